This design comes from an exercise in tuning for small area, a short achievable clock period and few clock cycles per item on the open sky130 flow, not from production work.
In this exercise RTL edits were held to simulation tests only and were not proved equivalent to the original.
The runs stand in the order in which they began. Some may have run side by side, so a run need not build on the results above it, and the first need not be the original design.
Some runs may be left out. An edit can pass the tests and still lose a function that they never use.
Power is estimated from default activity; no workload was simulated.

==> flow/design.v <==
package ebpc_pkg;
  localparam logic [5-1:0] ALL_ONES = 5'b00000;
  localparam logic [5-1:0] DBXZ_DBPNZ = 5'b00001;
  localparam logic [5-1:0] TWO_ONES_PREFIX = 5'b00010;
  localparam logic [5-1:0] SINGLE_ONE_PREFIX = 5'b00011;
  parameter int unsigned   LOG_MAX_WORDS = 24;
  parameter int unsigned   LOG_MAX_ZRLE_LEN = 4;
  parameter int unsigned   MAX_ZRLE_LEN = 2**LOG_MAX_ZRLE_LEN;
  parameter int unsigned   LOG_DATA_W = 3;  
  parameter int unsigned   DATA_W = 2**LOG_DATA_W;
  parameter int unsigned   BLOCK_SIZE = 8;
  parameter int unsigned   MAX_SYMB_LEN = BLOCK_SIZE > 3+$clog2(DATA_W) ? (BLOCK_SIZE > 5+$clog2(BLOCK_SIZE) ? BLOCK_SIZE : 5+$clog2(BLOCK_SIZE)): (3+$clog2(DATA_W)> 5+$clog2(BLOCK_SIZE)? 3+$clog2(DATA_W) : 5+$clog2(BLOCK_SIZE));
  typedef enum             {
                            TWO,
                            THREE_PLUS_LOGM,
                            FIVE,
                            FIVE_PLUS_LOGN,
                            N
                            } symb_len_t;
  typedef struct packed {
    logic [0:DATA_W] [BLOCK_SIZE-2:0] dbp;
    logic [DATA_W-1:0]                base;
  } dbp_block_t;
  typedef struct packed {
    logic [MAX_SYMB_LEN-1:0] symb;
    symb_len_t            len;
    logic                 zero;
  } encoding_t;
endpackage  
module fifo_slice
  #(
    parameter int unsigned W = 1
    )
  (
   input  logic  clk_i,
   input  logic  rst_ni,
   input  logic [W-1:0] din_i,
   input  logic  vld_i,
   output logic  rdy_o,
   output logic [W-1:0] dout_o,
   output logic  vld_o,
   input  logic  rdy_i
   );
  logic [W-1:0] data_d, data_q;
  typedef enum  {empty, full} state_t;
  state_t       state_d, state_q;
  assign dout_o = data_q;
  always_comb begin : fsm
    vld_o   = 1'b0;
    rdy_o = 1'b0;
    data_d  = data_q;
    state_d = state_q;
    case (state_q)
      empty: begin
        rdy_o = 1'b1;
        if (vld_i) begin
          state_d = full;
          data_d  = din_i;
        end
      end
      full: begin
        vld_o = 1'b1;
        if (rdy_i) begin
          rdy_o = 1'b1;
          if (vld_i)
            data_d = din_i;
          else
            state_d = empty;
        end
      end
      endcase  
  end  
  always @(posedge clk_i or negedge rst_ni) begin : sequential
    if (~rst_ni) begin
      state_q <= empty;
      data_q  <= '0;
    end else begin
      state_q <= state_d;
      data_q  <= data_d;
    end
  end
endmodule  
import ebpc_pkg::*;
module zrle_decoder
  (
   input logic              clk_i,
   input logic              rst_ni,
   input logic [DATA_W-1:0] znz_i,
   input logic              vld_i,
   output logic             rdy_o,
   output logic             znz_o,
   output logic             vld_o,
   input logic              flush_i,
   input logic              rdy_i
   );
  logic [2*DATA_W-1:0] stream_reg_d, stream_reg_q;
  logic [LOG_DATA_W:0] fill_state_d, fill_state_q;
  logic [LOG_MAX_ZRLE_LEN-1:0] zero_cnt_d, zero_cnt_q;
  typedef enum                 {empty, filling, full, zeros} state_t;
  state_t                      state_d, state_q;
  always_comb begin : fsm
    stream_reg_d = stream_reg_q;
    fill_state_d = fill_state_q;
    zero_cnt_d   = zero_cnt_q;
    state_d      = state_q;
    vld_o        = 1'b0;
    rdy_o        = 1'b0;
    znz_o        = stream_reg_q[2*DATA_W-1];
    case (state_q)
      empty : begin
        rdy_o = 1'b1;
        if (vld_i) begin
          state_d      = full;
          fill_state_d = DATA_W;
          stream_reg_d = {znz_i, {DATA_W{1'b0}}};
        end
      end
      full : begin
        vld_o = 1'b1;
        if (rdy_i) begin
          if (~stream_reg_q[2*DATA_W-1]) begin
            stream_reg_d = (stream_reg_q << 1+LOG_MAX_ZRLE_LEN);
            fill_state_d = fill_state_q - 1-LOG_MAX_ZRLE_LEN;
            if (stream_reg_q[2*DATA_W-2:2*DATA_W-LOG_MAX_ZRLE_LEN-1] > 'd0) begin
              state_d    = zeros;
              zero_cnt_d = stream_reg_q[2*DATA_W-2:2*DATA_W-LOG_MAX_ZRLE_LEN-1] - 1;
            end
          end else begin
            stream_reg_d = stream_reg_q << 1;
            fill_state_d = fill_state_q - 1;
          end  
          if (fill_state_d < DATA_W) begin
            rdy_o = 1'b1;
            if (vld_i) begin
              stream_reg_d         = stream_reg_d | ({znz_i, {DATA_W{1'b0}}} >> fill_state_d);
              fill_state_d         = fill_state_d + DATA_W;
            end else if (state_d != zeros)
              state_d            = filling;
          end
          if (flush_i) begin
            stream_reg_d = 'd0;
            state_d      = empty;
            fill_state_d = 'd0;
            zero_cnt_d     = 'd0;
            rdy_o = 1'b0;
          end
        end  
      end  
      filling : begin
        rdy_o = 1'b1;
        if (vld_i) begin
          stream_reg_d = stream_reg_q | ({znz_i, {DATA_W{1'b0}}} >> fill_state_q);
          fill_state_d = fill_state_q + DATA_W;
          state_d = full;
        end
        if (stream_reg_q[2*DATA_W-1] || fill_state_q > LOG_MAX_ZRLE_LEN) begin
          vld_o = 1'b1;
          if (rdy_i) begin
            if (flush_i) begin
              rdy_o = 1'b0;
              stream_reg_d = 'd0;
              state_d      = empty;
              fill_state_d = 'd0;
            end else if (stream_reg_q[2*DATA_W-1]) begin
              stream_reg_d     = stream_reg_d << 1;
              fill_state_d     = fill_state_d-1;
              if (fill_state_d == 'd0)
                state_d = empty;
            end else begin
              stream_reg_d = stream_reg_d << (LOG_MAX_ZRLE_LEN + 1);
              fill_state_d = fill_state_d - LOG_MAX_ZRLE_LEN - 1;
              if (stream_reg_q[2*DATA_W-2:2*DATA_W-LOG_MAX_ZRLE_LEN-1] > 'd0) begin
                state_d    = zeros;
                zero_cnt_d = stream_reg_q[2*DATA_W-2:2*DATA_W-LOG_MAX_ZRLE_LEN-1] - 1;
              end else if (fill_state_d == 'd0)
                state_d = empty;
            end
          end
        end
      end  
      zeros : begin
        znz_o = 1'b0;
        vld_o = 1'b1;
        if (rdy_i) begin
          if (flush_i) begin
            zero_cnt_d   = 'd0;
            state_d      = empty;
            stream_reg_d = 'd0;
          end else if (zero_cnt_q == 'd0) begin
            if (fill_state_q < DATA_W)
              state_d = filling;
            else if (fill_state_q == 'd0)
              state_d = empty;
            else
              state_d   = full;
          end else
            zero_cnt_d = zero_cnt_q - 1;
        end  
      end  
    endcase  
  end
  always_ff @(posedge clk_i or negedge rst_ni) begin : sequential
    if (~rst_ni) begin
      state_q      <= empty;
      zero_cnt_q   <= 'd0;
      stream_reg_q <= 'd0;
      fill_state_q <= 'd0;
    end else begin
      state_q      <= state_d;
      zero_cnt_q   <= zero_cnt_d;
      stream_reg_q <= stream_reg_d;
      fill_state_q <= fill_state_d;
    end  
  end
endmodule  
import ebpc_pkg::*;
module unpacker
  (
   input logic                 clk_i,
   input logic                 rst_ni,
   input logic [DATA_W-1:0]    data_i,
   input logic                 vld_i,
   output logic                rdy_o,
   output logic [DATA_W-1:0]   data_o,
   output logic [LOG_DATA_W:0] fill_state_o,
   input logic [LOG_DATA_W:0]  len_i,
   output logic                vld_o,
   input logic                 rdy_i,
   input logic                 clr_i
   );
  logic [2*DATA_W-1:0]       stream_reg_d, stream_reg_q;
  logic [LOG_DATA_W:0]     fill_state_d, fill_state_q;
  typedef enum             {idle, full, filling}                 state_t;
  state_t                      state_d, state_q;
  assign data_o = stream_reg_q[2*DATA_W-1:DATA_W];
  assign fill_state_o = fill_state_q;
  always_comb begin : fsm
    automatic logic [LOG_DATA_W:0] shift;
    shift        = 0;
    stream_reg_d = stream_reg_q;
    fill_state_d = fill_state_q;
    rdy_o        = 1'b0;
    vld_o        = 1'b0;
    state_d = state_q;
    case (state_q)
      idle: begin
        rdy_o     = 1'b1;
        if (vld_i) begin
          fill_state_d = DATA_W;
          stream_reg_d = {data_i, {DATA_W{1'b0}}};
          state_d = full;
        end
      end
      full : begin
        vld_o = 1'b1;
        if (rdy_i) begin
          shift        = len_i;
          stream_reg_d = stream_reg_q << shift;
          fill_state_d = fill_state_q - shift;
          if (fill_state_d < DATA_W) begin
            rdy_o = 1'b1;
            if (vld_i) begin
              stream_reg_d = stream_reg_d | ({data_i, {DATA_W{1'b0}}}>>fill_state_d);
              fill_state_d = fill_state_d+DATA_W;
            end else
              state_d = filling;
          end
        end  
      end  
      filling : begin
        rdy_o          = 1'b1;
        if (vld_i) begin
          state_d      = full;
          stream_reg_d = stream_reg_q | ({data_i, {DATA_W{1'b0}}}>>fill_state_d);
          fill_state_d = fill_state_q + DATA_W;
        end
        if (fill_state_q != 'd0) begin
          vld_o = 1'b1;
          if (rdy_i) begin
            shift        = len_i;
            stream_reg_d = stream_reg_d << shift;
            fill_state_d = fill_state_d - shift;
          end
        end
      end
    endcase  
    if (clr_i) begin
      rdy_o = 1'b0;
      stream_reg_d = 'd0;
      fill_state_d = 'd0;
      state_d      = idle;
    end
  end
  always_ff @(posedge(clk_i) or negedge(rst_ni)) begin : sequential
    if (~rst_ni) begin
      state_q      <= idle;
      stream_reg_q <= 'd0;
      fill_state_q <= 'd0;
    end else begin
      state_q      <= state_d;
      stream_reg_q <= stream_reg_d;
      fill_state_q <= fill_state_d;
    end
  end  
endmodule
import ebpc_pkg::*;
module expander
  (
   input logic [DATA_W-1:0]      data_i,
   output logic [LOG_DATA_W:0] zeros_o,
   output ebpc_pkg::symb_len_t             len_o,
   output logic [BLOCK_SIZE-2:0] dbx_dbp_o,
   output logic                  is_dbp_o
   );
  always_comb begin
    zeros_o   = 'd0;
    is_dbp_o  = 1'b0;
    len_o     = N;
    dbx_dbp_o = 'd0;
    if (data_i[DATA_W-1] == 1'b1) begin
      dbx_dbp_o                                                            = data_i[DATA_W-2 -: BLOCK_SIZE-1];
    end else if (data_i[DATA_W-1:DATA_W-2] == 2'b01) begin
      dbx_dbp_o                                                          = 'd0;
      len_o                                                              = TWO;
    end else if (data_i[DATA_W-1:DATA_W-3] == 3'b001) begin
      dbx_dbp_o                                                        = 'd0;
      len_o                                                            = THREE_PLUS_LOGM;
      zeros_o                                                          = data_i[DATA_W-4 -: LOG_DATA_W] + 1;
    end else if (data_i[DATA_W-1:DATA_W-5] == 5'b00000) begin
      dbx_dbp_o                                                      = {BLOCK_SIZE-1{1'b1}};
             len_o                                                   = FIVE;
           end else if (data_i[DATA_W-1:DATA_W-5] == 5'b00001) begin
             dbx_dbp_o                                             = {BLOCK_SIZE-1{1'b0}};
                    len_o                                          = FIVE;
                    is_dbp_o                                       = 1'b1;
                  end else if (data_i[DATA_W-1:DATA_W-5] == 5'b00010) begin
                    dbx_dbp_o                                    = ({2'b11, {BLOCK_SIZE-3{1'b0}}} >> data_i[DATA_W - 6 -: $clog2(BLOCK_SIZE-1)]);
                    len_o                                        = FIVE_PLUS_LOGN;
                  end else if (data_i[DATA_W-1:DATA_W-5] == 5'b00011) begin
                    dbx_dbp_o                                  = {BLOCK_SIZE-1{1'b0}} | ({1'b1, {BLOCK_SIZE-2{1'b0}}} >> data_i[DATA_W - 6 -: $clog2(BLOCK_SIZE-1)]);
                           len_o                               = FIVE_PLUS_LOGN;
                         end
  end  
endmodule  
import ebpc_pkg::*;
module symbol_decoder
  (
   input logic                          clk_i,
   input logic                          rst_ni,
   input logic [DATA_W-1:0]             data_i,
   input logic [LOG_DATA_W:0]           unpacker_fill_state_i,
   output logic [LOG_DATA_W:0]          len_o,
   input logic                          data_vld_i,
   output logic                         data_rdy_o,
   output logic [DATA_W-1:0]            data_o,
   output logic                         push_o,
   output logic                         vld_o,
   input logic                          rdy_i,
   input logic                          clr_i
   );
  logic [LOG_DATA_W:0]                dbx_cnt_d, dbx_cnt_q;
  logic [LOG_DATA_W-1:0]                  zero_cnt_d, zero_cnt_q;
  logic [BLOCK_SIZE-2:0]                expander_out;
  logic                                 expander_is_dbp;
  logic [LOG_DATA_W:0]                expander_zeros;
  ebpc_pkg::symb_len_t                            expander_len;
  logic [BLOCK_SIZE-2:0]                dbp_reg_d, dbp_reg_q;
  typedef enum                          {idle, dbx_decode, zeros} state_t;
  state_t                               state_d, state_q;
  function logic [$clog2(DATA_W+1)-1:0] get_shift(ebpc_pkg::symb_len_t s);
    if (s == TWO)
      get_shift = 2;
    else if (s == THREE_PLUS_LOGM)
      get_shift = 3 + $clog2(DATA_W);
    else if (s == FIVE)
      get_shift = 5;
    else if (s == FIVE_PLUS_LOGN)
      get_shift = 5 + $clog2(BLOCK_SIZE-1);
    else
      get_shift = BLOCK_SIZE;
  endfunction 
  always_comb begin : fsm
    data_rdy_o = 1'b0;
    vld_o      = 1'b0;
    state_d    = state_q;
    dbx_cnt_d  = dbx_cnt_q;
    zero_cnt_d = zero_cnt_q;
    dbp_reg_d  = dbp_reg_q;
    len_o      = get_shift(expander_len);
    push_o     = 1'b0;
    data_o = {dbp_reg_q ^ expander_out, {DATA_W-BLOCK_SIZE+1{1'b0}}};
    case (state_q)
      idle : begin
        data_o = data_i;
        len_o = DATA_W;
        if (unpacker_fill_state_i >= DATA_W && rdy_i) begin
          data_rdy_o = 1'b1;
          if (data_vld_i) begin
            push_o = 1'b1;
            state_d = dbx_decode;
          end
        end
      end
      dbx_decode : begin
        if (unpacker_fill_state_i >= get_shift(expander_len)) begin
          data_rdy_o = 1'b1;
          if (data_vld_i) begin
            dbx_cnt_d = dbx_cnt_q + 1;
            push_o    = 1'b1;
            if (expander_is_dbp) begin
              dbp_reg_d = expander_out;
              data_o = expander_out;
            end else
              dbp_reg_d   = expander_out ^ dbp_reg_q;
            if (|expander_zeros) begin
              zero_cnt_d  = expander_zeros - 1;
              state_d     = zeros;
              data_rdy_o  = 1'b0;
            end  
            if (dbx_cnt_q == DATA_W) begin
              dbp_reg_d = 'd0;
              state_d   = idle;
              dbx_cnt_d = 'd0;
              vld_o     = 1'b1;
            end
          end  
        end  
      end  
      zeros : begin
        push_o    = 1'b1;
        dbx_cnt_d = dbx_cnt_q + 1;
        if (zero_cnt_q == 'd0) begin
          data_rdy_o    = 1'b1;
          if (dbx_cnt_q == DATA_W) begin
            dbp_reg_d = 'd0;
            state_d   = idle;
            dbx_cnt_d = 'd0;
            vld_o = 1'b1;
          end else
            state_d = dbx_decode;
        end else begin  
          zero_cnt_d = zero_cnt_q-1;
        end  
      end  
    endcase  
    if (clr_i) begin
      dbx_cnt_d   = 'd0;
      zero_cnt_d  = 'd0;
      dbp_reg_d   = 'd0;
      state_d     = idle;
    end
  end  
  expander
    expander_i(
               .data_i(data_i),
               .zeros_o(expander_zeros),
               .len_o(expander_len),
               .dbx_dbp_o(expander_out),
               .is_dbp_o(expander_is_dbp)
               );
  always_ff @(posedge clk_i or negedge rst_ni) begin
    if (~rst_ni) begin
      dbx_cnt_q   <= 'd0;
      zero_cnt_q  <= 'd0;
      dbp_reg_q   <= 'd0;
      state_q     <= idle;
    end else begin
      dbx_cnt_q  <= dbx_cnt_d;
      zero_cnt_q <= zero_cnt_d;
      dbp_reg_q  <= dbp_reg_d;
      state_q    <= state_d;
    end
  end
endmodule  
import ebpc_pkg::*;
module buffer
  (
   input logic clk_i,
   input logic rst_ni,
   input logic [DATA_W-1:0] data_i,
   input logic push_i,
   input logic vld_i,
   output logic rdy_o,
   output ebpc_pkg::dbp_block_t data_o,
   output logic vld_o,
   input logic rdy_i,
   input logic clr_i
   );
  typedef enum {wait_base, filling, full} state_t;
  state_t      state_d, state_q;
  logic [DATA_W-1:0] base_d, base_q;
  logic [DATA_W:0][BLOCK_SIZE-2:0] shift_reg_d, shift_reg_q;
  logic                        vld_to_slice, rdy_from_slice;
  logic                        rdy_to_slice;
  ebpc_pkg::dbp_block_t                  dbp_block_to_fifo;
  always_comb begin : dbp_block_assign
    dbp_block_to_fifo.base = base_q;
    for (int i=0; i<DATA_W+1; i++)
      dbp_block_to_fifo.dbp[i] = shift_reg_q[i];
  end
  always_comb begin : fsm
    rdy_o        = 1'b0;
    shift_reg_d  = shift_reg_q;
    vld_to_slice = 1'b0;
    rdy_to_slice = rdy_i;
    state_d      = state_q;
    base_d       = base_q;
    case (state_q)
      wait_base : begin
        rdy_o = 1'b1;
        if (push_i) begin
          base_d  = data_i;
          state_d = filling;
        end
      end
      filling : begin
        rdy_o = 1'b1;
        if (push_i) begin
          shift_reg_d[DATA_W] = data_i[DATA_W-1:DATA_W-BLOCK_SIZE+1];
          for (int i=DATA_W-1; i>=0; i--)
            shift_reg_d[i] = shift_reg_q[i+1];
        end
        if (vld_i) begin
          state_d = full;
        end
      end  
      full : begin
        vld_to_slice = 1'b1;
        if (rdy_from_slice) begin
          rdy_o = 1'b1;
          if (push_i) begin
            base_d  = data_i;
            state_d = filling;
          end else
            state_d = wait_base;
        end
      end
    endcase  
    if (clr_i) begin
      for (int i=0; i<DATA_W+1; i++)
        shift_reg_d[i] = 'd0;
      base_d           = 'd0;
      state_d          = wait_base;
      rdy_to_slice     = 1'b1;
    end
  end
  always_ff @(posedge clk_i or negedge rst_ni) begin
    if (~rst_ni) begin
      for (int i=0; i<DATA_W+1; i++)
        shift_reg_q[i] <= 'd0;
      base_q           <= 'd0;
      state_q          <= wait_base;
    end else begin
      shift_reg_q <= shift_reg_d;
      base_q      <= base_d;
      state_q <= state_d;
    end
  end  
  fifo_slice #(.W((DATA_W+1)*(BLOCK_SIZE-1)+DATA_W))
    slice_i (
             .clk_i(clk_i),
             .rst_ni(rst_ni),
             .din_i(dbp_block_to_fifo),
             .vld_i(vld_to_slice),
             .rdy_o(rdy_from_slice),
             .dout_o(data_o),
             .vld_o(vld_o),
             .rdy_i(rdy_to_slice)
             );
endmodule  
import ebpc_pkg::*;
module delta_reverse
  (
   input logic                      clk_i,
   input logic                      rst_ni,
   input ebpc_pkg::dbp_block_t                data_i,
   input logic                      vld_i,
   output logic                     rdy_o,
   output logic signed [DATA_W-1:0] data_o,
   output logic                     vld_o,
   input logic                      rdy_i,
   input logic                      clr_i
   );
  logic signed [DATA_W:0]    diffs [0:BLOCK_SIZE-2];
  typedef enum               {base, stream} state_t;
  state_t                    state_d, state_q;
  logic signed [DATA_W-1:0]  acc_reg_d, acc_reg_q;
  logic [$clog2(BLOCK_SIZE-1)-1:0] diff_idx_d, diff_idx_q;
  always_comb begin
    for (int i=0; i<BLOCK_SIZE-1; i++)
      for (int j=0; j<DATA_W+1; j++)
        diffs[i][j] = data_i.dbp[j][BLOCK_SIZE-2-i];
  end
  always_comb begin : fsm
    state_d    = state_q;
    acc_reg_d  = acc_reg_q;
    rdy_o      = 1'b0;
    vld_o      = 1'b0;
    diff_idx_d = diff_idx_q;
    data_o     = acc_reg_q;
    case (state_q)
      base : begin
        diff_idx_d = 'd0;
        data_o    = data_i.base;
        if (vld_i) begin
          acc_reg_d = data_i.base + diffs[diff_idx_q];
          vld_o     = 1'b1;
          if (rdy_i) begin
            state_d    = stream;
            diff_idx_d = diff_idx_q + 'd1;
          end
        end
      end
      stream : begin
        vld_o = 1'b1;
        if (rdy_i) begin
          acc_reg_d      = acc_reg_q + diffs[diff_idx_q];
          if (diff_idx_q == 'd0) begin
            rdy_o = 1'b1;
            state_d      = base;
          end else if (diff_idx_q < BLOCK_SIZE-2)
            diff_idx_d = diff_idx_q + 'd1;
          else
            diff_idx_d = 'd0;
        end
      end  
    endcase  
    if (clr_i) begin
      state_d    = base;
      acc_reg_d  = 'd0;
      diff_idx_d = 'd0;
    end
  end
  always_ff @(posedge clk_i or negedge rst_ni) begin
    if (~rst_ni) begin
      state_q    <= base;
      acc_reg_q  <= 'd0;
      diff_idx_q <= 'd0;
    end else begin
      state_q    <= state_d;
      acc_reg_q  <= acc_reg_d;
      diff_idx_q <= diff_idx_d;
    end
  end  
endmodule  
import ebpc_pkg::*;
module bpc_decoder
  (
   input logic                          clk_i,
   input logic                          rst_ni,
   input logic [DATA_W-1:0]             bpc_i,
   input logic                          bpc_vld_i,
   output logic                         bpc_rdy_o,
   output logic [DATA_W-1:0]            data_o,
   output logic                         vld_o,
   input logic                          rdy_i,
   input logic                          clr_i
   );
  logic [DATA_W-1:0]                    data_unpacker_to_decoder;
  logic [LOG_DATA_W:0]                  fill_state_unpacker_to_decoder;
  logic [LOG_DATA_W:0]                  len_decoder_to_unpacker;
  logic                                 vld_unpacker_to_decoder, rdy_decoder_to_unpacker;
  logic [DATA_W-1:0]                    data_decoder_to_buffer;
  logic                                 push_decoder_to_buffer;
  logic                                 vld_decoder_to_buffer, rdy_buffer_to_decoder;
  ebpc_pkg::dbp_block_t                           data_buffer_to_dr;
  logic                                 vld_buffer_to_dr, rdy_dr_to_buffer;
  unpacker
    unpacker_i (
                .clk_i(clk_i),
                .rst_ni(rst_ni),
                .data_i(bpc_i),
                .vld_i(bpc_vld_i),
                .rdy_o(bpc_rdy_o),
                .data_o(data_unpacker_to_decoder),
                .fill_state_o(fill_state_unpacker_to_decoder),
                .len_i(len_decoder_to_unpacker),
                .vld_o(vld_unpacker_to_decoder),
                .rdy_i(rdy_decoder_to_unpacker),
                .clr_i(clr_i)
                );
  symbol_decoder
    decoder_i(
              .clk_i(clk_i),
              .rst_ni(rst_ni),
              .data_i(data_unpacker_to_decoder),
              .unpacker_fill_state_i(fill_state_unpacker_to_decoder),
              .len_o(len_decoder_to_unpacker),
              .data_vld_i(vld_unpacker_to_decoder),
              .data_rdy_o(rdy_decoder_to_unpacker),
              .data_o(data_decoder_to_buffer),
              .push_o(push_decoder_to_buffer),
              .vld_o(vld_decoder_to_buffer),
              .rdy_i(rdy_buffer_to_decoder),
              .clr_i(clr_i)
              );
  buffer
    buffer_i(
             .clk_i(clk_i),
             .rst_ni(rst_ni),
             .data_i(data_decoder_to_buffer),
             .push_i(push_decoder_to_buffer),
             .vld_i(vld_decoder_to_buffer),
             .rdy_o(rdy_buffer_to_decoder),
             .data_o(data_buffer_to_dr),
             .vld_o(vld_buffer_to_dr),
             .rdy_i(rdy_dr_to_buffer),
             .clr_i(clr_i)
             );
  delta_reverse
    dr_i(
         .clk_i(clk_i),
         .rst_ni(rst_ni),
         .data_i(data_buffer_to_dr),
         .vld_i(vld_buffer_to_dr),
         .rdy_o(rdy_dr_to_buffer),
         .data_o(data_o),
         .vld_o(vld_o),
         .rdy_i(rdy_i),
         .clr_i(clr_i)
         );
endmodule  
import ebpc_pkg::*;
module ebpc_decoder
  (
   input logic                     clk_i,
   input logic                     rst_ni,
   input logic [DATA_W-1:0]        bpc_i,
   input logic                     bpc_last_i,
   input logic                     bpc_vld_i,
   output logic                    bpc_rdy_o,
   input logic [DATA_W-1:0]        znz_i,
   input logic                     znz_last_i,
   input logic                     znz_vld_i,
   output logic                    znz_rdy_o,
   input logic [LOG_MAX_WORDS-1:0] num_words_i,
   input logic                     num_words_vld_i,
   output logic                    num_words_rdy_o,
   output logic [DATA_W-1:0]       data_o,
   output logic                    last_o,
   output logic                    vld_o,
   input logic                     rdy_i
   );
  logic [LOG_MAX_WORDS-1:0]             word_cnt_d, word_cnt_q;
  logic                                 vld_to_bpc, rdy_from_bpc;
  logic                                 block_bpc_inp_d, block_bpc_inp_q;
  assign bpc_rdy_o = (block_bpc_inp_q) ? 1'b0 : rdy_from_bpc;
  assign vld_to_bpc = (block_bpc_inp_q) ? 1'b0 : bpc_vld_i;
  logic                                 vld_to_zrld, rdy_from_zrld;
  logic                                 znz;
  logic                                 flush_to_zrld;
  logic                                 vld_from_zrld, rdy_to_zrld;
  logic                                 block_znz_inp_d, block_znz_inp_q;
  assign znz_rdy_o = (block_znz_inp_q) ? 1'b0 : rdy_from_zrld;
  assign vld_to_zrld = (block_znz_inp_q) ? 1'b0 : znz_vld_i;
  logic [DATA_W-1:0]                    data_from_bpc;
  logic                                 clr_to_bpc;
  logic                                 vld_from_bpc, rdy_to_bpc;
  typedef enum                          {idle, running, flush} state_t;
  state_t                               state_d, state_q;
  always_comb begin : fsm
    num_words_rdy_o = 1'b0;
    vld_o           = 1'b0;
    last_o          = 1'b0;
    word_cnt_d      = word_cnt_q;
    state_d         = state_q;
    flush_to_zrld   = 1'b0;
    clr_to_bpc      = 1'b0;
    data_o          = 'd0;
    rdy_to_bpc      = 1'b0;
    rdy_to_zrld     = 1'b0;
    block_bpc_inp_d = block_bpc_inp_q;
    block_znz_inp_d = block_znz_inp_q;
    case (state_q)
      idle : begin
        num_words_rdy_o = 1'b1;
        if (num_words_vld_i) begin
          word_cnt_d      = num_words_i;
          state_d         = running;
        end
      end
      running : begin
        if (vld_from_zrld) begin
          if (word_cnt_q == 'd0)
            last_o = 1'b1;
          if (znz) begin
            vld_o       = vld_from_bpc;
            data_o      = data_from_bpc;
            rdy_to_zrld = vld_from_bpc && rdy_i;
            rdy_to_bpc  = vld_from_bpc && rdy_i;
            if (vld_from_bpc && rdy_i) begin
              if (word_cnt_q == 'd0) begin
                flush_to_zrld   = 1'b1;
                clr_to_bpc      = 1'b1;
                state_d         = idle;
                block_znz_inp_d = 1'b0;
                block_bpc_inp_d = 1'b0;
              end else
                word_cnt_d = word_cnt_q-1;
            end
          end else begin
            vld_o       = 1'b1;
            rdy_to_zrld = rdy_i;
            data_o = 'd0;
            if (rdy_i) begin
              if (word_cnt_q == 'd0) begin
                flush_to_zrld = 1'b1;
                clr_to_bpc    = 1'b1;
                state_d       = idle;
                block_znz_inp_d = 1'b0;
                block_bpc_inp_d = 1'b0;
              end else
                word_cnt_d = word_cnt_q - 1;
            end
          end  
        end  
      end  
    endcase
    if (bpc_vld_i & bpc_last_i & bpc_rdy_o)
      block_bpc_inp_d = 1'b1;
    if (znz_vld_i & znz_last_i & znz_rdy_o)
      block_znz_inp_d = 1'b1;
  end  
  always_ff @(posedge clk_i or negedge rst_ni) begin : sequential
    if (~rst_ni) begin
      state_q         <= idle;
      word_cnt_q      <= 'd0;
      block_znz_inp_q <= 1'b0;
      block_bpc_inp_q <= 1'b0;
    end else begin
      state_q         <= state_d;
      word_cnt_q      <= word_cnt_d;
      block_znz_inp_q <= block_znz_inp_d;
      block_bpc_inp_q <= block_bpc_inp_d;
    end
  end
  zrle_decoder
    zrld_i (
            .clk_i(clk_i),
            .rst_ni(rst_ni),
            .znz_i(znz_i),
            .vld_i(vld_to_zrld),
            .rdy_o(rdy_from_zrld),
            .znz_o(znz),
            .vld_o(vld_from_zrld),
            .rdy_i(rdy_to_zrld),
            .flush_i(flush_to_zrld)
            );
  bpc_decoder
    bpcd_i (
            .clk_i(clk_i),
            .rst_ni(rst_ni),
            .bpc_i(bpc_i),
            .bpc_vld_i(vld_to_bpc),
            .bpc_rdy_o(rdy_from_bpc),
            .data_o(data_from_bpc),
            .vld_o(vld_from_bpc),
            .rdy_i(rdy_to_bpc),
            .clr_i(clr_to_bpc)
            );
endmodule  
==> flow/run.sh <==
#!/bin/bash
# synth_recipe.tcl (not shown) runs the flow's synth.tcl, then flattens the netlist and writes it again
# the make line also repeats each setting of config.mk as NAME=value (left out here)
make -C /OpenROAD-flow-scripts/flow DESIGN_CONFIG=/design/flow/config.mk WORK_HOME=/design/flow/orfs CLKGATE_MAP_FILE= SYNTH_SCRIPT=/design/flow/synth_recipe.tcl finish
==> flow/config.mk <==
export PLATFORM = sky130hd
export DESIGN_NAME = ebpc_decoder
export DESIGN_NICKNAME = ebpc_decoder
export VERILOG_FILES = /design/flow/design.v
export SDC_FILE = /design/flow/constraint.sdc
export NUM_CORES = 4
export LEC_CHECK = 0
export CAP_MARGIN = 20
export CORE_MARGIN = 2
export CORE_UTILIZATION = 40
export PLACE_DENSITY = 0.6
export SLEW_MARGIN = 20
==> flow/constraint.sdc <==
create_clock -name core_clock -period 12.0 [get_ports {clk_i}]
set_input_delay 2.4000 -clock core_clock [delete_from_list [all_inputs] [get_ports {clk_i}]]
set_output_delay 2.4000 -clock core_clock [all_outputs]
set_load 0.01 [all_outputs]
==> out/qor.txt, run 1 <==
Resized cells post-CTS: 0
Die Area: 46400 um2
Post-CTS Hold Buffers: 0
post-route setup TNS: 0 ns
Post-CTS Setup Bufs: 0
DRT Pass-1 Iters: 7
row count: 77
Final Hold Fails: 0
WP data arrival: 6.17 ns
routed length per placed instance: 20.4 um
Mapped Nets: 2159
Hold Path Depth: 0
Worst setup EP type: primary output
clk sinks: 271
synthesized area per cell: 8.68 um2
initial detailed-routing violation count: 1660
vias in the first global route: 14900
via count: 15700
mux share of post-synthesis cell area: 9.90%
antenna viol nets, final: 0
Post-synth EDFFs: 0
# IOs: 61
Yosys reg bits: 271
worst min path class: reg -> reg
post-route cell area: 19900 um2
post-synthesis sequential area ratio: 37.9%
most common cell in the netlist: dfrtp_1
chip width: 215 um
reg2reg path depth: 13
RSZ-0062 raised after global routing: false
cts bufs inserted: 34
top post-synthesis cells by count: dfrtp_1, nand2_1, nor2_1, clkbuf_1, a21oi_1
placed inst area: 18700 um2
grt total ovfl: 0
Area growth, synth to finish: 11.1%
Compound-Gate Fraction of Synth Area: 22.6%
Critical Path RT: 9.60 ns
CTS tree: done
Post-Synth Simple-Gate Area: 18.5%
clock-pin slew on the worst setup and hold paths: 0.06 ns
max cap viols: 0
post-synthesis xor/xnor area fraction: 1.92%
clk buf depth: 3
Mapped Area: 17900 um2
Startpoint Class: primary input
share of layout cells above drive strength 1: 10.5%
Die Ht: 215 um
IO buf count: 60
# DRC: 0
Tmin final: 8.57 ns
top cell type's share of synthesized area: 37.9%
Synth area leaders: dfrtp_1, mux2_2, nand2_1
routability cong.: 0.963
WL final: 53.4 mm
Synth warnings: 9
ys async rst share: 100%
main combinational cell family by area after synthesis: compound AO/OA/AOI/OAI gates
initial core utilization: 40.5%
Power Dens Cells: 257 nW/um2
clock root cell: clkbuf_16
H-tree Lvls: 2
Peak Freq: 117 MHz
CORE AREA: 44100 um2
Via density: 6.00
Least-Margin Pin Slew: 1.10 ns
leading area contributor after synthesis: dfrtp_1
Final setup viols: 0
post-synthesis adder-cell area fraction: 3.75%
crit path kind: in -> out
worst skew pair latency: 0.56 ns
global-route wire length before repair: 84.7 mm
DP Wirelength: 36.7 mm
CP max FO: 20
Final period util: 71.5%
Max VDD drop: 0.000175 V
initial antenna violation count: 1
Syn Inst Count: 2060
total global routing track utilization: 22.7%
number of library cell types mapped by synthesis: 93
outcome: finished clean
Main synth FF type: dfrtp_1
worst relative slew slack: 26.0%
NumNets Final: 2097
largest net degree at the start of global routing: 179
Lkg Pwr: 8.39 nW
Fin Clk Skew: 0.0186 ns
Pins Over Slew Limit: 0
==> worst max-delay path, stage by stage <==
cell and delay, ns:
clkdlybuf4s50_1 0.56, nand2_1 0.07, a21oi_1 0.18, o2111ai_1 0.48, nor2_4 0.74, o21a_4 0.26
o211a_1 0.20, nor3_1 0.07, nor4_1 0.54, clkdlybuf4s50_1 0.67
==> kinds of logic after synthesis <==
logic type / after synthesis
buf+inv: 242
xor+xnor: 36
mux: 150
flops: 271
simple gates: 699
fa+ha+maj: 52
compound gates: 610
==> area by class of cell <==
cell class              instances  area, um2
clock buffers                  44        958
well taps                     592        741
repair buffers                 76        742
multi-input cells            1547      10200
flip-flops and latches        271       6780
clock inverters                16        215
fillers                      4334      24300
diodes                          1       2.50
inverters                      68        255
==> placed cells by master, fill, tap and decap left out, drive strengths merged, types with 9 or more instances in the layout <==
cell / instances
or3: 17
nand4: 13
dfrtp: 271
xor2: 9
o22ai: 21
ha: 48
o31ai: 16
or4: 11
nor4: 15
o21bai: 9
a21oi: 138
inv: 68
a21o: 23
nor3: 52
o211ai: 14
clkinv: 10
o21a: 11
mux2: 84
clkbuf: 44
nor2b: 19
a221oi: 19
nor2: 166
mux2i: 53
or2: 13
o21ai: 168
nand2: 225
a31oi: 25
buf: 17
a22oi: 22
and2: 19
nand3: 101
clkdlybuf4s50: 59
a211oi: 35
nand2b: 20
a222oi: 9
a221o: 13
mux4: 13
xnor2: 25
==> final timing paths <==
| check | start | to | slack, ns |
|---|---|---|---|
| max in group asynchronous | rst_ni | zrld_i.fill_state_q[3] | 8.67 |
| min reg2reg | zrld_i.state_q[26] | zrld_i.state_q[26] | 0.38 |
| min in group asynchronous | rst_ni | bpcd_i.unpacker_i.stream_reg_q[4] | 1.85 |
| max reg2reg | bpcd_i.unpacker_i.stream_reg_q[14] | bpcd_i.unpacker_i.stream_reg_q[9] | 6.71 |
| max | rdy_i | bpc_rdy_o | 3.43 |
| min | zrld_i.state_q[26] | zrld_i.state_q[26] | 0.38 |
==> flip-flops by register name, indices dropped and copies added, names as in the netlist, 4 cells and up <==
name and cells:
bpcd_i.buffer_i.slice_i.data_q 64, bpcd_i.buffer_i.shift_reg_q 63, zrld_i.state_q 32, word_cnt_q 24, bpcd_i.unpacker_i.stream_reg_q 16, zrld_i.stream_reg_q 16, bpcd_i.buffer_i.base_q 8, bpcd_i.dr_i.acc_reg_q 8
bpcd_i.decoder_i.dbp_reg_q 7, bpcd_i.decoder_i.dbx_cnt_q 4, bpcd_i.unpacker_i.fill_state_q 4, zrld_i.fill_state_q 4, zrld_i.zero_cnt_q 4
==> power breakdown <==
| group | leakage [nW] | internal (W) | switching, W |
|---|---|---|---|
| clock network | 0.571 | 0.000639 | 0.000428 |
| registers | 3.57 | 0.00112 | 0.000295 |
| logic | 4.25 | 0.000932 | 0.00170 |
==> per-layer routing <==
metal / vias to the layer above / wire (um) / GRT usage, %
li1: 7388 / - / -
met1: 7638 / 23800 / 31.3
met2: 545 / 24700 / 36.2
met3: 119 / 3120 / 3.47
met4: 0 / 1830 / 8.14
met5: - / 0 / 0
==> stage by stage <==
stage,total power (W),hold WS (ns),setup WS [ns],utilization (%),cells
after floorplan,0.00327,0.429,5.63,-,2060
after global placement,0.00398,0.365,3.69,42.3,2554
after detailed placement,0.00400,0.367,3.61,42.3,2554
after CTS,0.00509,0.380,3.58,45.0,2614
after global routing,0.00547,0.386,3.32,45.0,2614
final,0.00511,0.375,3.43,45.0,2615
Testbench counts, summed over its fixed seeds: cycles 32,367, words 28,155.
==> inputs of run 2 (changes only) <==
==> flow/design.v (replaced) <==
package ebpc_pkg;
  localparam logic [5-1:0] ALL_ONES = 5'b00000;
  localparam logic [5-1:0] DBXZ_DBPNZ = 5'b00001;
  localparam logic [5-1:0] TWO_ONES_PREFIX = 5'b00010;
  localparam logic [5-1:0] SINGLE_ONE_PREFIX = 5'b00011;
  parameter int unsigned   LOG_MAX_WORDS = 24;
  parameter int unsigned   LOG_MAX_ZRLE_LEN = 4;
  parameter int unsigned   MAX_ZRLE_LEN = 2**LOG_MAX_ZRLE_LEN;
  parameter int unsigned   LOG_DATA_W = 3;  
  parameter int unsigned   DATA_W = 2**LOG_DATA_W;
  parameter int unsigned   BLOCK_SIZE = 8;
  parameter int unsigned   MAX_SYMB_LEN = BLOCK_SIZE > 3+$clog2(DATA_W) ? (BLOCK_SIZE > 5+$clog2(BLOCK_SIZE) ? BLOCK_SIZE : 5+$clog2(BLOCK_SIZE)): (3+$clog2(DATA_W)> 5+$clog2(BLOCK_SIZE)? 3+$clog2(DATA_W) : 5+$clog2(BLOCK_SIZE));
  typedef enum             {
                            TWO,
                            THREE_PLUS_LOGM,
                            FIVE,
                            FIVE_PLUS_LOGN,
                            N
                            } symb_len_t;
  typedef struct packed {
    logic [0:DATA_W] [BLOCK_SIZE-2:0] dbp;
    logic [DATA_W-1:0]                base;
  } dbp_block_t;
  typedef struct packed {
    logic [MAX_SYMB_LEN-1:0] symb;
    symb_len_t            len;
    logic                 zero;
  } encoding_t;
endpackage  
import ebpc_pkg::*;
module ebpc_decoder
  (
   input logic                     clk_i,
   input logic                     rst_ni,
   input logic [DATA_W-1:0]        bpc_i,
   input logic                     bpc_last_i,
   input logic                     bpc_vld_i,
   output logic                    bpc_rdy_o,
   input logic [DATA_W-1:0]        znz_i,
   input logic                     znz_last_i,
   input logic                     znz_vld_i,
   output logic                    znz_rdy_o,
   input logic [LOG_MAX_WORDS-1:0] num_words_i,
   input logic                     num_words_vld_i,
   output logic                    num_words_rdy_o,
   output logic [DATA_W-1:0]       data_o,
   output logic                    last_o,
   output logic                    vld_o,
   input logic                     rdy_i
   );
  logic [23:0] cnt_q;
  logic        act_q, fin_q, nxt_q;
  logic [7:0]  dout_q;
  logic        last_q, vld_q;
  logic [7:0]  z0_q, z1_q;
  logic        zv0_q, zv1_q;
  logic        zl0_q, zl1_q;
  logic [2:0]  zp_q;
  logic [3:0]  zc_q;
  logic [7:0]  b0_q, b1_q, b2_q;
  logic        bv0_q, bv1_q, bv2_q;
  logic        bl0_q, bl1_q, bl2_q;
  logic [2:0]  bp_q;
  logic        inbase_q;       
  logic [3:0]  k_q;            
  logic [6:0]  pv_q;           
  logic [6:0]  pl_q [8];       
  logic [7:0]  base_q;
  logic        dfull_q;        
  logic [7:0]  acc_q;
  logic [7:0]  row_q [7];
  logic [2:0]  om_q;
  logic        ov_q;
  assign data_o = dout_q;
  assign last_o = last_q;
  assign vld_o  = vld_q;
  logic [15:0] zsh;
  logic        zbit, zrun, zsym_ok;
  logic [3:0]  zcnt;
  assign zsh     = {z0_q, z1_q} << zp_q;
  assign zbit    = zsh[15];
  assign zcnt    = zsh[14:11];
  assign zrun    = (zc_q != 4'd0);
  assign zsym_ok = zv0_q && (zbit || !zp_q[2] || zv1_q);
  logic out_free, can_emit, emit, emit_nz, blk_end;
  logic adv, odone, ld_out;
  assign out_free = !vld_q || rdy_i;
  assign can_emit = act_q && (zrun || (zsym_ok && (!zbit || ov_q)));
  assign emit     = can_emit && out_free;
  assign emit_nz  = emit && !zrun && zbit;
  assign blk_end  = emit && fin_q;
  assign num_words_rdy_o = !act_q || (fin_q && !nxt_q);
  logic nw_take;
  assign nw_take = num_words_vld_i && num_words_rdy_o;
  always_ff @(posedge clk_i or negedge rst_ni) begin
    if (!rst_ni) begin
      cnt_q  <= '0;
      act_q  <= 1'b0;
      fin_q  <= 1'b0;
      nxt_q  <= 1'b0;
      last_q <= 1'b0;
      vld_q  <= 1'b0;
    end else begin
      if (emit) begin
        vld_q  <= 1'b1;
        last_q <= fin_q;
      end else if (rdy_i)
        vld_q <= 1'b0;
      if (!act_q) begin
        if (nw_take) begin
          cnt_q <= num_words_i;
          fin_q <= (num_words_i == '0);
          act_q <= 1'b1;
        end
      end else if (!fin_q) begin
        if (emit) begin
          cnt_q <= cnt_q - 24'd1;
          fin_q <= (cnt_q == 24'd1);
        end
      end else begin
        if (emit) begin
          if (nxt_q) begin
            fin_q <= (cnt_q == '0);
            nxt_q <= 1'b0;
          end else if (nw_take) begin
            cnt_q <= num_words_i;
            fin_q <= (num_words_i == '0);
          end else begin
            act_q <= 1'b0;
            fin_q <= 1'b0;
          end
        end else if (nw_take) begin
          cnt_q <= num_words_i;
          nxt_q <= 1'b1;
        end
      end
    end
  end
  always_ff @(posedge clk_i) begin
    if (emit)
      dout_q <= emit_nz ? acc_q : 8'd0;
  end
  assign znz_rdy_o = !zv1_q;
  always_ff @(posedge clk_i or negedge rst_ni) begin
    if (!rst_ni) begin
      zv0_q <= 1'b0;
      zv1_q <= 1'b0;
      zl0_q <= 1'b0;
      zl1_q <= 1'b0;
      zp_q  <= '0;
      zc_q  <= '0;
    end else begin
      logic [3:0] pn;
      logic [1:0] npop;
      logic       v0, v1, l0, l1;
      pn   = {1'b0, zp_q};
      if (emit) begin
        if (zrun)
          zc_q <= zc_q - 4'd1;
        else begin
          pn = {1'b0, zp_q} + (zbit ? 4'd1 : 4'd5);
          if (!zbit)
            zc_q <= zcnt;
        end
      end
      npop = {1'b0, pn[3]};
      if (blk_end) begin
        zc_q <= '0;
        if (pn[2:0] != 3'd0)
          npop = npop + 2'd1;
        pn = 4'd0;
      end
      zp_q <= pn[2:0];
      {v0, v1} = {zv0_q, zv1_q};
      {l0, l1} = {zl0_q, zl1_q};
      if (npop == 2'd1) begin
        {v0, v1} = {zv1_q, 1'b0};
        {l0, l1} = {zl1_q, 1'b0};
      end else if (npop == 2'd2) begin
        {v0, v1} = 2'b00;
        {l0, l1} = 2'b00;
      end
      if (znz_vld_i && !zv1_q) begin
        if (!v0) begin
          v0 = 1'b1; l0 = znz_last_i;
        end else begin
          v1 = 1'b1; l1 = znz_last_i;
        end
      end
      {zv0_q, zv1_q} <= {v0, v1};
      {zl0_q, zl1_q} <= {l0, l1};
    end
  end
  always_ff @(posedge clk_i) begin
    logic [1:0] npop;
    logic [3:0] pn;
    logic       v0;
    pn = {1'b0, zp_q};
    if (emit && !zrun)
      pn = {1'b0, zp_q} + (zbit ? 4'd1 : 4'd5);
    npop = {1'b0, pn[3]};
    if (blk_end && pn[2:0] != 3'd0)
      npop = npop + 2'd1;
    v0 = zv0_q;
    if (npop == 2'd1) begin
      z0_q <= z1_q;
      v0 = zv1_q;
    end else if (npop == 2'd2)
      v0 = 1'b0;
    if (znz_vld_i && !zv1_q) begin
      if (!v0) z0_q <= znz_i;
      else     z1_q <= znz_i;
    end
  end
  logic [15:0] bsh;
  logic [7:0]  win;
  assign bsh = {b0_q, b1_q} << bp_q;
  assign win = bsh[15:8];
  logic [3:0] slen;        
  logic [6:0] sdbx;        
  logic       sdbp, srun;
  always_comb begin
    slen = 4'd8;
    sdbx = win[6:0];
    sdbp = 1'b0;
    srun = 1'b0;
    if (win[7]) begin
      slen = 4'd8;
      sdbx = win[6:0];
    end else if (win[6]) begin
      slen = 4'd2;
      sdbx = 7'd0;
    end else if (win[5]) begin
      slen = 4'd6;
      sdbx = 7'd0;
      srun = 1'b1;
    end else if (win[4:3] == 2'b00) begin
      slen = 4'd5;
      sdbx = 7'h7f;
    end else if (win[4:3] == 2'b01) begin
      slen = 4'd5;
      sdbx = 7'd0;
      sdbp = 1'b1;
    end else if (win[4:3] == 2'b10) begin
      slen = 4'd8;
      sdbx = 7'b1100000 >> win[2:0];
    end else begin
      slen = 4'd8;
      sdbx = 7'b1000000 >> win[2:0];
    end
  end
  logic [3:0] bpn;         
  logic       bfit;        
  assign bpn  = {1'b0, bp_q} + slen;
  assign bfit = bv0_q && (bv1_q || bl0_q);
  logic       base_ok;
  assign base_ok = bfit;
  logic       go, d_base, d_sym, d_end;
  logic [6:0] newpl;
  logic [3:0] kn;          
  logic [7:0] wen;         
  assign go = !dfull_q || !ov_q;
  always_comb begin
    d_base = 1'b0;
    d_sym  = 1'b0;
    if (go) begin
      if (inbase_q)
        d_base = base_ok;
      else
        d_sym  = bfit;
    end
    newpl = sdbp ? 7'd0 : (sdbx ^ pv_q);
    kn    = k_q + (srun ? {1'b0, win[4:2]} + 4'd2 : 4'd1);
    for (int i = 0; i < 8; i++)
      wen[i] = d_sym && (k_q <= 4'(i)) && (4'(i) < kn);
  end
  assign d_end = d_sym && (k_q == 4'd8 || kn == 4'd9);
  logic [3:0] bpa;         
  logic [1:0] bnpop;
  logic       bl0_after;
  always_comb begin
    bpa   = {1'b0, bp_q};
    if (d_sym)
      bpa = bpn;
    bnpop = {1'b0, bpa[3] || d_base};
    bl0_after = bpa[3] ? bl1_q : bl0_q;
    if (d_end && bpa[2:0] != 3'd0 && bl0_after) begin
      bnpop = bnpop + 2'd1;
      bpa   = 4'd0;
    end
  end
  assign bpc_rdy_o = !bv2_q;
  logic btake;
  assign btake = bpc_vld_i && !bv2_q;
  always_ff @(posedge clk_i or negedge rst_ni) begin
    if (!rst_ni) begin
      bv0_q    <= 1'b0;
      bv1_q    <= 1'b0;
      bv2_q    <= 1'b0;
      bl0_q    <= 1'b0;
      bl1_q    <= 1'b0;
      bl2_q    <= 1'b0;
      bp_q     <= '0;
      inbase_q <= 1'b1;
      k_q      <= '0;
      pv_q     <= '0;
      dfull_q  <= 1'b0;
    end else begin
      logic v0, v1, v2, l0, l1, l2;
      {v0, v1, v2} = {bv0_q, bv1_q, bv2_q};
      {l0, l1, l2} = {bl0_q, bl1_q, bl2_q};
      if (bnpop == 2'd1) begin
        {v0, v1, v2} = {bv1_q, bv2_q, 1'b0};
        {l0, l1, l2} = {bl1_q, bl2_q, 1'b0};
      end else if (bnpop == 2'd2) begin
        {v0, v1, v2} = {bv2_q, 1'b0, 1'b0};
        {l0, l1, l2} = {bl2_q, 1'b0, 1'b0};
      end
      if (btake) begin
        if (!v0) begin
          v0 = 1'b1; l0 = bpc_last_i;
        end else if (!v1) begin
          v1 = 1'b1; l1 = bpc_last_i;
        end else begin
          v2 = 1'b1; l2 = bpc_last_i;
        end
      end
      {bv0_q, bv1_q, bv2_q} <= {v0, v1, v2};
      {bl0_q, bl1_q, bl2_q} <= {l0, l1, l2};
      bp_q <= bpa[2:0];
      if (d_base) begin
        inbase_q <= 1'b0;
        k_q      <= 4'd0;
        pv_q     <= '0;
      end
      if (d_sym) begin
        k_q  <= kn;
        pv_q <= newpl;
      end
      if (d_end) begin
        inbase_q <= 1'b1;
        dfull_q  <= 1'b1;
      end else if (ld_out)
        dfull_q  <= 1'b0;
    end
  end
  always_ff @(posedge clk_i) begin
    logic [7:0] s0, s1, s2;
    logic       v0, v1;
    {s0, s1, s2} = {b0_q, b1_q, b2_q};
    v0 = bv0_q;
    v1 = bv1_q;
    if (bnpop == 2'd1) begin
      {s0, s1} = {b1_q, b2_q};
      {v0, v1} = {bv1_q, bv2_q};
    end else if (bnpop == 2'd2) begin
      s0 = b2_q;
      {v0, v1} = {bv2_q, 1'b0};
    end
    if (btake) begin
      if (!v0)      s0 = bpc_i;
      else if (!v1) s1 = bpc_i;
      else          s2 = bpc_i;
    end
    {b0_q, b1_q, b2_q} <= {s0, s1, s2};
    if (d_base)
      base_q <= win;
    for (int i = 0; i < 8; i++)
      if (wen[i])
        pl_q[i] <= newpl;
  end
  assign adv    = emit_nz;
  assign odone  = (adv && (om_q == 3'd7 || fin_q)) || (blk_end && om_q != 3'd0);
  assign ld_out = dfull_q && (!ov_q || odone);
  always_ff @(posedge clk_i or negedge rst_ni) begin
    if (!rst_ni) begin
      om_q <= '0;
      ov_q <= 1'b0;
    end else begin
      if (ld_out) begin
        om_q <= '0;
        ov_q <= 1'b1;
      end else if (odone) begin
        om_q <= '0;
        ov_q <= 1'b0;
      end else if (adv)
        om_q <= om_q + 3'd1;
    end
  end
  always_ff @(posedge clk_i) begin
    if (ld_out) begin
      acc_q <= base_q;
      for (int j = 0; j < 7; j++)
        for (int b = 0; b < 8; b++)
          row_q[j][b] <= pl_q[b][6-j];
    end else if (adv) begin
      acc_q <= acc_q + row_q[0];
      for (int j = 0; j < 6; j++)
        row_q[j] <= row_q[j+1];
    end
  end
endmodule  
==> out/qor.txt, run 2 <==
outcome: finished clean
Die Ht: 180 um
Power Dens Cells: 236 nW/um2
routability cong.: 0.843
area of the multi-input gates: 5400 um2
most frequent cells in the layout: edfxtp_1, nand2_1, nor2_1
post-synthesis sequential area ratio: 53.6%
initial antenna violation count: 0
Max VDD drop: 0.000116 V
Layout fillers: 2815
number of library cell types mapped by synthesis: 82
clock power share: 24.2%
DRT Pass-1 Iters: 4
Critical Path RT: 12.20 ns
global-route wire length before repair: 42.6 mm
WL final: 25.8 mm
Crit Reg-Reg Startpoint: bp_q[0]
Fin Clk Skew: 0.00927 ns
# DRC: 0
top post-synthesis cells by count: edfxtp_1, nand2_1, nor2_1, a21oi_1, dfrtp_1
Synth warnings: 3
max cap viols: 0
reg2reg end: b2_q[6]
Pwr Total: 0.00335 W
Mapped Area: 12400 um2
top flop regs: pl_q x56, row_q x56, cnt_q x24
CP endpoint: b2_q[6]
Post-CTS Setup Bufs: 0
Worst R2R Setup Slack: 5.42 ns
worst relative slew slack: 33.1%
grt total ovfl: 0
Final setup viols: 0
Pint: 0.00212 W
IO buf count: 59
DP Wirelength: 17.3 mm
Final period util: 54.8%
post-route setup TNS: 0 ns
Yosys reg bits: 240
synthesized area per cell: 11.7 um2
share of layout cells above drive strength 1: 13.0%
Die Area: 32400 um2
worst min path class: reg -> reg
row count: 64
Worst setup EP type: flip-flop
leading area contributor after synthesis: edfxtp_1
reg2reg path depth: 18
clk sinks: 240
antenna viol nets, final: 0
Final Hold Fails: 0
vias in the first global route: 8160
Main synth FF type: edfxtp_1
Ant. Diodes: 0
Peak Freq: 152 MHz
Resized cells post-CTS: 0
chip width: 180 um
top cell type's share of synthesized area: 36.8%
Placed Cells: 1471
total global routing track utilization: 15.7%
RSZ-0062 raised after global routing: false
H-tree Lvls: 1
crit path kind: reg -> reg
CP max FO: 34
Pins Over Slew Limit: 0
largest net degree at the start of global routing: 67
Synth area leaders: edfxtp_1, dfrtp_1, dfxtp_1
via count: 8424
Syn Inst Count: 1056
Area growth, synth to finish: 14.6%
Post-synth EDFFs: 152
switching pwr: 0.00123 W
Fin Hold WS: 0.420 ns
most common cell in the netlist: edfxtp_1
sequential cell area: 6650 um2
clock-pin slew on the worst setup and hold paths: 0.06 ns
CTS tree: done
sequential power share: 39.7%
NumNets Final: 1183
Tmin final: 6.58 ns
Mapped Nets: 1134
Via density: 5.53
ys async rst share: 26.7%
commonest non-fill, non-tap cell in the layout: edfxtp_1
initial core utilization: 40.5%
cts bufs inserted: 28
CP Launch Point: bp_q[0]
Lkg Pwr: 5.21 nW
initial detailed-routing violation count: 630
Post-CTS Hold Buffers: 0
worst skew pair latency: 0.54 ns
CORE AREA: 30600 um2
Switching Fraction: 36.6%
Least-Margin Pin Slew: 1.00 ns
# IOs: 61
clk buf depth: 3
routed length per placed instance: 17.0 um
clock root cell: clkbuf_16
final std cells w/o fill: 1523
Comb power frac: 36.1%
WP data arrival: 6.77 ns
Startpoint Class: flip-flop
[run 2: cell types whose count changed after synthesis, sizes merged, moves of 67 or more]
cell,delta
nand2,-132
nor2,-84
clkbuf,-110
nand3,-84
a21oi,-67
edfxtp,+152
dfrtp,-208
o21ai,-116
[run 2: cell families after synthesis]
group,Yosys count,synth area share [%]
AO/OA/AOI/OAI,239,12.6
buffers and inverters,82,3.05
adder cells (fa/ha/maj),30,3.21
multiplexers,116,12.7
AND/OR/NAND/NOR,322,12.7
XOR/XNOR,27,2.06
flip-flops,240,53.6
[run 2: critical path, cell delays in order (launching register included)]
cell and delay [ns]:
dfrtp_1 0.94, mux4_1 0.79, or4b_1 0.62, nand2_1 0.11, nand2_1 0.09, inv_1 0.08
ha_1 0.22, a21o_1 0.18, a21oi_1 0.18, xor2_1 0.39, xnor2_4 0.15, o32a_2 0.24
a211oi_2 0.31, and2_1 0.21, ha_2 0.62, nand2_1 0.14, a21boi_0 0.19, or3_1 0.44
inv_1 0.32
[run 2: layer usage]
metal	share of wire [%]	routed length [um]	global-route usage [%]
met1	48	12300	22.3
met2	46	11800	25.1
met3	4.8	1250	2.63
met4	1.7	449	4.16
met5	0	0	0
[run 2: how the worst min path moves through the flow]
stage               slack [ns]  depth (start not counted)          end        from
global placement          0.40                          0  row_q[6][2]  pl_q[2][0]
finish                    0.42                          0  row_q[6][3]  pl_q[3][0]
CTS                       0.42                          0  row_q[6][3]  pl_q[3][0]
floorplan                 0.40                          0  row_q[6][0]  pl_q[0][0]
global route              0.42                          0  row_q[6][4]  pl_q[4][0]
detailed placement        0.40                          0  row_q[6][3]  pl_q[3][0]
[run 2: area by class of cell]
type	count	share of cell area [%]
clock buffers	37	5.32
clock inverters	15	0.881
repair buffers	69	4.65
well taps	396	3.49
multi-input cells	734	38.0
inverters	32	0.845
flip-flops and latches	240	46.8
[run 2: metrics by stage]
stage | cell area (um2) | utilization [%] | setup WS, ns
floorplan | 12400 | - | 6.68
global placement | 13300 | 43.5 | 5.13
detailed placement | 13300 | 43.5 | 5.04
CTS | 14200 | 46.4 | 5.02
global route | 14200 | 46.4 | 4.90
finish | 14200 | 46.4 | 5.42
[run 2: power by group through the flow]
stage	logic, W	clock network (W)	registers (W)
floorplan	0.000959	0	0.00126
detailed placement	0.00121	0	0.00134
CTS	0.00121	0.000831	0.00133
finish	0.00121	0.000809	0.00133
global placement	0.00119	0	0.00134
global route	0.00135	0.000866	0.00136
Testbench counts for the RTL of run 2, summed over its fixed seeds: cycles 29,085, words 28,155.
==> inputs of run 3 (changes only) <==
--- a/flow/design.v
+++ b/flow/design.v
@@ -51,11 +51,12 @@
   logic [23:0] cnt_q;
   logic        act_q, fin_q, nxt_q;
-  logic [7:0]  dout_q;
-  logic        last_q, vld_q;
-  logic [7:0]  z0_q, z1_q;
-  logic        zv0_q, zv1_q;
-  logic        zl0_q, zl1_q;
+  logic [7:0]  z0_q, z1_q, z2_q;
+  logic        zv0_q, zv1_q, zv2_q;
+  logic        zl0_q, zl1_q, zl2_q;
   logic [2:0]  zp_q;
   logic [3:0]  zc_q;
+  logic        fv0_q, fv1_q, fn0_q, fn1_q, fe0_q, fe1_q;
+  logic [7:0]  od0_q, od1_q;
+  logic        ov0_q, ov1_q, ol0_q, ol1_q;
   logic [7:0]  b0_q, b1_q, b2_q;
   logic        bv0_q, bv1_q, bv2_q;
@@ -72,9 +73,7 @@
   logic [2:0]  om_q;
   logic        ov_q;
-  assign data_o = dout_q;
-  assign last_o = last_q;
-  assign vld_o  = vld_q;
+  logic        adv, odone, ld_out;
   logic [15:0] zsh;
-  logic        zbit, zrun, zsym_ok;
+  logic        zbit, zrun, zsym_ok, zadv;
   logic [3:0]  zcnt;
   assign zsh     = {z0_q, z1_q} << zp_q;
@@ -82,12 +81,6 @@
   assign zcnt    = zsh[14:11];
   assign zrun    = (zc_q != 4'd0);
-  assign zsym_ok = zv0_q && (zbit || !zp_q[2] || zv1_q);
-  logic out_free, can_emit, emit, emit_nz, blk_end;
-  logic adv, odone, ld_out;
-  assign out_free = !vld_q || rdy_i;
-  assign can_emit = act_q && (zrun || (zsym_ok && (!zbit || ov_q)));
-  assign emit     = can_emit && out_free;
-  assign emit_nz  = emit && !zrun && zbit;
-  assign blk_end  = emit && fin_q;
+  assign zsym_ok = zv0_q && (zv1_q || zl0_q);
+  assign zadv    = act_q && !fv1_q && (zrun || zsym_ok);
   assign num_words_rdy_o = !act_q || (fin_q && !nxt_q);
   logic nw_take;
@@ -99,12 +92,5 @@
       fin_q  <= 1'b0;
       nxt_q  <= 1'b0;
-      last_q <= 1'b0;
-      vld_q  <= 1'b0;
     end else begin
-      if (emit) begin
-        vld_q  <= 1'b1;
-        last_q <= fin_q;
-      end else if (rdy_i)
-        vld_q <= 1'b0;
       if (!act_q) begin
         if (nw_take) begin
@@ -114,10 +100,10 @@
         end
       end else if (!fin_q) begin
-        if (emit) begin
+        if (zadv) begin
           cnt_q <= cnt_q - 24'd1;
           fin_q <= (cnt_q == 24'd1);
         end
       end else begin
-        if (emit) begin
+        if (zadv) begin
           if (nxt_q) begin
             fin_q <= (cnt_q == '0);
@@ -137,78 +123,134 @@
     end
   end
+  logic [3:0] zpn;
+  logic [1:0] znpop;
+  always_comb begin
+    zpn = {1'b0, zp_q};
+    if (zadv && !zrun)
+      zpn = {1'b0, zp_q} + (zbit ? 4'd1 : 4'd5);
+    znpop = {1'b0, zpn[3]};
+    if (zadv && fin_q) begin
+      if (zpn[2:0] != 3'd0)
+        znpop = znpop + 2'd1;
+      zpn = 4'd0;
+    end
+  end
+  assign znz_rdy_o = !zv2_q;
+  logic ztake;
+  assign ztake = znz_vld_i && !zv2_q;
+  always_ff @(posedge clk_i or negedge rst_ni) begin
+    if (!rst_ni) begin
+      {zv0_q, zv1_q, zv2_q} <= '0;
+      {zl0_q, zl1_q, zl2_q} <= '0;
+      zp_q <= '0;
+      zc_q <= '0;
+    end else begin
+      logic v0, v1, v2, l0, l1, l2;
+      {v0, v1, v2} = {zv0_q, zv1_q, zv2_q};
+      {l0, l1, l2} = {zl0_q, zl1_q, zl2_q};
+      if (znpop == 2'd1) begin
+        {v0, v1, v2} = {zv1_q, zv2_q, 1'b0};
+        {l0, l1, l2} = {zl1_q, zl2_q, 1'b0};
+      end else if (znpop == 2'd2) begin
+        {v0, v1, v2} = {zv2_q, 1'b0, 1'b0};
+        {l0, l1, l2} = {zl2_q, 1'b0, 1'b0};
+      end
+      if (ztake) begin
+        if (!v0) begin
+          v0 = 1'b1; l0 = znz_last_i;
+        end else if (!v1) begin
+          v1 = 1'b1; l1 = znz_last_i;
+        end else begin
+          v2 = 1'b1; l2 = znz_last_i;
+        end
+      end
+      {zv0_q, zv1_q, zv2_q} <= {v0, v1, v2};
+      {zl0_q, zl1_q, zl2_q} <= {l0, l1, l2};
+      zp_q <= zpn[2:0];
+      if (zadv) begin
+        if (fin_q)
+          zc_q <= '0;
+        else if (zrun)
+          zc_q <= zc_q - 4'd1;
+        else if (!zbit)
+          zc_q <= zcnt;
+      end
+    end
+  end
   always_ff @(posedge clk_i) begin
-    if (emit)
-      dout_q <= emit_nz ? acc_q : 8'd0;
+    logic [7:0] s0, s1, s2;
+    logic       v0, v1;
+    {s0, s1, s2} = {z0_q, z1_q, z2_q};
+    {v0, v1} = {zv0_q, zv1_q};
+    if (znpop == 2'd1) begin
+      {s0, s1} = {z1_q, z2_q};
+      {v0, v1} = {zv1_q, zv2_q};
+    end else if (znpop == 2'd2) begin
+      s0 = z2_q;
+      {v0, v1} = {zv2_q, 1'b0};
+    end
+    if (ztake) begin
+      if (!v0)      s0 = znz_i;
+      else if (!v1) s1 = znz_i;
+      else          s2 = znz_i;
+    end
+    {z0_q, z1_q, z2_q} <= {s0, s1, s2};
   end
-  assign znz_rdy_o = !zv1_q;
+  logic emit, emit_nz, blk_end, opop;
+  assign emit    = fv0_q && (!fn0_q || ov_q) && !ov1_q;
+  assign emit_nz = emit && fn0_q;
+  assign blk_end = emit && fe0_q;
+  assign opop    = ov0_q && rdy_i;
+  assign data_o = od0_q;
+  assign last_o = ol0_q;
+  assign vld_o  = ov0_q;
   always_ff @(posedge clk_i or negedge rst_ni) begin
     if (!rst_ni) begin
-      zv0_q <= 1'b0;
-      zv1_q <= 1'b0;
-      zl0_q <= 1'b0;
-      zl1_q <= 1'b0;
-      zp_q  <= '0;
-      zc_q  <= '0;
+      {fv0_q, fv1_q, fn0_q, fn1_q, fe0_q, fe1_q} <= '0;
+      {ov0_q, ov1_q, ol0_q, ol1_q} <= '0;
     end else begin
-      logic [3:0] pn;
-      logic [1:0] npop;
-      logic       v0, v1, l0, l1;
-      pn   = {1'b0, zp_q};
+      logic v0, v1;
+      {v0, v1} = {fv0_q, fv1_q};
       if (emit) begin
-        if (zrun)
-          zc_q <= zc_q - 4'd1;
-        else begin
-          pn = {1'b0, zp_q} + (zbit ? 4'd1 : 4'd5);
-          if (!zbit)
-            zc_q <= zcnt;
+        {fn0_q, fe0_q} <= {fn1_q, fe1_q};
+        {v0, v1} = {fv1_q, 1'b0};
+      end
+      if (zadv) begin
+        if (!v0) begin
+          {fn0_q, fe0_q} <= {!zrun && zbit, fin_q};
+          v0 = 1'b1;
+        end else begin
+          {fn1_q, fe1_q} <= {!zrun && zbit, fin_q};
+          v1 = 1'b1;
         end
       end
-      npop = {1'b0, pn[3]};
-      if (blk_end) begin
-        zc_q <= '0;
-        if (pn[2:0] != 3'd0)
-          npop = npop + 2'd1;
-        pn = 4'd0;
-      end
-      zp_q <= pn[2:0];
-      {v0, v1} = {zv0_q, zv1_q};
-      {l0, l1} = {zl0_q, zl1_q};
-      if (npop == 2'd1) begin
-        {v0, v1} = {zv1_q, 1'b0};
-        {l0, l1} = {zl1_q, 1'b0};
-      end else if (npop == 2'd2) begin
-        {v0, v1} = 2'b00;
-        {l0, l1} = 2'b00;
+      {fv0_q, fv1_q} <= {v0, v1};
+      {v0, v1} = {ov0_q, ov1_q};
+      if (opop) begin
+        ol0_q <= ol1_q;
+        {v0, v1} = {ov1_q, 1'b0};
       end
-      if (znz_vld_i && !zv1_q) begin
+      if (emit) begin
         if (!v0) begin
-          v0 = 1'b1; l0 = znz_last_i;
+          ol0_q <= fe0_q;
+          v0 = 1'b1;
         end else begin
-          v1 = 1'b1; l1 = znz_last_i;
+          ol1_q <= fe0_q;
+          v1 = 1'b1;
         end
       end
-      {zv0_q, zv1_q} <= {v0, v1};
-      {zl0_q, zl1_q} <= {l0, l1};
+      {ov0_q, ov1_q} <= {v0, v1};
     end
   end
   always_ff @(posedge clk_i) begin
-    logic [1:0] npop;
-    logic [3:0] pn;
-    logic       v0;
-    pn = {1'b0, zp_q};
-    if (emit && !zrun)
-      pn = {1'b0, zp_q} + (zbit ? 4'd1 : 4'd5);
-    npop = {1'b0, pn[3]};
-    if (blk_end && pn[2:0] != 3'd0)
-      npop = npop + 2'd1;
-    v0 = zv0_q;
-    if (npop == 2'd1) begin
-      z0_q <= z1_q;
-      v0 = zv1_q;
-    end else if (npop == 2'd2)
-      v0 = 1'b0;
-    if (znz_vld_i && !zv1_q) begin
-      if (!v0) z0_q <= znz_i;
-      else     z1_q <= znz_i;
+    logic v0;
+    v0 = ov0_q;
+    if (opop) begin
+      od0_q <= od1_q;
+      v0 = ov1_q;
+    end
+    if (emit) begin
+      if (!v0) od0_q <= fn0_q ? acc_q : 8'd0;
+      else     od1_q <= fn0_q ? acc_q : 8'd0;
     end
   end
@@ -254,6 +296,9 @@
   assign bpn  = {1'b0, bp_q} + slen;
   assign bfit = bv0_q && (bv1_q || bl0_q);
-  logic       base_ok;
-  assign base_ok = bfit;
+  logic       base_ok, bdrop;
+  logic [7:0] bbase;
+  assign bdrop   = (bp_q != 3'd0) && bl0_q;
+  assign base_ok = bv1_q || (bv0_q && bp_q == 3'd0);
+  assign bbase   = bdrop ? b1_q : win;
   logic       go, d_base, d_sym, d_end;
   logic [6:0] newpl;
@@ -278,14 +323,14 @@
   logic [3:0] bpa;         
   logic [1:0] bnpop;
-  logic       bl0_after;
   always_comb begin
     bpa   = {1'b0, bp_q};
-    if (d_sym)
-      bpa = bpn;
-    bnpop = {1'b0, bpa[3] || d_base};
-    bl0_after = bpa[3] ? bl1_q : bl0_q;
-    if (d_end && bpa[2:0] != 3'd0 && bl0_after) begin
-      bnpop = bnpop + 2'd1;
-      bpa   = 4'd0;
+    bnpop = 2'd0;
+    if (d_sym) begin
+      bpa   = bpn;
+      bnpop = {1'b0, bpn[3]};
+    end else if (d_base) begin
+      bnpop = bdrop ? 2'd2 : 2'd1;
+      if (bdrop)
+        bpa = 4'd0;
     end
   end
@@ -365,5 +410,5 @@
     {b0_q, b1_q, b2_q} <= {s0, s1, s2};
     if (d_base)
-      base_q <= win;
+      base_q <= bbase;
     for (int i = 0; i < 8; i++)
       if (wen[i])
@@ -371,5 +416,5 @@
   end
   assign adv    = emit_nz;
-  assign odone  = (adv && (om_q == 3'd7 || fin_q)) || (blk_end && om_q != 3'd0);
+  assign odone  = (adv && (om_q == 3'd7 || fe0_q)) || (blk_end && om_q != 3'd0);
   assign ld_out = dfull_q && (!ov_q || odone);
   always_ff @(posedge clk_i or negedge rst_ni) begin
==> out/qor.txt, run 3 <==
Die Ht: 187 um
via count: 9487
commonest non-fill, non-tap cell in the layout: nand2_1
Main synth FF type: edfxtp_1
IO buf count: 60
ys async rst share: 28.4%
worst relative slew slack: 28.6%
CORE AREA: 32700 um2
Max VDD drop: 0.000160 V
Synth area leaders: edfxtp_1, dfrtp_1, nand2_1
Critical Path RT: 12.43 ns
clock power share: 25.6%
max cap viols: 0
reg2reg path depth: 13
WL final: 29.3 mm
Fin Clk Skew: 0.0150 ns
switching pwr: 0.00135 W
Comb power frac: 36.4%
Post-CTS Hold Buffers: 0
Least-Margin Pin Slew: 1.07 ns
Pins Over Slew Limit: 0
clk buf depth: 3
outcome: finished clean
largest net degree at the start of global routing: 70
H-tree Lvls: 1
Startpoint Class: flip-flop
Placed Cells: 1696
top cell type's share of synthesized area: 34.2%
crit path kind: reg -> reg
row count: 66
post-route cell area: 15400 um2
Switching Fraction: 35.5%
top flop regs: pl_q x56, row_q x56, cnt_q x24
Mapped Nets: 1321
global-route wire length before repair: 48.7 mm
Crit Reg-Reg Startpoint: bp_q[0]
reg2reg end: b1_q[4]
Synth warnings: 3
Via density: 5.41
post-synthesis sequential area ratio: 54.4%
initial core utilization: 40.9%
RSZ-0062 raised after global routing: false
worst skew pair latency: 0.55 ns
synthesized area per cell: 10.8 um2
clock root cell: clkbuf_16
DP Wirelength: 19.2 mm
worst min path class: reg -> reg
Worst setup EP type: flip-flop
leading area contributor after synthesis: edfxtp_1
routed length per placed instance: 16.7 um
clock-pin slew on the worst setup and hold paths: 0.06 ns
total global routing track utilization: 16.7%
Ant. Diodes: 0
most common cell in the netlist: nand2_1
Mapped Area: 13400 um2
Power Dens Cells: 247 nW/um2
Worst R2R Setup Slack: 6.57 ns
final std cells w/o fill: 1755
cts bufs inserted: 30
Yosys reg bits: 268
post-route setup TNS: 0 ns
Peak Freq: 184 MHz
sequential power share: 38.0%
number of library cell types mapped by synthesis: 77
clk sinks: 268
placed inst area: 14300 um2
grt total ovfl: 0
Die Area: 34900 um2
routability cong.: 0.855
CP max FO: 20
Area growth, synth to finish: 15.3%
Tmin final: 5.43 ns
Syn Inst Count: 1243
antenna viol nets, final: 0
# IOs: 61
NumNets Final: 1367
Final Hold Fails: 0
Final period util: 45.3%
Final setup viols: 0
Pint: 0.00246 W
top post-synthesis cells by count: nand2_1, edfxtp_1, nor2_1, a21oi_1, dfrtp_1
CTS tree: done
chip width: 187 um
Resized cells post-CTS: 0
DRT Pass-1 Iters: 5
share of layout cells above drive strength 1: 11.8%
most frequent cells in the layout: nand2_1, edfxtp_1, nor2_1
Lkg Pwr: 6.02 nW
# DRC: 0
initial detailed-routing violation count: 731
CP endpoint: b1_q[4]
CP Launch Point: bp_q[0]
Post-synth EDFFs: 152
WP data arrival: 5.87 ns
Post-CTS Setup Bufs: 0
vias in the first global route: 9392
initial antenna violation count: 0
==> run 3: cell types whose count changed after synthesis, moves of 11 or more <==
cell and change:
a31oi_1 +13, and3_1 -11, clkbuf_1 +17, dfrtp_1 +12, dfxtp_1 +16, mux2i_1 -12
nand2_1 +156, nand2b_1 -15, nor2_1 +23, o21ai_0 +15
==> run 3: routing by layer <==
metal,wire length (um),vias up,GRT usage [%],part of all wire [%]
met5,0,-,0,0
met2,13000,266,26.2,45
met1,14100,4571,24.2,48
met3,1550,48,2.86,5.3
li1,-,4602,-,-
met4,580,0,4.12,2.0
==> run 3: cell families after synthesis <==
group,Yosys count,share of synthesized area (%)
buffers and inverters,98,3.20
adders and majority gates,30,2.98
AOI/OAI and AO/OA,254,11.7
xor gates and xnor gates,20,1.37
muxes,106,11.0
and+or+nand+nor,467,15.3
DFF,268,54.4
==> run 3: how the worst min path moves through the flow <==
stage / startpoint / endpoint / cells past startpoint
2_1_floorplan: pl_q[0][0] / row_q[6][0] / 0
3_3_place_gp: pl_q[0][0] / row_q[6][0] / 0
3_5_place_dp: pl_q[4][0] / row_q[6][4] / 0
4_1_cts: pl_q[5][0] / row_q[6][5] / 0
5_1_grt: pl_q[5][0] / row_q[6][5] / 0
6_report: pl_q[5][0] / row_q[6][5] / 0
==> run 3: per-stage QoR <==
step / worst slack (ns) / utilization [%] / power (W) / hold WS, ns
global placement: 6.74 / 43.8 / 0.00281 / 0.401
detailed placement: 6.61 / 43.8 / 0.00284 / 0.405
finish: 6.57 / 47.1 / 0.00381 / 0.423
global route: 6.11 / 47.1 / 0.00404 / 0.437
CTS: 6.58 / 47.0 / 0.00383 / 0.423
floorplan: 7.75 / - / 0.00247 / 0.400
==> run 3: power by group through the flow <==
stage | registers, W | logic, W | clock network (W)
global placement | 0.00146 | 0.00135 | 0
global route | 0.00147 | 0.00153 | 0.00104
detailed placement | 0.00146 | 0.00138 | 0
finish | 0.00145 | 0.00139 | 0.000974
CTS | 0.00145 | 0.00138 | 0.000998
floorplan | 0.00139 | 0.00107 | 0
==> run 3: area by class of cell <==
class	count	area, um2
timing repair buffer	73	691
clock inverter	19	263
inverter	39	146
sequential	268	7270
clock buffer	37	798
tap	442	553
multi-input combinational	877	5680
fill	3040	17300
==> run 3: worst max-delay path, stage by stage (launching register included) <==
cell and delay, ns:
dfrtp_1 0.88, mux4_1 0.66, mux2i_1 0.43, inv_1 0.23
ha_1 0.25, nor2_1 0.25, a21oi_1 0.12, ha_1 0.33
a21oi_1 0.33, nor4_1 0.09, a31oi_1 0.24, nand3_2 0.53
a32o_1 0.62, mux2_2 0.33
Testbench counts for the RTL of run 3, summed over its fixed seeds: cycles 29,214, words 28,155.
==> inputs of run 4 (changes only) <==
--- a/flow/design.v
+++ b/flow/design.v
@@ -54,5 +54,5 @@
   logic        zv0_q, zv1_q, zv2_q;
   logic        zl0_q, zl1_q, zl2_q;
-  logic [2:0]  zp_q;
+  logic [7:0]  zp_q;
   logic [3:0]  zc_q;
   logic        fv0_q, fv1_q, fn0_q, fn1_q, fe0_q, fe1_q;
@@ -62,5 +62,5 @@
   logic        bv0_q, bv1_q, bv2_q;
   logic        bl0_q, bl1_q, bl2_q;
-  logic [2:0]  bp_q;
+  logic [7:0]  bp_q;
   logic        inbase_q;       
   logic [3:0]  k_q;            
@@ -74,10 +74,19 @@
   logic        ov_q;
   logic        adv, odone, ld_out;
-  logic [15:0] zsh;
+  function automatic logic [7:0] window8(input logic [7:0] s0, input logic [7:0] s1,
+                                         input logic [7:0] p);
+    logic [15:0] c;
+    c = {s0, s1};
+    window8 = '0;
+    for (int j = 0; j < 8; j++)
+      for (int i = 0; i < 8; i++)
+        window8[7-j] = window8[7-j] | (p[i] & c[15-i-j]);
+  endfunction
+  logic [7:0]  zwin;
   logic        zbit, zrun, zsym_ok, zadv;
   logic [3:0]  zcnt;
-  assign zsh     = {z0_q, z1_q} << zp_q;
-  assign zbit    = zsh[15];
-  assign zcnt    = zsh[14:11];
+  assign zwin    = window8(z0_q, z1_q, zp_q);
+  assign zbit    = zwin[7];
+  assign zcnt    = zwin[6:3];
   assign zrun    = (zc_q != 4'd0);
   assign zsym_ok = zv0_q && (zv1_q || zl0_q);
@@ -88,5 +97,4 @@
   always_ff @(posedge clk_i or negedge rst_ni) begin
     if (!rst_ni) begin
-      cnt_q  <= '0;
       act_q  <= 1'b0;
       fin_q  <= 1'b0;
@@ -95,13 +103,10 @@
       if (!act_q) begin
         if (nw_take) begin
-          cnt_q <= num_words_i;
           fin_q <= (num_words_i == '0);
           act_q <= 1'b1;
         end
       end else if (!fin_q) begin
-        if (zadv) begin
-          cnt_q <= cnt_q - 24'd1;
+        if (zadv)
           fin_q <= (cnt_q == 24'd1);
-        end
       end else begin
         if (zadv) begin
@@ -109,29 +114,44 @@
             fin_q <= (cnt_q == '0);
             nxt_q <= 1'b0;
-          end else if (nw_take) begin
-            cnt_q <= num_words_i;
+          end else if (nw_take)
             fin_q <= (num_words_i == '0);
-          end else begin
+          else begin
             act_q <= 1'b0;
             fin_q <= 1'b0;
           end
-        end else if (nw_take) begin
-          cnt_q <= num_words_i;
+        end else if (nw_take)
           nxt_q <= 1'b1;
-        end
       end
     end
   end
-  logic [3:0] zpn;
+  always_ff @(posedge clk_i) begin
+    if (nw_take)
+      cnt_q <= num_words_i;
+    else if (zadv && !fin_q)
+      cnt_q <= cnt_q - 24'd1;
+  end
+  logic [7:0] zpn;
   logic [1:0] znpop;
   always_comb begin
-    zpn = {1'b0, zp_q};
-    if (zadv && !zrun)
-      zpn = {1'b0, zp_q} + (zbit ? 4'd1 : 4'd5);
-    znpop = {1'b0, zpn[3]};
+    logic wrap, rest;
+    zpn  = zp_q;
+    wrap = 1'b0;
+    rest = !zp_q[0];
+    if (zadv && !zrun) begin
+      if (zbit) begin
+        zpn  = {zp_q[6:0], zp_q[7]};
+        wrap = zp_q[7];
+        rest = !zp_q[7];
+      end else begin
+        zpn  = {zp_q[2:0], zp_q[7:3]};
+        wrap = |zp_q[7:3];
+        rest = !zp_q[3];
+      end
+    end
+    znpop = {1'b0, wrap};
     if (zadv && fin_q) begin
-      if (zpn[2:0] != 3'd0)
+      if (rest)
         znpop = znpop + 2'd1;
-      zpn = 4'd0;
+      zpn = 8'd1;
     end
   end
@@ -143,5 +163,5 @@
       {zv0_q, zv1_q, zv2_q} <= '0;
       {zl0_q, zl1_q, zl2_q} <= '0;
-      zp_q <= '0;
+      zp_q <= 8'd1;
       zc_q <= '0;
     end else begin
@@ -167,5 +187,5 @@
       {zv0_q, zv1_q, zv2_q} <= {v0, v1, v2};
       {zl0_q, zl1_q, zl2_q} <= {l0, l1, l2};
-      zp_q <= zpn[2:0];
+      zp_q <= zpn;
       if (zadv) begin
         if (fin_q)
@@ -207,36 +227,22 @@
   always_ff @(posedge clk_i or negedge rst_ni) begin
     if (!rst_ni) begin
-      {fv0_q, fv1_q, fn0_q, fn1_q, fe0_q, fe1_q} <= '0;
-      {ov0_q, ov1_q, ol0_q, ol1_q} <= '0;
+      {fv0_q, fv1_q} <= '0;
+      {ov0_q, ov1_q} <= '0;
     end else begin
       logic v0, v1;
       {v0, v1} = {fv0_q, fv1_q};
-      if (emit) begin
-        {fn0_q, fe0_q} <= {fn1_q, fe1_q};
+      if (emit)
         {v0, v1} = {fv1_q, 1'b0};
-      end
       if (zadv) begin
-        if (!v0) begin
-          {fn0_q, fe0_q} <= {!zrun && zbit, fin_q};
-          v0 = 1'b1;
-        end else begin
-          {fn1_q, fe1_q} <= {!zrun && zbit, fin_q};
-          v1 = 1'b1;
-        end
+        if (!v0) v0 = 1'b1;
+        else     v1 = 1'b1;
       end
       {fv0_q, fv1_q} <= {v0, v1};
       {v0, v1} = {ov0_q, ov1_q};
-      if (opop) begin
-        ol0_q <= ol1_q;
+      if (opop)
         {v0, v1} = {ov1_q, 1'b0};
-      end
       if (emit) begin
-        if (!v0) begin
-          ol0_q <= fe0_q;
-          v0 = 1'b1;
-        end else begin
-          ol1_q <= fe0_q;
-          v1 = 1'b1;
-        end
+        if (!v0) v0 = 1'b1;
+        else     v1 = 1'b1;
       end
       {ov0_q, ov1_q} <= {v0, v1};
@@ -245,92 +251,92 @@
   always_ff @(posedge clk_i) begin
     logic v0;
+    v0 = fv0_q;
+    if (emit) begin
+      {fn0_q, fe0_q} <= {fn1_q, fe1_q};
+      v0 = fv1_q;
+    end
+    if (zadv) begin
+      if (!v0) {fn0_q, fe0_q} <= {!zrun && zbit, fin_q};
+      else     {fn1_q, fe1_q} <= {!zrun && zbit, fin_q};
+    end
     v0 = ov0_q;
     if (opop) begin
-      od0_q <= od1_q;
+      {ol0_q, od0_q} <= {ol1_q, od1_q};
       v0 = ov1_q;
     end
     if (emit) begin
-      if (!v0) od0_q <= fn0_q ? acc_q : 8'd0;
-      else     od1_q <= fn0_q ? acc_q : 8'd0;
+      if (!v0) {ol0_q, od0_q} <= {fe0_q, fn0_q ? acc_q : 8'd0};
+      else     {ol1_q, od1_q} <= {fe0_q, fn0_q ? acc_q : 8'd0};
     end
   end
-  logic [15:0] bsh;
   logic [7:0]  win;
-  assign bsh = {b0_q, b1_q} << bp_q;
-  assign win = bsh[15:8];
-  logic [3:0] slen;        
+  assign win = window8(b0_q, b1_q, bp_q);
+  logic c_raw, c_zero, c_run, c_ones, c_dbp, c_two, c_one;
+  assign c_raw  = win[7];
+  assign c_zero = win[7:6] == 2'b01;
+  assign c_run  = win[7:5] == 3'b001;
+  assign c_ones = win[7:3] == 5'b00000;
+  assign c_dbp  = win[7:3] == 5'b00001;
+  assign c_two  = win[7:3] == 5'b00010;
+  assign c_one  = win[7:3] == 5'b00011;
+  logic l2, l5, l6, l8;    
+  assign l2 = c_zero;
+  assign l5 = c_ones || c_dbp;
+  assign l6 = c_run;
+  assign l8 = c_raw || c_two || c_one;
   logic [6:0] sdbx;        
-  logic       sdbp, srun;
   always_comb begin
-    slen = 4'd8;
-    sdbx = win[6:0];
-    sdbp = 1'b0;
-    srun = 1'b0;
-    if (win[7]) begin
-      slen = 4'd8;
-      sdbx = win[6:0];
-    end else if (win[6]) begin
-      slen = 4'd2;
-      sdbx = 7'd0;
-    end else if (win[5]) begin
-      slen = 4'd6;
-      sdbx = 7'd0;
-      srun = 1'b1;
-    end else if (win[4:3] == 2'b00) begin
-      slen = 4'd5;
-      sdbx = 7'h7f;
-    end else if (win[4:3] == 2'b01) begin
-      slen = 4'd5;
-      sdbx = 7'd0;
-      sdbp = 1'b1;
-    end else if (win[4:3] == 2'b10) begin
-      slen = 4'd8;
-      sdbx = 7'b1100000 >> win[2:0];
-    end else begin
-      slen = 4'd8;
-      sdbx = 7'b1000000 >> win[2:0];
-    end
+    sdbx = '0;
+    if (c_raw)  sdbx = win[6:0];
+    if (c_ones) sdbx = 7'h7f;
+    if (c_two)  sdbx = 7'b1100000 >> win[2:0];
+    if (c_one)  sdbx = 7'b1000000 >> win[2:0];
   end
-  logic [3:0] bpn;         
-  logic       bfit;        
-  assign bpn  = {1'b0, bp_q} + slen;
+  logic bfit;
   assign bfit = bv0_q && (bv1_q || bl0_q);
   logic       base_ok, bdrop;
   logic [7:0] bbase;
-  assign bdrop   = (bp_q != 3'd0) && bl0_q;
-  assign base_ok = bv1_q || (bv0_q && bp_q == 3'd0);
+  assign bdrop   = !bp_q[0] && bl0_q;
+  assign base_ok = bv1_q || (bv0_q && bp_q[0]);
   assign bbase   = bdrop ? b1_q : win;
   logic       go, d_base, d_sym, d_end;
   logic [6:0] newpl;
   logic [3:0] kn;          
-  logic [7:0] wen;         
-  assign go = !dfull_q || !ov_q;
-  always_comb begin
-    d_base = 1'b0;
-    d_sym  = 1'b0;
-    if (go) begin
-      if (inbase_q)
-        d_base = base_ok;
-      else
-        d_sym  = bfit;
-    end
-    newpl = sdbp ? 7'd0 : (sdbx ^ pv_q);
-    kn    = k_q + (srun ? {1'b0, win[4:2]} + 4'd2 : 4'd1);
-    for (int i = 0; i < 8; i++)
-      wen[i] = d_sym && (k_q <= 4'(i)) && (4'(i) < kn);
-  end
-  assign d_end = d_sym && (k_q == 4'd8 || kn == 4'd9);
-  logic [3:0] bpa;         
+  assign go     = !dfull_q || !ov_q;
+  assign d_base = go && inbase_q && base_ok;
+  assign d_sym  = go && !inbase_q && bfit;
+  assign newpl  = c_dbp ? 7'd0 : (sdbx ^ pv_q);
+  assign kn     = k_q + (c_run ? {1'b0, win[4:2]} + 4'd2 : 4'd1);
+  assign d_end  = d_sym && (k_q == 4'd8 || kn == 4'd9);
+  logic [7:0] bpn;
   logic [1:0] bnpop;
   always_comb begin
-    bpa   = {1'b0, bp_q};
+    logic wrap;
+    bpn  = bp_q;
+    wrap = 1'b0;
+    if (l2) begin
+      bpn  = {bp_q[5:0], bp_q[7:6]};
+      wrap = |bp_q[7:6];
+    end
+    if (l5) begin
+      bpn  = {bp_q[2:0], bp_q[7:3]};
+      wrap = |bp_q[7:3];
+    end
+    if (l6) begin
+      bpn  = {bp_q[1:0], bp_q[7:2]};
+      wrap = |bp_q[7:2];
+    end
+    if (l8)
+      wrap = 1'b1;
     bnpop = 2'd0;
-    if (d_sym) begin
-      bpa   = bpn;
-      bnpop = {1'b0, bpn[3]};
-    end else if (d_base) begin
-      bnpop = bdrop ? 2'd2 : 2'd1;
-      if (bdrop)
-        bpa = 4'd0;
+    if (d_sym)
+      bnpop = {1'b0, wrap};
+    else begin
+      bpn = bp_q;
+      if (d_base) begin
+        bnpop = bdrop ? 2'd2 : 2'd1;
+        if (bdrop)
+          bpn = 8'd1;
+      end
     end
   end
@@ -340,14 +346,8 @@
   always_ff @(posedge clk_i or negedge rst_ni) begin
     if (!rst_ni) begin
-      bv0_q    <= 1'b0;
-      bv1_q    <= 1'b0;
-      bv2_q    <= 1'b0;
-      bl0_q    <= 1'b0;
-      bl1_q    <= 1'b0;
-      bl2_q    <= 1'b0;
-      bp_q     <= '0;
+      {bv0_q, bv1_q, bv2_q} <= '0;
+      {bl0_q, bl1_q, bl2_q} <= '0;
+      bp_q     <= 8'd1;
       inbase_q <= 1'b1;
-      k_q      <= '0;
-      pv_q     <= '0;
       dfull_q  <= 1'b0;
     end else begin
@@ -373,14 +373,7 @@
       {bv0_q, bv1_q, bv2_q} <= {v0, v1, v2};
       {bl0_q, bl1_q, bl2_q} <= {l0, l1, l2};
-      bp_q <= bpa[2:0];
-      if (d_base) begin
+      bp_q <= bpn;
+      if (d_base)
         inbase_q <= 1'b0;
-        k_q      <= 4'd0;
-        pv_q     <= '0;
-      end
-      if (d_sym) begin
-        k_q  <= kn;
-        pv_q <= newpl;
-      end
       if (d_end) begin
         inbase_q <= 1'b1;
@@ -394,6 +387,5 @@
     logic       v0, v1;
     {s0, s1, s2} = {b0_q, b1_q, b2_q};
-    v0 = bv0_q;
-    v1 = bv1_q;
+    {v0, v1} = {bv0_q, bv1_q};
     if (bnpop == 2'd1) begin
       {s0, s1} = {b1_q, b2_q};
@@ -409,29 +401,33 @@
     end
     {b0_q, b1_q, b2_q} <= {s0, s1, s2};
-    if (d_base)
+    if (d_base) begin
       base_q <= bbase;
+      k_q    <= 4'd0;
+      pv_q   <= '0;
+    end
+    if (d_sym) begin
+      k_q  <= kn;
+      pv_q <= newpl;
+    end
     for (int i = 0; i < 8; i++)
-      if (wen[i])
+      if (d_sym && k_q <= 4'(i))
         pl_q[i] <= newpl;
   end
   assign adv    = emit_nz;
-  assign odone  = (adv && (om_q == 3'd7 || fe0_q)) || (blk_end && om_q != 3'd0);
+  assign odone  = (adv && (om_q == 3'd7 || fe0_q)) || (blk_end && ov_q && om_q != 3'd0);
   assign ld_out = dfull_q && (!ov_q || odone);
   always_ff @(posedge clk_i or negedge rst_ni) begin
-    if (!rst_ni) begin
-      om_q <= '0;
+    if (!rst_ni)
+      ov_q <= 1'b0;
+    else if (ld_out)
+      ov_q <= 1'b1;
+    else if (odone)
       ov_q <= 1'b0;
-    end else begin
-      if (ld_out) begin
-        om_q <= '0;
-        ov_q <= 1'b1;
-      end else if (odone) begin
-        om_q <= '0;
-        ov_q <= 1'b0;
-      end else if (adv)
-        om_q <= om_q + 3'd1;
-    end
   end
   always_ff @(posedge clk_i) begin
+    if (ld_out || odone)
+      om_q <= '0;
+    else if (adv)
+      om_q <= om_q + 3'd1;
     if (ld_out) begin
       acc_q <= base_q;
==> out/qor.txt, run 4 <==
Final period util: 37.6%
Fin Clk Skew: 0.0157 ns
post-route setup TNS: 0 ns
initial core utilization: 40.7%
post-synthesis sequential area ratio: 56.3%
RSZ-0062 raised after global routing: false
outcome: finished clean
Die Area: 35600 um2
crit path kind: reg -> out
routability cong.: 0.825
Post-CTS Hold Buffers: 0
clk buf depth: 3
Worst R2R Setup Slack: 7.92 ns
Syn Inst Count: 1240
CORE AREA: 33500 um2
hold path endpoint: row_q[6][3]
Via density: 5.27
Mapped Area: 13700 um2
Worst setup EP type: primary output
worst min path class: reg -> reg
global route hottest layer: met2
top flop regs: pl_q x56, row_q x56, cnt_q x24
final std cells w/o fill: 1744
DP Wirelength: 18.7 mm
Synth area leaders: edfxtp_1, dfrtp_1, dfxtp_1
clock root cell: clkbuf_16
Post-CTS Setup Bufs: 0
grt total ovfl: 0
# DRC: 0
reg2reg path depth: 12
DRT Pass-1 Iters: 6
via count: 9189
WL final: 27.8 mm
Critical Path RT: 9.60 ns
most frequent cells in the layout: nand2_1, edfxtp_1, nor2_1
NumNets Final: 1348
clk sinks: 278
Area growth, synth to finish: 13.4%
Global Route met2 Usage: 25.2%
Final setup viols: 0
Final Hold Fails: 0
ys async rst share: 15.1%
Hold Path Depth: 0
Startpoint Class: flip-flop
antenna viol nets, final: 0
Mapped Nets: 1316
top cell type's share of synthesized area: 41.8%
row count: 67
top post-synthesis cells by count: nand2_1, edfxtp_1, nor2_1, a21oi_1, mux2i_1
clock-pin slew on the worst setup and hold paths: 0.06 ns
CP max FO: 21
IO buf count: 60
Yosys reg bits: 278
Post-synth EDFFs: 190
most common cell in the netlist: nand2_1
chip width: 189 um
CTS tree: done
synthesized area per cell: 11.0 um2
Main synth FF type: edfxtp_1
number of library cell types mapped by synthesis: 78
Placed Cells: 1687
total global routing track utilization: 15.6%
reg2reg end: z0_q[7]
Peak Freq: 221 MHz
H-tree Lvls: 1
cts bufs inserted: 31
routed length per placed instance: 15.9 um
worst skew pair latency: 0.55 ns
Synth warnings: 3
max cap viols: 0
Crit Reg-Reg Startpoint: zc_q[0]
Least-Margin Pin Slew: 1.01 ns
share of layout cells above drive strength 1: 10.3%
GRT met3 Usage: 2.25%
Resized cells post-CTS: 0
vias in the first global route: 9052
largest net degree at the start of global routing: 70
WP data arrival: 2.12 ns
Pins Over Slew Limit: 0
leading area contributor after synthesis: edfxtp_1
Ant. Diodes: 0
Tmin final: 4.52 ns
worst min-delay path startpoint: pl_q[3][0]
global-route wire length before repair: 46.2 mm
initial antenna violation count: 0
worst relative slew slack: 32.4%
# IOs: 61
initial detailed-routing violation count: 919
commonest non-fill, non-tap cell in the layout: nand2_1
GRT met1 Usage: 22.0%
Die Ht: 189 um
run 4: cell count changes after synthesis, sizes merged, moves of 11 or more:
cell / previous run / this run
buf: 13 / 27
nand4: 3 / 14
edfxtp: 152 / 190
mux2i: 31 / 49
a31oi: 32 / 10
a22oi: 8 / 45
o21ai: 69 / 49
mux4: 19 / 0
nand2: 250 / 228
dfrtp: 75 / 39
run 4: cells by family after synthesis:
| logic type | synth area share [%] |
|---|---|
| AND/OR/NAND/NOR | 14.5 |
| flip-flops | 56.3 |
| AO/OA/AOI/OAI | 11.8 |
| buffers and inverters | 3.69 |
| multiplexers | 8.67 |
| XOR/XNOR | 2.37 |
| adder cells (fa/ha/maj) | 2.68 |
run 4: stage by stage:
stage          worst slack (ns)  area [um2]  utilization, %  hold WS, ns
2_1_floorplan              7.57       13700               -        0.400
3_3_place_gp               7.64       14500            43.3        0.400
3_5_place_dp               7.58       14500            43.3        0.405
4_1_cts                    7.43       15500            46.2        0.419
5_1_grt                    7.31       15500            46.2        0.422
6_report                   7.48       15500            46.2        0.417
run 4: per-layer routing:
layer | share of wire (%) | wire length [um] | vias up
met4 | 1.8 | 507 | 0
li1 | - | - | 4556
met3 | 4.7 | 1290 | 48
met2 | 46 | 12700 | 223
met5 | 0 | 0 | -
met1 | 48 | 13300 | 4362
run 4: how the worst max path moves through the flow:
stage / end / from / depth (start not counted)
2_1_floorplan: cnt_q[0] / num_words_vld_i / 4
3_3_place_gp: z2_q[4] / znz_vld_i / 4
3_5_place_dp: z2_q[2] / znz_vld_i / 4
4_1_cts: num_words_rdy_o / fin_q / 3
5_1_grt: num_words_rdy_o / fin_q / 3
6_report: num_words_rdy_o / fin_q / 3
run 4: critical path: stages, from the launching register on:
cell and delay [ns]:
dfrtp_1 0.76, nand2b_1 0.14, nand2_1 0.13, clkdlybuf4s50_1 0.54
run 4: area by class of cell:
type / count / area, um2
well taps: 448 / 561
flip-flops and latches: 278 / 7680
multi-input cells: 857 / 5490
clock inverters: 22 / 145
clock buffers: 35 / 822
repair buffers: 67 / 648
inverters: 37 / 139
fillers: 3102 / 18000
Testbench counts for the RTL of run 4, summed over its fixed seeds: cycles 29,214, words 28,155.
Power of run 4 is not shown: the default activity estimate is doubtful for this run.
==> inputs of run 5 (changes only) <==
--- a/flow/design.v
+++ b/flow/design.v
@@ -56,4 +56,5 @@
   logic [7:0]  zp_q;
   logic [3:0]  zc_q;
+  logic        zrun_q;         
   logic        fv0_q, fv1_q, fn0_q, fn1_q, fe0_q, fe1_q;
   logic [7:0]  od0_q, od1_q;
@@ -65,5 +66,4 @@
   logic        inbase_q;       
   logic [3:0]  k_q;            
-  logic [6:0]  pv_q;           
   logic [6:0]  pl_q [8];       
   logic [7:0]  base_q;
@@ -89,10 +89,11 @@
   assign zbit    = zwin[7];
   assign zcnt    = zwin[6:3];
-  assign zrun    = (zc_q != 4'd0);
+  assign zrun    = zrun_q;
   assign zsym_ok = zv0_q && (zv1_q || zl0_q);
   assign zadv    = act_q && !fv1_q && (zrun || zsym_ok);
-  assign num_words_rdy_o = !act_q || (fin_q && !nxt_q);
+  logic nwr_q;
+  assign num_words_rdy_o = nwr_q;
   logic nw_take;
-  assign nw_take = num_words_vld_i && num_words_rdy_o;
+  assign nw_take = num_words_vld_i && nwr_q;
   always_ff @(posedge clk_i or negedge rst_ni) begin
     if (!rst_ni) begin
@@ -100,27 +101,32 @@
       fin_q  <= 1'b0;
       nxt_q  <= 1'b0;
+      nwr_q  <= 1'b1;
     end else begin
+      logic a, f, n;
+      {a, f, n} = {act_q, fin_q, nxt_q};
       if (!act_q) begin
         if (nw_take) begin
-          fin_q <= (num_words_i == '0);
-          act_q <= 1'b1;
+          f = (num_words_i == '0);
+          a = 1'b1;
         end
       end else if (!fin_q) begin
         if (zadv)
-          fin_q <= (cnt_q == 24'd1);
+          f = (cnt_q == 24'd1);
       end else begin
         if (zadv) begin
           if (nxt_q) begin
-            fin_q <= (cnt_q == '0);
-            nxt_q <= 1'b0;
+            f = (cnt_q == '0);
+            n = 1'b0;
           end else if (nw_take)
-            fin_q <= (num_words_i == '0);
+            f = (num_words_i == '0);
           else begin
-            act_q <= 1'b0;
-            fin_q <= 1'b0;
+            a = 1'b0;
+            f = 1'b0;
           end
         end else if (nw_take)
-          nxt_q <= 1'b1;
+          n = 1'b1;
       end
+      {act_q, fin_q, nxt_q} <= {a, f, n};
+      nwr_q <= !a || (f && !n);
     end
   end
@@ -134,5 +140,5 @@
   logic [1:0] znpop;
   always_comb begin
-    logic wrap, rest;
+    logic wrap, rest, drop;
     zpn  = zp_q;
     wrap = 1'b0;
@@ -149,14 +155,13 @@
       end
     end
-    znpop = {1'b0, wrap};
-    if (zadv && fin_q) begin
-      if (rest)
-        znpop = znpop + 2'd1;
+    drop = zadv && fin_q && rest;
+    znpop = {wrap && drop, wrap ^ drop};
+    if (zadv && fin_q)
       zpn = 8'd1;
-    end
   end
-  assign znz_rdy_o = !zv2_q;
+  logic zrdy_q;
+  assign znz_rdy_o = zrdy_q;
   logic ztake;
-  assign ztake = znz_vld_i && !zv2_q;
+  assign ztake = znz_vld_i && zrdy_q;
   always_ff @(posedge clk_i or negedge rst_ni) begin
     if (!rst_ni) begin
@@ -165,4 +170,6 @@
       zp_q <= 8'd1;
       zc_q <= '0;
+      zrun_q <= 1'b0;
+      zrdy_q <= 1'b1;
     end else begin
       logic v0, v1, v2, l0, l1, l2;
@@ -186,13 +193,18 @@
       end
       {zv0_q, zv1_q, zv2_q} <= {v0, v1, v2};
+      zrdy_q <= !v2;
       {zl0_q, zl1_q, zl2_q} <= {l0, l1, l2};
       zp_q <= zpn;
       if (zadv) begin
-        if (fin_q)
-          zc_q <= '0;
-        else if (zrun)
-          zc_q <= zc_q - 4'd1;
-        else if (!zbit)
-          zc_q <= zcnt;
+        if (fin_q) begin
+          zc_q   <= '0;
+          zrun_q <= 1'b0;
+        end else if (zrun) begin
+          zc_q   <= zc_q - 4'd1;
+          zrun_q <= (zc_q != 4'd1);
+        end else if (!zbit) begin
+          zc_q   <= zcnt;
+          zrun_q <= (zcnt != 4'd0);
+        end
       end
     end
@@ -306,5 +318,7 @@
   assign d_base = go && inbase_q && base_ok;
   assign d_sym  = go && !inbase_q && bfit;
-  assign newpl  = c_dbp ? 7'd0 : (sdbx ^ pv_q);
+  logic [6:0] prev;
+  assign prev   = (k_q == 4'd0) ? 7'd0 : pl_q[7];
+  assign newpl  = c_dbp ? 7'd0 : (sdbx ^ prev);
   assign kn     = k_q + (c_run ? {1'b0, win[4:2]} + 4'd2 : 4'd1);
   assign d_end  = d_sym && (k_q == 4'd8 || kn == 4'd9);
@@ -341,7 +355,8 @@
     end
   end
-  assign bpc_rdy_o = !bv2_q;
+  logic brdy_q;
+  assign bpc_rdy_o = brdy_q;
   logic btake;
-  assign btake = bpc_vld_i && !bv2_q;
+  assign btake = bpc_vld_i && brdy_q;
   always_ff @(posedge clk_i or negedge rst_ni) begin
     if (!rst_ni) begin
@@ -349,4 +364,5 @@
       {bl0_q, bl1_q, bl2_q} <= '0;
       bp_q     <= 8'd1;
+      brdy_q   <= 1'b1;
       inbase_q <= 1'b1;
       dfull_q  <= 1'b0;
@@ -372,4 +388,5 @@
       end
       {bv0_q, bv1_q, bv2_q} <= {v0, v1, v2};
+      brdy_q <= !v2;
       {bl0_q, bl1_q, bl2_q} <= {l0, l1, l2};
       bp_q <= bpn;
@@ -404,9 +421,7 @@
       base_q <= bbase;
       k_q    <= 4'd0;
-      pv_q   <= '0;
     end
     if (d_sym) begin
       k_q  <= kn;
-      pv_q <= newpl;
     end
     for (int i = 0; i < 8; i++)
==> out/qor.txt, run 5 <==
most frequent cells in the layout: nand2_1, edfxtp_1, nor2_1
Synth area leaders: edfxtp_1, nand2_1, dfrtp_1
Worst R2R Setup Slack: 7.80 ns
CP max FO: 27
commonest non-fill, non-tap cell in the layout: nand2_1
Yosys reg bits: 275
Fin Hold WS: 0.417 ns
worst relative slew slack: 36.6%
Tmin final: 4.20 ns
Via density: 5.27
top post-synthesis cells by count: nand2_1, edfxtp_1, nor2_1, o21ai_0, clkbuf_1
Least-Margin Pin Slew: 0.947 ns
global-route wire length before repair: 46.8 mm
crit path kind: reg -> reg
post-route cell area: 15200 um2
# DRC: 0
initial core utilization: 40.8%
Post-CTS Setup Bufs: 0
post-synthesis sequential area ratio: 56.8%
Main synth FF type: edfxtp_1
total global routing track utilization: 16.0%
Startpoint Class: flip-flop
Critical Path RT: 12.19 ns
DP Wirelength: 18.5 mm
DRT Pass-1 Iters: 5
Worst setup EP type: flip-flop
number of library cell types mapped by synthesis: 67
Peak Freq: 238 MHz
top cell type's share of synthesized area: 41.2%
clock root cell: clkbuf_16
Post-CTS Hold Buffers: 0
Final period util: 35.0%
routability cong.: 0.830
Synth warnings: 3
row count: 66
max cap viols: 0
IO buf count: 60
Ant. Diodes: 0
synthesized area per cell: 10.5 um2
clk buf depth: 3
final core utilization: 46.5%
Syn Inst Count: 1268
Final setup viols: 0
chip width: 187 um
Die Area: 34800 um2
Post-synth EDFFs: 183
placed inst area: 14300 um2
WL final: 28.0 mm
WP data arrival: 4.38 ns
post-route setup TNS: 0 ns
initial antenna violation count: 0
top flop regs: pl_q x56, row_q x56, cnt_q x24
Mapped Nets: 1344
Die Ht: 187 um
leading area contributor after synthesis: edfxtp_1
ys async rst share: 16.7%
Layout fillers: 3039
clock-pin slew on the worst setup and hold paths: 0.06 ns
most common cell in the netlist: nand2_1
vias in the first global route: 9134
Fin Clk Skew: 0.0237 ns
worst min path class: reg -> reg
H-tree Lvls: 1
NumNets Final: 1375
grt total ovfl: 0
CTS tree: done
clk sinks: 275
Pins Over Slew Limit: 0
routed length per placed instance: 15.9 um
share of layout cells above drive strength 1: 8.47%
antenna viol nets, final: 0
via count: 9304
cts bufs inserted: 30
Resized cells post-CTS: 0
largest net degree at the start of global routing: 70
worst skew pair latency: 0.56 ns
Area growth, synth to finish: 14.0%
RSZ-0062 raised after global routing: false
Mapped Area: 13300 um2
Final Hold Fails: 0
# IOs: 61
outcome: finished clean
CORE AREA: 32700 um2
initial detailed-routing violation count: 855
## run 5: changes by cell type after synthesis, moves of 7 or more
cell | before | now
nand2_1 | 228 | 279
o21ai_0 | 44 | 83
a21oi_1 | 85 | 53
mux2_4 | 25 | 0
nor2_1 | 108 | 83
mux2_2 | 18 | 41
clkbuf_1 | 41 | 56
nor3_1 | 12 | 23
buf_6 | 9 | 0
a22oi_1 | 44 | 52
buf_1 | 0 | 8
o211ai_1 | 1 | 9
edfxtp_1 | 190 | 183
mux2i_1 | 47 | 40
## run 5: final cells by class
cell class | instances | area (um2) | share of cell area, %
clock buffers | 34 | 787 | 5.18
repair buffers | 70 | 668 | 4.40
well taps | 442 | 553 | 3.64
inverters | 33 | 124 | 0.815
flip-flops and latches | 275 | 7570 | 49.8
clock inverters | 21 | 124 | 0.815
multi-input cells | 889 | 5370 | 35.3
## run 5: cell families after synthesis
group	count (synthesis)	share of synthesized area [%]
simple gates	480	15.8
buf+inv	104	3.03
flops	275	56.8
xor+xnor	34	2.23
compound gates	262	12.6
fa+ha+maj	28	2.74
mux	85	6.82
## run 5: final timing paths
path                            startpoint     endpoint  cells past startpoint
min in group asynchronous           rst_ni        bv2_q                      2
worst max register to register     bp_q[6]      b2_q[0]                     10
worst min register to register  pl_q[3][0]  row_q[6][3]                      0
worst max-delay path               bp_q[6]      b2_q[0]                     10
worst min-delay path            pl_q[3][0]  row_q[6][3]                      0
max in group asynchronous           rst_ni        ov1_q                      2
## run 5: critical path, stage by stage, from the launching register on
cell      delay, ns
dfrtp_1        0.56
a22oi_1        0.25
and4_1         0.35
inv_1          0.10
ha_1           0.32
nor2_1         0.22
and3_1         0.21
o311ai_2       0.12
a22oi_4        0.79
mux2i_1        0.27
nor2_1         0.62
## run 5: through the flow
step / worst slack (ns) / cells
floorplan: 7.88 / 1268
global placement: 7.63 / 1708
detailed placement: 7.61 / 1709
CTS: 7.80 / 1764
global route: 7.45 / 1764
finish: 7.80 / 1764
## run 5: routing by layer
metal	wire, um	GRT usage [%]	up-vias
li1	-	-	4640
met4	625	4.58	0
met5	0	0	-
met3	1430	2.60	48
met2	12200	25.5	240
met1	13700	22.6	4376
Testbench counts for the RTL of run 5, summed over its fixed seeds: cycles 29,214, words 28,155.
Power of run 5 is not shown: the default activity estimate is doubtful for this run.
==> inputs of run 6 (changes only) <==
==> flow/flow/run.sh (new file) <==
#!/bin/bash
# Standard ORFS layout, with timing repair aiming for extra setup slack
# (the clock period and constraints are unchanged).
set -euo pipefail
bash standard.sh SETUP_SLACK_MARGIN=8 finish > standard_flow.log 2>&1
==> flow/standard.sh (new file) <==
#!/bin/bash
# synth_recipe.tcl (not shown) runs the flow's synth.tcl, then flattens the netlist and writes it again
# the make line also repeats each setting of config.mk as NAME=value (left out here)
make -C /OpenROAD-flow-scripts/flow DESIGN_CONFIG=/design/flow/config.mk WORK_HOME=/design/flow/orfs CLKGATE_MAP_FILE= SYNTH_SCRIPT=/design/flow/synth_recipe.tcl "${@:-finish}"
removed: flow/run.sh
==> out/qor.txt, run 6 <==
Pins Over Slew Limit: 0
global-route wire length before repair: 47.0 mm
Post-CTS Hold Buffers: 0
Fin Clk Skew: 0.0116 ns
row count: 66
routability cong.: 0.832
Crit Reg-Reg Startpoint: bp_q[5]
Crit path largest cell delay: 0.55 ns
leading area contributor after synthesis: edfxtp_1
Die Ht: 187 um
Synth area leaders: edfxtp_1, nand2_1, dfrtp_1
IO buf count: 60
reg2reg path depth: 11
via count: 9489
Worst R2R Setup Slack: 8.27 ns
post-synthesis sequential area ratio: 56.8%
synthesized area per cell: 10.5 um2
commonest non-fill, non-tap cell in the layout: nand2_1
Ant. Diodes: 0
sequential cell area: 7570 um2
Mapped Nets: 1344
initial antenna violation count: 0
CORE AREA: 32700 um2
chip width: 187 um
Synth warnings: 3
crit path kind: reg -> out
Tmin final: 3.87 ns
clk buf depth: 3
initial core utilization: 40.8%
cts bufs inserted: 30
pre-CTS WS: 7.59 ns
antenna viol nets, final: 0
Final Hold Fails: 0
DP Wirelength: 18.4 mm
worst skew pair latency: 0.55 ns
NumNets Final: 1379
worst min-delay path startpoint: pl_q[3][0]
clock-pin slew on the worst setup and hold paths: 0.06 ns
most frequent cells in the layout: nand2_1, edfxtp_1, o21ai_0
DRT Pass-1 Iters: 6
# DRC: 0
post-route setup TNS: 0 ns
ys async rst share: 16.7%
top post-synthesis cells by count: nand2_1, edfxtp_1, nor2_1, o21ai_0, clkbuf_1
number of library cell types mapped by synthesis: 67
total global routing track utilization: 16.0%
Critical Path RT: 9.60 ns
max cap viols: 0
outcome: finished clean
Least-Margin Pin Slew: 0.885 ns
worst-path cell chain: clkdlybuf4s50_1
Layout fillers: 2977
area of the multi-input gates: 5430 um2
Post-synth EDFFs: 183
Mapped Area: 13300 um2
# IOs: 61
Via density: 5.36
H-tree Lvls: 1
initial detailed-routing violation count: 840
Area growth, synth to finish: 15.5%
RSZ-0062 raised after global routing: false
clock root cell: clkbuf_16
CP max FO: 3
worst relative slew slack: 40.6%
grt total ovfl: 0
Main synth FF type: edfxtp_1
routed length per placed instance: 16.0 um
CTS tree: done
largest net degree at the start of global routing: 70
Final period util: 32.3%
vias in the first global route: 9053
share of layout cells above drive strength 1: 9.34%
Bufs and invs on worst path: 1
final setup margin: 8.13 ns
slowest CP cell: clkdlybuf4s50_1
WL final: 28.3 mm
family with the most delay on the worst path: buffers and inverters
clk sinks: 275
worst min path class: reg -> reg
reg2reg end: b1_q[1]
hold path endpoint: row_q[6][3]
most common cell in the netlist: nand2_1
Peak Freq: 258 MHz
Yosys reg bits: 275
Syn Inst Count: 1268
Final setup viols: 0
WP data arrival: 1.47 ns
top flop regs: pl_q x56, row_q x56, cnt_q x24
Hold Path Depth: 0
Startpoint Class: flip-flop
Die Area: 34800 um2
Worst setup EP type: primary output
top cell type's share of synthesized area: 41.2%
-- run 6: cell counts after synthesis --
No cell type changed its count.
-- run 6: worst max path at each step --
stage,from,depth (start not counted),end
final,ov0_q,1,vld_o
after global routing,zp_q[1],11,zl2_q
after detailed placement,num_words_vld_i,9,nwr_q
after floorplan,num_words_vld_i,3,cnt_q[0]
after global placement,num_words_vld_i,9,nwr_q
after CTS,bp_q[5],10,b2_q[2]
-- run 6: per-stage QoR --
step                hold WS [ns]  area [um2]  instances  utilization [%]
finish                     0.419       15400       1769             47.1
global route               0.426       15400       1769             47.1
detailed placement         0.405       14300       1707             43.7
global placement           0.401       14300       1707             43.7
CTS                        0.420       15300       1764             46.8
floorplan                  0.400       13300       1268                -
-- run 6: repair_timing --
item	in CTS	in global routing
pin swaps	1	1
buffers inserted	0	5
endpoints found under the setup margin	19	76
gates cloned	1	0
gates resized for setup	3	10
-- run 6: layout make-up --
class | instances | area share (%)
inverters | 33 | 0.804
flip-flops and latches | 275 | 49.2
multi-input cells | 890 | 35.3
clock buffers | 47 | 5.43
repair buffers | 73 | 4.61
well taps | 442 | 3.59
clock inverters | 9 | 1.12
-- run 6: routing by layer --
layer	vias up	wire, um	global-route usage, %
met2	268	12800	25.3
met3	47	1460	2.09
li1	4651	-	-
met5	-	0	0
met4	0	650	4.43
met1	4523	13300	23.0
-- run 6: cell families after synthesis --
kind of cell    after synthesis  synth area share [%]
compound gates              262                  12.6
xor+xnor                     34                  2.23
fa+ha+maj                    28                  2.74
buf+inv                     104                  3.03
flops                       275                  56.8
mux                          85                  6.82
simple gates                480                  15.8
Power of run 6 is not shown: the default activity estimate is doubtful for this run.
==> inputs of run 7 (changes only) <==
==> flow/run.sh (new file) <==
#!/bin/bash
# synth_recipe.tcl (not shown) runs the flow's synth.tcl, then flattens the netlist and writes it again
# the make line also repeats each setting of config.mk as NAME=value (left out here)
make -C /OpenROAD-flow-scripts/flow DESIGN_CONFIG=/design/flow/config.mk WORK_HOME=/design/flow/orfs CLKGATE_MAP_FILE= SYNTH_SCRIPT=/design/flow/synth_recipe.tcl finish
--- a/flow/config.mk
+++ b/flow/config.mk
@@ -9,4 +9,5 @@
 export CORE_MARGIN = 2
 export CORE_UTILIZATION = 40
+export CTS_BUF_LIST = sky130_fd_sc_hd__clkbuf_4 sky130_fd_sc_hd__clkbuf_8
 export PLACE_DENSITY = 0.6
 export SLEW_MARGIN = 20
removed: flow/flow/run.sh
removed: flow/standard.sh
==> out/qor.txt, run 7 <==
outcome: finished clean
Main synth FF type: edfxtp_1
most common cell in the netlist: nand2_1
# IOs: 61
DP Wirelength: 18.5 mm
post-route cell area: 15300 um2
number of library cell types mapped by synthesis: 67
synthesized area per cell: 10.5 um2
placed inst area: 14300 um2
row count: 66
vias in the first global route: 9337
CP max FO: 27
NumNets Final: 1393
initial core utilization: 40.8%
worst skew pair latency: 0.57 ns
Resized cells post-CTS: 0
top flop regs: pl_q x56, row_q x56, cnt_q x24
RSZ-0062 raised after global routing: false
ys async rst share: 16.7%
post-synthesis sequential area ratio: 56.8%
Critical Path RT: 12.18 ns
chip width: 187 um
routed length per placed instance: 15.7 um
Post-CTS Setup Bufs: 0
Mapped Nets: 1344
via count: 9488
Die Ht: 187 um
Area growth, synth to finish: 14.6%
Final Hold Fails: 0
H-tree Lvls: 2
clock-pin slew on the worst setup and hold paths: 0.06 ns
initial antenna violation count: 0
final std cells w/o fill: 1795
Worst setup EP type: flip-flop
Pins Over Slew Limit: 0
Peak Freq: 236 MHz
Ant. Diodes: 0
total global routing track utilization: 16.3%
clk buf depth: 3
leading area contributor after synthesis: edfxtp_1
top cell type's share of synthesized area: 41.2%
DRT Pass-1 Iters: 5
Fin Clk Skew: 0.0326 ns
cts bufs inserted: 48
Die Area: 34800 um2
most frequent cells in the layout: nand2_1, edfxtp_1, nor2_1
crit path kind: reg -> reg
top post-synthesis cells by count: nand2_1, edfxtp_1, nor2_1, o21ai_0, clkbuf_1
IO buf count: 60
post-route setup TNS: 0 ns
Final period util: 35.4%
Synth warnings: 3
Post-synth EDFFs: 183
Via density: 5.29
clk sinks: 275
CORE AREA: 32700 um2
clock root cell: clkbuf_8
global-route wire length before repair: 47.5 mm
Syn Inst Count: 1268
Synth area leaders: edfxtp_1, nand2_1, dfrtp_1
Startpoint Class: flip-flop
Yosys reg bits: 275
grt total ovfl: 0
Tmin final: 4.24 ns
Final setup viols: 0
largest net degree at the start of global routing: 70
max cap viols: 0
initial detailed-routing violation count: 827
routability cong.: 0.830
Post-CTS Hold Buffers: 0
WL final: 28.2 mm
Least-Margin Pin Slew: 0.965 ns
WP data arrival: 4.43 ns
CTS tree: done
worst min path class: reg -> reg
Mapped Area: 13300 um2
share of layout cells above drive strength 1: 11.3%
Placed Cells: 1709
antenna viol nets, final: 0
worst relative slew slack: 35.4%
commonest non-fill, non-tap cell in the layout: nand2_1
# DRC: 0
run 7: cell count changes in the layout (fill, tap and decap cells not counted), moves of 4 or more:
cell / before / now
clkbuf_16: 31 / 0
bufinv_16: 5 / 1
clkbuf_4: 0 / 19
clkbuf_8: 0 / 56
clkbuf_1: 16 / 0
run 7: layout make-up:
class                   instances  area [um2]
fillers                      3054       17400
flip-flops and latches        275        7570
multi-input cells             889        5370
clock buffers                  75         913
repair buffers                 70         668
well taps                     442         553
inverters                      33         124
clock inverters                11        81.3
run 7: logic make-up after synthesis:
family / synth area share [%]
AND/OR/NAND/NOR: 15.8
flip-flops: 56.8
AO/OA/AOI/OAI: 12.6
buffers and inverters: 3.03
multiplexers: 6.82
XOR/XNOR: 2.23
adder cells (fa/ha/maj): 2.74
run 7: critical path, cell delays in order, from the launching register on:
cell and delay (ns):
dfrtp_1 0.55, a22oi_1 0.25, and4_1 0.35, inv_1 0.10, ha_1 0.32, nor2_1 0.22
and3_1 0.21, o311ai_2 0.11, a22oi_4 0.80, mux2i_1 0.27, nor2_1 0.66
run 7: per-layer routing:
metal	GRT usage [%]	vias to the layer above	routed length [um]
li1	-	4687	-
met1	22.6	4493	13600
met2	25.5	243	12400
met3	3.16	65	1440
met4	5.59	0	719
met5	0	-	0
run 7: worst paths after layout:
kind,start,endpoint,slack [ns],depth (start not counted)
max reg2reg,bp_q[6],b2_q[0],7.76,10
max in group asynchronous,rst_ni,ov1_q,9.57,2
max,bp_q[6],b2_q[0],7.76,10
min,pl_q[3][0],row_q[6][3],0.42,0
min in group asynchronous,rst_ni,bl1_q,1.94,2
min reg2reg,pl_q[3][0],row_q[6][3],0.42,0
run 7: through the flow:
stage                     hold WS [ns]  util, %  setup WS [ns]
after global routing             0.428     46.7           7.42
final                            0.417     46.7           7.76
after CTS                        0.419     46.7           7.77
after detailed placement         0.406     43.7           7.61
after floorplan                  0.400        -           7.88
after global placement           0.401     43.7           7.63
Power of run 7 is not shown: the default activity estimate is doubtful for this run.
==> inputs of run 8 (changes only) <==
--- a/flow/design.v
+++ b/flow/design.v
@@ -71,5 +71,5 @@
   logic [7:0]  acc_q;
   logic [7:0]  row_q [7];
-  logic [2:0]  om_q;
+  logic [7:0]  om_q;           
   logic        ov_q;
   logic        adv, odone, ld_out;
@@ -430,5 +430,5 @@
   end
   assign adv    = emit_nz;
-  assign odone  = (adv && (om_q == 3'd7 || fe0_q)) || (blk_end && ov_q && om_q != 3'd0);
+  assign odone  = (adv && (om_q[7] || fe0_q)) || (blk_end && ov_q && !om_q[0]);
   assign ld_out = dfull_q && (!ov_q || odone);
   always_ff @(posedge clk_i or negedge rst_ni) begin
@@ -440,9 +440,15 @@
       ov_q <= 1'b0;
   end
+  logic [7:0] dsel;
+  always_comb begin
+    dsel = '0;
+    for (int j = 0; j < 7; j++)
+      dsel = dsel | ({8{om_q[j]}} & row_q[j]);
+  end
   always_ff @(posedge clk_i) begin
     if (ld_out || odone)
-      om_q <= '0;
+      om_q <= 8'd1;
     else if (adv)
-      om_q <= om_q + 3'd1;
+      om_q <= {om_q[6:0], 1'b0};
     if (ld_out) begin
       acc_q <= base_q;
@@ -450,9 +456,6 @@
         for (int b = 0; b < 8; b++)
           row_q[j][b] <= pl_q[b][6-j];
-    end else if (adv) begin
-      acc_q <= acc_q + row_q[0];
-      for (int j = 0; j < 6; j++)
-        row_q[j] <= row_q[j+1];
-    end
+    end else if (adv)
+      acc_q <= acc_q + dsel;
   end
 endmodule  
==> flow/flow/run.sh (new file) <==
#!/bin/bash
# Standard ORFS layout with timing repair aiming for extra setup slack and
# plain buffers on the ports (the clock period and constraints are unchanged).
set -euo pipefail
bash standard.sh SETUP_SLACK_MARGIN=9 'BUFFER_PORTS_ARGS=-buffer_cell sky130_fd_sc_hd__buf_2' finish > standard_flow.log 2>&1
==> flow/standard.sh (new file) <==
#!/bin/bash
# synth_recipe.tcl (not shown) runs the flow's synth.tcl, then flattens the netlist and writes it again
# the make line also repeats each setting of config.mk as NAME=value (left out here)
make -C /OpenROAD-flow-scripts/flow DESIGN_CONFIG=/design/flow/config.mk WORK_HOME=/design/flow/orfs CLKGATE_MAP_FILE= SYNTH_SCRIPT=/design/flow/synth_recipe.tcl "${@:-finish}"
--- a/flow/config.mk
+++ b/flow/config.mk
@@ -9,5 +9,4 @@
 export CORE_MARGIN = 2
 export CORE_UTILIZATION = 40
-export CTS_BUF_LIST = sky130_fd_sc_hd__clkbuf_4 sky130_fd_sc_hd__clkbuf_8
 export PLACE_DENSITY = 0.6
 export SLEW_MARGIN = 20
removed: flow/run.sh
==> out/qor.txt, run 8 <==
routed length per placed instance: 18.4 um
antenna viol nets, final: 0
Die Area: 34600 um2
worst-path cell chain: buf_6
initial core utilization: 40.6%
grt total ovfl: 0
Mapped Nets: 1217
row count: 66
family with the most delay on the worst path: flip-flops
DRT Pass-1 Iters: 5
Bufs and invs on worst path: 1
Crit path largest cell delay: 0.61 ns
post-route setup TNS: 0 ns
Critical Path RT: 9.60 ns
# IOs: 61
Via density: 5.52
Worst setup EP type: primary output
CTS tree: done
Syn Inst Count: 1144
Peak Freq: 271 MHz
Tmin final: 3.69 ns
routability cong.: 0.854
worst relative slew slack: 30.1%
worst min path class: reg -> reg
CP max FO: 3
Final Hold Fails: 0
worst skew pair latency: 0.56 ns
initial antenna violation count: 0
Die Ht: 186 um
# DRC: 0
top post-synthesis cells by count: edfxtp_1, nand2_1, nor2_1, o21ai_0, a22oi_1
slowest CP cell: dfstp_2
clock root cell: clkbuf_16
WL final: 31.9 mm
synthesized area per cell: 11.6 um2
share of layout cells above drive strength 1: 28.7%
Synth warnings: 3
Ant. Diodes: 0
WP data arrival: 1.29 ns
global-route wire length before repair: 49.2 mm
chip width: 186 um
crit path kind: reg -> out
Yosys reg bits: 280
via count: 9541
clk sinks: 280
clock-pin slew on the worst setup and hold paths: 0.06 ns
H-tree Lvls: 1
commonest non-fill, non-tap cell in the layout: edfxtp_1
outcome: finished clean
Area growth, synth to finish: 24.1%
NumNets Final: 1338
Post-synth EDFFs: 183
clk buf depth: 3
Synth area leaders: edfxtp_1, dfxtp_1, dfrtp_1
Main synth FF type: edfxtp_1
Final setup viols: 0
top flop regs: pl_q x56, row_q x56, cnt_q x24
top cell type's share of synthesized area: 41.5%
Final period util: 30.8%
IO buf count: 60
RSZ-0062 raised after global routing: true
most common cell in the netlist: edfxtp_1
DP Wirelength: 19.8 mm
Mapped Area: 13300 um2
vias in the first global route: 9220
post-synthesis sequential area ratio: 57.9%
Fin Clk Skew: 0.0110 ns
Least-Margin Pin Slew: 1.04 ns
largest net degree at the start of global routing: 59
CORE AREA: 32600 um2
Pins Over Slew Limit: 0
ys async rst share: 16.4%
Startpoint Class: flip-flop
cts bufs inserted: 29
total global routing track utilization: 17.9%
max cap viols: 0
number of library cell types mapped by synthesis: 74
most frequent cells in the layout: edfxtp_1, nand2_1, nor2_1
initial detailed-routing violation count: 988
leading area contributor after synthesis: edfxtp_1
run 8: area by class of cell:
type	count	area, um2
clock buffer	32	737
clock inverter	21	253
fill	2833	16200
inverter	27	119
multi-input combinational	774	5860
sequential	280	7710
tap	442	553
timing repair buffer	153	1220
run 8: cell families after synthesis:
logic type / synth area share, %
xor+xnor: 2.12
compound gates: 15.0
flops: 57.9
buf+inv: 3.05
mux: 7.60
fa+ha+maj: 2.47
simple gates: 11.8
run 8: per-layer routing:
metal,up-vias,GRT usage [%],share of wire [%]
met2,274,29.3,47
met5,-,0,0
met4,0,5.07,2.5
met3,64,2.19,4.4
met1,4640,24.9,46
li1,4563,-,-
run 8: timing repair:
action	4_1_cts	5_1_grt
pin swaps	27	30
cloned	1	2
gates resized for setup	83	55
setup endpoints to repair	143	127
buffers inserted	53	33
hold buffers	0	0
run 8: path summary, 6_finish.rpt:
check	to	start	slack, ns	cells after the start
max	num_words_rdy_o	nwr_q	8.31	1
min	row_q[0][5]	pl_q[5][6]	0.41	0
max reg2reg	b2_q[1]	bp_q[3]	8.98	11
min reg2reg	row_q[0][5]	pl_q[5][6]	0.41	0
max in group asynchronous	ov0_q	rst_ni	9.58	2
min in group asynchronous	bp_q[6]	rst_ni	1.93	2
run 8: stage by stage:
step | utilization [%] | area, um2 | hold slack [ns] | instances | setup WS, ns
finish | 50.4 | 16400 | 0.413 | 1729 | 8.31
global route | 50.4 | 16400 | 0.423 | 1729 | 8.28
CTS | 48.9 | 15900 | 0.415 | 1694 | 8.28
detailed placement | 43.4 | 14200 | 0.405 | 1587 | 7.92
global placement | 43.4 | 14200 | 0.401 | 1587 | 8.08
floorplan | - | 13700 | 0.400 | 1144 | 8.51
Testbench counts for the RTL of run 8, summed over its fixed seeds: cycles 29,214, words 28,155.
Power of run 8 is not shown: the default activity estimate is doubtful for this run.
==> inputs of run 9 (changes only) <==
==> flow/flow/run.sh (replaced) <==
#!/bin/bash
# Standard ORFS layout with timing repair aiming for extra setup slack and
# plain buffers on the ports (the clock period and constraints are unchanged).
set -euo pipefail
bash standard.sh SETUP_SLACK_MARGIN=8 'BUFFER_PORTS_ARGS=-buffer_cell sky130_fd_sc_hd__buf_2' finish > standard_flow.log 2>&1
==> out/qor.txt, run 9 <==
Least-Margin Pin Slew: 1.03 ns
Mapped Nets: 1217
max cap viols: 0
clk buf depth: 3
clk sinks: 280
Bufs and invs on worst path: 1
Synth warnings: 3
number of library cell types mapped by synthesis: 74
WP data arrival: 4.23 ns
top cell type's share of synthesized area: 41.5%
Main synth FF type: edfxtp_1
most frequent cells in the layout: edfxtp_1, nand2_1, nor2_1
WL final: 29.3 mm
share of layout cells above drive strength 1: 15.2%
antenna viol nets, final: 0
Die Area: 34600 um2
grt total ovfl: 0
initial core utilization: 40.6%
largest net degree at the start of global routing: 47
Area growth, synth to finish: 11.9%
CTS tree: done
worst relative slew slack: 30.9%
chip width: 186 um
outcome: finished clean
Post-synth EDFFs: 183
H-tree Lvls: 1
CORE AREA: 32600 um2
via count: 8983
RSZ-0062 raised after global routing: false
worst min path class: reg -> reg
NumNets Final: 1251
total global routing track utilization: 17.1%
cts bufs inserted: 30
slowest CP cell: dfrtp_1
worst skew pair latency: 0.55 ns
commonest non-fill, non-tap cell in the layout: edfxtp_1
ys async rst share: 16.4%
row count: 66
post-route setup TNS: 0 ns
Via density: 5.46
Pins Over Slew Limit: 0
global-route wire length before repair: 47.1 mm
most common cell in the netlist: edfxtp_1
Peak Freq: 264 MHz
Startpoint Class: flip-flop
clock-pin slew on the worst setup and hold paths: 0.07 ns
Synth area leaders: edfxtp_1, dfxtp_1, dfrtp_1
routed length per placed instance: 17.8 um
Critical Path RT: 12.44 ns
# IOs: 61
synthesized area per cell: 11.6 um2
family with the most delay on the worst path: simple AND/OR/NAND/NOR gates
Post-CTS Setup Bufs: 0
Final Hold Fails: 0
Layout fillers: 2993
initial antenna violation count: 0
Crit path largest cell delay: 0.57 ns
Mapped Area: 13300 um2
Worst setup EP type: flip-flop
Syn Inst Count: 1144
clock root cell: clkbuf_16
Final setup viols: 0
Tmin final: 3.79 ns
crit path kind: reg -> reg
initial detailed-routing violation count: 648
Ant. Diodes: 0
post-synthesis sequential area ratio: 57.9%
# DRC: 0
top post-synthesis cells by count: edfxtp_1, nand2_1, nor2_1, o21ai_0, a22oi_1
DP Wirelength: 19.7 mm
top flop regs: pl_q x56, row_q x56, cnt_q x24
vias in the first global route: 8742
Final period util: 31.6%
Fin Clk Skew: 0.0266 ns
Die Ht: 186 um
IO buf count: 60
routability cong.: 0.834
leading area contributor after synthesis: edfxtp_1
DRT Pass-1 Iters: 5
CP max FO: 25
Yosys reg bits: 280
worst-path cell chain: a22oi_1, nand4_1, ha_1, or2_2, nor2_1, o41ai_4, or2_1, buf_4, o31ai_4, mux2_2
## run 9: worst reg2reg max path, stage by stage (launching register included)
cell and delay (ns):
dfrtp_1 0.57, a22oi_1 0.26, nand4_1 0.27, ha_1 0.40, or2_2 0.36, nor2_1 0.19
o41ai_4 0.18, or2_1 0.31, buf_4 0.25, o31ai_4 0.51, mux2_2 0.39
## run 9: worst paths after layout
kind | start | endpoint | slack (ns) | depth (start not counted)
setup / recovery | bp_q[7] | bl0_q | 8.21 | 10
hold / removal | pl_q[4][6] | row_q[0][4] | 0.42 | 0
setup reg to reg | bp_q[7] | bl0_q | 8.21 | 10
hold reg to reg | pl_q[4][6] | row_q[0][4] | 0.42 | 0
max in group asynchronous | rst_ni | ov0_q | 9.60 | 2
min in group asynchronous | rst_ni | bp_q[1] | 1.95 | 2
## run 9: cells by family (layout without fill, tap and decap cells)
family / after synthesis / count (layout) / synth area share [%]
AO/OA/AOI/OAI: 295 / 295 / 15.0
XOR/XNOR: 32 / 32 / 2.12
adder cells (fa/ha/maj): 25 / 25 / 2.47
buffers and inverters: 91 / 149 / 3.05
flip-flops: 280 / 280 / 57.9
multiplexers: 96 / 96 / 7.60
AND/OR/NAND/NOR: 325 / 325 / 11.8
## run 9: cell type report
| type | instances | area (um2) | share of cell area, % |
|---|---|---|---|
| sequential | 280 | 7670 | 51.7 |
| multi-input combinational | 773 | 5210 | 35.1 |
| clock buffer | 49 | 913 | 6.16 |
| tap | 442 | 553 | 3.73 |
| timing repair buffer | 66 | 345 | 2.33 |
| inverter | 27 | 101 | 0.683 |
| clock inverter | 7 | 33.8 | 0.228 |
## run 9: stage by stage
stage	utilization [%]	instance area, um2	instances	hold slack (ns)	setup WS (ns)
2_1_floorplan	-	13300	1144	0.400	8.28
3_3_place_gp	42.5	13900	1588	0.400	7.52
3_5_place_dp	42.5	13900	1588	0.405	7.53
4_1_cts	45.4	14800	1644	0.414	8.09
5_1_grt	45.5	14800	1644	0.423	8.04
6_report	45.5	14800	1644	0.416	8.21
## run 9: metal layers
metal  GRT usage [%]  vias up  wire (um)
met5               0        -          0
met4            4.25        0        544
met3            1.94       45       1360
met2            28.5      240      13800
met1            23.7     4322      13700
li1                -     4376          -
## run 9: timing repair
action                                  4_1_cts  5_1_grt
pin swaps                                     0        1
gates resized for setup                       1        1
hold buffers                                  0        0
endpoints found under the setup margin        3       26
Power of run 9 is not shown: the default activity estimate is doubtful for this run.
==> inputs of run 10 (changes only) <==
--- a/flow/design.v
+++ b/flow/design.v
@@ -83,4 +83,27 @@
         window8[7-j] = window8[7-j] | (p[i] & c[15-i-j]);
   endfunction
+  function automatic logic [29:0] slots_next(input logic [7:0] s0, input logic [7:0] s1,
+                                             input logic [7:0] s2, input logic [2:0] v,
+                                             input logic [2:0] l, input logic [1:0] n,
+                                             input logic take, input logic [7:0] d,
+                                             input logic dl);
+    logic [7:0] t0, t1, t2;
+    logic [2:0] tv, tl;    
+    {t0, t1, t2, tv, tl} = {s0, s1, s2, v, l};
+    if (n == 2'd1)
+      {t0, t1, tv, tl} = {s1, s2, v[1:0], 1'b0, l[1:0], 1'b0};
+    else if (n == 2'd2)
+      {t0, tv, tl} = {s2, v[0], 2'b00, l[0], 2'b00};
+    if (take) begin
+      if (!tv[2]) begin
+        t0 = d; tv[2] = 1'b1; tl[2] = dl;
+      end else if (!tv[1]) begin
+        t1 = d; tv[1] = 1'b1; tl[1] = dl;
+      end else begin
+        t2 = d; tv[0] = 1'b1; tl[0] = dl;
+      end
+    end
+    slots_next = {t0, t1, t2, tv, tl};
+  endfunction
   logic [7:0]  zwin;
   logic        zbit, zrun, zsym_ok, zadv;
@@ -137,26 +160,29 @@
       cnt_q <= cnt_q - 24'd1;
   end
-  logic [7:0] zpn;
-  logic [1:0] znpop;
+  logic [7:0]  zpn1, zpn0;
+  logic [1:0]  zn1, zn0;
   always_comb begin
-    logic wrap, rest, drop;
-    zpn  = zp_q;
-    wrap = 1'b0;
-    rest = !zp_q[0];
-    if (zadv && !zrun) begin
-      if (zbit) begin
-        zpn  = {zp_q[6:0], zp_q[7]};
-        wrap = zp_q[7];
-        rest = !zp_q[7];
+    zpn1 = zp_q;
+    zpn0 = zp_q;
+    zn1  = 2'd0;
+    zn0  = 2'd0;
+    if (zadv) begin
+      if (zrun) begin
+        zn1 = {1'b0, fin_q && !zp_q[0]};
       end else begin
-        zpn  = {zp_q[2:0], zp_q[7:3]};
-        wrap = |zp_q[7:3];
-        rest = !zp_q[3];
+        zpn1 = {zp_q[6:0], zp_q[7]};
+        zpn0 = {zp_q[2:0], zp_q[7:3]};
+        zn1  = {1'b0, zp_q[7] || (fin_q && !zp_q[7])};
+        zn0  = {(|zp_q[7:3]) && fin_q && !zp_q[3],
+                (|zp_q[7:3]) ^ (fin_q && !zp_q[3])};
+      end
+      if (fin_q) begin
+        zpn1 = 8'd1;
+        zpn0 = 8'd1;
+      end
+      if (zrun) begin
+        zn0  = zn1;
       end
     end
-    drop = zadv && fin_q && rest;
-    znpop = {wrap && drop, wrap ^ drop};
-    if (zadv && fin_q)
-      zpn = 8'd1;
   end
   logic zrdy_q;
@@ -164,4 +190,10 @@
   logic ztake;
   assign ztake = znz_vld_i && zrdy_q;
+  logic [29:0] zs1, zs0, zs;
+  assign zs1 = slots_next(z0_q, z1_q, z2_q, {zv0_q, zv1_q, zv2_q}, {zl0_q, zl1_q, zl2_q},
+                          zn1, ztake, znz_i, znz_last_i);
+  assign zs0 = slots_next(z0_q, z1_q, z2_q, {zv0_q, zv1_q, zv2_q}, {zl0_q, zl1_q, zl2_q},
+                          zn0, ztake, znz_i, znz_last_i);
+  assign zs  = zbit ? zs1 : zs0;
   always_ff @(posedge clk_i or negedge rst_ni) begin
     if (!rst_ni) begin
@@ -173,27 +205,8 @@
       zrdy_q <= 1'b1;
     end else begin
-      logic v0, v1, v2, l0, l1, l2;
-      {v0, v1, v2} = {zv0_q, zv1_q, zv2_q};
-      {l0, l1, l2} = {zl0_q, zl1_q, zl2_q};
-      if (znpop == 2'd1) begin
-        {v0, v1, v2} = {zv1_q, zv2_q, 1'b0};
-        {l0, l1, l2} = {zl1_q, zl2_q, 1'b0};
-      end else if (znpop == 2'd2) begin
-        {v0, v1, v2} = {zv2_q, 1'b0, 1'b0};
-        {l0, l1, l2} = {zl2_q, 1'b0, 1'b0};
-      end
-      if (ztake) begin
-        if (!v0) begin
-          v0 = 1'b1; l0 = znz_last_i;
-        end else if (!v1) begin
-          v1 = 1'b1; l1 = znz_last_i;
-        end else begin
-          v2 = 1'b1; l2 = znz_last_i;
-        end
-      end
-      {zv0_q, zv1_q, zv2_q} <= {v0, v1, v2};
-      zrdy_q <= !v2;
-      {zl0_q, zl1_q, zl2_q} <= {l0, l1, l2};
-      zp_q <= zpn;
+      {zv0_q, zv1_q, zv2_q} <= zs[5:3];
+      zrdy_q <= !zs[3];
+      {zl0_q, zl1_q, zl2_q} <= zs[2:0];
+      zp_q <= zbit ? zpn1 : zpn0;
       if (zadv) begin
         if (fin_q) begin
@@ -210,23 +223,6 @@
     end
   end
-  always_ff @(posedge clk_i) begin
-    logic [7:0] s0, s1, s2;
-    logic       v0, v1;
-    {s0, s1, s2} = {z0_q, z1_q, z2_q};
-    {v0, v1} = {zv0_q, zv1_q};
-    if (znpop == 2'd1) begin
-      {s0, s1} = {z1_q, z2_q};
-      {v0, v1} = {zv1_q, zv2_q};
-    end else if (znpop == 2'd2) begin
-      s0 = z2_q;
-      {v0, v1} = {zv2_q, 1'b0};
-    end
-    if (ztake) begin
-      if (!v0)      s0 = znz_i;
-      else if (!v1) s1 = znz_i;
-      else          s2 = znz_i;
-    end
-    {z0_q, z1_q, z2_q} <= {s0, s1, s2};
-  end
+  always_ff @(posedge clk_i)
+    {z0_q, z1_q, z2_q} <= zs[29:6];
   logic emit, emit_nz, blk_end, opop;
   assign emit    = fv0_q && (!fn0_q || ov_q) && !ov1_q;
@@ -323,35 +319,20 @@
   assign kn     = k_q + (c_run ? {1'b0, win[4:2]} + 4'd2 : 4'd1);
   assign d_end  = d_sym && (k_q == 4'd8 || kn == 4'd9);
+  logic       bwrap, blate;
   logic [7:0] bpn;
-  logic [1:0] bnpop;
+  logic [1:0] bnearly;
+  assign bwrap = win[7] || (win[6] ? (|bp_q[7:6]) :
+                            win[5] ? (|bp_q[7:2]) :
+                            win[4] ? 1'b1 : (|bp_q[7:3]));
+  assign blate = d_sym && bwrap;
   always_comb begin
-    logic wrap;
-    bpn  = bp_q;
-    wrap = 1'b0;
-    if (l2) begin
-      bpn  = {bp_q[5:0], bp_q[7:6]};
-      wrap = |bp_q[7:6];
-    end
-    if (l5) begin
-      bpn  = {bp_q[2:0], bp_q[7:3]};
-      wrap = |bp_q[7:3];
-    end
-    if (l6) begin
-      bpn  = {bp_q[1:0], bp_q[7:2]};
-      wrap = |bp_q[7:2];
-    end
-    if (l8)
-      wrap = 1'b1;
-    bnpop = 2'd0;
-    if (d_sym)
-      bnpop = {1'b0, wrap};
-    else begin
-      bpn = bp_q;
-      if (d_base) begin
-        bnpop = bdrop ? 2'd2 : 2'd1;
-        if (bdrop)
-          bpn = 8'd1;
-      end
-    end
+    bpn = bp_q;
+    if (d_sym) begin
+      if (l2) bpn = {bp_q[5:0], bp_q[7:6]};
+      if (l5) bpn = {bp_q[2:0], bp_q[7:3]};
+      if (l6) bpn = {bp_q[1:0], bp_q[7:2]};
+    end else if (d_base && bdrop)
+      bpn = 8'd1;
+    bnearly = d_base ? (bdrop ? 2'd2 : 2'd1) : 2'd0;
   end
   logic brdy_q;
@@ -359,4 +340,10 @@
   logic btake;
   assign btake = bpc_vld_i && brdy_q;
+  logic [29:0] bs1, bse, bs;
+  assign bs1 = slots_next(b0_q, b1_q, b2_q, {bv0_q, bv1_q, bv2_q}, {bl0_q, bl1_q, bl2_q},
+                          2'd1, btake, bpc_i, bpc_last_i);
+  assign bse = slots_next(b0_q, b1_q, b2_q, {bv0_q, bv1_q, bv2_q}, {bl0_q, bl1_q, bl2_q},
+                          bnearly, btake, bpc_i, bpc_last_i);
+  assign bs  = blate ? bs1 : bse;
   always_ff @(posedge clk_i or negedge rst_ni) begin
     if (!rst_ni) begin
@@ -368,26 +355,7 @@
       dfull_q  <= 1'b0;
     end else begin
-      logic v0, v1, v2, l0, l1, l2;
-      {v0, v1, v2} = {bv0_q, bv1_q, bv2_q};
-      {l0, l1, l2} = {bl0_q, bl1_q, bl2_q};
-      if (bnpop == 2'd1) begin
-        {v0, v1, v2} = {bv1_q, bv2_q, 1'b0};
-        {l0, l1, l2} = {bl1_q, bl2_q, 1'b0};
-      end else if (bnpop == 2'd2) begin
-        {v0, v1, v2} = {bv2_q, 1'b0, 1'b0};
-        {l0, l1, l2} = {bl2_q, 1'b0, 1'b0};
-      end
-      if (btake) begin
-        if (!v0) begin
-          v0 = 1'b1; l0 = bpc_last_i;
-        end else if (!v1) begin
-          v1 = 1'b1; l1 = bpc_last_i;
-        end else begin
-          v2 = 1'b1; l2 = bpc_last_i;
-        end
-      end
-      {bv0_q, bv1_q, bv2_q} <= {v0, v1, v2};
-      brdy_q <= !v2;
-      {bl0_q, bl1_q, bl2_q} <= {l0, l1, l2};
+      {bv0_q, bv1_q, bv2_q} <= bs[5:3];
+      brdy_q <= !bs[3];
+      {bl0_q, bl1_q, bl2_q} <= bs[2:0];
       bp_q <= bpn;
       if (d_base)
@@ -401,21 +369,5 @@
   end
   always_ff @(posedge clk_i) begin
-    logic [7:0] s0, s1, s2;
-    logic       v0, v1;
-    {s0, s1, s2} = {b0_q, b1_q, b2_q};
-    {v0, v1} = {bv0_q, bv1_q};
-    if (bnpop == 2'd1) begin
-      {s0, s1} = {b1_q, b2_q};
-      {v0, v1} = {bv1_q, bv2_q};
-    end else if (bnpop == 2'd2) begin
-      s0 = b2_q;
-      {v0, v1} = {bv2_q, 1'b0};
-    end
-    if (btake) begin
-      if (!v0)      s0 = bpc_i;
-      else if (!v1) s1 = bpc_i;
-      else          s2 = bpc_i;
-    end
-    {b0_q, b1_q, b2_q} <= {s0, s1, s2};
+    {b0_q, b1_q, b2_q} <= bs[29:6];
     if (d_base) begin
       base_q <= bbase;
--- a/flow/config.mk
+++ b/flow/config.mk
@@ -9,4 +9,5 @@
 export CORE_MARGIN = 2
 export CORE_UTILIZATION = 40
+export CTS_CLUSTER_SIZE = 30
 export PLACE_DENSITY = 0.6
 export SLEW_MARGIN = 20
==> out/qor.txt, run 10 <==
outcome: finished clean
Area growth, synth to finish: 11.5%
chip width: 188 um
via count: 10000
DP Wirelength: 21.5 mm
Die Area: 35400 um2
routability cong.: 0.816
IO buf count: 60
cts bufs inserted: 29
NumNets Final: 1364
Synth warnings: 3
Syn Inst Count: 1262
H-tree Lvls: 1
hold path endpoint: row_q[2][0]
Mapped Area: 13600 um2
grt total ovfl: 0
global-route wire length before repair: 51.3 mm
Worst R2R Setup Slack: 8.27 ns
Final setup viols: 0
worst relative slew slack: 28.7%
Final Hold Fails: 0
Mapped Nets: 1334
Max VDD drop: 0.000151 V
Post-CTS Setup Bufs: 0
worst min-delay path startpoint: pl_q[0][4]
initial detailed-routing violation count: 1006
total global routing track utilization: 17.8%
clock root cell: clkbuf_16
Tmin final: 3.73 ns
Worst setup EP type: flip-flop
Lkg Pwr: 5.84 nW
most frequent cells in the layout: edfxtp_1, nand2_1, nor2_1
Startpoint Class: flip-flop
initial core utilization: 40.6%
Least-Margin Pin Slew: 1.06 ns
pre-CTS WS: 7.96 ns
row count: 67
share of layout cells above drive strength 1: 11.2%
CP max FO: 14
DRT Pass-1 Iters: 5
Die Ht: 188 um
top cell type's share of synthesized area: 40.5%
top flop regs: pl_q x56, row_q x56, cnt_q x24
clk buf depth: 3
vias in the first global route: 9575
Yosys reg bits: 280
Pins Over Slew Limit: 0
worst skew pair latency: 0.54 ns
leading area contributor after synthesis: edfxtp_1
most common cell in the netlist: edfxtp_1
RSZ-0062 raised after global routing: false
WP data arrival: 4.17 ns
top post-synthesis cells by count: edfxtp_1, nand2_1, nor2_1, a21oi_1, a22oi_1
post-route setup TNS: 0 ns
Post-CTS Hold Buffers: 0
post-synthesis sequential area ratio: 56.5%
ys async rst share: 16.4%
final core utilization: 45.3%
routed length per placed instance: 18.2 um
worst min path class: reg -> reg
Synth area leaders: edfxtp_1, dfxtp_1, dfrtp_1
Post-synth EDFFs: 183
largest net degree at the start of global routing: 60
Peak Freq: 268 MHz
Hold Path Depth: 0
Final period util: 31.1%
# IOs: 61
Pwr Total: 0.00329 W
clock-pin slew on the worst setup and hold paths: 0.06 ns
reg2reg path depth: 7
CORE AREA: 33400 um2
Critical Path RT: 12.44 ns
commonest non-fill, non-tap cell in the layout: edfxtp_1
Via density: 5.70
reg2reg end: b1_q[5]
# DRC: 0
Power Dens Cells: 217 nW/um2
Main synth FF type: edfxtp_1
synthesized area per cell: 10.8 um2
Ant. Diodes: 0
Fin Hold WS: 0.411 ns
initial antenna violation count: 0
crit path kind: reg -> reg
number of library cell types mapped by synthesis: 80
CTS tree: done
antenna viol nets, final: 0
Resized cells post-CTS: 0
max cap viols: 0
clk sinks: 280
Fin Clk Skew: 0.0121 ns
Crit Reg-Reg Startpoint: bp_q[2]
WL final: 32.1 mm
final setup margin: 8.27 ns
run 10: cell count changes after synthesis, moves of 8 or more:
cell	delta
a221oi_1	+14
a21oi_1	+17
nor2b_1	+8
inv_1	+26
clkbuf_1	+18
o22ai_1	+10
mux2i_1	-15
a211oi_1	+15
a211o_1	+11
nor2_1	+20
nand3_1	+17
nand4_1	+10
mux2_2	-32
a22oi_1	+9
run 10: layout make-up:
type | count | area (um2)
inverter | 54 | 203
timing repair buffer | 74 | 405
fill | 3096 | 18300
tap | 448 | 561
clock inverter | 14 | 97.6
sequential | 280 | 7670
clock buffer | 38 | 800
multi-input combinational | 853 | 5400
run 10: stage by stage:
step | instance area [um2] | cells
final | 15100 | 1761
after global routing | 15100 | 1761
after CTS | 15100 | 1757
after detailed placement | 14200 | 1705
after global placement | 14200 | 1705
after floorplan | 13600 | 1262
run 10: cell families (layout without fill, tap and decap cells):
kind of cell	after synthesis	count (layout)	share of synthesized area, %
and+or+nand+nor	375	375	13.0
muxes	48	48	3.58
AOI/OAI and AO/OA	369	369	18.4
DFF	280	280	56.5
buffers and inverters	129	180	3.74
xor gates and xnor gates	37	37	2.39
adders and majority gates	24	24	2.32
run 10: critical path: stages (launching register included):
cell	delay [ns]
dfrtp_1	0.56
a22oi_1	0.32
and4_1	0.44
mux2_2	0.38
o21ai_1	0.83
mux2i_1	0.78
nor2_1	0.09
a221oi_1	0.23
run 10: how the worst max path moves through the flow:
stage | depth (start not counted) | from | endpoint
finish | 7 | bp_q[2] | b1_q[5]
global route | 7 | bp_q[7] | b1_q[4]
CTS | 12 | bp_q[2] | dfull_q
detailed placement | 9 | num_words_vld_i | nwr_q
global placement | 7 | znz_vld_i | z1_q[5]
floorplan | 7 | znz_vld_i | z1_q[0]
run 10: metal layers:
metal	routed length (um)	GRT usage, %
met1	14900	25.2
met2	14600	28.4
met3	1700	2.44
met4	854	5.51
met5	0	0
run 10: report_power, final:
part           internal, W  switching (W)
Clock             0.000487       0.000366
Combinational     0.000330       0.000644
Sequential         0.00131       0.000150
Total              0.00213        0.00116
Testbench counts for the RTL of run 10, summed over its fixed seeds: cycles 29,214, words 28,155.
==> inputs of run 11 (changes only) <==
--- a/flow/config.mk
+++ b/flow/config.mk
@@ -9,5 +9,4 @@
 export CORE_MARGIN = 2
 export CORE_UTILIZATION = 40
-export CTS_CLUSTER_SIZE = 30
 export PLACE_DENSITY = 0.6
 export SLEW_MARGIN = 20
==> out/qor.txt, run 11 <==
outcome: finished clean
Lkg Pwr: 5.84 nW
Layout fillers: 3096
Die Area: 35400 um2
top flop regs: pl_q x56, row_q x56, cnt_q x24
routed length per placed instance: 18.2 um
Fin Clk Skew: 0.0121 ns
DRT Pass-1 Iters: 5
Yosys reg bits: 280
CTS tree: done
Pint: 0.00213 W
antenna viol nets, final: 0
Startpoint Class: flip-flop
Post-CTS Setup Bufs: 0
Post-CTS Hold Buffers: 0
initial core utilization: 40.6%
Final period util: 31.1%
synthesized area per cell: 10.8 um2
Final setup viols: 0
chip width: 188 um
Syn Inst Count: 1262
NumNets Final: 1364
routability cong.: 0.816
RSZ-0062 raised after global routing: false
ys async rst share: 16.4%
Synth area leaders: edfxtp_1, dfxtp_1, dfrtp_1
# DRC: 0
IO buf count: 60
Pwr Total: 0.00329 W
Worst setup EP type: flip-flop
Mapped Nets: 1334
switching pwr: 0.00116 W
total global routing track utilization: 17.8%
worst skew pair latency: 0.54 ns
cts bufs inserted: 29
# IOs: 61
initial detailed-routing violation count: 1006
Resized cells post-CTS: 0
max cap viols: 0
Die Ht: 188 um
Main synth FF type: edfxtp_1
final std cells w/o fill: 1761
post-synthesis sequential area ratio: 56.5%
largest net degree at the start of global routing: 60
worst min path class: reg -> reg
CP max FO: 14
grt total ovfl: 0
Power Dens Cells: 217 nW/um2
sequential power share: 44.4%
post-route setup TNS: 0 ns
Ant. Diodes: 0
Tmin final: 3.73 ns
Max VDD drop: 0.000151 V
worst relative slew slack: 28.7%
number of library cell types mapped by synthesis: 80
clk buf depth: 3
Peak Freq: 268 MHz
Via density: 5.70
commonest non-fill, non-tap cell in the layout: edfxtp_1
Switching Fraction: 35.3%
clock-pin slew on the worst setup and hold paths: 0.06 ns
WP data arrival: 4.17 ns
top post-synthesis cells by count: edfxtp_1, nand2_1, nor2_1, a21oi_1, a22oi_1
clock power share: 26.0%
most common cell in the netlist: edfxtp_1
Pins Over Slew Limit: 0
Critical Path RT: 12.44 ns
Area growth, synth to finish: 11.5%
top cell type's share of synthesized area: 40.5%
share of layout cells above drive strength 1: 11.2%
via count: 10000
crit path kind: reg -> reg
row count: 67
Final Hold Fails: 0
H-tree Lvls: 1
initial antenna violation count: 0
DP Wirelength: 21.5 mm
Synth warnings: 3
Least-Margin Pin Slew: 1.06 ns
vias in the first global route: 9575
WL final: 32.1 mm
clock root cell: clkbuf_16
clk sinks: 280
Mapped Area: 13600 um2
Placed Cells: 1705
Post-synth EDFFs: 183
Comb power frac: 29.6%
global-route wire length before repair: 51.3 mm
most frequent cells in the layout: edfxtp_1, nand2_1, nor2_1
leading area contributor after synthesis: edfxtp_1
CORE AREA: 33400 um2
## run 11: cell counts in the layout (fill, tap and decap cells not counted)
Identical to the previous run, type by type.
## run 11: per-layer routing
| metal | wire [um] | GRT usage (%) | part of all wire, % |
|---|---|---|---|
| met1 | 14900 | 25.2 | 47 |
| met2 | 14600 | 28.4 | 45 |
| met3 | 1700 | 2.44 | 5.3 |
| met4 | 854 | 5.51 | 2.7 |
| met5 | 0 | 0 | 0 |
## run 11: critical path, cell delays in order (launching register included)
cell      delay [ns]
dfrtp_1         0.56
a22oi_1         0.32
and4_1          0.44
mux2_2          0.38
o21ai_1         0.83
mux2i_1         0.78
nor2_1          0.09
a221oi_1        0.23
## run 11: worst paths after layout
kind | cells after the start | slack (ns) | endpoint | startpoint
setup / recovery | 7 | 8.27 | b1_q[5] | bp_q[2]
hold / removal | 0 | 0.41 | row_q[2][0] | pl_q[0][4]
setup reg to reg | 7 | 8.27 | b1_q[5] | bp_q[2]
hold reg to reg | 0 | 0.41 | row_q[2][0] | pl_q[0][4]
max in group asynchronous | 2 | 9.59 | ov_q | rst_ni
min in group asynchronous | 2 | 1.96 | bv2_q | rst_ni
## run 11: layout make-up
type | count | area [um2] | area share [%]
multi-input cells | 853 | 5400 | 35.7
clock inverters | 14 | 97.6 | 0.645
clock buffers | 38 | 800 | 5.28
repair buffers | 74 | 405 | 2.68
flip-flops and latches | 280 | 7670 | 50.7
well taps | 448 | 561 | 3.70
inverters | 54 | 203 | 1.34
## run 11: power groups by stage
stage,logic (W),registers [W],clock network [W]
2_1_floorplan,0.000710,0.00138,0
3_3_place_gp,0.000938,0.00147,0
3_5_place_dp,0.000958,0.00147,0
4_1_cts,0.000961,0.00145,0.000871
5_1_grt,0.00109,0.00148,0.000909
6_report,0.000974,0.00146,0.000853
## run 11: logic make-up (layout without fill, tap and decap cells)
family,Yosys count,in the layout,share of synthesized area (%)
AOI/OAI and AO/OA,369,369,18.4
adders and majority gates,24,24,2.32
and+or+nand+nor,375,375,13.0
xor gates and xnor gates,37,37,2.39
DFF,280,280,56.5
buffers and inverters,129,180,3.74
muxes,48,48,3.58
## run 11: through the flow
stage | worst slack (ns) | hold WS, ns | util (%) | area (um2)
3_5_place_dp | 7.96 | 0.405 | 42.5 | 14200
3_3_place_gp | 7.99 | 0.400 | 42.5 | 14200
6_report | 8.27 | 0.411 | 45.3 | 15100
5_1_grt | 8.08 | 0.421 | 45.3 | 15100
4_1_cts | 8.23 | 0.409 | 45.2 | 15100
2_1_floorplan | 8.14 | 0.400 | - | 13600
==> inputs of run 12 (changes only) <==
==> flow/flow/run.sh (replaced) <==
#!/bin/bash
# Standard ORFS layout with timing repair aiming for extra setup slack and
# plain buffers on the ports (the clock period and constraints are unchanged).
set -euo pipefail
bash standard.sh SETUP_SLACK_MARGIN=8.4 'BUFFER_PORTS_ARGS=-buffer_cell sky130_fd_sc_hd__buf_2' finish > standard_flow.log 2>&1
==> out/qor.txt, run 12 <==
Fin Clk Skew: 0.0123 ns
Lkg Pwr: 5.87 nW
clock root cell: clkbuf_16
max cap viols: 0
clock-pin slew on the worst setup and hold paths: 0.06 ns
Syn Inst Count: 1262
post-synthesis sequential area ratio: 56.5%
Max VDD drop: 0.000125 V
Synth area leaders: edfxtp_1, dfxtp_1, dfrtp_1
post-synthesis xor/xnor area fraction: 2.39%
Critical Path RT: 9.60 ns
Tmin final: 3.60 ns
vias in the first global route: 9768
via count: 10000
Worst R2R Setup Slack: 8.64 ns
synthesized area per cell: 10.8 um2
Via density: 5.66
largest net degree at the start of global routing: 47
Synth warnings: 3
GRT met1 Usage: 25.9%
Area growth, synth to finish: 12.4%
slowest CP cell: dfstp_2
routability cong.: 0.865
Power Dens Cells: 218 nW/um2
initial detailed-routing violation count: 927
Main synth FF type: edfxtp_1
global-route wire length before repair: 52.6 mm
Least-Margin Pin Slew: 0.979 ns
main combinational cell family by area after synthesis: compound AO/OA/AOI/OAI gates
DP Wirelength: 21.4 mm
final std cells w/o fill: 1768
CORE AREA: 33400 um2
top cell type's share of synthesized area: 40.5%
outcome: finished clean
Ant. Diodes: 0
global route hottest layer: met2
Startpoint Class: flip-flop
CP max FO: 2
Die Ht: 188 um
number of library cell types mapped by synthesis: 80
total global routing track utilization: 18.1%
top post-synthesis cells by count: edfxtp_1, nand2_1, nor2_1, a21oi_1, a22oi_1
ys async rst share: 16.4%
post-route setup TNS: 0 ns
WL final: 31.8 mm
Final setup viols: 0
Die Area: 35400 um2
initial antenna violation count: 0
RSZ-0062 raised after global routing: true
worst relative slew slack: 34.3%
top flop regs: pl_q x56, row_q x56, cnt_q x24
CP endpoint: znz_rdy_o
row count: 67
Final period util: 30.0%
Pins Over Slew Limit: 0
Mapped Nets: 1334
worst min path class: reg -> reg
grt total ovfl: 0
NumNets Final: 1368
most common cell in the netlist: edfxtp_1
Crit path depth: 1
Mapped Area: 13600 um2
Yosys reg bits: 280
post-route cell area: 15300 um2
CP Launch Point: zrdy_q
chip width: 188 um
Placed Cells: 1705
Compound-Gate Fraction of Synth Area: 18.4%
family with the most delay on the worst path: flip-flops
Peak Freq: 278 MHz
worst skew pair latency: 0.55 ns
DRT Pass-1 Iters: 6
worst-path cell chain: buf_6
Global Route met2 Usage: 28.6%
mux share of post-synthesis cell area: 3.58%
# IOs: 61
share of layout cells above drive strength 1: 11.7%
leading area contributor after synthesis: edfxtp_1
post-synthesis adder-cell area fraction: 2.32%
Bufs and invs on worst path: 1
IO buf count: 60
H-tree Lvls: 1
Final Hold Fails: 0
reg2reg end: pl_q[5][4]
WP data arrival: 1.20 ns
clk sinks: 280
reg2reg path depth: 10
crit path kind: reg -> out
# DRC: 0
clk buf depth: 3
commonest non-fill, non-tap cell in the layout: edfxtp_1
routed length per placed instance: 18.0 um
Post-Synth Simple-Gate Area: 13.0%
cts bufs inserted: 31
initial core utilization: 40.6%
Post-CTS Hold Buffers: 0
Crit path largest cell delay: 0.54 ns
Crit Reg-Reg Startpoint: bp_q[6]
GRT met3 Usage: 2.74%
placed inst area: 14200 um2
Worst setup EP type: primary output
most frequent cells in the layout: edfxtp_1, nand2_1, nor2_1
antenna viol nets, final: 0
Post-synth EDFFs: 183
CTS tree: done
## run 12: cell counts after synthesis
Identical to the previous run, type by type.
## run 12: per-stage QoR
stage | power [W] | util, % | hold WS [ns] | worst slack (ns)
after CTS | 0.00334 | 45.5 | 0.415 | 8.37
after detailed placement | 0.00242 | 42.5 | 0.405 | 7.92
final | 0.00332 | 45.6 | 0.417 | 8.40
after floorplan | 0.00209 | - | 0.400 | 8.24
after global routing | 0.00352 | 45.6 | 0.424 | 8.38
after global placement | 0.00241 | 42.5 | 0.401 | 7.98
## run 12: how the worst min path moves through the flow
stage	slack, ns	cells past startpoint	endpoint	startpoint
6_report	0.42	0	row_q[0][1]	pl_q[1][6]
3_5_place_dp	0.40	0	row_q[0][1]	pl_q[1][6]
2_1_floorplan	0.40	0	row_q[0][0]	pl_q[0][6]
3_3_place_gp	0.40	0	row_q[1][5]	pl_q[5][5]
4_1_cts	0.41	0	row_q[3][1]	pl_q[1][3]
5_1_grt	0.42	0	row_q[1][3]	pl_q[3][5]
## run 12: cell families after synthesis
family,after synthesis
DFF,280
muxes,48
and+or+nand+nor,375
xor gates and xnor gates,37
AOI/OAI and AO/OA,369
buffers and inverters,129
adders and majority gates,24
## run 12: timing repair
| item | 4_1_cts | 5_1_grt |
|---|---|---|
| setup endpoints to repair | 14 | 39 |
| resized for setup | 5 | 7 |
| pin swaps | 1 | 1 |
| setup buffers | 4 | 2 |
## run 12: cell type report
type                    instances  area (um2)
fillers                      3079       18200
flip-flops and latches        280        7670
multi-input cells             853        5430
clock buffers                  42         827
well taps                     448         561
repair buffers                 76         443
inverters                      54         203
clock inverters                15         128
## run 12: power by group
part	switching (W)	internal, W
clock	0.000368	0.000523
sequential	0.000148	0.00131
combinational	0.000642	0.000334
total	0.00116	0.00217
## run 12: metal layers
metal  part of all wire (%)  wire, um
met1                     47     14900
met2                     45     14400
met3                    5.7      1820
met4                    2.3       737
met5                      0         0
==> inputs of run 13 (changes only) <==
==> flow/design.v: back to that of run 8 <==
==> out/qor.txt, run 13 <==
outcome: finished clean
Post-CTS Hold Buffers: 0
Bufs and invs on worst path: 1
Area growth, synth to finish: 14.5%
Mapped Area: 13300 um2
Die Ht: 186 um
CP max FO: 2
Fin Clk Skew: 0.0183 ns
top cell type's share of synthesized area: 41.5%
Worst setup EP type: primary output
post-synthesis sequential area ratio: 57.9%
Mapped Nets: 1217
final std cells w/o fill: 1655
reg2reg path depth: 10
clock-pin slew on the worst setup and hold paths: 0.06 ns
row count: 66
Crit path largest cell delay: 0.55 ns
synthesized area per cell: 11.6 um2
leading area contributor after synthesis: edfxtp_1
Final setup viols: 0
GRT met1 Usage: 23.8%
worst skew pair latency: 0.52 ns
Worst R2R Setup Slack: 8.58 ns
most common cell in the netlist: edfxtp_1
crit path kind: reg -> out
Synth warnings: 3
Pins Over Slew Limit: 0
worst relative slew slack: 35.8%
Critical Path RT: 9.60 ns
Global Route met2 Usage: 28.8%
CP Launch Point: zrdy_q
clk sinks: 280
global route hottest layer: met2
DP Wirelength: 19.7 mm
slowest CP cell: dfstp_2
Final period util: 29.8%
# IOs: 61
routability cong.: 0.838
CTS tree: done
Placed Cells: 1586
most frequent cells in the layout: edfxtp_1, nand2_1, nor2_1
clk buf depth: 3
top post-synthesis cells by count: edfxtp_1, nand2_1, nor2_1, o21ai_0, a22oi_1
max cap viols: 0
routed length per placed instance: 18.0 um
initial antenna violation count: 0
clock root cell: clkbuf_16
DRT Pass-1 Iters: 5
Main synth FF type: edfxtp_1
Crit path depth: 1
initial core utilization: 40.6%
worst min-delay path startpoint: pl_q[1][3]
total global routing track utilization: 17.5%
family with the most delay on the worst path: flip-flops
Startpoint Class: flip-flop
largest net degree at the start of global routing: 63
IO buf count: 60
RSZ-0062 raised after global routing: true
top flop regs: pl_q x56, row_q x56, cnt_q x24
Syn Inst Count: 1144
Tmin final: 3.57 ns
GRT met3 Usage: 2.95%
global-route wire length before repair: 48.0 mm
WP data arrival: 1.17 ns
worst-path cell chain: buf_6
commonest non-fill, non-tap cell in the layout: edfxtp_1
WL final: 29.8 mm
Crit Reg-Reg Startpoint: bp_q[5]
initial detailed-routing violation count: 612
NumNets Final: 1261
Synth area leaders: edfxtp_1, dfxtp_1, dfrtp_1
Least-Margin Pin Slew: 0.955 ns
share of layout cells above drive strength 1: 17.0%
vias in the first global route: 8829
Via density: 5.46
Post-synth EDFFs: 183
grt total ovfl: 0
# DRC: 0
Hold Path Depth: 0
number of library cell types mapped by synthesis: 74
Yosys reg bits: 280
chip width: 186 um
Die Area: 34600 um2
worst min path class: reg -> reg
via count: 9041
antenna viol nets, final: 0
ys async rst share: 16.4%
pre-CTS WS: 7.53 ns
CORE AREA: 32600 um2
Final Hold Fails: 0
post-route setup TNS: 0 ns
final setup margin: 8.43 ns
Peak Freq: 280 MHz
cts bufs inserted: 34
H-tree Lvls: 2
Ant. Diodes: 0
-- run 13: cell type report --
cell class              count  area, um2
clock buffers              42        912
flip-flops and latches    280       7680
repair buffers             72        422
clock inverters            19        204
well taps                 442        553
multi-input cells         773       5300
inverters                  27        101
fillers                  2943      17500
-- run 13: metal layers --
layer / vias to the layer above / wire [um]
met5: - / 0
met4: 0 / 649
met3: 49 / 1430
met2: 247 / 13900
met1: 4349 / 13800
li1: 4396 / -
-- run 13: kinds of logic after synthesis --
| kind of cell | share of synthesized area, % |
|---|---|
| AO/OA/AOI/OAI | 15.0 |
| flip-flops | 57.9 |
| adder cells (fa/ha/maj) | 2.47 |
| XOR/XNOR | 2.12 |
| multiplexers | 7.60 |
| buffers and inverters | 3.05 |
| AND/OR/NAND/NOR | 11.8 |
-- run 13: worst register-to-register path: cells and delay by family, from the launching register on --
kind / cells / cell delay (ns)
flops: 1 / 0.56
compound gates: 3 / 0.73
buf+inv: 1 / 0.24
simple gates: 4 / 1.04
mux: 1 / 0.39
fa+ha+maj: 1 / 0.34
-- run 13: metrics by stage --
stage,util (%),hold WS (ns),cell area (um2)
after floorplan,-,0.400,13300
after global placement,42.4,0.400,13800
after detailed placement,42.5,0.405,13900
after CTS,46.2,0.416,15100
after global routing,46.5,0.420,15200
final,46.5,0.415,15200
-- run 13: final timing paths --
| kind | endpoint |
|---|---|
| max | znz_rdy_o |
| min | row_q[3][1] |
| max reg2reg | b1_q[6] |
| min reg2reg | row_q[3][1] |
| max in group asynchronous | zc_q[3] |
| min in group asynchronous | bp_q[7] |
-- run 13: timing repair --
| item | in CTS | in global routing |
|---|---|---|
| resized for setup | 10 | 16 |
| setup buffers | 6 | 2 |
| hold endpoints to repair | 0 | 0 |
| pin swaps | 4 | 1 |
| setup endpoints to repair | 64 | 109 |
Testbench counts for the RTL of run 13, summed over its fixed seeds: cycles 29,214, words 28,155.
Power of run 13 is not shown: the default activity estimate is doubtful for this run.
==> inputs of run 14 (changes only) <==
--- a/flow/design.v
+++ b/flow/design.v
@@ -51,7 +51,7 @@
   logic [23:0] cnt_q;
   logic        act_q, fin_q, nxt_q;
-  logic [7:0]  z0_q, z1_q, z2_q;
-  logic        zv0_q, zv1_q, zv2_q;
-  logic        zl0_q, zl1_q, zl2_q;
+  logic [7:0]  z0_q, z1_q;
+  logic        zv0_q, zv1_q;
+  logic        zl0_q, zl1_q;
   logic [7:0]  zp_q;
   logic [3:0]  zc_q;
@@ -90,5 +90,5 @@
   assign zcnt    = zwin[6:3];
   assign zrun    = zrun_q;
-  assign zsym_ok = zv0_q && (zv1_q || zl0_q);
+  assign zsym_ok = zv0_q && (zv1_q || zl0_q || (|zp_q[3:0]));
   assign zadv    = act_q && !fv1_q && (zrun || zsym_ok);
   logic nwr_q;
@@ -166,6 +166,6 @@
   always_ff @(posedge clk_i or negedge rst_ni) begin
     if (!rst_ni) begin
-      {zv0_q, zv1_q, zv2_q} <= '0;
-      {zl0_q, zl1_q, zl2_q} <= '0;
+      {zv0_q, zv1_q} <= '0;
+      {zl0_q, zl1_q} <= '0;
       zp_q <= 8'd1;
       zc_q <= '0;
@@ -173,26 +173,24 @@
       zrdy_q <= 1'b1;
     end else begin
-      logic v0, v1, v2, l0, l1, l2;
-      {v0, v1, v2} = {zv0_q, zv1_q, zv2_q};
-      {l0, l1, l2} = {zl0_q, zl1_q, zl2_q};
+      logic v0, v1, l0, l1;
+      {v0, v1} = {zv0_q, zv1_q};
+      {l0, l1} = {zl0_q, zl1_q};
       if (znpop == 2'd1) begin
-        {v0, v1, v2} = {zv1_q, zv2_q, 1'b0};
-        {l0, l1, l2} = {zl1_q, zl2_q, 1'b0};
+        {v0, v1} = {zv1_q, 1'b0};
+        {l0, l1} = {zl1_q, 1'b0};
       end else if (znpop == 2'd2) begin
-        {v0, v1, v2} = {zv2_q, 1'b0, 1'b0};
-        {l0, l1, l2} = {zl2_q, 1'b0, 1'b0};
+        {v0, v1} = 2'b00;
+        {l0, l1} = 2'b00;
       end
       if (ztake) begin
         if (!v0) begin
           v0 = 1'b1; l0 = znz_last_i;
-        end else if (!v1) begin
-          v1 = 1'b1; l1 = znz_last_i;
         end else begin
-          v2 = 1'b1; l2 = znz_last_i;
+          v1 = 1'b1; l1 = znz_last_i;
         end
       end
-      {zv0_q, zv1_q, zv2_q} <= {v0, v1, v2};
-      zrdy_q <= !v2;
-      {zl0_q, zl1_q, zl2_q} <= {l0, l1, l2};
+      {zv0_q, zv1_q} <= {v0, v1};
+      zrdy_q <= !v1;
+      {zl0_q, zl1_q} <= {l0, l1};
       zp_q <= zpn;
       if (zadv) begin
@@ -211,21 +209,15 @@
   end
   always_ff @(posedge clk_i) begin
-    logic [7:0] s0, s1, s2;
-    logic       v0, v1;
-    {s0, s1, s2} = {z0_q, z1_q, z2_q};
-    {v0, v1} = {zv0_q, zv1_q};
+    logic v0;
+    v0 = zv0_q;
     if (znpop == 2'd1) begin
-      {s0, s1} = {z1_q, z2_q};
-      {v0, v1} = {zv1_q, zv2_q};
-    end else if (znpop == 2'd2) begin
-      s0 = z2_q;
-      {v0, v1} = {zv2_q, 1'b0};
-    end
+      z0_q <= z1_q;
+      v0 = zv1_q;
+    end else if (znpop == 2'd2)
+      v0 = 1'b0;
     if (ztake) begin
-      if (!v0)      s0 = znz_i;
-      else if (!v1) s1 = znz_i;
-      else          s2 = znz_i;
+      if (!v0) z0_q <= znz_i;
+      else     z1_q <= znz_i;
     end
-    {z0_q, z1_q, z2_q} <= {s0, s1, s2};
   end
   logic emit, emit_nz, blk_end, opop;
==> flow/flow/run.sh (replaced) <==
#!/bin/bash
# Standard ORFS layout with timing repair aiming for extra setup slack and
# plain buffers on the ports (the clock period and constraints are unchanged).
set -euo pipefail
bash standard.sh SETUP_SLACK_MARGIN=8.7 'BUFFER_PORTS_ARGS=-buffer_cell sky130_fd_sc_hd__buf_2' finish > standard_flow.log 2>&1
==> out/qor.txt, run 14 <==
Area growth, synth to finish: 17.7%
H-tree Lvls: 1
Ant. Diodes: 0
top flop regs: pl_q x56, row_q x56, cnt_q x24
slowest CP cell: dfstp_2
chip width: 182 um
worst-path cell chain: buf_6
leading area contributor after synthesis: edfxtp_1
worst skew pair latency: 0.54 ns
Post-Synth Simple-Gate Area: 12.5%
Least-Margin Pin Slew: 0.914 ns
Worst setup EP type: primary output
top post-synthesis cells by count: edfxtp_1, nand2_1, nor2_1, a22oi_1, a21oi_1
routability cong.: 0.868
Die Area: 33200 um2
family with the most delay on the worst path: flip-flops
IO buf count: 60
synthesized area per cell: 11.7 um2
Via density: 5.57
cts bufs inserted: 30
Critical Path RT: 9.60 ns
Synth warnings: 3
initial antenna violation count: 0
commonest non-fill, non-tap cell in the layout: edfxtp_1
clock root cell: clkbuf_16
CORE AREA: 31400 um2
Synth area leaders: edfxtp_1, dfrtp_1, dfxtp_1
initial core utilization: 40.5%
Startpoint Class: flip-flop
share of layout cells above drive strength 1: 20.9%
routed length per placed instance: 18.2 um
Syn Inst Count: 1088
initial detailed-routing violation count: 882
max cap viols: 0
DRT Pass-1 Iters: 8
grt total ovfl: 0
Fin Clk Skew: 0.00648 ns
Final setup viols: 0
CTS tree: done
most frequent cells in the layout: edfxtp_1, nand2_1, nor2_1
Peak Freq: 278 MHz
final core utilization: 47.6%
post-synthesis xor/xnor area fraction: 2.34%
Bufs and invs on worst path: 1
Post-synth EDFFs: 183
Crit path largest cell delay: 0.55 ns
Mapped Nets: 1161
ys async rst share: 16.3%
clock-pin slew on the worst setup and hold paths: 0.06 ns
worst min path class: reg -> reg
mux share of post-synthesis cell area: 6.45%
Mapped Area: 12700 um2
Die Ht: 182 um
main combinational cell family by area after synthesis: compound AO/OA/AOI/OAI gates
most common cell in the netlist: edfxtp_1
Pins Over Slew Limit: 0
global-route wire length before repair: 45.8 mm
worst relative slew slack: 38.7%
post-route setup TNS: 0 ns
post-synthesis adder-cell area fraction: 2.58%
WL final: 29.0 mm
Tmin final: 3.59 ns
outcome: finished clean
crit path kind: reg -> out
Yosys reg bits: 270
via count: 8868
Final Hold Fails: 0
antenna viol nets, final: 0
post-synthesis sequential area ratio: 58.8%
# IOs: 61
CP max FO: 2
Compound-Gate Fraction of Synth Area: 14.5%
NumNets Final: 1240
RSZ-0062 raised after global routing: true
clk sinks: 270
Final period util: 29.9%
clk buf depth: 3
top cell type's share of synthesized area: 43.3%
row count: 65
Fin Hold WS: 0.416 ns
total global routing track utilization: 17.1%
DP Wirelength: 18.9 mm
vias in the first global route: 8514
Post-CTS Hold Buffers: 0
WP data arrival: 1.19 ns
number of library cell types mapped by synthesis: 78
largest net degree at the start of global routing: 45
# DRC: 0
Main synth FF type: edfxtp_1
## run 14: cell types whose count changed in the layout (fill, tap and decap cells not counted), sizes merged, moves of 5 or more
| cell | change |
|---|---|
| o21ai | -11 |
| nand2 | -8 |
| a21oi | -7 |
| mux2i | -14 |
| buf | +31 |
| dfxtp | -8 |
| a22o | -5 |
| o211ai | +9 |
| nor3 | +7 |
| mux2 | -8 |
## run 14: path summary, 6_finish.rpt
check,startpoint,end,slack (ns),cells after the start
max in group asynchronous,rst_ni,bp_q[6],9.61,2
min reg2reg,pl_q[2][5],row_q[1][2],0.42,0
max reg2reg,zp_q[1],z0_q[5],8.85,13
min in group asynchronous,rst_ni,bp_q[5],1.95,2
min,pl_q[2][5],row_q[1][2],0.42,0
max,zrdy_q,znz_rdy_o,8.41,1
## run 14: stage by stage
stage / area, um2 / instances / setup slack, ns
finish: 15000 / 1592 / 8.41
global route: 15000 / 1592 / 8.37
CTS: 14700 / 1573 / 8.38
detailed placement: 13300 / 1495 / 7.91
global placement: 13300 / 1495 / 7.90
floorplan: 12700 / 1088 / 8.50
## run 14: final cells by class
| type | instances | area (um2) |
|---|---|---|
| clock buffer | 39 | 806 |
| clock inverter | 16 | 165 |
| fill | 2860 | 16400 |
| inverter | 26 | 97.6 |
| multi-input combinational | 735 | 5140 |
| sequential | 270 | 7490 |
| tap | 402 | 503 |
| timing repair buffer | 104 | 758 |
## run 14: logic make-up (layout without fill, tap and decap cells)
family,Yosys count,count (layout)
buffers and inverters,87,185
AOI/OAI and AO/OA,275,277
muxes,74,74
DFF,270,270
adders and majority gates,25,25
and+or+nand+nor,323,325
xor gates and xnor gates,34,34
## run 14: per-layer routing
layer	vias to the layer above	share of wire [%]	track usage (%)
met3	47	5.0	2.45
met5	-	0	0
li1	4275	-	-
met4	0	2.3	5.26
met1	4267	45	23.2
met2	279	47	28.4
## run 14: repair_timing
| action | 4_1_cts | 5_1_grt |
|---|---|---|
| hold endpoints to repair | 0 | 0 |
| gates cloned | 2 | 3 |
| buffers inserted | 21 | 16 |
| pin swaps | 6 | 7 |
| endpoints found under the setup margin | 127 | 112 |
| gates resized for setup | 49 | 20 |
Testbench counts for the RTL of run 14, summed over its fixed seeds: cycles 29,513, words 28,155.
Power of run 14 is not shown: the default activity estimate is doubtful for this run.
==> inputs of run 15 (changes only) <==
==> flow/flow/run.sh (replaced) <==
#!/bin/bash
# Standard ORFS layout with timing repair aiming for extra setup slack and
# plain buffers on the ports (the clock period and constraints are unchanged).
set -euo pipefail
bash standard.sh SETUP_SLACK_MARGIN=8.4 'BUFFER_PORTS_ARGS=-buffer_cell sky130_fd_sc_hd__buf_2' finish > standard_flow.log 2>&1
==> out/qor.txt, run 15 <==
Final period util: 29.9%
initial antenna violation count: 0
Critical Path RT: 9.60 ns
grt total ovfl: 0
outcome: finished clean
Synth warnings: 3
post-synthesis sequential area ratio: 58.8%
clk buf depth: 3
Area growth, synth to finish: 14.2%
Main synth FF type: edfxtp_1
worst-path cell chain: buf_6
number of library cell types mapped by synthesis: 78
Startpoint Class: flip-flop
Synth area leaders: edfxtp_1, dfrtp_1, dfxtp_1
commonest non-fill, non-tap cell in the layout: edfxtp_1
Placed Cells: 1495
top flop regs: pl_q x56, row_q x56, cnt_q x24
antenna viol nets, final: 0
CORE AREA: 31400 um2
clock root cell: clkbuf_16
CTS tree: done
clock-pin slew on the worst setup and hold paths: 0.06 ns
RSZ-0062 raised after global routing: true
Peak Freq: 279 MHz
leading area contributor after synthesis: edfxtp_1
CP endpoint: znz_rdy_o
most frequent cells in the layout: edfxtp_1, nand2_1, nor2_1
worst min path class: reg -> reg
most common cell in the netlist: edfxtp_1
initial core utilization: 40.5%
Syn Inst Count: 1088
WL final: 28.4 mm
DRT Pass-1 Iters: 5
reg2reg end: dfull_q
Mapped Nets: 1161
crit path kind: reg -> out
Least-Margin Pin Slew: 0.886 ns
Bufs and invs on worst path: 1
Pins Over Slew Limit: 0
Tmin final: 3.59 ns
slowest CP cell: dfstp_2
CP Launch Point: zrdy_q
# IOs: 61
family with the most delay on the worst path: flip-flops
IO buf count: 60
Mapped Area: 12700 um2
vias in the first global route: 8457
share of layout cells above drive strength 1: 16.8%
Post-synth EDFFs: 183
Ant. Diodes: 0
CP max FO: 2
Yosys reg bits: 270
# DRC: 0
Post-Synth Simple-Gate Area: 12.5%
final std cells w/o fill: 1560
Die Ht: 182 um
area of the multi-input gates: 5000 um2
synthesized area per cell: 11.7 um2
H-tree Lvls: 1
largest net degree at the start of global routing: 45
ys async rst share: 16.3%
total global routing track utilization: 16.7%
routed length per placed instance: 18.2 um
Layout fillers: 2881
top cell type's share of synthesized area: 43.3%
sequential cell area: 7470 um2
mux share of post-synthesis cell area: 6.45%
Fin Clk Skew: 0.0152 ns
via count: 8788
routability cong.: 0.937
Fin Hold WS: 0.415 ns
worst skew pair latency: 0.54 ns
clk sinks: 270
row count: 65
max cap viols: 0
global-route wire length before repair: 45.1 mm
post-synthesis adder-cell area fraction: 2.58%
NumNets Final: 1210
Compound-Gate Fraction of Synth Area: 14.5%
post-route setup TNS: 0 ns
Crit Reg-Reg Startpoint: bp_q[4]
Crit path depth: 1
reg2reg path depth: 11
Final Hold Fails: 0
Via density: 5.63
Final setup viols: 0
WP data arrival: 1.19 ns
worst min-delay path startpoint: pl_q[4][6]
DP Wirelength: 19.0 mm
main combinational cell family by area after synthesis: compound AO/OA/AOI/OAI gates
worst relative slew slack: 40.7%
cts bufs inserted: 29
chip width: 182 um
Die Area: 33200 um2
initial detailed-routing violation count: 813
post-synthesis xor/xnor area fraction: 2.34%
Worst setup EP type: primary output
Worst R2R Setup Slack: 8.60 ns
Crit path largest cell delay: 0.55 ns
top post-synthesis cells by count: edfxtp_1, nand2_1, nor2_1, a22oi_1, a21oi_1
## run 15: kinds of logic after synthesis
group / Yosys count
adders and majority gates: 25
AOI/OAI and AO/OA: 275
muxes: 74
and+or+nand+nor: 323
buffers and inverters: 87
DFF: 270
xor gates and xnor gates: 34
## run 15: routing by layer
layer	global-route usage (%)	vias up	share of wire, %
li1	-	4201	-
met5	0	-	0
met2	28.1	303	46
met1	22.9	4224	45
met4	4.48	0	2.3
met3	2.29	60	6.4
## run 15: stage by stage
step                      util (%)  cell area [um2]  worst slack (ns)
after floorplan                  -            12700              8.47
after global placement        42.4            13300              7.86
after detailed placement      42.4            13300              7.83
after CTS                     45.9            14400              8.38
after global routing          46.2            14500              8.37
final                         46.2            14500              8.41
## run 15: how the worst min path moves through the flow
stage                     slack [ns]     endpoint  cells past startpoint
final                           0.41  row_q[0][4]                      0
after global routing            0.42  row_q[0][4]                      0
after global placement          0.40  row_q[2][2]                      0
after CTS                       0.41  row_q[0][4]                      0
after detailed placement        0.40  row_q[0][0]                      0
after floorplan                 0.40  row_q[0][0]                      0
## run 15: what timing repair did
item                                   CTS  global route
cloned                                   1             0
pin swaps                                3             2
setup endpoints to repair               77            93
hold buffers                             0             0
setup buffers                            9             3
gates resized for setup                 17            12
endpoints found under the hold margin    0             0
## run 15: final cells by class
type / count / area share (%)
clock inverter: 16 / 1.10
tap: 402 / 3.47
sequential: 270 / 51.5
inverter: 26 / 0.673
clock buffer: 36 / 5.61
timing repair buffer: 78 / 3.18
multi-input combinational: 732 / 34.5
Power of run 15 is not shown: the default activity estimate is doubtful for this run.
==> inputs of run 16 (changes only) <==
--- a/flow/design.v
+++ b/flow/design.v
@@ -101,5 +101,4 @@
       fin_q  <= 1'b0;
       nxt_q  <= 1'b0;
-      nwr_q  <= 1'b1;
     end else begin
       logic a, f, n;
@@ -128,8 +127,34 @@
       end
       {act_q, fin_q, nxt_q} <= {a, f, n};
-      nwr_q <= !a || (f && !n);
     end
   end
   always_ff @(posedge clk_i) begin
+    logic a, f, n;
+    {a, f, n} = {act_q, fin_q, nxt_q};
+    if (!act_q) begin
+      if (nw_take) begin
+        f = (num_words_i == '0);
+        a = 1'b1;
+      end
+    end else if (!fin_q) begin
+      if (zadv)
+        f = (cnt_q == 24'd1);
+    end else begin
+      if (zadv) begin
+        if (nxt_q) begin
+          f = (cnt_q == '0);
+          n = 1'b0;
+        end else if (nw_take)
+          f = (num_words_i == '0);
+        else begin
+          a = 1'b0;
+          f = 1'b0;
+        end
+      end else if (nw_take)
+        n = 1'b1;
+    end
+    nwr_q <= !a || (f && !n);
+  end
+  always_ff @(posedge clk_i) begin
     if (nw_take)
       cnt_q <= num_words_i;
@@ -162,4 +187,10 @@
   logic zrdy_q;
   assign znz_rdy_o = zrdy_q;
+  always_ff @(posedge clk_i) begin
+    logic v0a, v1a;
+    v0a = (znpop == 2'd0) ? zv0_q : (znpop == 2'd1) ? zv1_q : 1'b0;
+    v1a = (znpop == 2'd0) ? zv1_q : 1'b0;
+    zrdy_q <= !(v1a || (ztake && v0a));
+  end
   logic ztake;
   assign ztake = znz_vld_i && zrdy_q;
@@ -171,5 +202,4 @@
       zc_q <= '0;
       zrun_q <= 1'b0;
-      zrdy_q <= 1'b1;
     end else begin
       logic v0, v1, l0, l1;
@@ -191,5 +221,4 @@
       end
       {zv0_q, zv1_q} <= {v0, v1};
-      zrdy_q <= !v1;
       {zl0_q, zl1_q} <= {l0, l1};
       zp_q <= zpn;
@@ -349,4 +378,11 @@
   logic brdy_q;
   assign bpc_rdy_o = brdy_q;
+  always_ff @(posedge clk_i) begin
+    logic v0a, v1a, v2a;
+    v0a = (bnpop == 2'd0) ? bv0_q : (bnpop == 2'd1) ? bv1_q : bv2_q;
+    v1a = (bnpop == 2'd0) ? bv1_q : (bnpop == 2'd1) ? bv2_q : 1'b0;
+    v2a = (bnpop == 2'd0) ? bv2_q : 1'b0;
+    brdy_q <= !(v2a || (btake && v0a && v1a));
+  end
   logic btake;
   assign btake = bpc_vld_i && brdy_q;
@@ -356,5 +392,4 @@
       {bl0_q, bl1_q, bl2_q} <= '0;
       bp_q     <= 8'd1;
-      brdy_q   <= 1'b1;
       inbase_q <= 1'b1;
       dfull_q  <= 1'b0;
@@ -380,5 +415,4 @@
       end
       {bv0_q, bv1_q, bv2_q} <= {v0, v1, v2};
-      brdy_q <= !v2;
       {bl0_q, bl1_q, bl2_q} <= {l0, l1, l2};
       bp_q <= bpn;
==> flow/flow/run.sh (replaced) <==
#!/bin/bash
# Standard ORFS layout with timing repair aiming for extra setup slack and
# plain buffers on the ports (the clock period and constraints are unchanged).
set -euo pipefail
bash standard.sh SETUP_SLACK_MARGIN=8.7 'BUFFER_PORTS_ARGS=-buffer_cell sky130_fd_sc_hd__buf_2' finish > standard_flow.log 2>&1
==> out/qor.txt, run 16 <==
outcome: finished clean
reg2reg path depth: 13
final std cells w/o fill: 1624
Ant. Diodes: 0
pre-CTS WS: 7.76 ns
NumNets Final: 1274
top flop regs: pl_q x56, row_q x56, cnt_q x24
post-route setup TNS: 0 ns
grt total ovfl: 0
initial core utilization: 40.5%
Synth warnings: 3
Mapped Nets: 1170
cts bufs inserted: 29
Worst setup EP type: primary output
top post-synthesis cells by count: edfxtp_1, nor2_1, nand2_1, o21ai_0, a22oi_1
worst min-delay path startpoint: pl_q[3][3]
CP Launch Point: ov0_q
Die Area: 33300 um2
most frequent cells in the layout: edfxtp_1, nand2_1, nor2_1
Worst R2R Setup Slack: 8.72 ns
Die Ht: 183 um
Post-synth EDFFs: 183
number of library cell types mapped by synthesis: 72
via count: 9203
share of layout cells above drive strength 1: 24.4%
worst min path class: reg -> reg
Crit path depth: 1
Syn Inst Count: 1096
reg2reg end: b0_q[2]
commonest non-fill, non-tap cell in the layout: edfxtp_1
antenna viol nets, final: 0
Critical Path RT: 9.60 ns
most common cell in the netlist: edfxtp_1
Placed Cells: 1502
vias in the first global route: 8751
leading area contributor after synthesis: edfxtp_1
ys async rst share: 15.2%
largest net degree at the start of global routing: 61
Crit path largest cell delay: 0.40 ns
post-synthesis sequential area ratio: 58.4%
Fin Hold WS: 0.417 ns
worst-path cell chain: buf_2
synthesized area per cell: 11.6 um2
Main synth FF type: edfxtp_1
CP endpoint: vld_o
row count: 65
IO buf count: 60
final setup margin: 8.51 ns
clock root cell: clkbuf_16
slowest CP cell: dfrtp_1
WP data arrival: 1.09 ns
Pins Over Slew Limit: 0
H-tree Lvls: 1
Yosys reg bits: 270
clock-pin slew on the worst setup and hold paths: 0.06 ns
Tmin final: 3.49 ns
global-route wire length before repair: 47.5 mm
Final setup viols: 0
chip width: 183 um
DP Wirelength: 18.8 mm
Via density: 5.67
DRT Pass-1 Iters: 8
# IOs: 61
top cell type's share of synthesized area: 43.1%
worst skew pair latency: 0.55 ns
initial detailed-routing violation count: 909
CORE AREA: 31500 um2
worst relative slew slack: 30.7%
initial antenna violation count: 0
WL final: 30.1 mm
routability cong.: 0.882
Peak Freq: 286 MHz
Mapped Area: 12800 um2
routed length per placed instance: 18.5 um
RSZ-0062 raised after global routing: true
Area growth, synth to finish: 20.0%
Final period util: 29.1%
Fin Clk Skew: 0.0181 ns
Startpoint Class: flip-flop
Final Hold Fails: 0
# DRC: 0
CP max FO: 3
clk sinks: 270
Layout fillers: 2803
Crit Reg-Reg Startpoint: bp_q[4]
total global routing track utilization: 17.6%
Least-Margin Pin Slew: 1.03 ns
max cap viols: 0
clk buf depth: 3
Bufs and invs on worst path: 1
crit path kind: reg -> out
family with the most delay on the worst path: flip-flops
Synth area leaders: edfxtp_1, dfrtp_1, dfxtp_1
CTS tree: done
==> run 16: cell count changes in the layout (fill, tap and decap cells not counted), moves of 10 or more <==
cell     delta
buf_4      +43
buf_6      +10
dfxtp_1    -10
dfxtp_2    +10
mux2_2     +13
mux2_4     +11
nand2_1    -17
o21ai_0    +12
o21ai_1    -20
==> run 16: area by class of cell <==
class | instances | area, um2 | share of cell area, %
Inverter | 34 | 128 | 0.834
Clock inverter | 11 | 136 | 0.891
Timing Repair Buffer | 128 | 967 | 6.32
Sequential cell | 270 | 7480 | 48.9
Tap cell | 402 | 503 | 3.29
Multi-Input combinational cell | 737 | 5280 | 34.5
Clock buffer | 42 | 806 | 5.26
==> run 16: cells by family (layout without fill, tap and decap cells) <==
logic type	Yosys count	after routing	synth area share, %
muxes	82	82	7.16
AOI/OAI and AO/OA	278	278	14.6
and+or+nand+nor	315	319	11.8
DFF	270	270	58.4
xor gates and xnor gates	32	32	2.20
adders and majority gates	26	26	2.67
buffers and inverters	93	215	3.24
==> run 16: worst min path at each step <==
stage,to,depth (start not counted)
detailed placement,row_q[0][3],0
CTS,row_q[3][3],0
finish,row_q[3][3],0
global route,row_q[2][1],0
global placement,row_q[3][4],0
floorplan,row_q[0][0],0
==> run 16: layer usage <==
layer	share of wire (%)	track usage (%)	routed length, um	vias to the layer above
li1	-	-	-	4350
met1	45	24.5	13600	4471
met2	46	28.7	13900	307
met3	5.3	2.27	1580	75
met4	3.1	5.74	943	0
met5	0	0	0	-
==> run 16: what timing repair did <==
| action | 4_1_cts | 5_1_grt |
|---|---|---|
| pin swaps | 9 | 12 |
| setup endpoints to repair | 118 | 96 |
| hold buffers | 0 | 0 |
| cloned | 3 | 2 |
| setup buffers | 27 | 37 |
| resized for setup | 53 | 33 |
==> run 16: stage by stage <==
| step | utilization (%) | area [um2] |
|---|---|---|
| final | 48.6 | 15300 |
| after global routing | 48.6 | 15300 |
| after CTS | 47.1 | 14800 |
| after detailed placement | 42.6 | 13400 |
| after global placement | 42.6 | 13400 |
| after floorplan | - | 12900 |
Testbench counts for the RTL of run 16, summed over its fixed seeds: cycles 29,513, words 28,155.
Power of run 16 is not shown: the default activity estimate is doubtful for this run.
==> inputs of run 17 (changes only) <==
==> flow/flow/run.sh (replaced) <==
#!/bin/bash
# Standard ORFS layout with timing repair aiming for extra setup slack and
# plain buffers on the ports (the clock period and constraints are unchanged).
set -euo pipefail
bash standard.sh SETUP_SLACK_MARGIN=8.4 'BUFFER_PORTS_ARGS=-buffer_cell sky130_fd_sc_hd__buf_2' finish > standard_flow.log 2>&1
==> out/qor.txt, run 17 <==
post-synthesis sequential area ratio: 58.4%
worst skew pair latency: 0.54 ns
Critical Path RT: 9.60 ns
worst relative slew slack: 36.1%
main combinational cell family by area after synthesis: compound AO/OA/AOI/OAI gates
NumNets Final: 1224
largest net degree at the start of global routing: 61
total global routing track utilization: 17.1%
Post-synth EDFFs: 183
Post-Synth Simple-Gate Area: 11.8%
most frequent cells in the layout: edfxtp_1, nor2_1, nand2_1
Fin Clk Skew: 0.0222 ns
outcome: finished clean
share of layout cells above drive strength 1: 18.5%
top post-synthesis cells by count: edfxtp_1, nor2_1, nand2_1, o21ai_0, a22oi_1
Final setup viols: 0
# IOs: 61
commonest non-fill, non-tap cell in the layout: edfxtp_1
CP max FO: 4
most common cell in the netlist: edfxtp_1
Die Area: 33300 um2
clk sinks: 270
worst min path class: reg -> reg
Peak Freq: 282 MHz
routed length per placed instance: 18.2 um
family with the most delay on the worst path: flip-flops
Main synth FF type: edfxtp_1
synthesized area per cell: 11.6 um2
Via density: 5.63
Final period util: 29.5%
Final Hold Fails: 0
Ant. Diodes: 0
clock-pin slew on the worst setup and hold paths: 0.06 ns
clock root cell: clkbuf_16
# DRC: 0
post-route setup TNS: 0 ns
sequential cell area: 7460 um2
H-tree Lvls: 1
initial detailed-routing violation count: 801
initial antenna violation count: 0
number of library cell types mapped by synthesis: 72
Pins Over Slew Limit: 0
area of the multi-input gates: 5000 um2
Synth area leaders: edfxtp_1, dfrtp_1, dfxtp_1
Synth warnings: 3
post-synthesis xor/xnor area fraction: 2.20%
Area growth, synth to finish: 13.8%
CORE AREA: 31500 um2
crit path kind: reg -> out
Syn Inst Count: 1096
Mapped Area: 12800 um2
Yosys reg bits: 270
WP data arrival: 1.14 ns
chip width: 183 um
cts bufs inserted: 29
Worst setup EP type: primary output
RSZ-0062 raised after global routing: true
mux share of post-synthesis cell area: 7.16%
top cell type's share of synthesized area: 43.1%
worst-path cell chain: buf_2
Startpoint Class: flip-flop
IO buf count: 60
top flop regs: pl_q x56, row_q x56, cnt_q x24
clk buf depth: 3
ys async rst share: 15.2%
antenna viol nets, final: 0
Layout fillers: 2849
slowest CP cell: dfxtp_1
Die Ht: 183 um
routability cong.: 0.877
WL final: 28.6 mm
vias in the first global route: 8564
grt total ovfl: 0
Crit path depth: 1
Crit path largest cell delay: 0.42 ns
global-route wire length before repair: 46.3 mm
Bufs and invs on worst path: 1
initial core utilization: 40.5%
CTS tree: done
DRT Pass-1 Iters: 7
Mapped Nets: 1170
post-synthesis adder-cell area fraction: 2.67%
Compound-Gate Fraction of Synth Area: 14.6%
Worst R2R Setup Slack: 8.49 ns
reg2reg path depth: 10
row count: 65
Post-CTS Hold Buffers: 0
Tmin final: 3.54 ns
leading area contributor after synthesis: edfxtp_1
via count: 8865
DP Wirelength: 19.0 mm
max cap viols: 0
Least-Margin Pin Slew: 0.953 ns
Hold Path Depth: 0
==> run 17: cell counts after synthesis <==
Identical to the previous run, type by type.
==> run 17: final timing paths <==
path / start / to
setup / recovery: zrdy_q / znz_rdy_o
hold / removal: pl_q[2][0] / row_q[6][2]
setup reg to reg: zp_q[1] / z1_q[2]
hold reg to reg: pl_q[2][0] / row_q[6][2]
max in group asynchronous: rst_ni / bp_q[2]
min in group asynchronous: rst_ni / bp_q[7]
==> run 17: stage by stage <==
stage	cell area, um2	worst slack [ns]	cells	hold WS [ns]	util (%)
after CTS	14400	8.40	1566	0.416	45.8
after global placement	13300	7.89	1505	0.401	42.4
after global routing	14500	8.29	1574	0.421	46.1
final	14500	8.46	1574	0.416	46.1
after detailed placement	13300	7.75	1505	0.405	42.4
after floorplan	12800	8.49	1096	0.400	-
==> run 17: cells by family after synthesis <==
kind of cell               after synthesis
DFF                                    270
muxes                                   82
xor gates and xnor gates                32
and+or+nand+nor                        315
buffers and inverters                   93
AOI/OAI and AO/OA                      278
adders and majority gates               26
==> run 17: timing repair <==
action                                  4_1_cts  5_1_grt
pin swaps                                     3        5
resized for setup                            15       12
gates cloned                                  1        0
endpoints found under the setup margin       83       79
buffers inserted                              7        8
==> run 17: layout make-up <==
cell class | count | area share [%]
Inverter | 34 | 0.879
Tap cell | 402 | 3.46
Timing Repair Buffer | 81 | 3.26
Clock inverter | 20 | 1.47
Multi-Input combinational cell | 734 | 34.4
Sequential cell | 270 | 51.3
Clock buffer | 33 | 5.17
==> run 17: per-layer routing <==
metal	track usage (%)	part of all wire (%)	vias to the layer above
met1	24.3	47	4279
met5	0	0	-
met4	4.29	2.0	0
li1	-	-	4243
met3	2.33	5.7	56
met2	27.7	45	287
Power of run 17 is not shown: the default activity estimate is doubtful for this run.
==> inputs of run 18 (changes only) <==
--- a/flow/config.mk
+++ b/flow/config.mk
@@ -8,5 +8,5 @@
 export CAP_MARGIN = 20
 export CORE_MARGIN = 2
-export CORE_UTILIZATION = 40
-export PLACE_DENSITY = 0.6
+export CORE_UTILIZATION = 60
+export PLACE_DENSITY = 0.75
 export SLEW_MARGIN = 20
==> out/qor.txt, run 18 <==
Post-synth EDFFs: 183
clk sinks: 270
chip width: 150 um
initial core utilization: 60.9%
post-synthesis xor/xnor area fraction: 2.20%
clk buf depth: 3
CTS tree: done
top post-synthesis cells by count: edfxtp_1, nor2_1, nand2_1, o21ai_0, a22oi_1
Yosys reg bits: 270
reg2reg path depth: 11
leading area contributor after synthesis: edfxtp_1
post-synthesis sequential area ratio: 58.4%
post-route setup TNS: 0 ns
max cap viols: 0
post-synthesis adder-cell area fraction: 2.67%
antenna viol nets, final: 0
via count: 9008
routability cong.: 0.935
Synth area leaders: edfxtp_1, dfrtp_1, dfxtp_1
Crit path depth: 1
Area growth, synth to finish: 13.3%
Final setup viols: 0
Post-CTS Hold Buffers: 0
worst relative slew slack: 33.9%
Syn Inst Count: 1096
Compound-Gate Fraction of Synth Area: 14.6%
Die Area: 22400 um2
IO buf count: 60
Via density: 6.21
Startpoint Class: flip-flop
Fin Clk Skew: 0.0142 ns
WL final: 27.3 mm
global-route wire length before repair: 43.9 mm
DP Wirelength: 17.8 mm
DRT Pass-1 Iters: 7
Main synth FF type: edfxtp_1
clock root cell: clkbuf_16
Die Ht: 150 um
top flop regs: pl_q x56, row_q x56, cnt_q x24
Final period util: 29.6%
Mapped Nets: 1170
largest net degree at the start of global routing: 61
Worst setup EP type: primary output
share of layout cells above drive strength 1: 18.9%
initial detailed-routing violation count: 803
cts bufs inserted: 28
top cell type's share of synthesized area: 43.1%
Ant. Diodes: 0
Least-Margin Pin Slew: 0.985 ns
crit path kind: reg -> out
number of library cell types mapped by synthesis: 72
NumNets Final: 1227
worst skew pair latency: 0.54 ns
Peak Freq: 282 MHz
worst min path class: reg -> reg
slowest CP cell: dfxtp_1
vias in the first global route: 8462
WP data arrival: 1.15 ns
Mapped Area: 12800 um2
Bufs and invs on worst path: 1
CORE AREA: 21000 um2
Pins Over Slew Limit: 0
worst-path cell chain: buf_2
total global routing track utilization: 24.4%
Synth warnings: 3
clock-pin slew on the worst setup and hold paths: 0.06 ns
commonest non-fill, non-tap cell in the layout: edfxtp_1
# DRC: 0
Critical Path RT: 9.60 ns
CP max FO: 4
family with the most delay on the worst path: flip-flops
Final Hold Fails: 0
grt total ovfl: 0
initial antenna violation count: 0
row count: 53
Crit path largest cell delay: 0.43 ns
synthesized area per cell: 11.6 um2
routed length per placed instance: 18.8 um
RSZ-0062 raised after global routing: true
most frequent cells in the layout: edfxtp_1, nor2_1, nand2_1
Layout fillers: 1508
most common cell in the netlist: edfxtp_1
outcome: finished clean
# IOs: 61
main combinational cell family by area after synthesis: compound AO/OA/AOI/OAI gates
Post-Synth Simple-Gate Area: 11.8%
Hold Path Depth: 0
ys async rst share: 15.2%
H-tree Lvls: 1
Tmin final: 3.55 ns
mux share of post-synthesis cell area: 7.16%
run 18: cell types whose count changed in the layout (fill, tap and decap cells not counted), sizes merged:
| cell | previous run | this run |
|---|---|---|
| inv | 35 | 36 |
| clkinvlp | 1 | 2 |
| bufinv | 4 | 5 |
| buf | 81 | 85 |
| clkinv | 14 | 11 |
| clkbuf | 33 | 32 |
run 18: area by class of cell:
class | count | area (um2) | share of cell area, %
Timing Repair Buffer | 85 | 503 | 3.48
Multi-Input combinational cell | 734 | 5030 | 34.8
Sequential cell | 270 | 7460 | 51.6
Tap cell | 275 | 344 | 2.38
Clock inverter | 20 | 253 | 1.75
Inverter | 34 | 130 | 0.900
Clock buffer | 32 | 736 | 5.09
run 18: worst paths after layout:
| kind | start | endpoint | slack (ns) |
|---|---|---|---|
| hold / removal | pl_q[6][0] | row_q[6][6] | 0.41 |
| setup / recovery | zrdy_q | znz_rdy_o | 8.45 |
| min in group asynchronous | rst_ni | zl1_q | 1.85 |
| hold reg to reg | pl_q[6][0] | row_q[6][6] | 0.41 |
| max in group asynchronous | rst_ni | bp_q[1] | 9.73 |
| setup reg to reg | bp_q[3] | b2_q[2] | 8.56 |
run 18: routing by layer:
layer,part of all wire [%],vias to the layer above,GRT usage (%)
met3,7.4,70,3.75
met5,0,-,0
met4,2.7,0,6.46
met2,46,408,38.2
li1,-,4260,-
met1,44,4270,35.9
run 18: kinds of logic after synthesis:
kind of cell	count (synthesis)
muxes	82
adders and majority gates	26
and+or+nand+nor	315
DFF	270
xor gates and xnor gates	32
AOI/OAI and AO/OA	278
buffers and inverters	93
run 18: timing repair:
action,in CTS,in global routing
gates cloned,1,0
hold endpoints to repair,0,0
buffers inserted,10,11
pin swaps,3,6
setup endpoints to repair,74,80
gates resized for setup,15,15
run 18: worst register-to-register path: stages, from the launching register on:
cell	delay, ns
dfrtp_2	0.51
a22oi_1	0.26
nand4_1	0.27
inv_1	0.20
ha_1	0.32
nor2_2	0.11
a22oi_1	0.27
mux2_4	0.22
o221a_4	0.26
nor2_8	0.06
nor2b_1	0.20
o21a_1	0.41
run 18: per-stage QoR:
stage	util, %	setup WS (ns)	cell area (um2)	hold slack, ns	cells
2_1_floorplan	-	8.49	12800	0.400	1096
3_3_place_gp	62.8	7.96	13200	0.400	1376
3_5_place_dp	62.8	7.80	13200	0.405	1376
4_1_cts	68.2	8.41	14300	0.413	1439
5_1_grt	69.0	8.35	14500	0.423	1450
6_report	69.0	8.45	14500	0.411	1450
Power of run 18 is not shown: the default activity estimate is doubtful for this run.
==> inputs of run 19 (changes only) <==
--- a/flow/config.mk
+++ b/flow/config.mk
@@ -6,7 +6,8 @@
 export NUM_CORES = 4
 export LEC_CHECK = 0
+export ABC_AREA = 1
 export CAP_MARGIN = 20
 export CORE_MARGIN = 2
-export CORE_UTILIZATION = 60
-export PLACE_DENSITY = 0.75
+export CORE_UTILIZATION = 40
+export PLACE_DENSITY = 0.6
 export SLEW_MARGIN = 20
==> out/qor.txt, run 19 <==
RSZ-0062 raised after global routing: false
Tmin final: 3.51 ns
Hold Path Depth: 0
worst skew pair latency: 0.55 ns
Yosys reg bits: 270
Bufs and invs on worst path: 1
crit path kind: reg -> out
clock root cell: clkbuf_16
Worst setup EP type: primary output
routability cong.: 0.894
worst min-delay path startpoint: pl_q[4][2]
DRT Pass-1 Iters: 5
initial antenna violation count: 0
CP Launch Point: ov0_q
Mapped Area: 12900 um2
main combinational cell family by area after synthesis: simple AND/OR/NAND/NOR gates
number of library cell types mapped by synthesis: 56
Compound-Gate Fraction of Synth Area: 11.6%
chip width: 184 um
Post-CTS Hold Buffers: 0
antenna viol nets, final: 0
top cell type's share of synthesized area: 42.5%
NumNets Final: 1513
Final period util: 29.3%
Die Ht: 184 um
IO buf count: 60
Ant. Diodes: 0
CORE AREA: 31700 um2
# IOs: 61
DP Wirelength: 20.2 mm
mux share of post-synthesis cell area: 0%
global-route wire length before repair: 48.4 mm
total global routing track utilization: 17.7%
Post-Synth Simple-Gate Area: 21.0%
CP max FO: 3
Least-Margin Pin Slew: 0.858 ns
Synth area leaders: edfxtp_1, nand2_1, dfrtp_1
Syn Inst Count: 1380
share of layout cells above drive strength 1: 11.5%
post-synthesis xor/xnor area fraction: 1.29%
leading area contributor after synthesis: edfxtp_1
hold path endpoint: row_q[4][4]
Worst R2R Setup Slack: 8.63 ns
family with the most delay on the worst path: flip-flops
Via density: 5.30
Fin Clk Skew: 0.0292 ns
clock-pin slew on the worst setup and hold paths: 0.06 ns
top post-synthesis cells by count: nand2_1, edfxtp_1, inv_1, nor2_1, o21ai_0
WL final: 29.6 mm
worst-path cell chain: buf_2
clk sinks: 270
Mapped Nets: 1454
Critical Path RT: 9.60 ns
worst relative slew slack: 42.6%
most common cell in the netlist: nand2_1
Crit Reg-Reg Startpoint: bp_q[0]
Synth warnings: 3
grt total ovfl: 0
reg2reg end: b2_q[6]
initial detailed-routing violation count: 928
Main synth FF type: edfxtp_1
WP data arrival: 1.11 ns
Startpoint Class: flip-flop
post-synthesis adder-cell area fraction: 2.63%
clk buf depth: 3
Post-synth EDFFs: 183
row count: 65
synthesized area per cell: 9.37 um2
# DRC: 0
post-route setup TNS: 0 ns
routed length per placed instance: 15.9 um
CTS tree: done
Peak Freq: 285 MHz
initial core utilization: 40.8%
ys async rst share: 15.2%
Pins Over Slew Limit: 0
Area growth, synth to finish: 13.3%
commonest non-fill, non-tap cell in the layout: nand2_1
outcome: finished clean
H-tree Lvls: 1
cts bufs inserted: 30
area of the multi-input gates: 4830 um2
vias in the first global route: 9298
reg2reg path depth: 10
Layout fillers: 2990
most frequent cells in the layout: nand2_1, edfxtp_1, inv_1
Die Area: 33800 um2
largest net degree at the start of global routing: 73
slowest CP cell: dfrtp_1
post-synthesis sequential area ratio: 57.6%
Crit path largest cell delay: 0.41 ns
via count: 9883
top flop regs: pl_q x56, row_q x56, cnt_q x24
Final Hold Fails: 0
worst min path class: reg -> reg
max cap viols: 0
Final setup viols: 0
sequential cell area: 7450 um2
-- run 19: cell types whose count changed after synthesis, moves of 13 or more --
| cell | delta |
|---|---|
| mux2i_1 | -35 |
| a21o_1 | -13 |
| mux2_2 | -37 |
| a31oi_1 | +14 |
| nand3_1 | +19 |
| nand4_1 | +17 |
| nor2_1 | +21 |
| inv_1 | +94 |
| a22oi_1 | -59 |
| o21ai_0 | +37 |
| nor3_1 | -15 |
| nand2_1 | +307 |
| clkbuf_1 | -19 |
-- run 19: routing by layer --
metal | part of all wire, % | track usage [%] | vias up
met5 | 0 | 0 | -
met4 | 2.2 | 5.12 | 0
met3 | 5.1 | 2.34 | 48
met2 | 45 | 28.5 | 268
met1 | 47 | 25.2 | 4712
li1 | - | - | 4855
-- run 19: logic make-up (layout without fill, tap and decap cells) --
group           count (synthesis)  after routing
simple gates                  637            637
flops                         270            270
compound gates                252            252
buf+inv                       176            259
fa+ha+maj                      26             26
xor+xnor                       19             19
-- run 19: how the worst max path moves through the flow --
| stage | to | slack (ns) | cells after the start |
|---|---|---|---|
| after floorplan | cnt_q[0] | 8.45 | 3 |
| after global placement | cnt_q[14] | 7.22 | 6 |
| after detailed placement | cnt_q[14] | 7.17 | 6 |
| after CTS | cnt_q[14] | 8.41 | 6 |
| after global routing | z0_q[6] | 8.38 | 19 |
| final | vld_o | 8.49 | 1 |
-- run 19: per-stage QoR --
step	hold WS, ns	std cells	area [um2]	utilization [%]	setup slack, ns
after floorplan	0.400	1380	12900	-	8.45
after global placement	0.400	1805	13500	42.6	7.22
after detailed placement	0.405	1805	13500	42.6	7.17
after CTS	0.416	1861	14600	45.9	8.41
after global routing	0.421	1865	14700	46.2	8.38
final	0.413	1865	14700	46.2	8.49
-- run 19: final cells by class --
class / instances / share of cell area (%)
repair inverters: 1 / 0.0512
repair buffers: 65 / 2.30
flip-flops and latches: 270 / 50.8
multi-input cells: 934 / 32.9
inverters: 137 / 3.54
clock buffers: 41 / 5.69
clock inverters: 15 / 1.24
well taps: 402 / 3.43
-- run 19: what timing repair did --
item,4_1_cts,5_1_grt
cloned,0,1
gates resized for setup,11,13
setup buffers,0,2
pin swaps,0,2
endpoints found under the setup margin,106,63
Power of run 19 is not shown: the default activity estimate is doubtful for this run.
==> inputs of run 20 (changes only) <==
--- a/flow/design.v
+++ b/flow/design.v
@@ -90,5 +90,5 @@
   assign zcnt    = zwin[6:3];
   assign zrun    = zrun_q;
-  assign zsym_ok = zv0_q && (zv1_q || zl0_q || (|zp_q[3:0]));
+  assign zsym_ok = zv0_q && (zv1_q || zl0_q || (|zp_q[3:0]) || zbit);
   assign zadv    = act_q && !fv1_q && (zrun || zsym_ok);
   logic nwr_q;
--- a/flow/config.mk
+++ b/flow/config.mk
@@ -6,5 +6,4 @@
 export NUM_CORES = 4
 export LEC_CHECK = 0
-export ABC_AREA = 1
 export CAP_MARGIN = 20
 export CORE_MARGIN = 2
==> out/qor.txt, run 20 <==
outcome: finished clean
IO buf count: 60
top post-synthesis cells by count: edfxtp_1, nand2_1, nor2_1, a21oi_1, a22oi_1
Via density: 5.57
Critical Path RT: 9.60 ns
Final Hold Fails: 0
clk sinks: 270
slowest CP cell: dfxtp_1
RSZ-0062 raised after global routing: true
post-synthesis sequential area ratio: 59.6%
ys async rst share: 15.2%
synthesized area per cell: 11.6 um2
row count: 64
NumNets Final: 1201
CTS tree: done
antenna viol nets, final: 0
initial detailed-routing violation count: 884
reg2reg path depth: 13
Crit Reg-Reg Startpoint: bp_q[0]
Bufs and invs on worst path: 1
Synth warnings: 3
reg2reg end: b1_q[4]
top cell type's share of synthesized area: 44.0%
global-route wire length before repair: 44.6 mm
family with the most delay on the worst path: flip-flops
Hold Path Depth: 0
# DRC: 0
# IOs: 61
Crit path largest cell delay: 0.43 ns
Yosys reg bits: 270
routability cong.: 0.885
Final period util: 29.6%
grt total ovfl: 0
chip width: 181 um
CP max FO: 4
DP Wirelength: 18.2 mm
leading area contributor after synthesis: edfxtp_1
Worst R2R Setup Slack: 8.62 ns
Peak Freq: 281 MHz
clock root cell: clkbuf_16
most common cell in the netlist: edfxtp_1
vias in the first global route: 8419
Area growth, synth to finish: 13.7%
Synth area leaders: edfxtp_1, dfrtp_1, dfxtp_1
post-route setup TNS: 0 ns
final core utilization: 46.3%
worst min path class: reg -> reg
Layout fillers: 2785
worst-path cell chain: buf_2
WL final: 27.6 mm
clock-pin slew on the worst setup and hold paths: 0.06 ns
worst skew pair latency: 0.56 ns
total global routing track utilization: 16.5%
Die Area: 32700 um2
initial core utilization: 40.7%
share of layout cells above drive strength 1: 16.0%
Pins Over Slew Limit: 0
Mapped Area: 12500 um2
largest net degree at the start of global routing: 63
number of library cell types mapped by synthesis: 69
most frequent cells in the layout: edfxtp_1, nand2_1, nor2_1
clk buf depth: 3
Worst setup EP type: primary output
via count: 8600
Mapped Nets: 1153
Tmin final: 3.56 ns
Post-synth EDFFs: 183
H-tree Lvls: 1
Least-Margin Pin Slew: 0.934 ns
crit path kind: reg -> out
WP data arrival: 1.16 ns
commonest non-fill, non-tap cell in the layout: edfxtp_1
Die Ht: 181 um
Main synth FF type: edfxtp_1
routed length per placed instance: 17.9 um
worst relative slew slack: 37.3%
Startpoint Class: flip-flop
DRT Pass-1 Iters: 8
CORE AREA: 30700 um2
Syn Inst Count: 1079
worst min-delay path startpoint: pl_q[3][6]
hold path endpoint: row_q[0][3]
top flop regs: pl_q x56, row_q x56, cnt_q x24
initial antenna violation count: 0
max cap viols: 0
Fin Clk Skew: 0.0151 ns
cts bufs inserted: 29
Ant. Diodes: 0
Final setup viols: 0
## run 20: changes by cell type in the layout (fill, tap and decap cells not counted), moves of 15 or more
cell | before | now
and2_1 | 0 | 15
inv_1 | 127 | 26
nand3_1 | 41 | 21
a22oi_1 | 4 | 64
o21ai_0 | 100 | 62
mux2i_1 | 0 | 49
mux2_2 | 0 | 28
nor2_1 | 110 | 80
a31oi_1 | 24 | 9
a21oi_1 | 52 | 70
nand4_1 | 30 | 13
nand2_1 | 395 | 111
## run 20: logic make-up (layout without fill, tap and decap cells)
group | after synthesis | count (layout) | share of synthesized area [%]
compound gates | 265 | 265 | 13.7
xor+xnor | 35 | 35 | 2.45
fa+ha+maj | 26 | 26 | 2.72
buf+inv | 82 | 150 | 2.61
flops | 270 | 270 | 59.6
mux | 79 | 79 | 6.62
simple gates | 322 | 322 | 12.2
## run 20: per-stage QoR
| stage | std cells | setup slack, ns | hold WS (ns) | area, um2 |
|---|---|---|---|---|
| 2_1_floorplan | 1079 | 8.37 | 0.400 | 12500 |
| 3_3_place_gp | 1486 | 7.57 | 0.400 | 13100 |
| 3_5_place_dp | 1486 | 7.50 | 0.405 | 13100 |
| 4_1_cts | 1540 | 8.41 | 0.413 | 14100 |
| 5_1_grt | 1543 | 8.37 | 0.416 | 14200 |
| 6_report | 1543 | 8.44 | 0.408 | 14200 |
## run 20: timing repair
action                                  4_1_cts  5_1_grt
gates resized for setup                       9       20
endpoints found under the setup margin       57       85
setup buffers                                 3        3
hold buffers                                  0        0
pin swaps                                     3        1
## run 20: routing by layer
| layer | share of wire [%] | vias up | GRT usage (%) |
|---|---|---|---|
| met5 | 0 | - | 0 |
| li1 | - | 4138 | - |
| met1 | 46 | 4166 | 23.0 |
| met4 | 2.3 | 0 | 4.61 |
| met3 | 5.3 | 49 | 2.28 |
| met2 | 47 | 247 | 27.1 |
## run 20: worst max-delay path by stage
stage,start,end,slack [ns],cells after the start
after global placement,num_words_vld_i,nwr_q,7.57,7
final,brdy_q,bpc_rdy_o,8.44,1
after CTS,bp_q[5],pl_q[7][1],8.41,8
after floorplan,zp_q[0],z1_q[0],8.37,10
after detailed placement,num_words_vld_i,nwr_q,7.50,7
after global routing,zp_q[2],z0_q[0],8.37,12
## run 20: cell type report
type                       count  area, um2  area share, %
clock buffer                  37        766           5.39
clock inverter                14        168           1.18
inverter                      27        101          0.713
multi-input combinational    727       4810           33.9
sequential                   270       7450           52.5
tap                          396        495           3.49
timing repair buffer          72        409           2.88
Testbench counts for the RTL of run 20, summed over its fixed seeds: cycles 29,214, words 28,155.
Power of run 20 is not shown: the default activity estimate is doubtful for this run.
==> inputs of run 21 (changes only) <==
==> flow/flow/run.sh (replaced) <==
#!/bin/bash
# Standard ORFS layout with timing repair aiming for extra setup slack and
# plain buffers on the ports (the clock period and constraints are unchanged).
set -euo pipefail
bash standard.sh SETUP_SLACK_MARGIN=8.55 'BUFFER_PORTS_ARGS=-buffer_cell sky130_fd_sc_hd__buf_2' finish > standard_flow.log 2>&1
==> out/qor.txt, run 21 <==
Layout fillers: 2755
reg2reg path depth: 13
CP Launch Point: ov0_q
reg2reg end: b1_q[6]
clk sinks: 270
Bufs and invs on worst path: 1
Final Hold Fails: 0
top cell type's share of synthesized area: 44.0%
CORE AREA: 30700 um2
RSZ-0062 raised after global routing: true
largest net degree at the start of global routing: 42
Mapped Area: 12500 um2
clock-pin slew on the worst setup and hold paths: 0.06 ns
top flop regs: pl_q x56, row_q x56, cnt_q x24
crit path kind: reg -> out
most common cell in the netlist: edfxtp_1
Crit Reg-Reg Startpoint: bp_q[5]
Area growth, synth to finish: 16.4%
Peak Freq: 285 MHz
Post-synth EDFFs: 183
NumNets Final: 1225
slowest CP cell: dfrtp_1
Syn Inst Count: 1079
total global routing track utilization: 16.7%
ys async rst share: 15.2%
Worst setup EP type: primary output
leading area contributor after synthesis: edfxtp_1
hold path endpoint: row_q[2][1]
IO buf count: 60
initial detailed-routing violation count: 828
chip width: 181 um
Ant. Diodes: 0
antenna viol nets, final: 0
Startpoint Class: flip-flop
# IOs: 61
Post-CTS Hold Buffers: 0
Synth warnings: 3
clock root cell: clkbuf_16
# DRC: 0
most frequent cells in the layout: edfxtp_1, nand2_1, nor2_1
cts bufs inserted: 30
Via density: 5.55
post-synthesis sequential area ratio: 59.6%
synthesized area per cell: 11.6 um2
Die Ht: 181 um
vias in the first global route: 8507
worst min-delay path startpoint: pl_q[1][4]
WP data arrival: 1.10 ns
clk buf depth: 3
Fin Clk Skew: 0.0141 ns
worst relative slew slack: 35.6%
Die Area: 32700 um2
Mapped Nets: 1153
Tmin final: 3.50 ns
worst-path cell chain: buf_2
Final period util: 29.2%
max cap viols: 0
initial antenna violation count: 0
routability cong.: 0.875
Pins Over Slew Limit: 0
post-route setup TNS: 0 ns
post-route cell area: 14500 um2
routed length per placed instance: 17.8 um
grt total ovfl: 0
via count: 8716
H-tree Lvls: 1
Synth area leaders: edfxtp_1, dfrtp_1, dfxtp_1
CP max FO: 3
DP Wirelength: 18.3 mm
global-route wire length before repair: 44.8 mm
number of library cell types mapped by synthesis: 69
Main synth FF type: edfxtp_1
share of layout cells above drive strength 1: 19.1%
commonest non-fill, non-tap cell in the layout: edfxtp_1
worst min path class: reg -> reg
Yosys reg bits: 270
Worst R2R Setup Slack: 8.66 ns
outcome: finished clean
Critical Path RT: 9.60 ns
Hold Path Depth: 0
top post-synthesis cells by count: edfxtp_1, nand2_1, nor2_1, a21oi_1, a22oi_1
CTS tree: done
row count: 64
family with the most delay on the worst path: flip-flops
Least-Margin Pin Slew: 0.960 ns
placed inst area: 13100 um2
worst skew pair latency: 0.55 ns
Final setup viols: 0
DRT Pass-1 Iters: 5
WL final: 27.9 mm
initial core utilization: 40.7%
Crit path largest cell delay: 0.41 ns
run 21: cell count changes in the layout (fill, tap and decap cells not counted), sizes merged:
cell,change
bufinv,-2
inv,-1
clkinvlp,-2
clkinv,-5
buf,+23
clkbuf,+15
run 21: cell families after synthesis:
| logic type | after synthesis | synth area share, % |
|---|---|---|
| DFF | 270 | 59.6 |
| and+or+nand+nor | 322 | 12.2 |
| adders and majority gates | 26 | 2.72 |
| buffers and inverters | 82 | 2.61 |
| xor gates and xnor gates | 35 | 2.45 |
| muxes | 79 | 6.62 |
| AOI/OAI and AO/OA | 265 | 13.7 |
run 21: metal layers:
metal	part of all wire, %	wire length, um	up-vias	track usage [%]
li1	-	-	4189	-
met1	45	12700	4220	22.7
met5	0	0	-	0
met4	2.7	763	0	6.10
met3	5.4	1510	56	3.06
met2	46	13000	251	26.9
run 21: repair_timing:
action                                  4_1_cts  5_1_grt
gates cloned                                  0        0
endpoints found under the setup margin      101       84
resized for setup                            32       21
buffers inserted                             10       20
pin swaps                                     3        3
run 21: worst max-delay path by stage:
stage | end | cells past startpoint
CTS | vld_o | 1
global route | vld_o | 1
finish | vld_o | 1
global placement | nwr_q | 7
detailed placement | nwr_q | 7
floorplan | nwr_q | 6
run 21: final cells by class:
type | count | area (um2) | area share (%)
sequential | 270 | 7470 | 51.4
multi-input combinational | 727 | 4880 | 33.6
clock buffer | 52 | 948 | 6.52
timing repair buffer | 95 | 588 | 4.05
tap | 396 | 495 | 3.41
inverter | 27 | 101 | 0.697
clock inverter | 4 | 47.5 | 0.327
run 21: stage by stage:
step	instances	worst slack [ns]	hold WS, ns	utilization [%]
after CTS	1551	8.47	0.410	46.7
after global placement	1485	7.60	0.401	42.9
after global routing	1571	8.46	0.423	47.4
final	1571	8.50	0.413	47.4
after detailed placement	1485	7.54	0.405	42.9
after floorplan	1079	8.49	0.400	-
Power of run 21 is not shown: the default activity estimate is doubtful for this run.
==> inputs of run 22 (changes only) <==
==> flow/flow/run.sh (replaced) <==
#!/bin/bash
# Standard ORFS layout with timing repair aiming for extra setup slack and
# plain buffers on the ports (the clock period and constraints are unchanged).
set -euo pipefail
bash standard.sh SETUP_SLACK_MARGIN=8.4 'BUFFER_PORTS_ARGS=-buffer_cell sky130_fd_sc_hd__buf_2' finish > standard_flow.log 2>&1
--- a/flow/config.mk
+++ b/flow/config.mk
@@ -9,4 +9,6 @@
 export CORE_MARGIN = 2
 export CORE_UTILIZATION = 40
+export CTS_CLUSTER_DIAMETER = 100
+export CTS_CLUSTER_SIZE = 20
 export PLACE_DENSITY = 0.6
 export SLEW_MARGIN = 20
==> out/qor.txt, run 22 <==
outcome: finished clean
share of layout cells above drive strength 1: 14.1%
Bufs and invs on worst path: 1
worst min-delay path startpoint: pl_q[1][5]
chip width: 181 um
reg2reg path depth: 14
IO buf count: 60
clk buf depth: 3
slowest CP cell: dfxtp_1
crit path kind: reg -> out
post-route setup TNS: 0 ns
Pins Over Slew Limit: 0
WL final: 27.3 mm
Final setup viols: 0
worst min path class: reg -> reg
Die Area: 32700 um2
Hold Path Depth: 0
number of library cell types mapped by synthesis: 69
Yosys reg bits: 270
most frequent cells in the layout: edfxtp_1, nand2_1, nor2_1
hold path endpoint: row_q[1][1]
Syn Inst Count: 1079
# IOs: 61
row count: 64
initial core utilization: 40.7%
reg2reg end: b1_q[4]
most common cell in the netlist: edfxtp_1
cts bufs inserted: 17
Least-Margin Pin Slew: 0.968 ns
DRT Pass-1 Iters: 8
clk sinks: 270
commonest non-fill, non-tap cell in the layout: edfxtp_1
Peak Freq: 286 MHz
Worst R2R Setup Slack: 8.59 ns
RSZ-0062 raised after global routing: true
CP max FO: 4
Mapped Area: 12500 um2
Post-CTS Hold Buffers: 0
Crit path largest cell delay: 0.43 ns
# DRC: 0
leading area contributor after synthesis: edfxtp_1
synthesized area per cell: 11.6 um2
Post-synth EDFFs: 183
routed length per placed instance: 18.0 um
largest net degree at the start of global routing: 63
top flop regs: pl_q x56, row_q x56, cnt_q x24
via count: 8549
family with the most delay on the worst path: flip-flops
post-synthesis sequential area ratio: 59.6%
max cap viols: 0
WP data arrival: 1.10 ns
ys async rst share: 15.2%
routability cong.: 0.885
global-route wire length before repair: 44.1 mm
top post-synthesis cells by count: edfxtp_1, nand2_1, nor2_1, a21oi_1, a22oi_1
Final Hold Fails: 0
Synth warnings: 3
Via density: 5.62
Main synth FF type: edfxtp_1
worst-path cell chain: buf_2
CTS tree: done
NumNets Final: 1189
clock-pin slew on the worst setup and hold paths: 0.08 ns
Area growth, synth to finish: 10.2%
total global routing track utilization: 16.3%
Synth area leaders: edfxtp_1, dfrtp_1, dfxtp_1
antenna viol nets, final: 0
Mapped Nets: 1153
worst relative slew slack: 35.4%
DP Wirelength: 18.2 mm
worst skew pair latency: 0.50 ns
CORE AREA: 30700 um2
initial antenna violation count: 0
Ant. Diodes: 0
initial detailed-routing violation count: 825
Die Ht: 181 um
Startpoint Class: flip-flop
Fin Clk Skew: 0.0151 ns
Layout fillers: 2826
Tmin final: 3.50 ns
grt total ovfl: 0
Worst setup EP type: primary output
Final period util: 29.2%
H-tree Lvls: 1
vias in the first global route: 8222
Crit Reg-Reg Startpoint: bp_q[4]
Critical Path RT: 9.60 ns
top cell type's share of synthesized area: 44.0%
clock root cell: clkbuf_16
-- run 22: through the flow --
| step | cells | hold WS [ns] | setup slack, ns | util (%) | instance area (um2) |
|---|---|---|---|---|---|
| after floorplan | 1079 | 0.400 | 8.37 | - | 12500 |
| after global placement | 1486 | 0.400 | 7.57 | 42.7 | 13100 |
| after detailed placement | 1486 | 0.405 | 7.50 | 42.7 | 13100 |
| after CTS | 1518 | 0.418 | 8.39 | 44.6 | 13700 |
| after global routing | 1521 | 0.417 | 8.40 | 44.9 | 13800 |
| final | 1521 | 0.418 | 8.50 | 44.9 | 13800 |
-- run 22: worst max path at each step --
stage | start | end | cells after the start
after detailed placement | num_words_vld_i | nwr_q | 7
after global routing | zp_q[2] | z0_q[0] | 12
after CTS | bp_q[5] | pl_q[3][1] | 8
final | brdy_q | bpc_rdy_o | 1
after global placement | num_words_vld_i | nwr_q | 7
after floorplan | zp_q[0] | z1_q[0] | 10
-- run 22: metal layers --
layer,vias up,global-route usage (%),wire [um]
li1,4098,-,-
met1,4186,22.9,12700
met2,228,27.2,12900
met3,37,2.10,1280
met4,0,3.55,507
met5,-,0,0
-- run 22: repair_timing --
action,4_1_cts,5_1_grt
setup buffers,3,3
pin swaps,3,1
gates resized for setup,9,18
setup endpoints to repair,56,86
hold endpoints to repair,0,0
-- run 22: final cells by class --
class | count | area, um2 | share of cell area [%]
multi-input combinational | 727 | 4810 | 34.9
clock buffer | 27 | 463 | 3.36
clock inverter | 2 | 38.8 | 0.282
timing repair buffer | 72 | 407 | 2.95
inverter | 27 | 101 | 0.736
tap | 396 | 495 | 3.60
sequential | 270 | 7450 | 54.1
-- run 22: cell families (layout without fill, tap and decap cells) --
kind of cell             Yosys count  after routing  share of synthesized area, %
AO/OA/AOI/OAI                    265            265                          13.7
XOR/XNOR                          35             35                          2.45
adder cells (fa/ha/maj)           26             26                          2.72
buffers and inverters             82            128                          2.61
flip-flops                       270            270                          59.6
multiplexers                      79             79                          6.62
AND/OR/NAND/NOR                  322            322                          12.2
Power of run 22 is not shown: the default activity estimate is doubtful for this run.
==> inputs of run 23 (changes only) <==
--- a/flow/config.mk
+++ b/flow/config.mk
@@ -9,6 +9,6 @@
 export CORE_MARGIN = 2
 export CORE_UTILIZATION = 40
-export CTS_CLUSTER_DIAMETER = 100
-export CTS_CLUSTER_SIZE = 20
+export CTS_CLUSTER_DIAMETER = 120
+export CTS_CLUSTER_SIZE = 25
 export PLACE_DENSITY = 0.6
 export SLEW_MARGIN = 20
==> out/qor.txt, run 23 <==
CTS tree: done
Via density: 5.61
share of layout cells above drive strength 1: 14.0%
Post-synth EDFFs: 183
top cell type's share of synthesized area: 44.0%
most frequent cells in the layout: edfxtp_1, nand2_1, nor2_1
ys async rst share: 15.2%
CP max FO: 4
initial antenna violation count: 0
H-tree Lvls: 1
clk sinks: 270
worst relative slew slack: 35.4%
Area growth, synth to finish: 9.54%
number of library cell types mapped by synthesis: 69
Layout fillers: 2829
DP Wirelength: 18.2 mm
max cap viols: 0
DRT Pass-1 Iters: 5
crit path kind: reg -> out
Compound-Gate Fraction of Synth Area: 13.7%
Final period util: 29.1%
antenna viol nets, final: 0
Die Ht: 181 um
Critical Path RT: 9.60 ns
Crit path depth: 1
routed length per placed instance: 17.9 um
CORE AREA: 30700 um2
synthesized area per cell: 11.6 um2
row count: 64
Final setup viols: 0
clock-pin slew on the worst setup and hold paths: 0.10 ns
mux share of post-synthesis cell area: 6.62%
post-route setup TNS: 0 ns
total global routing track utilization: 16.2%
post-synthesis adder-cell area fraction: 2.72%
Synth warnings: 3
slowest CP cell: dfxtp_1
final setup margin: 8.50 ns
top flop regs: pl_q x56, row_q x56, cnt_q x24
leading area contributor after synthesis: edfxtp_1
worst min path class: reg -> reg
top post-synthesis cells by count: edfxtp_1, nand2_1, nor2_1, a21oi_1, a22oi_1
post-synthesis xor/xnor area fraction: 2.45%
Least-Margin Pin Slew: 0.962 ns
Pins Over Slew Limit: 0
initial detailed-routing violation count: 866
routability cong.: 0.885
Crit path largest cell delay: 0.43 ns
cts bufs inserted: 14
IO buf count: 60
placed inst area: 13100 um2
post-synthesis sequential area ratio: 59.6%
family with the most delay on the worst path: flip-flops
outcome: finished clean
post-route cell area: 13700 um2
Startpoint Class: flip-flop
Main synth FF type: edfxtp_1
Tmin final: 3.50 ns
Bufs and invs on worst path: 1
worst-path cell chain: buf_2
main combinational cell family by area after synthesis: compound AO/OA/AOI/OAI gates
Hold Path Depth: 0
Final Hold Fails: 0
WP data arrival: 1.10 ns
WL final: 27.1 mm
pre-CTS WS: 7.50 ns
Synth area leaders: edfxtp_1, dfrtp_1, dfxtp_1
commonest non-fill, non-tap cell in the layout: edfxtp_1
clock root cell: clkbuf_16
initial core utilization: 40.7%
grt total ovfl: 0
Worst setup EP type: primary output
Syn Inst Count: 1079
NumNets Final: 1186
most common cell in the netlist: edfxtp_1
Yosys reg bits: 270
# IOs: 61
vias in the first global route: 8187
via count: 8509
Peak Freq: 286 MHz
largest net degree at the start of global routing: 63
chip width: 181 um
worst skew pair latency: 0.50 ns
reg2reg path depth: 13
Mapped Nets: 1153
Fin Clk Skew: 0.0208 ns
RSZ-0062 raised after global routing: true
global-route wire length before repair: 43.8 mm
Post-Synth Simple-Gate Area: 12.2%
# DRC: 0
Mapped Area: 12500 um2
Die Area: 32700 um2
clk buf depth: 3
Ant. Diodes: 0
-- run 23: area by class of cell --
type | instances | area, um2 | area share [%]
clock inverter | 1 | 7.51 | 0.0549
multi-input combinational | 727 | 4810 | 35.2
timing repair buffer | 72 | 407 | 2.97
tap | 396 | 495 | 3.62
inverter | 27 | 101 | 0.741
sequential | 270 | 7450 | 54.5
clock buffer | 23 | 405 | 2.96
-- run 23: final timing paths --
| path | start | endpoint | slack (ns) |
|---|---|---|---|
| min in group asynchronous | rst_ni | bp_q[1] | 2.05 |
| max in group asynchronous | rst_ni | bp_q[7] | 9.30 |
| setup reg to reg | bp_q[0] | b1_q[1] | 8.59 |
| setup / recovery | zrdy_q | znz_rdy_o | 8.50 |
| hold reg to reg | pl_q[1][5] | row_q[1][1] | 0.42 |
| hold / removal | pl_q[1][5] | row_q[1][1] | 0.42 |
-- run 23: timing repair --
action                     CTS  global route
setup endpoints to repair   56            86
hold buffers                 0             0
pin swaps                    3             1
gates resized for setup      9            19
setup buffers                3             3
-- run 23: through the flow --
stage / std cells / util (%) / hold slack [ns]
6_report: 1516 / 44.6 / 0.419
5_1_grt: 1516 / 44.6 / 0.424
4_1_cts: 1513 / 44.3 / 0.421
3_5_place_dp: 1486 / 42.7 / 0.405
3_3_place_gp: 1486 / 42.7 / 0.400
2_1_floorplan: 1079 / - / 0.400
-- run 23: logic make-up after synthesis --
logic type	count (synthesis)
AOI/OAI and AO/OA	265
and+or+nand+nor	322
xor gates and xnor gates	35
muxes	79
adders and majority gates	26
buffers and inverters	82
DFF	270
-- run 23: per-layer routing --
layer | track usage (%) | vias up | routed length, um
met5 | 0 | - | 0
met4 | 3.26 | 0 | 435
met3 | 1.94 | 33 | 1280
met2 | 27.0 | 240 | 12800
met1 | 22.9 | 4145 | 12600
li1 | - | 4091 | -
Power of run 23 is not shown: the default activity estimate is doubtful for this run.
==> inputs of run 24 (changes only) <==
--- a/flow/config.mk
+++ b/flow/config.mk
@@ -9,6 +9,6 @@
 export CORE_MARGIN = 2
 export CORE_UTILIZATION = 40
-export CTS_CLUSTER_DIAMETER = 120
-export CTS_CLUSTER_SIZE = 25
+export CTS_CLUSTER_DIAMETER = 130
+export CTS_CLUSTER_SIZE = 30
 export PLACE_DENSITY = 0.6
 export SLEW_MARGIN = 20
==> out/qor.txt, run 24 <==
Fin Clk Skew: 0.0264 ns
leading area contributor after synthesis: edfxtp_1
post-synthesis sequential area ratio: 59.6%
max cap viols: 0
WP data arrival: 1.09 ns
Mapped Nets: 1153
area of the multi-input gates: 4810 um2
Final Hold Fails: 0
Peak Freq: 286 MHz
CORE AREA: 30700 um2
vias in the first global route: 8198
Crit path depth: 1
Main synth FF type: edfxtp_1
Least-Margin Pin Slew: 0.958 ns
routability cong.: 0.885
worst relative slew slack: 35.6%
Die Ht: 181 um
# DRC: 0
Synth warnings: 3
most common cell in the netlist: edfxtp_1
Worst setup EP type: primary output
clock-pin slew on the worst setup and hold paths: 0.12 ns
WL final: 27.0 mm
post-route setup TNS: 0 ns
uppermost layer routed: met4
Die Area: 32700 um2
CTS tree: done
reg2reg end: b1_q[4]
Crit Reg-Reg Startpoint: bp_q[0]
Ant. Diodes: 0
# IOs: 61
Placed Cells: 1486
Final period util: 29.1%
Yosys reg bits: 270
commonest non-fill, non-tap cell in the layout: edfxtp_1
reg2reg path depth: 13
top cell type's share of synthesized area: 44.0%
initial core utilization: 40.7%
family with the most delay on the worst path: flip-flops
Mapped Area: 12500 um2
Via density: 5.61
Synth area leaders: edfxtp_1, dfrtp_1, dfxtp_1
slowest CP cell: dfxtp_1
number of library cell types mapped by synthesis: 69
ys async rst share: 15.2%
global-route wire length before repair: 43.6 mm
final std cells w/o fill: 1512
row count: 64
Final setup viols: 0
final core utilization: 44.4%
largest net degree at the start of global routing: 63
most frequent cells in the layout: edfxtp_1, nand2_1, nor2_1
synthesized area per cell: 11.6 um2
crit path kind: reg -> out
Bufs and invs on worst path: 1
top flop regs: pl_q x56, row_q x56, cnt_q x24
IO buf count: 60
WL met2: 12.7 mm
via count: 8483
post-route cell area: 13600 um2
share of layout cells above drive strength 1: 14.0%
initial detailed-routing violation count: 845
hold path endpoint: row_q[3][1]
clk sinks: 270
met3 wire len: 1.22 mm
worst min path class: reg -> reg
Tmin final: 3.49 ns
worst min-delay path startpoint: pl_q[1][3]
Crit path largest cell delay: 0.44 ns
Metal-1 WL: 12.6 mm
top post-synthesis cells by count: edfxtp_1, nand2_1, nor2_1, a21oi_1, a22oi_1
routed length per placed instance: 17.9 um
grt total ovfl: 0
Worst R2R Setup Slack: 8.62 ns
Hold Path Depth: 0
clk buf depth: 3
Critical Path RT: 9.60 ns
NumNets Final: 1184
placed inst area: 13100 um2
RSZ-0062 raised after global routing: true
Syn Inst Count: 1079
total global routing track utilization: 16.1%
outcome: finished clean
clock root cell: clkbuf_16
CP max FO: 4
H-tree Lvls: 1
Post-CTS Hold Buffers: 0
sequential cell area: 7450 um2
Area growth, synth to finish: 9.07%
Post-synth EDFFs: 183
DRT Pass-1 Iters: 5
worst skew pair latency: 0.49 ns
Startpoint Class: flip-flop
antenna viol nets, final: 0
chip width: 181 um
Layout fillers: 2845
DP Wirelength: 18.2 mm
cts bufs inserted: 12
initial antenna violation count: 0
Pins Over Slew Limit: 0
worst-path cell chain: buf_2
==> run 24: cell counts after synthesis <==
No cell type changed its count.
==> run 24: through the flow <==
stage / setup WS (ns) / hold slack, ns
floorplan: 8.37 / 0.400
global placement: 7.57 / 0.400
detailed placement: 7.50 / 0.405
CTS: 8.36 / 0.430
global route: 8.39 / 0.432
finish: 8.51 / 0.423
==> run 24: layout make-up <==
class                      instances  share of cell area [%]
clock buffer                      20                    2.58
inverter                          27                   0.744
multi-input combinational        727                    35.3
sequential                       270                    54.7
tap                              396                    3.64
timing repair buffer              72                    2.99
==> run 24: cell families after synthesis <==
group,share of synthesized area (%)
and+or+nand+nor,12.2
DFF,59.6
AOI/OAI and AO/OA,13.7
buffers and inverters,2.61
muxes,6.62
xor gates and xnor gates,2.45
adders and majority gates,2.72
==> run 24: per-layer routing <==
layer / up-vias / global-route usage (%)
li1: 4076 / -
met1: 4124 / 22.9
met2: 243 / 26.8
met3: 40 / 1.65
met4: 0 / 3.74
met5: - / 0
==> run 24: worst max-delay path by stage <==
stage | to | from | slack [ns]
global placement | nwr_q | num_words_vld_i | 7.57
CTS | pl_q[2][1] | bp_q[5] | 8.36
global route | z0_q[0] | zp_q[2] | 8.39
floorplan | z1_q[0] | zp_q[0] | 8.37
detailed placement | nwr_q | num_words_vld_i | 7.50
finish | bpc_rdy_o | brdy_q | 8.51
==> run 24: timing repair <==
action,in CTS,in global routing
gates resized for setup,9,21
setup endpoints to repair,57,86
pin swaps,3,1
buffers inserted,3,3
Power of run 24 is not shown: the default activity estimate is doubtful for this run.
==> inputs of run 25 (changes only) <==
--- a/flow/design.v
+++ b/flow/design.v
@@ -58,6 +58,6 @@
   logic        zrun_q;         
   logic        fv0_q, fv1_q, fn0_q, fn1_q, fe0_q, fe1_q;
-  logic [7:0]  od0_q, od1_q;
-  logic        ov0_q, ov1_q, ol0_q, ol1_q;
+  logic [7:0]  od0_q;
+  logic        ov0_q, ol0_q;
   logic [7:0]  b0_q, b1_q, b2_q;
   logic        bv0_q, bv1_q, bv2_q;
@@ -250,9 +250,8 @@
     end
   end
-  logic emit, emit_nz, blk_end, opop;
-  assign emit    = fv0_q && (!fn0_q || ov_q) && !ov1_q;
+  logic emit, emit_nz, blk_end;
+  assign emit    = fv0_q && (!fn0_q || ov_q) && (!ov0_q || rdy_i);
   assign emit_nz = emit && fn0_q;
   assign blk_end = emit && fe0_q;
-  assign opop    = ov0_q && rdy_i;
   assign data_o = od0_q;
   assign last_o = ol0_q;
@@ -261,5 +260,5 @@
     if (!rst_ni) begin
       {fv0_q, fv1_q} <= '0;
-      {ov0_q, ov1_q} <= '0;
+      ov0_q <= 1'b0;
     end else begin
       logic v0, v1;
@@ -272,12 +271,8 @@
       end
       {fv0_q, fv1_q} <= {v0, v1};
-      {v0, v1} = {ov0_q, ov1_q};
-      if (opop)
-        {v0, v1} = {ov1_q, 1'b0};
-      if (emit) begin
-        if (!v0) v0 = 1'b1;
-        else     v1 = 1'b1;
-      end
-      {ov0_q, ov1_q} <= {v0, v1};
+      if (emit)
+        ov0_q <= 1'b1;
+      else if (rdy_i)
+        ov0_q <= 1'b0;
     end
   end
@@ -293,13 +288,6 @@
       else     {fn1_q, fe1_q} <= {!zrun && zbit, fin_q};
     end
-    v0 = ov0_q;
-    if (opop) begin
-      {ol0_q, od0_q} <= {ol1_q, od1_q};
-      v0 = ov1_q;
-    end
-    if (emit) begin
-      if (!v0) {ol0_q, od0_q} <= {fe0_q, fn0_q ? acc_q : 8'd0};
-      else     {ol1_q, od1_q} <= {fe0_q, fn0_q ? acc_q : 8'd0};
-    end
+    if (emit)
+      {ol0_q, od0_q} <= {fe0_q, fn0_q ? acc_q : 8'd0};
   end
   logic [7:0]  win;
--- a/flow/config.mk
+++ b/flow/config.mk
@@ -9,6 +9,6 @@
 export CORE_MARGIN = 2
 export CORE_UTILIZATION = 40
-export CTS_CLUSTER_DIAMETER = 130
-export CTS_CLUSTER_SIZE = 30
+export CTS_CLUSTER_DIAMETER = 100
+export CTS_CLUSTER_SIZE = 20
 export PLACE_DENSITY = 0.6
 export SLEW_MARGIN = 20
==> out/qor.txt, run 25 <==
post-synthesis adder-cell area fraction: 2.79%
Mapped Area: 12200 um2
post-route cell area: 13500 um2
clock root cell: clkbuf_16
most frequent cells in the layout: edfxtp_1, nand2_1, a22oi_1
IO buf count: 60
total global routing track utilization: 16.7%
Pins Over Slew Limit: 0
Critical Path RT: 9.60 ns
chip width: 179 um
RSZ-0062 raised after global routing: false
Hold Path Depth: 0
Synth area leaders: edfxtp_1, dfrtp_1, dfxtp_1
Worst setup EP type: primary output
row count: 63
Crit path largest cell delay: 0.45 ns
crit path kind: reg -> out
initial antenna violation count: 0
initial detailed-routing violation count: 851
slowest CP cell: dfxtp_1
Startpoint Class: flip-flop
initial core utilization: 40.9%
worst min path class: reg -> reg
Fin Clk Skew: 0.0205 ns
Bufs and invs on worst path: 1
sequential cell area: 7250 um2
Via density: 5.57
via count: 8198
worst skew pair latency: 0.49 ns
DRT Pass-1 Iters: 6
Final Hold Fails: 0
leading area contributor after synthesis: edfxtp_1
WP data arrival: 1.13 ns
placed inst area: 12800 um2
antenna viol nets, final: 0
Crit path depth: 1
Main synth FF type: edfxtp_1
reg2reg path depth: 13
Yosys reg bits: 260
cts bufs inserted: 17
top post-synthesis cells by count: edfxtp_1, nand2_1, nor2_1, a22oi_1, a21oi_1
top flop regs: pl_q x56, row_q x56, cnt_q x24
top cell type's share of synthesized area: 45.1%
outcome: finished clean
Ant. Diodes: 0
family with the most delay on the worst path: flip-flops
clk sinks: 260
Mapped Nets: 1115
main combinational cell family by area after synthesis: compound AO/OA/AOI/OAI gates
Die Area: 31900 um2
Final period util: 29.4%
CORE AREA: 29800 um2
grt total ovfl: 0
Post-Synth Simple-Gate Area: 12.7%
H-tree Lvls: 1
post-route setup TNS: 0 ns
WL final: 26.7 mm
Syn Inst Count: 1041
Layout fillers: 2752
Crit Reg-Reg Startpoint: bp_q[3]
Die Ht: 179 um
ys async rst share: 15.4%
commonest non-fill, non-tap cell in the layout: edfxtp_1
Synth warnings: 3
CTS tree: done
share of layout cells above drive strength 1: 16.2%
CP max FO: 4
NumNets Final: 1144
number of library cell types mapped by synthesis: 76
DP Wirelength: 18.0 mm
area of the multi-input gates: 4720 um2
synthesized area per cell: 11.7 um2
post-synthesis sequential area ratio: 59.4%
Area growth, synth to finish: 10.6%
Worst R2R Setup Slack: 8.56 ns
worst min-delay path startpoint: pl_q[1][0]
clk buf depth: 3
largest net degree at the start of global routing: 63
Compound-Gate Fraction of Synth Area: 13.8%
Final setup viols: 0
global-route wire length before repair: 42.3 mm
routed length per placed instance: 18.2 um
max cap viols: 0
routability cong.: 0.876
post-synthesis xor/xnor area fraction: 2.73%
Least-Margin Pin Slew: 0.946 ns
# IOs: 61
Post-CTS Hold Buffers: 0
vias in the first global route: 7864
Peak Freq: 283 MHz
mux share of post-synthesis cell area: 5.61%
Tmin final: 3.53 ns
# DRC: 0
CP Launch Point: zrdy_q
most common cell in the netlist: edfxtp_1
Post-synth EDFFs: 183
clock-pin slew on the worst setup and hold paths: 0.09 ns
worst-path cell chain: buf_2
worst relative slew slack: 36.5%
[run 25: cell count changes in the layout (fill, tap and decap cells not counted), sizes merged, moves of 7 or more]
cell    previous run  this run
dfxtp             46        37
mux2i             50        36
clkbuf            20        27
nor2              89        68
a21oi             71        60
nand2            111       123
[run 25: layout make-up]
type,count,area share (%)
Clock buffer,27,3.43
Multi-Input combinational cell,695,35.0
Sequential cell,260,53.8
Clock inverter,3,0.408
Tap cell,390,3.62
Timing Repair Buffer,71,3.00
Inverter,25,0.752
[run 25: metrics by stage]
stage	hold WS (ns)	util, %	setup slack [ns]	instances
floorplan	0.400	-	7.74	1041
global placement	0.400	42.9	7.75	1435
detailed placement	0.405	42.9	7.66	1436
CTS	0.416	45.0	8.42	1468
global route	0.426	45.2	8.38	1471
finish	0.416	45.2	8.47	1471
[run 25: cells by family after synthesis]
| family | after synthesis |
|---|---|
| AND/OR/NAND/NOR | 314 |
| flip-flops | 260 |
| AO/OA/AOI/OAI | 255 |
| buffers and inverters | 86 |
| multiplexers | 62 |
| XOR/XNOR | 38 |
| adder cells (fa/ha/maj) | 26 |
[run 25: repair_timing]
| action | 4_1_cts | 5_1_grt |
|---|---|---|
| hold endpoints to repair | 0 | 0 |
| setup endpoints to repair | 147 | 107 |
| buffers inserted | 2 | 3 |
| pin swaps | 2 | 1 |
| resized for setup | 15 | 15 |
[run 25: per-layer routing]
layer / up-vias / GRT usage, % / wire length [um]
met2: 236 / 27.5 / 12600
li1: 3940 / - / -
met1: 3989 / 23.5 / 12300
met5: - / 0 / 0
met3: 33 / 1.96 / 1340
met4: 0 / 4.34 / 432
[run 25: final timing paths]
path	endpoint
max	znz_rdy_o
min	row_q[6][1]
max reg2reg	b1_q[2]
min reg2reg	row_q[6][1]
max in group asynchronous	bp_q[6]
min in group asynchronous	bp_q[2]
Testbench counts for the RTL of run 25, summed over its fixed seeds: cycles 29,214, words 28,155.
Power of run 25 is not shown: the default activity estimate is doubtful for this run.
==> inputs of run 26 (changes only) <==
--- a/flow/config.mk
+++ b/flow/config.mk
@@ -9,6 +9,6 @@
 export CORE_MARGIN = 2
 export CORE_UTILIZATION = 40
-export CTS_CLUSTER_DIAMETER = 100
-export CTS_CLUSTER_SIZE = 20
+export CTS_CLUSTER_DIAMETER = 120
+export CTS_CLUSTER_SIZE = 25
 export PLACE_DENSITY = 0.6
 export SLEW_MARGIN = 20
==> out/qor.txt, run 26 <==
outcome: finished clean
Critical Path RT: 9.60 ns
worst skew pair latency: 0.50 ns
initial detailed-routing violation count: 783
Ant. Diodes: 0
worst-path cell chain: buf_2
Tmin final: 3.51 ns
reg2reg path depth: 13
slowest CP cell: dfxtp_1
Via density: 5.54
# IOs: 61
Crit Reg-Reg Startpoint: bp_q[0]
Synth warnings: 3
top post-synthesis cells by count: edfxtp_1, nand2_1, nor2_1, a22oi_1, a21oi_1
worst relative slew slack: 37.4%
clk sinks: 260
clk buf depth: 3
top cell type's share of synthesized area: 45.1%
grt total ovfl: 0
Startpoint Class: flip-flop
clock root cell: clkbuf_16
share of layout cells above drive strength 1: 16.1%
DP Wirelength: 18.0 mm
initial antenna violation count: 0
top flop regs: pl_q x56, row_q x56, cnt_q x24
Main synth FF type: edfxtp_1
crit path kind: reg -> out
row count: 63
routability cong.: 0.876
Area growth, synth to finish: 10.0%
Final Hold Fails: 0
leading area contributor after synthesis: edfxtp_1
Peak Freq: 285 MHz
reg2reg end: b1_q[2]
CTS tree: done
Layout fillers: 2762
global route hottest layer: met2
Least-Margin Pin Slew: 0.932 ns
worst min path class: reg -> reg
vias in the first global route: 7772
Yosys reg bits: 260
post-route setup TNS: 0 ns
most frequent cells in the layout: edfxtp_1, nand2_1, a22oi_1
clock-pin slew on the worst setup and hold paths: 0.09 ns
largest net degree at the start of global routing: 63
IO buf count: 60
number of library cell types mapped by synthesis: 76
WP data arrival: 1.11 ns
GRT met3 Usage: 1.96%
routed length per placed instance: 18.1 um
ys async rst share: 15.4%
Syn Inst Count: 1041
H-tree Lvls: 1
# DRC: 0
chip width: 179 um
Die Ht: 179 um
Mapped Area: 12200 um2
Crit path largest cell delay: 0.44 ns
CP Launch Point: brdy_q
Final period util: 29.2%
global-route wire length before repair: 41.9 mm
family with the most delay on the worst path: flip-flops
most common cell in the netlist: edfxtp_1
NumNets Final: 1141
Bufs and invs on worst path: 1
antenna viol nets, final: 0
WL final: 26.5 mm
CP endpoint: bpc_rdy_o
Die Area: 31900 um2
Fin Clk Skew: 0.0281 ns
Synth area leaders: edfxtp_1, dfrtp_1, dfxtp_1
synthesized area per cell: 11.7 um2
max cap viols: 0
Final setup viols: 0
Post-synth EDFFs: 183
Post-CTS Hold Buffers: 0
CP max FO: 4
CORE AREA: 29800 um2
RSZ-0062 raised after global routing: false
total global routing track utilization: 16.6%
post-synthesis sequential area ratio: 59.4%
Global Route met2 Usage: 27.2%
commonest non-fill, non-tap cell in the layout: edfxtp_1
DRT Pass-1 Iters: 5
initial core utilization: 40.9%
Mapped Nets: 1115
via count: 8123
Worst R2R Setup Slack: 8.59 ns
GRT met1 Usage: 23.5%
Pins Over Slew Limit: 0
Crit path depth: 1
Worst setup EP type: primary output
cts bufs inserted: 14
## run 26: how the worst min path moves through the flow
stage | cells past startpoint | start | endpoint
floorplan | 0 | pl_q[0][6] | row_q[0][0]
global placement | 0 | pl_q[1][2] | row_q[4][1]
detailed placement | 0 | pl_q[5][5] | row_q[1][5]
CTS | 0 | pl_q[1][0] | row_q[6][1]
global route | 0 | pl_q[6][6] | row_q[0][6]
finish | 0 | pl_q[1][0] | row_q[6][1]
## run 26: routing by layer
layer | wire length (um) | part of all wire [%]
met1 | 12400 | 47
met2 | 12500 | 47
met3 | 1130 | 4.3
met4 | 427 | 1.6
met5 | 0 | 0
## run 26: timing repair
action,in CTS,in global routing
buffers inserted,2,3
gates resized for setup,15,18
endpoints found under the setup margin,147,148
pin swaps,2,1
endpoints found under the hold margin,0,0
## run 26: kinds of logic (layout without fill, tap and decap cells)
| logic type | after synthesis | after routing | share of synthesized area (%) |
|---|---|---|---|
| AND/OR/NAND/NOR | 314 | 314 | 12.7 |
| flip-flops | 260 | 260 | 59.4 |
| adder cells (fa/ha/maj) | 26 | 26 | 2.79 |
| buffers and inverters | 86 | 120 | 2.95 |
| AO/OA/AOI/OAI | 255 | 255 | 13.8 |
| XOR/XNOR | 38 | 38 | 2.73 |
| multiplexers | 62 | 62 | 5.61 |
## run 26: final cells by class
cell class / count / area [um2] / area share, %
Clock buffer: 22 / 402 / 3.00
Clock inverter: 2 / 33.8 / 0.252
Inverter: 25 / 101 / 0.756
Multi-Input combinational cell: 695 / 4720 / 35.2
Sequential cell: 260 / 7250 / 54.1
Tap cell: 390 / 488 / 3.64
Timing Repair Buffer: 71 / 409 / 3.05
## run 26: through the flow
| step | instances | setup WS [ns] | hold slack [ns] | cell area (um2) | utilization [%] |
|---|---|---|---|---|---|
| finish | 1465 | 8.49 | 0.416 | 13400 | 45.0 |
| detailed placement | 1436 | 7.66 | 0.405 | 12800 | 42.9 |
| CTS | 1462 | 8.41 | 0.416 | 13300 | 44.7 |
| floorplan | 1041 | 7.74 | 0.400 | 12200 | - |
| global placement | 1435 | 7.75 | 0.400 | 12800 | 42.9 |
| global route | 1465 | 8.39 | 0.433 | 13400 | 45.0 |
Power of run 26 is not shown: the default activity estimate is doubtful for this run.
==> inputs of run 27 (changes only) <==
==> flow/flow/run.sh (replaced) <==
#!/bin/bash
# Standard ORFS layout with timing repair aiming for extra setup slack and
# plain buffers on the ports (the clock period and constraints are unchanged).
set -euo pipefail
bash standard.sh SETUP_SLACK_MARGIN=8.3 'BUFFER_PORTS_ARGS=-buffer_cell sky130_fd_sc_hd__buf_2' finish > standard_flow.log 2>&1
==> out/qor.txt, run 27 <==
outcome: finished clean
Ant. Diodes: 0
worst skew pair latency: 0.50 ns
post-synthesis sequential area ratio: 59.4%
worst-path cell chain: buf_2, nand2b_4, nand3_4, a21oi_2, nor2b_1, nand2b_4, clkinvlp_4, buf_8, nand2_1, o21ai_1
NumNets Final: 1139
worst relative slew slack: 37.1%
most common cell in the netlist: edfxtp_1
Via density: 5.54
# IOs: 61
crit path kind: in -> reg
Pins Over Slew Limit: 0
top cell type's share of synthesized area: 45.1%
vias in the first global route: 7766
Synth area leaders: edfxtp_1, dfrtp_1, dfxtp_1
Crit Reg-Reg Startpoint: bp_q[6]
Critical Path RT: 12.23 ns
most frequent CP cell: nand2b_4
grt total ovfl: 0
commonest non-fill, non-tap cell in the layout: edfxtp_1
row count: 63
Syn Inst Count: 1041
Final period util: 29.7%
Peak Freq: 281 MHz
clock-pin slew on the worst setup and hold paths: 0.10 ns
clock root cell: clkbuf_16
DP Wirelength: 18.0 mm
WP data arrival: 3.79 ns
CP max FO: 62
synthesized area per cell: 11.7 um2
number of library cell types mapped by synthesis: 76
Final Hold Fails: 0
top flop regs: pl_q x56, row_q x56, cnt_q x24
cts bufs inserted: 14
ys async rst share: 15.4%
reg2reg path depth: 9
share of layout cells above drive strength 1: 15.3%
chip width: 179 um
final core utilization: 44.8%
clk sinks: 260
Area growth, synth to finish: 9.61%
Tmin final: 3.56 ns
max cap viols: 0
antenna viol nets, final: 0
initial core utilization: 40.9%
initial detailed-routing violation count: 799
RSZ-0062 raised after global routing: true
# DRC: 0
routed length per placed instance: 18.1 um
Mapped Area: 12200 um2
leading area contributor after synthesis: edfxtp_1
Startpoint Class: primary input
post-route setup TNS: 0 ns
largest net degree at the start of global routing: 63
Main synth FF type: edfxtp_1
routability cong.: 0.876
Crit path largest cell delay: 0.25 ns
IO buf count: 60
WL final: 26.5 mm
Mapped Nets: 1115
Yosys reg bits: 260
worst min path class: reg -> reg
Synth warnings: 3
Fin Clk Skew: 0.0276 ns
DRT Pass-1 Iters: 5
CP endpoint: acc_q[6]
total global routing track utilization: 16.6%
clk buf depth: 3
Layout fillers: 2767
Final setup viols: 0
reg2reg end: pl_q[1][4]
CTS tree: done
initial antenna violation count: 0
H-tree Lvls: 1
CORE AREA: 29800 um2
slowest CP cell: nand2b_4
Hold Path Depth: 0
CP Launch Point: rdy_i
most frequent cells in the layout: edfxtp_1, nand2_1, a22oi_1
via count: 8110
Least-Margin Pin Slew: 0.943 ns
Die Ht: 179 um
Worst setup EP type: flip-flop
global-route wire length before repair: 41.9 mm
Die Area: 31900 um2
top post-synthesis cells by count: edfxtp_1, nand2_1, nor2_1, a22oi_1, a21oi_1
Post-synth EDFFs: 183
Worst R2R Setup Slack: 8.51 ns
## run 27: cell types whose count changed in the layout (fill, tap and decap cells not counted), sizes merged
| cell | previous run | this run |
|---|---|---|
| buf | 71 | 69 |
## run 27: kinds of logic (layout without fill, tap and decap cells)
group,Yosys count,count (layout),share of synthesized area (%)
AOI/OAI and AO/OA,255,255,13.8
adders and majority gates,26,26,2.79
DFF,260,260,59.4
and+or+nand+nor,314,314,12.7
buffers and inverters,86,118,2.95
xor gates and xnor gates,38,38,2.73
muxes,62,62,5.61
## run 27: metal layers
layer	vias to the layer above	part of all wire, %	routed length (um)	track usage [%]
met5	-	0	0	0
li1	3917	-	-	-
met1	3948	47	12400	23.5
met2	219	47	12500	27.2
met3	26	4.4	1180	1.96
met4	0	1.5	403	3.90
## run 27: how the worst min path moves through the flow
stage | start | end
2_1_floorplan | pl_q[0][6] | row_q[0][0]
3_3_place_gp | pl_q[1][2] | row_q[4][1]
3_5_place_dp | pl_q[5][5] | row_q[1][5]
4_1_cts | pl_q[1][0] | row_q[6][1]
5_1_grt | pl_q[6][6] | row_q[0][6]
6_report | pl_q[1][0] | row_q[6][1]
## run 27: metrics by stage
step / cells / instance area (um2) / hold slack, ns / setup slack, ns
floorplan: 1041 / 12200 / 0.400 / 7.74
global placement: 1435 / 12800 / 0.400 / 7.75
detailed placement: 1436 / 12800 / 0.405 / 7.66
CTS: 1462 / 13300 / 0.416 / 8.31
global route: 1463 / 13400 / 0.433 / 8.26
finish: 1463 / 13400 / 0.416 / 8.44
## run 27: final cells by class
type / count / area, um2 / share of cell area, %
timing repair buffer: 69 / 389 / 2.91
clock inverter: 2 / 33.8 / 0.253
multi-input combinational: 695 / 4700 / 35.2
tap: 390 / 488 / 3.65
clock buffer: 22 / 402 / 3.01
sequential: 260 / 7240 / 54.2
inverter: 25 / 101 / 0.759
## run 27: what timing repair did
action                                  in CTS  in global routing
hold buffers                                 0                  0
buffers inserted                             2                  1
pin swaps                                    2                  1
endpoints found under the setup margin     119                103
gates resized for setup                      8                 16
## run 27: worst max-delay path: cells and delay by family
family,cells,cell delay (ns)
AND/OR/NAND/NOR,5,0.77
AO/OA/AOI/OAI,2,0.11
buffers and inverters,3,0.46
Power of run 27 is not shown: the default activity estimate is doubtful for this run.
==> inputs of run 28 (changes only) <==
==> flow/flow/run.sh (replaced) <==
#!/bin/bash
# Standard ORFS layout with timing repair aiming for extra setup slack and
# plain buffers on the ports (the clock period and constraints are unchanged).
set -euo pipefail
bash standard.sh SETUP_SLACK_MARGIN=8.55 'BUFFER_PORTS_ARGS=-buffer_cell sky130_fd_sc_hd__buf_2' finish > standard_flow.log 2>&1
==> out/qor.txt, run 28 <==
most frequent cells in the layout: edfxtp_1, nand2_1, a22oi_1
Layout fillers: 2761
largest net degree at the start of global routing: 63
family with the most delay on the worst path: flip-flops
Pins Over Slew Limit: 0
leading area contributor after synthesis: edfxtp_1
Final Hold Fails: 0
Tmin final: 3.49 ns
crit path kind: reg -> out
final core utilization: 45.8%
grt total ovfl: 0
most common cell in the netlist: edfxtp_1
via count: 8215
routability cong.: 0.867
commonest non-fill, non-tap cell in the layout: edfxtp_1
Post-synth EDFFs: 183
CTS tree: done
worst relative slew slack: 34.2%
IO buf count: 60
DRT Pass-1 Iters: 7
# DRC: 0
Area growth, synth to finish: 12.0%
Post-CTS Hold Buffers: 0
Crit path largest cell delay: 0.45 ns
Peak Freq: 286 MHz
final setup margin: 8.51 ns
antenna viol nets, final: 0
cts bufs inserted: 14
Syn Inst Count: 1041
Fin Clk Skew: 0.0213 ns
chip width: 179 um
Final setup viols: 0
Critical Path RT: 9.60 ns
top cell type's share of synthesized area: 45.1%
post-route setup TNS: 0 ns
pre-CTS WS: 7.66 ns
vias in the first global route: 7768
slowest CP cell: edfxtp_1
worst min path class: reg -> reg
RSZ-0062 raised after global routing: true
initial detailed-routing violation count: 835
# IOs: 61
share of layout cells above drive strength 1: 18.9%
Mapped Area: 12200 um2
Startpoint Class: flip-flop
H-tree Lvls: 1
initial antenna violation count: 0
Mapped Nets: 1115
routed length per placed instance: 17.8 um
CP max FO: 1
Worst setup EP type: primary output
clock-pin slew on the worst setup and hold paths: 0.10 ns
worst skew pair latency: 0.50 ns
NumNets Final: 1161
WL final: 26.5 mm
Synth warnings: 3
Ant. Diodes: 0
Synth area leaders: edfxtp_1, dfrtp_1, dfxtp_1
worst-path cell chain: buf_6
Final period util: 29.1%
Via density: 5.53
clk buf depth: 3
Least-Margin Pin Slew: 0.982 ns
Yosys reg bits: 260
WP data arrival: 1.09 ns
clock root cell: clkbuf_16
clk sinks: 260
Die Area: 31900 um2
Main synth FF type: edfxtp_1
row count: 63
Die Ht: 179 um
ys async rst share: 15.4%
max cap viols: 0
global-route wire length before repair: 41.8 mm
top post-synthesis cells by count: edfxtp_1, nand2_1, nor2_1, a22oi_1, a21oi_1
top flop regs: pl_q x56, row_q x56, cnt_q x24
outcome: finished clean
total global routing track utilization: 16.5%
post-synthesis sequential area ratio: 59.4%
number of library cell types mapped by synthesis: 76
Bufs and invs on worst path: 1
CORE AREA: 29800 um2
DP Wirelength: 17.7 mm
synthesized area per cell: 11.7 um2
initial core utilization: 40.9%
run 28: cell counts after synthesis:
No cell type changed its count.
run 28: final timing paths:
path | start | to | slack [ns] | cells past startpoint
setup / recovery | od0_q[5] | data_o[5] | 8.51 | 1
hold reg to reg | pl_q[3][1] | row_q[5][3] | 0.42 | 0
hold / removal | pl_q[3][1] | row_q[5][3] | 0.42 | 0
min in group asynchronous | rst_ni | bl1_q | 2.04 | 1
max in group asynchronous | rst_ni | bp_q[4] | 9.32 | 1
setup reg to reg | bp_q[6] | b1_q[1] | 8.69 | 14
run 28: metrics by stage:
step	std cells	instance area, um2	hold WS [ns]
4_1_cts	1465	13400	0.421
2_1_floorplan	1041	12200	0.400
3_3_place_gp	1436	12800	0.400
5_1_grt	1485	13600	0.432
3_5_place_dp	1436	12800	0.405
6_report	1485	13600	0.422
run 28: what timing repair did:
| action | in CTS | in global routing |
|---|---|---|
| setup buffers | 5 | 18 |
| pin swaps | 2 | 2 |
| resized for setup | 28 | 29 |
| cloned | 0 | 1 |
| setup endpoints to repair | 172 | 172 |
run 28: final cells by class:
type,instances,area (um2),share of cell area (%)
Sequential cell,260,7260,53.2
Multi-Input combinational cell,695,4790,35.1
Timing Repair Buffer,91,587,4.30
Tap cell,390,488,3.58
Clock buffer,23,405,2.97
Inverter,25,101,0.743
Clock inverter,1,16.3,0.119
run 28: logic make-up after synthesis:
group	after synthesis	synth area share, %
AOI/OAI and AO/OA	255	13.8
xor gates and xnor gates	38	2.73
adders and majority gates	26	2.79
buffers and inverters	86	2.95
DFF	260	59.4
muxes	62	5.61
and+or+nand+nor	314	12.7
run 28: routing by layer:
metal  share of wire (%)  vias up  routed length (um)  GRT usage [%]
met5                   0        -                   0              0
met4                 1.7        0                 441           4.13
met3                 5.5       34                1450           2.13
met2                  47      242               12400           26.6
met1                  46     3973               12200           23.6
li1                    -     3966                   -              -
Power of run 28 is not shown: the default activity estimate is doubtful for this run.
==> inputs of run 29 (changes only) <==
==> flow/flow/run.sh (replaced) <==
#!/bin/bash
# Standard ORFS layout with timing repair aiming for extra setup slack and
# plain buffers on the ports (the clock period and constraints are unchanged).
set -euo pipefail
bash standard.sh SETUP_SLACK_MARGIN=8.4 'BUFFER_PORTS_ARGS=-buffer_cell sky130_fd_sc_hd__buf_2' finish > standard_flow.log 2>&1
--- a/flow/config.mk
+++ b/flow/config.mk
@@ -13,2 +13,3 @@
 export PLACE_DENSITY = 0.6
 export SLEW_MARGIN = 20
+export TNS_END_PERCENT = 10
==> out/qor.txt, run 29 <==
Yosys reg bits: 260
Mapped Nets: 1115
CTS tree: done
Synth area leaders: edfxtp_1, dfrtp_1, dfxtp_1
RSZ-0062 raised after global routing: true
Ant. Diodes: 0
Final Hold Fails: 0
initial core utilization: 40.9%
antenna viol nets, final: 0
Pins Over Slew Limit: 0
post-route cell area: 13400 um2
share of layout cells above drive strength 1: 15.5%
main combinational cell family by area after synthesis: compound AO/OA/AOI/OAI gates
NumNets Final: 1140
worst relative slew slack: 30.0%
Critical Path RT: 12.23 ns
total global routing track utilization: 16.7%
Post-Synth Simple-Gate Area: 12.7%
Die Ht: 179 um
Syn Inst Count: 1041
max cap viols: 0
number of library cell types mapped by synthesis: 76
most frequent cells in the layout: edfxtp_1, nand2_1, a22oi_1
initial antenna violation count: 0
chip width: 179 um
IO buf count: 60
# IOs: 61
Synth warnings: 3
Layout fillers: 2761
top post-synthesis cells by count: edfxtp_1, nand2_1, nor2_1, a22oi_1, a21oi_1
Post-synth EDFFs: 183
clock-pin slew on the worst setup and hold paths: 0.10 ns
Peak Freq: 278 MHz
initial detailed-routing violation count: 923
CP max FO: 62
Via density: 5.56
row count: 63
most common cell in the netlist: edfxtp_1
WP data arrival: 3.82 ns
Final period util: 30.0%
Fin Clk Skew: 0.0245 ns
synthesized area per cell: 11.7 um2
Crit Reg-Reg Startpoint: bp_q[5]
WL final: 26.4 mm
worst skew pair latency: 0.49 ns
Area growth, synth to finish: 9.73%
Main synth FF type: edfxtp_1
top cell type's share of synthesized area: 45.1%
clk sinks: 260
mux share of post-synthesis cell area: 5.61%
DP Wirelength: 17.9 mm
Least-Margin Pin Slew: 1.04 ns
largest net degree at the start of global routing: 63
via count: 8141
post-route setup TNS: 0 ns
post-synthesis sequential area ratio: 59.4%
CP Launch Point: rdy_i
DRT Pass-1 Iters: 6
ys async rst share: 15.4%
top flop regs: pl_q x56, row_q x56, cnt_q x24
cts bufs inserted: 14
vias in the first global route: 7814
commonest non-fill, non-tap cell in the layout: edfxtp_1
post-synthesis xor/xnor area fraction: 2.73%
area of the multi-input gates: 4720 um2
Worst setup EP type: flip-flop
sequential cell area: 7250 um2
post-synthesis adder-cell area fraction: 2.79%
outcome: finished clean
Final setup viols: 0
final std cells w/o fill: 1464
crit path kind: in -> reg
# DRC: 0
Tmin final: 3.59 ns
routed length per placed instance: 18.0 um
routability cong.: 0.874
Mapped Area: 12200 um2
clk buf depth: 3
clock root cell: clkbuf_16
CORE AREA: 29800 um2
Compound-Gate Fraction of Synth Area: 13.8%
Startpoint Class: primary input
worst min path class: reg -> reg
placed inst area: 12800 um2
leading area contributor after synthesis: edfxtp_1
Die Area: 31900 um2
worst min-delay path startpoint: pl_q[2][4]
H-tree Lvls: 1
grt total ovfl: 0
Placed Cells: 1435
global-route wire length before repair: 42.3 mm
## run 29: cell counts after synthesis
No cell type changed its count.
## run 29: timing repair
item / in CTS / in global routing
endpoints found under the setup margin: 149 / 175
gates resized for setup: 5 / 22
gates cloned: 0 / 0
pin swaps: 2 / 2
buffers inserted: 3 / 2
hold buffers: 0 / 0
## run 29: worst max-delay path: stages
cell,delay (ns)
buf_2,0.11
nand2b_4,0.15
nand3_4,0.09
a21oi_2,0.05
nor2b_1,0.21
nand2b_4,0.26
clkinvlp_4,0.11
buf_6,0.25
nand2_1,0.11
o21ai_1,0.06
## run 29: kinds of logic after synthesis
family                     Yosys count
and+or+nand+nor                    314
DFF                                260
AOI/OAI and AO/OA                  255
buffers and inverters               86
muxes                               62
xor gates and xnor gates            38
adders and majority gates           26
## run 29: final cells by class
cell class                 instances  share of cell area, %
clock buffer                      23                   3.03
tap                              390                   3.65
clock inverter                     1                  0.122
timing repair buffer              70                   2.96
sequential                       260                   54.2
multi-input combinational        695                   35.3
inverter                          25                  0.758
## run 29: per-stage QoR
step	hold WS, ns	utilization (%)	worst slack (ns)
global placement	0.400	42.9	7.76
detailed placement	0.405	42.9	7.65
global route	0.432	44.9	8.26
finish	0.424	44.9	8.41
floorplan	0.400	-	7.73
CTS	0.426	44.5	8.14
## run 29: per-layer routing
layer | share of wire (%) | global-route usage [%]
met4 | 1.6 | 3.15
met2 | 47 | 27.8
met5 | 0 | 0
met3 | 4.3 | 1.81
met1 | 47 | 23.6
## run 29: final timing paths
path | endpoint | slack, ns | cells past startpoint
worst max register to register | b1_q[0] | 8.55 | 13
worst max-delay path | acc_q[7] | 8.41 | 10
worst min register to register | row_q[2][2] | 0.42 | 0
worst min-delay path | row_q[2][2] | 0.42 | 0
min in group asynchronous | bp_q[3] | 2.05 | 1
max in group asynchronous | bp_q[6] | 9.29 | 1
Power of run 29 is not shown: the default activity estimate is doubtful for this run.
==> inputs of run 30 (changes only) <==
==> flow/run.sh (new file) <==
#!/bin/bash
# synth_recipe.tcl (not shown) runs the flow's synth.tcl, then flattens the netlist and writes it again
# the make line also repeats each setting of config.mk as NAME=value (left out here)
make -C /OpenROAD-flow-scripts/flow DESIGN_CONFIG=/design/flow/config.mk WORK_HOME=/design/flow/orfs CLKGATE_MAP_FILE= SYNTH_SCRIPT=/design/flow/synth_recipe.tcl finish
--- a/flow/config.mk
+++ b/flow/config.mk
@@ -13,3 +13,2 @@
 export PLACE_DENSITY = 0.6
 export SLEW_MARGIN = 20
-export TNS_END_PERCENT = 10
removed: flow/flow/run.sh
removed: flow/standard.sh
==> out/qor.txt, run 30 <==
crit path kind: in -> reg
worst relative slew slack: 35.4%
grt total ovfl: 0
worst min path class: reg -> reg
CP max FO: 62
CP Launch Point: rdy_i
top post-synthesis cells by count: edfxtp_1, nand2_1, nor2_1, a22oi_1, a21oi_1
H-tree Lvls: 1
outcome: finished clean
ys async rst share: 15.4%
DP Wirelength: 17.8 mm
Via density: 5.51
WP data arrival: 4.78 ns
most common cell in the netlist: edfxtp_1
routed length per placed instance: 18.0 um
clock-pin slew on the worst setup and hold paths: 0.10 ns
max cap viols: 0
Bufs and invs on worst path: 3
CTS tree: done
commonest non-fill, non-tap cell in the layout: edfxtp_1
WL final: 26.3 mm
Ant. Diodes: 0
post-route setup TNS: 0 ns
Crit path largest cell delay: 0.59 ns
top flop regs: pl_q x56, row_q x56, cnt_q x24
worst skew pair latency: 0.50 ns
Die Ht: 179 um
top cell type's share of synthesized area: 45.1%
Least-Margin Pin Slew: 0.964 ns
Final period util: 38.0%
antenna viol nets, final: 0
Mapped Area: 12200 um2
# IOs: 61
most frequent CP cell: nand2b_1
largest net degree at the start of global routing: 63
CP endpoint: acc_q[7]
Post-synth EDFFs: 183
initial detailed-routing violation count: 773
slowest CP cell: buf_4
post-synthesis sequential area ratio: 59.4%
NumNets Final: 1135
total global routing track utilization: 16.6%
reg2reg end: z0_q[5]
# DRC: 0
vias in the first global route: 7789
clock root cell: clkbuf_16
Yosys reg bits: 260
Final Hold Fails: 0
Mapped Nets: 1115
synthesized area per cell: 11.7 um2
Worst setup EP type: flip-flop
Syn Inst Count: 1041
initial core utilization: 40.9%
Tmin final: 4.56 ns
cts bufs inserted: 14
Pins Over Slew Limit: 0
Crit Reg-Reg Startpoint: zp_q[3]
Peak Freq: 219 MHz
DRT Pass-1 Iters: 6
number of library cell types mapped by synthesis: 76
reg2reg path depth: 12
clk buf depth: 3
Final setup viols: 0
Die Area: 31900 um2
most frequent cells in the layout: edfxtp_1, nand2_1, nor2_1
Worst R2R Setup Slack: 7.48 ns
global-route wire length before repair: 42.0 mm
clk sinks: 260
Post-CTS Setup Bufs: 0
Fin Clk Skew: 0.0227 ns
Synth area leaders: edfxtp_1, dfrtp_1, dfxtp_1
family with the most delay on the worst path: buffers and inverters
share of layout cells above drive strength 1: 7.67%
chip width: 179 um
row count: 63
CORE AREA: 29800 um2
leading area contributor after synthesis: edfxtp_1
routability cong.: 0.855
IO buf count: 60
initial antenna violation count: 0
Area growth, synth to finish: 10.6%
final core utilization: 45.2%
Startpoint Class: primary input
Post-CTS Hold Buffers: 0
Synth warnings: 3
RSZ-0062 raised after global routing: false
Layout fillers: 2782
Main synth FF type: edfxtp_1
via count: 8033
Critical Path RT: 12.22 ns
worst-path cell chain: clkdlybuf4s50_1, nand2b_1, nand3_1, a21oi_1, nor2b_1, nand2b_1, inv_2, buf_4, o21ai_0
Crit path depth: 9
Resized cells post-CTS: 0
-- run 30: cell counts after synthesis --
Identical to the previous run, type by type.
-- run 30: worst register-to-register path: stages (launching register included) --
cell and delay, ns:
dfrtp_1 0.51, a22oi_1 0.24, nand4_1 0.60, o221ai_1 0.68, nor2_1 0.16, o21ai_0 0.23, nand2_1 0.11, ha_1 0.69
nor3b_1 0.12, a21oi_1 0.23, nand3_1 0.52, nor2_1 0.26, a21oi_1 0.06
-- run 30: layout make-up --
class	instances	area, um2	area share (%)
clock buffer	22	402	2.98
clock inverter	2	17.5	0.130
inverter	25	93.8	0.696
multi-input combinational	695	4600	34.1
sequential	260	7240	53.7
tap	390	488	3.62
timing repair buffer	65	636	4.72
-- run 30: cells by family (layout without fill, tap and decap cells) --
logic type / Yosys count / count (layout) / synth area share [%]
compound gates: 255 / 255 / 13.8
xor+xnor: 38 / 38 / 2.73
fa+ha+maj: 26 / 26 / 2.79
buf+inv: 86 / 114 / 2.95
flops: 260 / 260 / 59.4
mux: 62 / 62 / 5.61
simple gates: 314 / 314 / 12.7
-- run 30: how the worst min path moves through the flow --
stage / start / to / slack [ns] / cells after the start
2_1_floorplan: pl_q[0][6] / row_q[0][0] / 0.40 / 0
3_3_place_gp: pl_q[4][5] / row_q[1][4] / 0.40 / 0
3_5_place_dp: pl_q[6][5] / row_q[1][6] / 0.40 / 0
4_1_cts: pl_q[4][4] / row_q[2][4] / 0.42 / 0
5_1_grt: pl_q[4][4] / row_q[2][4] / 0.43 / 0
6_report: pl_q[4][4] / row_q[2][4] / 0.42 / 0
-- run 30: through the flow --
stage               instances  setup WS [ns]  area [um2]  hold slack [ns]
finish                   1459           7.44       13500            0.421
global route             1459           6.98       13500            0.427
CTS                      1459           7.45       13500            0.424
detailed placement       1435           6.93       13100            0.405
global placement         1435           6.99       13000            0.401
floorplan                1041           7.22       12200            0.400
-- run 30: layer usage --
metal | vias up | global-route usage [%] | wire, um
met4 | 0 | 3.52 | 377
met5 | - | 0 | 0
met1 | 3882 | 24.0 | 12600
met2 | 198 | 27.1 | 12100
met3 | 31 | 1.81 | 1220
li1 | 3922 | - | -
Power of run 30 is not shown: the default activity estimate is doubtful for this run.
==> inputs of run 31 (changes only) <==
--- a/flow/design.v
+++ b/flow/design.v
@@ -409,5 +409,5 @@
       if (d_end) begin
         inbase_q <= 1'b1;
-        dfull_q  <= 1'b1;
+        dfull_q  <= !ld_out;
       end else if (ld_out)
         dfull_q  <= 1'b0;
@@ -445,5 +445,7 @@
   assign adv    = emit_nz;
   assign odone  = (adv && (om_q[7] || fe0_q)) || (blk_end && ov_q && !om_q[0]);
-  assign ld_out = dfull_q && (!ov_q || odone);
+  logic d_top;
+  assign d_top  = d_sym && (k_q == 4'd8);
+  assign ld_out = (dfull_q || d_top) && (!ov_q || odone);
   always_ff @(posedge clk_i or negedge rst_ni) begin
     if (!rst_ni)
==> flow/flow/run.sh (new file) <==
#!/bin/bash
# Standard ORFS layout with timing repair aiming for extra setup slack and
# plain buffers on the ports (the clock period and constraints are unchanged).
set -euo pipefail
bash standard.sh SETUP_SLACK_MARGIN=8.4 'BUFFER_PORTS_ARGS=-buffer_cell sky130_fd_sc_hd__buf_2' finish > standard_flow.log 2>&1
==> flow/standard.sh (new file) <==
#!/bin/bash
# synth_recipe.tcl (not shown) runs the flow's synth.tcl, then flattens the netlist and writes it again
# the make line also repeats each setting of config.mk as NAME=value (left out here)
make -C /OpenROAD-flow-scripts/flow DESIGN_CONFIG=/design/flow/config.mk WORK_HOME=/design/flow/orfs CLKGATE_MAP_FILE= SYNTH_SCRIPT=/design/flow/synth_recipe.tcl "${@:-finish}"
removed: flow/run.sh
==> out/qor.txt, run 31 <==
row count: 64
Final period util: 29.7%
Synth area leaders: edfxtp_1, dfrtp_1, dfxtp_1
Via density: 5.59
Lkg Pwr: 4.70 nW
WL final: 27.3 mm
largest net degree at the start of global routing: 64
sequential cell area: 7250 um2
Main synth FF type: edfxtp_1
Post-Synth Simple-Gate Area: 12.8%
RSZ-0062 raised after global routing: true
commonest non-fill, non-tap cell in the layout: edfxtp_1
share of layout cells above drive strength 1: 16.3%
initial antenna violation count: 0
routed length per placed instance: 18.2 um
post-synthesis adder-cell area fraction: 2.76%
antenna viol nets, final: 0
Worst setup EP type: flip-flop
Ant. Diodes: 0
Tmin final: 3.56 ns
initial core utilization: 40.5%
NumNets Final: 1167
global-route wire length before repair: 43.4 mm
worst min path class: reg -> reg
leading area contributor after synthesis: edfxtp_1
H-tree Lvls: 1
top cell type's share of synthesized area: 44.5%
Area growth, synth to finish: 10.2%
Final Hold Fails: 0
Comb power frac: 31.7%
CP max FO: 31
switching pwr: 0.000979 W
total global routing track utilization: 16.3%
area of the multi-input gates: 4890 um2
post-synthesis sequential area ratio: 58.7%
Startpoint Class: primary input
Die Ht: 180 um
most frequent cells in the layout: edfxtp_1, nand2_1, a22oi_1, nor2_1, buf_2
Pint: 0.00182 W
Power Dens Cells: 206 nW/um2
post-route setup TNS: 0 ns
Final setup viols: 0
CTS tree: done
Switching Fraction: 35.0%
final setup margin: 8.44 ns
routability cong.: 0.861
clk buf depth: 3
# IOs: 61
mux share of post-synthesis cell area: 6.42%
Critical Path RT: 12.17 ns
initial detailed-routing violation count: 813
Die Area: 32300 um2
ys async rst share: 15.4%
worst relative slew slack: 32.9%
cts bufs inserted: 14
Layout fillers: 2835
pre-CTS WS: 7.33 ns
Yosys reg bits: 260
Syn Inst Count: 1064
sequential power share: 49.8%
main combinational cell family by area after synthesis: compound AO/OA/AOI/OAI gates
Placed Cells: 1462
via count: 8373
clock-pin slew on the worst setup and hold paths: 0.09 ns
Fin Clk Skew: 0.0263 ns
synthesized area per cell: 11.6 um2
Synth warnings: 3
clock power share: 18.5%
top flop regs: pl_q x56, row_q x56, cnt_q x24
DP Wirelength: 18.4 mm
Pins Over Slew Limit: 0
Mapped Area: 12300 um2
most common cell in the netlist: edfxtp_1
top post-synthesis cells by count: edfxtp_1, nand2_1, nor2_1, a22oi_1, a21oi_1
post-synthesis xor/xnor area fraction: 2.41%
IO buf count: 60
Least-Margin Pin Slew: 1.01 ns
chip width: 180 um
Post-synth EDFFs: 183
clk sinks: 260
worst skew pair latency: 0.49 ns
Mapped Nets: 1138
DRT Pass-1 Iters: 5
Max VDD drop: 0.000110 V
clock root cell: clkbuf_16
outcome: finished clean
vias in the first global route: 7992
Post-CTS Hold Buffers: 0
max cap viols: 0
WP data arrival: 3.72 ns
final std cells w/o fill: 1497
# DRC: 0
grt total ovfl: 0
Peak Freq: 281 MHz
CORE AREA: 30500 um2
number of library cell types mapped by synthesis: 73
crit path kind: in -> reg
Compound-Gate Fraction of Synth Area: 14.0%
## run 31: changes by cell type in the layout (fill, tap and decap cells not counted), sizes merged, moves of 5 or more
cell,delta
buf,+67
clkdlybuf4s50,-59
nand2,+19
mux2,+14
mux2i,-9
o21ai,-7
a21oi,-5
and4,-5
nand4,+5
## run 31: kinds of logic after synthesis
| kind of cell | after synthesis |
|---|---|
| flip-flops | 260 |
| buffers and inverters | 89 |
| multiplexers | 67 |
| AO/OA/AOI/OAI | 257 |
| XOR/XNOR | 34 |
| adder cells (fa/ha/maj) | 26 |
| AND/OR/NAND/NOR | 331 |
## run 31: area by class of cell
type	count	share of cell area [%]
sequential	260	53.3
multi-input combinational	715	35.9
tap	396	3.64
timing repair buffer	73	3.02
clock buffer	23	2.98
inverter	27	0.865
timing repair inverter	2	0.129
clock inverter	1	0.120
## run 31: routing by layer
layer	global-route usage, %	up-vias	wire [um]
met2	26.3	259	12700
met3	2.01	31	1410
li1	-	4032	-
met1	23.6	4051	12700
met4	3.61	0	376
met5	0	-	0
## run 31: timing repair
action,4_1_cts,5_1_grt
pin swaps,1,3
buffers inserted,1,8
gates cloned,0,2
setup endpoints to repair,74,118
gates resized for setup,16,20
## run 31: through the flow
| step | power [W] | area (um2) | util [%] | hold WS, ns |
|---|---|---|---|---|
| detailed placement | 0.00227 | 12900 | 42.4 | 0.405 |
| finish | 0.00280 | 13600 | 44.6 | 0.427 |
| CTS | 0.00281 | 13400 | 44.1 | 0.425 |
| global route | 0.00299 | 13600 | 44.6 | 0.432 |
| global placement | 0.00226 | 12900 | 42.4 | 0.400 |
| floorplan | 0.00202 | 12400 | - | 0.400 |
## run 31: worst max-delay path: stages
cell and delay [ns]:
buf_2 0.09, nand2b_1 0.16, nand3_2 0.19, o21ai_2 0.27, o21ai_4 0.26, inv_6 0.33
## run 31: worst paths after layout
check | startpoint | end | depth (start not counted) | slack, ns
worst max-delay path | rdy_i | row_q[2][2] | 6 | 8.44
worst min-delay path | pl_q[2][3] | row_q[3][2] | 0 | 0.43
worst max register to register | bp_q[0] | b2_q[7] | 8 | 8.60
worst min register to register | pl_q[2][3] | row_q[3][2] | 0 | 0.43
max in group asynchronous | rst_ni | bp_q[6] | 1 | 9.24
min in group asynchronous | rst_ni | bv2_q | 1 | 2.06
## run 31: power groups by stage
stage,Sequential (W),Combinational [W],Clock (W)
floorplan,0.00130,0.000722,0
global route,0.00142,0.00100,0.000563
finish,0.00139,0.000887,0.000517
detailed placement,0.00141,0.000864,0
global placement,0.00141,0.000851,0
CTS,0.00139,0.000883,0.000536
Testbench counts for the RTL of run 31, summed over its fixed seeds: cycles 29,134, words 28,155.
==> inputs of run 32 (changes only) <==
--- a/flow/design.v
+++ b/flow/design.v
@@ -328,5 +328,5 @@
   assign d_sym  = go && !inbase_q && bfit;
   logic [6:0] prev;
-  assign prev   = (k_q == 4'd0) ? 7'd0 : pl_q[7];
+  assign prev   = pl_q[7];
   assign newpl  = c_dbp ? 7'd0 : (sdbx ^ prev);
   assign kn     = k_q + (c_run ? {1'b0, win[4:2]} + 4'd2 : 4'd1);
@@ -440,12 +440,10 @@
     end
     for (int i = 0; i < 8; i++)
-      if (d_sym && k_q <= 4'(i))
-        pl_q[i] <= newpl;
+      if (d_base || (d_sym && k_q <= 4'(i)))
+        pl_q[i] <= d_base ? 7'd0 : newpl;
   end
   assign adv    = emit_nz;
   assign odone  = (adv && (om_q[7] || fe0_q)) || (blk_end && ov_q && !om_q[0]);
-  logic d_top;
-  assign d_top  = d_sym && (k_q == 4'd8);
-  assign ld_out = (dfull_q || d_top) && (!ov_q || odone);
+  assign ld_out = (dfull_q || d_end) && (!ov_q || odone);
   always_ff @(posedge clk_i or negedge rst_ni) begin
     if (!rst_ni)
==> out/qor.txt, run 32 <==
outcome: finished clean
Die Ht: 180 um
routability cong.: 0.845
clock root cell: clkbuf_16
Via density: 5.80
worst skew pair latency: 0.50 ns
number of library cell types mapped by synthesis: 80
WL final: 28.8 mm
Final period util: 30.1%
initial detailed-routing violation count: 864
clk buf depth: 3
Global Route met2 Usage: 28.4%
initial antenna violation count: 0
crit path kind: reg -> reg
ys async rst share: 15.4%
max cap viols: 0
Post-synth EDFFs: 183
Layout fillers: 2804
Final Hold Fails: 0
Area growth, synth to finish: 14.7%
Mapped Area: 12400 um2
CTS tree: done
leading area contributor after synthesis: edfxtp_1
grt total ovfl: 0
via count: 8714
share of layout cells above drive strength 1: 22.7%
Pins Over Slew Limit: 0
Fin Hold WS: 0.420 ns
# DRC: 0
clk sinks: 260
Hold Path Depth: 0
clock-pin slew on the worst setup and hold paths: 0.10 ns
commonest non-fill, non-tap cell in the layout: edfxtp_1
Peak Freq: 277 MHz
worst min path class: reg -> reg
Mapped Nets: 1105
worst relative slew slack: 39.5%
WP data arrival: 3.87 ns
antenna viol nets, final: 0
total global routing track utilization: 17.4%
global-route wire length before repair: 46.2 mm
DRT Pass-1 Iters: 8
H-tree Lvls: 1
Critical Path RT: 12.26 ns
reg2reg path depth: 12
vias in the first global route: 8271
CP max FO: 6
post-route setup TNS: 0 ns
GRT met3 Usage: 2.28%
# IOs: 61
most frequent cells in the layout: edfxtp_1, nand2_1, nor2_1
largest net degree at the start of global routing: 42
post-route cell area: 14200 um2
Final setup viols: 0
row count: 64
Least-Margin Pin Slew: 0.896 ns
RSZ-0062 raised after global routing: true
most common cell in the netlist: edfxtp_1
placed inst area: 13000 um2
synthesized area per cell: 12.0 um2
Yosys reg bits: 260
cts bufs inserted: 14
Die Area: 32400 um2
Ant. Diodes: 0
IO buf count: 60
CORE AREA: 30600 um2
top flop regs: pl_q x56, row_q x56, cnt_q x24
Main synth FF type: edfxtp_1
Syn Inst Count: 1031
Synth area leaders: edfxtp_1, dfrtp_1, dfxtp_1
top cell type's share of synthesized area: 44.3%
chip width: 180 um
Fin Clk Skew: 0.0213 ns
Worst setup EP type: flip-flop
initial core utilization: 40.6%
pre-CTS WS: 7.03 ns
DP Wirelength: 18.9 mm
Tmin final: 3.61 ns
NumNets Final: 1172
Synth warnings: 3
top post-synthesis cells by count: edfxtp_1, nor2_1, a22oi_1, nand2_1, o21ai_0
global route hottest layer: met2
Startpoint Class: flip-flop
GRT met1 Usage: 24.8%
post-synthesis sequential area ratio: 58.4%
final setup margin: 8.39 ns
routed length per placed instance: 19.2 um
[run 32: changes by cell type in the layout (fill, tap and decap cells not counted), moves of 8 or more]
cell       before  now
nand2_1       140   63
o2111ai_1       1    9
a21oi_1        52   32
buf_4          12   42
mux2_4         19    7
mux2_2         17   41
[run 32: area by class of cell]
class	instances	area, um2	area share (%)
Clock buffer	23	405	2.85
Clock inverter	1	16.3	0.114
Inverter	28	105	0.739
Multi-Input combinational cell	681	5090	35.8
Sequential cell	260	7250	51.0
Tap cell	396	495	3.48
Timing Repair Buffer	113	865	6.08
[run 32: path summary, 6_finish.rpt]
check	startpoint	end	slack, ns
setup / recovery	bp_q[5]	acc_q[2]	8.39
hold / removal	pl_q[0][2]	row_q[4][0]	0.42
setup reg to reg	bp_q[5]	acc_q[2]	8.39
hold reg to reg	pl_q[0][2]	row_q[4][0]	0.42
max in group asynchronous	rst_ni	bp_q[2]	9.70
min in group asynchronous	rst_ni	bp_q[3]	1.88
[run 32: what timing repair did]
item | 4_1_cts | 5_1_grt
hold buffers | 0 | 0
endpoints found under the hold margin | 0 | 0
gates cloned | 3 | 1
endpoints found under the setup margin | 174 | 141
gates resized for setup | 49 | 29
setup buffers | 34 | 9
pin swaps | 14 | 12
[run 32: cells by family (layout without fill, tap and decap cells)]
logic type      count (synthesis)  count (layout)  share of synthesized area, %
xor+xnor                       30              30                          2.12
simple gates                  274             274                          11.1
mux                            81              81                          7.20
flops                         260             260                          58.4
fa+ha+maj                      26              26                          2.74
compound gates                270             270                          15.5
buf+inv                        90             165                          2.97
[run 32: metal layers]
metal  vias to the layer above  wire (um)
li1                       4109          -
met5                         -          0
met3                        46       1450
met1                      4292      13200
met2                       267      13600
met4                         0        541
[run 32: critical path: stages (launching register included)]
cell and delay [ns]:
dfrtp_2 0.48, a22o_1 0.24, or4_4 0.58, and3_1 0.24, ha_4 0.32, nand3_2 0.12
and3_4 0.21, nor4b_4 0.25, mux2i_4 0.12, a21oi_4 0.21, buf_12 0.15, buf_12 0.11
mux2_2 0.32
[run 32: through the flow]
step | util [%] | cells
after CTS | 45.8 | 1492
final | 46.5 | 1502
after global placement | 42.6 | 1431
after floorplan | - | 1031
after detailed placement | 42.6 | 1431
after global routing | 46.5 | 1502
Testbench counts for the RTL of run 32, summed over its fixed seeds: cycles 28,934, words 28,155.
Power of run 32 is not shown: the default activity estimate is doubtful for this run.
==> inputs of run 33 (changes only) <==
--- a/flow/design.v
+++ b/flow/design.v
@@ -54,5 +54,5 @@
   logic        zv0_q, zv1_q;
   logic        zl0_q, zl1_q;
-  logic [7:0]  zp_q;
+  logic [2:0]  zp_q;
   logic [3:0]  zc_q;
   logic        zrun_q;         
@@ -63,5 +63,5 @@
   logic        bv0_q, bv1_q, bv2_q;
   logic        bl0_q, bl1_q, bl2_q;
-  logic [7:0]  bp_q;
+  logic [2:0]  bp_q;
   logic        inbase_q;       
   logic [3:0]  k_q;            
@@ -74,21 +74,14 @@
   logic        ov_q;
   logic        adv, odone, ld_out;
-  function automatic logic [7:0] window8(input logic [7:0] s0, input logic [7:0] s1,
-                                         input logic [7:0] p);
-    logic [15:0] c;
-    c = {s0, s1};
-    window8 = '0;
-    for (int j = 0; j < 8; j++)
-      for (int i = 0; i < 8; i++)
-        window8[7-j] = window8[7-j] | (p[i] & c[15-i-j]);
-  endfunction
   logic [7:0]  zwin;
   logic        zbit, zrun, zsym_ok, zadv;
   logic [3:0]  zcnt;
-  assign zwin    = window8(z0_q, z1_q, zp_q);
+  logic [15:0] zsh;
+  assign zsh     = {z0_q, z1_q} << zp_q;
+  assign zwin    = zsh[15:8];
   assign zbit    = zwin[7];
   assign zcnt    = zwin[6:3];
   assign zrun    = zrun_q;
-  assign zsym_ok = zv0_q && (zv1_q || zl0_q || (|zp_q[3:0]) || zbit);
+  assign zsym_ok = zv0_q && (zv1_q || zl0_q || !zp_q[2] || zbit);
   assign zadv    = act_q && !fv1_q && (zrun || zsym_ok);
   logic nwr_q;
@@ -162,26 +155,19 @@
       cnt_q <= cnt_q - 24'd1;
   end
-  logic [7:0] zpn;
+  logic [2:0] zpn;
   logic [1:0] znpop;
   always_comb begin
+    logic [3:0] sum;
     logic wrap, rest, drop;
-    zpn  = zp_q;
-    wrap = 1'b0;
-    rest = !zp_q[0];
-    if (zadv && !zrun) begin
-      if (zbit) begin
-        zpn  = {zp_q[6:0], zp_q[7]};
-        wrap = zp_q[7];
-        rest = !zp_q[7];
-      end else begin
-        zpn  = {zp_q[2:0], zp_q[7:3]};
-        wrap = |zp_q[7:3];
-        rest = !zp_q[3];
-      end
-    end
+    sum = {1'b0, zp_q};
+    if (zadv && !zrun)
+      sum = {1'b0, zp_q} + (zbit ? 4'd1 : 4'd5);
+    zpn  = sum[2:0];
+    wrap = sum[3];
+    rest = sum[2:0] != 3'd0;
     drop = zadv && fin_q && rest;
     znpop = {wrap && drop, wrap ^ drop};
     if (zadv && fin_q)
-      zpn = 8'd1;
+      zpn = 3'd0;
   end
   logic zrdy_q;
@@ -199,5 +185,5 @@
       {zv0_q, zv1_q} <= '0;
       {zl0_q, zl1_q} <= '0;
-      zp_q <= 8'd1;
+      zp_q <= 3'd0;
       zc_q <= '0;
       zrun_q <= 1'b0;
@@ -292,5 +278,7 @@
   end
   logic [7:0]  win;
-  assign win = window8(b0_q, b1_q, bp_q);
+  logic [15:0] bsh;
+  assign bsh = {b0_q, b1_q} << bp_q;
+  assign win = bsh[15:8];
   logic c_raw, c_zero, c_run, c_ones, c_dbp, c_two, c_one;
   assign c_raw  = win[7];
@@ -318,6 +306,6 @@
   logic       base_ok, bdrop;
   logic [7:0] bbase;
-  assign bdrop   = !bp_q[0] && bl0_q;
-  assign base_ok = bv1_q || (bv0_q && bp_q[0]);
+  assign bdrop   = (bp_q != 3'd0) && bl0_q;
+  assign base_ok = bv1_q || (bv0_q && bp_q == 3'd0);
   assign bbase   = bdrop ? b1_q : win;
   logic       go, d_base, d_sym, d_end;
@@ -332,27 +320,17 @@
   assign kn     = k_q + (c_run ? {1'b0, win[4:2]} + 4'd2 : 4'd1);
   assign d_end  = d_sym && (k_q == 4'd8 || kn == 4'd9);
-  logic [7:0] bpn;
+  logic [2:0] bpn;
   logic [1:0] bnpop;
   always_comb begin
-    logic wrap;
-    bpn  = bp_q;
-    wrap = 1'b0;
-    if (l2) begin
-      bpn  = {bp_q[5:0], bp_q[7:6]};
-      wrap = |bp_q[7:6];
-    end
-    if (l5) begin
-      bpn  = {bp_q[2:0], bp_q[7:3]};
-      wrap = |bp_q[7:3];
-    end
-    if (l6) begin
-      bpn  = {bp_q[1:0], bp_q[7:2]};
-      wrap = |bp_q[7:2];
-    end
-    if (l8)
-      wrap = 1'b1;
+    logic [3:0] sum;
+    sum = {1'b0, bp_q};
+    if (l2) sum = {1'b0, bp_q} + 4'd2;
+    if (l5) sum = {1'b0, bp_q} + 4'd5;
+    if (l6) sum = {1'b0, bp_q} + 4'd6;
+    if (l8) sum = {1'b1, bp_q};
+    bpn   = sum[2:0];
     bnpop = 2'd0;
     if (d_sym)
-      bnpop = {1'b0, wrap};
+      bnpop = {1'b0, sum[3]};
     else begin
       bpn = bp_q;
@@ -360,5 +338,5 @@
         bnpop = bdrop ? 2'd2 : 2'd1;
         if (bdrop)
-          bpn = 8'd1;
+          bpn = 3'd0;
       end
     end
@@ -379,5 +357,5 @@
       {bv0_q, bv1_q, bv2_q} <= '0;
       {bl0_q, bl1_q, bl2_q} <= '0;
-      bp_q     <= 8'd1;
+      bp_q     <= 3'd0;
       inbase_q <= 1'b1;
       dfull_q  <= 1'b0;
==> out/qor.txt, run 33 <==
Global Route met2 Usage: 28.1%
Synth warnings: 3
Critical Path RT: 12.25 ns
max cap viols: 0
most common cell in the netlist: edfxtp_1
initial core utilization: 40.4%
share of layout cells above drive strength 1: 24.0%
total global routing track utilization: 17.0%
Layout fillers: 2592
Main synth FF type: edfxtp_1
Crit path largest cell delay: 0.52 ns
largest net degree at the start of global routing: 41
routed length per placed instance: 18.4 um
Hold Path Depth: 0
worst min path class: reg -> reg
Final Hold Fails: 0
Die Area: 31300 um2
number of library cell types mapped by synthesis: 78
grt total ovfl: 0
top flop regs: pl_q x56, row_q x56, cnt_q x24
crit path kind: reg -> reg
Final period util: 31.2%
Ant. Diodes: 0
routability cong.: 0.859
Post-CTS Hold Buffers: 0
CTS tree: done
Area growth, synth to finish: 18.5%
chip width: 177 um
Final setup viols: 0
DRT Pass-1 Iters: 5
reg2reg end: acc_q[6]
Syn Inst Count: 971
Tmin final: 3.75 ns
Crit Reg-Reg Startpoint: bp_q[0]
slowest CP cell: dfrtp_4
initial antenna violation count: 0
Peak Freq: 267 MHz
WL final: 26.9 mm
worst-path cell chain: buf_12, mux4_2, mux2i_4, buf_6, ha_4, and2_4, ha_4, a21oi_2, xor2_1, xnor2_1, o21ai_2, nor2_4, nor2_4, buf_6, buf_16, mux2_4
NumNets Final: 1146
cts bufs inserted: 14
worst min-delay path startpoint: pl_q[1][1]
# DRC: 0
global route hottest layer: met2
Mapped Area: 12000 um2
placed inst area: 12700 um2
worst relative slew slack: 30.3%
Yosys reg bits: 250
worst skew pair latency: 0.50 ns
outcome: finished clean
clk sinks: 250
Startpoint Class: flip-flop
# IOs: 61
CP max FO: 5
Synth area leaders: edfxtp_1, dfxtp_1, dfrtp_1
most frequent cells in the layout: edfxtp_1, nand2_1, nor2_1
Least-Margin Pin Slew: 1.03 ns
CORE AREA: 29600 um2
antenna viol nets, final: 0
clock-pin slew on the worst setup and hold paths: 0.11 ns
clk buf depth: 3
sequential cell area: 7000 um2
post-route cell area: 14200 um2
Die Ht: 177 um
RSZ-0062 raised after global routing: true
WP data arrival: 4.00 ns
hold path endpoint: row_q[5][1]
clock root cell: clkbuf_16
Worst R2R Setup Slack: 8.25 ns
Via density: 5.41
initial detailed-routing violation count: 612
reg2reg path depth: 16
post-route setup TNS: 0 ns
via count: 7917
Worst setup EP type: flip-flop
H-tree Lvls: 1
top cell type's share of synthesized area: 46.0%
synthesized area per cell: 12.3 um2
Post-synth EDFFs: 183
vias in the first global route: 7592
area of the multi-input gates: 5090 um2
row count: 63
GRT met3 Usage: 1.76%
post-synthesis sequential area ratio: 58.5%
commonest non-fill, non-tap cell in the layout: edfxtp_1
global-route wire length before repair: 42.1 mm
Fin Clk Skew: 0.0294 ns
Mapped Nets: 1052
DP Wirelength: 17.4 mm
IO buf count: 60
ys async rst share: 12.0%
GRT met1 Usage: 24.1%
top post-synthesis cells by count: edfxtp_1, nor2_1, nand2_1, a21oi_1, o21ai_0
leading area contributor after synthesis: edfxtp_1
Pins Over Slew Limit: 0
run 33: changes by cell type after synthesis, sizes merged, moves of 12 or more:
cell    previous run  this run
nor2              68        90
clkbuf            49        30
mux4               0        12
a21oi             42        55
a22oi             65        16
o21ai             61        49
nand2             65        82
run 33: stage by stage:
stage               utilization [%]  std cells  hold WS [ns]  worst slack [ns]
finish                         47.9       1463         0.422              8.25
global route                   47.9       1463         0.429              8.16
global placement               42.8       1381         0.402              7.15
detailed placement             42.8       1381         0.405              7.06
floorplan                         -        971         0.400              7.50
CTS                            47.0       1449         0.426              8.31
run 33: worst max-delay path by stage:
stage               startpoint        to  slack [ns]  cells past startpoint
floorplan              bp_q[0]  acc_q[0]        7.50                     16
global placement       bp_q[0]  acc_q[3]        7.15                     14
detailed placement     bp_q[0]  acc_q[3]        7.06                     14
CTS                    bp_q[0]  acc_q[3]        8.31                     16
global route           bp_q[0]  acc_q[6]        8.16                     16
finish                 bp_q[0]  acc_q[6]        8.25                     16
run 33: kinds of logic (layout without fill, tap and decap cells):
group,count (synthesis),after routing,share of synthesized area (%)
AOI/OAI and AO/OA,212,213,12.0
xor gates and xnor gates,38,38,2.78
adders and majority gates,33,33,3.58
buffers and inverters,72,171,2.67
DFF,250,250,58.5
muxes,85,85,9.35
and+or+nand+nor,281,283,11.1
run 33: worst max-delay path, delay by kind of cell, from the launching register on:
kind | cells | cell delay (ns)
and+or+nand+nor | 3 | 0.39
buffers and inverters | 4 | 0.55
adders and majority gates | 2 | 0.47
AOI/OAI and AO/OA | 2 | 0.25
muxes | 3 | 1.01
xor gates and xnor gates | 2 | 0.32
DFF | 1 | 0.52
run 33: area by class of cell:
| cell class | instances | share of cell area, % |
|---|---|---|
| inverters | 29 | 0.813 |
| well taps | 390 | 3.45 |
| clock inverters | 1 | 0.212 |
| flip-flops and latches | 250 | 49.5 |
| multi-input cells | 652 | 36.0 |
| repair buffers | 118 | 7.08 |
| clock buffers | 23 | 3.01 |
run 33: repair_timing:
action | 4_1_cts | 5_1_grt
gates resized for setup | 72 | 23
pin swaps | 12 | 12
setup endpoints to repair | 193 | 181
setup buffers | 38 | 9
cloned | 6 | 5
run 33: per-layer routing:
layer | vias up | share of wire, % | wire length (um)
li1 | 3832 | - | -
met1 | 3845 | 46 | 12400
met2 | 203 | 47 | 12800
met3 | 37 | 4.2 | 1140
met4 | 0 | 2.1 | 559
met5 | - | 0 | 0
Testbench counts for the RTL of run 33, summed over its fixed seeds: cycles 28,934, words 28,155.
Power of run 33 is not shown: the default activity estimate is doubtful for this run.
==> inputs of run 34 (changes only) <==
--- a/flow/design.v
+++ b/flow/design.v
@@ -316,5 +316,5 @@
   assign d_sym  = go && !inbase_q && bfit;
   logic [6:0] prev;
-  assign prev   = pl_q[7];
+  assign prev   = (k_q == 4'd0) ? 7'd0 : pl_q[7];
   assign newpl  = c_dbp ? 7'd0 : (sdbx ^ prev);
   assign kn     = k_q + (c_run ? {1'b0, win[4:2]} + 4'd2 : 4'd1);
@@ -418,10 +418,12 @@
     end
     for (int i = 0; i < 8; i++)
-      if (d_base || (d_sym && k_q <= 4'(i)))
-        pl_q[i] <= d_base ? 7'd0 : newpl;
+      if (d_sym && k_q <= 4'(i))
+        pl_q[i] <= newpl;
   end
   assign adv    = emit_nz;
   assign odone  = (adv && (om_q[7] || fe0_q)) || (blk_end && ov_q && !om_q[0]);
-  assign ld_out = (dfull_q || d_end) && (!ov_q || odone);
+  logic d_top;
+  assign d_top  = d_sym && (k_q == 4'd8);
+  assign ld_out = (dfull_q || d_top) && (!ov_q || odone);
   always_ff @(posedge clk_i or negedge rst_ni) begin
     if (!rst_ni)
==> out/qor.txt, run 34 <==
crit path kind: reg -> reg
Layout fillers: 2632
synthesized area per cell: 12.1 um2
WP data arrival: 4.04 ns
top flop regs: pl_q x56, row_q x56, cnt_q x24
Mapped Nets: 1079
most frequent cells in the layout: edfxtp_1, nand2_1, buf_2
NumNets Final: 1162
Post-CTS Hold Buffers: 0
Synth warnings: 3
Fin Clk Skew: 0.0297 ns
slowest CP cell: or4b_4
routed length per placed instance: 18.4 um
Least-Margin Pin Slew: 1.03 ns
most common cell in the netlist: edfxtp_1
number of library cell types mapped by synthesis: 78
share of layout cells above drive strength 1: 22.8%
post-route setup TNS: 0 ns
row count: 63
global-route wire length before repair: 43.3 mm
ys async rst share: 12.0%
commonest non-fill, non-tap cell in the layout: edfxtp_1
Mapped Area: 12100 um2
RSZ-0062 raised after global routing: true
outcome: finished clean
Syn Inst Count: 998
routability cong.: 0.804
cts bufs inserted: 14
vias in the first global route: 7990
clock root cell: clkbuf_16
initial antenna violation count: 0
top cell type's share of synthesized area: 45.4%
worst min path class: reg -> reg
grt total ovfl: 0
worst skew pair latency: 0.49 ns
max cap viols: 0
initial core utilization: 40.8%
clk buf depth: 3
family with the most delay on the worst path: simple AND/OR/NAND/NOR gates
DP Wirelength: 18.0 mm
sequential cell area: 7000 um2
Ant. Diodes: 0
area of the multi-input gates: 5200 um2
Die Area: 31700 um2
Die Ht: 178 um
largest net degree at the start of global routing: 66
Crit path largest cell delay: 0.54 ns
clk sinks: 250
CTS tree: done
Critical Path RT: 12.39 ns
Startpoint Class: flip-flop
final std cells w/o fill: 1479
antenna viol nets, final: 0
total global routing track utilization: 17.3%
WL final: 27.2 mm
IO buf count: 60
Via density: 5.53
Placed Cells: 1408
Final setup viols: 0
Main synth FF type: edfxtp_1
placed inst area: 12800 um2
H-tree Lvls: 1
CP max FO: 8
Tmin final: 3.66 ns
# IOs: 61
leading area contributor after synthesis: edfxtp_1
Worst setup EP type: flip-flop
Pins Over Slew Limit: 0
chip width: 178 um
Post-synth EDFFs: 183
Bufs and invs on worst path: 4
Final Hold Fails: 0
Yosys reg bits: 250
DRT Pass-1 Iters: 5
Peak Freq: 273 MHz
via count: 8179
top post-synthesis cells by count: edfxtp_1, nand2_1, nor2_1, a21oi_1, o21ai_0
Final period util: 30.5%
initial detailed-routing violation count: 540
CORE AREA: 29700 um2
worst relative slew slack: 31.1%
worst-path cell chain: buf_12, mux4_2, nor2_2, a21oi_2, inv_2, ha_4, or2_4, nand3_4, a211oi_4, or4b_4, o21ai_4, mux2i_4, buf_6, buf_16, mux2_4
Synth area leaders: edfxtp_1, dfxtp_1, dfrtp_1
# DRC: 0
post-route cell area: 14100 um2
Area growth, synth to finish: 16.6%
post-synthesis sequential area ratio: 57.7%
clock-pin slew on the worst setup and hold paths: 0.09 ns
-- run 34: changes by cell type in the layout (fill, tap and decap cells not counted), sizes merged, moves of 4 or more --
| cell | change |
|---|---|
| nor2 | -26 |
| xor2 | +6 |
| nor2b | -4 |
| a22o | -5 |
| buf | -7 |
| xnor2 | -10 |
| nor3b | +4 |
| a221o | +7 |
| and2 | +5 |
| o31ai | -6 |
| nand2 | +25 |
| mux2i | +9 |
| nand2b | +4 |
-- run 34: metal layers --
metal | vias up | routed length [um] | track usage (%)
met5 | - | 0 | 0
met4 | 0 | 792 | 5.70
met3 | 50 | 1250 | 2.13
met2 | 226 | 13100 | 29.4
met1 | 3994 | 12100 | 22.9
li1 | 3909 | - | -
-- run 34: kinds of logic (layout without fill, tap and decap cells) --
family,Yosys count,in the layout,synth area share (%)
flops,250,250,57.7
buf+inv,74,163,2.46
simple gates,312,314,12.6
fa+ha+maj,33,33,3.53
compound gates,201,201,11.1
xor+xnor,34,34,2.46
mux,94,94,10.2
-- run 34: area by class of cell --
type | count | area share (%)
multi-input cells | 676 | 36.8
flip-flops and latches | 250 | 49.6
clock buffers | 22 | 2.84
well taps | 390 | 3.46
clock inverters | 2 | 0.230
inverters | 28 | 0.771
repair buffers | 111 | 6.32
-- run 34: path summary, 6_finish.rpt --
| path | start | end | slack [ns] | cells past startpoint |
|---|---|---|---|---|
| min reg2reg | pl_q[3][0] | row_q[6][3] | 0.42 | 0 |
| max | bp_q[0] | b1_q[0] | 8.34 | 15 |
| max in group asynchronous | rst_ni | zp_q[0] | 9.52 | 1 |
| min | pl_q[3][0] | row_q[6][3] | 0.42 | 0 |
| min in group asynchronous | rst_ni | bl2_q | 1.95 | 1 |
| max reg2reg | bp_q[0] | b1_q[0] | 8.34 | 15 |
-- run 34: what timing repair did --
item | 4_1_cts | 5_1_grt
endpoints found under the setup margin | 188 | 110
gates resized for setup | 44 | 36
cloned | 4 | 2
buffers inserted | 26 | 15
pin swaps | 10 | 12
-- run 34: stage by stage --
| stage | hold slack (ns) | worst slack, ns | util, % |
|---|---|---|---|
| 6_report | 0.424 | 8.34 | 47.5 |
| 4_1_cts | 0.423 | 8.23 | 46.4 |
| 3_3_place_gp | 0.403 | 7.64 | 43.2 |
| 3_5_place_dp | 0.405 | 7.55 | 43.2 |
| 5_1_grt | 0.432 | 8.21 | 47.5 |
| 2_1_floorplan | 0.400 | 8.20 | - |
Testbench counts for the RTL of run 34, summed over its fixed seeds: cycles 29,134, words 28,155.
Power of run 34 is not shown: the default activity estimate is doubtful for this run.

## separate check: timing with driven ports
Ports are ideal in the flow. The routed layouts listed here were re-timed in OpenROAD. Step 1 assumes that a clkbuf_16 drives the clock port and a buf_2 every other input. Step 2, shift: input delay + t, output delay - t, t = (earliest + latest rising clock arrival at the registers) / 2. This alone moves slack from input paths to output paths. Three values: no drivers, after step 1, after step 2; two values: the first two.
run | t, ns | setup WS [ns] | latest minus earliest clock arrival (ns) | slew at the worst register clock pin (ns) | worst data-port slew with drivers (ns)
run 1 | 0.607 | 3.426 / 3.340 / 3.340 | 0.020 / 0.019 | 0.06 / 0.06 | 0.08
run 2 | 0.581 | 5.423 / 5.423 / 5.423 | 0.009 / 0.009 | 0.07 / 0.07 | 0.04
run 3 | 0.589 | 6.569 / 6.569 / 6.569 | 0.018 / 0.018 | 0.06 / 0.06 | 0.04
run 4 | 0.587 | 7.485 / 7.436 / 7.601 | 0.019 / 0.018 | 0.07 / 0.07 | 0.05
run 5 | 0.598 | 7.803 / 7.803 / 7.575 | 0.024 / 0.024 | 0.06 / 0.06 | 0.04
run 6 | 0.593 | 8.130 / 8.079 / 7.661 | 0.012 / 0.013 | 0.06 / 0.06 | 0.04
run 7 | 0.599 | 7.756 / 7.756 / 7.587 | 0.035 / 0.035 | 0.06 / 0.06 | 0.04
run 8 | 0.601 | 8.310 / 8.261 / 7.978 | 0.011 / 0.011 | 0.07 / 0.07 | 0.05
run 9 | 0.587 | 8.210 / 8.210 / 7.868 | 0.034 / 0.034 | 0.07 / 0.07 | 0.05
run 10 | 0.586 | 8.272 / 8.272 / 7.943 | 0.013 / 0.014 | 0.07 / 0.07 | 0.04
run 11 | 0.586 | 8.272 / 8.272 / 7.943 | 0.013 / 0.014 | 0.07 / 0.07 | 0.04
run 12 | 0.595 | 8.405 / 8.356 / 7.996 | 0.012 / 0.013 | 0.06 / 0.06 | 0.04
run 13 | 0.556 | 8.426 / 8.379 / 8.095 | 0.021 / 0.020 | 0.06 / 0.06 | 0.05
run 14 | 0.586 | 8.409 / 8.360 / 8.067 | 0.007 / 0.008 | 0.06 / 0.06 | 0.04
run 15 | 0.574 | 8.412 / 8.367 / 8.029 | 0.016 / 0.016 | 0.06 / 0.06 | 0.04
run 16 | 0.590 | 8.510 / 8.460 / 8.225 | 0.020 / 0.020 | 0.06 / 0.06 | 0.04
run 17 | 0.582 | 8.458 / 8.408 / 8.014 | 0.024 / 0.024 | 0.06 / 0.06 | 0.04
run 18 | 0.581 | 8.449 / 8.400 / 8.016 | 0.016 / 0.015 | 0.06 / 0.06 | 0.04
run 19 | 0.591 | 8.486 / 8.433 / 8.089 | 0.029 / 0.029 | 0.06 / 0.06 | 0.04
run 20 | 0.599 | 8.444 / 8.398 / 8.060 | 0.015 / 0.015 | 0.06 / 0.06 | 0.03
run 21 | 0.591 | 8.497 / 8.449 / 8.112 | 0.017 / 0.017 | 0.06 / 0.06 | 0.04
run 22 | 0.538 | 8.499 / 8.455 / 8.070 | 0.015 / 0.015 | 0.09 / 0.09 | 0.03
run 23 | 0.532 | 8.504 / 8.460 / 8.078 | 0.021 / 0.021 | 0.11 / 0.11 | 0.03
run 24 | 0.522 | 8.508 / 8.463 / 8.069 | 0.029 / 0.029 | 0.12 / 0.12 | 0.03
run 25 | 0.536 | 8.472 / 8.423 / 8.009 | 0.026 / 0.026 | 0.09 / 0.09 | 0.03
run 26 | 0.535 | 8.494 / 8.444 / 8.009 | 0.028 / 0.028 | 0.10 / 0.10 | 0.03
run 27 | 0.534 | 8.441 / 8.442 / 7.933 | 0.028 / 0.027 | 0.10 / 0.10 | 0.03
run 28 | 0.530 | 8.510 / 8.463 / 8.140 | 0.024 / 0.025 | 0.11 / 0.11 | 0.04
run 29 | 0.526 | 8.405 / 8.427 / 7.901 | 0.024 / 0.024 | 0.11 / 0.11 | 0.03
run 30 | 0.530 | 7.444 / 7.461 / 6.931 | 0.025 / 0.025 | 0.10 / 0.10 | 0.04
run 31 | 0.525 | 8.441 / 8.430 / 7.943 | 0.027 / 0.026 | 0.11 / 0.11 | 0.03
run 32 | 0.540 | 8.386 / 8.386 / 7.962 | 0.022 / 0.022 | 0.11 / 0.11 | 0.04
run 33 | 0.534 | 8.250 / 8.250 / 7.892 | 0.029 / 0.029 | 0.11 / 0.11 | 0.04
run 34 | 0.526 | 8.341 / 8.341 / 7.902 | 0.031 / 0.031 | 0.10 / 0.10 | 0.04
After both steps setup and hold are still met in every run listed. For run 30, which loses most, drivers alone change the setup slack by +0.017 ns; drivers and shift together by -0.513 ns.
